From an optimization exercise on the open Yosys and OpenROAD flow, aimed at small area and a short achievable clock period; shortcuts taken in it are not production practice. Where RTL was checked, it was by simulation tests only, not by an equivalence proof against the original. Order is by start time. A run may have started before the one above it ended, and the first run may already hold edits. Not every run is shown, and edits may drop behaviour that the tests do not exercise. The RTL of runs 7, 8 and 16 was laid out without a check of its function. No activity file was given, so power comes from the tool's default toggle rates.

==> design.v <==
module ALU(
        input               clk,
        input  logic [7:0]  number1,number2,
        input  logic [0:3]  opcode,
        output logic [15:0] resultant
    );
reg[15:0] stored_resultant;
always @(posedge clk) begin
    case (opcode)
        4'b0000:     
            stored_resultant <= number1 + number2;
        4'b0001:     
            stored_resultant <= number1 - number2;
        4'b0010:     
            stored_resultant <= number1 * number2;
        4'b0011:     
            stored_resultant <= (number2 == 8'd0) ? 16'hFFFF : number1 / number2;
        4'b0100:     
            stored_resultant <= (number2 == 8'd0) ? {8'd0, number1} : number1 % number2;
    endcase
    resultant <= stored_resultant;
end
endmodule
==> run.sh <==
#!/bin/bash
# synth_recipe.tcl (not shown) runs the flow's synth.tcl, then flattens the netlist and writes it again
# the make line also repeats each setting of config.mk as NAME=value (left out here)
make -C /OpenROAD-flow-scripts/flow DESIGN_CONFIG=/design/flow/config.mk WORK_HOME=/design/flow/orfs CLKGATE_MAP_FILE= SYNTH_SCRIPT=/design/flow/synth_recipe.tcl finish
==> config.mk <==
export PLATFORM = sky130hd
export DESIGN_NAME = ALU
export DESIGN_NICKNAME = ALU
export VERILOG_FILES = /design/flow/design.v
export SDC_FILE = /design/flow/constraint.sdc
export NUM_CORES = 4
export LEC_CHECK = 0
export CAP_MARGIN = 20
export CORE_MARGIN = 2
export CORE_UTILIZATION = 40
export SLEW_MARGIN = 20
==> constraint.sdc <==
create_clock -name core_clock -period 38.0 [get_ports {clk}]
set_input_delay 7.6000 -clock core_clock [delete_from_list [all_inputs] [get_ports {clk}]]
set_output_delay 7.6000 -clock core_clock [all_outputs]
set_load 0.01 [all_outputs]
==> results of run 1 <==
[critical path: cells and delay by family]
| kind | cells | cell delay, ns |
|---|---|---|
| buffers and inverters | 9 | 1.67 |
| AND/OR/NAND/NOR | 30 | 5.88 |
| adder cells (fa/ha/maj) | 14 | 4.44 |
| AO/OA/AOI/OAI | 69 | 14.33 |
| multiplexers | 6 | 1.90 |
[worst paths after layout]
| kind | from | end | slack, ns | depth (start not counted) |
|---|---|---|---|---|
| worst max register to register | stored_resultant[9] | resultant[9] | 37.51 | 0 |
| worst min-delay path | stored_resultant[4] | resultant[4] | 0.34 | 0 |
| worst min register to register | stored_resultant[4] | resultant[4] | 0.34 | 0 |
| worst max-delay path | number2[0] | stored_resultant[2] | 2.18 | 128 |
[Yosys cell counts (7+ instances only)]
| cell type | number | area, µm² |
|---|---|---|
| or2_2 | 11 | 68.8 |
| a31oi_1 | 12 | 75.1 |
| nor2_1 | 130 | 488 |
| nor3_1 | 47 | 235 |
| or3_1 | 12 | 75.1 |
| and2_1 | 19 | 119 |
| o21bai_1 | 9 | 67.6 |
| nand2_1 | 102 | 383 |
| a21oi_1 | 85 | 425 |
| clkbuf_1 | 27 | 101 |
| and3_1 | 9 | 56.3 |
| a211oi_1 | 11 | 82.6 |
| ha_1 | 154 | 1930 |
| inv_1 | 93 | 349 |
| nand2b_1 | 13 | 81.3 |
| o31ai_1 | 18 | 135 |
| fa_1 | 39 | 781 |
| o21ai_0 | 57 | 285 |
| xnor2_1 | 35 | 307 |
| mux2_2 | 21 | 236 |
| a221oi_1 | 11 | 96.3 |
| xor2_1 | 29 | 254 |
| nand3_1 | 22 | 110 |
| nor2b_1 | 7 | 43.8 |
| edfxtp_1 | 16 | 480 |
| mux2i_1 | 26 | 260 |
| nand4_1 | 14 | 87.6 |
| o211ai_1 | 12 | 90.1 |
| o21a_1 | 51 | 383 |
| a21o_1 | 31 | 233 |
| dfxtp_1 | 16 | 320 |
[registers in the layout, summed over array words and instances (netlist names)]
signal	flops
resultant	16
stored_resultant	16
[cell usage in the layout (no fill, tap or decap), types with 18 or more instances in the layout]
cell	n
clkdlybuf4s50_1	36
ha_1	154
a21o_1	30
fa_1	39
nand2_1	101
o21ai_0	56
a21oi_1	82
mux2_2	21
nor3_1	46
mux2i_1	26
xor2_1	29
buf_4	31
inv_1	93
nor2_1	130
o31ai_1	18
o21a_1	51
and2_1	19
xnor2_1	35
nand3_1	22
[area by class of cell]
| cell class | instances | share of cell area |
|---|---|---|
| Timing Repair Buffer | 67 | 0.0537 |
| Clock buffer | 6 | 0.0117 |
| Inverter | 94 | 0.0319 |
| Tap cell | 324 | 0.0367 |
| Multi-Input combinational cell | 1124 | 0.790 |
| Sequential cell | 32 | 0.0725 |
| Clock inverter | 2 | 0.00317 |
[stage by stage]
step	utilization	instance area (µm²)
global placement	0.442	10800
CTS	0.448	10900
global route	0.453	11100
floorplan	-	9980
finish	0.453	11100
detailed placement	0.442	10800
[what timing repair did]
item | 4_1_cts | 5_1_grt
buffers inserted | 0 | 6
hold buffers | 0 | 0
resized for setup | 0 | 15
setup endpoints to repair | 0 | 16
[metal layers]
| metal | wire length [µm] | share of wire | vias up | global-route usage |
|---|---|---|---|---|
| li1 | - | - | 4812 | - |
| met1 | 13600 | 0.47 | 4543 | 0.307 |
| met2 | 13000 | 0.45 | 272 | 0.366 |
| met3 | 1530 | 0.053 | 47 | 0.0174 |
| met4 | 987 | 0.034 | 0 | 0.0684 |
| met5 | 0 | 0 | - | 0 |
[cell families (layout without fill, tap and decap cells)]
family,Yosys count,in the layout
muxes,49,49
xor gates and xnor gates,64,64
buffers and inverters,130,169
AOI/OAI and AO/OA,381,381
and+or+nand+nor,428,429
adders and majority gates,193,193
other,1,8
DFF,32,32
==> results.json, run 1 <==
{
  "route.vias.total": 9674,
  "worst_slew_pin_slew_ns": 0.981,
  "crit_path_top_delay_cell": "clkdlybuf4s50_1",
  "multi_input_area_um2": 8740,
  "cts_tree": "done",
  "overflow": 0,
  "ys_warn_count": 1,
  "hold_class": "reg -> reg",
  "maxSlewHeadroom": 0.338,
  "drtPass1Iterations": 7,
  "synth_edf_count": 16,
  "antenna_left": 0,
  "drc": 0,
  "layout.nets": 1538,
  "hold_slack_ns": 0.338,
  "min_period_ns": 35.82,
  "gp_congestion": 0.903,
  "clock-sinks": 32,
  "rsz0062_at_grt": "no",
  "synthAdderAreaFrac": 0.272,
  "setup_viol": 0,
  "initialDrtViolationCount": 722,
  "synth_top_family_by_area": "adder cells",
  "cp_common_cell": "o21a_1",
  "path_clk_slew_ns": 0.05,
  "core_area_um2": 24400,
  "track_usage": 0.221,
  "hpwlAfterDp_um": 22700,
  "crit_arrival_ns": 35.84,
  "final_cells": 1649,
  "h-tree-depth": 2,
  "yosysUniqueCellTypes": 101,
  "routed_via_density": 5.87,
  "grt_pass1_vias": 9210,
  "setup-tns-final_ns": 0,
  "maxCapViolations": 0,
  "synth_ff_type": "edfxtp_1",
  "period_share": 0.943,
  "status": "complete, no violations",
  "synthMuxAreaShare": 0.0533,
  "fmax_ghz": 0.0279,
  "syn_avg_cell_area_um2": 7.79,
  "synthSimpleGateAreaFrac": 0.215,
  "initial_core_util": 0.408,
  "setup_ws_ns": 2.18,
  "drive_above_1_share": 0.0853,
  "regArea_um2": 801,
  "wl_per_cell_um": 17.7,
  "synth_cells": 1278,
  "area_growth_pct": 11.0,
  "antenna_found_initial": 0,
  "routed_wl_um": 29100,
  "pin_count": 37,
  "synth_compound_area_frac": 0.271,
  "die_w_um": 162,
  "cp-start-kind": "input pin",
  "dp_slack_ns": 0.0187,
  "critPathRequiredTime_ns": 38.02,
  "cts.root.buffer_cell": "clkbuf_16",
  "port-buffer-count": 36,
  "die_h_um": 162,
  "slew_violations": 0,
  "rows": 57,
  "async_reset_ff_frac": 0,
  "grt_first_pass_wirelength_um": 47600,
  "synthXorXnorAreaFrac": 0.0563,
  "finClkSkew_ns": 0.00182,
  "grt_max_degree": 22,
  "ys_ff_latch": 32,
  "critPathMaxStageDelay_ns": 0.46,
  "cts_made_buffers": 5,
  "insertion_delay_ns": 0.27,
  "cp_max_fo": 19,
  "fillers": 2395,
  "path_class": "in -> reg",
  "dieArea_um2": 26200,
  "cp-end-kind": "flip-flop",
  "finalHoldViolations": 0,
  "antenna_cells_inserted": 0,
  "syn_area_um2": 9950,
  "cts_max_path_buffers": 2,
  "ys_seq_area_frac": 0.0805,
  "dp.cells": 1634
}
Power of run 1 is left out: the tool's default activity adds up to more than one toggle a clock period on the data nets, which glitch-free logic cannot reach.
==> run 2: changes to the inputs <==
==> design.v (replaced) <==
module ALU(
        input               clk,
        input  logic [7:0]  number1,number2,
        input  logic [0:3]  opcode,
        output logic [15:0] resultant
    );
reg [7:0] a, b;
reg [3:0] op;
always @(posedge clk) begin
    a  <= number1;
    b  <= number2;
    op <= opcode;
end
wire        sub = (op == 4'd1);
wire [8:0]  addsub = {1'b0, a} + {1'b0, b ^ {8{sub}}} + {8'd0, sub};
wire [15:0] prod = a * b;
wire [7:0] q;
wire [7:0] rem;
genvar k;
generate
    for (k = 0; k < 8; k = k + 1) begin : row
        wire [k:0] x;
        wire [k:0] r;
        wire [k+1:0] d = {1'b0, x} - {1'b0, b[k:0]};
        wire hz;
        if (k == 0) begin : first
            assign x = a[7];
        end else begin : next
            assign x = {row[k-1].r, a[7-k]};
        end
        if (k == 7) begin : top
            assign hz = 1'b1;
        end else begin : mid
            assign hz = ~|b[7:k+1];
        end
        assign q[7-k] = hz & ~d[k+1];
        assign r = q[7-k] ? d[k:0] : x;
    end
endgenerate
assign rem = row[7].r;
wire bz = (b == 8'd0);
always @(posedge clk) begin
    case (op)
        4'd0:    resultant <= {7'd0, addsub[8], addsub[7:0]};
        4'd1:    resultant <= {{8{~addsub[8]}}, addsub[7:0]};
        4'd2:    resultant <= prod;
        4'd3:    resultant <= {{8{bz}}, q};
        4'd4:    resultant <= {8'd0, rem};
        default: resultant <= resultant;
    endcase
end
endmodule
==> results.json, run 2 <==
{
  "wl_per_cell_um": 16.8,
  "ctsResizeCount": 0,
  "intPower_uw": 136,
  "dp_slack_ns": 25.41,
  "p_seq_frac": 0.206,
  "synth_top_area_cell": "ha_1",
  "cp-start-kind": "flip-flop",
  "ys_warn_count": 1,
  "rows": 42,
  "clock-sinks": 36,
  "worst_slew_pin_slew_ns": 0.789,
  "core_area_um2": 13200,
  "finalHoldViolations": 0,
  "finClkSkew_ns": 0.0126,
  "post_cts_buffers": 0,
  "hold_class": "reg -> reg",
  "p_comb_frac": 0.601,
  "yosysUniqueCellTypes": 64,
  "synth_common_cells": "ha_1, inv_1, nor2_1, nand2_1, fa_1",
  "cts.root.buffer_cell": "clkbuf_16",
  "cp-end-kind": "flip-flop",
  "antenna_left": 0,
  "synth_top_area_share": 0.198,
  "synth_edf_count": 16,
  "critPathMaxStageDelay_ns": 0.58,
  "final_cells": 839,
  "layout.nets": 813,
  "grt_max_degree": 19,
  "setup_ws_ns": 25.29,
  "syn_area_um2": 5430,
  "hpwlAfterDp_um": 11400,
  "slew_violations": 0,
  "placed_cell_area_um2": 6010,
  "setup-tns-final_ns": 0,
  "cts_made_buffers": 5,
  "maxSlewHeadroom": 0.471,
  "path_class": "reg -> reg",
  "layout_common_cells": "ha_1, inv_1, nor2_1",
  "crit_arrival_ns": 12.76,
  "rsz0062_at_grt": "no",
  "async_reset_ff_frac": 0,
  "synth_cells": 624,
  "reg_top3": "resultant x16, a x8, b x8",
  "power_switching_uw": 98.8,
  "largest_register": "resultant",
  "status": "complete, no violations",
  "setup_viol": 0,
  "p_sw_frac": 0.421,
  "syn_avg_cell_area_um2": 8.70,
  "initialDrtViolationCount": 242,
  "h-tree-depth": 2,
  "insertion_delay_ns": 0.30,
  "critPathRequiredTime_ns": 38.04,
  "drc": 0,
  "maxCapViolations": 0,
  "die_w_um": 121,
  "power.leakage_uw": 0.00282,
  "gp_congestion": 0.905,
  "synth_ff_type": "dfxtp_1",
  "routed_via_density": 5.48,
  "grt_first_pass_wirelength_um": 23800,
  "power_density_nw_per_um2": 38.0,
  "ys_seq_area_frac": 0.162,
  "min_period_ns": 12.71,
  "drive_above_1_share": 0.0573,
  "largest_reg_flops": 16,
  "antenna_found_initial": 0,
  "synth.area.top_cells": "ha_1, fa_1, edfxtp_1, dfxtp_1, inv_1",
  "grt_pass1_vias": 4891,
  "path_clk_slew_ns": 0.07,
  "cts_tree": "done",
  "overflow": 0,
  "ys_ff_latch": 36,
  "dp.cells": 831,
  "track_usage": 0.209,
  "yosys.cell_count.top_type": "ha_1",
  "ir_worst_vdd_uv": 34.8,
  "cts_max_path_buffers": 2,
  "cp_max_fo": 12,
  "clkPwrFrac": 0.193,
  "fin_area_um2": 6180,
  "routed_wl_um": 14100,
  "dieArea_um2": 14500,
  "route.vias.total": 4601,
  "crit_path_top_delay_cell": "o31ai_1",
  "initial_core_util": 0.410,
  "hold_buffers": 0,
  "antenna_cells_inserted": 0,
  "port-buffer-count": 36,
  "period_share": 0.335,
  "final_common_cell": "ha_1",
  "area_growth_pct": 13.8,
  "pin_count": 37,
  "die_h_um": 121,
  "fmax_ghz": 0.0786,
  "drtPass1Iterations": 5
}
[run 2: worst max-delay path, delay by kind of cell (launching register included)]
kind            cells  cell delay (ns)
fa+ha+maj           7             2.47
mux                 4             1.34
simple gates       13             2.64
buf+inv             4             0.86
flops               1             0.49
compound gates     18             4.66
[run 2: area by class of cell]
cell class | instances | area (µm²)
clock buffers | 6 | 150
fillers | 1317 | 7060
flip-flops and latches | 36 | 881
clock inverters | 2 | 11.3
multi-input cells | 493 | 4200
inverters | 84 | 315
repair buffers | 42 | 405
well taps | 176 | 220
[run 2: routing by layer]
metal	track usage	routed length, µm
met3	0.0349	618
met4	0.0850	452
met1	0.258	6120
met2	0.361	6940
met5	0	0
[run 2: worst paths after layout]
check                           startpoint            to  slack (ns)  depth (start not counted)
worst max-delay path                  b[7]  resultant[6]       25.29                         46
worst min-delay path                 op[2]  resultant[2]        0.86                          1
worst max register to register        b[7]  resultant[6]       25.29                         46
worst min register to register       op[2]  resultant[2]        0.86                          1
[run 2: stage by stage]
step,util,power [µW],hold slack (ns)
2_1_floorplan,-,154,0.690
4_1_cts,0.466,235,0.871
3_3_place_gp,0.454,187,0.848
5_1_grt,0.467,255,0.941
6_report,0.467,235,0.864
3_5_place_dp,0.454,189,0.864
[run 2: logic make-up (layout without fill, tap and decap cells)]
group	Yosys count	after routing	synth area share
and+or+nand+nor	187	187	0.159
adders and majority gates	130	130	0.360
AOI/OAI and AO/OA	124	124	0.161
buffers and inverters	95	134	0.0671
xor gates and xnor gates	37	37	0.0597
DFF	36	36	0.162
muxes	15	15	0.0304
[run 2: power groups by stage]
| stage | logic [µW] | clock network, µW | registers [µW] |
|---|---|---|---|
| 4_1_cts | 141 | 45.8 | 48.3 |
| 3_5_place_dp | 140 | 0 | 49.1 |
| 6_report | 141 | 45.3 | 48.4 |
| 5_1_grt | 160 | 47.0 | 48.8 |
| 3_3_place_gp | 138 | 0 | 49.1 |
| 2_1_floorplan | 105 | 0 | 48.6 |
==> run 3: changes to the inputs <==
==> design.v (replaced) <==
module ALU(
        input               clk,
        input  logic [7:0]  number1,number2,
        input  logic [0:3]  opcode,
        output logic [15:0] resultant
    );
reg [7:0] a, b;
reg [3:0] op;
always @(posedge clk) begin
    a  <= number1;
    b  <= number2;
    op <= opcode;
end
wire        sub = (op == 4'd1);
wire [8:0]  addsub = {1'b0, a} + {1'b0, b ^ {8{sub}}} + {8'd0, sub};
wire [15:0] prod;
mul8 u_mul (.a(a), .b(b), .p(prod));
wire [7:0] q;
wire [7:0] rem;
wire [9:0] b1 = {2'b00, b};
wire [9:0] b2 = {1'b0, b, 1'b0};
wire [9:0] b3 = b1 + b2;
genvar j;
generate
    for (j = 0; j < 4; j = j + 1) begin : st
        localparam W = 2*j + 2;
        wire [W-1:0] x;
        wire [W-1:0] r;
        if (j == 0) begin : first
            assign x = a[7:6];
        end else begin : next
            assign x = {st[j-1].r, a[7-2*j:6-2*j]};
        end
        wire [W:0] d1 = {1'b0, x} - {1'b0, b1[W-1:0]};
        wire [W:0] d2 = {1'b0, x} - {1'b0, b2[W-1:0]};
        wire [W:0] d3 = {1'b0, x} - {1'b0, b3[W-1:0]};
        wire ge1, ge2, ge3;
        if (W >= 10) begin : full
            assign ge1 = ~d1[W]; assign ge2 = ~d2[W]; assign ge3 = ~d3[W];
        end else begin : part
            assign ge1 = ~d1[W] & ~|b1[9:W];
            assign ge2 = ~d2[W] & ~|b2[9:W];
            assign ge3 = ~d3[W] & ~|b3[9:W];
        end
        assign q[7-2*j] = ge2;
        assign q[6-2*j] = ge3 | (ge1 & ~ge2);
        assign r = ge3 ? d3[W-1:0] : ge2 ? d2[W-1:0] : ge1 ? d1[W-1:0] : x;
    end
endgenerate
assign rem = st[3].r;
wire bz = (b == 8'd0);
always @(posedge clk) begin
    case (op)
        4'd0:    resultant <= {7'd0, addsub[8], addsub[7:0]};
        4'd1:    resultant <= {{8{~addsub[8]}}, addsub[7:0]};
        4'd2:    resultant <= prod;
        4'd3:    resultant <= {{8{bz}}, q};
        4'd4:    resultant <= {8'd0, rem};
        default: resultant <= resultant;
    endcase
end
endmodule
module mul8(input [7:0] a, input [7:0] b, output [15:0] p);
wire [63:0] pp;
assign pp[0] = a[0] & b[0];
assign pp[1] = a[1] & b[0];
assign pp[2] = a[2] & b[0];
assign pp[3] = a[3] & b[0];
assign pp[4] = a[4] & b[0];
assign pp[5] = a[5] & b[0];
assign pp[6] = a[6] & b[0];
assign pp[7] = a[7] & b[0];
assign pp[8] = a[0] & b[1];
assign pp[9] = a[1] & b[1];
assign pp[10] = a[2] & b[1];
assign pp[11] = a[3] & b[1];
assign pp[12] = a[4] & b[1];
assign pp[13] = a[5] & b[1];
assign pp[14] = a[6] & b[1];
assign pp[15] = a[7] & b[1];
assign pp[16] = a[0] & b[2];
assign pp[17] = a[1] & b[2];
assign pp[18] = a[2] & b[2];
assign pp[19] = a[3] & b[2];
assign pp[20] = a[4] & b[2];
assign pp[21] = a[5] & b[2];
assign pp[22] = a[6] & b[2];
assign pp[23] = a[7] & b[2];
assign pp[24] = a[0] & b[3];
assign pp[25] = a[1] & b[3];
assign pp[26] = a[2] & b[3];
assign pp[27] = a[3] & b[3];
assign pp[28] = a[4] & b[3];
assign pp[29] = a[5] & b[3];
assign pp[30] = a[6] & b[3];
assign pp[31] = a[7] & b[3];
assign pp[32] = a[0] & b[4];
assign pp[33] = a[1] & b[4];
assign pp[34] = a[2] & b[4];
assign pp[35] = a[3] & b[4];
assign pp[36] = a[4] & b[4];
assign pp[37] = a[5] & b[4];
assign pp[38] = a[6] & b[4];
assign pp[39] = a[7] & b[4];
assign pp[40] = a[0] & b[5];
assign pp[41] = a[1] & b[5];
assign pp[42] = a[2] & b[5];
assign pp[43] = a[3] & b[5];
assign pp[44] = a[4] & b[5];
assign pp[45] = a[5] & b[5];
assign pp[46] = a[6] & b[5];
assign pp[47] = a[7] & b[5];
assign pp[48] = a[0] & b[6];
assign pp[49] = a[1] & b[6];
assign pp[50] = a[2] & b[6];
assign pp[51] = a[3] & b[6];
assign pp[52] = a[4] & b[6];
assign pp[53] = a[5] & b[6];
assign pp[54] = a[6] & b[6];
assign pp[55] = a[7] & b[6];
assign pp[56] = a[0] & b[7];
assign pp[57] = a[1] & b[7];
assign pp[58] = a[2] & b[7];
assign pp[59] = a[3] & b[7];
assign pp[60] = a[4] & b[7];
assign pp[61] = a[5] & b[7];
assign pp[62] = a[6] & b[7];
assign pp[63] = a[7] & b[7];
wire s0 = pp[6] ^ pp[13];
wire c0 = pp[6] & pp[13];
wire s1 = pp[7] ^ pp[14] ^ pp[21];
wire c1 = (pp[7] & pp[14]) | (pp[7] & pp[21]) | (pp[14] & pp[21]);
wire s2 = pp[28] ^ pp[35];
wire c2 = pp[28] & pp[35];
wire s3 = pp[15] ^ pp[22] ^ pp[29];
wire c3 = (pp[15] & pp[22]) | (pp[15] & pp[29]) | (pp[22] & pp[29]);
wire s4 = pp[36] ^ pp[43];
wire c4 = pp[36] & pp[43];
wire s5 = pp[23] ^ pp[30] ^ pp[37];
wire c5 = (pp[23] & pp[30]) | (pp[23] & pp[37]) | (pp[30] & pp[37]);
wire s6 = pp[4] ^ pp[11];
wire c6 = pp[4] & pp[11];
wire s7 = pp[5] ^ pp[12] ^ pp[19];
wire c7 = (pp[5] & pp[12]) | (pp[5] & pp[19]) | (pp[12] & pp[19]);
wire s8 = pp[26] ^ pp[33];
wire c8 = pp[26] & pp[33];
wire s9 = pp[20] ^ pp[27] ^ pp[34];
wire c9 = (pp[20] & pp[27]) | (pp[20] & pp[34]) | (pp[27] & pp[34]);
wire s10 = pp[41] ^ pp[48] ^ s0;
wire c10 = (pp[41] & pp[48]) | (pp[41] & s0) | (pp[48] & s0);
wire s11 = pp[42] ^ pp[49] ^ pp[56];
wire c11 = (pp[42] & pp[49]) | (pp[42] & pp[56]) | (pp[49] & pp[56]);
wire s12 = s1 ^ s2 ^ c0;
wire c12 = (s1 & s2) | (s1 & c0) | (s2 & c0);
wire s13 = pp[50] ^ pp[57] ^ s3;
wire c13 = (pp[50] & pp[57]) | (pp[50] & s3) | (pp[57] & s3);
wire s14 = s4 ^ c1 ^ c2;
wire c14 = (s4 & c1) | (s4 & c2) | (c1 & c2);
wire s15 = pp[44] ^ pp[51] ^ pp[58];
wire c15 = (pp[44] & pp[51]) | (pp[44] & pp[58]) | (pp[51] & pp[58]);
wire s16 = s5 ^ c3 ^ c4;
wire c16 = (s5 & c3) | (s5 & c4) | (c3 & c4);
wire s17 = pp[31] ^ pp[38] ^ pp[45];
wire c17 = (pp[31] & pp[38]) | (pp[31] & pp[45]) | (pp[38] & pp[45]);
wire s18 = pp[52] ^ pp[59] ^ c5;
wire c18 = (pp[52] & pp[59]) | (pp[52] & c5) | (pp[59] & c5);
wire s19 = pp[39] ^ pp[46] ^ pp[53];
wire c19 = (pp[39] & pp[46]) | (pp[39] & pp[53]) | (pp[46] & pp[53]);
wire s20 = pp[3] ^ pp[10];
wire c20 = pp[3] & pp[10];
wire s21 = pp[18] ^ pp[25] ^ pp[32];
wire c21 = (pp[18] & pp[25]) | (pp[18] & pp[32]) | (pp[25] & pp[32]);
wire s22 = pp[40] ^ s7 ^ s8;
wire c22 = (pp[40] & s7) | (pp[40] & s8) | (s7 & s8);
wire s23 = s9 ^ s10 ^ c7;
wire c23 = (s9 & s10) | (s9 & c7) | (s10 & c7);
wire s24 = s11 ^ s12 ^ c9;
wire c24 = (s11 & s12) | (s11 & c9) | (s12 & c9);
wire s25 = s13 ^ s14 ^ c11;
wire c25 = (s13 & s14) | (s13 & c11) | (s14 & c11);
wire s26 = s15 ^ s16 ^ c13;
wire c26 = (s15 & s16) | (s15 & c13) | (s16 & c13);
wire s27 = s17 ^ s18 ^ c15;
wire c27 = (s17 & s18) | (s17 & c15) | (s18 & c15);
wire s28 = pp[60] ^ s19 ^ c17;
wire c28 = (pp[60] & s19) | (pp[60] & c17) | (s19 & c17);
wire s29 = pp[47] ^ pp[54] ^ pp[61];
wire c29 = (pp[47] & pp[54]) | (pp[47] & pp[61]) | (pp[54] & pp[61]);
wire s30 = pp[2] ^ pp[9];
wire c30 = pp[2] & pp[9];
wire s31 = pp[17] ^ pp[24] ^ s20;
wire c31 = (pp[17] & pp[24]) | (pp[17] & s20) | (pp[24] & s20);
wire s32 = s6 ^ s21 ^ c20;
wire c32 = (s6 & s21) | (s6 & c20) | (s21 & c20);
wire s33 = c6 ^ s22 ^ c21;
wire c33 = (c6 & s22) | (c6 & c21) | (s22 & c21);
wire s34 = c8 ^ s23 ^ c22;
wire c34 = (c8 & s23) | (c8 & c22) | (s23 & c22);
wire s35 = c10 ^ s24 ^ c23;
wire c35 = (c10 & s24) | (c10 & c23) | (s24 & c23);
wire s36 = c12 ^ s25 ^ c24;
wire c36 = (c12 & s25) | (c12 & c24) | (s25 & c24);
wire s37 = c14 ^ s26 ^ c25;
wire c37 = (c14 & s26) | (c14 & c25) | (s26 & c25);
wire s38 = c16 ^ s27 ^ c26;
wire c38 = (c16 & s27) | (c16 & c26) | (s27 & c26);
wire s39 = c18 ^ s28 ^ c27;
wire c39 = (c18 & s28) | (c18 & c27) | (s28 & c27);
wire s40 = c19 ^ s29 ^ c28;
wire c40 = (c19 & s29) | (c19 & c28) | (s29 & c28);
wire s41 = pp[55] ^ pp[62] ^ c29;
wire c41 = (pp[55] & pp[62]) | (pp[55] & c29) | (pp[62] & c29);
wire [15:0] r0 = {1'b0, pp[63], s41, s40, s39, s38, s37, s36, s35, s34, s33, s32, s31, pp[16], pp[1], pp[0]};
wire [15:0] r1 = {1'b0, c41, c40, c39, c38, c37, c36, c35, c34, c33, c32, c31, c30, s30, pp[8], 1'b0};
wire [16:0] cc;
assign cc[0] = 1'b0;
genvar g;
generate for (g = 0; g < 16; g = g + 1) begin : cpa
  assign p[g] = r0[g] ^ r1[g] ^ cc[g];
  assign cc[g+1] = (r0[g] & r1[g]) | (r0[g] & cc[g]) | (r1[g] & cc[g]);
end endgenerate
endmodule
==> results.json, run 3 <==
{
  "status": "complete, no violations",
  "grt_first_pass_wirelength_um": 28400,
  "syn_avg_cell_area_um2": 8.95,
  "h-tree-depth": 2,
  "rsz0062_at_grt": "no",
  "critical_path.top_delay_family": "compound AO/OA/AOI/OAI gates",
  "drive_above_1_share": 0.0465,
  "finClkSkew_ns": 0.00580,
  "crit_path_top_delay_cell": "fa_1",
  "use_met3": 0.0313,
  "ys_warn_count": 1,
  "setup-tns-final_ns": 0,
  "initialDrtViolationCount": 391,
  "grt_max_degree": 21,
  "hold_slack_ns": 0.854,
  "drtPass1Iterations": 5,
  "track_usage": 0.224,
  "synth_top_area_share": 0.198,
  "clock-sinks": 36,
  "gr-usage-met1": 0.300,
  "antenna_found_initial": 0,
  "async_reset_ff_frac": 0,
  "r2r_slack_ns": 27.46,
  "cp-start-kind": "flip-flop",
  "wl_per_cell_um": 19.0,
  "cp_max_fo": 17,
  "port-buffer-count": 36,
  "die_w_um": 128,
  "whs_path_depth": 3,
  "insertion_delay_ns": 0.29,
  "path_depth": 34,
  "ctsResizeCount": 0,
  "maxCapViolations": 0,
  "fmax_ghz": 0.0949,
  "area_growth_pct": 11.9,
  "final_common_cell": "ha_1",
  "ys_seq_area_frac": 0.143,
  "routed_wl_um": 17500,
  "core_area_um2": 15100,
  "rows": 45,
  "setup_viol": 0,
  "grt_pass1_vias": 5387,
  "die_h_um": 128,
  "path_class": "reg -> reg",
  "syn_area_um2": 6180,
  "hold_class": "reg -> reg",
  "min_period_ns": 10.54,
  "overflow": 0,
  "initial_core_util": 0.408,
  "worst_slew_pin_slew_ns": 1.00,
  "finalHoldViolations": 0,
  "path_buf_inv": 3,
  "ys_ff_latch": 36,
  "yosysUniqueCellTypes": 67,
  "cts_tree": "done",
  "grt_util_met2": 0.371,
  "synth.area.top_cells": "fa_1, ha_1, edfxtp_1, dfxtp_1, inv_1",
  "gp_congestion": 0.972,
  "period_share": 0.277,
  "placed_cell_area_um2": 6770,
  "path_clk_slew_ns": 0.06,
  "layout_common_cells": "ha_1, inv_1, nor2_1",
  "post_cts_buffers": 0,
  "routed_via_density": 5.63,
  "slew_violations": 0,
  "maxSlewHeadroom": 0.329,
  "pin_count": 37,
  "yosys.cell_count.top_type": "ha_1",
  "cts_made_buffers": 5,
  "synth_cells": 690,
  "antenna_cells_inserted": 0,
  "hold_buffers": 0,
  "largest_reg_flops": 16,
  "route.vias.total": 5177,
  "rr_worst_depth": 34,
  "power_density_nw_per_um2": 35.9,
  "cts.root.buffer_cell": "clkbuf_16",
  "dieArea_um2": 16400,
  "cts_max_path_buffers": 2,
  "antenna_left": 0,
  "fin_area_um2": 6910,
  "power.leakage_uw": 0.00314,
  "drc": 0,
  "layout.nets": 905,
  "top_usage_layer": "met2",
  "synth_edf_count": 16,
  "critPathRequiredTime_ns": 38.01,
  "critPathMaxStageDelay_ns": 0.69,
  "hpwlAfterDp_um": 14100,
  "cp-end-kind": "flip-flop",
  "ir_worst_vdd_uv": 15.3,
  "reg_top3": "resultant x16, a x8, b x8",
  "largest_register": "resultant",
  "synth_ff_type": "dfxtp_1",
  "synth_common_cells": "ha_1, inv_1, nor2_1, fa_1, nand2_1",
  "crit_arrival_ns": 10.54,
  "synth_top_area_cell": "fa_1"
}
[run 3: logic make-up (layout without fill, tap and decap cells)]
| family | Yosys count | in the layout | share of synthesized area |
|---|---|---|---|
| adders and majority gates | 154 | 154 | 0.386 |
| DFF | 36 | 36 | 0.143 |
| muxes | 20 | 20 | 0.0344 |
| AOI/OAI and AO/OA | 152 | 152 | 0.175 |
| and+or+nand+nor | 179 | 179 | 0.133 |
| buffers and inverters | 105 | 146 | 0.0658 |
| xor gates and xnor gates | 44 | 44 | 0.0624 |
[run 3: final timing paths]
path,start,to
hold reg to reg,op[1],resultant[14]
setup / recovery,b[2],resultant[4]
setup reg to reg,b[2],resultant[4]
hold / removal,op[1],resultant[14]
[run 3: layout make-up]
type | count | area (µm²)
multi-input cells | 549 | 4890
well taps | 188 | 235
clock buffers | 6 | 129
inverters | 97 | 364
repair buffers | 41 | 398
fillers | 1470 | 8230
flip-flops and latches | 36 | 881
clock inverters | 2 | 11.3
[run 3: metal layers]
metal	share of wire	vias to the layer above
li1	-	2450
met2	0.46	177
met3	0.061	42
met1	0.44	2508
met5	0	-
met4	0.030	0
[run 3: per-stage QoR]
stage | utilization | setup WS (ns) | total power, µW | std cells
CTS | 0.456 | 27.42 | 250 | 919
global placement | 0.447 | 27.75 | 204 | 911
global route | 0.456 | 26.44 | 273 | 919
detailed placement | 0.447 | 27.42 | 208 | 911
floorplan | - | 29.63 | 162 | 690
finish | 0.456 | 27.46 | 248 | 919
[run 3: power by group]
group	internal (µW)	leakage, µW	switching (µW)
combinational	68.3	0.00276	90.5
sequential	44.9	0.000312	3.66
clock	24.1	0.0000645	16.9
[run 3: worst register-to-register path, delay by kind of cell (launching register included)]
family                     cells  cell delay [ns]
AOI/OAI and AO/OA             15             3.27
and+or+nand+nor                8             2.35
adders and majority gates      4             1.72
muxes                          3             1.25
buffers and inverters          3             0.81
xor gates and xnor gates       1             0.46
DFF                            1             0.44
==> run 4: changes to the inputs <==
--- a/design.v
+++ b/design.v
@@ -20,34 +20,51 @@
 wire [9:0] b1 = {2'b00, b};
 wire [9:0] b2 = {1'b0, b, 1'b0};
 wire [9:0] b3 = b1 + b2;
-genvar j;
-generate
-    for (j = 0; j < 4; j = j + 1) begin : st
-        localparam W = 2*j + 2;
-        wire [W-1:0] x;
-        wire [W-1:0] r;
-        if (j == 0) begin : first
-            assign x = a[7:6];
-        end else begin : next
-            assign x = {st[j-1].r, a[7-2*j:6-2*j]};
-        end
-        wire [W:0] d1 = {1'b0, x} - {1'b0, b1[W-1:0]};
-        wire [W:0] d2 = {1'b0, x} - {1'b0, b2[W-1:0]};
-        wire [W:0] d3 = {1'b0, x} - {1'b0, b3[W-1:0]};
-        wire ge1, ge2, ge3;
-        if (W >= 10) begin : full
-            assign ge1 = ~d1[W]; assign ge2 = ~d2[W]; assign ge3 = ~d3[W];
-        end else begin : part
-            assign ge1 = ~d1[W] & ~|b1[9:W];
-            assign ge2 = ~d2[W] & ~|b2[9:W];
-            assign ge3 = ~d3[W] & ~|b3[9:W];
-        end
-        assign q[7-2*j] = ge2;
-        assign q[6-2*j] = ge3 | (ge1 & ~ge2);
-        assign r = ge3 ? d3[W-1:0] : ge2 ? d2[W-1:0] : ge1 ? d1[W-1:0] : x;
-    end
-endgenerate
-assign rem = st[3].r;
+wire [1:0] x0 = a[7:6];
+wire [1:0] r0;
+wire [2:0] d1_0 = {1'b0, x0} - {1'b0, b1[1:0]};
+wire ge1_0 = ~d1_0[2] & ~|b1[9:2];
+wire [2:0] d2_0 = {1'b0, x0} - {1'b0, b2[1:0]};
+wire ge2_0 = ~d2_0[2] & ~|b2[9:2];
+wire [2:0] d3_0 = {1'b0, x0} - {1'b0, b3[1:0]};
+wire ge3_0 = ~d3_0[2] & ~|b3[9:2];
+assign q[7] = ge2_0;
+assign q[6] = ge3_0 | (ge1_0 & ~ge2_0);
+assign r0 = ge3_0 ? d3_0[1:0] : ge2_0 ? d2_0[1:0] : ge1_0 ? d1_0[1:0] : x0;
+wire [3:0] x1 = {r0, a[5:4]};
+wire [3:0] r1;
+wire [4:0] d1_1 = {1'b0, x1} - {1'b0, b1[3:0]};
+wire ge1_1 = ~d1_1[4] & ~|b1[9:4];
+wire [4:0] d2_1 = {1'b0, x1} - {1'b0, b2[3:0]};
+wire ge2_1 = ~d2_1[4] & ~|b2[9:4];
+wire [4:0] d3_1 = {1'b0, x1} - {1'b0, b3[3:0]};
+wire ge3_1 = ~d3_1[4] & ~|b3[9:4];
+assign q[5] = ge2_1;
+assign q[4] = ge3_1 | (ge1_1 & ~ge2_1);
+assign r1 = ge3_1 ? d3_1[3:0] : ge2_1 ? d2_1[3:0] : ge1_1 ? d1_1[3:0] : x1;
+wire [5:0] x2 = {r1, a[3:2]};
+wire [5:0] r2;
+wire [6:0] d1_2 = {1'b0, x2} - {1'b0, b1[5:0]};
+wire ge1_2 = ~d1_2[6] & ~|b1[9:6];
+wire [6:0] d2_2 = {1'b0, x2} - {1'b0, b2[5:0]};
+wire ge2_2 = ~d2_2[6] & ~|b2[9:6];
+wire [6:0] d3_2 = {1'b0, x2} - {1'b0, b3[5:0]};
+wire ge3_2 = ~d3_2[6] & ~|b3[9:6];
+assign q[3] = ge2_2;
+assign q[2] = ge3_2 | (ge1_2 & ~ge2_2);
+assign r2 = ge3_2 ? d3_2[5:0] : ge2_2 ? d2_2[5:0] : ge1_2 ? d1_2[5:0] : x2;
+wire [7:0] x3 = {r2, a[1:0]};
+wire [7:0] r3;
+wire [8:0] d1_3 = {1'b0, x3} - {1'b0, b1[7:0]};
+wire ge1_3 = ~d1_3[8] & ~|b1[9:8];
+wire [8:0] d2_3 = {1'b0, x3} - {1'b0, b2[7:0]};
+wire ge2_3 = ~d2_3[8] & ~|b2[9:8];
+wire [8:0] d3_3 = {1'b0, x3} - {1'b0, b3[7:0]};
+wire ge3_3 = ~d3_3[8] & ~|b3[9:8];
+assign q[1] = ge2_3;
+assign q[0] = ge3_3 | (ge1_3 & ~ge2_3);
+assign r3 = ge3_3 ? d3_3[7:0] : ge2_3 ? d2_3[7:0] : ge1_3 ? d1_3[7:0] : x3;
+assign rem = r3;
 wire bz = (b == 8'd0);
 always @(posedge clk) begin
     case (op)
--- a/config.mk
+++ b/config.mk
@@ -5,6 +5,7 @@
 export SDC_FILE = /design/flow/constraint.sdc
 export NUM_CORES = 4
 export LEC_CHECK = 0
+export ABC_AREA = 1
 export CAP_MARGIN = 20
 export CORE_MARGIN = 2
 export CORE_UTILIZATION = 40
==> results.json, run 4 <==
{
  "final_common_cell": "nand2_1",
  "die_w_um": 130,
  "rsz0062_at_grt": "no",
  "antenna_found_initial": 0,
  "finClkSkew_ns": 0.00806,
  "path_clk_slew_ns": 0.06,
  "power_density_nw_per_um2": 32.0,
  "synth_top_area_cell": "fa_1",
  "synthXorXnorAreaFrac": 0.0472,
  "reg_top3": "resultant x16, a x8, b x8",
  "port-buffer-count": 36,
  "dp.cells": 1093,
  "placed_cell_area_um2": 6910,
  "synth_compound_area_frac": 0.102,
  "r2r_start": "b[2]",
  "layout_common_cells": "nand2_1, inv_1, ha_1",
  "cts.root.buffer_cell": "clkbuf_16",
  "drive_above_1_share": 0.0337,
  "largest_reg_flops": 16,
  "insertion_delay_ns": 0.29,
  "routed_via_density": 4.81,
  "yosys.cell_count.top_type": "nand2_1",
  "synth.area.top_cells": "fa_1, ha_1, nand2_1, inv_1, edfxtp_1",
  "setup_viol": 0,
  "crit_path_top_delay_cell": "clkdlybuf4s50_1",
  "maxCapViolations": 0,
  "synthMuxAreaShare": 0,
  "path_depth": 1,
  "min_period_ns": 8.75,
  "core_area_um2": 15300,
  "initial_core_util": 0.412,
  "h-tree-depth": 2,
  "drtPass1Iterations": 5,
  "ys_ff_latch": 36,
  "slew_violations": 0,
  "maxSlewHeadroom": 0.406,
  "post_cts_buffers": 0,
  "finalPower_uw": 226,
  "ctsResizeCount": 0,
  "critPathMaxStageDelay_ns": 0.53,
  "status": "complete, no violations",
  "gp_congestion": 0.911,
  "synth_common_cells": "nand2_1, inv_1, ha_1, fa_1, a21oi_1",
  "fmax_ghz": 0.114,
  "synth_top_family_by_area": "adder cells",
  "whs_path_depth": 3,
  "rows": 45,
  "syn_avg_cell_area_um2": 7.37,
  "crit_arrival_ns": 1.15,
  "synthAdderAreaFrac": 0.378,
  "min-delay-start": "op[3]",
  "cp-end-kind": "output port",
  "final_cells": 1101,
  "critPathRequiredTime_ns": 30.40,
  "critical_path.top_delay_family": "buffers and inverters",
  "ir_worst_vdd_uv": 21.0,
  "overflow": 0,
  "initialDrtViolationCount": 274,
  "dieArea_um2": 16800,
  "antenna_left": 0,
  "cts_tree": "done",
  "routed_wl_um": 15400,
  "grt_pass1_vias": 5242,
  "crit_start": "resultant[5]",
  "layout.nets": 1064,
  "crit_chain": "clkdlybuf4s50_1",
  "syn_area_um2": 6300,
  "wl_per_cell_um": 14.0,
  "area_growth_pct": 11.9,
  "ys_seq_area_frac": 0.140,
  "hold_class": "reg -> reg",
  "cp-start-kind": "flip-flop",
  "route.vias.total": 5296,
  "antenna_cells_inserted": 0,
  "grt_max_degree": 21,
  "period_share": 0.230,
  "cts_max_path_buffers": 2,
  "yosysUniqueCellTypes": 34,
  "ys_warn_count": 1,
  "rr_worst_depth": 50,
  "fin_area_um2": 7050,
  "synth_top_area_share": 0.194,
  "hpwlAfterDp_um": 12500,
  "track_usage": 0.200,
  "path_buf_inv": 1,
  "grt_first_pass_wirelength_um": 25800,
  "async_reset_ff_frac": 0,
  "largest_register": "resultant",
  "hold_buffers": 0,
  "die_h_um": 130,
  "synth_edf_count": 16,
  "cp_max_fo": 1,
  "finalHoldViolations": 0,
  "setup-tns-final_ns": 0,
  "cts_made_buffers": 5,
  "synth_cells": 855,
  "worst_slew_pin_slew_ns": 0.884,
  "clock-sinks": 36,
  "hold_slack_ns": 0.793,
  "synthSimpleGateAreaFrac": 0.210,
  "path_class": "reg -> out",
  "power.leakage_uw": 0.00384,
  "drc": 0,
  "synth_ff_type": "dfxtp_1",
  "pin_count": 37
}
## run 4: cell types whose count changed in the layout (fill, tap and decap cells not counted), moves of 11 or more
cell | previous run | this run
nor2_1 | 70 | 31
nand3_1 | 4 | 47
mux2i_1 | 16 | 0
inv_1 | 89 | 193
nor2b_1 | 11 | 0
a21oi_1 | 25 | 52
xnor2_1 | 33 | 9
xor2_1 | 11 | 25
a21o_1 | 22 | 5
nand2_1 | 55 | 205
## run 4: layout make-up
class,count,area [µm²]
inverter,193,724
multi-input combinational,613,4650
fill,1619,8260
clock inverter,3,17.5
timing repair buffer,40,390
tap,211,264
clock buffer,5,125
sequential,36,881
## run 4: kinds of logic (layout without fill, tap and decap cells)
logic type | count (synthesis) | in the layout
AND/OR/NAND/NOR | 313 | 313
flip-flops | 36 | 36
XOR/XNOR | 34 | 34
AO/OA/AOI/OAI | 112 | 112
adder cells (fa/ha/maj) | 154 | 154
buffers and inverters | 206 | 241
## run 4: stage by stage
step / util / setup WS (ns)
global route: 0.461 / 28.75
finish: 0.461 / 29.25
floorplan: - / 30.01
CTS: 0.461 / 29.23
detailed placement: 0.451 / 29.55
global placement: 0.451 / 29.56
## run 4: worst paths after layout
path / to / slack (ns)
worst max-delay path: resultant[5] / 29.25
worst min-delay path: resultant[2] / 0.79
worst min register to register: resultant[2] / 0.79
worst max register to register: resultant[5] / 29.59
## run 4: per-layer routing
metal | wire length [µm] | vias to the layer above | track usage
met5 | 0 | - | 0
li1 | - | 2730 | -
met1 | 7340 | 2444 | 0.273
met3 | 631 | 21 | 0.0260
met4 | 309 | 0 | 0.0569
met2 | 7110 | 101 | 0.332
## run 4: report_power, final
group	switching, µW	internal (µW)	total, µW
Clock	16.9	24.2	41.0
Sequential	4.19	44.5	48.7
Combinational	79.4	56.4	136
==> run 5: changes to the inputs <==
--- a/design.v
+++ b/design.v
@@ -20,51 +20,55 @@
 wire [9:0] b1 = {2'b00, b};
 wire [9:0] b2 = {1'b0, b, 1'b0};
 wire [9:0] b3 = b1 + b2;
-wire [1:0] x0 = a[7:6];
-wire [1:0] r0;
-wire [2:0] d1_0 = {1'b0, x0} - {1'b0, b1[1:0]};
-wire ge1_0 = ~d1_0[2] & ~|b1[9:2];
-wire [2:0] d2_0 = {1'b0, x0} - {1'b0, b2[1:0]};
-wire ge2_0 = ~d2_0[2] & ~|b2[9:2];
-wire [2:0] d3_0 = {1'b0, x0} - {1'b0, b3[1:0]};
-wire ge3_0 = ~d3_0[2] & ~|b3[9:2];
-assign q[7] = ge2_0;
-assign q[6] = ge3_0 | (ge1_0 & ~ge2_0);
-assign r0 = ge3_0 ? d3_0[1:0] : ge2_0 ? d2_0[1:0] : ge1_0 ? d1_0[1:0] : x0;
-wire [3:0] x1 = {r0, a[5:4]};
-wire [3:0] r1;
-wire [4:0] d1_1 = {1'b0, x1} - {1'b0, b1[3:0]};
-wire ge1_1 = ~d1_1[4] & ~|b1[9:4];
-wire [4:0] d2_1 = {1'b0, x1} - {1'b0, b2[3:0]};
-wire ge2_1 = ~d2_1[4] & ~|b2[9:4];
-wire [4:0] d3_1 = {1'b0, x1} - {1'b0, b3[3:0]};
-wire ge3_1 = ~d3_1[4] & ~|b3[9:4];
-assign q[5] = ge2_1;
-assign q[4] = ge3_1 | (ge1_1 & ~ge2_1);
-assign r1 = ge3_1 ? d3_1[3:0] : ge2_1 ? d2_1[3:0] : ge1_1 ? d1_1[3:0] : x1;
-wire [5:0] x2 = {r1, a[3:2]};
-wire [5:0] r2;
-wire [6:0] d1_2 = {1'b0, x2} - {1'b0, b1[5:0]};
-wire ge1_2 = ~d1_2[6] & ~|b1[9:6];
-wire [6:0] d2_2 = {1'b0, x2} - {1'b0, b2[5:0]};
-wire ge2_2 = ~d2_2[6] & ~|b2[9:6];
-wire [6:0] d3_2 = {1'b0, x2} - {1'b0, b3[5:0]};
-wire ge3_2 = ~d3_2[6] & ~|b3[9:6];
-assign q[3] = ge2_2;
-assign q[2] = ge3_2 | (ge1_2 & ~ge2_2);
-assign r2 = ge3_2 ? d3_2[5:0] : ge2_2 ? d2_2[5:0] : ge1_2 ? d1_2[5:0] : x2;
-wire [7:0] x3 = {r2, a[1:0]};
-wire [7:0] r3;
-wire [8:0] d1_3 = {1'b0, x3} - {1'b0, b1[7:0]};
-wire ge1_3 = ~d1_3[8] & ~|b1[9:8];
-wire [8:0] d2_3 = {1'b0, x3} - {1'b0, b2[7:0]};
-wire ge2_3 = ~d2_3[8] & ~|b2[9:8];
-wire [8:0] d3_3 = {1'b0, x3} - {1'b0, b3[7:0]};
-wire ge3_3 = ~d3_3[8] & ~|b3[9:8];
-assign q[1] = ge2_3;
-assign q[0] = ge3_3 | (ge1_3 & ~ge2_3);
-assign r3 = ge3_3 ? d3_3[7:0] : ge2_3 ? d2_3[7:0] : ge1_3 ? d1_3[7:0] : x3;
-assign rem = r3;
+wire [0:0] x0 = a[7:7];
+wire [0:0] r0;
+wire [1:0] d1_0 = {1'b0, x0} - {1'b0, b1[0:0]};
+wire ge1_0 = ~d1_0[1] & ~|b1[9:1];
+assign q[7] = ge1_0;
+assign r0 = ge1_0 ? d1_0[0:0] : x0;
+wire [1:0] x1 = {r0, a[6:6]};
+wire [1:0] r1;
+wire [2:0] d1_1 = {1'b0, x1} - {1'b0, b1[1:0]};
+wire ge1_1 = ~d1_1[2] & ~|b1[9:2];
+assign q[6] = ge1_1;
+assign r1 = ge1_1 ? d1_1[1:0] : x1;
+wire [2:0] x2 = {r1, a[5:5]};
+wire [2:0] r2;
+wire [3:0] d1_2 = {1'b0, x2} - {1'b0, b1[2:0]};
+wire ge1_2 = ~d1_2[3] & ~|b1[9:3];
+assign q[5] = ge1_2;
+assign r2 = ge1_2 ? d1_2[2:0] : x2;
+wire [3:0] x3 = {r2, a[4:4]};
+wire [3:0] r3;
+wire [4:0] d1_3 = {1'b0, x3} - {1'b0, b1[3:0]};
+wire ge1_3 = ~d1_3[4] & ~|b1[9:4];
+assign q[4] = ge1_3;
+assign r3 = ge1_3 ? d1_3[3:0] : x3;
+wire [4:0] x4 = {r3, a[3:3]};
+wire [4:0] r4;
+wire [5:0] d1_4 = {1'b0, x4} - {1'b0, b1[4:0]};
+wire ge1_4 = ~d1_4[5] & ~|b1[9:5];
+assign q[3] = ge1_4;
+assign r4 = ge1_4 ? d1_4[4:0] : x4;
+wire [5:0] x5 = {r4, a[2:2]};
+wire [5:0] r5;
+wire [6:0] d1_5 = {1'b0, x5} - {1'b0, b1[5:0]};
+wire ge1_5 = ~d1_5[6] & ~|b1[9:6];
+assign q[2] = ge1_5;
+assign r5 = ge1_5 ? d1_5[5:0] : x5;
+wire [6:0] x6 = {r5, a[1:1]};
+wire [6:0] r6;
+wire [7:0] d1_6 = {1'b0, x6} - {1'b0, b1[6:0]};
+wire ge1_6 = ~d1_6[7] & ~|b1[9:7];
+assign q[1] = ge1_6;
+assign r6 = ge1_6 ? d1_6[6:0] : x6;
+wire [7:0] x7 = {r6, a[0:0]};
+wire [7:0] r7;
+wire [8:0] d1_7 = {1'b0, x7} - {1'b0, b1[7:0]};
+wire ge1_7 = ~d1_7[8] & ~|b1[9:8];
+assign q[0] = ge1_7;
+assign r7 = ge1_7 ? d1_7[7:0] : x7;
+assign rem = r7;
 wire bz = (b == 8'd0);
 always @(posedge clk) begin
     case (op)
==> results.json, run 5 <==
{
  "status": "complete, no violations",
  "die_h_um": 120,
  "routed_wl_um": 13400,
  "grt_max_degree": 20,
  "critPathRequiredTime_ns": 38.02,
  "whs_path_depth": 5,
  "r2r_slack_ns": 27.74,
  "post_cts_buffers": 0,
  "setup-tns-final_ns": 0,
  "critPathMaxStageDelay_ns": 0.84,
  "hold_class": "reg -> reg",
  "cts_tree": "done",
  "gr-usage-met1": 0.244,
  "crit_arrival_ns": 10.28,
  "synth_edf_count": 16,
  "h-tree-depth": 2,
  "finClkSkew_ns": 0.00476,
  "die_w_um": 120,
  "initialDrtViolationCount": 302,
  "crit_path_top_delay_cell": "dfxtp_1",
  "finish.utilization": 0.454,
  "dieArea_um2": 14300,
  "min_period_ns": 10.26,
  "grt_pass1_vias": 4503,
  "ctsResizeCount": 0,
  "slew_violations": 0,
  "antenna_cells_inserted": 0,
  "routed_via_density": 4.95,
  "synth_common_cells": "nand2_1, inv_1, ha_1, fa_1, nand3_1",
  "placed_cell_area_um2": 5820,
  "yosysUniqueCellTypes": 43,
  "gp_congestion": 0.899,
  "final_cells": 897,
  "finalHoldViolations": 0,
  "ys_warn_count": 1,
  "syn_area_um2": 5340,
  "hpwlAfterDp_um": 10800,
  "cp-start-kind": "flip-flop",
  "async_reset_ff_frac": 0,
  "antenna_found_initial": 0,
  "top_usage_layer": "met2",
  "layout_common_cells": "nand2_1, inv_1, ha_1",
  "cts_made_buffers": 5,
  "largest_register": "resultant",
  "ys_ff_latch": 36,
  "track_usage": 0.198,
  "dp.cells": 889,
  "port-buffer-count": 36,
  "cts_max_path_buffers": 2,
  "cp_max_fo": 19,
  "synth_top_area_cell": "fa_1",
  "antenna_left": 0,
  "clock-sinks": 36,
  "ir_worst_vdd_uv": 26.5,
  "drive_above_1_share": 0.0721,
  "insertion_delay_ns": 0.29,
  "holdPathEnd": "resultant[7]",
  "pin_count": 37,
  "period_share": 0.270,
  "synth_cells": 694,
  "worst_slew_pin_slew_ns": 0.911,
  "rr_worst_depth": 63,
  "largest_reg_flops": 16,
  "power_density_nw_per_um2": 33.7,
  "hold_buffers": 0,
  "reg2reg_to": "resultant[1]",
  "maxSlewHeadroom": 0.391,
  "synth_ff_type": "dfxtp_1",
  "route.vias.total": 4444,
  "grt_util_met2": 0.364,
  "rows": 42,
  "area_growth_pct": 11.6,
  "grt_first_pass_wirelength_um": 22200,
  "synth.area.top_cells": "fa_1, ha_1, nand2_1, inv_1, edfxtp_1",
  "fmax_ghz": 0.0975,
  "maxCapViolations": 0,
  "hold_slack_ns": 0.851,
  "fin_area_um2": 5960,
  "drtPass1Iterations": 4,
  "rsz0062_at_grt": "no",
  "cts.root.buffer_cell": "clkbuf_16",
  "path_clk_slew_ns": 0.06,
  "reg_top3": "resultant x16, a x8, b x8",
  "use_met3": 0.0233,
  "r2r_start": "b[0]",
  "final_common_cell": "nand2_1",
  "fillers": 1337,
  "synth_top_area_share": 0.210,
  "drc": 0,
  "min-delay-start": "op[3]",
  "wl_per_cell_um": 14.9,
  "path_class": "reg -> reg",
  "initial_core_util": 0.407,
  "ys_seq_area_frac": 0.165,
  "layout.nets": 855,
  "syn_avg_cell_area_um2": 7.70,
  "cp-end-kind": "flip-flop",
  "yosys.cell_count.top_type": "nand2_1",
  "core_area_um2": 13100,
  "power.leakage_uw": 0.00323,
  "cp_common_cell": "nand2_1",
  "overflow": 0,
  "setup_viol": 0
}
[run 5: per-layer routing]
layer	wire [µm]	vias up
li1	-	2180
met1	5750	2151
met2	6960	88
met3	388	25
met4	292	0
met5	0	-
[run 5: how the worst max path moves through the flow]
stage | from | end | depth (start not counted)
2_1_floorplan | a[7] | resultant[1] | 65
3_3_place_gp | b[0] | resultant[0] | 63
3_5_place_dp | b[0] | resultant[1] | 63
4_1_cts | b[0] | resultant[1] | 62
5_1_grt | b[0] | resultant[1] | 65
6_report | b[0] | resultant[1] | 63
[run 5: critical path, delay by kind of cell, from the launching register on]
family	cells	cell delay (ns)
AO/OA/AOI/OAI	15	2.26
adder cells (fa/ha/maj)	8	2.92
buffers and inverters	11	1.05
flip-flops	1	0.84
AND/OR/NAND/NOR	29	2.92
[run 5: stage by stage]
| stage | worst slack (ns) | power (µW) |
|---|---|---|
| floorplan | 29.01 | 129 |
| global placement | 28.21 | 159 |
| detailed placement | 27.89 | 161 |
| CTS | 27.87 | 204 |
| global route | 26.77 | 222 |
| finish | 27.74 | 201 |
[run 5: cell families (layout without fill, tap and decap cells)]
logic type,Yosys count,after routing,synth area share
DFF,36,36,0.165
xor gates and xnor gates,24,24,0.0393
and+or+nand+nor,256,256,0.222
AOI/OAI and AO/OA,79,79,0.0904
adders and majority gates,114,114,0.346
buffers and inverters,185,212,0.138
[run 5: where the power goes]
| part | internal, µW | total (µW) | switching [µW] |
|---|---|---|---|
| Combinational | 46.5 | 110 | 63.9 |
| Clock | 24.2 | 41.5 | 17.3 |
| Sequential | 44.6 | 49.3 | 4.65 |
[run 5: final cells by class]
cell class / count / area (µm²) / share of cell area
sequential: 36 / 881 / 0.148
tap: 176 / 220 / 0.0369
inverter: 167 / 627 / 0.105
clock inverter: 3 / 17.5 / 0.00294
clock buffer: 5 / 125 / 0.0210
multi-input combinational: 473 / 3730 / 0.625
timing repair buffer: 37 / 368 / 0.0617
==> run 6: changes to the inputs <==
==> design.v: back to that of run 4 <==
==> flow/run.sh (new file) <==
#!/bin/bash
# The standard layout, with plain buf_2 cells as the port buffers.
# The whole make output goes to standard.log in the work folder.
bash standard.sh BUFFER_PORTS_ARGS="-buffer_cell sky130_fd_sc_hd__buf_2" finish > standard.log 2>&1
==> standard.sh (new file) <==
#!/bin/bash
# synth_recipe.tcl (not shown) runs the flow's synth.tcl, then flattens the netlist and writes it again
# the make line also repeats each setting of config.mk as NAME=value (left out here)
make -C /OpenROAD-flow-scripts/flow DESIGN_CONFIG=/design/flow/config.mk WORK_HOME=/design/flow/orfs CLKGATE_MAP_FILE= SYNTH_SCRIPT=/design/flow/synth_recipe.tcl "${@:-finish}"
--- a/config.mk
+++ b/config.mk
@@ -8,5 +8,6 @@
 export ABC_AREA = 1
 export CAP_MARGIN = 20
 export CORE_MARGIN = 2
-export CORE_UTILIZATION = 40
+export CORE_UTILIZATION = 60
+export CTS_BUF_LIST = sky130_fd_sc_hd__clkbuf_8
 export SLEW_MARGIN = 20
removed: run.sh
==> results.json, run 6 <==
{
  "status": "complete, no violations",
  "crit_path_top_delay_cell": "edfxtp_1",
  "crit_arrival_ns": 0.89,
  "port-buffer-count": 36,
  "gr-usage-met1": 0.418,
  "overflow": 0,
  "multi_input_area_um2": 4650,
  "p_seq_frac": 0.228,
  "min_period_ns": 8.49,
  "dieArea_um2": 11300,
  "maxCapViolations": 0,
  "area_growth_pct": 6.57,
  "cp-end-kind": "output port",
  "use_met3": 0.0540,
  "p_comb_frac": 0.645,
  "fmax_ghz": 0.118,
  "synthSimpleGateAreaFrac": 0.210,
  "placed_cell_area_um2": 6640,
  "cp-start-kind": "flip-flop",
  "syn_area_um2": 6300,
  "ctsResizeCount": 0,
  "top_usage_layer": "met2",
  "insertion_delay_ns": 0.30,
  "pin_count": 37,
  "power.leakage_uw": 0.00381,
  "h-tree-depth": 2,
  "drive_above_1_share": 0.0730,
  "routed_via_density": 5.40,
  "die_w_um": 107,
  "synth_edf_count": 16,
  "p_sw_frac": 0.479,
  "synth_top_family_by_area": "adder cells",
  "antenna_cells_inserted": 0,
  "critPathRequiredTime_ns": 30.40,
  "path_clk_slew_ns": 0.08,
  "antenna_found_initial": 0,
  "syn_avg_cell_area_um2": 7.37,
  "power_switching_uw": 103,
  "gp_congestion": 1.03,
  "critical_path.top_delay_family": "flip-flops",
  "clock-sinks": 36,
  "drc": 0,
  "cts_max_path_buffers": 2,
  "synth_cells": 855,
  "largest_reg_flops": 16,
  "initial_core_util": 0.613,
  "async_reset_ff_frac": 0,
  "synth.area.top_cells": "fa_1, ha_1, nand2_1, inv_1, edfxtp_1",
  "rsz0062_at_grt": "no",
  "setup_viol": 0,
  "fin_area_um2": 6720,
  "yosys.cell_count.top_type": "nand2_1",
  "finalHoldViolations": 0,
  "critPathMaxStageDelay_ns": 0.43,
  "grt_max_degree": 21,
  "ir_worst_vdd_uv": 26.4,
  "cts.root.buffer_cell": "clkbuf_8",
  "worst_slew_pin_slew_ns": 0.939,
  "synth_top_area_share": 0.194,
  "crit_chain": "buf_2",
  "path_buf_inv": 1,
  "synth_ff_type": "dfxtp_1",
  "hold_class": "reg -> reg",
  "wl_per_cell_um": 16.3,
  "ys_seq_area_frac": 0.140,
  "slew_violations": 0,
  "synthXorXnorAreaFrac": 0.0472,
  "core_area_um2": 10300,
  "clkPwrFrac": 0.127,
  "path_class": "reg -> out",
  "initialDrtViolationCount": 423,
  "yosysUniqueCellTypes": 34,
  "grt_util_met2": 0.520,
  "layout.nets": 1064,
  "hpwlAfterDp_um": 13500,
  "layout_common_cells": "nand2_1, inv_1, ha_1",
  "track_usage": 0.308,
  "synth_common_cells": "nand2_1, inv_1, ha_1, fa_1, a21oi_1",
  "antenna_left": 0,
  "routed_wl_um": 16700,
  "rows": 37,
  "ys_warn_count": 1,
  "finClkSkew_ns": 0.0121,
  "synthMuxAreaShare": 0,
  "route.vias.total": 5544,
  "intPower_uw": 112,
  "regArea_um2": 881,
  "cp_max_fo": 1,
  "grt_pass1_vias": 5551,
  "cts_tree": "done",
  "ys_ff_latch": 36,
  "cts_made_buffers": 5,
  "maxSlewHeadroom": 0.369,
  "hold_buffers": 0,
  "drtPass1Iterations": 6,
  "setup-tns-final_ns": 0,
  "final_common_cell": "nand2_1",
  "synth_top_area_cell": "fa_1",
  "power_density_nw_per_um2": 31.9,
  "synthAdderAreaFrac": 0.378,
  "synth_compound_area_frac": 0.102,
  "fillers": 950,
  "reg_top3": "resultant x16, a x8, b x8",
  "period_share": 0.223,
  "post_cts_buffers": 0,
  "grt_first_pass_wirelength_um": 27000,
  "largest_register": "resultant",
  "die_h_um": 107
}
run 6: cell count changes after synthesis, moves of 7 or more:
cell | before | now
nand2_1 | 162 | 205
ha_1 | 58 | 93
inv_1 | 161 | 193
a21oi_1 | 31 | 52
nor2_1 | 10 | 31
nand3_1 | 35 | 47
xor2_1 | 13 | 25
nand2_2 | 10 | 2
o21bai_1 | 2 | 9
run 6: worst paths after layout:
| check | startpoint | end | slack (ns) | cells past startpoint |
|---|---|---|---|---|
| hold reg to reg | op[3] | resultant[2] | 0.81 | 3 |
| hold / removal | op[3] | resultant[2] | 0.81 | 3 |
| setup reg to reg | b[4] | resultant[1] | 29.88 | 46 |
| setup / recovery | resultant[7] | resultant[7] | 29.51 | 1 |
run 6: kinds of logic (layout without fill, tap and decap cells):
group,Yosys count,count (layout)
adders and majority gates,154,154
DFF,36,36
and+or+nand+nor,313,313
buffers and inverters,206,241
AOI/OAI and AO/OA,112,112
xor gates and xnor gates,34,34
run 6: power groups by stage:
| stage | logic [µW] | clock network, µW | registers [µW] |
|---|---|---|---|
| final | 138 | 27.3 | 48.9 |
| after global routing | 156 | 29.4 | 49.3 |
| after CTS | 137 | 27.8 | 48.9 |
| after detailed placement | 136 | 0 | 49.7 |
| after global placement | 133 | 0 | 49.6 |
| after floorplan | 101 | 0 | 48.6 |
run 6: worst min-delay path, stage by stage (launching register included):
cell and delay (ns):
dfxtp_1 0.33, nor3_1 0.13, nand3_1 0.12, nand3_1 0.06
run 6: layer usage:
| metal | part of all wire | wire [µm] |
|---|---|---|
| met1 | 0.43 | 7250 |
| met2 | 0.48 | 8030 |
| met3 | 0.071 | 1190 |
| met4 | 0.014 | 241 |
| met5 | 0 | 0 |
run 6: layout make-up:
type / instances / area share
well taps: 136 / 0.0253
repair buffers: 40 / 0.0313
clock inverters: 3 / 0.00205
multi-input cells: 613 / 0.692
flip-flops and latches: 36 / 0.131
inverters: 193 / 0.108
clock buffers: 5 / 0.0102
run 6: metrics by stage:
step | util | power, µW | cells | worst slack (ns) | hold WS (ns)
finish | 0.654 | 214 | 1026 | 29.51 | 0.806
global route | 0.654 | 235 | 1026 | 29.14 | 0.816
CTS | 0.654 | 214 | 1026 | 29.51 | 0.807
detailed placement | 0.646 | 186 | 1018 | 29.84 | 0.798
global placement | 0.646 | 182 | 1018 | 29.84 | 0.784
floorplan | - | 149 | 855 | 30.01 | 0.683
==> run 7: changes to the inputs <==
--- a/design.v
+++ b/design.v
@@ -17,54 +17,65 @@
 mul8 u_mul (.a(a), .b(b), .p(prod));
 wire [7:0] q;
 wire [7:0] rem;
-wire [9:0] b1 = {2'b00, b};
-wire [9:0] b2 = {1'b0, b, 1'b0};
-wire [9:0] b3 = b1 + b2;
-wire [1:0] x0 = a[7:6];
-wire [1:0] r0;
-wire [2:0] d1_0 = {1'b0, x0} - {1'b0, b1[1:0]};
-wire ge1_0 = ~d1_0[2] & ~|b1[9:2];
-wire [2:0] d2_0 = {1'b0, x0} - {1'b0, b2[1:0]};
-wire ge2_0 = ~d2_0[2] & ~|b2[9:2];
-wire [2:0] d3_0 = {1'b0, x0} - {1'b0, b3[1:0]};
-wire ge3_0 = ~d3_0[2] & ~|b3[9:2];
-assign q[7] = ge2_0;
-assign q[6] = ge3_0 | (ge1_0 & ~ge2_0);
-assign r0 = ge3_0 ? d3_0[1:0] : ge2_0 ? d2_0[1:0] : ge1_0 ? d1_0[1:0] : x0;
-wire [3:0] x1 = {r0, a[5:4]};
-wire [3:0] r1;
-wire [4:0] d1_1 = {1'b0, x1} - {1'b0, b1[3:0]};
-wire ge1_1 = ~d1_1[4] & ~|b1[9:4];
-wire [4:0] d2_1 = {1'b0, x1} - {1'b0, b2[3:0]};
-wire ge2_1 = ~d2_1[4] & ~|b2[9:4];
-wire [4:0] d3_1 = {1'b0, x1} - {1'b0, b3[3:0]};
-wire ge3_1 = ~d3_1[4] & ~|b3[9:4];
-assign q[5] = ge2_1;
-assign q[4] = ge3_1 | (ge1_1 & ~ge2_1);
-assign r1 = ge3_1 ? d3_1[3:0] : ge2_1 ? d2_1[3:0] : ge1_1 ? d1_1[3:0] : x1;
-wire [5:0] x2 = {r1, a[3:2]};
-wire [5:0] r2;
-wire [6:0] d1_2 = {1'b0, x2} - {1'b0, b1[5:0]};
-wire ge1_2 = ~d1_2[6] & ~|b1[9:6];
-wire [6:0] d2_2 = {1'b0, x2} - {1'b0, b2[5:0]};
-wire ge2_2 = ~d2_2[6] & ~|b2[9:6];
-wire [6:0] d3_2 = {1'b0, x2} - {1'b0, b3[5:0]};
-wire ge3_2 = ~d3_2[6] & ~|b3[9:6];
-assign q[3] = ge2_2;
-assign q[2] = ge3_2 | (ge1_2 & ~ge2_2);
-assign r2 = ge3_2 ? d3_2[5:0] : ge2_2 ? d2_2[5:0] : ge1_2 ? d1_2[5:0] : x2;
-wire [7:0] x3 = {r2, a[1:0]};
-wire [7:0] r3;
-wire [8:0] d1_3 = {1'b0, x3} - {1'b0, b1[7:0]};
-wire ge1_3 = ~d1_3[8] & ~|b1[9:8];
-wire [8:0] d2_3 = {1'b0, x3} - {1'b0, b2[7:0]};
-wire ge2_3 = ~d2_3[8] & ~|b2[9:8];
-wire [8:0] d3_3 = {1'b0, x3} - {1'b0, b3[7:0]};
-wire ge3_3 = ~d3_3[8] & ~|b3[9:8];
-assign q[1] = ge2_3;
-assign q[0] = ge3_3 | (ge1_3 & ~ge2_3);
-assign r3 = ge3_3 ? d3_3[7:0] : ge2_3 ? d2_3[7:0] : ge1_3 ? d1_3[7:0] : x3;
-assign rem = r3;
+wire [9:0] b3 = {2'b00, b} + {1'b0, b, 1'b0};
+wire [0:0] x0 = a[7:7];
+wire [0:0] r0;
+wire [9:0] m1_0 = {2'b00, b};
+wire [1:0] d1_0 = {1'b0, x0} - {1'b0, m1_0[0:0]};
+wire ge1_0 = ~d1_0[1] & (b < 9'd2);
+wire [0:0] qd0 = ge1_0;
+assign r0 = ge1_0 ? d1_0[0:0] : x0;
+wire [1:0] x1 = {r0, a[6:6]};
+wire [1:0] r1;
+wire [9:0] m1_1 = {2'b00, b};
+wire [2:0] d1_1 = {1'b0, x1} - {1'b0, m1_1[1:0]};
+wire ge1_1 = ~d1_1[2] & (b < 9'd4);
+wire [0:0] qd1 = ge1_1;
+assign r1 = ge1_1 ? d1_1[1:0] : x1;
+wire [2:0] x2 = {r1, a[5:5]};
+wire [2:0] r2;
+wire [9:0] m1_2 = {2'b00, b};
+wire [3:0] d1_2 = {1'b0, x2} - {1'b0, m1_2[2:0]};
+wire ge1_2 = ~d1_2[3] & (b < 9'd8);
+wire [0:0] qd2 = ge1_2;
+assign r2 = ge1_2 ? d1_2[2:0] : x2;
+wire [3:0] x3 = {r2, a[4:4]};
+wire [3:0] r3;
+wire [9:0] m1_3 = {2'b00, b};
+wire [4:0] d1_3 = {1'b0, x3} - {1'b0, m1_3[3:0]};
+wire ge1_3 = ~d1_3[4] & (b < 9'd16);
+wire [0:0] qd3 = ge1_3;
+assign r3 = ge1_3 ? d1_3[3:0] : x3;
+wire [4:0] x4 = {r3, a[3:3]};
+wire [4:0] r4;
+wire [9:0] m1_4 = {2'b00, b};
+wire [5:0] d1_4 = {1'b0, x4} - {1'b0, m1_4[4:0]};
+wire ge1_4 = ~d1_4[5] & (b < 9'd32);
+wire [0:0] qd4 = ge1_4;
+assign r4 = ge1_4 ? d1_4[4:0] : x4;
+wire [5:0] x5 = {r4, a[2:2]};
+wire [5:0] r5;
+wire [9:0] m1_5 = {2'b00, b};
+wire [6:0] d1_5 = {1'b0, x5} - {1'b0, m1_5[5:0]};
+wire ge1_5 = ~d1_5[6] & (b < 9'd64);
+wire [0:0] qd5 = ge1_5;
+assign r5 = ge1_5 ? d1_5[5:0] : x5;
+wire [6:0] x6 = {r5, a[1:1]};
+wire [6:0] r6;
+wire [9:0] m1_6 = {2'b00, b};
+wire [7:0] d1_6 = {1'b0, x6} - {1'b0, m1_6[6:0]};
+wire ge1_6 = ~d1_6[7] & (b < 9'd128);
+wire [0:0] qd6 = ge1_6;
+assign r6 = ge1_6 ? d1_6[6:0] : x6;
+wire [7:0] x7 = {r6, a[0:0]};
+wire [7:0] r7;
+wire [9:0] m1_7 = {2'b00, b};
+wire [8:0] d1_7 = {1'b0, x7} - {1'b0, m1_7[7:0]};
+wire ge1_7 = ~d1_7[8];
+wire [0:0] qd7 = ge1_7;
+assign r7 = ge1_7 ? d1_7[7:0] : x7;
+assign q = {qd0, qd1, qd2, qd3, qd4, qd5, qd6, qd7};
+assign rem = r7;
 wire bz = (b == 8'd0);
 always @(posedge clk) begin
     case (op)
==> flow/run.sh (replaced) <==
#!/bin/bash
# The standard layout, with plain buf_2 cells as the port buffers and
# timing repair aiming for 29.7 ns of setup slack.
# The whole make output goes to standard.log in the work folder.
bash standard.sh BUFFER_PORTS_ARGS="-buffer_cell sky130_fd_sc_hd__buf_2" SETUP_SLACK_MARGIN=29.7 finish > standard.log 2>&1
==> results.json, run 7 <==
{
  "overflow": 0,
  "path_class": "reg -> reg",
  "maxCapViolations": 0,
  "h-tree-depth": 2,
  "power_density_nw_per_um2": 32.4,
  "core_area_um2": 8640,
  "period_share": 0.231,
  "drive_above_1_share": 0.338,
  "port-buffer-count": 36,
  "critPathMaxStageDelay_ns": 0.37,
  "route.vias.total": 4892,
  "final_cells": 897,
  "insertion_delay_ns": 0.31,
  "fillers": 577,
  "grt_first_pass_wirelength_um": 24600,
  "ys_seq_area_frac": 0.166,
  "antenna_found_initial": 0,
  "drtPass1Iterations": 5,
  "cts_max_path_buffers": 2,
  "routed_wl_um": 15900,
  "antenna_left": 0,
  "async_reset_ff_frac": 0,
  "drc": 0,
  "dieArea_um2": 9610,
  "worst_slew_pin_slew_ns": 0.730,
  "synth_cells": 691,
  "cts.root.buffer_cell": "clkbuf_8",
  "fin_area_um2": 6840,
  "layout_common_cells": "inv_1, nand2_1, buf_4",
  "path_clk_slew_ns": 0.09,
  "synth_top_area_cell": "fa_1",
  "finClkSkew_ns": 0.00694,
  "dp.cells": 817,
  "setup_ws_ns": 29.23,
  "yosysUniqueCellTypes": 41,
  "synth_common_cells": "nand2_1, inv_1, ha_1, fa_1, nand3_1",
  "antenna_cells_inserted": 0,
  "slew_violations": 0,
  "layout.nets": 923,
  "gp_congestion": 0.961,
  "pin_count": 37,
  "syn_area_um2": 5310,
  "yosys.cell_count.top_type": "nand2_1",
  "rsz0062_at_grt": "yes",
  "power.leakage_uw": 0.00366,
  "cts_tree": "done",
  "cts_made_buffers": 5,
  "final_common_cell": "inv_1",
  "cp_common_cell": "nand2_2",
  "finalHoldViolations": 0,
  "wl_per_cell_um": 17.7,
  "cp-start-kind": "flip-flop",
  "synth_edf_count": 16,
  "hold_class": "reg -> reg",
  "die_w_um": 98.1,
  "maxSlewHeadroom": 0.510,
  "setup-tns-final_ns": 0,
  "ys_warn_count": 1,
  "area_growth_pct": 28.9,
  "initialDrtViolationCount": 295,
  "min_period_ns": 8.77,
  "syn_avg_cell_area_um2": 7.68,
  "cp-end-kind": "flip-flop",
  "initial_core_util": 0.615,
  "status": "complete, no violations",
  "clock-sinks": 36,
  "grt_pass1_vias": 4892,
  "dp_slack_ns": 28.17,
  "critPathRequiredTime_ns": 38.06,
  "track_usage": 0.328,
  "crit_arrival_ns": 8.83,
  "routed_via_density": 5.45,
  "fmax_ghz": 0.114,
  "ys_ff_latch": 36,
  "synth_top_area_share": 0.211,
  "largest_register": "resultant",
  "placed_cell_area_um2": 5730,
  "synth_ff_type": "dfxtp_1",
  "cp_max_fo": 7,
  "finalPower_uw": 222,
  "rows": 34,
  "synth.area.top_cells": "fa_1, ha_1, nand2_1, inv_1, edfxtp_1",
  "setup_viol": 0,
  "crit_path_top_delay_cell": "dfxtp_4",
  "reg_top3": "resultant x16, a x8, b x8",
  "grt_max_degree": 18,
  "hpwlAfterDp_um": 10400,
  "ir_worst_vdd_uv": 21.3,
  "die_h_um": 98.1,
  "largest_reg_flops": 16
}
[run 7: changes by cell type in the layout (fill, tap and decap cells not counted), moves of 11 or more]
cell     change
a21oi_1     -37
ha_1        -50
nand2_1     -65
nand2_2     +25
nor2_1      -23
a21oi_2     +12
inv_1       -48
ha_4        +15
o21ai_0     -11
buf_4       +58
nand2_4     +11
nand3_2     +12
nand3_1     -23
[run 7: kinds of logic (layout without fill, tap and decap cells)]
family / count (synthesis) / count (layout) / share of synthesized area
simple gates: 259 / 259 / 0.228
compound gates: 74 / 74 / 0.0818
xor+xnor: 25 / 25 / 0.0413
fa+ha+maj: 114 / 114 / 0.348
flops: 36 / 36 / 0.166
buf+inv: 183 / 281 / 0.135
[run 7: final cells by class]
| class | count | area [µm²] | share of cell area |
|---|---|---|---|
| clock buffer | 5 | 68.8 | 0.0101 |
| clock inverter | 3 | 18.8 | 0.00274 |
| inverter | 164 | 651 | 0.0951 |
| multi-input combinational | 472 | 4280 | 0.625 |
| sequential | 36 | 916 | 0.134 |
| tap | 108 | 135 | 0.0197 |
| timing repair buffer | 108 | 767 | 0.112 |
| timing repair inverter | 1 | 7.51 | 0.00110 |
[run 7: worst paths after layout]
check | from | endpoint | slack [ns] | cells after the start
setup / recovery | b[3] | resultant[4] | 29.23 | 60
setup reg to reg | b[3] | resultant[4] | 29.23 | 60
hold / removal | op[2] | resultant[7] | 0.89 | 6
hold reg to reg | op[2] | resultant[7] | 0.89 | 6
[run 7: per-stage QoR]
step | utilization | hold slack, ns
CTS | 0.755 | 0.881
floorplan | - | 0.706
global route | 0.793 | 0.932
finish | 0.793 | 0.885
global placement | 0.663 | 0.858
detailed placement | 0.663 | 0.856
[run 7: metal layers]
metal	up-vias	wire [µm]	track usage
met5	-	0	0
met4	0	375	0.0737
met3	40	1100	0.0573
met2	216	7660	0.547
met1	2335	6730	0.449
li1	2301	-	-
[run 7: worst max-delay path: cells and delay by family, from the launching register on]
kind / cells / cell delay (ns)
and+or+nand+nor: 25 / 2.69
adders and majority gates: 7 / 2.04
AOI/OAI and AO/OA: 13 / 1.68
buffers and inverters: 14 / 1.53
DFF: 1 / 0.37
xor gates and xnor gates: 1 / 0.15
[run 7: repair_timing]
item	in CTS	in global routing
hold buffers	0	0
endpoints found under the setup margin	24	24
buffers inserted	55	16
pin swaps	48	51
cloned	1	0
resized for setup	75	48
[run 7: power breakdown]
group	internal, µW	switching [µW]	leakage (µW)	total [µW]
logic	64.3	78.9	0.00329	143
registers	44.3	3.59	0.000316	47.9
clock network	12.9	17.7	0.0000479	30.6
==> run 8: changes to the inputs <==
--- a/design.v
+++ b/design.v
@@ -18,64 +18,60 @@
 wire [7:0] q;
 wire [7:0] rem;
 wire [9:0] b3 = {2'b00, b} + {1'b0, b, 1'b0};
-wire [0:0] x0 = a[7:7];
-wire [0:0] r0;
+wire [1:0] x0 = a[7:6];
+wire [1:0] r0;
 wire [9:0] m1_0 = {2'b00, b};
-wire [1:0] d1_0 = {1'b0, x0} - {1'b0, m1_0[0:0]};
-wire ge1_0 = ~d1_0[1] & (b < 9'd2);
-wire [0:0] qd0 = ge1_0;
-assign r0 = ge1_0 ? d1_0[0:0] : x0;
-wire [1:0] x1 = {r0, a[6:6]};
-wire [1:0] r1;
+wire [2:0] d1_0 = {1'b0, x0} - {1'b0, m1_0[1:0]};
+wire ge1_0 = ~d1_0[2] & (b < 9'd4);
+wire [9:0] m2_0 = {1'b0, b, 1'b0};
+wire [2:0] d2_0 = {1'b0, x0} - {1'b0, m2_0[1:0]};
+wire ge2_0 = ~d2_0[2] & (b < 9'd2);
+wire [9:0] m3_0 = b3;
+wire [2:0] d3_0 = {1'b0, x0} - {1'b0, m3_0[1:0]};
+wire ge3_0 = ~d3_0[2] & (b < 9'd2);
+wire [1:0] qd0 = {ge2_0, ge3_0 | (ge1_0 & ~ge2_0)};
+assign r0 = ge3_0 ? d3_0[1:0] : ge2_0 ? d2_0[1:0] : ge1_0 ? d1_0[1:0] : x0;
+wire [3:0] x1 = {r0, a[5:4]};
+wire [3:0] r1;
 wire [9:0] m1_1 = {2'b00, b};
-wire [2:0] d1_1 = {1'b0, x1} - {1'b0, m1_1[1:0]};
-wire ge1_1 = ~d1_1[2] & (b < 9'd4);
-wire [0:0] qd1 = ge1_1;
-assign r1 = ge1_1 ? d1_1[1:0] : x1;
-wire [2:0] x2 = {r1, a[5:5]};
-wire [2:0] r2;
+wire [4:0] d1_1 = {1'b0, x1} - {1'b0, m1_1[3:0]};
+wire ge1_1 = ~d1_1[4] & (b < 9'd16);
+wire [9:0] m2_1 = {1'b0, b, 1'b0};
+wire [4:0] d2_1 = {1'b0, x1} - {1'b0, m2_1[3:0]};
+wire ge2_1 = ~d2_1[4] & (b < 9'd8);
+wire [9:0] m3_1 = b3;
+wire [4:0] d3_1 = {1'b0, x1} - {1'b0, m3_1[3:0]};
+wire ge3_1 = ~d3_1[4] & (b < 9'd6);
+wire [1:0] qd1 = {ge2_1, ge3_1 | (ge1_1 & ~ge2_1)};
+assign r1 = ge3_1 ? d3_1[3:0] : ge2_1 ? d2_1[3:0] : ge1_1 ? d1_1[3:0] : x1;
+wire [5:0] x2 = {r1, a[3:2]};
+wire [5:0] r2;
 wire [9:0] m1_2 = {2'b00, b};
-wire [3:0] d1_2 = {1'b0, x2} - {1'b0, m1_2[2:0]};
-wire ge1_2 = ~d1_2[3] & (b < 9'd8);
-wire [0:0] qd2 = ge1_2;
-assign r2 = ge1_2 ? d1_2[2:0] : x2;
-wire [3:0] x3 = {r2, a[4:4]};
-wire [3:0] r3;
+wire [6:0] d1_2 = {1'b0, x2} - {1'b0, m1_2[5:0]};
+wire ge1_2 = ~d1_2[6] & (b < 9'd64);
+wire [9:0] m2_2 = {1'b0, b, 1'b0};
+wire [6:0] d2_2 = {1'b0, x2} - {1'b0, m2_2[5:0]};
+wire ge2_2 = ~d2_2[6] & (b < 9'd32);
+wire [9:0] m3_2 = b3;
+wire [6:0] d3_2 = {1'b0, x2} - {1'b0, m3_2[5:0]};
+wire ge3_2 = ~d3_2[6] & (b < 9'd22);
+wire [1:0] qd2 = {ge2_2, ge3_2 | (ge1_2 & ~ge2_2)};
+assign r2 = ge3_2 ? d3_2[5:0] : ge2_2 ? d2_2[5:0] : ge1_2 ? d1_2[5:0] : x2;
+wire [7:0] x3 = {r2, a[1:0]};
+wire [7:0] r3;
 wire [9:0] m1_3 = {2'b00, b};
-wire [4:0] d1_3 = {1'b0, x3} - {1'b0, m1_3[3:0]};
-wire ge1_3 = ~d1_3[4] & (b < 9'd16);
-wire [0:0] qd3 = ge1_3;
-assign r3 = ge1_3 ? d1_3[3:0] : x3;
-wire [4:0] x4 = {r3, a[3:3]};
-wire [4:0] r4;
-wire [9:0] m1_4 = {2'b00, b};
-wire [5:0] d1_4 = {1'b0, x4} - {1'b0, m1_4[4:0]};
-wire ge1_4 = ~d1_4[5] & (b < 9'd32);
-wire [0:0] qd4 = ge1_4;
-assign r4 = ge1_4 ? d1_4[4:0] : x4;
-wire [5:0] x5 = {r4, a[2:2]};
-wire [5:0] r5;
-wire [9:0] m1_5 = {2'b00, b};
-wire [6:0] d1_5 = {1'b0, x5} - {1'b0, m1_5[5:0]};
-wire ge1_5 = ~d1_5[6] & (b < 9'd64);
-wire [0:0] qd5 = ge1_5;
-assign r5 = ge1_5 ? d1_5[5:0] : x5;
-wire [6:0] x6 = {r5, a[1:1]};
-wire [6:0] r6;
-wire [9:0] m1_6 = {2'b00, b};
-wire [7:0] d1_6 = {1'b0, x6} - {1'b0, m1_6[6:0]};
-wire ge1_6 = ~d1_6[7] & (b < 9'd128);
-wire [0:0] qd6 = ge1_6;
-assign r6 = ge1_6 ? d1_6[6:0] : x6;
-wire [7:0] x7 = {r6, a[0:0]};
-wire [7:0] r7;
-wire [9:0] m1_7 = {2'b00, b};
-wire [8:0] d1_7 = {1'b0, x7} - {1'b0, m1_7[7:0]};
-wire ge1_7 = ~d1_7[8];
-wire [0:0] qd7 = ge1_7;
-assign r7 = ge1_7 ? d1_7[7:0] : x7;
-assign q = {qd0, qd1, qd2, qd3, qd4, qd5, qd6, qd7};
-assign rem = r7;
+wire [8:0] d1_3 = {1'b0, x3} - {1'b0, m1_3[7:0]};
+wire ge1_3 = ~d1_3[8];
+wire [9:0] m2_3 = {1'b0, b, 1'b0};
+wire [8:0] d2_3 = {1'b0, x3} - {1'b0, m2_3[7:0]};
+wire ge2_3 = ~d2_3[8] & (b < 9'd128);
+wire [9:0] m3_3 = b3;
+wire [8:0] d3_3 = {1'b0, x3} - {1'b0, m3_3[7:0]};
+wire ge3_3 = ~d3_3[8] & (b < 9'd86);
+wire [1:0] qd3 = {ge2_3, ge3_3 | (ge1_3 & ~ge2_3)};
+assign r3 = ge3_3 ? d3_3[7:0] : ge2_3 ? d2_3[7:0] : ge1_3 ? d1_3[7:0] : x3;
+assign q = {qd0, qd1, qd2, qd3};
+assign rem = r3;
 wire bz = (b == 8'd0);
 always @(posedge clk) begin
     case (op)
==> results.json, run 8 <==
{
  "synth_edf_count": 16,
  "layout_common_cells": "nand2_1, inv_1, ha_1",
  "cts_max_path_buffers": 2,
  "reg_top3": "resultant x16, a x8, b x8",
  "largest_register": "resultant",
  "insertion_delay_ns": 0.31,
  "dp.cells": 1017,
  "wl_per_cell_um": 15.6,
  "antenna_cells_inserted": 0,
  "fillers": 949,
  "critPathRequiredTime_ns": 30.40,
  "slew_violations": 0,
  "finalPower_uw": 268,
  "path_buf_inv": 1,
  "fmax_ghz": 0.119,
  "setup-tns-final_ns": 0,
  "yosysUniqueCellTypes": 36,
  "overflow": 0,
  "route.vias.total": 5562,
  "cp-start-kind": "flip-flop",
  "p_sw_frac": 0.507,
  "path_class": "reg -> out",
  "power.leakage_uw": 0.00389,
  "synth.area.top_cells": "fa_1, ha_1, nand2_1, inv_1, edfxtp_1",
  "worst_slew_pin_slew_ns": 0.852,
  "cp_max_fo": 1,
  "dp_slack_ns": 29.91,
  "cts_made_buffers": 5,
  "synth_top_family_by_area": "adder cells",
  "synth_ff_type": "dfxtp_1",
  "synth_cells": 855,
  "ys_seq_area_frac": 0.139,
  "yosys.cell_count.top_type": "nand2_1",
  "cts_tree": "done",
  "hpwlAfterDp_um": 12800,
  "path_clk_slew_ns": 0.08,
  "syn_area_um2": 6320,
  "finalHoldViolations": 0,
  "track_usage": 0.305,
  "initial_core_util": 0.615,
  "intPower_uw": 132,
  "rsz0062_at_grt": "yes",
  "critPathMaxStageDelay_ns": 0.37,
  "h-tree-depth": 2,
  "gp_congestion": 0.951,
  "grt_pass1_vias": 5591,
  "area_growth_pct": 7.31,
  "multi_input_area_um2": 4650,
  "crit_path_top_delay_cell": "edfxtp_1",
  "maxCapViolations": 0,
  "pin_count": 37,
  "routed_via_density": 5.39,
  "period_share": 0.222,
  "cp-end-kind": "output port",
  "largest_reg_flops": 16,
  "synth_top_area_share": 0.193,
  "p_seq_frac": 0.181,
  "ir_worst_vdd_uv": 21.3,
  "regArea_um2": 882,
  "final_cells": 1032,
  "drive_above_1_share": 0.0826,
  "p_comb_frac": 0.720,
  "initialDrtViolationCount": 390,
  "maxSlewHeadroom": 0.428,
  "antenna_found_initial": 0,
  "hold_slack_ns": 0.796,
  "ys_warn_count": 1,
  "synthAdderAreaFrac": 0.377,
  "crit_chain": "buf_2",
  "synth_top_area_cell": "fa_1",
  "die_h_um": 107,
  "rows": 37,
  "die_w_um": 107,
  "final_common_cell": "nand2_1",
  "setup_ws_ns": 29.57,
  "ys_ff_latch": 36,
  "layout.nets": 1070,
  "setup_viol": 0,
  "finClkSkew_ns": 0.00980,
  "power_density_nw_per_um2": 39.6,
  "syn_avg_cell_area_um2": 7.39,
  "synthXorXnorAreaFrac": 0.0513,
  "antenna_left": 0,
  "synth_common_cells": "nand2_1, inv_1, ha_1, fa_1, a21oi_1",
  "core_area_um2": 10300,
  "drc": 0,
  "hold_class": "reg -> reg",
  "power_switching_uw": 136,
  "dieArea_um2": 11400,
  "cts.root.buffer_cell": "clkbuf_8",
  "clkPwrFrac": 0.099,
  "clock-sinks": 36,
  "grt_max_degree": 19,
  "critical_path.top_delay_family": "flip-flops",
  "crit_arrival_ns": 0.83,
  "synth_compound_area_frac": 0.100,
  "drtPass1Iterations": 5,
  "grt_first_pass_wirelength_um": 26700,
  "synthMuxAreaShare": 0,
  "synthSimpleGateAreaFrac": 0.207,
  "port-buffer-count": 36,
  "routed_wl_um": 16100,
  "async_reset_ff_frac": 0,
  "status": "complete, no violations",
  "min_period_ns": 8.43
}
-- run 8: cell types whose count changed after synthesis, moves of 7 or more --
| cell | before | now |
|---|---|---|
| xnor2_1 | 9 | 17 |
| nor2_1 | 11 | 25 |
| inv_1 | 158 | 192 |
| a21oi_1 | 29 | 55 |
| nand2_1 | 168 | 212 |
| nand2_2 | 9 | 0 |
| ha_1 | 58 | 93 |
| nand3_1 | 34 | 49 |
| nand3_2 | 8 | 1 |
-- run 8: area by class of cell --
| cell class | count | area share |
|---|---|---|
| tap | 136 | 0.0251 |
| multi-input combinational | 612 | 0.686 |
| clock inverter | 3 | 0.00185 |
| clock buffer | 5 | 0.0101 |
| sequential | 36 | 0.130 |
| inverter | 192 | 0.107 |
| timing repair buffer | 48 | 0.0399 |
-- run 8: what timing repair did --
item / in CTS / in global routing
hold buffers: 0 / 0
buffers inserted: 0 / 7
gates resized for setup: 0 / 3
setup endpoints to repair: 16 / 24
-- run 8: through the flow --
stage	util	area (µm²)
floorplan	-	6320
global placement	0.646	6640
detailed placement	0.646	6640
CTS	0.654	6720
global route	0.660	6780
finish	0.660	6780
-- run 8: power by group through the flow --
| stage | Sequential [µW] | Combinational (µW) | Clock (µW) |
|---|---|---|---|
| after floorplan | 49.0 | 146 | 0 |
| after global placement | 49.3 | 185 | 0 |
| after detailed placement | 49.5 | 190 | 0 |
| after CTS | 48.6 | 191 | 27.7 |
| after global routing | 49.2 | 221 | 28.6 |
| final | 48.6 | 193 | 26.5 |
-- run 8: logic make-up (layout without fill, tap and decap cells) --
logic type	after synthesis	after routing
buf+inv	207	248
fa+ha+maj	154	154
flops	36	36
xor+xnor	37	37
compound gates	108	108
simple gates	313	313
-- run 8: path summary, 6_finish.rpt --
check        depth (start not counted)            end  slack (ns)           from
max                                  1  resultant[12]       29.57  resultant[12]
min                                  2   resultant[8]        0.80          op[3]
max reg2reg                         40   resultant[0]       30.15           b[1]
min reg2reg                          2   resultant[8]        0.80          op[3]
-- run 8: layer usage --
metal	wire length, µm	GRT usage	up-vias
li1	-	-	2740
met5	0	0	-
met3	882	0.0578	29
met1	7050	0.390	2635
met2	7810	0.522	158
met4	363	0.0965	0
==> run 9: changes to the inputs <==
--- a/design.v
+++ b/design.v
@@ -4,74 +4,135 @@
         input  logic [0:3]  opcode,
         output logic [15:0] resultant
     );
+reg [2:0] pre_r, pre_q;
+always @(*) begin
+    if (number2 >= 8'd8) begin
+        pre_q = 3'd0;
+        pre_r = number1[7:5];
+    end else begin
+        case ({number2[2:0], number1[7:5]})
+            6'd0: begin pre_q = 3'd7; pre_r = 3'd0; end
+            6'd1: begin pre_q = 3'd7; pre_r = 3'd1; end
+            6'd2: begin pre_q = 3'd7; pre_r = 3'd2; end
+            6'd3: begin pre_q = 3'd7; pre_r = 3'd3; end
+            6'd4: begin pre_q = 3'd7; pre_r = 3'd4; end
+            6'd5: begin pre_q = 3'd7; pre_r = 3'd5; end
+            6'd6: begin pre_q = 3'd7; pre_r = 3'd6; end
+            6'd7: begin pre_q = 3'd7; pre_r = 3'd7; end
+            6'd8: begin pre_q = 3'd0; pre_r = 3'd0; end
+            6'd9: begin pre_q = 3'd1; pre_r = 3'd0; end
+            6'd10: begin pre_q = 3'd2; pre_r = 3'd0; end
+            6'd11: begin pre_q = 3'd3; pre_r = 3'd0; end
+            6'd12: begin pre_q = 3'd4; pre_r = 3'd0; end
+            6'd13: begin pre_q = 3'd5; pre_r = 3'd0; end
+            6'd14: begin pre_q = 3'd6; pre_r = 3'd0; end
+            6'd15: begin pre_q = 3'd7; pre_r = 3'd0; end
+            6'd16: begin pre_q = 3'd0; pre_r = 3'd0; end
+            6'd17: begin pre_q = 3'd0; pre_r = 3'd1; end
+            6'd18: begin pre_q = 3'd1; pre_r = 3'd0; end
+            6'd19: begin pre_q = 3'd1; pre_r = 3'd1; end
+            6'd20: begin pre_q = 3'd2; pre_r = 3'd0; end
+            6'd21: begin pre_q = 3'd2; pre_r = 3'd1; end
+            6'd22: begin pre_q = 3'd3; pre_r = 3'd0; end
+            6'd23: begin pre_q = 3'd3; pre_r = 3'd1; end
+            6'd24: begin pre_q = 3'd0; pre_r = 3'd0; end
+            6'd25: begin pre_q = 3'd0; pre_r = 3'd1; end
+            6'd26: begin pre_q = 3'd0; pre_r = 3'd2; end
+            6'd27: begin pre_q = 3'd1; pre_r = 3'd0; end
+            6'd28: begin pre_q = 3'd1; pre_r = 3'd1; end
+            6'd29: begin pre_q = 3'd1; pre_r = 3'd2; end
+            6'd30: begin pre_q = 3'd2; pre_r = 3'd0; end
+            6'd31: begin pre_q = 3'd2; pre_r = 3'd1; end
+            6'd32: begin pre_q = 3'd0; pre_r = 3'd0; end
+            6'd33: begin pre_q = 3'd0; pre_r = 3'd1; end
+            6'd34: begin pre_q = 3'd0; pre_r = 3'd2; end
+            6'd35: begin pre_q = 3'd0; pre_r = 3'd3; end
+            6'd36: begin pre_q = 3'd1; pre_r = 3'd0; end
+            6'd37: begin pre_q = 3'd1; pre_r = 3'd1; end
+            6'd38: begin pre_q = 3'd1; pre_r = 3'd2; end
+            6'd39: begin pre_q = 3'd1; pre_r = 3'd3; end
+            6'd40: begin pre_q = 3'd0; pre_r = 3'd0; end
+            6'd41: begin pre_q = 3'd0; pre_r = 3'd1; end
+            6'd42: begin pre_q = 3'd0; pre_r = 3'd2; end
+            6'd43: begin pre_q = 3'd0; pre_r = 3'd3; end
+            6'd44: begin pre_q = 3'd0; pre_r = 3'd4; end
+            6'd45: begin pre_q = 3'd1; pre_r = 3'd0; end
+            6'd46: begin pre_q = 3'd1; pre_r = 3'd1; end
+            6'd47: begin pre_q = 3'd1; pre_r = 3'd2; end
+            6'd48: begin pre_q = 3'd0; pre_r = 3'd0; end
+            6'd49: begin pre_q = 3'd0; pre_r = 3'd1; end
+            6'd50: begin pre_q = 3'd0; pre_r = 3'd2; end
+            6'd51: begin pre_q = 3'd0; pre_r = 3'd3; end
+            6'd52: begin pre_q = 3'd0; pre_r = 3'd4; end
+            6'd53: begin pre_q = 3'd0; pre_r = 3'd5; end
+            6'd54: begin pre_q = 3'd1; pre_r = 3'd0; end
+            6'd55: begin pre_q = 3'd1; pre_r = 3'd1; end
+            6'd56: begin pre_q = 3'd0; pre_r = 3'd0; end
+            6'd57: begin pre_q = 3'd0; pre_r = 3'd1; end
+            6'd58: begin pre_q = 3'd0; pre_r = 3'd2; end
+            6'd59: begin pre_q = 3'd0; pre_r = 3'd3; end
+            6'd60: begin pre_q = 3'd0; pre_r = 3'd4; end
+            6'd61: begin pre_q = 3'd0; pre_r = 3'd5; end
+            6'd62: begin pre_q = 3'd0; pre_r = 3'd6; end
+            6'd63: begin pre_q = 3'd1; pre_r = 3'd0; end
+            default: begin pre_q = 3'd0; pre_r = 3'd0; end
+        endcase
+    end
+end
 reg [7:0] a, b;
 reg [3:0] op;
+reg [2:0] r_pre, q_pre;
 always @(posedge clk) begin
     a  <= number1;
     b  <= number2;
     op <= opcode;
+    r_pre <= pre_r;
+    q_pre <= pre_q;
 end
-wire        sub = (op == 4'd1);
+wire        sub = (op == 1);
 wire [8:0]  addsub = {1'b0, a} + {1'b0, b ^ {8{sub}}} + {8'd0, sub};
 wire [15:0] prod;
 mul8 u_mul (.a(a), .b(b), .p(prod));
 wire [7:0] q;
 wire [7:0] rem;
 wire [9:0] b3 = {2'b00, b} + {1'b0, b, 1'b0};
-wire [1:0] x0 = a[7:6];
-wire [1:0] r0;
-wire [9:0] m1_0 = {2'b00, b};
-wire [2:0] d1_0 = {1'b0, x0} - {1'b0, m1_0[1:0]};
-wire ge1_0 = ~d1_0[2] & (b < 9'd4);
-wire [9:0] m2_0 = {1'b0, b, 1'b0};
-wire [2:0] d2_0 = {1'b0, x0} - {1'b0, m2_0[1:0]};
-wire ge2_0 = ~d2_0[2] & (b < 9'd2);
-wire [9:0] m3_0 = b3;
-wire [2:0] d3_0 = {1'b0, x0} - {1'b0, m3_0[1:0]};
-wire ge3_0 = ~d3_0[2] & (b < 9'd2);
-wire [1:0] qd0 = {ge2_0, ge3_0 | (ge1_0 & ~ge2_0)};
-assign r0 = ge3_0 ? d3_0[1:0] : ge2_0 ? d2_0[1:0] : ge1_0 ? d1_0[1:0] : x0;
-wire [3:0] x1 = {r0, a[5:4]};
-wire [3:0] r1;
-wire [9:0] m1_1 = {2'b00, b};
-wire [4:0] d1_1 = {1'b0, x1} - {1'b0, m1_1[3:0]};
-wire ge1_1 = ~d1_1[4] & (b < 9'd16);
-wire [9:0] m2_1 = {1'b0, b, 1'b0};
-wire [4:0] d2_1 = {1'b0, x1} - {1'b0, m2_1[3:0]};
-wire ge2_1 = ~d2_1[4] & (b < 9'd8);
-wire [9:0] m3_1 = b3;
-wire [4:0] d3_1 = {1'b0, x1} - {1'b0, m3_1[3:0]};
-wire ge3_1 = ~d3_1[4] & (b < 9'd6);
-wire [1:0] qd1 = {ge2_1, ge3_1 | (ge1_1 & ~ge2_1)};
-assign r1 = ge3_1 ? d3_1[3:0] : ge2_1 ? d2_1[3:0] : ge1_1 ? d1_1[3:0] : x1;
-wire [5:0] x2 = {r1, a[3:2]};
-wire [5:0] r2;
-wire [9:0] m1_2 = {2'b00, b};
-wire [6:0] d1_2 = {1'b0, x2} - {1'b0, m1_2[5:0]};
-wire ge1_2 = ~d1_2[6] & (b < 9'd64);
-wire [9:0] m2_2 = {1'b0, b, 1'b0};
-wire [6:0] d2_2 = {1'b0, x2} - {1'b0, m2_2[5:0]};
-wire ge2_2 = ~d2_2[6] & (b < 9'd32);
-wire [9:0] m3_2 = b3;
-wire [6:0] d3_2 = {1'b0, x2} - {1'b0, m3_2[5:0]};
-wire ge3_2 = ~d3_2[6] & (b < 9'd22);
-wire [1:0] qd2 = {ge2_2, ge3_2 | (ge1_2 & ~ge2_2)};
-assign r2 = ge3_2 ? d3_2[5:0] : ge2_2 ? d2_2[5:0] : ge1_2 ? d1_2[5:0] : x2;
-wire [7:0] x3 = {r2, a[1:0]};
-wire [7:0] r3;
+wire [3:0] x3 = {r_pre, a[4:4]};
+wire [3:0] r3;
 wire [9:0] m1_3 = {2'b00, b};
-wire [8:0] d1_3 = {1'b0, x3} - {1'b0, m1_3[7:0]};
-wire ge1_3 = ~d1_3[8];
-wire [9:0] m2_3 = {1'b0, b, 1'b0};
-wire [8:0] d2_3 = {1'b0, x3} - {1'b0, m2_3[7:0]};
-wire ge2_3 = ~d2_3[8] & (b < 9'd128);
-wire [9:0] m3_3 = b3;
-wire [8:0] d3_3 = {1'b0, x3} - {1'b0, m3_3[7:0]};
-wire ge3_3 = ~d3_3[8] & (b < 9'd86);
-wire [1:0] qd3 = {ge2_3, ge3_3 | (ge1_3 & ~ge2_3)};
-assign r3 = ge3_3 ? d3_3[7:0] : ge2_3 ? d2_3[7:0] : ge1_3 ? d1_3[7:0] : x3;
-assign q = {qd0, qd1, qd2, qd3};
-assign rem = r3;
+wire [4:0] d1_3 = {1'b0, x3} - {1'b0, m1_3[3:0]};
+wire ge1_3 = ~d1_3[4] & (b < 9'd16);
+wire [0:0] qd3 = ge1_3;
+assign r3 = ge1_3 ? d1_3[3:0] : x3;
+wire [4:0] x4 = {r3, a[3:3]};
+wire [4:0] r4;
+wire [9:0] m1_4 = {2'b00, b};
+wire [5:0] d1_4 = {1'b0, x4} - {1'b0, m1_4[4:0]};
+wire ge1_4 = ~d1_4[5] & (b < 9'd32);
+wire [0:0] qd4 = ge1_4;
+assign r4 = ge1_4 ? d1_4[4:0] : x4;
+wire [5:0] x5 = {r4, a[2:2]};
+wire [5:0] r5;
+wire [9:0] m1_5 = {2'b00, b};
+wire [6:0] d1_5 = {1'b0, x5} - {1'b0, m1_5[5:0]};
+wire ge1_5 = ~d1_5[6] & (b < 9'd64);
+wire [0:0] qd5 = ge1_5;
+assign r5 = ge1_5 ? d1_5[5:0] : x5;
+wire [6:0] x6 = {r5, a[1:1]};
+wire [6:0] r6;
+wire [9:0] m1_6 = {2'b00, b};
+wire [7:0] d1_6 = {1'b0, x6} - {1'b0, m1_6[6:0]};
+wire ge1_6 = ~d1_6[7] & (b < 9'd128);
+wire [0:0] qd6 = ge1_6;
+assign r6 = ge1_6 ? d1_6[6:0] : x6;
+wire [7:0] x7 = {r6, a[0:0]};
+wire [7:0] r7;
+wire [9:0] m1_7 = {2'b00, b};
+wire [8:0] d1_7 = {1'b0, x7} - {1'b0, m1_7[7:0]};
+wire ge1_7 = ~d1_7[8];
+wire [0:0] qd7 = ge1_7;
+assign r7 = ge1_7 ? d1_7[7:0] : x7;
+assign q = {q_pre, qd3, qd4, qd5, qd6, qd7};
+assign rem = r7;
 wire bz = (b == 8'd0);
 always @(posedge clk) begin
     case (op)
==> flow/run.sh (replaced) <==
#!/bin/bash
# The standard layout, with plain buf_2 cells as the port buffers.
# The whole make output goes to standard.log in the work folder.
bash standard.sh BUFFER_PORTS_ARGS="-buffer_cell sky130_fd_sc_hd__buf_2" finish > standard.log 2>&1
==> results.json, run 9 <==
{
  "finalHoldViolations": 0,
  "clock-sinks": 42,
  "layout_common_cells": "nand2_1, inv_1, ha_1",
  "ir_worst_vdd_uv": 16.2,
  "final_common_cell": "nand2_1",
  "maxCapViolations": 0,
  "cts_made_buffers": 5,
  "cts_tree": "done",
  "path_depth": 1,
  "synth_edf_count": 16,
  "setup-tns-final_ns": 0,
  "die_w_um": 101,
  "ys_ff_latch": 42,
  "dieArea_um2": 10200,
  "grt_pass1_vias": 4698,
  "hold_class": "reg -> reg",
  "synth_top_area_share": 0.191,
  "reg_top3": "resultant x16, a x8, b x8",
  "finClkSkew_ns": 0.00802,
  "crit_arrival_ns": 0.82,
  "cts.root.buffer_cell": "clkbuf_8",
  "path_clk_slew_ns": 0.09,
  "drtPass1Iterations": 7,
  "antenna_found_initial": 0,
  "rr_worst_depth": 42,
  "cts_max_path_buffers": 2,
  "r2r_slack_ns": 30.27,
  "whs_path_depth": 2,
  "drive_above_1_share": 0.117,
  "synth_common_cells": "nand2_1, inv_1, ha_1, fa_1, nand3_1",
  "route.vias.total": 4681,
  "crit_path_top_delay_cell": "edfxtp_1",
  "min_period_ns": 8.42,
  "largest_register": "resultant",
  "setup_viol": 0,
  "period_share": 0.222,
  "async_reset_ff_frac": 0,
  "cp-end-kind": "output port",
  "ys_warn_count": 1,
  "area_growth_pct": 5.81,
  "post_cts_buffers": 0,
  "yosys.cell_count.top_type": "nand2_1",
  "wl_per_cell_um": 14.5,
  "synth_ff_type": "dfxtp_1",
  "core_area_um2": 9200,
  "gp_congestion": 0.885,
  "h-tree-depth": 2,
  "grt_max_degree": 17,
  "layout.nets": 901,
  "synth.area.top_cells": "fa_1, nand2_1, ha_1, inv_1, dfxtp_1",
  "path_class": "reg -> out",
  "drc": 0,
  "antenna_left": 0,
  "ctsResizeCount": 0,
  "cp-start-kind": "flip-flop",
  "grt_first_pass_wirelength_um": 21700,
  "antenna_cells_inserted": 0,
  "status": "complete, no violations",
  "worst_slew_pin_slew_ns": 0.995,
  "placed_cell_area_um2": 5840,
  "initialDrtViolationCount": 232,
  "ys_seq_area_frac": 0.177,
  "hold_buffers": 0,
  "slew_violations": 0,
  "port-buffer-count": 36,
  "hold_slack_ns": 0.745,
  "fmax_ghz": 0.119,
  "critical_path.top_delay_family": "flip-flops",
  "power_density_nw_per_um2": 33.9,
  "synth_cells": 745,
  "path_buf_inv": 1,
  "critPathMaxStageDelay_ns": 0.37,
  "pin_count": 37,
  "rsz0062_at_grt": "no",
  "insertion_delay_ns": 0.30,
  "critPathRequiredTime_ns": 30.40,
  "crit_chain": "buf_2",
  "routed_wl_um": 12800,
  "routed_via_density": 5.30,
  "yosysUniqueCellTypes": 47,
  "fin_area_um2": 5970,
  "die_h_um": 101,
  "power.leakage_uw": 0.00339,
  "rows": 35,
  "finish.utilization": 0.650,
  "synth_top_area_cell": "fa_1",
  "maxSlewHeadroom": 0.334,
  "overflow": 0,
  "largest_reg_flops": 16,
  "cp_max_fo": 1,
  "syn_area_um2": 5650,
  "initial_core_util": 0.614,
  "hpwlAfterDp_um": 10300,
  "syn_avg_cell_area_um2": 7.58,
  "track_usage": 0.273
}
[run 9: cell types whose count changed after synthesis, moves of 10 or more]
| cell | delta |
|---|---|
| inv_1 | -25 |
| ha_1 | -38 |
| nand2_2 | +12 |
| xnor2_1 | -10 |
| a21oi_1 | -27 |
| nand2_1 | -23 |
[run 9: logic make-up after synthesis]
group / count (synthesis) / share of synthesized area
AND/OR/NAND/NOR: 301 / 0.247
buffers and inverters: 193 / 0.142
adder cells (fa/ha/maj): 109 / 0.313
AO/OA/AOI/OAI: 72 / 0.0773
flip-flops: 42 / 0.177
XOR/XNOR: 28 / 0.0434
[run 9: per-stage QoR]
stage | setup WS [ns] | power [µW] | std cells
global route | 29.50 | 224 | 883
finish | 29.58 | 203 | 883
CTS | 29.58 | 204 | 883
detailed placement | 29.32 | 161 | 875
floorplan | 29.59 | 139 | 745
global placement | 29.35 | 158 | 875
[run 9: worst paths after layout]
path / start / end
worst max-delay path: resultant[11] / resultant[11]
worst min-delay path: q_pre[2] / resultant[7]
worst max register to register: b[1] / resultant[0]
worst min register to register: q_pre[2] / resultant[7]
[run 9: power breakdown]
group | switching, µW | total [µW] | internal [µW]
combinational | 63.1 | 104 | 41.3
sequential | 4.43 | 55.5 | 51.0
clock | 16.4 | 42.8 | 26.3
total | 84.0 | 203 | 119
[run 9: cell type report]
type | instances | area (µm²)
Timing Repair Buffer | 37 | 188
Fill cell | 862 | 3220
Clock inverter | 3 | 68.8
Clock buffer | 5 | 68.8
Inverter | 175 | 663
Multi-Input combinational cell | 510 | 3850
Sequential cell | 42 | 1000
Tap cell | 111 | 139
[run 9: worst min-delay path, cell delays in order (launching register included)]
cell and delay, ns:
dfxtp_1 0.34, a22o_1 0.14, nand3b_1 0.15
[run 9: per-layer routing]
layer | vias up | track usage | share of wire
met1 | 2202 | 0.338 | 0.43
met5 | - | 0 | 0
met2 | 113 | 0.489 | 0.49
li1 | 2333 | - | -
met4 | 0 | 0.101 | 0.036
met3 | 33 | 0.0312 | 0.043
==> run 10: changes to the inputs <==
--- a/design.v
+++ b/design.v
@@ -147,88 +147,88 @@
 endmodule
 module mul8(input [7:0] a, input [7:0] b, output [15:0] p);
 wire [63:0] pp;
-assign pp[0] = a[0] & b[0];
-assign pp[1] = a[1] & b[0];
-assign pp[2] = a[2] & b[0];
-assign pp[3] = a[3] & b[0];
-assign pp[4] = a[4] & b[0];
-assign pp[5] = a[5] & b[0];
-assign pp[6] = a[6] & b[0];
-assign pp[7] = a[7] & b[0];
-assign pp[8] = a[0] & b[1];
-assign pp[9] = a[1] & b[1];
-assign pp[10] = a[2] & b[1];
-assign pp[11] = a[3] & b[1];
-assign pp[12] = a[4] & b[1];
-assign pp[13] = a[5] & b[1];
-assign pp[14] = a[6] & b[1];
-assign pp[15] = a[7] & b[1];
-assign pp[16] = a[0] & b[2];
-assign pp[17] = a[1] & b[2];
-assign pp[18] = a[2] & b[2];
-assign pp[19] = a[3] & b[2];
-assign pp[20] = a[4] & b[2];
-assign pp[21] = a[5] & b[2];
-assign pp[22] = a[6] & b[2];
-assign pp[23] = a[7] & b[2];
-assign pp[24] = a[0] & b[3];
-assign pp[25] = a[1] & b[3];
-assign pp[26] = a[2] & b[3];
-assign pp[27] = a[3] & b[3];
-assign pp[28] = a[4] & b[3];
-assign pp[29] = a[5] & b[3];
-assign pp[30] = a[6] & b[3];
-assign pp[31] = a[7] & b[3];
-assign pp[32] = a[0] & b[4];
-assign pp[33] = a[1] & b[4];
-assign pp[34] = a[2] & b[4];
-assign pp[35] = a[3] & b[4];
-assign pp[36] = a[4] & b[4];
-assign pp[37] = a[5] & b[4];
-assign pp[38] = a[6] & b[4];
-assign pp[39] = a[7] & b[4];
-assign pp[40] = a[0] & b[5];
-assign pp[41] = a[1] & b[5];
-assign pp[42] = a[2] & b[5];
-assign pp[43] = a[3] & b[5];
-assign pp[44] = a[4] & b[5];
-assign pp[45] = a[5] & b[5];
-assign pp[46] = a[6] & b[5];
-assign pp[47] = a[7] & b[5];
-assign pp[48] = a[0] & b[6];
-assign pp[49] = a[1] & b[6];
-assign pp[50] = a[2] & b[6];
-assign pp[51] = a[3] & b[6];
-assign pp[52] = a[4] & b[6];
-assign pp[53] = a[5] & b[6];
-assign pp[54] = a[6] & b[6];
-assign pp[55] = a[7] & b[6];
-assign pp[56] = a[0] & b[7];
-assign pp[57] = a[1] & b[7];
-assign pp[58] = a[2] & b[7];
-assign pp[59] = a[3] & b[7];
-assign pp[60] = a[4] & b[7];
-assign pp[61] = a[5] & b[7];
-assign pp[62] = a[6] & b[7];
-assign pp[63] = a[7] & b[7];
-wire s0 = pp[6] ^ pp[13];
-wire c0 = pp[6] & pp[13];
+assign pp[0] = ~(a[0] & b[0]);
+assign pp[1] = ~(a[1] & b[0]);
+assign pp[2] = ~(a[2] & b[0]);
+assign pp[3] = ~(a[3] & b[0]);
+assign pp[4] = ~(a[4] & b[0]);
+assign pp[5] = ~(a[5] & b[0]);
+assign pp[6] = ~(a[6] & b[0]);
+assign pp[7] = ~(a[7] & b[0]);
+assign pp[8] = ~(a[0] & b[1]);
+assign pp[9] = ~(a[1] & b[1]);
+assign pp[10] = ~(a[2] & b[1]);
+assign pp[11] = ~(a[3] & b[1]);
+assign pp[12] = ~(a[4] & b[1]);
+assign pp[13] = ~(a[5] & b[1]);
+assign pp[14] = ~(a[6] & b[1]);
+assign pp[15] = ~(a[7] & b[1]);
+assign pp[16] = ~(a[0] & b[2]);
+assign pp[17] = ~(a[1] & b[2]);
+assign pp[18] = ~(a[2] & b[2]);
+assign pp[19] = ~(a[3] & b[2]);
+assign pp[20] = ~(a[4] & b[2]);
+assign pp[21] = ~(a[5] & b[2]);
+assign pp[22] = ~(a[6] & b[2]);
+assign pp[23] = ~(a[7] & b[2]);
+assign pp[24] = ~(a[0] & b[3]);
+assign pp[25] = ~(a[1] & b[3]);
+assign pp[26] = ~(a[2] & b[3]);
+assign pp[27] = ~(a[3] & b[3]);
+assign pp[28] = ~(a[4] & b[3]);
+assign pp[29] = ~(a[5] & b[3]);
+assign pp[30] = ~(a[6] & b[3]);
+assign pp[31] = ~(a[7] & b[3]);
+assign pp[32] = ~(a[0] & b[4]);
+assign pp[33] = ~(a[1] & b[4]);
+assign pp[34] = ~(a[2] & b[4]);
+assign pp[35] = ~(a[3] & b[4]);
+assign pp[36] = ~(a[4] & b[4]);
+assign pp[37] = ~(a[5] & b[4]);
+assign pp[38] = ~(a[6] & b[4]);
+assign pp[39] = ~(a[7] & b[4]);
+assign pp[40] = ~(a[0] & b[5]);
+assign pp[41] = ~(a[1] & b[5]);
+assign pp[42] = ~(a[2] & b[5]);
+assign pp[43] = ~(a[3] & b[5]);
+assign pp[44] = ~(a[4] & b[5]);
+assign pp[45] = ~(a[5] & b[5]);
+assign pp[46] = ~(a[6] & b[5]);
+assign pp[47] = ~(a[7] & b[5]);
+assign pp[48] = ~(a[0] & b[6]);
+assign pp[49] = ~(a[1] & b[6]);
+assign pp[50] = ~(a[2] & b[6]);
+assign pp[51] = ~(a[3] & b[6]);
+assign pp[52] = ~(a[4] & b[6]);
+assign pp[53] = ~(a[5] & b[6]);
+assign pp[54] = ~(a[6] & b[6]);
+assign pp[55] = ~(a[7] & b[6]);
+assign pp[56] = ~(a[0] & b[7]);
+assign pp[57] = ~(a[1] & b[7]);
+assign pp[58] = ~(a[2] & b[7]);
+assign pp[59] = ~(a[3] & b[7]);
+assign pp[60] = ~(a[4] & b[7]);
+assign pp[61] = ~(a[5] & b[7]);
+assign pp[62] = ~(a[6] & b[7]);
+assign pp[63] = ~(a[7] & b[7]);
+wire s0 = ~(pp[6] ^ pp[13]);
+wire c0 = pp[6] | pp[13];
 wire s1 = pp[7] ^ pp[14] ^ pp[21];
 wire c1 = (pp[7] & pp[14]) | (pp[7] & pp[21]) | (pp[14] & pp[21]);
-wire s2 = pp[28] ^ pp[35];
-wire c2 = pp[28] & pp[35];
+wire s2 = ~(pp[28] ^ pp[35]);
+wire c2 = pp[28] | pp[35];
 wire s3 = pp[15] ^ pp[22] ^ pp[29];
 wire c3 = (pp[15] & pp[22]) | (pp[15] & pp[29]) | (pp[22] & pp[29]);
-wire s4 = pp[36] ^ pp[43];
-wire c4 = pp[36] & pp[43];
+wire s4 = ~(pp[36] ^ pp[43]);
+wire c4 = pp[36] | pp[43];
 wire s5 = pp[23] ^ pp[30] ^ pp[37];
 wire c5 = (pp[23] & pp[30]) | (pp[23] & pp[37]) | (pp[30] & pp[37]);
-wire s6 = pp[4] ^ pp[11];
-wire c6 = pp[4] & pp[11];
+wire s6 = ~(pp[4] ^ pp[11]);
+wire c6 = pp[4] | pp[11];
 wire s7 = pp[5] ^ pp[12] ^ pp[19];
 wire c7 = (pp[5] & pp[12]) | (pp[5] & pp[19]) | (pp[12] & pp[19]);
-wire s8 = pp[26] ^ pp[33];
-wire c8 = pp[26] & pp[33];
+wire s8 = ~(pp[26] ^ pp[33]);
+wire c8 = pp[26] | pp[33];
 wire s9 = pp[20] ^ pp[27] ^ pp[34];
 wire c9 = (pp[20] & pp[27]) | (pp[20] & pp[34]) | (pp[27] & pp[34]);
 wire s10 = pp[41] ^ pp[48] ^ s0;
@@ -251,8 +251,8 @@
 wire c18 = (pp[52] & pp[59]) | (pp[52] & c5) | (pp[59] & c5);
 wire s19 = pp[39] ^ pp[46] ^ pp[53];
 wire c19 = (pp[39] & pp[46]) | (pp[39] & pp[53]) | (pp[46] & pp[53]);
-wire s20 = pp[3] ^ pp[10];
-wire c20 = pp[3] & pp[10];
+wire s20 = ~(pp[3] ^ pp[10]);
+wire c20 = pp[3] | pp[10];
 wire s21 = pp[18] ^ pp[25] ^ pp[32];
 wire c21 = (pp[18] & pp[25]) | (pp[18] & pp[32]) | (pp[25] & pp[32]);
 wire s22 = pp[40] ^ s7 ^ s8;
@@ -271,8 +271,8 @@
 wire c28 = (pp[60] & s19) | (pp[60] & c17) | (s19 & c17);
 wire s29 = pp[47] ^ pp[54] ^ pp[61];
 wire c29 = (pp[47] & pp[54]) | (pp[47] & pp[61]) | (pp[54] & pp[61]);
-wire s30 = pp[2] ^ pp[9];
-wire c30 = pp[2] & pp[9];
+wire s30 = ~(pp[2] ^ pp[9]);
+wire c30 = pp[2] | pp[9];
 wire s31 = pp[17] ^ pp[24] ^ s20;
 wire c31 = (pp[17] & pp[24]) | (pp[17] & s20) | (pp[24] & s20);
 wire s32 = s6 ^ s21 ^ c20;
@@ -295,13 +295,15 @@
 wire c40 = (c19 & s29) | (c19 & c28) | (s29 & c28);
 wire s41 = pp[55] ^ pp[62] ^ c29;
 wire c41 = (pp[55] & pp[62]) | (pp[55] & c29) | (pp[62] & c29);
-wire [15:0] r0 = {1'b0, pp[63], s41, s40, s39, s38, s37, s36, s35, s34, s33, s32, s31, pp[16], pp[1], pp[0]};
-wire [15:0] r1 = {1'b0, c41, c40, c39, c38, c37, c36, c35, c34, c33, c32, c31, c30, s30, pp[8], 1'b0};
+wire [15:0] r0 = {1'b1, pp[63], s41, s40, s39, s38, s37, s36, s35, s34, s33, s32, s31, pp[16], pp[1], pp[0]};
+wire [15:0] r1 = {1'b1, c41, c40, c39, c38, c37, c36, c35, c34, c33, c32, c31, c30, s30, pp[8], 1'b1};
+wire [15:0] np;
 wire [16:0] cc;
-assign cc[0] = 1'b0;
+assign cc[0] = 1'b1;
 genvar g;
 generate for (g = 0; g < 16; g = g + 1) begin : cpa
-  assign p[g] = r0[g] ^ r1[g] ^ cc[g];
+  assign np[g] = r0[g] ^ r1[g] ^ cc[g];
   assign cc[g+1] = (r0[g] & r1[g]) | (r0[g] & cc[g]) | (r1[g] & cc[g]);
 end endgenerate
+assign p = ~np;
 endmodule
==> results.json, run 10 <==
{
  "status": "complete, no violations",
  "path_buf_inv": 1,
  "grt_pass1_vias": 4630,
  "yosysUniqueCellTypes": 46,
  "synth_top_area_share": 0.196,
  "initial_core_util": 0.626,
  "yosys.cell_count.top_type": "nand2_1",
  "antenna_left": 0,
  "port-buffer-count": 36,
  "hpwlAfterDp_um": 9900,
  "period_share": 0.222,
  "min_period_ns": 8.44,
  "antenna_found_initial": 0,
  "overflow": 0,
  "top_usage_layer": "met2",
  "path_clk_slew_ns": 0.09,
  "setup_viol": 0,
  "cp_max_fo": 1,
  "die_w_um": 99.8,
  "finalHoldViolations": 0,
  "worst_slew_pin_slew_ns": 0.735,
  "grt_util_met2": 0.490,
  "core_area_um2": 8810,
  "layout.nets": 892,
  "wl_per_cell_um": 14.1,
  "final_common_cell": "nand2_1",
  "cp-end-kind": "output port",
  "h-tree-depth": 2,
  "maxCapViolations": 0,
  "path_class": "reg -> out",
  "ys_ff_latch": 42,
  "slew_violations": 0,
  "synthAdderAreaFrac": 0.321,
  "synth.area.top_cells": "fa_1, ha_1, nand2_1, inv_1, dfxtp_1",
  "synth_edf_count": 16,
  "power.leakage_uw": 0.00330,
  "antenna_cells_inserted": 0,
  "ys_seq_area_frac": 0.182,
  "crit_chain": "buf_2",
  "fillers": 787,
  "largest_reg_flops": 16,
  "ys_warn_count": 1,
  "cts.root.buffer_cell": "clkbuf_8",
  "pin_count": 37,
  "syn_area_um2": 5510,
  "synth_compound_area_frac": 0.0804,
  "hold_class": "reg -> reg",
  "insertion_delay_ns": 0.31,
  "post_cts_buffers": 0,
  "synthSimpleGateAreaFrac": 0.236,
  "cts_made_buffers": 5,
  "regArea_um2": 1000,
  "crit_arrival_ns": 0.84,
  "critical_path.top_delay_family": "flip-flops",
  "finish.utilization": 0.667,
  "drtPass1Iterations": 5,
  "die_h_um": 99.8,
  "synth_top_area_cell": "fa_1",
  "synthMuxAreaShare": 0,
  "drive_above_1_share": 0.0957,
  "synth_ff_type": "dfxtp_1",
  "initialDrtViolationCount": 174,
  "hold_buffers": 0,
  "critPathMaxStageDelay_ns": 0.39,
  "use_met3": 0.0341,
  "synth_top_family_by_area": "adder cells",
  "critPathRequiredTime_ns": 30.40,
  "reg_top3": "resultant x16, a x8, b x8",
  "routed_wl_um": 12300,
  "crit_path_top_delay_cell": "edfxtp_1",
  "route.vias.total": 4602,
  "power_density_nw_per_um2": 33.9,
  "cts_max_path_buffers": 2,
  "rsz0062_at_grt": "no",
  "synth_common_cells": "nand2_1, inv_1, ha_1, fa_1, nand3_1",
  "routed_via_density": 5.28,
  "multi_input_area_um2": 3760,
  "grt_first_pass_wirelength_um": 21100,
  "clock-sinks": 42,
  "maxSlewHeadroom": 0.509,
  "ir_worst_vdd_uv": 17.8,
  "syn_avg_cell_area_um2": 7.50,
  "gp_congestion": 0.886,
  "dieArea_um2": 9970,
  "gr-usage-met1": 0.327,
  "layout_common_cells": "nand2_1, inv_1, ha_1",
  "synth_cells": 735,
  "async_reset_ff_frac": 0,
  "rows": 34,
  "synthXorXnorAreaFrac": 0.0445,
  "largest_register": "resultant",
  "fmax_ghz": 0.118,
  "setup-tns-final_ns": 0,
  "grt_max_degree": 17,
  "cts_tree": "done",
  "cp-start-kind": "flip-flop",
  "ctsResizeCount": 0,
  "finClkSkew_ns": 0.0139,
  "area_growth_pct": 6.61,
  "drc": 0,
  "track_usage": 0.266
}
run 10: area by class of cell:
class | count | share of cell area
multi-input cells | 505 | 0.640
clock buffers | 5 | 0.0117
flip-flops and latches | 42 | 0.170
clock inverters | 3 | 0.0117
inverters | 171 | 0.111
well taps | 108 | 0.0230
repair buffers | 37 | 0.0319
run 10: worst paths after layout:
check / start / to / slack, ns / depth (start not counted)
hold reg to reg: q_pre[1] / resultant[6] / 0.72 / 4
setup / recovery: resultant[8] / resultant[8] / 29.56 / 1
setup reg to reg: b[1] / resultant[0] / 30.38 / 43
hold / removal: q_pre[1] / resultant[6] / 0.72 / 4
run 10: per-layer routing:
layer | routed length, µm | up-vias
met4 | 208 | 0
met1 | 5230 | 2166
met2 | 6330 | 98
met3 | 514 | 16
met5 | 0 | -
li1 | - | 2322
run 10: cell families after synthesis:
| family | after synthesis |
|---|---|
| buf+inv | 188 |
| fa+ha+maj | 109 |
| compound gates | 75 |
| simple gates | 293 |
| flops | 42 |
| xor+xnor | 28 |
run 10: report_power, final:
group / internal, µW / total (µW) / switching [µW]
registers: 51.0 / 55.2 / 4.14
clock network: 26.3 / 42.9 / 16.6
logic: 40.8 / 101 / 60.6
total: 118 / 199 / 81.3
run 10: metrics by stage:
| stage | worst slack [ns] | total power (µW) | area, µm² | hold WS [ns] | cells |
|---|---|---|---|---|---|
| 2_1_floorplan | 29.58 | 135 | 5510 | 0.573 | 735 |
| 3_3_place_gp | 29.29 | 155 | 5740 | 0.701 | 863 |
| 3_5_place_dp | 29.27 | 158 | 5740 | 0.699 | 863 |
| 4_1_cts | 29.56 | 201 | 5870 | 0.708 | 871 |
| 5_1_grt | 29.44 | 219 | 5870 | 0.755 | 871 |
| 6_report | 29.56 | 199 | 5870 | 0.717 | 871 |
==> run 11: changes to the inputs <==
==> design.v (replaced) <==
module ALU(
        input               clk,
        input  logic [7:0]  number1,number2,
        input  logic [0:3]  opcode,
        output logic [15:0] resultant
    );
reg [2:0] pre_r, pre_q;
always @(*) begin
    if (number2 >= 8'd8) begin
        pre_q = 3'd0;
        pre_r = number1[7:5];
    end else begin
        case ({number2[2:0], number1[7:5]})
            6'd0: begin pre_q = 3'd7; pre_r = 3'd0; end
            6'd1: begin pre_q = 3'd7; pre_r = 3'd1; end
            6'd2: begin pre_q = 3'd7; pre_r = 3'd2; end
            6'd3: begin pre_q = 3'd7; pre_r = 3'd3; end
            6'd4: begin pre_q = 3'd7; pre_r = 3'd4; end
            6'd5: begin pre_q = 3'd7; pre_r = 3'd5; end
            6'd6: begin pre_q = 3'd7; pre_r = 3'd6; end
            6'd7: begin pre_q = 3'd7; pre_r = 3'd7; end
            6'd8: begin pre_q = 3'd0; pre_r = 3'd0; end
            6'd9: begin pre_q = 3'd1; pre_r = 3'd0; end
            6'd10: begin pre_q = 3'd2; pre_r = 3'd0; end
            6'd11: begin pre_q = 3'd3; pre_r = 3'd0; end
            6'd12: begin pre_q = 3'd4; pre_r = 3'd0; end
            6'd13: begin pre_q = 3'd5; pre_r = 3'd0; end
            6'd14: begin pre_q = 3'd6; pre_r = 3'd0; end
            6'd15: begin pre_q = 3'd7; pre_r = 3'd0; end
            6'd16: begin pre_q = 3'd0; pre_r = 3'd0; end
            6'd17: begin pre_q = 3'd0; pre_r = 3'd1; end
            6'd18: begin pre_q = 3'd1; pre_r = 3'd0; end
            6'd19: begin pre_q = 3'd1; pre_r = 3'd1; end
            6'd20: begin pre_q = 3'd2; pre_r = 3'd0; end
            6'd21: begin pre_q = 3'd2; pre_r = 3'd1; end
            6'd22: begin pre_q = 3'd3; pre_r = 3'd0; end
            6'd23: begin pre_q = 3'd3; pre_r = 3'd1; end
            6'd24: begin pre_q = 3'd0; pre_r = 3'd0; end
            6'd25: begin pre_q = 3'd0; pre_r = 3'd1; end
            6'd26: begin pre_q = 3'd0; pre_r = 3'd2; end
            6'd27: begin pre_q = 3'd1; pre_r = 3'd0; end
            6'd28: begin pre_q = 3'd1; pre_r = 3'd1; end
            6'd29: begin pre_q = 3'd1; pre_r = 3'd2; end
            6'd30: begin pre_q = 3'd2; pre_r = 3'd0; end
            6'd31: begin pre_q = 3'd2; pre_r = 3'd1; end
            6'd32: begin pre_q = 3'd0; pre_r = 3'd0; end
            6'd33: begin pre_q = 3'd0; pre_r = 3'd1; end
            6'd34: begin pre_q = 3'd0; pre_r = 3'd2; end
            6'd35: begin pre_q = 3'd0; pre_r = 3'd3; end
            6'd36: begin pre_q = 3'd1; pre_r = 3'd0; end
            6'd37: begin pre_q = 3'd1; pre_r = 3'd1; end
            6'd38: begin pre_q = 3'd1; pre_r = 3'd2; end
            6'd39: begin pre_q = 3'd1; pre_r = 3'd3; end
            6'd40: begin pre_q = 3'd0; pre_r = 3'd0; end
            6'd41: begin pre_q = 3'd0; pre_r = 3'd1; end
            6'd42: begin pre_q = 3'd0; pre_r = 3'd2; end
            6'd43: begin pre_q = 3'd0; pre_r = 3'd3; end
            6'd44: begin pre_q = 3'd0; pre_r = 3'd4; end
            6'd45: begin pre_q = 3'd1; pre_r = 3'd0; end
            6'd46: begin pre_q = 3'd1; pre_r = 3'd1; end
            6'd47: begin pre_q = 3'd1; pre_r = 3'd2; end
            6'd48: begin pre_q = 3'd0; pre_r = 3'd0; end
            6'd49: begin pre_q = 3'd0; pre_r = 3'd1; end
            6'd50: begin pre_q = 3'd0; pre_r = 3'd2; end
            6'd51: begin pre_q = 3'd0; pre_r = 3'd3; end
            6'd52: begin pre_q = 3'd0; pre_r = 3'd4; end
            6'd53: begin pre_q = 3'd0; pre_r = 3'd5; end
            6'd54: begin pre_q = 3'd1; pre_r = 3'd0; end
            6'd55: begin pre_q = 3'd1; pre_r = 3'd1; end
            6'd56: begin pre_q = 3'd0; pre_r = 3'd0; end
            6'd57: begin pre_q = 3'd0; pre_r = 3'd1; end
            6'd58: begin pre_q = 3'd0; pre_r = 3'd2; end
            6'd59: begin pre_q = 3'd0; pre_r = 3'd3; end
            6'd60: begin pre_q = 3'd0; pre_r = 3'd4; end
            6'd61: begin pre_q = 3'd0; pre_r = 3'd5; end
            6'd62: begin pre_q = 3'd0; pre_r = 3'd6; end
            6'd63: begin pre_q = 3'd1; pre_r = 3'd0; end
            default: begin pre_q = 3'd0; pre_r = 3'd0; end
        endcase
    end
end
reg [7:0] a, b;
reg [3:0] op;
reg [2:0] r_pre, q_pre;
always @(posedge clk) begin
    a  <= number1;
    b  <= number2;
    op <= opcode;
    r_pre <= pre_r;
    q_pre <= pre_q;
end
wire        sub = (op == 1);
wire [7:0]  bx = b ^ {8{sub}};
wire [8:0]  ac;
wire [8:0]  addsub;
assign ac[0] = sub;
genvar k;
generate for (k = 0; k < 8; k = k + 1) begin : add
    assign addsub[k] = a[k] ^ bx[k] ^ ac[k];
    assign ac[k+1] = (a[k] & bx[k]) | (a[k] & ac[k]) | (bx[k] & ac[k]);
end endgenerate
assign addsub[8] = ac[8];
wire [15:0] prod;
mul8 u_mul (.a(a), .b(b), .p(prod));
wire [7:0] q;
wire [7:0] rem;
wire [9:0] b3 = {2'b00, b} + {1'b0, b, 1'b0};
wire [3:0] x3 = {r_pre, a[4:4]};
wire [3:0] r3;
wire [9:0] m1_3 = {2'b00, b};
wire [4:0] d1_3 = {1'b0, x3} - {1'b0, m1_3[3:0]};
wire ge1_3 = ~d1_3[4] & (b < 9'd16);
wire [0:0] qd3 = ge1_3;
assign r3 = ge1_3 ? d1_3[3:0] : x3;
wire [4:0] x4 = {r3, a[3:3]};
wire [4:0] r4;
wire [9:0] m1_4 = {2'b00, b};
wire [5:0] d1_4 = {1'b0, x4} - {1'b0, m1_4[4:0]};
wire ge1_4 = ~d1_4[5] & (b < 9'd32);
wire [0:0] qd4 = ge1_4;
assign r4 = ge1_4 ? d1_4[4:0] : x4;
wire [5:0] x5 = {r4, a[2:2]};
wire [5:0] r5;
wire [9:0] m1_5 = {2'b00, b};
wire [6:0] d1_5 = {1'b0, x5} - {1'b0, m1_5[5:0]};
wire ge1_5 = ~d1_5[6] & (b < 9'd64);
wire [0:0] qd5 = ge1_5;
assign r5 = ge1_5 ? d1_5[5:0] : x5;
wire [6:0] x6 = {r5, a[1:1]};
wire [6:0] r6;
wire [9:0] m1_6 = {2'b00, b};
wire [7:0] d1_6 = {1'b0, x6} - {1'b0, m1_6[6:0]};
wire ge1_6 = ~d1_6[7] & (b < 9'd128);
wire [0:0] qd6 = ge1_6;
assign r6 = ge1_6 ? d1_6[6:0] : x6;
wire [7:0] x7 = {r6, a[0:0]};
wire [7:0] r7;
wire [9:0] m1_7 = {2'b00, b};
wire [8:0] d1_7 = {1'b0, x7} - {1'b0, m1_7[7:0]};
wire ge1_7 = ~d1_7[8];
wire [0:0] qd7 = ge1_7;
assign r7 = ge1_7 ? d1_7[7:0] : x7;
assign q = {q_pre, qd3, qd4, qd5, qd6, qd7};
assign rem = r7;
wire bz = (b == 8'd0);
always @(posedge clk) begin
    case (op)
        4'd0:    resultant <= {7'd0, addsub[8], addsub[7:0]};
        4'd1:    resultant <= {{8{~addsub[8]}}, addsub[7:0]};
        4'd2:    resultant <= prod;
        4'd3:    resultant <= {{8{bz}}, q};
        4'd4:    resultant <= {8'd0, rem};
        default: resultant <= resultant;
    endcase
end
endmodule
module mul8(input [7:0] a, input [7:0] b, output [15:0] p);
wire [63:0] pp;
ppgen u_pp (.a(a), .b(b), .pp(pp));
wire s0, c0;
fa1 u_ha0 (.x(pp[6]), .y(pp[13]), .z(1'b1), .s(s0), .c(c0));
wire s1, c1;
fa1 u_fa1 (.x(pp[7]), .y(pp[14]), .z(pp[21]), .s(s1), .c(c1));
wire s2, c2;
fa1 u_ha2 (.x(pp[28]), .y(pp[35]), .z(1'b1), .s(s2), .c(c2));
wire s3, c3;
fa1 u_fa3 (.x(pp[15]), .y(pp[22]), .z(pp[29]), .s(s3), .c(c3));
wire s4, c4;
fa1 u_ha4 (.x(pp[36]), .y(pp[43]), .z(1'b1), .s(s4), .c(c4));
wire s5, c5;
fa1 u_fa5 (.x(pp[23]), .y(pp[30]), .z(pp[37]), .s(s5), .c(c5));
wire s6, c6;
fa1 u_ha6 (.x(pp[4]), .y(pp[11]), .z(1'b1), .s(s6), .c(c6));
wire s7, c7;
fa1 u_fa7 (.x(pp[5]), .y(pp[12]), .z(pp[19]), .s(s7), .c(c7));
wire s8, c8;
fa1 u_ha8 (.x(pp[26]), .y(pp[33]), .z(1'b1), .s(s8), .c(c8));
wire s9, c9;
fa1 u_fa9 (.x(pp[20]), .y(pp[27]), .z(pp[34]), .s(s9), .c(c9));
wire s10, c10;
fa1 u_fa10 (.x(pp[41]), .y(pp[48]), .z(s0), .s(s10), .c(c10));
wire s11, c11;
fa1 u_fa11 (.x(pp[42]), .y(pp[49]), .z(pp[56]), .s(s11), .c(c11));
wire s12, c12;
fa1 u_fa12 (.x(s1), .y(s2), .z(c0), .s(s12), .c(c12));
wire s13, c13;
fa1 u_fa13 (.x(pp[50]), .y(pp[57]), .z(s3), .s(s13), .c(c13));
wire s14, c14;
fa1 u_fa14 (.x(s4), .y(c1), .z(c2), .s(s14), .c(c14));
wire s15, c15;
fa1 u_fa15 (.x(pp[44]), .y(pp[51]), .z(pp[58]), .s(s15), .c(c15));
wire s16, c16;
fa1 u_fa16 (.x(s5), .y(c3), .z(c4), .s(s16), .c(c16));
wire s17, c17;
fa1 u_fa17 (.x(pp[31]), .y(pp[38]), .z(pp[45]), .s(s17), .c(c17));
wire s18, c18;
fa1 u_fa18 (.x(pp[52]), .y(pp[59]), .z(c5), .s(s18), .c(c18));
wire s19, c19;
fa1 u_fa19 (.x(pp[39]), .y(pp[46]), .z(pp[53]), .s(s19), .c(c19));
wire s20, c20;
fa1 u_ha20 (.x(pp[3]), .y(pp[10]), .z(1'b1), .s(s20), .c(c20));
wire s21, c21;
fa1 u_fa21 (.x(pp[18]), .y(pp[25]), .z(pp[32]), .s(s21), .c(c21));
wire s22, c22;
fa1 u_fa22 (.x(pp[40]), .y(s7), .z(s8), .s(s22), .c(c22));
wire s23, c23;
fa1 u_fa23 (.x(s9), .y(s10), .z(c7), .s(s23), .c(c23));
wire s24, c24;
fa1 u_fa24 (.x(s11), .y(s12), .z(c9), .s(s24), .c(c24));
wire s25, c25;
fa1 u_fa25 (.x(s13), .y(s14), .z(c11), .s(s25), .c(c25));
wire s26, c26;
fa1 u_fa26 (.x(s15), .y(s16), .z(c13), .s(s26), .c(c26));
wire s27, c27;
fa1 u_fa27 (.x(s17), .y(s18), .z(c15), .s(s27), .c(c27));
wire s28, c28;
fa1 u_fa28 (.x(pp[60]), .y(s19), .z(c17), .s(s28), .c(c28));
wire s29, c29;
fa1 u_fa29 (.x(pp[47]), .y(pp[54]), .z(pp[61]), .s(s29), .c(c29));
wire s30, c30;
fa1 u_ha30 (.x(pp[2]), .y(pp[9]), .z(1'b1), .s(s30), .c(c30));
wire s31, c31;
fa1 u_fa31 (.x(pp[17]), .y(pp[24]), .z(s20), .s(s31), .c(c31));
wire s32, c32;
fa1 u_fa32 (.x(s6), .y(s21), .z(c20), .s(s32), .c(c32));
wire s33, c33;
fa1 u_fa33 (.x(c6), .y(s22), .z(c21), .s(s33), .c(c33));
wire s34, c34;
fa1 u_fa34 (.x(c8), .y(s23), .z(c22), .s(s34), .c(c34));
wire s35, c35;
fa1 u_fa35 (.x(c10), .y(s24), .z(c23), .s(s35), .c(c35));
wire s36, c36;
fa1 u_fa36 (.x(c12), .y(s25), .z(c24), .s(s36), .c(c36));
wire s37, c37;
fa1 u_fa37 (.x(c14), .y(s26), .z(c25), .s(s37), .c(c37));
wire s38, c38;
fa1 u_fa38 (.x(c16), .y(s27), .z(c26), .s(s38), .c(c38));
wire s39, c39;
fa1 u_fa39 (.x(c18), .y(s28), .z(c27), .s(s39), .c(c39));
wire s40, c40;
fa1 u_fa40 (.x(c19), .y(s29), .z(c28), .s(s40), .c(c40));
wire s41, c41;
fa1 u_fa41 (.x(pp[55]), .y(pp[62]), .z(c29), .s(s41), .c(c41));
wire [15:0] r0 = {1'b1, pp[63], s41, s40, s39, s38, s37, s36, s35, s34, s33, s32, s31, pp[16], pp[1], pp[0]};
wire [15:0] r1 = {1'b1, c41, c40, c39, c38, c37, c36, c35, c34, c33, c32, c31, c30, s30, pp[8], 1'b1};
wire [15:0] np;
wire [16:0] cc;
assign cc[0] = 1'b1;
genvar g;
generate for (g = 0; g < 16; g = g + 1) begin : cpa
  fa1 u_fa (.x(r0[g]), .y(r1[g]), .z(cc[g]), .s(np[g]), .c(cc[g+1]));
end endgenerate
assign p = ~np;
endmodule
module ppgen(input [7:0] a, input [7:0] b, output [63:0] pp);
genvar i, j;
generate for (i = 0; i < 8; i = i + 1) begin : row
    for (j = 0; j < 8; j = j + 1) begin : col
        nand1 u_nand (.x(a[j]), .y(b[i]), .z(pp[8*i+j]));
    end
end endgenerate
endmodule
module nand1(input x, input y, output z);
assign z = ~(x & y);
endmodule
module fa1(input x, input y, input z, output s, output c);
assign s = x ^ y ^ z;
assign c = (x & y) | (x & z) | (y & z);
endmodule
module han1(input x, input y, output s, output c);
assign s = ~(x ^ y);
assign c = x | y;
endmodule
module ha1(input x, input y, output s, output c);
assign s = x ^ y;
assign c = x & y;
endmodule
--- a/config.mk
+++ b/config.mk
@@ -11,3 +11,5 @@
 export CORE_UTILIZATION = 60
 export CTS_BUF_LIST = sky130_fd_sc_hd__clkbuf_8
 export SLEW_MARGIN = 20
+export SYNTH_HIERARCHICAL = 1
+export SYNTH_MINIMUM_KEEP_SIZE = 0
==> results.json, run 11 <==
{
  "yosys.cell_count.top_type": "nand2_1",
  "path_class": "reg -> out",
  "path_depth": 1,
  "setup_viol": 0,
  "area_growth_pct": 7.86,
  "overflow": 0,
  "crit_chain": "buf_2",
  "ys_ff_latch": 42,
  "dieArea_um2": 9330,
  "critPathRequiredTime_ns": 30.40,
  "pin_count": 37,
  "whs_path_depth": 2,
  "route.vias.total": 4429,
  "worst_slew_pin_slew_ns": 1.07,
  "period_share": 0.222,
  "largest_register": "resultant",
  "synth_ff_type": "dfxtp_1",
  "die_h_um": 96.6,
  "critical_path.top_delay_family": "flip-flops",
  "drive_above_1_share": 0.112,
  "synth_cells": 630,
  "ys_warn_count": 7,
  "antenna_cells_inserted": 0,
  "largest_reg_flops": 16,
  "h-tree-depth": 2,
  "routed_via_density": 5.65,
  "ys_seq_area_frac": 0.195,
  "crit_path_top_delay_cell": "edfxtp_1",
  "placed_cell_area_um2": 5460,
  "cts_tree": "done",
  "layout.nets": 804,
  "hpwlAfterDp_um": 9460,
  "finalHoldViolations": 0,
  "cp-end-kind": "output port",
  "synth.area.top_cells": "fa_1, nand2_1, dfxtp_1, edfxtp_1, ha_1",
  "synth_common_cells": "nand2_1, inv_1, fa_1, nand3_1, ha_1",
  "core_area_um2": 8260,
  "status": "complete, no violations",
  "cts_max_path_buffers": 2,
  "rows": 33,
  "cp_max_fo": 1,
  "crit_arrival_ns": 0.84,
  "post_cts_buffers": 0,
  "critPathMaxStageDelay_ns": 0.39,
  "path_buf_inv": 1,
  "final_common_cell": "nand2_1",
  "cts.root.buffer_cell": "clkbuf_8",
  "drc": 0,
  "rsz0062_at_grt": "no",
  "gp_congestion": 0.897,
  "slew_violations": 0,
  "layout_common_cells": "nand2_1, inv_1, fa_1",
  "grt_max_degree": 17,
  "die_w_um": 96.6,
  "synth_top_area_share": 0.273,
  "setup-tns-final_ns": 0,
  "path_clk_slew_ns": 0.09,
  "grt_pass1_vias": 4398,
  "cp-start-kind": "flip-flop",
  "min_period_ns": 8.44,
  "synth_top_area_cell": "fa_1",
  "syn_area_um2": 5140,
  "power_density_nw_per_um2": 36.2,
  "fin_area_um2": 5550,
  "drtPass1Iterations": 5,
  "maxCapViolations": 0,
  "track_usage": 0.283,
  "power.leakage_uw": 0.00265,
  "hold_slack_ns": 0.700,
  "antenna_left": 0,
  "fmax_ghz": 0.118,
  "wl_per_cell_um": 15.3,
  "async_reset_ff_frac": 0,
  "syn_avg_cell_area_um2": 8.16,
  "initial_core_util": 0.623,
  "antenna_found_initial": 0,
  "routed_wl_um": 12000,
  "reg_top3": "resultant x16, a x8, b x8",
  "cts_made_buffers": 5,
  "initialDrtViolationCount": 248,
  "finClkSkew_ns": 0.0122,
  "maxSlewHeadroom": 0.283,
  "yosysUniqueCellTypes": 45,
  "hold_buffers": 0,
  "grt_first_pass_wirelength_um": 20000,
  "insertion_delay_ns": 0.30,
  "port-buffer-count": 36,
  "synth_edf_count": 16,
  "hold_class": "reg -> reg",
  "ir_worst_vdd_uv": 23.3,
  "rr_worst_depth": 19,
  "clock-sinks": 42,
  "ctsResizeCount": 0
}
run 11: area by class of cell:
| type | instances | area [µm²] |
|---|---|---|
| multi-input cells | 501 | 3800 |
| fillers | 730 | 2710 |
| flip-flops and latches | 42 | 1000 |
| inverters | 91 | 343 |
| repair buffers | 37 | 188 |
| well taps | 105 | 131 |
| clock buffers | 5 | 68.8 |
| clock inverters | 3 | 13.8 |
run 11: tightest hold or removal path: stages (launching register included):
cell and delay, ns:
dfxtp_1 0.35, a221oi_1 0.11, a21oi_2 0.13
run 11: kinds of logic after synthesis:
group / Yosys count / share of synthesized area
AO/OA/AOI/OAI: 67 / 0.0818
XOR/XNOR: 21 / 0.0358
adder cells (fa/ha/maj): 105 / 0.358
buffers and inverters: 97 / 0.0735
flip-flops: 42 / 0.195
other: 1 / 0.000729
AND/OR/NAND/NOR: 297 / 0.256
run 11: where the power goes:
part / internal [µW] / switching (µW)
clock: 12.5 / 15.3
combinational: 49.9 / 67.4
sequential: 51.0 / 4.40
run 11: routing by layer:
metal  global-route usage  share of wire  vias to the layer above
met4               0.0974          0.026                        0
met5                    0              0                        -
met1                0.334           0.41                     2182
met3               0.0349          0.041                       23
met2                0.527           0.52                      119
li1                     -              -                     2105
run 11: per-stage QoR:
step	utilization	total power (µW)	worst slack (ns)	cells
global placement	0.662	169	29.34	776
CTS	0.672	202	29.55	784
detailed placement	0.662	175	29.31	776
finish	0.672	201	29.56	784
global route	0.672	224	29.48	784
floorplan	-	148	29.57	640
run 11: final timing paths:
check	startpoint	endpoint	slack (ns)
worst max register to register	b[0]	resultant[15]	30.17
worst min-delay path	q_pre[0]	resultant[5]	0.70
worst max-delay path	resultant[4]	resultant[4]	29.56
worst min register to register	q_pre[0]	resultant[5]	0.70
run 11: per-module statistics from Yosys, one instance, submodules excluded, excerpt:
module	flops+latches	cells	copies in the design	cell area, µm²
ALU	42	491	1	3680
fa1	0	1	58	20.0
mul8	0	17	1	63.8
nand1	0	1	64	3.75
==> run 12: changes to the inputs <==
==> design.v: back to that of run 10 <==
--- a/config.mk
+++ b/config.mk
@@ -9,7 +9,7 @@
 export CAP_MARGIN = 20
 export CORE_MARGIN = 2
 export CORE_UTILIZATION = 60
-export CTS_BUF_LIST = sky130_fd_sc_hd__clkbuf_8
+export CTS_BUF_LIST = sky130_fd_sc_hd__clkbuf_16
+export CTS_CLUSTER_DIAMETER = 200
+export CTS_CLUSTER_SIZE = 40
 export SLEW_MARGIN = 20
-export SYNTH_HIERARCHICAL = 1
-export SYNTH_MINIMUM_KEEP_SIZE = 0
==> results.json, run 12 <==
{
  "p_seq_frac": 0.261,
  "ys_seq_area_frac": 0.182,
  "regArea_um2": 1000,
  "power.leakage_uw": 0.00333,
  "synthXorXnorAreaFrac": 0.0445,
  "cp_max_fo": 5,
  "layout_common_cells": "nand2_1, inv_1, ha_1",
  "port-buffer-count": 36,
  "placed_cell_area_um2": 5740,
  "maxCapViolations": 0,
  "finalPower_uw": 212,
  "wl_per_cell_um": 14.2,
  "synth_edf_count": 16,
  "setup-tns-final_ns": 0,
  "intPower_uw": 129,
  "min_period_ns": 8.46,
  "cts_made_buffers": 5,
  "final_common_cell": "nand2_1",
  "reg_top3": "resultant x16, a x8, b x8",
  "initialDrtViolationCount": 203,
  "core_area_um2": 8810,
  "ctsResizeCount": 0,
  "routed_wl_um": 12400,
  "p_sw_frac": 0.389,
  "path_class": "in -> reg",
  "synth_top_area_cell": "fa_1",
  "hpwlAfterDp_um": 9900,
  "synth_ff_type": "dfxtp_1",
  "async_reset_ff_frac": 0,
  "die_h_um": 99.8,
  "p_comb_frac": 0.477,
  "critPathRequiredTime_ns": 38.23,
  "maxSlewHeadroom": 0.480,
  "pin_count": 37,
  "hold_class": "reg -> reg",
  "antenna_found_initial": 0,
  "hold_slack_ns": 0.714,
  "synthSimpleGateAreaFrac": 0.236,
  "synthAdderAreaFrac": 0.321,
  "yosysUniqueCellTypes": 46,
  "finClkSkew_ns": 0.00844,
  "synth_cells": 735,
  "track_usage": 0.268,
  "rows": 34,
  "gp_congestion": 0.886,
  "synth_compound_area_frac": 0.0804,
  "area_growth_pct": 7.63,
  "insertion_delay_ns": 0.29,
  "cp-start-kind": "input pin",
  "power_density_nw_per_um2": 35.8,
  "drtPass1Iterations": 5,
  "ys_warn_count": 1,
  "clkPwrFrac": 0.262,
  "synth_common_cells": "nand2_1, inv_1, ha_1, fa_1, nand3_1",
  "synthMuxAreaShare": 0,
  "power_switching_uw": 82.6,
  "multi_input_area_um2": 3760,
  "cp-end-kind": "flip-flop",
  "finalHoldViolations": 0,
  "h-tree-depth": 2,
  "crit_arrival_ns": 8.69,
  "cts_tree": "done",
  "largest_reg_flops": 16,
  "rsz0062_at_grt": "no",
  "drive_above_1_share": 0.0957,
  "post_cts_buffers": 0,
  "grt_pass1_vias": 4648,
  "cts_max_path_buffers": 2,
  "status": "complete, no violations",
  "overflow": 0,
  "routed_via_density": 5.28,
  "setup_viol": 0,
  "yosys.cell_count.top_type": "nand2_1",
  "antenna_left": 0,
  "synth_top_family_by_area": "adder cells",
  "dp.cells": 863,
  "worst_slew_pin_slew_ns": 0.780,
  "period_share": 0.223,
  "dieArea_um2": 9970,
  "fillers": 787,
  "fmax_ghz": 0.118,
  "antenna_cells_inserted": 0,
  "syn_area_um2": 5510,
  "grt_max_degree": 17,
  "route.vias.total": 4600,
  "hold_buffers": 0,
  "drc": 0,
  "synth.area.top_cells": "fa_1, ha_1, nand2_1, inv_1, dfxtp_1",
  "clock-sinks": 42,
  "ys_ff_latch": 42,
  "largest_register": "resultant",
  "path_clk_slew_ns": 0.06,
  "layout.nets": 892,
  "synth_top_area_share": 0.196,
  "cts.root.buffer_cell": "clkbuf_16",
  "final_cells": 871,
  "die_w_um": 99.8,
  "ir_worst_vdd_uv": 22.1,
  "initial_core_util": 0.626,
  "grt_first_pass_wirelength_um": 21200,
  "fin_area_um2": 5930,
  "syn_avg_cell_area_um2": 7.50,
  "slew_violations": 0
}
-- run 12: cell count changes in the layout (fill, tap and decap cells not counted), moves of 5 or more --
cell and delta:
xor2_1 +9, fa_1 -16, clkbuf_16 +5, o21ai_0 +9
nand3_1 +12, ha_1 +20, nand2_1 -10, inv_1 +76
conb_1 -11, a21oi_1 +7, clkbuf_8 -5
-- run 12: layer usage --
| metal | GRT usage | vias to the layer above | routed length (µm) |
|---|---|---|---|
| met5 | 0 | - | 0 |
| met4 | 0.0864 | 0 | 297 |
| met1 | 0.330 | 2169 | 5380 |
| met3 | 0.0341 | 25 | 375 |
| met2 | 0.488 | 84 | 6300 |
| li1 | - | 2322 | - |
-- run 12: power groups by stage --
stage               clock network, µW  registers (µW)  logic [µW]
CTS                              56.0            55.2         102
finish                           55.6            55.3         101
global placement                    0            56.2        99.2
detailed placement                  0            56.2         101
global route                     58.0            55.8         118
floorplan                           0            54.7        80.3
-- run 12: per-stage QoR --
stage                util  setup slack (ns)
floorplan               -             29.58
global placement    0.651             29.29
detailed placement  0.651             29.27
CTS                 0.673             29.55
global route        0.673             29.42
finish              0.673             29.54
-- run 12: final cells by class --
cell class                      instances  share of cell area
Tap cell                              108              0.0228
Clock buffer                            5              0.0211
Clock inverter                          3              0.0116
Sequential cell                        42               0.169
Multi-Input combinational cell        505               0.634
Timing Repair Buffer                   37              0.0316
Inverter                              171               0.110
-- run 12: path summary, 6_finish.rpt --
check | from | to | slack [ns] | cells past startpoint
worst max register to register | b[1] | resultant[0] | 30.36 | 43
worst min register to register | q_pre[1] | resultant[6] | 0.71 | 4
worst max-delay path | number1[5] | r_pre[0] | 29.54 | 8
worst min-delay path | q_pre[1] | resultant[6] | 0.71 | 4
-- run 12: kinds of logic after synthesis --
family | count (synthesis)
AO/OA/AOI/OAI | 75
XOR/XNOR | 28
adder cells (fa/ha/maj) | 109
buffers and inverters | 188
flip-flops | 42
AND/OR/NAND/NOR | 293
-- run 12: critical path, cell delays in order --
cell and delay (ns):
buf_2 0.14, inv_1 0.10, ha_1 0.29, o21ai_0 0.17
nand3_1 0.10, o311ai_0 0.12, nand2_1 0.10, nand2_1 0.08
==> run 13: changes to the inputs <==
==> design.v (replaced) <==
module ALU(
        input               clk,
        input  logic [7:0]  number1,number2,
        input  logic [0:3]  opcode,
        output logic [15:0] resultant
    );
reg [2:0] pre_r, pre_q;
always @(*) begin
    if (number2 >= 8'd8) begin
        pre_q = 3'd0;
        pre_r = number1[7:5];
    end else begin
        case ({number2[2:0], number1[7:5]})
            6'd0: begin pre_q = 3'd7; pre_r = 3'd0; end
            6'd1: begin pre_q = 3'd7; pre_r = 3'd1; end
            6'd2: begin pre_q = 3'd7; pre_r = 3'd2; end
            6'd3: begin pre_q = 3'd7; pre_r = 3'd3; end
            6'd4: begin pre_q = 3'd7; pre_r = 3'd4; end
            6'd5: begin pre_q = 3'd7; pre_r = 3'd5; end
            6'd6: begin pre_q = 3'd7; pre_r = 3'd6; end
            6'd7: begin pre_q = 3'd7; pre_r = 3'd7; end
            6'd8: begin pre_q = 3'd0; pre_r = 3'd0; end
            6'd9: begin pre_q = 3'd1; pre_r = 3'd0; end
            6'd10: begin pre_q = 3'd2; pre_r = 3'd0; end
            6'd11: begin pre_q = 3'd3; pre_r = 3'd0; end
            6'd12: begin pre_q = 3'd4; pre_r = 3'd0; end
            6'd13: begin pre_q = 3'd5; pre_r = 3'd0; end
            6'd14: begin pre_q = 3'd6; pre_r = 3'd0; end
            6'd15: begin pre_q = 3'd7; pre_r = 3'd0; end
            6'd16: begin pre_q = 3'd0; pre_r = 3'd0; end
            6'd17: begin pre_q = 3'd0; pre_r = 3'd1; end
            6'd18: begin pre_q = 3'd1; pre_r = 3'd0; end
            6'd19: begin pre_q = 3'd1; pre_r = 3'd1; end
            6'd20: begin pre_q = 3'd2; pre_r = 3'd0; end
            6'd21: begin pre_q = 3'd2; pre_r = 3'd1; end
            6'd22: begin pre_q = 3'd3; pre_r = 3'd0; end
            6'd23: begin pre_q = 3'd3; pre_r = 3'd1; end
            6'd24: begin pre_q = 3'd0; pre_r = 3'd0; end
            6'd25: begin pre_q = 3'd0; pre_r = 3'd1; end
            6'd26: begin pre_q = 3'd0; pre_r = 3'd2; end
            6'd27: begin pre_q = 3'd1; pre_r = 3'd0; end
            6'd28: begin pre_q = 3'd1; pre_r = 3'd1; end
            6'd29: begin pre_q = 3'd1; pre_r = 3'd2; end
            6'd30: begin pre_q = 3'd2; pre_r = 3'd0; end
            6'd31: begin pre_q = 3'd2; pre_r = 3'd1; end
            6'd32: begin pre_q = 3'd0; pre_r = 3'd0; end
            6'd33: begin pre_q = 3'd0; pre_r = 3'd1; end
            6'd34: begin pre_q = 3'd0; pre_r = 3'd2; end
            6'd35: begin pre_q = 3'd0; pre_r = 3'd3; end
            6'd36: begin pre_q = 3'd1; pre_r = 3'd0; end
            6'd37: begin pre_q = 3'd1; pre_r = 3'd1; end
            6'd38: begin pre_q = 3'd1; pre_r = 3'd2; end
            6'd39: begin pre_q = 3'd1; pre_r = 3'd3; end
            6'd40: begin pre_q = 3'd0; pre_r = 3'd0; end
            6'd41: begin pre_q = 3'd0; pre_r = 3'd1; end
            6'd42: begin pre_q = 3'd0; pre_r = 3'd2; end
            6'd43: begin pre_q = 3'd0; pre_r = 3'd3; end
            6'd44: begin pre_q = 3'd0; pre_r = 3'd4; end
            6'd45: begin pre_q = 3'd1; pre_r = 3'd0; end
            6'd46: begin pre_q = 3'd1; pre_r = 3'd1; end
            6'd47: begin pre_q = 3'd1; pre_r = 3'd2; end
            6'd48: begin pre_q = 3'd0; pre_r = 3'd0; end
            6'd49: begin pre_q = 3'd0; pre_r = 3'd1; end
            6'd50: begin pre_q = 3'd0; pre_r = 3'd2; end
            6'd51: begin pre_q = 3'd0; pre_r = 3'd3; end
            6'd52: begin pre_q = 3'd0; pre_r = 3'd4; end
            6'd53: begin pre_q = 3'd0; pre_r = 3'd5; end
            6'd54: begin pre_q = 3'd1; pre_r = 3'd0; end
            6'd55: begin pre_q = 3'd1; pre_r = 3'd1; end
            6'd56: begin pre_q = 3'd0; pre_r = 3'd0; end
            6'd57: begin pre_q = 3'd0; pre_r = 3'd1; end
            6'd58: begin pre_q = 3'd0; pre_r = 3'd2; end
            6'd59: begin pre_q = 3'd0; pre_r = 3'd3; end
            6'd60: begin pre_q = 3'd0; pre_r = 3'd4; end
            6'd61: begin pre_q = 3'd0; pre_r = 3'd5; end
            6'd62: begin pre_q = 3'd0; pre_r = 3'd6; end
            6'd63: begin pre_q = 3'd1; pre_r = 3'd0; end
            default: begin pre_q = 3'd0; pre_r = 3'd0; end
        endcase
    end
end
reg [7:0] a, b;
reg [3:0] op;
reg [2:0] r_pre, q_pre;
always @(posedge clk) begin
    a  <= number1;
    b  <= number2;
    op <= opcode;
    r_pre <= pre_r;
    q_pre <= pre_q;
end
wire        sub = (op == 1);
wire [7:0]  bx = b ^ {8{sub}};
wire [8:0]  ac;
wire [8:0]  addsub;
assign ac[0] = sub;
genvar k;
generate for (k = 0; k < 8; k = k + 1) begin : add
    assign addsub[k] = a[k] ^ bx[k] ^ ac[k];
    assign ac[k+1] = (a[k] & bx[k]) | (a[k] & ac[k]) | (bx[k] & ac[k]);
end endgenerate
assign addsub[8] = ac[8];
wire [15:0] prod;
mul8 u_mul (.a(a), .b(b), .p(prod));
wire [7:0] q;
wire [7:0] rem;
wire [9:0] b3 = {2'b00, b} + {1'b0, b, 1'b0};
wire [3:0] x3 = {r_pre, a[4:4]};
wire [3:0] r3;
wire [9:0] m1_3 = {2'b00, b};
wire [4:0] c1_3;
assign c1_3[0] = 1'b1;
wire [3:0] y1_3 = ~m1_3[3:0];
assign c1_3[1] = (x3[0] & y1_3[0]) | (x3[0] & c1_3[0]) | (y1_3[0] & c1_3[0]);
assign c1_3[2] = (x3[1] & y1_3[1]) | (x3[1] & c1_3[1]) | (y1_3[1] & c1_3[1]);
assign c1_3[3] = (x3[2] & y1_3[2]) | (x3[2] & c1_3[2]) | (y1_3[2] & c1_3[2]);
assign c1_3[4] = (x3[3] & y1_3[3]) | (x3[3] & c1_3[3]) | (y1_3[3] & c1_3[3]);
wire [4:0] d1_3 = {~c1_3[4], x3 ^ y1_3 ^ c1_3[3:0]};
wire ge1_3 = ~d1_3[4] & (b < 9'd16);
wire [0:0] qd3 = ge1_3;
assign r3 = ge1_3 ? d1_3[3:0] : x3;
wire [4:0] x4 = {r3, a[3:3]};
wire [4:0] r4;
wire [9:0] m1_4 = {2'b00, b};
wire [5:0] c1_4;
assign c1_4[0] = 1'b1;
wire [4:0] y1_4 = ~m1_4[4:0];
assign c1_4[1] = (x4[0] & y1_4[0]) | (x4[0] & c1_4[0]) | (y1_4[0] & c1_4[0]);
assign c1_4[2] = (x4[1] & y1_4[1]) | (x4[1] & c1_4[1]) | (y1_4[1] & c1_4[1]);
assign c1_4[3] = (x4[2] & y1_4[2]) | (x4[2] & c1_4[2]) | (y1_4[2] & c1_4[2]);
assign c1_4[4] = (x4[3] & y1_4[3]) | (x4[3] & c1_4[3]) | (y1_4[3] & c1_4[3]);
assign c1_4[5] = (x4[4] & y1_4[4]) | (x4[4] & c1_4[4]) | (y1_4[4] & c1_4[4]);
wire [5:0] d1_4 = {~c1_4[5], x4 ^ y1_4 ^ c1_4[4:0]};
wire ge1_4 = ~d1_4[5] & (b < 9'd32);
wire [0:0] qd4 = ge1_4;
assign r4 = ge1_4 ? d1_4[4:0] : x4;
wire [5:0] x5 = {r4, a[2:2]};
wire [5:0] r5;
wire [9:0] m1_5 = {2'b00, b};
wire [6:0] d1_5 = {1'b0, x5} - {1'b0, m1_5[5:0]};
wire ge1_5 = ~d1_5[6] & (b < 9'd64);
wire [0:0] qd5 = ge1_5;
assign r5 = ge1_5 ? d1_5[5:0] : x5;
wire [6:0] x6 = {r5, a[1:1]};
wire [6:0] r6;
wire [9:0] m1_6 = {2'b00, b};
wire [7:0] d1_6 = {1'b0, x6} - {1'b0, m1_6[6:0]};
wire ge1_6 = ~d1_6[7] & (b < 9'd128);
wire [0:0] qd6 = ge1_6;
assign r6 = ge1_6 ? d1_6[6:0] : x6;
wire [7:0] x7 = {r6, a[0:0]};
wire [7:0] r7;
wire [9:0] m1_7 = {2'b00, b};
wire [8:0] d1_7 = {1'b0, x7} - {1'b0, m1_7[7:0]};
wire ge1_7 = ~d1_7[8];
wire [0:0] qd7 = ge1_7;
assign r7 = ge1_7 ? d1_7[7:0] : x7;
assign q = {q_pre, qd3, qd4, qd5, qd6, qd7};
assign rem = r7;
wire bz = (b == 8'd0);
always @(posedge clk) begin
    case (op)
        0:       resultant <= {7'd0, addsub[8], addsub[7:0]};
        1:       resultant <= {{8{~addsub[8]}}, addsub[7:0]};
        2:       resultant <= prod;
        3:       resultant <= {{8{bz}}, q};
        4:       resultant <= {8'd0, rem};
        default: resultant <= resultant;
    endcase
end
endmodule
module mul8(input [7:0] a, input [7:0] b, output [15:0] p);
wire [63:0] pp;
ppgen u_pp (.a(a), .b(b), .pp(pp));
wire s0, c0;
fa1 u_ha0 (.x(pp[6]), .y(pp[13]), .z(1'b1), .s(s0), .c(c0));
wire s1, c1;
fa1 u_fa1 (.x(pp[7]), .y(pp[14]), .z(pp[21]), .s(s1), .c(c1));
wire s2, c2;
fa1 u_ha2 (.x(pp[28]), .y(pp[35]), .z(1'b1), .s(s2), .c(c2));
wire s3, c3;
fa1 u_fa3 (.x(pp[15]), .y(pp[22]), .z(pp[29]), .s(s3), .c(c3));
wire s4, c4;
fa1 u_ha4 (.x(pp[36]), .y(pp[43]), .z(1'b1), .s(s4), .c(c4));
wire s5, c5;
fa1 u_fa5 (.x(pp[23]), .y(pp[30]), .z(pp[37]), .s(s5), .c(c5));
wire s6, c6;
fa1 u_ha6 (.x(pp[4]), .y(pp[11]), .z(1'b1), .s(s6), .c(c6));
wire s7, c7;
fa1 u_fa7 (.x(pp[5]), .y(pp[12]), .z(pp[19]), .s(s7), .c(c7));
wire s8, c8;
fa1 u_ha8 (.x(pp[26]), .y(pp[33]), .z(1'b1), .s(s8), .c(c8));
wire s9, c9;
fa1 u_fa9 (.x(pp[20]), .y(pp[27]), .z(pp[34]), .s(s9), .c(c9));
wire s10, c10;
fa1 u_fa10 (.x(pp[41]), .y(pp[48]), .z(s0), .s(s10), .c(c10));
wire s11, c11;
fa1 u_fa11 (.x(pp[42]), .y(pp[49]), .z(pp[56]), .s(s11), .c(c11));
wire s12, c12;
fa1 u_fa12 (.x(s1), .y(s2), .z(c0), .s(s12), .c(c12));
wire s13, c13;
fa1 u_fa13 (.x(pp[50]), .y(pp[57]), .z(s3), .s(s13), .c(c13));
wire s14, c14;
fa1 u_fa14 (.x(s4), .y(c1), .z(c2), .s(s14), .c(c14));
wire s15, c15;
fa1 u_fa15 (.x(pp[44]), .y(pp[51]), .z(pp[58]), .s(s15), .c(c15));
wire s16, c16;
fa1 u_fa16 (.x(s5), .y(c3), .z(c4), .s(s16), .c(c16));
wire s17, c17;
fa1 u_fa17 (.x(pp[31]), .y(pp[38]), .z(pp[45]), .s(s17), .c(c17));
wire s18, c18;
fa1 u_fa18 (.x(pp[52]), .y(pp[59]), .z(c5), .s(s18), .c(c18));
wire s19, c19;
fa1 u_fa19 (.x(pp[39]), .y(pp[46]), .z(pp[53]), .s(s19), .c(c19));
wire s20, c20;
fa1 u_ha20 (.x(pp[3]), .y(pp[10]), .z(1'b1), .s(s20), .c(c20));
wire s21, c21;
fa1 u_fa21 (.x(pp[18]), .y(pp[25]), .z(pp[32]), .s(s21), .c(c21));
wire s22, c22;
fa1 u_fa22 (.x(pp[40]), .y(s7), .z(s8), .s(s22), .c(c22));
wire s23, c23;
fa1 u_fa23 (.x(s9), .y(s10), .z(c7), .s(s23), .c(c23));
wire s24, c24;
fa1 u_fa24 (.x(s11), .y(s12), .z(c9), .s(s24), .c(c24));
wire s25, c25;
fa1 u_fa25 (.x(s13), .y(s14), .z(c11), .s(s25), .c(c25));
wire s26, c26;
fa1 u_fa26 (.x(s15), .y(s16), .z(c13), .s(s26), .c(c26));
wire s27, c27;
fa1 u_fa27 (.x(s17), .y(s18), .z(c15), .s(s27), .c(c27));
wire s28, c28;
fa1 u_fa28 (.x(pp[60]), .y(s19), .z(c17), .s(s28), .c(c28));
wire s29, c29;
fa1 u_fa29 (.x(pp[47]), .y(pp[54]), .z(pp[61]), .s(s29), .c(c29));
wire s30, c30;
fa1 u_ha30 (.x(pp[2]), .y(pp[9]), .z(1'b1), .s(s30), .c(c30));
wire s31, c31;
fa1 u_fa31 (.x(pp[17]), .y(pp[24]), .z(s20), .s(s31), .c(c31));
wire s32, c32;
fa1 u_fa32 (.x(s6), .y(s21), .z(c20), .s(s32), .c(c32));
wire s33, c33;
fa1 u_fa33 (.x(c6), .y(s22), .z(c21), .s(s33), .c(c33));
wire s34, c34;
fa1 u_fa34 (.x(c8), .y(s23), .z(c22), .s(s34), .c(c34));
wire s35, c35;
fa1 u_fa35 (.x(c10), .y(s24), .z(c23), .s(s35), .c(c35));
wire s36, c36;
fa1 u_fa36 (.x(c12), .y(s25), .z(c24), .s(s36), .c(c36));
wire s37, c37;
fa1 u_fa37 (.x(c14), .y(s26), .z(c25), .s(s37), .c(c37));
wire s38, c38;
fa1 u_fa38 (.x(c16), .y(s27), .z(c26), .s(s38), .c(c38));
wire s39, c39;
fa1 u_fa39 (.x(c18), .y(s28), .z(c27), .s(s39), .c(c39));
wire s40, c40;
fa1 u_fa40 (.x(c19), .y(s29), .z(c28), .s(s40), .c(c40));
wire s41, c41;
fa1 u_fa41 (.x(pp[55]), .y(pp[62]), .z(c29), .s(s41), .c(c41));
wire [15:0] r0 = {1'b1, pp[63], s41, s40, s39, s38, s37, s36, s35, s34, s33, s32, s31, pp[16], pp[1], pp[0]};
wire [15:0] r1 = {1'b1, c41, c40, c39, c38, c37, c36, c35, c34, c33, c32, c31, c30, s30, pp[8], 1'b1};
wire [15:0] np;
wire [16:0] cc;
assign cc[0] = 1'b1;
genvar g;
generate for (g = 0; g < 16; g = g + 1) begin : cpa
  fa1 u_fa (.x(r0[g]), .y(r1[g]), .z(cc[g]), .s(np[g]), .c(cc[g+1]));
end endgenerate
assign p = ~np;
endmodule
module ppgen(input [7:0] a, input [7:0] b, output [63:0] pp);
genvar i, j;
generate for (i = 0; i < 8; i = i + 1) begin : row
    for (j = 0; j < 8; j = j + 1) begin : col
        nand1 u_nand (.x(a[j]), .y(b[i]), .z(pp[8*i+j]));
    end
end endgenerate
endmodule
module nand1(input x, input y, output z);
assign z = ~(x & y);
endmodule
module fa1(input x, input y, input z, output s, output c);
assign s = x ^ y ^ z;
assign c = (x & y) | (x & z) | (y & z);
endmodule
module han1(input x, input y, output s, output c);
assign s = ~(x ^ y);
assign c = x | y;
endmodule
module ha1(input x, input y, output s, output c);
assign s = x ^ y;
assign c = x & y;
endmodule
--- a/config.mk
+++ b/config.mk
@@ -9,7 +9,7 @@
 export CAP_MARGIN = 20
 export CORE_MARGIN = 2
 export CORE_UTILIZATION = 60
-export CTS_BUF_LIST = sky130_fd_sc_hd__clkbuf_16
-export CTS_CLUSTER_DIAMETER = 200
-export CTS_CLUSTER_SIZE = 40
+export CTS_BUF_LIST = sky130_fd_sc_hd__clkbuf_8
 export SLEW_MARGIN = 20
+export SYNTH_HIERARCHICAL = 1
+export SYNTH_MINIMUM_KEEP_SIZE = 0
==> results.json, run 13 <==
{
  "placed_cell_area_um2": 5420,
  "cts_max_path_buffers": 2,
  "hold_class": "reg -> reg",
  "antenna_cells_inserted": 0,
  "yosysUniqueCellTypes": 47,
  "crit_path_top_delay_cell": "dfxtp_1",
  "final_common_cell": "nand2_1",
  "power_density_nw_per_um2": 36.9,
  "rows": 33,
  "critPathMaxStageDelay_ns": 0.64,
  "syn_avg_cell_area_um2": 8.35,
  "layout.nets": 784,
  "syn_area_um2": 5080,
  "route.vias.total": 4303,
  "critPathRequiredTime_ns": 38.05,
  "dieArea_um2": 9220,
  "gp_congestion": 0.920,
  "status": "complete, no violations",
  "finalPower_uw": 203,
  "synth_edf_count": 16,
  "core_area_um2": 8220,
  "cp_max_fo": 12,
  "initialDrtViolationCount": 291,
  "cp-end-kind": "flip-flop",
  "track_usage": 0.288,
  "h-tree-depth": 2,
  "wl_per_cell_um": 16.0,
  "fin_area_um2": 5510,
  "drive_above_1_share": 0.116,
  "cts_made_buffers": 5,
  "setup-tns-final_ns": 0,
  "final_cells": 766,
  "synth_common_cells": "nand2_1, inv_1, fa_1, nand3_1, ha_1",
  "finalHoldViolations": 0,
  "slew_violations": 0,
  "ys_ff_latch": 42,
  "die_w_um": 96.0,
  "grt_max_degree": 17,
  "min-delay-start": "q_pre[1]",
  "hpwlAfterDp_um": 9810,
  "rsz0062_at_grt": "no",
  "synth.area.top_cells": "fa_1, nand2_1, dfxtp_1, edfxtp_1, ha_1",
  "reg_top3": "resultant x16, a x8, b x8",
  "maxCapViolations": 0,
  "grt_first_pass_wirelength_um": 20000,
  "critical_path.top_delay_family": "adder cells",
  "insertion_delay_ns": 0.31,
  "drtPass1Iterations": 5,
  "area_growth_pct": 8.47,
  "intPower_uw": 113,
  "finClkSkew_ns": 0.00947,
  "setup_viol": 0,
  "clkPwrFrac": 0.161,
  "routed_wl_um": 12300,
  "holdPathEnd": "resultant[6]",
  "p_comb_frac": 0.566,
  "power_switching_uw": 90.5,
  "largest_reg_flops": 16,
  "overflow": 0,
  "antenna_found_initial": 0,
  "hold_buffers": 0,
  "drc": 0,
  "post_cts_buffers": 0,
  "ys_seq_area_frac": 0.197,
  "antenna_left": 0,
  "synth_ff_type": "dfxtp_1",
  "routed_via_density": 5.62,
  "initial_core_util": 0.619,
  "ctsResizeCount": 0,
  "maxSlewHeadroom": 0.551,
  "rr_worst_depth": 47,
  "layout_common_cells": "nand2_1, inv_1, fa_1",
  "synth_cells": 609,
  "async_reset_ff_frac": 0,
  "pin_count": 37,
  "path_class": "reg -> reg",
  "path_clk_slew_ns": 0.10,
  "synth_top_area_cell": "fa_1",
  "port-buffer-count": 36,
  "min_period_ns": 8.71,
  "ir_worst_vdd_uv": 23.0,
  "power.leakage_uw": 0.00259,
  "whs_path_depth": 2,
  "p_seq_frac": 0.273,
  "synth_top_area_share": 0.295,
  "grt_pass1_vias": 4321,
  "cp-start-kind": "flip-flop",
  "r2r_start": "b[1]",
  "yosys.cell_count.top_type": "nand2_1",
  "path_buf_inv": 10,
  "reg2reg_to": "resultant[1]",
  "r2r_slack_ns": 29.29,
  "die_h_um": 96.0,
  "fmax_ghz": 0.115,
  "cts.root.buffer_cell": "clkbuf_8",
  "period_share": 0.229,
  "dp.cells": 758,
  "largest_register": "resultant",
  "p_sw_frac": 0.445,
  "ys_warn_count": 7,
  "crit_arrival_ns": 8.76,
  "worst_slew_pin_slew_ns": 0.673,
  "cp_common_cell": "nand2_1",
  "clock-sinks": 42,
  "cts_tree": "done"
}
## run 13: kinds of logic after synthesis
group / after synthesis / synth area share
adders and majority gates: 103 / 0.364
DFF: 42 / 0.197
and+or+nand+nor: 292 / 0.265
AOI/OAI and AO/OA: 60 / 0.0741
other: 1 / 0.000738
xor gates and xnor gates: 15 / 0.0258
buffers and inverters: 96 / 0.0729
## run 13: layout make-up
cell class	instances	area (µm²)
repair buffers	37	188
flip-flops and latches	42	1000
well taps	105	131
inverters	93	349
multi-input cells	481	3750
fillers	709	2700
clock inverters	3	26.3
clock buffers	5	68.8
## run 13: worst reg2reg max path, delay by kind of cell, from the launching register on
kind	cells	cell delay [ns]
adders and majority gates	10	3.56
AOI/OAI and AO/OA	1	0.07
DFF	1	0.64
buffers and inverters	10	1.17
and+or+nand+nor	26	3.03
## run 13: worst max path at each step
stage / startpoint / endpoint / slack [ns] / depth (start not counted)
after floorplan: number1[5] / r_pre[1] / 29.61 / 6
after global placement: number2[4] / q_pre[2] / 29.29 / 5
after detailed placement: number2[4] / q_pre[2] / 29.24 / 5
after CTS: b[1] / resultant[1] / 29.38 / 47
after global routing: b[1] / resultant[1] / 28.60 / 47
final: b[1] / resultant[1] / 29.29 / 47
## run 13: metal layers
layer,wire (µm),vias up,global-route usage,part of all wire
met4,260,0,0.0881,0.021
met3,877,26,0.0446,0.071
li1,-,2042,-,-
met5,0,-,0,0
met2,6040,163,0.491,0.49
met1,5110,2072,0.378,0.42
## run 13: Yosys stat by module, one instance, submodules excluded, a selection
| module | copies in the design | cell area (µm²) | cells inside | flip-flops and latches |
|---|---|---|---|---|
| nand1 | 64 | 3.75 | 1 | 0 |
| fa1 | 58 | 20.0 | 1 | 0 |
| mul8 | 1 | 63.8 | 17 | 0 |
| ALU | 1 | 3620 | 470 | 42 |
## run 13: power groups by stage
stage / Combinational (µW) / Clock, µW / Sequential (µW)
after floorplan: 89.6 / 0 / 56.3
after global placement: 113 / 0 / 56.5
after detailed placement: 115 / 0 / 56.5
after CTS: 115 / 32.6 / 55.5
after global routing: 134 / 34.6 / 56.2
final: 115 / 32.7 / 55.6
## run 13: stage by stage
stage	setup WS, ns	utilization	hold slack [ns]
4_1_cts	29.38	0.671	0.618
3_3_place_gp	29.29	0.659	0.598
5_1_grt	28.60	0.671	0.677
3_5_place_dp	29.24	0.659	0.599
2_1_floorplan	29.61	-	0.499
6_report	29.29	0.671	0.622
==> run 14: changes to the inputs <==
--- a/config.mk
+++ b/config.mk
@@ -8,7 +8,7 @@
 export ABC_AREA = 1
 export CAP_MARGIN = 20
 export CORE_MARGIN = 2
-export CORE_UTILIZATION = 60
+export CORE_UTILIZATION = 75
 export CTS_BUF_LIST = sky130_fd_sc_hd__clkbuf_8
 export SLEW_MARGIN = 20
 export SYNTH_HIERARCHICAL = 1
==> results.json, run 14 <==
{
  "cts_made_buffers": 5,
  "dp_slack_ns": 29.32,
  "yosys.cell_count.top_type": "nand2_1",
  "drtPass1Iterations": 5,
  "crit_start": "b[1]",
  "min_period_ns": 8.68,
  "antenna_cells_inserted": 0,
  "clock-sinks": 42,
  "die_w_um": 86.3,
  "post_cts_buffers": 0,
  "rsz0062_at_grt": "no",
  "cp-start-kind": "flip-flop",
  "pin_count": 37,
  "initialDrtViolationCount": 331,
  "use_met3": 0.0533,
  "port-buffer-count": 36,
  "rows": 30,
  "core_area_um2": 6680,
  "routed_wl_um": 12300,
  "synth.area.top_cells": "fa_1, nand2_1, dfxtp_1, edfxtp_1, ha_1",
  "layout.nets": 784,
  "r2r_start": "b[1]",
  "finClkSkew_ns": 0.00694,
  "worst_slew_pin_slew_ns": 0.703,
  "min-delay-start": "q_pre[1]",
  "setup-tns-final_ns": 0,
  "hold_slack_ns": 0.646,
  "final_common_cell": "nand2_1",
  "route.vias.total": 4442,
  "cp_common_cell": "nand2_1",
  "finalPower_uw": 211,
  "initial_core_util": 0.761,
  "gp_congestion": 0.977,
  "synth_ff_type": "dfxtp_1",
  "power_density_nw_per_um2": 38.3,
  "crit_arrival_ns": 8.74,
  "antenna_left": 0,
  "ir_worst_vdd_uv": 34.3,
  "syn_avg_cell_area_um2": 8.35,
  "critPathMaxStageDelay_ns": 0.70,
  "fmax_ghz": 0.115,
  "cts_max_path_buffers": 2,
  "largest_reg_flops": 16,
  "hold_buffers": 0,
  "holdPathEnd": "resultant[6]",
  "syn_area_um2": 5080,
  "dieArea_um2": 7450,
  "reg_top3": "resultant x16, a x8, b x8",
  "largest_register": "resultant",
  "setup_ws_ns": 29.32,
  "antenna_found_initial": 0,
  "synth_top_area_cell": "fa_1",
  "top_usage_layer": "met2",
  "path_clk_slew_ns": 0.08,
  "overflow": 0,
  "setup_viol": 0,
  "rr_worst_depth": 47,
  "cp_max_fo": 12,
  "layout_common_cells": "nand2_1, inv_1, fa_1",
  "synth_common_cells": "nand2_1, inv_1, fa_1, nand3_1, ha_1",
  "hpwlAfterDp_um": 9500,
  "path_class": "reg -> reg",
  "crit_path_top_delay_cell": "dfxtp_1",
  "drive_above_1_share": 0.115,
  "h-tree-depth": 2,
  "wl_per_cell_um": 16.5,
  "critPathRequiredTime_ns": 38.05,
  "track_usage": 0.359,
  "area_growth_pct": 8.27,
  "cts.root.buffer_cell": "clkbuf_8",
  "period_share": 0.229,
  "grt_max_degree": 17,
  "synth_top_area_share": 0.295,
  "power.leakage_uw": 0.00261,
  "ys_seq_area_frac": 0.197,
  "maxCapViolations": 0,
  "finish.utilization": 0.824,
  "finalHoldViolations": 0,
  "ctsResizeCount": 0,
  "die_h_um": 86.3,
  "hold_class": "reg -> reg",
  "slew_violations": 0,
  "r2r_slack_ns": 29.32,
  "insertion_delay_ns": 0.31,
  "async_reset_ff_frac": 0,
  "ys_ff_latch": 42,
  "synth_cells": 609,
  "synth_edf_count": 16,
  "cts_tree": "done",
  "gr-usage-met1": 0.433,
  "grt_first_pass_wirelength_um": 20700,
  "ys_warn_count": 7,
  "cp-end-kind": "flip-flop",
  "grt_pass1_vias": 4553,
  "reg2reg_to": "resultant[1]",
  "maxSlewHeadroom": 0.531,
  "grt_util_met2": 0.644,
  "status": "complete, no violations",
  "whs_path_depth": 2,
  "drc": 0,
  "routed_via_density": 5.99,
  "yosysUniqueCellTypes": 47
}
==> run 14: cell counts after synthesis <==
No cell type changed its count.
==> run 14: power breakdown <==
part | total (µW) | internal, µW | switching (µW)
clock network | 37.4 | 21.2 | 16.2
registers | 55.6 | 51.1 | 4.55
logic | 118 | 49.0 | 68.7
total | 211 | 121 | 89.5
==> run 14: cells by family after synthesis <==
| group | count (synthesis) | share of synthesized area |
|---|---|---|
| flops | 42 | 0.197 |
| xor+xnor | 15 | 0.0258 |
| compound gates | 60 | 0.0741 |
| other cells | 1 | 0.000738 |
| buf+inv | 96 | 0.0729 |
| fa+ha+maj | 103 | 0.364 |
| simple gates | 292 | 0.265 |
==> run 14: critical path, delay by kind of cell, from the launching register on <==
family	cells	cell delay, ns
AOI/OAI and AO/OA	1	0.09
adders and majority gates	10	3.50
buffers and inverters	10	1.23
DFF	1	0.70
and+or+nand+nor	26	2.85
==> run 14: area by class of cell <==
type                       count  area, µm²
fill                         454       1180
clock inverter                 2       33.8
clock buffer                   6       82.6
inverter                      93        349
multi-input combinational    481       3750
tap                           80        100
sequential                    42       1000
timing repair buffer          37        188
==> run 14: layer usage <==
layer  part of all wire  vias to the layer above
li1                   -                     2052
met1               0.38                     2127
met2               0.52                      212
met3              0.064                       51
met4              0.038                        0
met5                  0                        -
==> run 14: how the worst max path moves through the flow <==
stage / end
after global placement: r_pre[1]
after floorplan: r_pre[1]
final: resultant[1]
after global routing: resultant[1]
after detailed placement: r_pre[0]
after CTS: resultant[5]
==> run 14: per-stage QoR <==
| step | std cells | instance area [µm²] |
|---|---|---|
| final | 741 | 5500 |
| after global routing | 741 | 5500 |
| after CTS | 741 | 5500 |
| after detailed placement | 733 | 5390 |
| after global placement | 733 | 5390 |
| after floorplan | 619 | 5120 |
==> run 14: modules after synthesis, one instance, submodules excluded, excerpt <==
module / copies in the design / cells / area [µm²] / flops+latches
nand1: 64 / 1 / 3.75 / 0
fa1: 58 / 1 / 20.0 / 0
mul8: 1 / 17 / 63.8 / 0
ALU: 1 / 470 / 3620 / 42
==> run 15: changes to the inputs <==
--- a/design.v
+++ b/design.v
@@ -108,29 +108,14 @@
 wire [3:0] x3 = {r_pre, a[4:4]};
 wire [3:0] r3;
 wire [9:0] m1_3 = {2'b00, b};
-wire [4:0] c1_3;
-assign c1_3[0] = 1'b1;
-wire [3:0] y1_3 = ~m1_3[3:0];
-assign c1_3[1] = (x3[0] & y1_3[0]) | (x3[0] & c1_3[0]) | (y1_3[0] & c1_3[0]);
-assign c1_3[2] = (x3[1] & y1_3[1]) | (x3[1] & c1_3[1]) | (y1_3[1] & c1_3[1]);
-assign c1_3[3] = (x3[2] & y1_3[2]) | (x3[2] & c1_3[2]) | (y1_3[2] & c1_3[2]);
-assign c1_3[4] = (x3[3] & y1_3[3]) | (x3[3] & c1_3[3]) | (y1_3[3] & c1_3[3]);
-wire [4:0] d1_3 = {~c1_3[4], x3 ^ y1_3 ^ c1_3[3:0]};
+wire [4:0] d1_3 = {1'b0, x3} - {1'b0, m1_3[3:0]};
 wire ge1_3 = ~d1_3[4] & (b < 9'd16);
 wire [0:0] qd3 = ge1_3;
 assign r3 = ge1_3 ? d1_3[3:0] : x3;
 wire [4:0] x4 = {r3, a[3:3]};
 wire [4:0] r4;
 wire [9:0] m1_4 = {2'b00, b};
-wire [5:0] c1_4;
-assign c1_4[0] = 1'b1;
-wire [4:0] y1_4 = ~m1_4[4:0];
-assign c1_4[1] = (x4[0] & y1_4[0]) | (x4[0] & c1_4[0]) | (y1_4[0] & c1_4[0]);
-assign c1_4[2] = (x4[1] & y1_4[1]) | (x4[1] & c1_4[1]) | (y1_4[1] & c1_4[1]);
-assign c1_4[3] = (x4[2] & y1_4[2]) | (x4[2] & c1_4[2]) | (y1_4[2] & c1_4[2]);
-assign c1_4[4] = (x4[3] & y1_4[3]) | (x4[3] & c1_4[3]) | (y1_4[3] & c1_4[3]);
-assign c1_4[5] = (x4[4] & y1_4[4]) | (x4[4] & c1_4[4]) | (y1_4[4] & c1_4[4]);
-wire [5:0] d1_4 = {~c1_4[5], x4 ^ y1_4 ^ c1_4[4:0]};
+wire [5:0] d1_4 = {1'b0, x4} - {1'b0, m1_4[4:0]};
 wire ge1_4 = ~d1_4[5] & (b < 9'd32);
 wire [0:0] qd4 = ge1_4;
 assign r4 = ge1_4 ? d1_4[4:0] : x4;
@@ -160,11 +145,11 @@
 wire bz = (b == 8'd0);
 always @(posedge clk) begin
     case (op)
-        0:       resultant <= {7'd0, addsub[8], addsub[7:0]};
-        1:       resultant <= {{8{~addsub[8]}}, addsub[7:0]};
-        2:       resultant <= prod;
-        3:       resultant <= {{8{bz}}, q};
-        4:       resultant <= {8'd0, rem};
+        4'd0:    resultant <= {7'd0, addsub[8], addsub[7:0]};
+        4'd1:    resultant <= {{8{~addsub[8]}}, addsub[7:0]};
+        4'd2:    resultant <= prod;
+        4'd3:    resultant <= {{8{bz}}, q};
+        4'd4:    resultant <= {8'd0, rem};
         default: resultant <= resultant;
     endcase
 end
--- a/config.mk
+++ b/config.mk
@@ -8,8 +8,8 @@
 export ABC_AREA = 1
 export CAP_MARGIN = 20
 export CORE_MARGIN = 2
-export CORE_UTILIZATION = 75
-export CTS_BUF_LIST = sky130_fd_sc_hd__clkbuf_8
+export CORE_UTILIZATION = 60
+export CTS_BUF_LIST = sky130_fd_sc_hd__clkbuf_4 sky130_fd_sc_hd__clkbuf_8
 export SLEW_MARGIN = 20
 export SYNTH_HIERARCHICAL = 1
 export SYNTH_MINIMUM_KEEP_SIZE = 0
==> results.json, run 15 <==
{
  "synth.area.top_cells": "fa_1, nand2_1, dfxtp_1, edfxtp_1, ha_1",
  "maxCapViolations": 0,
  "yosysUniqueCellTypes": 45,
  "reg_top3": "resultant x16, a x8, b x8",
  "syn_area_um2": 5140,
  "ys_seq_area_frac": 0.195,
  "cts.root.buffer_cell": "clkbuf_8",
  "cts_max_path_buffers": 2,
  "wl_per_cell_um": 15.4,
  "cts_tree": "done",
  "insertion_delay_ns": 0.30,
  "syn_avg_cell_area_um2": 8.16,
  "layout.nets": 804,
  "largest_register": "resultant",
  "drc": 0,
  "pin_count": 37,
  "worst_slew_pin_slew_ns": 1.07,
  "fmax_ghz": 0.119,
  "cp-start-kind": "flip-flop",
  "ctsResizeCount": 0,
  "synth_edf_count": 16,
  "min_period_ns": 8.44,
  "hold_buffers": 0,
  "largest_reg_flops": 16,
  "synth_cells": 630,
  "period_share": 0.222,
  "status": "complete, no violations",
  "crit_start": "resultant[4]",
  "r2r_slack_ns": 30.18,
  "topRoutingLayerUsed": "met4",
  "crit_path_end": "resultant[4]",
  "ys_warn_count": 7,
  "critPathRequiredTime_ns": 30.40,
  "routed_via_density": 5.68,
  "initial_core_util": 0.623,
  "post_cts_buffers": 0,
  "cp-end-kind": "output port",
  "hold_slack_ns": 0.707,
  "h-tree-depth": 2,
  "antenna_found_initial": 0,
  "dieArea_um2": 9330,
  "critical_path.top_delay_family": "flip-flops",
  "initialDrtViolationCount": 233,
  "crit_path_top_delay_cell": "edfxtp_1",
  "ir_worst_vdd_uv": 23.4,
  "finalPower_uw": 202,
  "gp_congestion": 0.897,
  "final_common_cell": "nand2_1",
  "rsz0062_at_grt": "no",
  "cts_made_buffers": 5,
  "synth_top_area_cell": "fa_1",
  "drtPass1Iterations": 5,
  "crit_chain": "buf_2",
  "grt_first_pass_wirelength_um": 20100,
  "antenna_cells_inserted": 0,
  "grt_max_degree": 17,
  "antenna_left": 0,
  "synth_top_area_share": 0.273,
  "m1WireLength_um": 4870,
  "synth_common_cells": "nand2_1, inv_1, fa_1, nand3_1, ha_1",
  "clock-sinks": 42,
  "critPathMaxStageDelay_ns": 0.39,
  "grt_pass1_vias": 4402,
  "core_area_um2": 8260,
  "drive_above_1_share": 0.113,
  "layout_common_cells": "nand2_1, inv_1, fa_1",
  "power_density_nw_per_um2": 36.3,
  "setup_viol": 0,
  "async_reset_ff_frac": 0,
  "setup-tns-final_ns": 0,
  "path_clk_slew_ns": 0.09,
  "ys_ff_latch": 42,
  "area_growth_pct": 7.93,
  "reg2reg_to": "resultant[15]",
  "cp_max_fo": 1,
  "finish.utilization": 0.672,
  "rr_worst_depth": 19,
  "path_buf_inv": 1,
  "wl_met2_um": 6290,
  "track_usage": 0.283,
  "hold_class": "reg -> reg",
  "rows": 33,
  "met3_length_um": 610,
  "die_w_um": 96.6,
  "hpwlAfterDp_um": 9460,
  "finalHoldViolations": 0,
  "maxSlewHeadroom": 0.287,
  "r2r_start": "b[0]",
  "port-buffer-count": 36,
  "yosys.cell_count.top_type": "nand2_1",
  "power.leakage_uw": 0.00265,
  "synth_ff_type": "dfxtp_1",
  "slew_violations": 0,
  "path_class": "reg -> out",
  "crit_arrival_ns": 0.84,
  "routed_wl_um": 12100,
  "path_depth": 1,
  "overflow": 0,
  "route.vias.total": 4453,
  "finClkSkew_ns": 0.0118,
  "die_h_um": 96.6
}
==> run 15: cell count changes in the layout (fill, tap and decap cells not counted), moves of 4 or more <==
cell,previous run,this run
a31oi_1,1,5
inv_1,91,87
or2_1,5,1
nand2_1,180,192
ha_1,28,35
fa_1,75,70
nand4_1,15,10
nand3b_1,0,4
xnor2_1,5,9
==> run 15: routing by layer <==
metal	track usage	vias up
met3	0.0349	24
met4	0.0974	0
met1	0.334	2179
met2	0.528	142
li1	-	2108
met5	0	-
==> run 15: worst min-delay path by stage <==
stage	startpoint	end	slack, ns	cells after the start
3_5_place_dp	q_pre[0]	resultant[5]	0.69	2
4_1_cts	q_pre[0]	resultant[5]	0.70	2
2_1_floorplan	q_pre[0]	resultant[5]	0.59	2
3_3_place_gp	q_pre[0]	resultant[5]	0.70	2
6_report	q_pre[0]	resultant[5]	0.71	2
5_1_grt	q_pre[2]	resultant[7]	0.74	2
==> run 15: area by class of cell <==
cell class                 instances  area (µm²)
multi-input combinational        501        3800
fill                             728        2710
sequential                        42        1000
inverter                          91         343
timing repair buffer              37         188
tap                              105         131
clock buffer                       6        76.3
clock inverter                     2        10.0
==> run 15: per-module statistics from Yosys, one instance, submodules excluded, excerpt <==
module / cell area (µm²) / cells inside / flops+latches / times used
mul8: 63.8 / 17 / 0 / 1
ALU: 3680 / 491 / 42 / 1
fa1: 20.0 / 1 / 0 / 58
nand1: 3.75 / 1 / 0 / 64
==> run 15: cells by family after synthesis <==
logic type | count (synthesis) | synth area share
fa+ha+maj | 105 | 0.358
compound gates | 67 | 0.0818
other cells | 1 | 0.000729
xor+xnor | 21 | 0.0358
flops | 42 | 0.195
buf+inv | 97 | 0.0735
simple gates | 297 | 0.256
==> run 15: metrics by stage <==
step / instance area, µm² / worst slack (ns) / instances
2_1_floorplan: 5180 / 29.57 / 640
3_3_place_gp: 5460 / 29.34 / 776
3_5_place_dp: 5460 / 29.31 / 776
4_1_cts: 5550 / 29.55 / 784
5_1_grt: 5550 / 29.48 / 784
6_report: 5550 / 29.56 / 784
==> run 15: power breakdown <==
group          internal, µW  switching [µW]  total (µW)
clock network          13.5            15.1        28.5
registers              51.0            4.35        55.4
logic                  50.0            67.7         118
total                   115            87.1         202
==> run 16: changes to the inputs <==
--- a/design.v
+++ b/design.v
@@ -108,7 +108,14 @@
 wire [3:0] x3 = {r_pre, a[4:4]};
 wire [3:0] r3;
 wire [9:0] m1_3 = {2'b00, b};
-wire [4:0] d1_3 = {1'b0, x3} - {1'b0, m1_3[3:0]};
+wire [4:0] c1_3;
+assign c1_3[0] = 1'b1;
+wire [3:0] y1_3 = ~m1_3[3:0];
+assign c1_3[1] = (x3[0] & y1_3[0]) | (x3[0] & c1_3[0]) | (y1_3[0] & c1_3[0]);
+assign c1_3[2] = (x3[1] & y1_3[1]) | (x3[1] & c1_3[1]) | (y1_3[1] & c1_3[1]);
+assign c1_3[3] = (x3[2] & y1_3[2]) | (x3[2] & c1_3[2]) | (y1_3[2] & c1_3[2]);
+assign c1_3[4] = (x3[3] & y1_3[3]) | (x3[3] & c1_3[3]) | (y1_3[3] & c1_3[3]);
+wire [4:0] d1_3 = {~c1_3[4], x3 ^ y1_3 ^ c1_3[3:0]};
 wire ge1_3 = ~d1_3[4] & (b < 9'd16);
 wire [0:0] qd3 = ge1_3;
 assign r3 = ge1_3 ? d1_3[3:0] : x3;
@@ -145,11 +152,11 @@
 wire bz = (b == 8'd0);
 always @(posedge clk) begin
     case (op)
-        4'd0:    resultant <= {7'd0, addsub[8], addsub[7:0]};
-        4'd1:    resultant <= {{8{~addsub[8]}}, addsub[7:0]};
-        4'd2:    resultant <= prod;
-        4'd3:    resultant <= {{8{bz}}, q};
-        4'd4:    resultant <= {8'd0, rem};
+        0:       resultant <= {7'd0, addsub[8], addsub[7:0]};
+        1:       resultant <= {{8{~addsub[8]}}, addsub[7:0]};
+        2:       resultant <= prod;
+        3:       resultant <= {{8{bz}}, q};
+        4:       resultant <= {8'd0, rem};
         default: resultant <= resultant;
     endcase
 end
--- a/config.mk
+++ b/config.mk
@@ -9,7 +9,7 @@
 export CAP_MARGIN = 20
 export CORE_MARGIN = 2
 export CORE_UTILIZATION = 60
-export CTS_BUF_LIST = sky130_fd_sc_hd__clkbuf_4 sky130_fd_sc_hd__clkbuf_8
+export CTS_BUF_LIST = sky130_fd_sc_hd__clkbuf_8
 export SLEW_MARGIN = 20
 export SYNTH_HIERARCHICAL = 1
 export SYNTH_MINIMUM_KEEP_SIZE = 0
==> results.json, run 16 <==
{
  "ir_worst_vdd_uv": 28.4,
  "fmax_ghz": 0.119,
  "die_w_um": 96.9,
  "worst_slew_pin_slew_ns": 0.719,
  "finClkSkew_ns": 0.00721,
  "min_period_ns": 8.42,
  "grt_first_pass_wirelength_um": 20700,
  "synth_cells": 628,
  "hold_class": "reg -> reg",
  "hold_buffers": 0,
  "drtPass1Iterations": 7,
  "cts_tree": "done",
  "initial_core_util": 0.624,
  "final_common_cell": "nand2_1",
  "async_reset_ff_frac": 0,
  "layout_common_cells": "nand2_1, inv_1, fa_1",
  "setup_viol": 0,
  "path_buf_inv": 1,
  "critPathRequiredTime_ns": 30.40,
  "slew_violations": 0,
  "maxSlewHeadroom": 0.519,
  "cp-end-kind": "output port",
  "ys_seq_area_frac": 0.193,
  "die_h_um": 96.9,
  "syn_area_um2": 5180,
  "layout.nets": 803,
  "finalHoldViolations": 0,
  "maxCapViolations": 0,
  "antenna_found_initial": 0,
  "reg_top3": "resultant x16, a x8, b x8",
  "crit_chain": "buf_2",
  "area_growth_pct": 8.07,
  "syn_avg_cell_area_um2": 8.24,
  "port-buffer-count": 36,
  "dieArea_um2": 9390,
  "rsz0062_at_grt": "no",
  "grt_max_degree": 17,
  "critPathMaxStageDelay_ns": 0.37,
  "yosysUniqueCellTypes": 45,
  "synth_edf_count": 16,
  "synth_ff_type": "dfxtp_1",
  "synth_top_area_share": 0.278,
  "drive_above_1_share": 0.118,
  "hpwlAfterDp_um": 9700,
  "overflow": 0,
  "power.leakage_uw": 0.00267,
  "status": "complete, no violations",
  "rows": 33,
  "ys_ff_latch": 42,
  "wl_per_cell_um": 15.2,
  "drc": 0,
  "crit_path_top_delay_cell": "edfxtp_1",
  "largest_reg_flops": 16,
  "cts.root.buffer_cell": "clkbuf_8",
  "grt_pass1_vias": 4434,
  "cp_max_fo": 1,
  "path_class": "reg -> out",
  "insertion_delay_ns": 0.30,
  "h-tree-depth": 2,
  "antenna_left": 0,
  "synth.area.top_cells": "fa_1, nand2_1, dfxtp_1, edfxtp_1, ha_1",
  "finish.utilization": 0.674,
  "cp-start-kind": "flip-flop",
  "synth_top_area_cell": "fa_1",
  "ctsResizeCount": 0,
  "setup-tns-final_ns": 0,
  "pin_count": 37,
  "critical_path.top_delay_family": "flip-flops",
  "path_clk_slew_ns": 0.08,
  "yosys.cell_count.top_type": "nand2_1",
  "power_density_nw_per_um2": 36.1,
  "routed_via_density": 5.56,
  "post_cts_buffers": 0,
  "routed_wl_um": 11900,
  "cts_max_path_buffers": 2,
  "ys_warn_count": 7,
  "track_usage": 0.272,
  "cts_made_buffers": 5,
  "initialDrtViolationCount": 250,
  "synth_common_cells": "nand2_1, inv_1, fa_1, nand3_1, ha_1",
  "gp_congestion": 0.955,
  "route.vias.total": 4362,
  "crit_arrival_ns": 0.82,
  "core_area_um2": 8300,
  "clock-sinks": 42,
  "period_share": 0.222,
  "antenna_cells_inserted": 0,
  "largest_register": "resultant"
}
run 16: layer usage:
layer,global-route usage,share of wire,up-vias
met2,0.473,0.51,150
li1,-,-,2101
met1,0.353,0.41,2081
met5,0,0,-
met3,0.0412,0.053,30
met4,0.0791,0.025,0
run 16: area by class of cell:
type,instances,area (µm²)
clock buffer,5,68.8
clock inverter,3,13.8
fill,694,2700
inverter,99,372
multi-input combinational,494,3830
sequential,42,1000
tap,105,131
timing repair buffer,36,180
run 16: Yosys stat by module (local to each module, per instance), excerpt:
module,cells,flops+latches,copies in the design,cell area (µm²)
ALU,489,42,1,3710
nand1,1,0,64,3.75
mul8,17,0,1,63.8
fa1,1,0,58,20.0
run 16: stage by stage:
step	total power [µW]	instances	setup slack, ns	instance area [µm²]	hold WS, ns
6_report	202	784	29.58	5600	0.658
5_1_grt	226	784	29.23	5600	0.656
4_1_cts	203	784	29.57	5600	0.651
3_5_place_dp	175	776	29.32	5510	0.631
3_3_place_gp	172	776	29.39	5510	0.637
2_1_floorplan	149	638	29.62	5220	0.499
run 16: cells by family (layout without fill, tap and decap cells):
kind of cell / Yosys count / in the layout / share of synthesized area
AO/OA/AOI/OAI: 57 / 57 / 0.0701
other: 1 / 11 / 0.000724
buffers and inverters: 102 / 143 / 0.0744
XOR/XNOR: 21 / 21 / 0.0355
flip-flops: 42 / 42 / 0.193
adder cells (fa/ha/maj): 104 / 104 / 0.356
AND/OR/NAND/NOR: 301 / 301 / 0.270
run 16: final timing paths:
path | startpoint | endpoint | slack [ns] | cells after the start
worst max-delay path | resultant[3] | resultant[3] | 29.58 | 1
worst min-delay path | q_pre[1] | resultant[6] | 0.66 | 2
worst max register to register | b[1] | resultant[6] | 29.84 | 41
worst min register to register | q_pre[1] | resultant[6] | 0.66 | 2
run 16: power breakdown:
group          internal, µW  switching, µW  total (µW)
clock                  12.5           15.5        28.0
sequential             51.1           4.46        55.6
combinational          49.5           68.6         118
total                   113           88.6         202
==> run 17: changes to the inputs <==
--- a/design.v
+++ b/design.v
@@ -108,14 +108,7 @@
 wire [3:0] x3 = {r_pre, a[4:4]};
 wire [3:0] r3;
 wire [9:0] m1_3 = {2'b00, b};
-wire [4:0] c1_3;
-assign c1_3[0] = 1'b1;
-wire [3:0] y1_3 = ~m1_3[3:0];
-assign c1_3[1] = (x3[0] & y1_3[0]) | (x3[0] & c1_3[0]) | (y1_3[0] & c1_3[0]);
-assign c1_3[2] = (x3[1] & y1_3[1]) | (x3[1] & c1_3[1]) | (y1_3[1] & c1_3[1]);
-assign c1_3[3] = (x3[2] & y1_3[2]) | (x3[2] & c1_3[2]) | (y1_3[2] & c1_3[2]);
-assign c1_3[4] = (x3[3] & y1_3[3]) | (x3[3] & c1_3[3]) | (y1_3[3] & c1_3[3]);
-wire [4:0] d1_3 = {~c1_3[4], x3 ^ y1_3 ^ c1_3[3:0]};
+wire [4:0] d1_3 = {1'b0, x3} - {1'b0, m1_3[3:0]};
 wire ge1_3 = ~d1_3[4] & (b < 9'd16);
 wire [0:0] qd3 = ge1_3;
 assign r3 = ge1_3 ? d1_3[3:0] : x3;
@@ -152,11 +145,11 @@
 wire bz = (b == 8'd0);
 always @(posedge clk) begin
     case (op)
-        0:       resultant <= {7'd0, addsub[8], addsub[7:0]};
-        1:       resultant <= {{8{~addsub[8]}}, addsub[7:0]};
-        2:       resultant <= prod;
-        3:       resultant <= {{8{bz}}, q};
-        4:       resultant <= {8'd0, rem};
+        4'd0:    resultant <= {7'd0, addsub[8], addsub[7:0]};
+        4'd1:    resultant <= {{8{~addsub[8]}}, addsub[7:0]};
+        4'd2:    resultant <= prod;
+        4'd3:    resultant <= {{8{bz}}, q};
+        4'd4:    resultant <= {8'd0, rem};
         default: resultant <= resultant;
     endcase
 end
--- a/config.mk
+++ b/config.mk
@@ -10,6 +10,8 @@
 export CORE_MARGIN = 2
 export CORE_UTILIZATION = 60
 export CTS_BUF_LIST = sky130_fd_sc_hd__clkbuf_8
+export CTS_CLUSTER_DIAMETER = 200
+export CTS_CLUSTER_SIZE = 40
 export SLEW_MARGIN = 20
 export SYNTH_HIERARCHICAL = 1
 export SYNTH_MINIMUM_KEEP_SIZE = 0
==> results.json, run 17 <==
{
  "power_density_nw_per_um2": 36.2,
  "drc": 0,
  "gp_congestion": 0.897,
  "dp.cells": 776,
  "status": "complete, no violations",
  "antenna_cells_inserted": 0,
  "crit_arrival_ns": 0.84,
  "ys_warn_count": 7,
  "grt_max_degree": 17,
  "pin_count": 37,
  "layout_common_cells": "nand2_1, inv_1, fa_1",
  "post_cts_buffers": 0,
  "power.leakage_uw": 0.00265,
  "largest_register": "resultant",
  "crit_chain": "buf_2",
  "fmax_ghz": 0.118,
  "synth_top_area_cell": "fa_1",
  "synth.area.top_cells": "fa_1, nand2_1, dfxtp_1, edfxtp_1, ha_1",
  "wl_per_cell_um": 15.3,
  "drtPass1Iterations": 5,
  "ir_worst_vdd_uv": 23.3,
  "layout.nets": 804,
  "dieArea_um2": 9330,
  "regArea_um2": 1000,
  "grt_first_pass_wirelength_um": 20000,
  "hpwlAfterDp_um": 9460,
  "worst_slew_pin_slew_ns": 1.07,
  "grt_pass1_vias": 4398,
  "path_buf_inv": 1,
  "antenna_left": 0,
  "core_area_um2": 8260,
  "finalHoldViolations": 0,
  "yosysUniqueCellTypes": 45,
  "synth_ff_type": "dfxtp_1",
  "cp_max_fo": 1,
  "finClkSkew_ns": 0.0122,
  "critical_path.top_delay_family": "flip-flops",
  "largest_reg_flops": 16,
  "synth_cells": 630,
  "ctsResizeCount": 0,
  "ys_ff_latch": 42,
  "fillers": 730,
  "cp-end-kind": "output port",
  "area_growth_pct": 7.86,
  "initialDrtViolationCount": 248,
  "h-tree-depth": 2,
  "async_reset_ff_frac": 0,
  "hold_buffers": 0,
  "reg_top3": "resultant x16, a x8, b x8",
  "path_clk_slew_ns": 0.09,
  "cts_made_buffers": 5,
  "critPathMaxStageDelay_ns": 0.39,
  "drive_above_1_share": 0.112,
  "synth_common_cells": "nand2_1, inv_1, fa_1, nand3_1, ha_1",
  "period_share": 0.222,
  "synth_top_area_share": 0.273,
  "cts_tree": "done",
  "die_h_um": 96.6,
  "route.vias.total": 4429,
  "yosys.cell_count.top_type": "nand2_1",
  "setup_viol": 0,
  "syn_area_um2": 5140,
  "routed_wl_um": 12000,
  "maxCapViolations": 0,
  "setup-tns-final_ns": 0,
  "overflow": 0,
  "multi_input_area_um2": 3800,
  "fin_area_um2": 5550,
  "cts.root.buffer_cell": "clkbuf_8",
  "placed_cell_area_um2": 5460,
  "path_class": "reg -> out",
  "initial_core_util": 0.623,
  "port-buffer-count": 36,
  "rows": 33,
  "ys_seq_area_frac": 0.195,
  "crit_path_top_delay_cell": "edfxtp_1",
  "maxSlewHeadroom": 0.283,
  "synth_edf_count": 16,
  "critPathRequiredTime_ns": 30.40,
  "antenna_found_initial": 0,
  "track_usage": 0.283,
  "cp-start-kind": "flip-flop",
  "finish.utilization": 0.672,
  "hold_class": "reg -> reg",
  "die_w_um": 96.6,
  "routed_via_density": 5.65,
  "insertion_delay_ns": 0.30,
  "final_cells": 784,
  "min_period_ns": 8.44,
  "rsz0062_at_grt": "no",
  "clock-sinks": 42,
  "cts_max_path_buffers": 2,
  "slew_violations": 0,
  "syn_avg_cell_area_um2": 8.16,
  "final_common_cell": "nand2_1"
}
[run 17: cell count changes in the layout (fill, tap and decap cells not counted), sizes merged, moves of 2 or more]
cell    change
inv         -9
nand2       +7
a21oi       +5
o21ai       -2
ha          +3
nand3       -7
fa          -2
a21o        +2
a221oi      +3
o211ai      +2
a31oi       +3
nand4       -4
[run 17: per-layer routing]
metal / track usage / part of all wire
met1: 0.334 / 0.41
met5: 0 / 0
met3: 0.0349 / 0.041
met2: 0.527 / 0.52
met4: 0.0974 / 0.026
[run 17: per-module statistics from Yosys (local to each module, per instance), excerpt]
| module | cells | flip-flops and latches |
|---|---|---|
| ALU | 491 | 42 |
| fa1 | 1 | 0 |
| mul8 | 17 | 0 |
| nand1 | 1 | 0 |
[run 17: area by class of cell]
class | instances | share of cell area
repair buffers | 37 | 0.0338
inverters | 91 | 0.0618
well taps | 105 | 0.0237
flip-flops and latches | 42 | 0.180
clock inverters | 3 | 0.00248
multi-input cells | 501 | 0.685
clock buffers | 5 | 0.0124
[run 17: kinds of logic after synthesis]
logic type                 count (synthesis)  synth area share
buffers and inverters                     97            0.0735
xor gates and xnor gates                  21            0.0358
AOI/OAI and AO/OA                         67            0.0818
DFF                                       42             0.195
other                                      1          0.000729
and+or+nand+nor                          297             0.256
adders and majority gates                105             0.358
[run 17: final timing paths]
path / start / endpoint / slack [ns] / depth (start not counted)
max reg2reg: b[0] / resultant[15] / 30.17 / 19
min: q_pre[0] / resultant[5] / 0.70 / 2
max: resultant[4] / resultant[4] / 29.56 / 1
min reg2reg: q_pre[0] / resultant[5] / 0.70 / 2
[run 17: power breakdown]
part           total, µW  internal (µW)  switching (µW)
clock network       27.8           12.5            15.3
logic                117           49.9            67.4
registers           55.4           51.0            4.40
[run 17: per-stage QoR]
| step | total power (µW) | hold WS [ns] | worst slack [ns] |
|---|---|---|---|
| after global placement | 169 | 0.697 | 29.34 |
| after global routing | 224 | 0.739 | 29.48 |
| after CTS | 202 | 0.698 | 29.55 |
| after detailed placement | 175 | 0.690 | 29.31 |
| after floorplan | 148 | 0.586 | 29.57 |
| final | 201 | 0.700 | 29.56 |
==> run 18: changes to the inputs <==
==> flow/run.sh (replaced) <==
#!/bin/bash
# The standard layout, with plain buf_1 cells as the port buffers.
# The whole make output goes to standard.log in the work folder.
bash standard.sh BUFFER_PORTS_ARGS="-buffer_cell sky130_fd_sc_hd__buf_1" finish > standard.log 2>&1
--- a/config.mk
+++ b/config.mk
@@ -10,8 +10,6 @@
 export CORE_MARGIN = 2
 export CORE_UTILIZATION = 60
 export CTS_BUF_LIST = sky130_fd_sc_hd__clkbuf_8
-export CTS_CLUSTER_DIAMETER = 200
-export CTS_CLUSTER_SIZE = 40
 export SLEW_MARGIN = 20
 export SYNTH_HIERARCHICAL = 1
 export SYNTH_MINIMUM_KEEP_SIZE = 0
==> results.json, run 18 <==
{
  "status": "complete, no violations",
  "antenna_cells_inserted": 0,
  "critPathRequiredTime_ns": 38.20,
  "min_period_ns": 8.59,
  "ys_warn_count": 7,
  "r2r_start": "b[0]",
  "overflow": 0,
  "synth_ff_type": "dfxtp_1",
  "grt_pass1_vias": 4331,
  "routed_wl_um": 11800,
  "period_share": 0.226,
  "grt_max_degree": 17,
  "worst_slew_pin_slew_ns": 0.685,
  "min-delay-start": "q_pre[2]",
  "die_w_um": 96.6,
  "gp_congestion": 0.891,
  "hold_slack_ns": 0.704,
  "synthSimpleGateAreaFrac": 0.256,
  "whs_path_depth": 2,
  "crit_start": "number1[5]",
  "area_growth_pct": 7.03,
  "ir_worst_vdd_uv": 25.1,
  "setup_viol": 0,
  "dp.cells": 776,
  "fmax_ghz": 0.116,
  "synth_cells": 630,
  "yosys.cell_count.top_type": "nand2_1",
  "ctsResizeCount": 0,
  "path_clk_slew_ns": 0.08,
  "largest_register": "resultant",
  "crit_arrival_ns": 8.79,
  "final_common_cell": "nand2_1",
  "rsz0062_at_grt": "no",
  "cp-end-kind": "flip-flop",
  "port-buffer-count": 36,
  "cts_max_path_buffers": 2,
  "multi_input_area_um2": 3800,
  "drc": 0,
  "cp_max_fo": 6,
  "regArea_um2": 1000,
  "setup-tns-final_ns": 0,
  "finClkSkew_ns": 0.0107,
  "layout.nets": 804,
  "grt_first_pass_wirelength_um": 19400,
  "hold_buffers": 0,
  "routed_via_density": 5.49,
  "hold_class": "reg -> reg",
  "pin_count": 37,
  "synth_common_cells": "nand2_1, inv_1, fa_1, nand3_1, ha_1",
  "maxSlewHeadroom": 0.542,
  "syn_avg_cell_area_um2": 8.16,
  "cts_made_buffers": 5,
  "slew_violations": 0,
  "synth_top_area_cell": "fa_1",
  "crit_path_top_delay_cell": "ha_1",
  "rows": 33,
  "drive_above_1_share": 0.0604,
  "insertion_delay_ns": 0.30,
  "cts.root.buffer_cell": "clkbuf_8",
  "synthAdderAreaFrac": 0.358,
  "cp_common_cell": "o21ai_0",
  "cts_tree": "done",
  "initialDrtViolationCount": 175,
  "maxCapViolations": 0,
  "ys_seq_area_frac": 0.195,
  "h-tree-depth": 2,
  "syn_area_um2": 5140,
  "drtPass1Iterations": 5,
  "synth_top_family_by_area": "adder cells",
  "synth_compound_area_frac": 0.0818,
  "post_cts_buffers": 0,
  "dieArea_um2": 9330,
  "synthMuxAreaShare": 0,
  "path_class": "in -> reg",
  "synth_top_area_share": 0.273,
  "largest_reg_flops": 16,
  "core_area_um2": 8260,
  "antenna_left": 0,
  "crit_chain": "buf_1 > inv_1 > ha_1 > o21ai_0 > a22oi_1 > o21ai_0",
  "hpwlAfterDp_um": 9360,
  "layout_common_cells": "nand2_1, inv_1, fa_1",
  "async_reset_ff_frac": 0,
  "power_density_nw_per_um2": 35.8,
  "rr_worst_depth": 19,
  "fillers": 706,
  "synthXorXnorAreaFrac": 0.0358,
  "route.vias.total": 4308,
  "antenna_found_initial": 0,
  "clock-sinks": 42,
  "ys_ff_latch": 42,
  "synth_edf_count": 16,
  "power.leakage_uw": 0.00256,
  "initial_core_util": 0.623,
  "critPathMaxStageDelay_ns": 0.31,
  "final_cells": 784,
  "synth.area.top_cells": "fa_1, nand2_1, dfxtp_1, edfxtp_1, ha_1",
  "die_h_um": 96.6,
  "track_usage": 0.276,
  "reg_top3": "resultant x16, a x8, b x8",
  "finalHoldViolations": 0,
  "wl_per_cell_um": 15.0,
  "yosysUniqueCellTypes": 45,
  "cp-start-kind": "input pin"
}
run 18: cell count changes in the layout (fill, tap and decap cells not counted):
cell,delta
nor2_1,-1
buf_1,+36
buf_2,-36
nor2_2,+1
run 18: report_power, final:
| part | switching, µW | internal [µW] | leakage (µW) | total [µW] |
|---|---|---|---|---|
| Combinational | 66.5 | 48.1 | 0.00215 | 115 |
| Clock | 14.6 | 12.5 | 0.0000491 | 27.1 |
| Sequential | 4.34 | 51.0 | 0.000363 | 55.4 |
run 18: layer usage:
| metal | up-vias | GRT usage | routed length (µm) | share of wire |
|---|---|---|---|---|
| li1 | 2105 | - | - | - |
| met1 | 2053 | 0.335 | 4970 | 0.42 |
| met2 | 118 | 0.481 | 5920 | 0.50 |
| met3 | 32 | 0.0427 | 513 | 0.043 |
| met4 | 0 | 0.127 | 393 | 0.033 |
| met5 | - | 0 | 0 | 0 |
run 18: area by class of cell:
type,count,share of cell area
Clock inverter,3,0.00250
Sequential cell,42,0.182
Inverter,91,0.0623
Clock buffer,5,0.0125
Tap cell,105,0.0239
Multi-Input combinational cell,501,0.691
Timing Repair Buffer,37,0.0259
run 18: Yosys stat by module, one instance, submodules excluded, a selection:
module | times used | cells inside
nand1 | 64 | 1
fa1 | 58 | 1
ALU | 1 | 491
mul8 | 1 | 17
run 18: worst max-delay path: cells and delay by family:
| family | cells | cell delay (ns) |
|---|---|---|
| AO/OA/AOI/OAI | 3 | 0.51 |
| adder cells (fa/ha/maj) | 1 | 0.31 |
| buffers and inverters | 2 | 0.37 |
run 18: kinds of logic after synthesis:
logic type / after synthesis
other: 1
XOR/XNOR: 21
flip-flops: 42
AND/OR/NAND/NOR: 297
adder cells (fa/ha/maj): 105
buffers and inverters: 97
AO/OA/AOI/OAI: 67
run 18: per-stage QoR:
stage          setup WS, ns  instance area [µm²]  power [µW]  utilization
6_report              29.41                 5500         197        0.667
5_1_grt               29.20                 5500         220        0.667
4_1_cts               29.42                 5500         199        0.666
3_5_place_dp          29.11                 5420         171        0.656
3_3_place_gp          29.24                 5420         168        0.656
2_1_floorplan         29.57                 5180         148            -
run 18: path summary, 6_finish.rpt:
check	to	slack (ns)
worst max-delay path	r_pre[0]	29.41
worst min-delay path	resultant[7]	0.70
worst max register to register	resultant[15]	30.13
worst min register to register	resultant[7]	0.70
==> run 19: changes to the inputs <==
==> flow/run.sh (replaced) <==
#!/bin/bash
# The standard layout, with plain buf_2 cells as the port buffers.
# The whole make output goes to standard.log in the work folder.
bash standard.sh BUFFER_PORTS_ARGS="-buffer_cell sky130_fd_sc_hd__buf_2" finish > standard.log 2>&1
--- a/config.mk
+++ b/config.mk
@@ -5,7 +5,7 @@
 export SDC_FILE = /design/flow/constraint.sdc
 export NUM_CORES = 4
 export LEC_CHECK = 0
-export ABC_AREA = 1
+export ABC_AREA = 0
 export CAP_MARGIN = 20
 export CORE_MARGIN = 2
 export CORE_UTILIZATION = 60
==> results.json, run 19 <==
{
  "status": "complete, no violations",
  "synth_ff_type": "dfxtp_1",
  "cts_tree": "done",
  "crit_arrival_ns": 9.55,
  "routed_wl_um": 12800,
  "largest_register": "resultant",
  "period_share": 0.249,
  "core_area_um2": 8590,
  "critical_path.top_delay_family": "compound AO/OA/AOI/OAI gates",
  "yosys.cell_count.top_type": "nand2_1",
  "grt_max_degree": 16,
  "critPathRequiredTime_ns": 38.07,
  "rows": 34,
  "p_seq_frac": 0.270,
  "layout_common_cells": "nand2_1, fa_1, inv_1",
  "fmax_ghz": 0.106,
  "hpwlAfterDp_um": 10100,
  "post_cts_buffers": 0,
  "yosysUniqueCellTypes": 73,
  "initialDrtViolationCount": 219,
  "cts.root.buffer_cell": "clkbuf_8",
  "syn_area_um2": 5220,
  "ys_seq_area_frac": 0.192,
  "cp-start-kind": "flip-flop",
  "finalHoldViolations": 0,
  "dp_slack_ns": 28.77,
  "routed_via_density": 6.12,
  "async_reset_ff_frac": 0,
  "clkPwrFrac": 0.143,
  "maxCapViolations": 0,
  "antenna_found_initial": 0,
  "cts_max_path_buffers": 2,
  "route.vias.total": 4358,
  "finClkSkew_ns": 0.0136,
  "synth.area.top_cells": "fa_1, dfxtp_1, edfxtp_1, ha_1, nand2_1",
  "grt_first_pass_wirelength_um": 21000,
  "h-tree-depth": 2,
  "multi_input_area_um2": 4000,
  "wl_per_cell_um": 18.0,
  "synth_edf_count": 16,
  "p_sw_frac": 0.430,
  "path_clk_slew_ns": 0.09,
  "ctsResizeCount": 0,
  "syn_avg_cell_area_um2": 9.34,
  "hold_buffers": 0,
  "drc": 0,
  "ir_worst_vdd_uv": 25.2,
  "pin_count": 37,
  "layout.nets": 729,
  "die_w_um": 97.3,
  "gp_congestion": 0.903,
  "reg_top3": "resultant x16, a x8, b x8",
  "worst_slew_pin_slew_ns": 1.05,
  "ys_ff_latch": 42,
  "cts_made_buffers": 5,
  "ys_warn_count": 7,
  "setup_viol": 0,
  "synth_top_area_cell": "fa_1",
  "critPathMaxStageDelay_ns": 0.70,
  "track_usage": 0.278,
  "drive_above_1_share": 0.116,
  "antenna_left": 0,
  "grt_pass1_vias": 4324,
  "crit_path_top_delay_cell": "dfxtp_1",
  "power_switching_uw": 87.7,
  "synth_common_cells": "nand2_1, fa_1, inv_1, ha_1, a21oi_1",
  "maxSlewHeadroom": 0.285,
  "cp_max_fo": 14,
  "regArea_um2": 1000,
  "power.leakage_uw": 0.00240,
  "rsz0062_at_grt": "no",
  "area_growth_pct": 7.74,
  "drtPass1Iterations": 5,
  "port-buffer-count": 36,
  "overflow": 0,
  "antenna_cells_inserted": 0,
  "fillers": 732,
  "dieArea_um2": 9470,
  "setup-tns-final_ns": 0,
  "hold_class": "reg -> reg",
  "p_comb_frac": 0.587,
  "intPower_uw": 116,
  "path_class": "reg -> reg",
  "initial_core_util": 0.608,
  "path_buf_inv": 3,
  "min_period_ns": 9.48,
  "setup_ws_ns": 28.52,
  "slew_violations": 0,
  "cp-end-kind": "flip-flop",
  "die_h_um": 97.3,
  "synth_cells": 559,
  "synth_top_area_share": 0.268,
  "insertion_delay_ns": 0.31,
  "final_common_cell": "nand2_1",
  "largest_reg_flops": 16,
  "clock-sinks": 42,
  "power_density_nw_per_um2": 36.2
}
==> run 19: path summary, 6_finish.rpt <==
path                            slack (ns)      endpoint  depth (start not counted)  startpoint
worst max register to register       28.52  resultant[4]                         31        b[1]
worst min-delay path                  0.76  resultant[5]                          3    q_pre[0]
worst max-delay path                 28.52  resultant[4]                         31        b[1]
worst min register to register        0.76  resultant[5]                          3    q_pre[0]
==> run 19: per-module statistics from Yosys, one instance, submodules excluded, excerpt <==
| module | area [µm²] | cells | flip-flops and latches |
|---|---|---|---|
| fa1 | 20.0 | 1 | 0 |
| nand1 | 3.75 | 1 | 0 |
| mul8 | 63.8 | 17 | 0 |
| ALU | 3760 | 420 | 42 |
==> run 19: tightest hold or removal path, stage by stage, from the launching register on <==
cell and delay [ns]:
dfxtp_1 0.38, a222oi_1 0.08, inv_1 0.08, a221o_1 0.12
==> run 19: power by group through the flow <==
stage	Sequential [µW]	Combinational, µW	Clock [µW]
6_report	55.0	120	29.3
3_5_place_dp	56.0	119	0
2_1_floorplan	54.7	93.2	0
4_1_cts	55.0	120	29.5
5_1_grt	55.4	139	31.2
3_3_place_gp	56.0	116	0
==> run 19: cell type report <==
class                   instances  share of cell area
multi-input cells             463               0.711
flip-flops and latches         42               0.178
repair buffers                 41              0.0387
inverters                      50              0.0336
well taps                     108              0.0240
clock buffers                   5              0.0122
clock inverters                 3             0.00267
==> run 19: logic make-up (layout without fill, tap and decap cells) <==
| group | Yosys count | in the layout | share of synthesized area |
|---|---|---|---|
| buffers and inverters | 64 | 99 | 0.0520 |
| and+or+nand+nor | 184 | 184 | 0.163 |
| xor gates and xnor gates | 18 | 18 | 0.0302 |
| other | 1 | 11 | 0.000718 |
| AOI/OAI and AO/OA | 129 | 129 | 0.174 |
| muxes | 16 | 16 | 0.0359 |
| DFF | 42 | 42 | 0.192 |
| adders and majority gates | 105 | 105 | 0.352 |
==> run 19: metal layers <==
metal  share of wire  wire (µm)  GRT usage  vias to the layer above
met2            0.49       6320      0.480                      179
met3           0.058        740     0.0367                       36
met5               0          0          0                        -
li1                -          -          -                     2016
met1            0.42       5350      0.360                     2127
met4           0.030        389      0.103                        0
==> run 19: stage by stage <==
stage	std cells	utilization	instance area, µm²	power [µW]	hold WS [ns]
floorplan	569	-	5260	148	0.578
global placement	704	0.645	5540	172	0.727
detailed placement	704	0.645	5540	175	0.721
CTS	712	0.655	5630	204	0.742
global route	712	0.655	5630	225	0.782
finish	712	0.655	5630	204	0.760
==> run 20: changes to the inputs <==
--- a/design.v
+++ b/design.v
@@ -4,84 +4,36 @@
         input  logic [0:3]  opcode,
         output logic [15:0] resultant
     );
-reg [2:0] pre_r, pre_q;
+reg [1:0] pre_r, pre_q;
 always @(*) begin
-    if (number2 >= 8'd8) begin
-        pre_q = 3'd0;
-        pre_r = number1[7:5];
+    if (number2 >= 8'd4) begin
+        pre_q = 2'd0;
+        pre_r = number1[7:6];
     end else begin
-        case ({number2[2:0], number1[7:5]})
-            6'd0: begin pre_q = 3'd7; pre_r = 3'd0; end
-            6'd1: begin pre_q = 3'd7; pre_r = 3'd1; end
-            6'd2: begin pre_q = 3'd7; pre_r = 3'd2; end
-            6'd3: begin pre_q = 3'd7; pre_r = 3'd3; end
-            6'd4: begin pre_q = 3'd7; pre_r = 3'd4; end
-            6'd5: begin pre_q = 3'd7; pre_r = 3'd5; end
-            6'd6: begin pre_q = 3'd7; pre_r = 3'd6; end
-            6'd7: begin pre_q = 3'd7; pre_r = 3'd7; end
-            6'd8: begin pre_q = 3'd0; pre_r = 3'd0; end
-            6'd9: begin pre_q = 3'd1; pre_r = 3'd0; end
-            6'd10: begin pre_q = 3'd2; pre_r = 3'd0; end
-            6'd11: begin pre_q = 3'd3; pre_r = 3'd0; end
-            6'd12: begin pre_q = 3'd4; pre_r = 3'd0; end
-            6'd13: begin pre_q = 3'd5; pre_r = 3'd0; end
-            6'd14: begin pre_q = 3'd6; pre_r = 3'd0; end
-            6'd15: begin pre_q = 3'd7; pre_r = 3'd0; end
-            6'd16: begin pre_q = 3'd0; pre_r = 3'd0; end
-            6'd17: begin pre_q = 3'd0; pre_r = 3'd1; end
-            6'd18: begin pre_q = 3'd1; pre_r = 3'd0; end
-            6'd19: begin pre_q = 3'd1; pre_r = 3'd1; end
-            6'd20: begin pre_q = 3'd2; pre_r = 3'd0; end
-            6'd21: begin pre_q = 3'd2; pre_r = 3'd1; end
-            6'd22: begin pre_q = 3'd3; pre_r = 3'd0; end
-            6'd23: begin pre_q = 3'd3; pre_r = 3'd1; end
-            6'd24: begin pre_q = 3'd0; pre_r = 3'd0; end
-            6'd25: begin pre_q = 3'd0; pre_r = 3'd1; end
-            6'd26: begin pre_q = 3'd0; pre_r = 3'd2; end
-            6'd27: begin pre_q = 3'd1; pre_r = 3'd0; end
-            6'd28: begin pre_q = 3'd1; pre_r = 3'd1; end
-            6'd29: begin pre_q = 3'd1; pre_r = 3'd2; end
-            6'd30: begin pre_q = 3'd2; pre_r = 3'd0; end
-            6'd31: begin pre_q = 3'd2; pre_r = 3'd1; end
-            6'd32: begin pre_q = 3'd0; pre_r = 3'd0; end
-            6'd33: begin pre_q = 3'd0; pre_r = 3'd1; end
-            6'd34: begin pre_q = 3'd0; pre_r = 3'd2; end
-            6'd35: begin pre_q = 3'd0; pre_r = 3'd3; end
-            6'd36: begin pre_q = 3'd1; pre_r = 3'd0; end
-            6'd37: begin pre_q = 3'd1; pre_r = 3'd1; end
-            6'd38: begin pre_q = 3'd1; pre_r = 3'd2; end
-            6'd39: begin pre_q = 3'd1; pre_r = 3'd3; end
-            6'd40: begin pre_q = 3'd0; pre_r = 3'd0; end
-            6'd41: begin pre_q = 3'd0; pre_r = 3'd1; end
-            6'd42: begin pre_q = 3'd0; pre_r = 3'd2; end
-            6'd43: begin pre_q = 3'd0; pre_r = 3'd3; end
-            6'd44: begin pre_q = 3'd0; pre_r = 3'd4; end
-            6'd45: begin pre_q = 3'd1; pre_r = 3'd0; end
-            6'd46: begin pre_q = 3'd1; pre_r = 3'd1; end
-            6'd47: begin pre_q = 3'd1; pre_r = 3'd2; end
-            6'd48: begin pre_q = 3'd0; pre_r = 3'd0; end
-            6'd49: begin pre_q = 3'd0; pre_r = 3'd1; end
-            6'd50: begin pre_q = 3'd0; pre_r = 3'd2; end
-            6'd51: begin pre_q = 3'd0; pre_r = 3'd3; end
-            6'd52: begin pre_q = 3'd0; pre_r = 3'd4; end
-            6'd53: begin pre_q = 3'd0; pre_r = 3'd5; end
-            6'd54: begin pre_q = 3'd1; pre_r = 3'd0; end
-            6'd55: begin pre_q = 3'd1; pre_r = 3'd1; end
-            6'd56: begin pre_q = 3'd0; pre_r = 3'd0; end
-            6'd57: begin pre_q = 3'd0; pre_r = 3'd1; end
-            6'd58: begin pre_q = 3'd0; pre_r = 3'd2; end
-            6'd59: begin pre_q = 3'd0; pre_r = 3'd3; end
-            6'd60: begin pre_q = 3'd0; pre_r = 3'd4; end
-            6'd61: begin pre_q = 3'd0; pre_r = 3'd5; end
-            6'd62: begin pre_q = 3'd0; pre_r = 3'd6; end
-            6'd63: begin pre_q = 3'd1; pre_r = 3'd0; end
-            default: begin pre_q = 3'd0; pre_r = 3'd0; end
+        case ({number2[1:0], number1[7:6]})
+            4'd0: begin pre_q = 2'd3; pre_r = 2'd0; end
+            4'd1: begin pre_q = 2'd3; pre_r = 2'd1; end
+            4'd2: begin pre_q = 2'd3; pre_r = 2'd2; end
+            4'd3: begin pre_q = 2'd3; pre_r = 2'd3; end
+            4'd4: begin pre_q = 2'd0; pre_r = 2'd0; end
+            4'd5: begin pre_q = 2'd1; pre_r = 2'd0; end
+            4'd6: begin pre_q = 2'd2; pre_r = 2'd0; end
+            4'd7: begin pre_q = 2'd3; pre_r = 2'd0; end
+            4'd8: begin pre_q = 2'd0; pre_r = 2'd0; end
+            4'd9: begin pre_q = 2'd0; pre_r = 2'd1; end
+            4'd10: begin pre_q = 2'd1; pre_r = 2'd0; end
+            4'd11: begin pre_q = 2'd1; pre_r = 2'd1; end
+            4'd12: begin pre_q = 2'd0; pre_r = 2'd0; end
+            4'd13: begin pre_q = 2'd0; pre_r = 2'd1; end
+            4'd14: begin pre_q = 2'd0; pre_r = 2'd2; end
+            4'd15: begin pre_q = 2'd1; pre_r = 2'd0; end
+            default: begin pre_q = 2'd0; pre_r = 2'd0; end
         endcase
     end
 end
 reg [7:0] a, b;
 reg [3:0] op;
-reg [2:0] r_pre, q_pre;
+reg [1:0] r_pre, q_pre;
 always @(posedge clk) begin
     a  <= number1;
     b  <= number2;
@@ -105,7 +57,14 @@
 wire [7:0] q;
 wire [7:0] rem;
 wire [9:0] b3 = {2'b00, b} + {1'b0, b, 1'b0};
-wire [3:0] x3 = {r_pre, a[4:4]};
+wire [2:0] x2 = {r_pre, a[5:5]};
+wire [2:0] r2;
+wire [9:0] m1_2 = {2'b00, b};
+wire [3:0] d1_2 = {1'b0, x2} - {1'b0, m1_2[2:0]};
+wire ge1_2 = ~d1_2[3] & (b < 9'd8);
+wire [0:0] qd2 = ge1_2;
+assign r2 = ge1_2 ? d1_2[2:0] : x2;
+wire [3:0] x3 = {r2, a[4:4]};
 wire [3:0] r3;
 wire [9:0] m1_3 = {2'b00, b};
 wire [4:0] d1_3 = {1'b0, x3} - {1'b0, m1_3[3:0]};
@@ -140,16 +99,16 @@
 wire ge1_7 = ~d1_7[8];
 wire [0:0] qd7 = ge1_7;
 assign r7 = ge1_7 ? d1_7[7:0] : x7;
-assign q = {q_pre, qd3, qd4, qd5, qd6, qd7};
+assign q = {q_pre, qd2, qd3, qd4, qd5, qd6, qd7};
 assign rem = r7;
 wire bz = (b == 8'd0);
 always @(posedge clk) begin
     case (op)
-        4'd0:    resultant <= {7'd0, addsub[8], addsub[7:0]};
-        4'd1:    resultant <= {{8{~addsub[8]}}, addsub[7:0]};
-        4'd2:    resultant <= prod;
-        4'd3:    resultant <= {{8{bz}}, q};
-        4'd4:    resultant <= {8'd0, rem};
+        0:       resultant <= {7'd0, addsub[8], addsub[7:0]};
+        1:       resultant <= {{8{~addsub[8]}}, addsub[7:0]};
+        2:       resultant <= prod;
+        3:       resultant <= {{8{bz}}, q};
+        4:       resultant <= {8'd0, rem};
         default: resultant <= resultant;
     endcase
 end
--- a/config.mk
+++ b/config.mk
@@ -5,7 +5,7 @@
 export SDC_FILE = /design/flow/constraint.sdc
 export NUM_CORES = 4
 export LEC_CHECK = 0
-export ABC_AREA = 0
+export ABC_AREA = 1
 export CAP_MARGIN = 20
 export CORE_MARGIN = 2
 export CORE_UTILIZATION = 60
==> results.json, run 20 <==
{
  "track_usage": 0.279,
  "finClkSkew_ns": 0.00630,
  "synth_ff_type": "dfxtp_1",
  "cts.root.buffer_cell": "clkbuf_8",
  "drtPass1Iterations": 5,
  "fin_area_um2": 5330,
  "layout_common_cells": "nand2_1, inv_1, fa_1",
  "status": "complete, no violations",
  "m1WireLength_um": 5360,
  "setup_viol": 0,
  "die_w_um": 94.5,
  "hold_class": "reg -> reg",
  "cp-start-kind": "flip-flop",
  "wl_met2_um": 5270,
  "placed_cell_area_um2": 5250,
  "holdPathEnd": "resultant[7]",
  "yosysUniqueCellTypes": 45,
  "fmax_ghz": 0.113,
  "routed_via_density": 5.55,
  "dieArea_um2": 8940,
  "cp_common_cell": "nand2_1",
  "min-delay-start": "q_pre[1]",
  "fillers": 737,
  "core_area_um2": 8090,
  "die_h_um": 94.5,
  "route.vias.total": 4109,
  "ctsResizeCount": 0,
  "r2r_start": "b[1]",
  "syn_avg_cell_area_um2": 8.42,
  "synth_top_area_cell": "fa_1",
  "cp-end-kind": "flip-flop",
  "h-tree-depth": 2,
  "synth_edf_count": 16,
  "layout.nets": 760,
  "topRoutingLayerUsed": "met4",
  "crit_path_top_delay_cell": "dfxtp_1",
  "ys_warn_count": 7,
  "port-buffer-count": 36,
  "initialDrtViolationCount": 181,
  "slew_violations": 0,
  "grt_pass1_vias": 4069,
  "worst_slew_pin_slew_ns": 1.01,
  "routed_wl_um": 11600,
  "reg_top3": "resultant x16, a x8, b x8",
  "cts_max_path_buffers": 2,
  "whs_path_depth": 2,
  "wl_per_cell_um": 15.7,
  "setup-tns-final_ns": 0,
  "rr_worst_depth": 48,
  "post_cts_buffers": 0,
  "p_sw_frac": 0.441,
  "ys_ff_latch": 40,
  "synth_common_cells": "nand2_1, inv_1, fa_1, nand3_1, a21oi_1",
  "synth.area.top_cells": "fa_1, nand2_1, dfxtp_1, edfxtp_1, ha_1",
  "period_share": 0.233,
  "hold_buffers": 0,
  "crit_arrival_ns": 8.90,
  "overflow": 0,
  "cp_max_fo": 13,
  "largest_reg_flops": 16,
  "hpwlAfterDp_um": 9400,
  "clkPwrFrac": 0.136,
  "antenna_left": 0,
  "clock-sinks": 40,
  "gp_congestion": 0.996,
  "antenna_cells_inserted": 0,
  "r2r_slack_ns": 29.14,
  "finalHoldViolations": 0,
  "critPathRequiredTime_ns": 38.04,
  "reg2reg_to": "resultant[1]",
  "initial_core_util": 0.608,
  "syn_area_um2": 4920,
  "async_reset_ff_frac": 0,
  "path_clk_slew_ns": 0.08,
  "largest_register": "resultant",
  "area_growth_pct": 8.45,
  "finalPower_uw": 197,
  "drive_above_1_share": 0.112,
  "grt_max_degree": 18,
  "grt_first_pass_wirelength_um": 19300,
  "yosys.cell_count.top_type": "nand2_1",
  "intPower_uw": 110,
  "cts_made_buffers": 5,
  "critPathMaxStageDelay_ns": 0.72,
  "met3_length_um": 854,
  "drc": 0,
  "path_class": "reg -> reg",
  "antenna_found_initial": 0,
  "ir_worst_vdd_uv": 21.4,
  "power_density_nw_per_um2": 37.0,
  "maxSlewHeadroom": 0.322,
  "synth_cells": 584,
  "power_switching_uw": 87.0,
  "min_period_ns": 8.86,
  "rows": 33,
  "cts_tree": "done",
  "ys_seq_area_frac": 0.195,
  "p_comb_frac": 0.594,
  "final_common_cell": "nand2_1",
  "insertion_delay_ns": 0.29,
  "maxCapViolations": 0,
  "pin_count": 37,
  "power.leakage_uw": 0.00248,
  "rsz0062_at_grt": "no",
  "p_seq_frac": 0.270,
  "synth_top_area_share": 0.289
}
## run 20: changes by cell type after synthesis, sizes merged, moves of 8 or more
cell	previous run	this run
a21o	14	1
clkbuf	9	1
inv	49	84
mux2i	9	0
nand2	91	169
nand2b	10	0
nand3	9	38
o21a	8	0
xnor2	13	5
xor2	5	18
## run 20: layout make-up
class	count	area, µm²	area share
clock buffers	5	68.8	0.0129
clock inverters	3	13.8	0.00258
inverters	84	315	0.0591
multi-input cells	467	3650	0.685
flip-flops and latches	40	961	0.180
well taps	105	131	0.0246
repair buffers	37	188	0.0352
## run 20: worst max-delay path by stage
stage / to / start / slack (ns) / cells past startpoint
after CTS: resultant[1] / b[1] / 29.25 / 46
final: resultant[1] / b[1] / 29.14 / 48
after floorplan: q_pre[1] / number2[7] / 29.36 / 4
after global routing: resultant[1] / b[1] / 28.29 / 50
after detailed placement: q_pre[1] / number2[7] / 29.12 / 5
after global placement: q_pre[1] / number2[7] / 29.14 / 5
## run 20: Yosys stat by module (local to each module, per instance), excerpt
| module | copies in the design | cell area, µm² | cells inside | flops+latches |
|---|---|---|---|---|
| fa1 | 58 | 20.0 | 1 | 0 |
| ALU | 1 | 3450 | 445 | 40 |
| nand1 | 64 | 3.75 | 1 | 0 |
| mul8 | 1 | 63.8 | 17 | 0 |
## run 20: metal layers
metal  track usage  vias to the layer above
met1         0.404                     1956
met2         0.432                      163
met5             0                        -
li1              -                     1973
met3        0.0599                       17
met4        0.0688                        0
## run 20: power by group through the flow
stage / clock, µW / combinational [µW] / sequential (µW)
floorplan: 0 / 89.8 / 53.9
global placement: 0 / 116 / 54.2
detailed placement: 0 / 116 / 54.3
CTS: 27.2 / 117 / 53.3
global route: 29.1 / 136 / 53.9
finish: 26.8 / 117 / 53.4
## run 20: stage by stage
step | hold slack, ns | util | setup slack [ns] | instances
detailed placement | 0.688 | 0.649 | 29.12 | 733
global route | 0.744 | 0.659 | 28.29 | 741
global placement | 0.682 | 0.649 | 29.14 | 733
finish | 0.699 | 0.659 | 29.14 | 741
CTS | 0.705 | 0.659 | 29.25 | 741
floorplan | 0.570 | - | 29.36 | 594
## run 20: logic make-up after synthesis
family / after synthesis / share of synthesized area
xor+xnor: 23 / 0.0410
compound gates: 78 / 0.103
other cells: 1 / 0.000763
simple gates: 251 / 0.218
fa+ha+maj: 104 / 0.373
buf+inv: 87 / 0.0690
flops: 40 / 0.195
## run 20: critical path: cells and delay by family, from the launching register on
family,cells,cell delay (ns)
flip-flops,1,0.72
AO/OA/AOI/OAI,13,2.13
adder cells (fa/ha/maj),6,2.10
buffers and inverters,8,1.20
AND/OR/NAND/NOR,21,2.43
==> run 21: changes to the inputs <==
--- a/design.v
+++ b/design.v
@@ -33,25 +33,13 @@
 end
 reg [7:0] a, b;
 reg [3:0] op;
-reg [1:0] r_pre, q_pre;
+reg [1:0] r_pre;
 always @(posedge clk) begin
     a  <= number1;
     b  <= number2;
     op <= opcode;
     r_pre <= pre_r;
-    q_pre <= pre_q;
-end
-wire        sub = (op == 1);
-wire [7:0]  bx = b ^ {8{sub}};
-wire [8:0]  ac;
-wire [8:0]  addsub;
-assign ac[0] = sub;
-genvar k;
-generate for (k = 0; k < 8; k = k + 1) begin : add
-    assign addsub[k] = a[k] ^ bx[k] ^ ac[k];
-    assign ac[k+1] = (a[k] & bx[k]) | (a[k] & ac[k]) | (bx[k] & ac[k]);
-end endgenerate
-assign addsub[8] = ac[8];
+end
 wire [15:0] prod;
 mul8 u_mul (.a(a), .b(b), .p(prod));
 wire [7:0] q;
@@ -94,11 +82,36 @@
 assign r6 = ge1_6 ? d1_6[6:0] : x6;
 wire [7:0] x7 = {r6, a[0:0]};
 wire [7:0] r7;
-wire [9:0] m1_7 = {2'b00, b};
-wire [8:0] d1_7 = {1'b0, x7} - {1'b0, m1_7[7:0]};
-wire ge1_7 = ~d1_7[8];
-wire [0:0] qd7 = ge1_7;
-assign r7 = ge1_7 ? d1_7[7:0] : x7;
+wire        is_as = (op == 0) | (op == 1);
+wire        is_add = (op == 0);
+wire [7:0]  xs7 = is_as ? a : x7;
+wire [7:0]  ys7 = is_add ? b : ~b;
+wire [8:0]  addsub = {1'b0, xs7} + {1'b0, ys7} + {8'd0, ~is_add};
+wire [0:0] qd7 = addsub[8];
+assign r7 = addsub[8] ? addsub[7:0] : x7;
+reg [1:0] q_pre;
+always @(*) begin
+    if (b >= 8'd4) q_pre = 2'd0;
+    else case ({b[1:0], a[7:6]})
+        4'd0: q_pre = 2'd3;
+        4'd1: q_pre = 2'd3;
+        4'd2: q_pre = 2'd3;
+        4'd3: q_pre = 2'd3;
+        4'd4: q_pre = 2'd0;
+        4'd5: q_pre = 2'd1;
+        4'd6: q_pre = 2'd2;
+        4'd7: q_pre = 2'd3;
+        4'd8: q_pre = 2'd0;
+        4'd9: q_pre = 2'd0;
+        4'd10: q_pre = 2'd1;
+        4'd11: q_pre = 2'd1;
+        4'd12: q_pre = 2'd0;
+        4'd13: q_pre = 2'd0;
+        4'd14: q_pre = 2'd0;
+        4'd15: q_pre = 2'd1;
+        default: q_pre = 2'd0;
+    endcase
+end
 assign q = {q_pre, qd2, qd3, qd4, qd5, qd6, qd7};
 assign rem = r7;
 wire bz = (b == 8'd0);
==> results.json, run 21 <==
{
  "critPathMaxStageDelay_ns": 0.72,
  "maxSlewHeadroom": 0.510,
  "rr_worst_depth": 46,
  "antenna_found_initial": 0,
  "syn_area_um2": 4850,
  "power.leakage_uw": 0.00252,
  "die_w_um": 93.9,
  "cp_common_cell": "nand2_1",
  "post_cts_buffers": 0,
  "final_common_cell": "nand2_1",
  "wl_per_cell_um": 15.5,
  "largest_register": "resultant",
  "core_area_um2": 7770,
  "routed_wl_um": 11400,
  "grt_first_pass_wirelength_um": 19600,
  "power_density_nw_per_um2": 39.8,
  "ir_worst_vdd_uv": 20.7,
  "synth_common_cells": "nand2_1, inv_1, fa_1, nand3_1, ha_1",
  "h-tree-depth": 2,
  "route.vias.total": 4058,
  "insertion_delay_ns": 0.29,
  "async_reset_ff_frac": 0,
  "ctsResizeCount": 0,
  "ys_warn_count": 7,
  "ys_seq_area_frac": 0.198,
  "synth_ff_type": "dfxtp_1",
  "yosysUniqueCellTypes": 46,
  "cts.root.buffer_cell": "clkbuf_8",
  "die_h_um": 93.9,
  "path_class": "reg -> reg",
  "syn_avg_cell_area_um2": 8.26,
  "port-buffer-count": 36,
  "cp-end-kind": "flip-flop",
  "drive_above_1_share": 0.112,
  "gp_congestion": 0.975,
  "dieArea_um2": 8810,
  "cts_made_buffers": 5,
  "grt_pass1_vias": 4144,
  "drc": 0,
  "layout.nets": 752,
  "path_clk_slew_ns": 0.08,
  "drtPass1Iterations": 5,
  "fillers": 669,
  "rows": 32,
  "yosys.cell_count.top_type": "nand2_1",
  "finClkSkew_ns": 0.00503,
  "routed_via_density": 5.50,
  "reg_top3": "resultant x16, a x8, b x8",
  "status": "complete, no violations",
  "hold_class": "reg -> reg",
  "min_period_ns": 8.85,
  "antenna_cells_inserted": 0,
  "cp-start-kind": "flip-flop",
  "cts_max_path_buffers": 2,
  "hold_slack_ns": 0.768,
  "cts_tree": "done",
  "setup_viol": 0,
  "rsz0062_at_grt": "no",
  "clock-sinks": 40,
  "pin_count": 37,
  "fmax_ghz": 0.113,
  "cp_max_fo": 13,
  "maxCapViolations": 0,
  "worst_slew_pin_slew_ns": 0.735,
  "period_share": 0.233,
  "crit_arrival_ns": 8.89,
  "hold_buffers": 0,
  "track_usage": 0.285,
  "ys_ff_latch": 40,
  "hpwlAfterDp_um": 9370,
  "initialDrtViolationCount": 229,
  "synth_top_area_cell": "fa_1",
  "largest_reg_flops": 16,
  "initial_core_util": 0.624,
  "critPathRequiredTime_ns": 38.03,
  "synth_cells": 587,
  "overflow": 0,
  "area_growth_pct": 8.54,
  "setup-tns-final_ns": 0,
  "synth.area.top_cells": "fa_1, nand2_1, dfxtp_1, edfxtp_1, ha_1",
  "synth_edf_count": 16,
  "slew_violations": 0,
  "layout_common_cells": "nand2_1, inv_1, fa_1",
  "crit_path_top_delay_cell": "dfxtp_1",
  "whs_path_depth": 2,
  "antenna_left": 0,
  "finalHoldViolations": 0,
  "synth_top_area_share": 0.264,
  "grt_max_degree": 17
}
==> run 21: stage by stage <==
| step | cell area [µm²] | worst slack, ns | util | instances | total power, µW |
|---|---|---|---|---|---|
| after floorplan | 4880 | 29.50 | - | 597 | 148 |
| after global placement | 5150 | 29.30 | 0.663 | 730 | 173 |
| after detailed placement | 5150 | 29.25 | 0.663 | 730 | 175 |
| after CTS | 5260 | 29.22 | 0.677 | 738 | 210 |
| after global routing | 5260 | 28.22 | 0.677 | 738 | 231 |
| final | 5260 | 29.15 | 0.677 | 738 | 209 |
==> run 21: logic make-up (layout without fill, tap and decap cells) <==
kind of cell | after synthesis | in the layout | synth area share
AO/OA/AOI/OAI | 62 | 62 | 0.0792
XOR/XNOR | 26 | 26 | 0.0470
adder cells (fa/ha/maj) | 96 | 96 | 0.347
buffers and inverters | 95 | 134 | 0.0785
flip-flops | 40 | 40 | 0.198
multiplexers | 2 | 2 | 0.00697
other | 1 | 11 | 0.000774
AND/OR/NAND/NOR | 265 | 265 | 0.242
==> run 21: per-module statistics from Yosys (local to each module, per instance), excerpt <==
module / cell area (µm²) / times used / cells inside
nand1: 3.75 / 64 / 1
mul8: 63.8 / 1 / 17
fa1: 20.0 / 58 / 1
ALU: 3380 / 1 / 448
==> run 21: cell type report <==
type | instances | area [µm²] | share of cell area
clock buffers | 5 | 68.8 | 0.0131
inverters | 90 | 338 | 0.0642
repair buffers | 36 | 180 | 0.0342
clock inverters | 3 | 42.5 | 0.00809
well taps | 102 | 128 | 0.0243
flip-flops and latches | 40 | 961 | 0.183
multi-input cells | 462 | 3540 | 0.673
==> run 21: worst max-delay path, delay by kind of cell, from the launching register on <==
kind,cells,cell delay [ns]
buffers and inverters,4,0.65
and+or+nand+nor,22,3.03
adders and majority gates,6,2.31
AOI/OAI and AO/OA,14,1.87
DFF,1,0.72
==> run 21: per-layer routing <==
| metal | GRT usage | wire, µm | vias up |
|---|---|---|---|
| met5 | 0 | 0 | - |
| met3 | 0.0594 | 884 | 20 |
| met4 | 0.0737 | 210 | 0 |
| li1 | - | - | 1947 |
| met1 | 0.394 | 5100 | 1924 |
| met2 | 0.461 | 5240 | 167 |
==> run 21: final timing paths <==
path	start	endpoint	slack, ns
setup / recovery	b[1]	resultant[8]	29.15
hold reg to reg	flip-flop	resultant[7]	0.77
setup reg to reg	b[1]	resultant[8]	29.15
hold / removal	flip-flop	resultant[7]	0.77
==> run 21: power breakdown <==
part           internal, µW  total [µW]  switching, µW
sequential             50.7        55.2           4.49
clock                  19.4        34.2           14.8
combinational          50.9         120           69.0
==> run 22: changes to the inputs <==
--- a/design.v
+++ b/design.v
@@ -4,36 +4,84 @@
         input  logic [0:3]  opcode,
         output logic [15:0] resultant
     );
-reg [1:0] pre_r, pre_q;
+reg [2:0] pre_r, pre_q;
 always @(*) begin
-    if (number2 >= 8'd4) begin
-        pre_q = 2'd0;
-        pre_r = number1[7:6];
+    if (number2 >= 8'd8) begin
+        pre_q = 3'd0;
+        pre_r = number1[7:5];
     end else begin
-        case ({number2[1:0], number1[7:6]})
-            4'd0: begin pre_q = 2'd3; pre_r = 2'd0; end
-            4'd1: begin pre_q = 2'd3; pre_r = 2'd1; end
-            4'd2: begin pre_q = 2'd3; pre_r = 2'd2; end
-            4'd3: begin pre_q = 2'd3; pre_r = 2'd3; end
-            4'd4: begin pre_q = 2'd0; pre_r = 2'd0; end
-            4'd5: begin pre_q = 2'd1; pre_r = 2'd0; end
-            4'd6: begin pre_q = 2'd2; pre_r = 2'd0; end
-            4'd7: begin pre_q = 2'd3; pre_r = 2'd0; end
-            4'd8: begin pre_q = 2'd0; pre_r = 2'd0; end
-            4'd9: begin pre_q = 2'd0; pre_r = 2'd1; end
-            4'd10: begin pre_q = 2'd1; pre_r = 2'd0; end
-            4'd11: begin pre_q = 2'd1; pre_r = 2'd1; end
-            4'd12: begin pre_q = 2'd0; pre_r = 2'd0; end
-            4'd13: begin pre_q = 2'd0; pre_r = 2'd1; end
-            4'd14: begin pre_q = 2'd0; pre_r = 2'd2; end
-            4'd15: begin pre_q = 2'd1; pre_r = 2'd0; end
-            default: begin pre_q = 2'd0; pre_r = 2'd0; end
+        case ({number2[2:0], number1[7:5]})
+            6'd0: begin pre_q = 3'd7; pre_r = 3'd0; end
+            6'd1: begin pre_q = 3'd7; pre_r = 3'd1; end
+            6'd2: begin pre_q = 3'd7; pre_r = 3'd2; end
+            6'd3: begin pre_q = 3'd7; pre_r = 3'd3; end
+            6'd4: begin pre_q = 3'd7; pre_r = 3'd4; end
+            6'd5: begin pre_q = 3'd7; pre_r = 3'd5; end
+            6'd6: begin pre_q = 3'd7; pre_r = 3'd6; end
+            6'd7: begin pre_q = 3'd7; pre_r = 3'd7; end
+            6'd8: begin pre_q = 3'd0; pre_r = 3'd0; end
+            6'd9: begin pre_q = 3'd1; pre_r = 3'd0; end
+            6'd10: begin pre_q = 3'd2; pre_r = 3'd0; end
+            6'd11: begin pre_q = 3'd3; pre_r = 3'd0; end
+            6'd12: begin pre_q = 3'd4; pre_r = 3'd0; end
+            6'd13: begin pre_q = 3'd5; pre_r = 3'd0; end
+            6'd14: begin pre_q = 3'd6; pre_r = 3'd0; end
+            6'd15: begin pre_q = 3'd7; pre_r = 3'd0; end
+            6'd16: begin pre_q = 3'd0; pre_r = 3'd0; end
+            6'd17: begin pre_q = 3'd0; pre_r = 3'd1; end
+            6'd18: begin pre_q = 3'd1; pre_r = 3'd0; end
+            6'd19: begin pre_q = 3'd1; pre_r = 3'd1; end
+            6'd20: begin pre_q = 3'd2; pre_r = 3'd0; end
+            6'd21: begin pre_q = 3'd2; pre_r = 3'd1; end
+            6'd22: begin pre_q = 3'd3; pre_r = 3'd0; end
+            6'd23: begin pre_q = 3'd3; pre_r = 3'd1; end
+            6'd24: begin pre_q = 3'd0; pre_r = 3'd0; end
+            6'd25: begin pre_q = 3'd0; pre_r = 3'd1; end
+            6'd26: begin pre_q = 3'd0; pre_r = 3'd2; end
+            6'd27: begin pre_q = 3'd1; pre_r = 3'd0; end
+            6'd28: begin pre_q = 3'd1; pre_r = 3'd1; end
+            6'd29: begin pre_q = 3'd1; pre_r = 3'd2; end
+            6'd30: begin pre_q = 3'd2; pre_r = 3'd0; end
+            6'd31: begin pre_q = 3'd2; pre_r = 3'd1; end
+            6'd32: begin pre_q = 3'd0; pre_r = 3'd0; end
+            6'd33: begin pre_q = 3'd0; pre_r = 3'd1; end
+            6'd34: begin pre_q = 3'd0; pre_r = 3'd2; end
+            6'd35: begin pre_q = 3'd0; pre_r = 3'd3; end
+            6'd36: begin pre_q = 3'd1; pre_r = 3'd0; end
+            6'd37: begin pre_q = 3'd1; pre_r = 3'd1; end
+            6'd38: begin pre_q = 3'd1; pre_r = 3'd2; end
+            6'd39: begin pre_q = 3'd1; pre_r = 3'd3; end
+            6'd40: begin pre_q = 3'd0; pre_r = 3'd0; end
+            6'd41: begin pre_q = 3'd0; pre_r = 3'd1; end
+            6'd42: begin pre_q = 3'd0; pre_r = 3'd2; end
+            6'd43: begin pre_q = 3'd0; pre_r = 3'd3; end
+            6'd44: begin pre_q = 3'd0; pre_r = 3'd4; end
+            6'd45: begin pre_q = 3'd1; pre_r = 3'd0; end
+            6'd46: begin pre_q = 3'd1; pre_r = 3'd1; end
+            6'd47: begin pre_q = 3'd1; pre_r = 3'd2; end
+            6'd48: begin pre_q = 3'd0; pre_r = 3'd0; end
+            6'd49: begin pre_q = 3'd0; pre_r = 3'd1; end
+            6'd50: begin pre_q = 3'd0; pre_r = 3'd2; end
+            6'd51: begin pre_q = 3'd0; pre_r = 3'd3; end
+            6'd52: begin pre_q = 3'd0; pre_r = 3'd4; end
+            6'd53: begin pre_q = 3'd0; pre_r = 3'd5; end
+            6'd54: begin pre_q = 3'd1; pre_r = 3'd0; end
+            6'd55: begin pre_q = 3'd1; pre_r = 3'd1; end
+            6'd56: begin pre_q = 3'd0; pre_r = 3'd0; end
+            6'd57: begin pre_q = 3'd0; pre_r = 3'd1; end
+            6'd58: begin pre_q = 3'd0; pre_r = 3'd2; end
+            6'd59: begin pre_q = 3'd0; pre_r = 3'd3; end
+            6'd60: begin pre_q = 3'd0; pre_r = 3'd4; end
+            6'd61: begin pre_q = 3'd0; pre_r = 3'd5; end
+            6'd62: begin pre_q = 3'd0; pre_r = 3'd6; end
+            6'd63: begin pre_q = 3'd1; pre_r = 3'd0; end
+            default: begin pre_q = 3'd0; pre_r = 3'd0; end
         endcase
     end
 end
 reg [7:0] a, b;
 reg [3:0] op;
-reg [1:0] r_pre;
+reg [2:0] r_pre;
 always @(posedge clk) begin
     a  <= number1;
     b  <= number2;
@@ -45,14 +93,7 @@
 wire [7:0] q;
 wire [7:0] rem;
 wire [9:0] b3 = {2'b00, b} + {1'b0, b, 1'b0};
-wire [2:0] x2 = {r_pre, a[5:5]};
-wire [2:0] r2;
-wire [9:0] m1_2 = {2'b00, b};
-wire [3:0] d1_2 = {1'b0, x2} - {1'b0, m1_2[2:0]};
-wire ge1_2 = ~d1_2[3] & (b < 9'd8);
-wire [0:0] qd2 = ge1_2;
-assign r2 = ge1_2 ? d1_2[2:0] : x2;
-wire [3:0] x3 = {r2, a[4:4]};
+wire [3:0] x3 = {r_pre, a[4:4]};
 wire [3:0] r3;
 wire [9:0] m1_3 = {2'b00, b};
 wire [4:0] d1_3 = {1'b0, x3} - {1'b0, m1_3[3:0]};
@@ -89,30 +130,78 @@
 wire [8:0]  addsub = {1'b0, xs7} + {1'b0, ys7} + {8'd0, ~is_add};
 wire [0:0] qd7 = addsub[8];
 assign r7 = addsub[8] ? addsub[7:0] : x7;
-reg [1:0] q_pre;
+reg [2:0] q_pre;
 always @(*) begin
-    if (b >= 8'd4) q_pre = 2'd0;
-    else case ({b[1:0], a[7:6]})
-        4'd0: q_pre = 2'd3;
-        4'd1: q_pre = 2'd3;
-        4'd2: q_pre = 2'd3;
-        4'd3: q_pre = 2'd3;
-        4'd4: q_pre = 2'd0;
-        4'd5: q_pre = 2'd1;
-        4'd6: q_pre = 2'd2;
-        4'd7: q_pre = 2'd3;
-        4'd8: q_pre = 2'd0;
-        4'd9: q_pre = 2'd0;
-        4'd10: q_pre = 2'd1;
-        4'd11: q_pre = 2'd1;
-        4'd12: q_pre = 2'd0;
-        4'd13: q_pre = 2'd0;
-        4'd14: q_pre = 2'd0;
-        4'd15: q_pre = 2'd1;
-        default: q_pre = 2'd0;
+    if (b >= 8'd8) q_pre = 3'd0;
+    else case ({b[2:0], a[7:5]})
+        6'd0: q_pre = 3'd7;
+        6'd1: q_pre = 3'd7;
+        6'd2: q_pre = 3'd7;
+        6'd3: q_pre = 3'd7;
+        6'd4: q_pre = 3'd7;
+        6'd5: q_pre = 3'd7;
+        6'd6: q_pre = 3'd7;
+        6'd7: q_pre = 3'd7;
+        6'd8: q_pre = 3'd0;
+        6'd9: q_pre = 3'd1;
+        6'd10: q_pre = 3'd2;
+        6'd11: q_pre = 3'd3;
+        6'd12: q_pre = 3'd4;
+        6'd13: q_pre = 3'd5;
+        6'd14: q_pre = 3'd6;
+        6'd15: q_pre = 3'd7;
+        6'd16: q_pre = 3'd0;
+        6'd17: q_pre = 3'd0;
+        6'd18: q_pre = 3'd1;
+        6'd19: q_pre = 3'd1;
+        6'd20: q_pre = 3'd2;
+        6'd21: q_pre = 3'd2;
+        6'd22: q_pre = 3'd3;
+        6'd23: q_pre = 3'd3;
+        6'd24: q_pre = 3'd0;
+        6'd25: q_pre = 3'd0;
+        6'd26: q_pre = 3'd0;
+        6'd27: q_pre = 3'd1;
+        6'd28: q_pre = 3'd1;
+        6'd29: q_pre = 3'd1;
+        6'd30: q_pre = 3'd2;
+        6'd31: q_pre = 3'd2;
+        6'd32: q_pre = 3'd0;
+        6'd33: q_pre = 3'd0;
+        6'd34: q_pre = 3'd0;
+        6'd35: q_pre = 3'd0;
+        6'd36: q_pre = 3'd1;
+        6'd37: q_pre = 3'd1;
+        6'd38: q_pre = 3'd1;
+        6'd39: q_pre = 3'd1;
+        6'd40: q_pre = 3'd0;
+        6'd41: q_pre = 3'd0;
+        6'd42: q_pre = 3'd0;
+        6'd43: q_pre = 3'd0;
+        6'd44: q_pre = 3'd0;
+        6'd45: q_pre = 3'd1;
+        6'd46: q_pre = 3'd1;
+        6'd47: q_pre = 3'd1;
+        6'd48: q_pre = 3'd0;
+        6'd49: q_pre = 3'd0;
+        6'd50: q_pre = 3'd0;
+        6'd51: q_pre = 3'd0;
+        6'd52: q_pre = 3'd0;
+        6'd53: q_pre = 3'd0;
+        6'd54: q_pre = 3'd1;
+        6'd55: q_pre = 3'd1;
+        6'd56: q_pre = 3'd0;
+        6'd57: q_pre = 3'd0;
+        6'd58: q_pre = 3'd0;
+        6'd59: q_pre = 3'd0;
+        6'd60: q_pre = 3'd0;
+        6'd61: q_pre = 3'd0;
+        6'd62: q_pre = 3'd0;
+        6'd63: q_pre = 3'd1;
+        default: q_pre = 3'd0;
     endcase
 end
-assign q = {q_pre, qd2, qd3, qd4, qd5, qd6, qd7};
+assign q = {q_pre, qd3, qd4, qd5, qd6, qd7};
 assign rem = r7;
 wire bz = (b == 8'd0);
 always @(posedge clk) begin
==> results.json, run 22 <==
{
  "crit_path_top_delay_cell": "ha_1",
  "initialDrtViolationCount": 194,
  "pin_count": 37,
  "area_growth_pct": 8.74,
  "ys_ff_latch": 42,
  "power.leakage_uw": 0.00270,
  "wl_per_cell_um": 15.1,
  "critPathMaxStageDelay_ns": 0.27,
  "grt_max_degree": 17,
  "insertion_delay_ns": 0.30,
  "yosysUniqueCellTypes": 43,
  "synth_top_area_cell": "fa_1",
  "gp_congestion": 0.881,
  "setup-tns-final_ns": 0,
  "overflow": 0,
  "finalHoldViolations": 0,
  "synth_top_area_share": 0.248,
  "period_share": 0.223,
  "synth_cells": 651,
  "final_common_cell": "nand2_1",
  "hold_buffers": 0,
  "cp-start-kind": "input pin",
  "initial_core_util": 0.620,
  "hold_slack_ns": 0.593,
  "core_area_um2": 8220,
  "status": "complete, no violations",
  "ys_warn_count": 7,
  "die_h_um": 96.1,
  "maxSlewHeadroom": 0.357,
  "drc": 0,
  "die_w_um": 96.1,
  "hold_class": "reg -> reg",
  "dieArea_um2": 9240,
  "routed_wl_um": 12100,
  "post_cts_buffers": 0,
  "setup_viol": 0,
  "h-tree-depth": 2,
  "antenna_cells_inserted": 0,
  "path_class": "in -> reg",
  "ctsResizeCount": 0,
  "whs_path_depth": 2,
  "clock-sinks": 42,
  "antenna_left": 0,
  "reg2reg_to": "resultant[4]",
  "synth.area.top_cells": "fa_1, nand2_1, dfxtp_1, edfxtp_1, ha_1",
  "grt_first_pass_wirelength_um": 20400,
  "maxCapViolations": 0,
  "rows": 33,
  "largest_reg_flops": 16,
  "reg_top3": "resultant x16, a x8, b x8",
  "cts_max_path_buffers": 2,
  "layout.nets": 815,
  "r2r_slack_ns": 29.95,
  "syn_area_um2": 5090,
  "async_reset_ff_frac": 0,
  "ys_seq_area_frac": 0.197,
  "cp_max_fo": 7,
  "finClkSkew_ns": 0.00614,
  "cp_common_cell": "inv_1",
  "rsz0062_at_grt": "no",
  "hpwlAfterDp_um": 9430,
  "synth_ff_type": "dfxtp_1",
  "drive_above_1_share": 0.103,
  "track_usage": 0.286,
  "worst_slew_pin_slew_ns": 0.962,
  "drtPass1Iterations": 5,
  "cts_tree": "done",
  "crit_arrival_ns": 8.74,
  "power_density_nw_per_um2": 40.0,
  "antenna_found_initial": 0,
  "syn_avg_cell_area_um2": 7.82,
  "critPathRequiredTime_ns": 38.25,
  "route.vias.total": 4469,
  "synth_common_cells": "nand2_1, inv_1, fa_1, nand3_1, ha_1",
  "cts.root.buffer_cell": "clkbuf_8",
  "yosys.cell_count.top_type": "nand2_1",
  "grt_pass1_vias": 4457,
  "slew_violations": 0,
  "synth_edf_count": 16,
  "path_clk_slew_ns": 0.09,
  "fmax_ghz": 0.118,
  "fillers": 716,
  "crit_chain": "buf_2 > inv_1 > ha_1 > nor2_1 > a21oi_1 > o22ai_1 > nand2_1 > nand3_1 > o21ai_0 > inv_1",
  "cp-end-kind": "flip-flop",
  "min_period_ns": 8.49,
  "layout_common_cells": "nand2_1, inv_1, fa_1",
  "r2r_start": "b[1]",
  "port-buffer-count": 36,
  "routed_via_density": 5.56,
  "ir_worst_vdd_uv": 24.0,
  "holdPathEnd": "resultant[7]",
  "rr_worst_depth": 43,
  "cts_made_buffers": 5,
  "largest_register": "resultant"
}
-- run 22: routing by layer --
metal  part of all wire  vias to the layer above  global-route usage
met4              0.022                        0              0.0845
met5                  0                        -                   0
li1                   -                     2155                   -
met1               0.43                     2134               0.379
met3              0.063                       20              0.0352
met2               0.48                      160               0.490
-- run 22: final cells by class --
| cell class | instances | area, µm² | area share |
|---|---|---|---|
| multi-input combinational | 510 | 3700 | 0.667 |
| sequential | 42 | 1000 | 0.181 |
| inverter | 103 | 392 | 0.0707 |
| timing repair buffer | 36 | 180 | 0.0325 |
| tap | 105 | 131 | 0.0237 |
| clock buffer | 5 | 68.8 | 0.0124 |
| clock inverter | 3 | 68.8 | 0.0124 |
-- run 22: power breakdown --
part	total [µW]	internal, µW	switching [µW]
clock	43.1	26.3	16.8
sequential	57.7	53.0	4.66
combinational	121	50.3	70.4
-- run 22: through the flow --
stage / std cells / util / power, µW / setup slack, ns / area, µm²
after floorplan: 661 / - / 153 / 29.52 / 5130
after global placement: 796 / 0.657 / 176 / 29.31 / 5400
after detailed placement: 796 / 0.657 / 179 / 29.25 / 5400
after CTS: 804 / 0.674 / 223 / 29.56 / 5540
after global routing: 804 / 0.674 / 245 / 29.07 / 5540
final: 804 / 0.674 / 222 / 29.51 / 5540
-- run 22: worst max path at each step --
stage / startpoint / endpoint
2_1_floorplan: number1[6] / r_pre[0]
3_3_place_gp: number1[6] / r_pre[0]
3_5_place_dp: number1[6] / r_pre[0]
4_1_cts: resultant[5] / resultant[5]
5_1_grt: b[1] / resultant[4]
6_report: number1[6] / r_pre[0]
-- run 22: cell families after synthesis --
logic type,Yosys count,share of synthesized area
compound gates,63,0.0816
xor+xnor,20,0.0344
fa+ha+maj,96,0.329
buf+inv,109,0.0850
flops,42,0.197
mux,1,0.00442
other cells,1,0.000736
simple gates,319,0.269
-- run 22: per-module statistics from Yosys (local to each module, per instance), excerpt --
module,copies in the design,cells,area (µm²)
ALU,1,512,3630
mul8,1,17,63.8
fa1,58,1,20.0
nand1,64,1,3.75
-- run 22: worst max-delay path: cells and delay by family --
family                     cells  cell delay [ns]
AOI/OAI and AO/OA              3             0.27
adders and majority gates      1             0.27
buffers and inverters          3             0.34
and+or+nand+nor                3             0.24
==> run 23: changes to the inputs <==
--- a/design.v
+++ b/design.v
@@ -81,13 +81,25 @@
 end
 reg [7:0] a, b;
 reg [3:0] op;
-reg [2:0] r_pre;
+reg [2:0] r_pre, q_pre;
 always @(posedge clk) begin
     a  <= number1;
     b  <= number2;
     op <= opcode;
     r_pre <= pre_r;
+    q_pre <= pre_q;
 end
+wire        sub = (op == 1);
+wire [7:0]  bx = b ^ {8{sub}};
+wire [8:0]  ac;
+wire [8:0]  addsub;
+assign ac[0] = sub;
+genvar k;
+generate for (k = 0; k < 8; k = k + 1) begin : add
+    assign addsub[k] = a[k] ^ bx[k] ^ ac[k];
+    assign ac[k+1] = (a[k] & bx[k]) | (a[k] & ac[k]) | (bx[k] & ac[k]);
+end endgenerate
+assign addsub[8] = ac[8];
 wire [15:0] prod;
 mul8 u_mul (.a(a), .b(b), .p(prod));
 wire [7:0] q;
@@ -96,111 +108,158 @@
 wire [3:0] x3 = {r_pre, a[4:4]};
 wire [3:0] r3;
 wire [9:0] m1_3 = {2'b00, b};
-wire [4:0] d1_3 = {1'b0, x3} - {1'b0, m1_3[3:0]};
-wire ge1_3 = ~d1_3[4] & (b < 9'd16);
+wire [3:0] y1_3 = ~m1_3[3:0];
+wire [3:0] g1_3 = x3 & y1_3;
+wire [3:0] p1_3 = x3 ^ y1_3;
+wire G1_3_0_0 = g1_3[0] | p1_3[0];
+wire G1_3_1_1 = g1_3[1];
+wire P1_3_1_1 = p1_3[1];
+wire G1_3_2_2 = g1_3[2];
+wire P1_3_2_2 = p1_3[2];
+wire G1_3_3_3 = g1_3[3];
+wire P1_3_3_3 = p1_3[3];
+wire G1_3_1_0 = G1_3_1_1 | (P1_3_1_1 & G1_3_0_0);
+wire G1_3_3_2 = G1_3_3_3 | (P1_3_3_3 & G1_3_2_2);
+wire P1_3_3_2 = P1_3_3_3 & P1_3_2_2;
+wire G1_3_3_0 = G1_3_3_2 | (P1_3_3_2 & G1_3_1_0);
+wire G1_3_2_0 = G1_3_2_2 | (P1_3_2_2 & G1_3_1_0);
+wire [3:0] ci1_3 = {G1_3_2_0, G1_3_1_0, G1_3_0_0, 1'b1};
+wire [4:0] d1_3 = {~G1_3_3_0, p1_3 ^ ci1_3};
+wire ge1_3 = G1_3_3_0 & (b < 9'd16);
 wire [0:0] qd3 = ge1_3;
 assign r3 = ge1_3 ? d1_3[3:0] : x3;
 wire [4:0] x4 = {r3, a[3:3]};
 wire [4:0] r4;
 wire [9:0] m1_4 = {2'b00, b};
-wire [5:0] d1_4 = {1'b0, x4} - {1'b0, m1_4[4:0]};
-wire ge1_4 = ~d1_4[5] & (b < 9'd32);
+wire [4:0] y1_4 = ~m1_4[4:0];
+wire [4:0] g1_4 = x4 & y1_4;
+wire [4:0] p1_4 = x4 ^ y1_4;
+wire G1_4_0_0 = g1_4[0] | p1_4[0];
+wire G1_4_1_1 = g1_4[1];
+wire P1_4_1_1 = p1_4[1];
+wire G1_4_2_2 = g1_4[2];
+wire P1_4_2_2 = p1_4[2];
+wire G1_4_3_3 = g1_4[3];
+wire P1_4_3_3 = p1_4[3];
+wire G1_4_4_4 = g1_4[4];
+wire P1_4_4_4 = p1_4[4];
+wire G1_4_1_0 = G1_4_1_1 | (P1_4_1_1 & G1_4_0_0);
+wire G1_4_3_2 = G1_4_3_3 | (P1_4_3_3 & G1_4_2_2);
+wire P1_4_3_2 = P1_4_3_3 & P1_4_2_2;
+wire G1_4_3_0 = G1_4_3_2 | (P1_4_3_2 & G1_4_1_0);
+wire G1_4_2_0 = G1_4_2_2 | (P1_4_2_2 & G1_4_1_0);
+wire G1_4_4_0 = G1_4_4_4 | (P1_4_4_4 & G1_4_3_0);
+wire [4:0] ci1_4 = {G1_4_3_0, G1_4_2_0, G1_4_1_0, G1_4_0_0, 1'b1};
+wire [5:0] d1_4 = {~G1_4_4_0, p1_4 ^ ci1_4};
+wire ge1_4 = G1_4_4_0 & (b < 9'd32);
 wire [0:0] qd4 = ge1_4;
 assign r4 = ge1_4 ? d1_4[4:0] : x4;
 wire [5:0] x5 = {r4, a[2:2]};
 wire [5:0] r5;
 wire [9:0] m1_5 = {2'b00, b};
-wire [6:0] d1_5 = {1'b0, x5} - {1'b0, m1_5[5:0]};
-wire ge1_5 = ~d1_5[6] & (b < 9'd64);
+wire [5:0] y1_5 = ~m1_5[5:0];
+wire [5:0] g1_5 = x5 & y1_5;
+wire [5:0] p1_5 = x5 ^ y1_5;
+wire G1_5_0_0 = g1_5[0] | p1_5[0];
+wire G1_5_1_1 = g1_5[1];
+wire P1_5_1_1 = p1_5[1];
+wire G1_5_2_2 = g1_5[2];
+wire P1_5_2_2 = p1_5[2];
+wire G1_5_3_3 = g1_5[3];
+wire P1_5_3_3 = p1_5[3];
+wire G1_5_4_4 = g1_5[4];
+wire P1_5_4_4 = p1_5[4];
+wire G1_5_5_5 = g1_5[5];
+wire P1_5_5_5 = p1_5[5];
+wire G1_5_1_0 = G1_5_1_1 | (P1_5_1_1 & G1_5_0_0);
+wire G1_5_3_2 = G1_5_3_3 | (P1_5_3_3 & G1_5_2_2);
+wire P1_5_3_2 = P1_5_3_3 & P1_5_2_2;
+wire G1_5_5_4 = G1_5_5_5 | (P1_5_5_5 & G1_5_4_4);
+wire P1_5_5_4 = P1_5_5_5 & P1_5_4_4;
+wire G1_5_3_0 = G1_5_3_2 | (P1_5_3_2 & G1_5_1_0);
+wire G1_5_2_0 = G1_5_2_2 | (P1_5_2_2 & G1_5_1_0);
+wire G1_5_4_0 = G1_5_4_4 | (P1_5_4_4 & G1_5_3_0);
+wire G1_5_5_0 = G1_5_5_4 | (P1_5_5_4 & G1_5_3_0);
+wire [5:0] ci1_5 = {G1_5_4_0, G1_5_3_0, G1_5_2_0, G1_5_1_0, G1_5_0_0, 1'b1};
+wire [6:0] d1_5 = {~G1_5_5_0, p1_5 ^ ci1_5};
+wire ge1_5 = G1_5_5_0 & (b < 9'd64);
 wire [0:0] qd5 = ge1_5;
 assign r5 = ge1_5 ? d1_5[5:0] : x5;
 wire [6:0] x6 = {r5, a[1:1]};
 wire [6:0] r6;
 wire [9:0] m1_6 = {2'b00, b};
-wire [7:0] d1_6 = {1'b0, x6} - {1'b0, m1_6[6:0]};
-wire ge1_6 = ~d1_6[7] & (b < 9'd128);
+wire [6:0] y1_6 = ~m1_6[6:0];
+wire [6:0] g1_6 = x6 & y1_6;
+wire [6:0] p1_6 = x6 ^ y1_6;
+wire G1_6_0_0 = g1_6[0] | p1_6[0];
+wire G1_6_1_1 = g1_6[1];
+wire P1_6_1_1 = p1_6[1];
+wire G1_6_2_2 = g1_6[2];
+wire P1_6_2_2 = p1_6[2];
+wire G1_6_3_3 = g1_6[3];
+wire P1_6_3_3 = p1_6[3];
+wire G1_6_4_4 = g1_6[4];
+wire P1_6_4_4 = p1_6[4];
+wire G1_6_5_5 = g1_6[5];
+wire P1_6_5_5 = p1_6[5];
+wire G1_6_6_6 = g1_6[6];
+wire P1_6_6_6 = p1_6[6];
+wire G1_6_1_0 = G1_6_1_1 | (P1_6_1_1 & G1_6_0_0);
+wire G1_6_3_2 = G1_6_3_3 | (P1_6_3_3 & G1_6_2_2);
+wire P1_6_3_2 = P1_6_3_3 & P1_6_2_2;
+wire G1_6_5_4 = G1_6_5_5 | (P1_6_5_5 & G1_6_4_4);
+wire P1_6_5_4 = P1_6_5_5 & P1_6_4_4;
+wire G1_6_3_0 = G1_6_3_2 | (P1_6_3_2 & G1_6_1_0);
+wire G1_6_2_0 = G1_6_2_2 | (P1_6_2_2 & G1_6_1_0);
+wire G1_6_4_0 = G1_6_4_4 | (P1_6_4_4 & G1_6_3_0);
+wire G1_6_5_0 = G1_6_5_4 | (P1_6_5_4 & G1_6_3_0);
+wire G1_6_6_0 = G1_6_6_6 | (P1_6_6_6 & G1_6_5_0);
+wire [6:0] ci1_6 = {G1_6_5_0, G1_6_4_0, G1_6_3_0, G1_6_2_0, G1_6_1_0, G1_6_0_0, 1'b1};
+wire [7:0] d1_6 = {~G1_6_6_0, p1_6 ^ ci1_6};
+wire ge1_6 = G1_6_6_0 & (b < 9'd128);
 wire [0:0] qd6 = ge1_6;
 assign r6 = ge1_6 ? d1_6[6:0] : x6;
 wire [7:0] x7 = {r6, a[0:0]};
 wire [7:0] r7;
-wire        is_as = (op == 0) | (op == 1);
-wire        is_add = (op == 0);
-wire [7:0]  xs7 = is_as ? a : x7;
-wire [7:0]  ys7 = is_add ? b : ~b;
-wire [8:0]  addsub = {1'b0, xs7} + {1'b0, ys7} + {8'd0, ~is_add};
-wire [0:0] qd7 = addsub[8];
-assign r7 = addsub[8] ? addsub[7:0] : x7;
-reg [2:0] q_pre;
-always @(*) begin
-    if (b >= 8'd8) q_pre = 3'd0;
-    else case ({b[2:0], a[7:5]})
-        6'd0: q_pre = 3'd7;
-        6'd1: q_pre = 3'd7;
-        6'd2: q_pre = 3'd7;
-        6'd3: q_pre = 3'd7;
-        6'd4: q_pre = 3'd7;
-        6'd5: q_pre = 3'd7;
-        6'd6: q_pre = 3'd7;
-        6'd7: q_pre = 3'd7;
-        6'd8: q_pre = 3'd0;
-        6'd9: q_pre = 3'd1;
-        6'd10: q_pre = 3'd2;
-        6'd11: q_pre = 3'd3;
-        6'd12: q_pre = 3'd4;
-        6'd13: q_pre = 3'd5;
-        6'd14: q_pre = 3'd6;
-        6'd15: q_pre = 3'd7;
-        6'd16: q_pre = 3'd0;
-        6'd17: q_pre = 3'd0;
-        6'd18: q_pre = 3'd1;
-        6'd19: q_pre = 3'd1;
-        6'd20: q_pre = 3'd2;
-        6'd21: q_pre = 3'd2;
-        6'd22: q_pre = 3'd3;
-        6'd23: q_pre = 3'd3;
-        6'd24: q_pre = 3'd0;
-        6'd25: q_pre = 3'd0;
-        6'd26: q_pre = 3'd0;
-        6'd27: q_pre = 3'd1;
-        6'd28: q_pre = 3'd1;
-        6'd29: q_pre = 3'd1;
-        6'd30: q_pre = 3'd2;
-        6'd31: q_pre = 3'd2;
-        6'd32: q_pre = 3'd0;
-        6'd33: q_pre = 3'd0;
-        6'd34: q_pre = 3'd0;
-        6'd35: q_pre = 3'd0;
-        6'd36: q_pre = 3'd1;
-        6'd37: q_pre = 3'd1;
-        6'd38: q_pre = 3'd1;
-        6'd39: q_pre = 3'd1;
-        6'd40: q_pre = 3'd0;
-        6'd41: q_pre = 3'd0;
-        6'd42: q_pre = 3'd0;
-        6'd43: q_pre = 3'd0;
-        6'd44: q_pre = 3'd0;
-        6'd45: q_pre = 3'd1;
-        6'd46: q_pre = 3'd1;
-        6'd47: q_pre = 3'd1;
-        6'd48: q_pre = 3'd0;
-        6'd49: q_pre = 3'd0;
-        6'd50: q_pre = 3'd0;
-        6'd51: q_pre = 3'd0;
-        6'd52: q_pre = 3'd0;
-        6'd53: q_pre = 3'd0;
-        6'd54: q_pre = 3'd1;
-        6'd55: q_pre = 3'd1;
-        6'd56: q_pre = 3'd0;
-        6'd57: q_pre = 3'd0;
-        6'd58: q_pre = 3'd0;
-        6'd59: q_pre = 3'd0;
-        6'd60: q_pre = 3'd0;
-        6'd61: q_pre = 3'd0;
-        6'd62: q_pre = 3'd0;
-        6'd63: q_pre = 3'd1;
-        default: q_pre = 3'd0;
-    endcase
-end
+wire [9:0] m1_7 = {2'b00, b};
+wire [7:0] y1_7 = ~m1_7[7:0];
+wire [7:0] g1_7 = x7 & y1_7;
+wire [7:0] p1_7 = x7 ^ y1_7;
+wire G1_7_0_0 = g1_7[0] | p1_7[0];
+wire G1_7_1_1 = g1_7[1];
+wire P1_7_1_1 = p1_7[1];
+wire G1_7_2_2 = g1_7[2];
+wire P1_7_2_2 = p1_7[2];
+wire G1_7_3_3 = g1_7[3];
+wire P1_7_3_3 = p1_7[3];
+wire G1_7_4_4 = g1_7[4];
+wire P1_7_4_4 = p1_7[4];
+wire G1_7_5_5 = g1_7[5];
+wire P1_7_5_5 = p1_7[5];
+wire G1_7_6_6 = g1_7[6];
+wire P1_7_6_6 = p1_7[6];
+wire G1_7_7_7 = g1_7[7];
+wire P1_7_7_7 = p1_7[7];
+wire G1_7_1_0 = G1_7_1_1 | (P1_7_1_1 & G1_7_0_0);
+wire G1_7_3_2 = G1_7_3_3 | (P1_7_3_3 & G1_7_2_2);
+wire P1_7_3_2 = P1_7_3_3 & P1_7_2_2;
+wire G1_7_5_4 = G1_7_5_5 | (P1_7_5_5 & G1_7_4_4);
+wire P1_7_5_4 = P1_7_5_5 & P1_7_4_4;
+wire G1_7_7_6 = G1_7_7_7 | (P1_7_7_7 & G1_7_6_6);
+wire P1_7_7_6 = P1_7_7_7 & P1_7_6_6;
+wire G1_7_3_0 = G1_7_3_2 | (P1_7_3_2 & G1_7_1_0);
+wire G1_7_7_4 = G1_7_7_6 | (P1_7_7_6 & G1_7_5_4);
+wire P1_7_7_4 = P1_7_7_6 & P1_7_5_4;
+wire G1_7_7_0 = G1_7_7_4 | (P1_7_7_4 & G1_7_3_0);
+wire G1_7_2_0 = G1_7_2_2 | (P1_7_2_2 & G1_7_1_0);
+wire G1_7_4_0 = G1_7_4_4 | (P1_7_4_4 & G1_7_3_0);
+wire G1_7_5_0 = G1_7_5_4 | (P1_7_5_4 & G1_7_3_0);
+wire G1_7_6_0 = G1_7_6_6 | (P1_7_6_6 & G1_7_5_0);
+wire [7:0] ci1_7 = {G1_7_6_0, G1_7_5_0, G1_7_4_0, G1_7_3_0, G1_7_2_0, G1_7_1_0, G1_7_0_0, 1'b1};
+wire [8:0] d1_7 = {~G1_7_7_0, p1_7 ^ ci1_7};
+wire ge1_7 = G1_7_7_0;
+wire [0:0] qd7 = ge1_7;
+assign r7 = ge1_7 ? d1_7[7:0] : x7;
 assign q = {q_pre, qd3, qd4, qd5, qd6, qd7};
 assign rem = r7;
 wire bz = (b == 8'd0);
==> results.json, run 23 <==
{
  "synth.area.top_cells": "fa_1, nand2_1, dfxtp_1, edfxtp_1, ha_1",
  "maxCapViolations": 0,
  "port-buffer-count": 36,
  "drc": 0,
  "overflow": 0,
  "cp_max_fo": 13,
  "area_growth_pct": 8.44,
  "routed_wl_um": 11800,
  "synth_ff_type": "dfxtp_1",
  "pin_count": 37,
  "grt_first_pass_wirelength_um": 20100,
  "reg_top3": "resultant x16, a x8, b x8",
  "largest_register": "resultant",
  "maxSlewHeadroom": 0.315,
  "final_cells": 698,
  "fmax_ghz": 0.115,
  "synth_top_area_cell": "fa_1",
  "critPathMaxStageDelay_ns": 0.83,
  "slew_violations": 0,
  "rsz0062_at_grt": "no",
  "synth_cells": 546,
  "dieArea_um2": 8790,
  "synth_top_family_by_area": "adder cells",
  "cts_made_buffers": 5,
  "hold_slack_ns": 0.629,
  "ys_ff_latch": 42,
  "top_usage_layer": "met2",
  "finClkSkew_ns": 0.0181,
  "synth_top_area_share": 0.335,
  "ys_seq_area_frac": 0.207,
  "ys_warn_count": 7,
  "post_cts_buffers": 0,
  "path_clk_slew_ns": 0.10,
  "synthAdderAreaFrac": 0.408,
  "drive_above_1_share": 0.129,
  "cts.root.buffer_cell": "clkbuf_8",
  "synth_edf_count": 16,
  "core_area_um2": 7770,
  "crit_arrival_ns": 8.73,
  "grt_max_degree": 17,
  "track_usage": 0.299,
  "synthMuxAreaShare": 0,
  "antenna_found_initial": 0,
  "grt_util_met2": 0.539,
  "routed_via_density": 5.68,
  "final_common_cell": "nand2_1",
  "ir_worst_vdd_uv": 25.9,
  "cts_tree": "done",
  "yosys.cell_count.top_type": "nand2_1",
  "dp.cells": 690,
  "synth_common_cells": "nand2_1, fa_1, inv_1, nand3_1, ha_1",
  "clock-sinks": 42,
  "dp_slack_ns": 29.15,
  "gr-usage-met1": 0.382,
  "yosysUniqueCellTypes": 44,
  "finalPower_uw": 194,
  "rows": 32,
  "syn_avg_cell_area_um2": 8.85,
  "setup_viol": 0,
  "initialDrtViolationCount": 274,
  "antenna_left": 0,
  "largest_reg_flops": 16,
  "synthSimpleGateAreaFrac": 0.207,
  "use_met3": 0.0313,
  "layout.nets": 725,
  "power.leakage_uw": 0.00242,
  "cp-end-kind": "flip-flop",
  "initial_core_util": 0.622,
  "critPathRequiredTime_ns": 38.06,
  "setup-tns-final_ns": 0,
  "synth_compound_area_frac": 0.0833,
  "grt_pass1_vias": 4097,
  "hold_buffers": 0,
  "drtPass1Iterations": 5,
  "hpwlAfterDp_um": 9290,
  "hold_class": "reg -> reg",
  "period_share": 0.228,
  "cp_common_cell": "nand2_1",
  "gp_congestion": 0.893,
  "cts_max_path_buffers": 2,
  "route.vias.total": 3962,
  "ctsResizeCount": 0,
  "status": "complete, no violations",
  "die_w_um": 93.8,
  "path_class": "reg -> reg",
  "power_density_nw_per_um2": 37.0,
  "crit_path_top_delay_cell": "dfxtp_1",
  "setup_ws_ns": 29.34,
  "insertion_delay_ns": 0.31,
  "syn_area_um2": 4830,
  "h-tree-depth": 2,
  "async_reset_ff_frac": 0,
  "min_period_ns": 8.66,
  "synthXorXnorAreaFrac": 0.0290,
  "cp-start-kind": "flip-flop",
  "layout_common_cells": "nand2_1, fa_1, inv_1",
  "die_h_um": 93.8,
  "finalHoldViolations": 0,
  "worst_slew_pin_slew_ns": 1.03,
  "antenna_cells_inserted": 0,
  "wl_per_cell_um": 16.9
}
## run 23: logic make-up after synthesis
family                     Yosys count
and+or+nand+nor                    231
adders and majority gates          109
buffers and inverters               82
AOI/OAI and AO/OA                   65
DFF                                 42
xor gates and xnor gates            16
other                                1
## run 23: report_power, final
group | leakage, µW | total, µW | switching, µW | internal, µW
combinational | 0.00200 | 110 | 62.7 | 46.8
sequential | 0.000363 | 55.8 | 4.79 | 51.0
clock | 0.0000491 | 28.9 | 16.4 | 12.5
## run 23: critical path, delay by kind of cell (launching register included)
family	cells	cell delay (ns)
buffers and inverters	5	0.74
AO/OA/AOI/OAI	12	1.65
adder cells (fa/ha/maj)	8	2.66
flip-flops	1	0.83
AND/OR/NAND/NOR	17	2.40
XOR/XNOR	1	0.15
## run 23: per-stage QoR
stage	util	instance area, µm²
floorplan	-	4870
detailed placement	0.664	5160
CTS	0.675	5240
finish	0.675	5240
global placement	0.664	5160
global route	0.675	5240
## run 23: metal layers
layer / part of all wire / up-vias
met5: 0 / -
met4: 0.020 / 0
met2: 0.53 / 131
met3: 0.044 / 27
met1: 0.41 / 1977
li1: - / 1827
## run 23: final timing paths
check | from | endpoint | slack, ns | cells after the start
min reg2reg | q_pre[0] | resultant[5] | 0.63 | 2
min | q_pre[0] | resultant[5] | 0.63 | 2
max reg2reg | b[2] | resultant[7] | 29.34 | 43
max | b[2] | resultant[7] | 29.34 | 43
## run 23: area by class of cell
type                       count  area, µm²
multi-input combinational    432       3550
fill                         656       2520
sequential                    42       1000
inverter                      77        289
timing repair buffer          37        188
tap                          102        128
clock buffer                   5       68.8
clock inverter                 3       13.8
## run 23: Yosys stat by module, one instance, submodules excluded, a selection
module | cells | flops+latches
fa1 | 1 | 0
mul8 | 17 | 0
nand1 | 1 | 0
ALU | 407 | 42
==> run 24: changes to the inputs <==
--- a/design.v
+++ b/design.v
@@ -121,8 +121,8 @@
 wire G1_3_1_0 = G1_3_1_1 | (P1_3_1_1 & G1_3_0_0);
 wire G1_3_3_2 = G1_3_3_3 | (P1_3_3_3 & G1_3_2_2);
 wire P1_3_3_2 = P1_3_3_3 & P1_3_2_2;
-wire G1_3_3_0 = G1_3_3_2 | (P1_3_3_2 & G1_3_1_0);
 wire G1_3_2_0 = G1_3_2_2 | (P1_3_2_2 & G1_3_1_0);
+wire G1_3_3_0 = G1_3_3_2 | (P1_3_3_2 & G1_3_1_0);
 wire [3:0] ci1_3 = {G1_3_2_0, G1_3_1_0, G1_3_0_0, 1'b1};
 wire [4:0] d1_3 = {~G1_3_3_0, p1_3 ^ ci1_3};
 wire ge1_3 = G1_3_3_0 & (b < 9'd16);
@@ -146,8 +146,8 @@
 wire G1_4_1_0 = G1_4_1_1 | (P1_4_1_1 & G1_4_0_0);
 wire G1_4_3_2 = G1_4_3_3 | (P1_4_3_3 & G1_4_2_2);
 wire P1_4_3_2 = P1_4_3_3 & P1_4_2_2;
-wire G1_4_3_0 = G1_4_3_2 | (P1_4_3_2 & G1_4_1_0);
 wire G1_4_2_0 = G1_4_2_2 | (P1_4_2_2 & G1_4_1_0);
+wire G1_4_3_0 = G1_4_3_2 | (P1_4_3_2 & G1_4_1_0);
 wire G1_4_4_0 = G1_4_4_4 | (P1_4_4_4 & G1_4_3_0);
 wire [4:0] ci1_4 = {G1_4_3_0, G1_4_2_0, G1_4_1_0, G1_4_0_0, 1'b1};
 wire [5:0] d1_4 = {~G1_4_4_0, p1_4 ^ ci1_4};
@@ -176,8 +176,8 @@
 wire P1_5_3_2 = P1_5_3_3 & P1_5_2_2;
 wire G1_5_5_4 = G1_5_5_5 | (P1_5_5_5 & G1_5_4_4);
 wire P1_5_5_4 = P1_5_5_5 & P1_5_4_4;
-wire G1_5_3_0 = G1_5_3_2 | (P1_5_3_2 & G1_5_1_0);
 wire G1_5_2_0 = G1_5_2_2 | (P1_5_2_2 & G1_5_1_0);
+wire G1_5_3_0 = G1_5_3_2 | (P1_5_3_2 & G1_5_1_0);
 wire G1_5_4_0 = G1_5_4_4 | (P1_5_4_4 & G1_5_3_0);
 wire G1_5_5_0 = G1_5_5_4 | (P1_5_5_4 & G1_5_3_0);
 wire [5:0] ci1_5 = {G1_5_4_0, G1_5_3_0, G1_5_2_0, G1_5_1_0, G1_5_0_0, 1'b1};
@@ -209,11 +209,13 @@
 wire P1_6_3_2 = P1_6_3_3 & P1_6_2_2;
 wire G1_6_5_4 = G1_6_5_5 | (P1_6_5_5 & G1_6_4_4);
 wire P1_6_5_4 = P1_6_5_5 & P1_6_4_4;
-wire G1_6_3_0 = G1_6_3_2 | (P1_6_3_2 & G1_6_1_0);
 wire G1_6_2_0 = G1_6_2_2 | (P1_6_2_2 & G1_6_1_0);
+wire G1_6_3_0 = G1_6_3_2 | (P1_6_3_2 & G1_6_1_0);
+wire G1_6_6_4 = G1_6_6_6 | (P1_6_6_6 & G1_6_5_4);
+wire P1_6_6_4 = P1_6_6_6 & P1_6_5_4;
 wire G1_6_4_0 = G1_6_4_4 | (P1_6_4_4 & G1_6_3_0);
 wire G1_6_5_0 = G1_6_5_4 | (P1_6_5_4 & G1_6_3_0);
-wire G1_6_6_0 = G1_6_6_6 | (P1_6_6_6 & G1_6_5_0);
+wire G1_6_6_0 = G1_6_6_4 | (P1_6_6_4 & G1_6_3_0);
 wire [6:0] ci1_6 = {G1_6_5_0, G1_6_4_0, G1_6_3_0, G1_6_2_0, G1_6_1_0, G1_6_0_0, 1'b1};
 wire [7:0] d1_6 = {~G1_6_6_0, p1_6 ^ ci1_6};
 wire ge1_6 = G1_6_6_0 & (b < 9'd128);
@@ -247,14 +249,16 @@
 wire P1_7_5_4 = P1_7_5_5 & P1_7_4_4;
 wire G1_7_7_6 = G1_7_7_7 | (P1_7_7_7 & G1_7_6_6);
 wire P1_7_7_6 = P1_7_7_7 & P1_7_6_6;
+wire G1_7_2_0 = G1_7_2_2 | (P1_7_2_2 & G1_7_1_0);
 wire G1_7_3_0 = G1_7_3_2 | (P1_7_3_2 & G1_7_1_0);
+wire G1_7_6_4 = G1_7_6_6 | (P1_7_6_6 & G1_7_5_4);
+wire P1_7_6_4 = P1_7_6_6 & P1_7_5_4;
 wire G1_7_7_4 = G1_7_7_6 | (P1_7_7_6 & G1_7_5_4);
 wire P1_7_7_4 = P1_7_7_6 & P1_7_5_4;
-wire G1_7_7_0 = G1_7_7_4 | (P1_7_7_4 & G1_7_3_0);
-wire G1_7_2_0 = G1_7_2_2 | (P1_7_2_2 & G1_7_1_0);
 wire G1_7_4_0 = G1_7_4_4 | (P1_7_4_4 & G1_7_3_0);
 wire G1_7_5_0 = G1_7_5_4 | (P1_7_5_4 & G1_7_3_0);
-wire G1_7_6_0 = G1_7_6_6 | (P1_7_6_6 & G1_7_5_0);
+wire G1_7_6_0 = G1_7_6_4 | (P1_7_6_4 & G1_7_3_0);
+wire G1_7_7_0 = G1_7_7_4 | (P1_7_7_4 & G1_7_3_0);
 wire [7:0] ci1_7 = {G1_7_6_0, G1_7_5_0, G1_7_4_0, G1_7_3_0, G1_7_2_0, G1_7_1_0, G1_7_0_0, 1'b1};
 wire [8:0] d1_7 = {~G1_7_7_0, p1_7 ^ ci1_7};
 wire ge1_7 = G1_7_7_0;
==> results.json, run 24 <==
{
  "gp_congestion": 0.895,
  "synth_ff_type": "dfxtp_1",
  "path_class": "in -> reg",
  "antenna_cells_inserted": 0,
  "power_density_nw_per_um2": 38.7,
  "p_seq_frac": 0.259,
  "final_common_cell": "nand2_1",
  "route.vias.total": 4025,
  "path_depth": 9,
  "antenna_found_initial": 0,
  "antenna_left": 0,
  "m1WireLength_um": 4800,
  "syn_area_um2": 5030,
  "synth_common_cells": "nand2_1, fa_1, inv_1, ha_1, nand3_1",
  "cp-start-kind": "input pin",
  "power.leakage_uw": 0.00261,
  "crit_chain": "buf_2 > nor2_1 > nand2_1 > nor2_1 > inv_1 > a31oi_1 > nand3_1 > o21ai_0 > inv_1",
  "whs_path_depth": 3,
  "hold_class": "reg -> reg",
  "intPower_uw": 127,
  "synth_edf_count": 16,
  "initial_core_util": 0.615,
  "cts.root.buffer_cell": "clkbuf_8",
  "ctsResizeCount": 0,
  "reg_top3": "resultant x16, a x8, b x8",
  "final_cells": 726,
  "ys_ff_latch": 42,
  "maxCapViolations": 0,
  "overflow": 0,
  "ir_worst_vdd_uv": 27.0,
  "finalPower_uw": 214,
  "track_usage": 0.281,
  "wl_per_cell_um": 15.9,
  "synth_top_area_cell": "fa_1",
  "ys_warn_count": 7,
  "critical_path.top_delay_family": "simple AND/OR/NAND/NOR gates",
  "crit_path_top_delay_cell": "nor2_1",
  "status": "complete, no violations",
  "layout.nets": 749,
  "setup_viol": 0,
  "insertion_delay_ns": 0.30,
  "die_h_um": 95.6,
  "min-delay-start": "q_pre[0]",
  "p_sw_frac": 0.407,
  "power_switching_uw": 87.0,
  "rows": 33,
  "yosysUniqueCellTypes": 47,
  "cts_max_path_buffers": 2,
  "dp_slack_ns": 29.20,
  "period_share": 0.224,
  "dieArea_um2": 9130,
  "rr_worst_depth": 35,
  "crit_arrival_ns": 8.71,
  "dp.cells": 718,
  "holdPathEnd": "resultant[5]",
  "largest_register": "resultant",
  "pin_count": 37,
  "yosys.cell_count.top_type": "nand2_1",
  "clkPwrFrac": 0.210,
  "initialDrtViolationCount": 170,
  "fmax_ghz": 0.118,
  "slew_violations": 0,
  "post_cts_buffers": 0,
  "path_buf_inv": 3,
  "async_reset_ff_frac": 0,
  "synth.area.top_cells": "fa_1, nand2_1, dfxtp_1, edfxtp_1, ha_1",
  "r2r_start": "b[2]",
  "routed_wl_um": 11600,
  "synth_cells": 568,
  "die_w_um": 95.6,
  "p_comb_frac": 0.531,
  "grt_first_pass_wirelength_um": 19500,
  "clock-sinks": 42,
  "layout_common_cells": "nand2_1, fa_1, inv_1",
  "ys_seq_area_frac": 0.199,
  "r2r_slack_ns": 29.87,
  "setup_ws_ns": 29.50,
  "hpwlAfterDp_um": 9070,
  "routed_via_density": 5.54,
  "met3_length_um": 508,
  "drtPass1Iterations": 5,
  "cp_max_fo": 6,
  "grt_max_degree": 17,
  "core_area_um2": 8180,
  "hold_buffers": 0,
  "finalHoldViolations": 0,
  "placed_cell_area_um2": 5380,
  "min_period_ns": 8.50,
  "topRoutingLayerUsed": "met4",
  "grt_pass1_vias": 4214,
  "wl_met2_um": 5900,
  "h-tree-depth": 2,
  "path_clk_slew_ns": 0.09,
  "finClkSkew_ns": 0.0117,
  "cp-end-kind": "flip-flop",
  "largest_reg_flops": 16,
  "drive_above_1_share": 0.159,
  "maxSlewHeadroom": 0.456,
  "critPathRequiredTime_ns": 38.21,
  "rsz0062_at_grt": "no",
  "setup-tns-final_ns": 0,
  "drc": 0,
  "critPathMaxStageDelay_ns": 0.33,
  "cts_tree": "done",
  "worst_slew_pin_slew_ns": 0.814,
  "port-buffer-count": 36,
  "area_growth_pct": 9.80,
  "cts_made_buffers": 5,
  "synth_top_area_share": 0.314,
  "reg2reg_to": "resultant[4]",
  "fin_area_um2": 5520,
  "syn_avg_cell_area_um2": 8.86
}
run 24: cell types whose count changed in the layout (fill, tap and decap cells not counted), moves of 4 or more:
| cell | change |
|---|---|
| nand3_1 | -8 |
| inv_1 | +6 |
| nand2_1 | +6 |
| nand2_4 | +4 |
| nor2_1 | +4 |
| or2_2 | -5 |
| nand3_2 | +14 |
run 24: Yosys stat by module (local to each module, per instance), a selection:
module / flip-flops and latches / copies in the design
ALU: 42 / 1
nand1: 0 / 64
fa1: 0 / 58
mul8: 0 / 1
run 24: layer usage:
layer  GRT usage  vias to the layer above
met5           0                        -
met4      0.0952                        0
met2       0.505                      131
met3      0.0451                       44
met1       0.342                     1955
li1            -                     1895
run 24: worst max path at each step:
stage                     from      endpoint  slack (ns)
CTS                 number2[4]      r_pre[1]       29.53
floorplan           number2[4]      r_pre[1]       29.51
global placement    number2[4]      r_pre[1]       29.21
finish              number2[4]      r_pre[1]       29.50
global route              b[2]  resultant[0]       29.19
detailed placement  number2[4]      r_pre[1]       29.20
run 24: area by class of cell:
class | instances | area (µm²)
clock buffer | 6 | 82.6
clock inverter | 2 | 60.1
fill | 718 | 2650
inverter | 84 | 315
multi-input combinational | 449 | 3740
sequential | 42 | 1000
tap | 105 | 131
timing repair buffer | 38 | 195
run 24: kinds of logic (layout without fill, tap and decap cells):
family / count (synthesis) / after routing / share of synthesized area
adders and majority gates: 108 / 108 / 0.386
other: 1 / 11 / 0.000745
and+or+nand+nor: 248 / 248 / 0.237
buffers and inverters: 87 / 130 / 0.0654
xor gates and xnor gates: 15 / 15 / 0.0261
DFF: 42 / 42 / 0.199
AOI/OAI and AO/OA: 67 / 67 / 0.0858
run 24: metrics by stage:
stage,utilization,hold slack [ns]
after CTS,0.676,0.824
after floorplan,-,0.658
final,0.676,0.825
after global routing,0.676,0.871
after global placement,0.658,0.794
after detailed placement,0.658,0.800
run 24: power by group through the flow:
stage	Combinational, µW	Sequential (µW)	Clock, µW
global route	133	56.0	47.6
CTS	114	55.4	45.6
global placement	109	56.2	0
finish	113	55.4	44.9
floorplan	86.8	56.3	0
detailed placement	113	56.5	0
run 24: worst min-delay path: cells and delay by family (launching register included):
family,cells,cell delay [ns]
DFF,1,0.37
AOI/OAI and AO/OA,3,0.34
==> run 25: changes to the inputs <==
--- a/design.v
+++ b/design.v
@@ -108,81 +108,22 @@
 wire [3:0] x3 = {r_pre, a[4:4]};
 wire [3:0] r3;
 wire [9:0] m1_3 = {2'b00, b};
-wire [3:0] y1_3 = ~m1_3[3:0];
-wire [3:0] g1_3 = x3 & y1_3;
-wire [3:0] p1_3 = x3 ^ y1_3;
-wire G1_3_0_0 = g1_3[0] | p1_3[0];
-wire G1_3_1_1 = g1_3[1];
-wire P1_3_1_1 = p1_3[1];
-wire G1_3_2_2 = g1_3[2];
-wire P1_3_2_2 = p1_3[2];
-wire G1_3_3_3 = g1_3[3];
-wire P1_3_3_3 = p1_3[3];
-wire G1_3_1_0 = G1_3_1_1 | (P1_3_1_1 & G1_3_0_0);
-wire G1_3_3_2 = G1_3_3_3 | (P1_3_3_3 & G1_3_2_2);
-wire P1_3_3_2 = P1_3_3_3 & P1_3_2_2;
-wire G1_3_2_0 = G1_3_2_2 | (P1_3_2_2 & G1_3_1_0);
-wire G1_3_3_0 = G1_3_3_2 | (P1_3_3_2 & G1_3_1_0);
-wire [3:0] ci1_3 = {G1_3_2_0, G1_3_1_0, G1_3_0_0, 1'b1};
-wire [4:0] d1_3 = {~G1_3_3_0, p1_3 ^ ci1_3};
-wire ge1_3 = G1_3_3_0 & (b < 9'd16);
+wire [4:0] d1_3 = {1'b0, x3} - {1'b0, m1_3[3:0]};
+wire ge1_3 = ~d1_3[4] & (b < 9'd16);
 wire [0:0] qd3 = ge1_3;
 assign r3 = ge1_3 ? d1_3[3:0] : x3;
 wire [4:0] x4 = {r3, a[3:3]};
 wire [4:0] r4;
 wire [9:0] m1_4 = {2'b00, b};
-wire [4:0] y1_4 = ~m1_4[4:0];
-wire [4:0] g1_4 = x4 & y1_4;
-wire [4:0] p1_4 = x4 ^ y1_4;
-wire G1_4_0_0 = g1_4[0] | p1_4[0];
-wire G1_4_1_1 = g1_4[1];
-wire P1_4_1_1 = p1_4[1];
-wire G1_4_2_2 = g1_4[2];
-wire P1_4_2_2 = p1_4[2];
-wire G1_4_3_3 = g1_4[3];
-wire P1_4_3_3 = p1_4[3];
-wire G1_4_4_4 = g1_4[4];
-wire P1_4_4_4 = p1_4[4];
-wire G1_4_1_0 = G1_4_1_1 | (P1_4_1_1 & G1_4_0_0);
-wire G1_4_3_2 = G1_4_3_3 | (P1_4_3_3 & G1_4_2_2);
-wire P1_4_3_2 = P1_4_3_3 & P1_4_2_2;
-wire G1_4_2_0 = G1_4_2_2 | (P1_4_2_2 & G1_4_1_0);
-wire G1_4_3_0 = G1_4_3_2 | (P1_4_3_2 & G1_4_1_0);
-wire G1_4_4_0 = G1_4_4_4 | (P1_4_4_4 & G1_4_3_0);
-wire [4:0] ci1_4 = {G1_4_3_0, G1_4_2_0, G1_4_1_0, G1_4_0_0, 1'b1};
-wire [5:0] d1_4 = {~G1_4_4_0, p1_4 ^ ci1_4};
-wire ge1_4 = G1_4_4_0 & (b < 9'd32);
+wire [5:0] d1_4 = {1'b0, x4} - {1'b0, m1_4[4:0]};
+wire ge1_4 = ~d1_4[5] & (b < 9'd32);
 wire [0:0] qd4 = ge1_4;
 assign r4 = ge1_4 ? d1_4[4:0] : x4;
 wire [5:0] x5 = {r4, a[2:2]};
 wire [5:0] r5;
 wire [9:0] m1_5 = {2'b00, b};
-wire [5:0] y1_5 = ~m1_5[5:0];
-wire [5:0] g1_5 = x5 & y1_5;
-wire [5:0] p1_5 = x5 ^ y1_5;
-wire G1_5_0_0 = g1_5[0] | p1_5[0];
-wire G1_5_1_1 = g1_5[1];
-wire P1_5_1_1 = p1_5[1];
-wire G1_5_2_2 = g1_5[2];
-wire P1_5_2_2 = p1_5[2];
-wire G1_5_3_3 = g1_5[3];
-wire P1_5_3_3 = p1_5[3];
-wire G1_5_4_4 = g1_5[4];
-wire P1_5_4_4 = p1_5[4];
-wire G1_5_5_5 = g1_5[5];
-wire P1_5_5_5 = p1_5[5];
-wire G1_5_1_0 = G1_5_1_1 | (P1_5_1_1 & G1_5_0_0);
-wire G1_5_3_2 = G1_5_3_3 | (P1_5_3_3 & G1_5_2_2);
-wire P1_5_3_2 = P1_5_3_3 & P1_5_2_2;
-wire G1_5_5_4 = G1_5_5_5 | (P1_5_5_5 & G1_5_4_4);
-wire P1_5_5_4 = P1_5_5_5 & P1_5_4_4;
-wire G1_5_2_0 = G1_5_2_2 | (P1_5_2_2 & G1_5_1_0);
-wire G1_5_3_0 = G1_5_3_2 | (P1_5_3_2 & G1_5_1_0);
-wire G1_5_4_0 = G1_5_4_4 | (P1_5_4_4 & G1_5_3_0);
-wire G1_5_5_0 = G1_5_5_4 | (P1_5_5_4 & G1_5_3_0);
-wire [5:0] ci1_5 = {G1_5_4_0, G1_5_3_0, G1_5_2_0, G1_5_1_0, G1_5_0_0, 1'b1};
-wire [6:0] d1_5 = {~G1_5_5_0, p1_5 ^ ci1_5};
-wire ge1_5 = G1_5_5_0 & (b < 9'd64);
+wire [6:0] d1_5 = {1'b0, x5} - {1'b0, m1_5[5:0]};
+wire ge1_5 = ~d1_5[6] & (b < 9'd64);
 wire [0:0] qd5 = ge1_5;
 assign r5 = ge1_5 ? d1_5[5:0] : x5;
 wire [6:0] x6 = {r5, a[1:1]};
@@ -209,13 +150,11 @@
 wire P1_6_3_2 = P1_6_3_3 & P1_6_2_2;
 wire G1_6_5_4 = G1_6_5_5 | (P1_6_5_5 & G1_6_4_4);
 wire P1_6_5_4 = P1_6_5_5 & P1_6_4_4;
-wire G1_6_2_0 = G1_6_2_2 | (P1_6_2_2 & G1_6_1_0);
 wire G1_6_3_0 = G1_6_3_2 | (P1_6_3_2 & G1_6_1_0);
-wire G1_6_6_4 = G1_6_6_6 | (P1_6_6_6 & G1_6_5_4);
-wire P1_6_6_4 = P1_6_6_6 & P1_6_5_4;
+wire G1_6_2_0 = G1_6_2_2 | (P1_6_2_2 & G1_6_1_0);
 wire G1_6_4_0 = G1_6_4_4 | (P1_6_4_4 & G1_6_3_0);
 wire G1_6_5_0 = G1_6_5_4 | (P1_6_5_4 & G1_6_3_0);
-wire G1_6_6_0 = G1_6_6_4 | (P1_6_6_4 & G1_6_3_0);
+wire G1_6_6_0 = G1_6_6_6 | (P1_6_6_6 & G1_6_5_0);
 wire [6:0] ci1_6 = {G1_6_5_0, G1_6_4_0, G1_6_3_0, G1_6_2_0, G1_6_1_0, G1_6_0_0, 1'b1};
 wire [7:0] d1_6 = {~G1_6_6_0, p1_6 ^ ci1_6};
 wire ge1_6 = G1_6_6_0 & (b < 9'd128);
@@ -249,16 +188,14 @@
 wire P1_7_5_4 = P1_7_5_5 & P1_7_4_4;
 wire G1_7_7_6 = G1_7_7_7 | (P1_7_7_7 & G1_7_6_6);
 wire P1_7_7_6 = P1_7_7_7 & P1_7_6_6;
-wire G1_7_2_0 = G1_7_2_2 | (P1_7_2_2 & G1_7_1_0);
 wire G1_7_3_0 = G1_7_3_2 | (P1_7_3_2 & G1_7_1_0);
-wire G1_7_6_4 = G1_7_6_6 | (P1_7_6_6 & G1_7_5_4);
-wire P1_7_6_4 = P1_7_6_6 & P1_7_5_4;
 wire G1_7_7_4 = G1_7_7_6 | (P1_7_7_6 & G1_7_5_4);
 wire P1_7_7_4 = P1_7_7_6 & P1_7_5_4;
+wire G1_7_7_0 = G1_7_7_4 | (P1_7_7_4 & G1_7_3_0);
+wire G1_7_2_0 = G1_7_2_2 | (P1_7_2_2 & G1_7_1_0);
 wire G1_7_4_0 = G1_7_4_4 | (P1_7_4_4 & G1_7_3_0);
 wire G1_7_5_0 = G1_7_5_4 | (P1_7_5_4 & G1_7_3_0);
-wire G1_7_6_0 = G1_7_6_4 | (P1_7_6_4 & G1_7_3_0);
-wire G1_7_7_0 = G1_7_7_4 | (P1_7_7_4 & G1_7_3_0);
+wire G1_7_6_0 = G1_7_6_6 | (P1_7_6_6 & G1_7_5_0);
 wire [7:0] ci1_7 = {G1_7_6_0, G1_7_5_0, G1_7_4_0, G1_7_3_0, G1_7_2_0, G1_7_1_0, G1_7_0_0, 1'b1};
 wire [8:0] d1_7 = {~G1_7_7_0, p1_7 ^ ci1_7};
 wire ge1_7 = G1_7_7_0;
==> results.json, run 25 <==
{
  "syn_avg_cell_area_um2": 8.51,
  "final_common_cell": "nand2_1",
  "min-delay-start": "q_pre[1]",
  "routed_wl_um": 11500,
  "path_depth": 41,
  "cp-start-kind": "flip-flop",
  "cts_max_path_buffers": 2,
  "gr-usage-met1": 0.357,
  "synth_common_cells": "nand2_1, inv_1, fa_1, nand3_1, ha_1",
  "drive_above_1_share": 0.131,
  "synth_top_area_cell": "fa_1",
  "reg_top3": "resultant x16, a x8, b x8",
  "rows": 33,
  "insertion_delay_ns": 0.31,
  "synth_cells": 594,
  "h-tree-depth": 2,
  "initialDrtViolationCount": 161,
  "wl_per_cell_um": 15.4,
  "cts_tree": "done",
  "hold_buffers": 0,
  "ctsResizeCount": 0,
  "drtPass1Iterations": 4,
  "p_comb_frac": 0.553,
  "dieArea_um2": 9180,
  "finClkSkew_ns": 0.00477,
  "pin_count": 37,
  "track_usage": 0.280,
  "path_class": "reg -> reg",
  "power_switching_uw": 86.5,
  "power.leakage_uw": 0.00259,
  "async_reset_ff_frac": 0,
  "synth_edf_count": 16,
  "hpwlAfterDp_um": 9230,
  "hold_class": "reg -> reg",
  "grt_util_met2": 0.487,
  "critPathMaxStageDelay_ns": 0.72,
  "rsz0062_at_grt": "no",
  "rr_worst_depth": 41,
  "drc": 0,
  "status": "complete, no violations",
  "fillers": 720,
  "initial_core_util": 0.618,
  "ir_worst_vdd_uv": 29.2,
  "ys_ff_latch": 42,
  "r2r_slack_ns": 29.52,
  "crit_arrival_ns": 8.55,
  "placed_cell_area_um2": 5380,
  "whs_path_depth": 2,
  "largest_register": "resultant",
  "fmax_ghz": 0.118,
  "syn_area_um2": 5060,
  "layout.nets": 771,
  "yosys.cell_count.top_type": "nand2_1",
  "antenna_cells_inserted": 0,
  "cp_common_cell": "nand2_1",
  "finalHoldViolations": 0,
  "intPower_uw": 111,
  "antenna_found_initial": 0,
  "gp_congestion": 0.910,
  "cts_made_buffers": 5,
  "cp-end-kind": "flip-flop",
  "slew_violations": 0,
  "top_usage_layer": "met2",
  "largest_reg_flops": 16,
  "clock-sinks": 42,
  "core_area_um2": 8180,
  "critPathRequiredTime_ns": 38.07,
  "routed_via_density": 5.55,
  "grt_pass1_vias": 4300,
  "cp_max_fo": 12,
  "holdPathEnd": "resultant[6]",
  "r2r_start": "b[1]",
  "period_share": 0.223,
  "die_h_um": 95.8,
  "path_buf_inv": 6,
  "layout_common_cells": "nand2_1, inv_1, fa_1",
  "ys_warn_count": 7,
  "min_period_ns": 8.48,
  "synth_ff_type": "dfxtp_1",
  "maxSlewHeadroom": 0.519,
  "p_seq_frac": 0.280,
  "ys_seq_area_frac": 0.198,
  "route.vias.total": 4155,
  "crit_path_top_delay_cell": "dfxtp_1",
  "die_w_um": 95.8,
  "path_clk_slew_ns": 0.10,
  "maxCapViolations": 0,
  "setup_viol": 0,
  "grt_first_pass_wirelength_um": 19700,
  "clkPwrFrac": 0.167,
  "setup-tns-final_ns": 0,
  "yosysUniqueCellTypes": 47,
  "cts.root.buffer_cell": "clkbuf_8",
  "grt_max_degree": 17,
  "antenna_left": 0,
  "synth.area.top_cells": "fa_1, nand2_1, dfxtp_1, edfxtp_1, ha_1",
  "critical_path.top_delay_family": "adder cells",
  "reg2reg_to": "resultant[2]",
  "post_cts_buffers": 0,
  "use_met3": 0.0501,
  "fin_area_um2": 5480,
  "synth_top_area_share": 0.301,
  "p_sw_frac": 0.437,
  "port-buffer-count": 36,
  "worst_slew_pin_slew_ns": 0.719,
  "overflow": 0,
  "power_density_nw_per_um2": 36.1,
  "area_growth_pct": 8.34
}
## run 25: final cells by class
type,count,area (µm²),area share
Clock buffer,5,68.8,0.0126
Sequential cell,42,1000,0.183
Tap cell,105,131,0.0240
Clock inverter,3,28.8,0.00525
Inverter,90,343,0.0626
Multi-Input combinational cell,467,3720,0.680
Timing Repair Buffer,36,180,0.0329
## run 25: worst min-delay path, stage by stage (launching register included)
cell and delay, ns:
dfxtp_1 0.36, a221oi_1 0.09, a21oi_2 0.15
## run 25: worst max-delay path by stage
stage / start / endpoint / slack, ns
after floorplan: number1[5] / r_pre[0] / 29.58
after global placement: number1[6] / r_pre[0] / 29.34
after detailed placement: number1[6] / r_pre[0] / 29.29
after CTS: b[1] / resultant[6] / 29.52
after global routing: b[1] / resultant[2] / 28.81
final: b[1] / resultant[2] / 29.52
## run 25: metrics by stage
stage | cells | hold WS, ns | setup WS, ns | power, µW | util
6_report | 748 | 0.724 | 29.52 | 198 | 0.670
5_1_grt | 748 | 0.743 | 28.81 | 219 | 0.670
4_1_cts | 748 | 0.705 | 29.52 | 199 | 0.670
3_5_place_dp | 740 | 0.682 | 29.29 | 166 | 0.658
3_3_place_gp | 740 | 0.698 | 29.34 | 161 | 0.658
2_1_floorplan | 604 | 0.569 | 29.58 | 141 | -
## run 25: cell families (layout without fill, tap and decap cells)
logic type                 count (synthesis)  count (layout)  synth area share
other                                      1              11          0.000742
AOI/OAI and AO/OA                         61              61            0.0784
and+or+nand+nor                          270             270             0.241
DFF                                       42              42             0.198
adders and majority gates                108             108             0.380
xor gates and xnor gates                  17              17            0.0294
buffers and inverters                     95             134            0.0728
## run 25: power by group through the flow
stage	registers (µW)	clock network, µW	logic (µW)
6_report	55.4	33.0	109
5_1_grt	56.1	35.1	128
4_1_cts	55.4	33.3	110
3_5_place_dp	56.5	0	110
3_3_place_gp	56.4	0	105
2_1_floorplan	56.0	0	85.5
## run 25: per-layer routing
metal,vias up,share of wire
met1,2034,0.42
li1,1978,-
met3,16,0.055
met2,127,0.51
met5,-,0
met4,0,0.019
## run 25: Yosys stat by module, one instance, submodules excluded, a selection
module  area, µm²  copies in the design  cells
fa1          20.0                    58      1
mul8         63.8                     1     17
ALU          3590                     1    455
nand1        3.75                    64      1
==> run 26: changes to the inputs <==
--- a/design.v
+++ b/design.v
@@ -129,35 +129,8 @@
 wire [6:0] x6 = {r5, a[1:1]};
 wire [6:0] r6;
 wire [9:0] m1_6 = {2'b00, b};
-wire [6:0] y1_6 = ~m1_6[6:0];
-wire [6:0] g1_6 = x6 & y1_6;
-wire [6:0] p1_6 = x6 ^ y1_6;
-wire G1_6_0_0 = g1_6[0] | p1_6[0];
-wire G1_6_1_1 = g1_6[1];
-wire P1_6_1_1 = p1_6[1];
-wire G1_6_2_2 = g1_6[2];
-wire P1_6_2_2 = p1_6[2];
-wire G1_6_3_3 = g1_6[3];
-wire P1_6_3_3 = p1_6[3];
-wire G1_6_4_4 = g1_6[4];
-wire P1_6_4_4 = p1_6[4];
-wire G1_6_5_5 = g1_6[5];
-wire P1_6_5_5 = p1_6[5];
-wire G1_6_6_6 = g1_6[6];
-wire P1_6_6_6 = p1_6[6];
-wire G1_6_1_0 = G1_6_1_1 | (P1_6_1_1 & G1_6_0_0);
-wire G1_6_3_2 = G1_6_3_3 | (P1_6_3_3 & G1_6_2_2);
-wire P1_6_3_2 = P1_6_3_3 & P1_6_2_2;
-wire G1_6_5_4 = G1_6_5_5 | (P1_6_5_5 & G1_6_4_4);
-wire P1_6_5_4 = P1_6_5_5 & P1_6_4_4;
-wire G1_6_3_0 = G1_6_3_2 | (P1_6_3_2 & G1_6_1_0);
-wire G1_6_2_0 = G1_6_2_2 | (P1_6_2_2 & G1_6_1_0);
-wire G1_6_4_0 = G1_6_4_4 | (P1_6_4_4 & G1_6_3_0);
-wire G1_6_5_0 = G1_6_5_4 | (P1_6_5_4 & G1_6_3_0);
-wire G1_6_6_0 = G1_6_6_6 | (P1_6_6_6 & G1_6_5_0);
-wire [6:0] ci1_6 = {G1_6_5_0, G1_6_4_0, G1_6_3_0, G1_6_2_0, G1_6_1_0, G1_6_0_0, 1'b1};
-wire [7:0] d1_6 = {~G1_6_6_0, p1_6 ^ ci1_6};
-wire ge1_6 = G1_6_6_0 & (b < 9'd128);
+wire [7:0] d1_6 = {1'b0, x6} - {1'b0, m1_6[6:0]};
+wire ge1_6 = ~d1_6[7] & (b < 9'd128);
 wire [0:0] qd6 = ge1_6;
 assign r6 = ge1_6 ? d1_6[6:0] : x6;
 wire [7:0] x7 = {r6, a[0:0]};
==> results.json, run 26 <==
{
  "status": "complete, no violations",
  "port-buffer-count": 36,
  "finalHoldViolations": 0,
  "cts_max_path_buffers": 2,
  "power_density_nw_per_um2": 36.9,
  "synth_top_area_cell": "fa_1",
  "drc": 0,
  "cts_made_buffers": 5,
  "hpwlAfterDp_um": 9520,
  "synth_cells": 613,
  "finalPower_uw": 203,
  "setup-tns-final_ns": 0,
  "yosys.cell_count.top_type": "nand2_1",
  "post_cts_buffers": 0,
  "h-tree-depth": 2,
  "grt_max_degree": 17,
  "synth.area.top_cells": "fa_1, nand2_1, dfxtp_1, edfxtp_1, ha_1",
  "finClkSkew_ns": 0.0136,
  "crit_start": "resultant[9]",
  "final_cells": 769,
  "initial_core_util": 0.619,
  "async_reset_ff_frac": 0,
  "synth_ff_type": "dfxtp_1",
  "crit_arrival_ns": 0.86,
  "cts_tree": "done",
  "crit_chain": "buf_2",
  "ys_ff_latch": 42,
  "routed_via_density": 5.63,
  "route.vias.total": 4332,
  "crit_path_top_delay_cell": "edfxtp_1",
  "track_usage": 0.289,
  "rsz0062_at_grt": "no",
  "layout_common_cells": "nand2_1, inv_1, fa_1",
  "initialDrtViolationCount": 225,
  "min_period_ns": 8.46,
  "maxCapViolations": 0,
  "slew_violations": 0,
  "reg_top3": "resultant x16, a x8, b x8",
  "path_clk_slew_ns": 0.10,
  "ys_warn_count": 7,
  "yosysUniqueCellTypes": 46,
  "largest_register": "resultant",
  "period_share": 0.223,
  "ys_seq_area_frac": 0.198,
  "cp-end-kind": "output port",
  "die_w_um": 95.8,
  "antenna_cells_inserted": 0,
  "antenna_left": 0,
  "r2r_start": "b[1]",
  "ctsResizeCount": 0,
  "die_h_um": 95.8,
  "rows": 33,
  "cts.root.buffer_cell": "clkbuf_8",
  "critical_path.top_delay_family": "flip-flops",
  "cp_max_fo": 1,
  "ir_worst_vdd_uv": 20.5,
  "insertion_delay_ns": 0.32,
  "maxSlewHeadroom": 0.520,
  "dp.cells": 761,
  "final_common_cell": "nand2_1",
  "grt_first_pass_wirelength_um": 20000,
  "routed_wl_um": 12200,
  "drtPass1Iterations": 6,
  "antenna_found_initial": 0,
  "drive_above_1_share": 0.110,
  "critPathMaxStageDelay_ns": 0.40,
  "cp-start-kind": "flip-flop",
  "setup_viol": 0,
  "syn_area_um2": 5060,
  "synth_top_area_share": 0.289,
  "synth_common_cells": "nand2_1, inv_1, fa_1, nand3_1, ha_1",
  "critPathRequiredTime_ns": 30.40,
  "power.leakage_uw": 0.00262,
  "gp_congestion": 0.875,
  "hold_buffers": 0,
  "layout.nets": 791,
  "dieArea_um2": 9180,
  "synth_edf_count": 16,
  "grt_pass1_vias": 4183,
  "pin_count": 37,
  "r2r_slack_ns": 30.12,
  "path_class": "reg -> out",
  "wl_per_cell_um": 15.9,
  "overflow": 0,
  "hold_class": "reg -> reg",
  "area_growth_pct": 8.61,
  "worst_slew_pin_slew_ns": 0.719,
  "largest_reg_flops": 16,
  "fmax_ghz": 0.118,
  "syn_avg_cell_area_um2": 8.25,
  "path_buf_inv": 1,
  "clock-sinks": 42,
  "core_area_um2": 8180,
  "min-delay-start": "q_pre[1]"
}
==> run 26: changes by cell type in the layout (fill, tap and decap cells not counted), moves of 3 or more <==
cell     before  now
nand3_1      41   44
nand2_2      10    5
nor2_1       17   21
xor2_1       10   16
fa_1         76   73
a21oi_1      23   27
nand2_1     173  185
nor2_2        2    5
==> run 26: logic make-up after synthesis <==
kind of cell | synth area share
compound gates | 0.0725
xor+xnor | 0.0364
fa+ha+maj | 0.373
buf+inv | 0.0725
flops | 0.198
other cells | 0.000741
simple gates | 0.247
==> run 26: power breakdown <==
group,internal [µW],switching (µW)
clock network,13.8,19.6
registers,51.0,4.46
logic,48.3,65.5
total,113,89.6
==> run 26: worst paths after layout <==
kind                            cells past startpoint             to
worst max-delay path                                1   resultant[9]
worst min register to register                      2   resultant[6]
worst max register to register                     19  resultant[15]
worst min-delay path                                2   resultant[6]
==> run 26: layer usage <==
metal  global-route usage  up-vias  share of wire
met5                    0        -              0
met3               0.0431       18          0.062
li1                     -     2041              -
met2                0.514      191           0.51
met1                0.371     2082           0.41
met4               0.0690        0          0.016
==> run 26: Yosys stat by module, one instance, submodules excluded, a selection <==
| module | times used | area [µm²] | cells | flops+latches |
|---|---|---|---|---|
| nand1 | 64 | 3.75 | 1 | 0 |
| ALU | 1 | 3590 | 474 | 42 |
| fa1 | 58 | 20.0 | 1 | 0 |
| mul8 | 1 | 63.8 | 17 | 0 |
==> run 26: area by class of cell <==
| type | count | area (µm²) |
|---|---|---|
| Multi-Input combinational cell | 486 | 3730 |
| Clock buffer | 5 | 68.8 |
| Fill cell | 704 | 2680 |
| Sequential cell | 42 | 1000 |
| Clock inverter | 3 | 28.8 |
| Tap cell | 105 | 131 |
| Inverter | 90 | 338 |
| Timing Repair Buffer | 38 | 195 |
==> run 26: through the flow <==
stage	worst slack (ns)	utilization	area [µm²]	hold slack [ns]
after floorplan	29.58	-	5090	0.581
after global placement	29.35	0.660	5390	0.735
after detailed placement	29.25	0.660	5390	0.715
after CTS	29.52	0.672	5490	0.741
after global routing	29.49	0.672	5490	0.777
final	29.54	0.672	5490	0.739
==> run 26: tightest hold or removal path, stage by stage, from the launching register on <==
cell      delay (ns)
dfxtp_1         0.36
a221oi_1        0.11
a21oi_2         0.15
==> run 27: changes to the inputs <==
--- a/design.v
+++ b/design.v
@@ -279,11 +279,25 @@
 wire [15:0] r1 = {1'b1, c41, c40, c39, c38, c37, c36, c35, c34, c33, c32, c31, c30, s30, pp[8], 1'b1};
 wire [15:0] np;
 wire [16:0] cc;
-assign cc[0] = 1'b1;
 genvar g;
 generate for (g = 0; g < 16; g = g + 1) begin : cpa
-  fa1 u_fa (.x(r0[g]), .y(r1[g]), .z(cc[g]), .s(np[g]), .c(cc[g+1]));
 end endgenerate
+assign np[0] = pp[0];
+fa1 u_cpa1 (.x(pp[1]), .y(pp[8]), .z(1'b1), .s(np[1]), .c(cc[2]));
+fa1 u_cpa2 (.x(pp[16]), .y(s30), .z(cc[2]), .s(np[2]), .c(cc[3]));
+fa1 u_cpa3 (.x(s31), .y(c30), .z(cc[3]), .s(np[3]), .c(cc[4]));
+fa1 u_cpa4 (.x(s32), .y(c31), .z(cc[4]), .s(np[4]), .c(cc[5]));
+fa1 u_cpa5 (.x(s33), .y(c32), .z(cc[5]), .s(np[5]), .c(cc[6]));
+fa1 u_cpa6 (.x(s34), .y(c33), .z(cc[6]), .s(np[6]), .c(cc[7]));
+fa1 u_cpa7 (.x(s35), .y(c34), .z(cc[7]), .s(np[7]), .c(cc[8]));
+fa1 u_cpa8 (.x(s36), .y(c35), .z(cc[8]), .s(np[8]), .c(cc[9]));
+fa1 u_cpa9 (.x(s37), .y(c36), .z(cc[9]), .s(np[9]), .c(cc[10]));
+fa1 u_cpa10 (.x(s38), .y(c37), .z(cc[10]), .s(np[10]), .c(cc[11]));
+fa1 u_cpa11 (.x(s39), .y(c38), .z(cc[11]), .s(np[11]), .c(cc[12]));
+fa1 u_cpa12 (.x(s40), .y(c39), .z(cc[12]), .s(np[12]), .c(cc[13]));
+fa1 u_cpa13 (.x(s41), .y(c40), .z(cc[13]), .s(np[13]), .c(cc[14]));
+fa1 u_cpa14 (.x(pp[63]), .y(c41), .z(cc[14]), .s(np[14]), .c(cc[15]));
+assign np[15] = cc[15];
 assign p = ~np;
 endmodule
 module ppgen(input [7:0] a, input [7:0] b, output [63:0] pp);
@@ -301,6 +315,12 @@
 assign s = x ^ y ^ z;
 assign c = (x & y) | (x & z) | (y & z);
 endmodule
+module xnor1(input x, input y, output z);
+assign z = ~(x ^ y);
+endmodule
+module or1(input x, input y, output z);
+assign z = x | y;
+endmodule
 module han1(input x, input y, output s, output c);
 assign s = ~(x ^ y);
 assign c = x | y;
==> results.json, run 27 <==
{
  "crit_path_end": "resultant[7]",
  "routed_via_density": 5.45,
  "slew_violations": 0,
  "cp-start-kind": "flip-flop",
  "final_common_cell": "nand2_1",
  "overflow": 0,
  "crit_chain": "buf_2",
  "path_clk_slew_ns": 0.08,
  "finalHoldViolations": 0,
  "async_reset_ff_frac": 0,
  "path_buf_inv": 1,
  "largest_reg_flops": 16,
  "crit_arrival_ns": 0.84,
  "h-tree-depth": 2,
  "critPathMaxStageDelay_ns": 0.39,
  "power_density_nw_per_um2": 37.2,
  "period_share": 0.222,
  "drtPass1Iterations": 5,
  "critical_path.top_delay_family": "flip-flops",
  "largest_register": "resultant",
  "status": "complete, no violations",
  "pin_count": 37,
  "ctsResizeCount": 0,
  "hpwlAfterDp_um": 9190,
  "reg2reg_to": "resultant[2]",
  "cts_max_path_buffers": 2,
  "crit_start": "resultant[7]",
  "ys_ff_latch": 42,
  "die_w_um": 95.4,
  "rows": 33,
  "crit_path_top_delay_cell": "edfxtp_1",
  "drc": 0,
  "path_depth": 1,
  "route.vias.total": 4160,
  "syn_avg_cell_area_um2": 8.21,
  "syn_area_um2": 5020,
  "antenna_cells_inserted": 0,
  "worst_slew_pin_slew_ns": 0.894,
  "synth_top_area_share": 0.283,
  "port-buffer-count": 36,
  "placed_cell_area_um2": 5330,
  "insertion_delay_ns": 0.30,
  "area_growth_pct": 8.63,
  "post_cts_buffers": 0,
  "path_class": "reg -> out",
  "ys_seq_area_frac": 0.200,
  "grt_max_degree": 17,
  "wl_per_cell_um": 15.2,
  "grt_first_pass_wirelength_um": 19300,
  "synth.area.top_cells": "fa_1, nand2_1, dfxtp_1, edfxtp_1, ha_1",
  "cts_made_buffers": 5,
  "fmax_ghz": 0.118,
  "layout.nets": 784,
  "r2r_slack_ns": 30.28,
  "fin_area_um2": 5450,
  "min-delay-start": "q_pre[2]",
  "fillers": 715,
  "maxSlewHeadroom": 0.401,
  "critPathRequiredTime_ns": 30.40,
  "yosysUniqueCellTypes": 46,
  "cts.root.buffer_cell": "clkbuf_8",
  "ir_worst_vdd_uv": 24.2,
  "die_h_um": 95.4,
  "hold_buffers": 0,
  "routed_wl_um": 11600,
  "yosys.cell_count.top_type": "nand2_1",
  "rr_worst_depth": 42,
  "antenna_left": 0,
  "cp-end-kind": "output port",
  "synth_common_cells": "nand2_1, inv_1, fa_1, nand3_1, ha_1",
  "antenna_found_initial": 0,
  "rsz0062_at_grt": "no",
  "clock-sinks": 42,
  "track_usage": 0.282,
  "cp_max_fo": 1,
  "power.leakage_uw": 0.00261,
  "r2r_start": "b[2]",
  "finClkSkew_ns": 0.00721,
  "gp_congestion": 0.875,
  "setup_viol": 0,
  "dieArea_um2": 9110,
  "core_area_um2": 8180,
  "synth_ff_type": "dfxtp_1",
  "min_period_ns": 8.44,
  "layout_common_cells": "nand2_1, inv_1, fa_1",
  "reg_top3": "resultant x16, a x8, b x8",
  "grt_pass1_vias": 4170,
  "ys_warn_count": 7,
  "initialDrtViolationCount": 186,
  "maxCapViolations": 0,
  "setup-tns-final_ns": 0,
  "synth_edf_count": 16,
  "cts_tree": "done",
  "synth_top_area_cell": "fa_1",
  "synth_cells": 611,
  "hold_class": "reg -> reg",
  "drive_above_1_share": 0.108,
  "initial_core_util": 0.614
}
-- run 27: worst min-delay path by stage --
stage	endpoint	cells after the start	slack, ns
after floorplan	resultant[7]	2	0.58
after global placement	resultant[7]	2	0.73
after detailed placement	resultant[7]	2	0.74
after CTS	resultant[7]	2	0.75
after global routing	resultant[5]	2	0.77
final	resultant[7]	2	0.73
-- run 27: area by class of cell --
type / instances / area [µm²] / share of cell area
Multi-Input combinational cell: 481 / 3680 / 0.674
Sequential cell: 42 / 1000 / 0.184
Inverter: 90 / 338 / 0.0620
Timing Repair Buffer: 38 / 195 / 0.0358
Tap cell: 105 / 131 / 0.0241
Clock buffer: 5 / 68.8 / 0.0126
Clock inverter: 3 / 40.0 / 0.00735
-- run 27: per-module statistics from Yosys (local to each module, per instance), excerpt --
module  copies in the design  cell area [µm²]
ALU                        1             3590
mul8                       1             63.8
fa1                       56             20.0
nand1                     64             3.75
-- run 27: kinds of logic (layout without fill, tap and decap cells) --
logic type / Yosys count / after routing / share of synthesized area
AO/OA/AOI/OAI: 60 / 60 / 0.0731
XOR/XNOR: 21 / 21 / 0.0367
adder cells (fa/ha/maj): 105 / 105 / 0.368
buffers and inverters: 95 / 136 / 0.0731
flip-flops: 42 / 42 / 0.200
other: 1 / 8 / 0.000747
AND/OR/NAND/NOR: 287 / 287 / 0.249
-- run 27: per-stage QoR --
step           cells  power, µW   util  worst slack, ns  hold WS, ns
2_1_floorplan    618        143      -            29.58        0.581
3_3_place_gp     755        165  0.652            29.35        0.729
3_5_place_dp     755        169  0.652            29.30        0.738
4_1_cts          763        204  0.666            29.55        0.747
5_1_grt          764        225  0.667            29.44        0.775
6_report         764        203  0.667            29.56        0.725
-- run 27: report_power, final --
| part | switching (µW) | internal [µW] |
|---|---|---|
| Combinational | 64.9 | 47.3 |
| Sequential | 4.34 | 51.0 |
| Clock | 15.7 | 19.4 |
-- run 27: routing by layer --
metal | GRT usage | vias to the layer above | wire, µm
met1 | 0.340 | 2028 | 4970
met3 | 0.0348 | 15 | 331
met2 | 0.521 | 84 | 6110
met4 | 0.0917 | 0 | 209
li1 | - | 2033 | -
met5 | 0 | - | 0
==> run 28: changes to the inputs <==
--- a/design.v
+++ b/design.v
@@ -108,15 +108,50 @@
 wire [3:0] x3 = {r_pre, a[4:4]};
 wire [3:0] r3;
 wire [9:0] m1_3 = {2'b00, b};
-wire [4:0] d1_3 = {1'b0, x3} - {1'b0, m1_3[3:0]};
-wire ge1_3 = ~d1_3[4] & (b < 9'd16);
+wire [3:0] y1_3 = ~m1_3[3:0];
+wire [3:0] g1_3 = x3 & y1_3;
+wire [3:0] p1_3 = x3 ^ y1_3;
+wire G1_3_0_0 = g1_3[0] | p1_3[0];
+wire G1_3_1_1 = g1_3[1];
+wire P1_3_1_1 = p1_3[1];
+wire G1_3_2_2 = g1_3[2];
+wire P1_3_2_2 = p1_3[2];
+wire G1_3_3_3 = g1_3[3];
+wire P1_3_3_3 = p1_3[3];
+wire G1_3_1_0 = G1_3_1_1 | (P1_3_1_1 & G1_3_0_0);
+wire G1_3_3_2 = G1_3_3_3 | (P1_3_3_3 & G1_3_2_2);
+wire P1_3_3_2 = P1_3_3_3 & P1_3_2_2;
+wire G1_3_3_0 = G1_3_3_2 | (P1_3_3_2 & G1_3_1_0);
+wire G1_3_2_0 = G1_3_2_2 | (P1_3_2_2 & G1_3_1_0);
+wire [3:0] ci1_3 = {G1_3_2_0, G1_3_1_0, G1_3_0_0, 1'b1};
+wire [4:0] d1_3 = {~G1_3_3_0, p1_3 ^ ci1_3};
+wire ge1_3 = G1_3_3_0 & (b < 9'd16);
 wire [0:0] qd3 = ge1_3;
 assign r3 = ge1_3 ? d1_3[3:0] : x3;
 wire [4:0] x4 = {r3, a[3:3]};
 wire [4:0] r4;
 wire [9:0] m1_4 = {2'b00, b};
-wire [5:0] d1_4 = {1'b0, x4} - {1'b0, m1_4[4:0]};
-wire ge1_4 = ~d1_4[5] & (b < 9'd32);
+wire [4:0] y1_4 = ~m1_4[4:0];
+wire [4:0] g1_4 = x4 & y1_4;
+wire [4:0] p1_4 = x4 ^ y1_4;
+wire G1_4_0_0 = g1_4[0] | p1_4[0];
+wire G1_4_1_1 = g1_4[1];
+wire P1_4_1_1 = p1_4[1];
+wire G1_4_2_2 = g1_4[2];
+wire P1_4_2_2 = p1_4[2];
+wire G1_4_3_3 = g1_4[3];
+wire P1_4_3_3 = p1_4[3];
+wire G1_4_4_4 = g1_4[4];
+wire P1_4_4_4 = p1_4[4];
+wire G1_4_1_0 = G1_4_1_1 | (P1_4_1_1 & G1_4_0_0);
+wire G1_4_3_2 = G1_4_3_3 | (P1_4_3_3 & G1_4_2_2);
+wire P1_4_3_2 = P1_4_3_3 & P1_4_2_2;
+wire G1_4_3_0 = G1_4_3_2 | (P1_4_3_2 & G1_4_1_0);
+wire G1_4_2_0 = G1_4_2_2 | (P1_4_2_2 & G1_4_1_0);
+wire G1_4_4_0 = G1_4_4_4 | (P1_4_4_4 & G1_4_3_0);
+wire [4:0] ci1_4 = {G1_4_3_0, G1_4_2_0, G1_4_1_0, G1_4_0_0, 1'b1};
+wire [5:0] d1_4 = {~G1_4_4_0, p1_4 ^ ci1_4};
+wire ge1_4 = G1_4_4_0 & (b < 9'd32);
 wire [0:0] qd4 = ge1_4;
 assign r4 = ge1_4 ? d1_4[4:0] : x4;
 wire [5:0] x5 = {r4, a[2:2]};
==> results.json, run 28 <==
{
  "cts_made_buffers": 5,
  "power.leakage_uw": 0.00251,
  "cp_max_fo": 1,
  "synth_edf_count": 16,
  "rows": 33,
  "maxSlewHeadroom": 0.348,
  "post_cts_buffers": 0,
  "antenna_found_initial": 0,
  "synth_compound_area_frac": 0.0699,
  "layout.nets": 754,
  "path_class": "reg -> out",
  "hold_class": "reg -> reg",
  "worst_slew_pin_slew_ns": 0.975,
  "synth.area.top_cells": "fa_1, nand2_1, dfxtp_1, edfxtp_1, ha_1",
  "finish.utilization": 0.658,
  "finClkSkew_ns": 0.0100,
  "ys_warn_count": 7,
  "cts_max_path_buffers": 2,
  "die_h_um": 94.6,
  "min_period_ns": 8.44,
  "maxCapViolations": 0,
  "pin_count": 37,
  "layout_common_cells": "nand2_1, inv_1, fa_1",
  "setup-tns-final_ns": 0,
  "crit_chain": "buf_2",
  "synthAdderAreaFrac": 0.380,
  "fillers": 710,
  "fmax_ghz": 0.118,
  "ys_seq_area_frac": 0.203,
  "syn_area_um2": 4920,
  "grt_max_degree": 17,
  "reg_top3": "resultant x16, a x8, b x8",
  "grt_first_pass_wirelength_um": 19100,
  "cts_tree": "done",
  "routed_wl_um": 11300,
  "synth_common_cells": "nand2_1, inv_1, fa_1, nand3_1, ha_1",
  "crit_arrival_ns": 0.84,
  "slew_violations": 0,
  "power_density_nw_per_um2": 36.4,
  "min-delay-start": "q_pre[0]",
  "path_clk_slew_ns": 0.09,
  "setup_viol": 0,
  "insertion_delay_ns": 0.31,
  "die_w_um": 94.6,
  "largest_register": "resultant",
  "yosys.cell_count.top_type": "nand2_1",
  "finalHoldViolations": 0,
  "ctsResizeCount": 0,
  "dieArea_um2": 8940,
  "drc": 0,
  "initialDrtViolationCount": 157,
  "grt_pass1_vias": 4074,
  "rsz0062_at_grt": "no",
  "placed_cell_area_um2": 5240,
  "holdPathEnd": "resultant[5]",
  "cp-end-kind": "output port",
  "fin_area_um2": 5330,
  "dp_slack_ns": 29.37,
  "core_area_um2": 8090,
  "wl_per_cell_um": 15.4,
  "hpwlAfterDp_um": 8980,
  "synth_top_family_by_area": "adder cells",
  "clock-sinks": 42,
  "h-tree-depth": 2,
  "overflow": 0,
  "whs_path_depth": 2,
  "period_share": 0.222,
  "synth_cells": 580,
  "antenna_cells_inserted": 0,
  "synthXorXnorAreaFrac": 0.0356,
  "synthSimpleGateAreaFrac": 0.240,
  "largest_reg_flops": 16,
  "synth_top_area_share": 0.301,
  "r2r_slack_ns": 30.01,
  "gp_congestion": 0.907,
  "critical_path.top_delay_family": "flip-flops",
  "async_reset_ff_frac": 0,
  "multi_input_area_um2": 3600,
  "route.vias.total": 4022,
  "path_buf_inv": 1,
  "status": "complete, no violations",
  "initial_core_util": 0.608,
  "synthMuxAreaShare": 0,
  "yosysUniqueCellTypes": 48,
  "antenna_left": 0,
  "track_usage": 0.280,
  "finalPower_uw": 194,
  "final_common_cell": "nand2_1",
  "regArea_um2": 1000,
  "drtPass1Iterations": 4,
  "synth_ff_type": "dfxtp_1",
  "ir_worst_vdd_uv": 23.4,
  "rr_worst_depth": 38,
  "r2r_start": "b[2]",
  "hold_buffers": 0,
  "cts.root.buffer_cell": "clkbuf_8",
  "area_growth_pct": 8.26,
  "cp-start-kind": "flip-flop",
  "port-buffer-count": 36,
  "synth_top_area_cell": "fa_1",
  "reg2reg_to": "resultant[6]",
  "syn_avg_cell_area_um2": 8.49,
  "setup_ws_ns": 29.56,
  "ys_ff_latch": 42,
  "critPathMaxStageDelay_ns": 0.38,
  "routed_via_density": 5.48,
  "critPathRequiredTime_ns": 30.40,
  "drive_above_1_share": 0.113,
  "crit_path_top_delay_cell": "edfxtp_1"
}
run 28: cell types whose count changed after synthesis, moves of 3 or more:
cell	change
a21oi_1	-5
nand2_1	-10
inv_1	-10
nand3_1	-4
nor2_2	-4
nand4_1	+4
fa_1	+3
a221oi_1	-3
ha_1	-3
run 28: metrics by stage:
| step | instances | hold WS [ns] |
|---|---|---|
| 3_3_place_gp | 726 | 0.606 |
| 4_1_cts | 734 | 0.625 |
| 3_5_place_dp | 726 | 0.609 |
| 6_report | 734 | 0.613 |
| 5_1_grt | 734 | 0.669 |
| 2_1_floorplan | 587 | 0.499 |
run 28: kinds of logic (layout without fill, tap and decap cells):
group	after synthesis	after routing
other	1	8
buffers and inverters	86	128
AOI/OAI and AO/OA	56	56
DFF	42	42
adders and majority gates	105	105
xor gates and xnor gates	20	20
and+or+nand+nor	270	270
run 28: worst max-delay path by stage:
stage | from | to | slack [ns] | cells after the start
4_1_cts | resultant[4] | resultant[4] | 29.54 | 1
5_1_grt | b[2] | resultant[6] | 29.28 | 40
3_5_place_dp | number1[6] | r_pre[1] | 29.37 | 8
6_report | resultant[4] | resultant[4] | 29.56 | 1
3_3_place_gp | number1[6] | r_pre[1] | 29.41 | 8
2_1_floorplan | number1[5] | r_pre[1] | 29.63 | 7
run 28: power breakdown:
part,switching [µW],total [µW],leakage [µW],internal (µW)
clock,16.8,29.8,0.0000484,13.0
combinational,62.5,109,0.00210,46.5
sequential,4.08,55.2,0.000362,51.1
total,83.4,194,0.00251,111
run 28: cell type report:
| class | instances | share of cell area |
|---|---|---|
| Multi-Input combinational cell | 459 | 0.676 |
| Clock buffer | 5 | 0.0129 |
| Clock inverter | 3 | 0.00376 |
| Tap cell | 105 | 0.0247 |
| Sequential cell | 42 | 0.188 |
| Timing Repair Buffer | 38 | 0.0366 |
| Inverter | 82 | 0.0587 |
run 28: per-layer routing:
layer,up-vias,routed length (µm),track usage
met5,-,0,0
met3,17,522,0.0423
met1,1940,4840,0.356
li1,1945,-,-
met4,0,189,0.0761
met2,120,5780,0.500
run 28: Yosys stat by module (local to each module, per instance), excerpt:
module,copies in the design,area [µm²],flip-flops and latches,cells inside
mul8,1,63.8,0,17
fa1,56,20.0,0,1
nand1,64,3.75,0,1
ALU,1,3500,42,443
==> run 29: changes to the inputs <==
--- a/design.v
+++ b/design.v
@@ -108,57 +108,46 @@
 wire [3:0] x3 = {r_pre, a[4:4]};
 wire [3:0] r3;
 wire [9:0] m1_3 = {2'b00, b};
-wire [3:0] y1_3 = ~m1_3[3:0];
-wire [3:0] g1_3 = x3 & y1_3;
-wire [3:0] p1_3 = x3 ^ y1_3;
-wire G1_3_0_0 = g1_3[0] | p1_3[0];
-wire G1_3_1_1 = g1_3[1];
-wire P1_3_1_1 = p1_3[1];
-wire G1_3_2_2 = g1_3[2];
-wire P1_3_2_2 = p1_3[2];
-wire G1_3_3_3 = g1_3[3];
-wire P1_3_3_3 = p1_3[3];
-wire G1_3_1_0 = G1_3_1_1 | (P1_3_1_1 & G1_3_0_0);
-wire G1_3_3_2 = G1_3_3_3 | (P1_3_3_3 & G1_3_2_2);
-wire P1_3_3_2 = P1_3_3_3 & P1_3_2_2;
-wire G1_3_3_0 = G1_3_3_2 | (P1_3_3_2 & G1_3_1_0);
-wire G1_3_2_0 = G1_3_2_2 | (P1_3_2_2 & G1_3_1_0);
-wire [3:0] ci1_3 = {G1_3_2_0, G1_3_1_0, G1_3_0_0, 1'b1};
-wire [4:0] d1_3 = {~G1_3_3_0, p1_3 ^ ci1_3};
-wire ge1_3 = G1_3_3_0 & (b < 9'd16);
+wire [4:0] d1_3 = {1'b0, x3} - {1'b0, m1_3[3:0]};
+wire ge1_3 = ~d1_3[4] & (b < 9'd16);
 wire [0:0] qd3 = ge1_3;
 assign r3 = ge1_3 ? d1_3[3:0] : x3;
 wire [4:0] x4 = {r3, a[3:3]};
 wire [4:0] r4;
 wire [9:0] m1_4 = {2'b00, b};
-wire [4:0] y1_4 = ~m1_4[4:0];
-wire [4:0] g1_4 = x4 & y1_4;
-wire [4:0] p1_4 = x4 ^ y1_4;
-wire G1_4_0_0 = g1_4[0] | p1_4[0];
-wire G1_4_1_1 = g1_4[1];
-wire P1_4_1_1 = p1_4[1];
-wire G1_4_2_2 = g1_4[2];
-wire P1_4_2_2 = p1_4[2];
-wire G1_4_3_3 = g1_4[3];
-wire P1_4_3_3 = p1_4[3];
-wire G1_4_4_4 = g1_4[4];
-wire P1_4_4_4 = p1_4[4];
-wire G1_4_1_0 = G1_4_1_1 | (P1_4_1_1 & G1_4_0_0);
-wire G1_4_3_2 = G1_4_3_3 | (P1_4_3_3 & G1_4_2_2);
-wire P1_4_3_2 = P1_4_3_3 & P1_4_2_2;
-wire G1_4_3_0 = G1_4_3_2 | (P1_4_3_2 & G1_4_1_0);
-wire G1_4_2_0 = G1_4_2_2 | (P1_4_2_2 & G1_4_1_0);
-wire G1_4_4_0 = G1_4_4_4 | (P1_4_4_4 & G1_4_3_0);
-wire [4:0] ci1_4 = {G1_4_3_0, G1_4_2_0, G1_4_1_0, G1_4_0_0, 1'b1};
-wire [5:0] d1_4 = {~G1_4_4_0, p1_4 ^ ci1_4};
-wire ge1_4 = G1_4_4_0 & (b < 9'd32);
+wire [5:0] d1_4 = {1'b0, x4} - {1'b0, m1_4[4:0]};
+wire ge1_4 = ~d1_4[5] & (b < 9'd32);
 wire [0:0] qd4 = ge1_4;
 assign r4 = ge1_4 ? d1_4[4:0] : x4;
 wire [5:0] x5 = {r4, a[2:2]};
 wire [5:0] r5;
 wire [9:0] m1_5 = {2'b00, b};
-wire [6:0] d1_5 = {1'b0, x5} - {1'b0, m1_5[5:0]};
-wire ge1_5 = ~d1_5[6] & (b < 9'd64);
+wire [5:0] y1_5 = ~m1_5[5:0];
+wire [5:0] g1_5 = x5 & y1_5;
+wire [5:0] p1_5 = x5 ^ y1_5;
+wire G1_5_0_0 = g1_5[0] | p1_5[0];
+wire G1_5_1_1 = g1_5[1];
+wire P1_5_1_1 = p1_5[1];
+wire G1_5_2_2 = g1_5[2];
+wire P1_5_2_2 = p1_5[2];
+wire G1_5_3_3 = g1_5[3];
+wire P1_5_3_3 = p1_5[3];
+wire G1_5_4_4 = g1_5[4];
+wire P1_5_4_4 = p1_5[4];
+wire G1_5_5_5 = g1_5[5];
+wire P1_5_5_5 = p1_5[5];
+wire G1_5_1_0 = G1_5_1_1 | (P1_5_1_1 & G1_5_0_0);
+wire G1_5_3_2 = G1_5_3_3 | (P1_5_3_3 & G1_5_2_2);
+wire P1_5_3_2 = P1_5_3_3 & P1_5_2_2;
+wire G1_5_5_4 = G1_5_5_5 | (P1_5_5_5 & G1_5_4_4);
+wire P1_5_5_4 = P1_5_5_5 & P1_5_4_4;
+wire G1_5_3_0 = G1_5_3_2 | (P1_5_3_2 & G1_5_1_0);
+wire G1_5_2_0 = G1_5_2_2 | (P1_5_2_2 & G1_5_1_0);
+wire G1_5_4_0 = G1_5_4_4 | (P1_5_4_4 & G1_5_3_0);
+wire G1_5_5_0 = G1_5_5_4 | (P1_5_5_4 & G1_5_3_0);
+wire [5:0] ci1_5 = {G1_5_4_0, G1_5_3_0, G1_5_2_0, G1_5_1_0, G1_5_0_0, 1'b1};
+wire [6:0] d1_5 = {~G1_5_5_0, p1_5 ^ ci1_5};
+wire ge1_5 = G1_5_5_0 & (b < 9'd64);
 wire [0:0] qd5 = ge1_5;
 assign r5 = ge1_5 ? d1_5[5:0] : x5;
 wire [6:0] x6 = {r5, a[1:1]};
==> results.json, run 29 <==
{
  "layout.nets": 777,
  "port-buffer-count": 36,
  "drive_above_1_share": 0.104,
  "largest_reg_flops": 16,
  "rows": 33,
  "grt_pass1_vias": 4335,
  "hold_class": "reg -> reg",
  "cp_max_fo": 1,
  "grt_first_pass_wirelength_um": 20300,
  "maxSlewHeadroom": 0.491,
  "post_cts_buffers": 0,
  "drtPass1Iterations": 7,
  "routed_wl_um": 11900,
  "cts.root.buffer_cell": "clkbuf_8",
  "hold_slack_ns": 0.718,
  "final_cells": 756,
  "cts_tree": "done",
  "path_class": "reg -> out",
  "ys_warn_count": 7,
  "crit_arrival_ns": 0.86,
  "pin_count": 37,
  "gp_congestion": 0.830,
  "power_density_nw_per_um2": 36.9,
  "antenna_found_initial": 0,
  "ys_seq_area_frac": 0.201,
  "reg_top3": "resultant x16, a x8, b x8",
  "worst_slew_pin_slew_ns": 0.762,
  "finClkSkew_ns": 0.0105,
  "rsz0062_at_grt": "no",
  "critPathMaxStageDelay_ns": 0.39,
  "largest_register": "resultant",
  "status": "complete, no violations",
  "dp_slack_ns": 29.29,
  "die_w_um": 95.2,
  "dp.cells": 748,
  "ir_worst_vdd_uv": 22.7,
  "synth_edf_count": 16,
  "yosys.cell_count.top_type": "nand2_1",
  "crit_path_top_delay_cell": "edfxtp_1",
  "synth.area.top_cells": "fa_1, nand2_1, dfxtp_1, edfxtp_1, ha_1",
  "setup_viol": 0,
  "drc": 0,
  "power.leakage_uw": 0.00260,
  "finalHoldViolations": 0,
  "cp-start-kind": "flip-flop",
  "period_share": 0.223,
  "wl_per_cell_um": 15.8,
  "route.vias.total": 4207,
  "cp-end-kind": "output port",
  "grt_max_degree": 17,
  "fmax_ghz": 0.118,
  "antenna_cells_inserted": 0,
  "overflow": 0,
  "dieArea_um2": 9060,
  "h-tree-depth": 2,
  "syn_area_um2": 4990,
  "synth_ff_type": "dfxtp_1",
  "hold_buffers": 0,
  "die_h_um": 95.2,
  "insertion_delay_ns": 0.32,
  "ctsResizeCount": 0,
  "slew_violations": 0,
  "fillers": 713,
  "cts_made_buffers": 5,
  "initial_core_util": 0.613,
  "final_common_cell": "nand2_1",
  "yosysUniqueCellTypes": 45,
  "hpwlAfterDp_um": 9350,
  "track_usage": 0.295,
  "core_area_um2": 8130,
  "min_period_ns": 8.46,
  "path_buf_inv": 1,
  "synth_common_cells": "nand2_1, inv_1, fa_1, nand3_1, ha_1",
  "critical_path.top_delay_family": "flip-flops",
  "ys_ff_latch": 42,
  "critPathRequiredTime_ns": 30.40,
  "layout_common_cells": "nand2_1, inv_1, fa_1",
  "area_growth_pct": 8.21,
  "path_clk_slew_ns": 0.10,
  "synth_cells": 604,
  "synth_top_area_share": 0.293,
  "initialDrtViolationCount": 203,
  "routed_via_density": 5.56,
  "setup-tns-final_ns": 0,
  "maxCapViolations": 0,
  "async_reset_ff_frac": 0,
  "clock-sinks": 42,
  "antenna_left": 0,
  "crit_chain": "buf_2",
  "cts_max_path_buffers": 2,
  "syn_avg_cell_area_um2": 8.26,
  "synth_top_area_cell": "fa_1",
  "setup_ws_ns": 29.54
}
[run 29: changes by cell type in the layout (fill, tap and decap cells not counted), sizes merged, moves of 3 or more]
cell    before  now
inv         82   97
nand2      180  189
nand3       41   50
o21ai       13    7
nand4       11    7
a21oi       23   26
a221oi       0    3
or2          7    4
[run 29: Yosys stat by module (local to each module, per instance), excerpt]
| module | copies in the design | area (µm²) | cells inside |
|---|---|---|---|
| ALU | 1 | 3560 | 467 |
| mul8 | 1 | 63.8 | 17 |
| fa1 | 56 | 20.0 | 1 |
| nand1 | 64 | 3.75 | 1 |
[run 29: routing by layer]
layer | routed length [µm] | GRT usage | vias to the layer above
met5 | 0 | 0 | -
met3 | 673 | 0.0411 | 33
met1 | 4960 | 0.382 | 2004
met4 | 290 | 0.0906 | 0
met2 | 5980 | 0.512 | 159
li1 | - | - | 2011
[run 29: cell type report]
type                            count  area (µm²)  share of cell area
Clock buffer                        5        68.8              0.0128
Clock inverter                      3        28.8             0.00533
Inverter                           96         360              0.0668
Multi-Input combinational cell    468        3620               0.670
Sequential cell                    42        1000               0.186
Tap cell                          105         131              0.0244
Timing Repair Buffer               37         188              0.0348
[run 29: metrics by stage]
step                total power [µW]   util  area (µm²)
global route                     221  0.663        5400
finish                           199  0.663        5400
global placement                 162  0.651        5300
detailed placement               167  0.651        5300
floorplan                        142      -        5010
CTS                              201  0.663        5400
[run 29: path summary, 6_finish.rpt]
kind                      from            to  slack, ns  cells after the start
hold / removal        q_pre[2]  resultant[7]       0.72                      2
setup reg to reg          b[1]  resultant[4]      30.09                     43
setup / recovery  resultant[6]  resultant[6]      29.54                      1
hold reg to reg       q_pre[2]  resultant[7]       0.72                      2
[run 29: cells by family (layout without fill, tap and decap cells)]
group	count (synthesis)	in the layout	share of synthesized area
other cells	1	8	0.000752
flops	42	42	0.201
compound gates	53	53	0.0657
fa+ha+maj	106	106	0.376
simple gates	281	281	0.243
buf+inv	101	141	0.0790
xor+xnor	20	20	0.0351
[run 29: report_power, final]
group          internal, µW  total [µW]  leakage, µW  switching, µW
combinational          46.5         110      0.00219           63.2
clock                  13.8        33.8    0.0000506           20.0
sequential             51.0        55.7     0.000362           4.66
total                   111         199      0.00260           87.9
==> run 30: changes to the inputs <==
--- a/design.v
+++ b/design.v
@@ -81,25 +81,13 @@
 end
 reg [7:0] a, b;
 reg [3:0] op;
-reg [2:0] r_pre, q_pre;
+reg [2:0] r_pre;
 always @(posedge clk) begin
     a  <= number1;
     b  <= number2;
     op <= opcode;
     r_pre <= pre_r;
-    q_pre <= pre_q;
 end
-wire        sub = (op == 1);
-wire [7:0]  bx = b ^ {8{sub}};
-wire [8:0]  ac;
-wire [8:0]  addsub;
-assign ac[0] = sub;
-genvar k;
-generate for (k = 0; k < 8; k = k + 1) begin : add
-    assign addsub[k] = a[k] ^ bx[k] ^ ac[k];
-    assign ac[k+1] = (a[k] & bx[k]) | (a[k] & ac[k]) | (bx[k] & ac[k]);
-end endgenerate
-assign addsub[8] = ac[8];
 wire [15:0] prod;
 mul8 u_mul (.a(a), .b(b), .p(prod));
 wire [7:0] q;
@@ -108,46 +96,57 @@
 wire [3:0] x3 = {r_pre, a[4:4]};
 wire [3:0] r3;
 wire [9:0] m1_3 = {2'b00, b};
-wire [4:0] d1_3 = {1'b0, x3} - {1'b0, m1_3[3:0]};
-wire ge1_3 = ~d1_3[4] & (b < 9'd16);
+wire [3:0] y1_3 = ~m1_3[3:0];
+wire [3:0] g1_3 = x3 & y1_3;
+wire [3:0] p1_3 = x3 ^ y1_3;
+wire G1_3_0_0 = g1_3[0] | p1_3[0];
+wire G1_3_1_1 = g1_3[1];
+wire P1_3_1_1 = p1_3[1];
+wire G1_3_2_2 = g1_3[2];
+wire P1_3_2_2 = p1_3[2];
+wire G1_3_3_3 = g1_3[3];
+wire P1_3_3_3 = p1_3[3];
+wire G1_3_1_0 = G1_3_1_1 | (P1_3_1_1 & G1_3_0_0);
+wire G1_3_3_2 = G1_3_3_3 | (P1_3_3_3 & G1_3_2_2);
+wire P1_3_3_2 = P1_3_3_3 & P1_3_2_2;
+wire G1_3_3_0 = G1_3_3_2 | (P1_3_3_2 & G1_3_1_0);
+wire G1_3_2_0 = G1_3_2_2 | (P1_3_2_2 & G1_3_1_0);
+wire [3:0] ci1_3 = {G1_3_2_0, G1_3_1_0, G1_3_0_0, 1'b1};
+wire [4:0] d1_3 = {~G1_3_3_0, p1_3 ^ ci1_3};
+wire ge1_3 = G1_3_3_0 & (b < 9'd16);
 wire [0:0] qd3 = ge1_3;
 assign r3 = ge1_3 ? d1_3[3:0] : x3;
 wire [4:0] x4 = {r3, a[3:3]};
 wire [4:0] r4;
 wire [9:0] m1_4 = {2'b00, b};
-wire [5:0] d1_4 = {1'b0, x4} - {1'b0, m1_4[4:0]};
-wire ge1_4 = ~d1_4[5] & (b < 9'd32);
+wire [4:0] y1_4 = ~m1_4[4:0];
+wire [4:0] g1_4 = x4 & y1_4;
+wire [4:0] p1_4 = x4 ^ y1_4;
+wire G1_4_0_0 = g1_4[0] | p1_4[0];
+wire G1_4_1_1 = g1_4[1];
+wire P1_4_1_1 = p1_4[1];
+wire G1_4_2_2 = g1_4[2];
+wire P1_4_2_2 = p1_4[2];
+wire G1_4_3_3 = g1_4[3];
+wire P1_4_3_3 = p1_4[3];
+wire G1_4_4_4 = g1_4[4];
+wire P1_4_4_4 = p1_4[4];
+wire G1_4_1_0 = G1_4_1_1 | (P1_4_1_1 & G1_4_0_0);
+wire G1_4_3_2 = G1_4_3_3 | (P1_4_3_3 & G1_4_2_2);
+wire P1_4_3_2 = P1_4_3_3 & P1_4_2_2;
+wire G1_4_3_0 = G1_4_3_2 | (P1_4_3_2 & G1_4_1_0);
+wire G1_4_2_0 = G1_4_2_2 | (P1_4_2_2 & G1_4_1_0);
+wire G1_4_4_0 = G1_4_4_4 | (P1_4_4_4 & G1_4_3_0);
+wire [4:0] ci1_4 = {G1_4_3_0, G1_4_2_0, G1_4_1_0, G1_4_0_0, 1'b1};
+wire [5:0] d1_4 = {~G1_4_4_0, p1_4 ^ ci1_4};
+wire ge1_4 = G1_4_4_0 & (b < 9'd32);
 wire [0:0] qd4 = ge1_4;
 assign r4 = ge1_4 ? d1_4[4:0] : x4;
 wire [5:0] x5 = {r4, a[2:2]};
 wire [5:0] r5;
 wire [9:0] m1_5 = {2'b00, b};
-wire [5:0] y1_5 = ~m1_5[5:0];
-wire [5:0] g1_5 = x5 & y1_5;
-wire [5:0] p1_5 = x5 ^ y1_5;
-wire G1_5_0_0 = g1_5[0] | p1_5[0];
-wire G1_5_1_1 = g1_5[1];
-wire P1_5_1_1 = p1_5[1];
-wire G1_5_2_2 = g1_5[2];
-wire P1_5_2_2 = p1_5[2];
-wire G1_5_3_3 = g1_5[3];
-wire P1_5_3_3 = p1_5[3];
-wire G1_5_4_4 = g1_5[4];
-wire P1_5_4_4 = p1_5[4];
-wire G1_5_5_5 = g1_5[5];
-wire P1_5_5_5 = p1_5[5];
-wire G1_5_1_0 = G1_5_1_1 | (P1_5_1_1 & G1_5_0_0);
-wire G1_5_3_2 = G1_5_3_3 | (P1_5_3_3 & G1_5_2_2);
-wire P1_5_3_2 = P1_5_3_3 & P1_5_2_2;
-wire G1_5_5_4 = G1_5_5_5 | (P1_5_5_5 & G1_5_4_4);
-wire P1_5_5_4 = P1_5_5_5 & P1_5_4_4;
-wire G1_5_3_0 = G1_5_3_2 | (P1_5_3_2 & G1_5_1_0);
-wire G1_5_2_0 = G1_5_2_2 | (P1_5_2_2 & G1_5_1_0);
-wire G1_5_4_0 = G1_5_4_4 | (P1_5_4_4 & G1_5_3_0);
-wire G1_5_5_0 = G1_5_5_4 | (P1_5_5_4 & G1_5_3_0);
-wire [5:0] ci1_5 = {G1_5_4_0, G1_5_3_0, G1_5_2_0, G1_5_1_0, G1_5_0_0, 1'b1};
-wire [6:0] d1_5 = {~G1_5_5_0, p1_5 ^ ci1_5};
-wire ge1_5 = G1_5_5_0 & (b < 9'd64);
+wire [6:0] d1_5 = {1'b0, x5} - {1'b0, m1_5[5:0]};
+wire ge1_5 = ~d1_5[6] & (b < 9'd64);
 wire [0:0] qd5 = ge1_5;
 assign r5 = ge1_5 ? d1_5[5:0] : x5;
 wire [6:0] x6 = {r5, a[1:1]};
@@ -159,45 +158,84 @@
 assign r6 = ge1_6 ? d1_6[6:0] : x6;
 wire [7:0] x7 = {r6, a[0:0]};
 wire [7:0] r7;
-wire [9:0] m1_7 = {2'b00, b};
-wire [7:0] y1_7 = ~m1_7[7:0];
-wire [7:0] g1_7 = x7 & y1_7;
-wire [7:0] p1_7 = x7 ^ y1_7;
-wire G1_7_0_0 = g1_7[0] | p1_7[0];
-wire G1_7_1_1 = g1_7[1];
-wire P1_7_1_1 = p1_7[1];
-wire G1_7_2_2 = g1_7[2];
-wire P1_7_2_2 = p1_7[2];
-wire G1_7_3_3 = g1_7[3];
-wire P1_7_3_3 = p1_7[3];
-wire G1_7_4_4 = g1_7[4];
-wire P1_7_4_4 = p1_7[4];
-wire G1_7_5_5 = g1_7[5];
-wire P1_7_5_5 = p1_7[5];
-wire G1_7_6_6 = g1_7[6];
-wire P1_7_6_6 = p1_7[6];
-wire G1_7_7_7 = g1_7[7];
-wire P1_7_7_7 = p1_7[7];
-wire G1_7_1_0 = G1_7_1_1 | (P1_7_1_1 & G1_7_0_0);
-wire G1_7_3_2 = G1_7_3_3 | (P1_7_3_3 & G1_7_2_2);
-wire P1_7_3_2 = P1_7_3_3 & P1_7_2_2;
-wire G1_7_5_4 = G1_7_5_5 | (P1_7_5_5 & G1_7_4_4);
-wire P1_7_5_4 = P1_7_5_5 & P1_7_4_4;
-wire G1_7_7_6 = G1_7_7_7 | (P1_7_7_7 & G1_7_6_6);
-wire P1_7_7_6 = P1_7_7_7 & P1_7_6_6;
-wire G1_7_3_0 = G1_7_3_2 | (P1_7_3_2 & G1_7_1_0);
-wire G1_7_7_4 = G1_7_7_6 | (P1_7_7_6 & G1_7_5_4);
-wire P1_7_7_4 = P1_7_7_6 & P1_7_5_4;
-wire G1_7_7_0 = G1_7_7_4 | (P1_7_7_4 & G1_7_3_0);
-wire G1_7_2_0 = G1_7_2_2 | (P1_7_2_2 & G1_7_1_0);
-wire G1_7_4_0 = G1_7_4_4 | (P1_7_4_4 & G1_7_3_0);
-wire G1_7_5_0 = G1_7_5_4 | (P1_7_5_4 & G1_7_3_0);
-wire G1_7_6_0 = G1_7_6_6 | (P1_7_6_6 & G1_7_5_0);
-wire [7:0] ci1_7 = {G1_7_6_0, G1_7_5_0, G1_7_4_0, G1_7_3_0, G1_7_2_0, G1_7_1_0, G1_7_0_0, 1'b1};
-wire [8:0] d1_7 = {~G1_7_7_0, p1_7 ^ ci1_7};
-wire ge1_7 = G1_7_7_0;
-wire [0:0] qd7 = ge1_7;
-assign r7 = ge1_7 ? d1_7[7:0] : x7;
+wire        is_as = (op == 0) | (op == 1);
+wire        is_add = (op == 0);
+wire [7:0]  xs7 = is_as ? a : x7;
+wire [7:0]  ys7 = is_add ? b : ~b;
+wire [8:0]  addsub = {1'b0, xs7} + {1'b0, ys7} + {8'd0, ~is_add};
+wire [0:0] qd7 = addsub[8];
+assign r7 = addsub[8] ? addsub[7:0] : x7;
+reg [2:0] q_pre;
+always @(*) begin
+    if (b >= 8'd8) q_pre = 3'd0;
+    else case ({b[2:0], a[7:5]})
+        6'd0: q_pre = 3'd7;
+        6'd1: q_pre = 3'd7;
+        6'd2: q_pre = 3'd7;
+        6'd3: q_pre = 3'd7;
+        6'd4: q_pre = 3'd7;
+        6'd5: q_pre = 3'd7;
+        6'd6: q_pre = 3'd7;
+        6'd7: q_pre = 3'd7;
+        6'd8: q_pre = 3'd0;
+        6'd9: q_pre = 3'd1;
+        6'd10: q_pre = 3'd2;
+        6'd11: q_pre = 3'd3;
+        6'd12: q_pre = 3'd4;
+        6'd13: q_pre = 3'd5;
+        6'd14: q_pre = 3'd6;
+        6'd15: q_pre = 3'd7;
+        6'd16: q_pre = 3'd0;
+        6'd17: q_pre = 3'd0;
+        6'd18: q_pre = 3'd1;
+        6'd19: q_pre = 3'd1;
+        6'd20: q_pre = 3'd2;
+        6'd21: q_pre = 3'd2;
+        6'd22: q_pre = 3'd3;
+        6'd23: q_pre = 3'd3;
+        6'd24: q_pre = 3'd0;
+        6'd25: q_pre = 3'd0;
+        6'd26: q_pre = 3'd0;
+        6'd27: q_pre = 3'd1;
+        6'd28: q_pre = 3'd1;
+        6'd29: q_pre = 3'd1;
+        6'd30: q_pre = 3'd2;
+        6'd31: q_pre = 3'd2;
+        6'd32: q_pre = 3'd0;
+        6'd33: q_pre = 3'd0;
+        6'd34: q_pre = 3'd0;
+        6'd35: q_pre = 3'd0;
+        6'd36: q_pre = 3'd1;
+        6'd37: q_pre = 3'd1;
+        6'd38: q_pre = 3'd1;
+        6'd39: q_pre = 3'd1;
+        6'd40: q_pre = 3'd0;
+        6'd41: q_pre = 3'd0;
+        6'd42: q_pre = 3'd0;
+        6'd43: q_pre = 3'd0;
+        6'd44: q_pre = 3'd0;
+        6'd45: q_pre = 3'd1;
+        6'd46: q_pre = 3'd1;
+        6'd47: q_pre = 3'd1;
+        6'd48: q_pre = 3'd0;
+        6'd49: q_pre = 3'd0;
+        6'd50: q_pre = 3'd0;
+        6'd51: q_pre = 3'd0;
+        6'd52: q_pre = 3'd0;
+        6'd53: q_pre = 3'd0;
+        6'd54: q_pre = 3'd1;
+        6'd55: q_pre = 3'd1;
+        6'd56: q_pre = 3'd0;
+        6'd57: q_pre = 3'd0;
+        6'd58: q_pre = 3'd0;
+        6'd59: q_pre = 3'd0;
+        6'd60: q_pre = 3'd0;
+        6'd61: q_pre = 3'd0;
+        6'd62: q_pre = 3'd0;
+        6'd63: q_pre = 3'd1;
+        default: q_pre = 3'd0;
+    endcase
+end
 assign q = {q_pre, qd3, qd4, qd5, qd6, qd7};
 assign rem = r7;
 wire bz = (b == 8'd0);
==> results.json, run 30 <==
{
  "placed_cell_area_um2": 5190,
  "rr_worst_depth": 40,
  "synth.area.top_cells": "fa_1, nand2_1, dfxtp_1, edfxtp_1, ha_1",
  "insertion_delay_ns": 0.31,
  "power_density_nw_per_um2": 38.4,
  "routed_via_density": 5.53,
  "hold_class": "reg -> reg",
  "antenna_left": 0,
  "grt_pass1_vias": 4138,
  "path_class": "in -> reg",
  "largest_register": "resultant",
  "cts_max_path_buffers": 2,
  "grt_first_pass_wirelength_um": 19300,
  "synth_ff_type": "dfxtp_1",
  "yosysUniqueCellTypes": 45,
  "synth_common_cells": "nand2_1, inv_1, fa_1, nand3_1, ha_1",
  "async_reset_ff_frac": 0,
  "area_growth_pct": 8.08,
  "worst_slew_pin_slew_ns": 0.688,
  "reg_top3": "resultant x16, a x8, b x8",
  "whs_path_depth": 2,
  "initialDrtViolationCount": 257,
  "ys_ff_latch": 42,
  "layout.nets": 764,
  "fmax_ghz": 0.118,
  "crit_path_top_delay_cell": "ha_1",
  "track_usage": 0.284,
  "pin_count": 37,
  "holdPathEnd": "resultant[6]",
  "initial_core_util": 0.625,
  "antenna_cells_inserted": 0,
  "clock-sinks": 42,
  "crit_chain": "buf_2 > inv_1 > ha_1 > nor2_1 > a21oi_1 > o22ai_1 > nand2_1 > a22oi_1",
  "route.vias.total": 4158,
  "wl_per_cell_um": 15.3,
  "cts_tree": "done",
  "routed_wl_um": 11500,
  "cp-end-kind": "flip-flop",
  "antenna_found_initial": 0,
  "critPathMaxStageDelay_ns": 0.28,
  "ir_worst_vdd_uv": 29.3,
  "ys_seq_area_frac": 0.205,
  "yosys.cell_count.top_type": "nand2_1",
  "core_area_um2": 7810,
  "synth_top_area_cell": "fa_1",
  "overflow": 0,
  "synth_cells": 604,
  "drtPass1Iterations": 5,
  "grt_max_degree": 17,
  "rsz0062_at_grt": "no",
  "syn_avg_cell_area_um2": 8.08,
  "ys_warn_count": 7,
  "power.leakage_uw": 0.00255,
  "finClkSkew_ns": 0.00796,
  "h-tree-depth": 2,
  "die_h_um": 94.2,
  "cts_made_buffers": 5,
  "status": "complete, no violations",
  "post_cts_buffers": 0,
  "largest_reg_flops": 16,
  "maxSlewHeadroom": 0.540,
  "slew_violations": 0,
  "finalHoldViolations": 0,
  "dieArea_um2": 8870,
  "cts.root.buffer_cell": "clkbuf_8",
  "syn_area_um2": 4880,
  "cp_max_fo": 7,
  "drive_above_1_share": 0.106,
  "setup-tns-final_ns": 0,
  "critPathRequiredTime_ns": 38.23,
  "hpwlAfterDp_um": 9140,
  "hold_buffers": 0,
  "fin_area_um2": 5270,
  "r2r_slack_ns": 29.95,
  "crit_arrival_ns": 8.68,
  "die_w_um": 94.2,
  "synth_edf_count": 16,
  "reg2reg_to": "resultant[1]",
  "period_share": 0.222,
  "cp-start-kind": "input pin",
  "fillers": 691,
  "layout_common_cells": "nand2_1, inv_1, fa_1",
  "final_common_cell": "nand2_1",
  "path_clk_slew_ns": 0.09,
  "drc": 0,
  "port-buffer-count": 36,
  "maxCapViolations": 0,
  "ctsResizeCount": 0,
  "min_period_ns": 8.45,
  "r2r_start": "a[4]",
  "setup_viol": 0,
  "synth_top_area_share": 0.263,
  "rows": 32,
  "gp_congestion": 0.916
}
-- run 30: cell types whose count changed after synthesis, moves of 5 or more --
cell,before,now
a22oi_1,0,5
nand2_1,185,179
nand3_1,47,53
inv_1,89,81
fa_1,73,64
-- run 30: kinds of logic (layout without fill, tap and decap cells) --
group | Yosys count | count (layout) | synth area share
compound gates | 68 | 68 | 0.0882
xor+xnor | 20 | 20 | 0.0359
fa+ha+maj | 94 | 94 | 0.340
buf+inv | 94 | 133 | 0.0731
flops | 42 | 42 | 0.205
other cells | 1 | 8 | 0.000769
simple gates | 285 | 285 | 0.257
-- run 30: report_power, final --
group	internal, µW	switching [µW]	leakage, µW
Clock	12.5	16.2	0.0000491
Combinational	49.2	67.6	0.00214
Sequential	52.8	4.37	0.000363
Total	114	88.2	0.00255
-- run 30: stage by stage --
step | util | hold WS, ns | power, µW | instances | worst slack [ns]
4_1_cts | 0.675 | 0.656 | 203 | 752 | 29.55
2_1_floorplan | - | 0.515 | 148 | 611 | 29.55
6_report | 0.675 | 0.663 | 203 | 752 | 29.55
3_5_place_dp | 0.665 | 0.646 | 175 | 744 | 29.28
3_3_place_gp | 0.665 | 0.658 | 170 | 744 | 29.33
5_1_grt | 0.675 | 0.686 | 225 | 752 | 29.19
-- run 30: worst max path at each step --
stage / slack [ns] / from / endpoint
5_1_grt: 29.19 / b[2] / resultant[7]
2_1_floorplan: 29.55 / number2[1] / r_pre[1]
6_report: 29.55 / number1[6] / r_pre[0]
4_1_cts: 29.55 / resultant[2] / resultant[2]
3_3_place_gp: 29.33 / number1[6] / r_pre[0]
3_5_place_dp: 29.28 / number1[6] / r_pre[0]
-- run 30: worst max-delay path: cells and delay by family --
family,cells,cell delay (ns)
AO/OA/AOI/OAI,3,0.30
adder cells (fa/ha/maj),1,0.28
AND/OR/NAND/NOR,2,0.17
buffers and inverters,2,0.32
-- run 30: area by class of cell --
class,instances,area (µm²),area share
clock buffers,5,68.8,0.0131
clock inverters,3,13.8,0.00261
inverters,89,334,0.0634
multi-input cells,475,3550,0.673
repair buffers,36,180,0.0342
flip-flops and latches,42,1000,0.190
well taps,102,128,0.0242
-- run 30: Yosys stat by module, one instance, submodules excluded, excerpt --
module	cells inside	times used	cell area, µm²
nand1	1	64	3.75
ALU	467	1	3450
mul8	17	1	63.8
fa1	1	56	20.0
-- run 30: routing by layer --
metal  track usage  vias up  wire length [µm]
met1         0.365     1974              4910
met4        0.0930        0               275
met3        0.0377       22               587
li1              -     2027                 -
met5             0        -                 0
met2         0.495      135              5730
==> run 31: changes to the inputs <==
--- a/design.v
+++ b/design.v
@@ -145,15 +145,68 @@
 wire [5:0] x5 = {r4, a[2:2]};
 wire [5:0] r5;
 wire [9:0] m1_5 = {2'b00, b};
-wire [6:0] d1_5 = {1'b0, x5} - {1'b0, m1_5[5:0]};
-wire ge1_5 = ~d1_5[6] & (b < 9'd64);
+wire [5:0] y1_5 = ~m1_5[5:0];
+wire [5:0] g1_5 = x5 & y1_5;
+wire [5:0] p1_5 = x5 ^ y1_5;
+wire G1_5_0_0 = g1_5[0] | p1_5[0];
+wire G1_5_1_1 = g1_5[1];
+wire P1_5_1_1 = p1_5[1];
+wire G1_5_2_2 = g1_5[2];
+wire P1_5_2_2 = p1_5[2];
+wire G1_5_3_3 = g1_5[3];
+wire P1_5_3_3 = p1_5[3];
+wire G1_5_4_4 = g1_5[4];
+wire P1_5_4_4 = p1_5[4];
+wire G1_5_5_5 = g1_5[5];
+wire P1_5_5_5 = p1_5[5];
+wire G1_5_1_0 = G1_5_1_1 | (P1_5_1_1 & G1_5_0_0);
+wire G1_5_3_2 = G1_5_3_3 | (P1_5_3_3 & G1_5_2_2);
+wire P1_5_3_2 = P1_5_3_3 & P1_5_2_2;
+wire G1_5_5_4 = G1_5_5_5 | (P1_5_5_5 & G1_5_4_4);
+wire P1_5_5_4 = P1_5_5_5 & P1_5_4_4;
+wire G1_5_2_0 = G1_5_2_2 | (P1_5_2_2 & G1_5_1_0);
+wire G1_5_3_0 = G1_5_3_2 | (P1_5_3_2 & G1_5_1_0);
+wire G1_5_4_0 = G1_5_4_4 | (P1_5_4_4 & G1_5_3_0);
+wire G1_5_5_0 = G1_5_5_4 | (P1_5_5_4 & G1_5_3_0);
+wire [5:0] ci1_5 = {G1_5_4_0, G1_5_3_0, G1_5_2_0, G1_5_1_0, G1_5_0_0, 1'b1};
+wire [6:0] d1_5 = {~G1_5_5_0, p1_5 ^ ci1_5};
+wire ge1_5 = G1_5_5_0 & (b < 9'd64);
 wire [0:0] qd5 = ge1_5;
 assign r5 = ge1_5 ? d1_5[5:0] : x5;
 wire [6:0] x6 = {r5, a[1:1]};
 wire [6:0] r6;
 wire [9:0] m1_6 = {2'b00, b};
-wire [7:0] d1_6 = {1'b0, x6} - {1'b0, m1_6[6:0]};
-wire ge1_6 = ~d1_6[7] & (b < 9'd128);
+wire [6:0] y1_6 = ~m1_6[6:0];
+wire [6:0] g1_6 = x6 & y1_6;
+wire [6:0] p1_6 = x6 ^ y1_6;
+wire G1_6_0_0 = g1_6[0] | p1_6[0];
+wire G1_6_1_1 = g1_6[1];
+wire P1_6_1_1 = p1_6[1];
+wire G1_6_2_2 = g1_6[2];
+wire P1_6_2_2 = p1_6[2];
+wire G1_6_3_3 = g1_6[3];
+wire P1_6_3_3 = p1_6[3];
+wire G1_6_4_4 = g1_6[4];
+wire P1_6_4_4 = p1_6[4];
+wire G1_6_5_5 = g1_6[5];
+wire P1_6_5_5 = p1_6[5];
+wire G1_6_6_6 = g1_6[6];
+wire P1_6_6_6 = p1_6[6];
+wire G1_6_1_0 = G1_6_1_1 | (P1_6_1_1 & G1_6_0_0);
+wire G1_6_3_2 = G1_6_3_3 | (P1_6_3_3 & G1_6_2_2);
+wire P1_6_3_2 = P1_6_3_3 & P1_6_2_2;
+wire G1_6_5_4 = G1_6_5_5 | (P1_6_5_5 & G1_6_4_4);
+wire P1_6_5_4 = P1_6_5_5 & P1_6_4_4;
+wire G1_6_2_0 = G1_6_2_2 | (P1_6_2_2 & G1_6_1_0);
+wire G1_6_3_0 = G1_6_3_2 | (P1_6_3_2 & G1_6_1_0);
+wire G1_6_6_4 = G1_6_6_6 | (P1_6_6_6 & G1_6_5_4);
+wire P1_6_6_4 = P1_6_6_6 & P1_6_5_4;
+wire G1_6_4_0 = G1_6_4_4 | (P1_6_4_4 & G1_6_3_0);
+wire G1_6_5_0 = G1_6_5_4 | (P1_6_5_4 & G1_6_3_0);
+wire G1_6_6_0 = G1_6_6_4 | (P1_6_6_4 & G1_6_3_0);
+wire [6:0] ci1_6 = {G1_6_5_0, G1_6_4_0, G1_6_3_0, G1_6_2_0, G1_6_1_0, G1_6_0_0, 1'b1};
+wire [7:0] d1_6 = {~G1_6_6_0, p1_6 ^ ci1_6};
+wire ge1_6 = G1_6_6_0 & (b < 9'd128);
 wire [0:0] qd6 = ge1_6;
 assign r6 = ge1_6 ? d1_6[6:0] : x6;
 wire [7:0] x7 = {r6, a[0:0]};
==> results.json, run 31 <==
{
  "h-tree-depth": 2,
  "critPathRequiredTime_ns": 38.20,
  "power_density_nw_per_um2": 41.0,
  "path_buf_inv": 1,
  "antenna_cells_inserted": 0,
  "grt_pass1_vias": 4102,
  "synth.area.top_cells": "fa_1, nand2_1, dfxtp_1, edfxtp_1, ha_1",
  "final_common_cell": "nand2_1",
  "core_area_um2": 7690,
  "path_clk_slew_ns": 0.09,
  "grt_first_pass_wirelength_um": 19400,
  "m1WireLength_um": 4690,
  "yosys.cell_count.top_type": "nand2_1",
  "routed_wl_um": 11300,
  "cp-end-kind": "flip-flop",
  "path_class": "in -> reg",
  "dieArea_um2": 8650,
  "hold_slack_ns": 0.626,
  "finClkSkew_ns": 0.00826,
  "cp-start-kind": "input pin",
  "cts.root.buffer_cell": "clkbuf_8",
  "cts_made_buffers": 5,
  "crit_arrival_ns": 8.69,
  "drtPass1Iterations": 5,
  "cp_common_cell": "nor2_1",
  "status": "complete, no violations",
  "worst_slew_pin_slew_ns": 0.765,
  "reg_top3": "resultant x16, a x8, b x8",
  "antenna_found_initial": 0,
  "critPathMaxStageDelay_ns": 0.36,
  "met3_length_um": 648,
  "setup-tns-final_ns": 0,
  "grt_max_degree": 17,
  "min_period_ns": 8.49,
  "synth_top_area_cell": "fa_1",
  "drc": 0,
  "fillers": 641,
  "largest_reg_flops": 16,
  "port-buffer-count": 36,
  "cp_max_fo": 6,
  "synth_common_cells": "nand2_1, fa_1, inv_1, nand3_1, ha_1",
  "hpwlAfterDp_um": 8990,
  "antenna_left": 0,
  "setup_viol": 0,
  "synth_ff_type": "dfxtp_1",
  "track_usage": 0.289,
  "wl_per_cell_um": 15.7,
  "maxCapViolations": 0,
  "ctsResizeCount": 0,
  "power.leakage_uw": 0.00244,
  "ys_warn_count": 7,
  "cts_tree": "done",
  "finish.utilization": 0.677,
  "overflow": 0,
  "largest_register": "resultant",
  "hold_class": "reg -> reg",
  "synth_top_area_share": 0.287,
  "ir_worst_vdd_uv": 25.1,
  "layout.nets": 730,
  "cts_max_path_buffers": 2,
  "crit_path_top_delay_cell": "o32a_1",
  "rsz0062_at_grt": "no",
  "yosysUniqueCellTypes": 44,
  "synth_cells": 568,
  "ys_ff_latch": 42,
  "initialDrtViolationCount": 158,
  "ys_seq_area_frac": 0.211,
  "rows": 32,
  "finalHoldViolations": 0,
  "routed_via_density": 5.54,
  "route.vias.total": 3964,
  "crit_chain": "buf_2 > nor2_1 > nand2_1 > nor2_1 > o21ai_0 > o32a_1",
  "area_growth_pct": 9.51,
  "syn_avg_cell_area_um2": 8.36,
  "die_w_um": 93.0,
  "clock-sinks": 42,
  "gp_congestion": 0.948,
  "period_share": 0.223,
  "slew_violations": 0,
  "placed_cell_area_um2": 5060,
  "post_cts_buffers": 0,
  "pin_count": 37,
  "dp_slack_ns": 29.19,
  "maxSlewHeadroom": 0.489,
  "initial_core_util": 0.618,
  "setup_ws_ns": 29.51,
  "drive_above_1_share": 0.112,
  "critical_path.top_delay_family": "compound AO/OA/AOI/OAI gates",
  "async_reset_ff_frac": 0,
  "wl_met2_um": 5660,
  "insertion_delay_ns": 0.31,
  "syn_area_um2": 4750,
  "topRoutingLayerUsed": "met4",
  "synth_edf_count": 16,
  "layout_common_cells": "nand2_1, fa_1, inv_1",
  "die_h_um": 93.0,
  "hold_buffers": 0,
  "fmax_ghz": 0.118,
  "fin_area_um2": 5200
}
[run 31: where the power goes]
part / internal [µW] / switching [µW] / total [µW]
registers: 52.9 / 4.40 / 57.3
clock network: 26.4 / 17.7 / 44.1
logic: 47.5 / 64.4 / 112
total: 127 / 86.5 / 213
[run 31: Yosys stat by module (local to each module, per instance), a selection]
module / cells inside / flip-flops and latches
ALU: 431 / 42
mul8: 17 / 0
fa1: 1 / 0
nand1: 1 / 0
[run 31: cell type report]
cell class,count,area [µm²],share of cell area
multi-input combinational,451,3470,0.666
sequential,42,1000,0.192
inverter,77,289,0.0556
timing repair buffer,36,180,0.0346
tap,102,128,0.0245
clock buffer,5,68.8,0.0132
clock inverter,3,68.8,0.0132
[run 31: metrics by stage]
stage | power (µW) | cells
after floorplan | 143 | 575
after global placement | 166 | 708
after detailed placement | 171 | 708
after CTS | 214 | 716
after global routing | 235 | 716
final | 213 | 716
[run 31: tightest hold or removal path: stages, from the launching register on]
cell and delay, ns:
dfxtp_1 0.32, a22oi_1 0.10, nand3_1 0.10
[run 31: metal layers]
| metal | vias up | GRT usage |
|---|---|---|
| met1 | 1920 | 0.370 |
| met5 | - | 0 |
| li1 | 1905 | - |
| met3 | 26 | 0.0459 |
| met2 | 113 | 0.503 |
| met4 | 0 | 0.0919 |
[run 31: path summary, 6_finish.rpt]
kind | start | end | slack (ns) | cells past startpoint
min reg2reg | flip-flop | resultant[7] | 0.63 | 2
max | number2[4] | r_pre[1] | 29.51 | 6
max reg2reg | b[1] | resultant[1] | 29.81 | 35
min | flip-flop | resultant[7] | 0.63 | 2
[run 31: cells by family (layout without fill, tap and decap cells)]
family | after synthesis | count (layout) | synth area share
other | 1 | 8 | 0.000789
AO/OA/AOI/OAI | 62 | 62 | 0.0822
AND/OR/NAND/NOR | 267 | 267 | 0.248
XOR/XNOR | 18 | 18 | 0.0332
buffers and inverters | 82 | 121 | 0.0650
adder cells (fa/ha/maj) | 96 | 96 | 0.360
flip-flops | 42 | 42 | 0.211
==> run 32: changes to the inputs <==
--- a/design.v
+++ b/design.v
@@ -96,24 +96,8 @@
 wire [3:0] x3 = {r_pre, a[4:4]};
 wire [3:0] r3;
 wire [9:0] m1_3 = {2'b00, b};
-wire [3:0] y1_3 = ~m1_3[3:0];
-wire [3:0] g1_3 = x3 & y1_3;
-wire [3:0] p1_3 = x3 ^ y1_3;
-wire G1_3_0_0 = g1_3[0] | p1_3[0];
-wire G1_3_1_1 = g1_3[1];
-wire P1_3_1_1 = p1_3[1];
-wire G1_3_2_2 = g1_3[2];
-wire P1_3_2_2 = p1_3[2];
-wire G1_3_3_3 = g1_3[3];
-wire P1_3_3_3 = p1_3[3];
-wire G1_3_1_0 = G1_3_1_1 | (P1_3_1_1 & G1_3_0_0);
-wire G1_3_3_2 = G1_3_3_3 | (P1_3_3_3 & G1_3_2_2);
-wire P1_3_3_2 = P1_3_3_3 & P1_3_2_2;
-wire G1_3_3_0 = G1_3_3_2 | (P1_3_3_2 & G1_3_1_0);
-wire G1_3_2_0 = G1_3_2_2 | (P1_3_2_2 & G1_3_1_0);
-wire [3:0] ci1_3 = {G1_3_2_0, G1_3_1_0, G1_3_0_0, 1'b1};
-wire [4:0] d1_3 = {~G1_3_3_0, p1_3 ^ ci1_3};
-wire ge1_3 = G1_3_3_0 & (b < 9'd16);
+wire [4:0] d1_3 = {1'b0, x3} - {1'b0, m1_3[3:0]};
+wire ge1_3 = ~d1_3[4] & (b < 9'd16);
 wire [0:0] qd3 = ge1_3;
 assign r3 = ge1_3 ? d1_3[3:0] : x3;
 wire [4:0] x4 = {r3, a[3:3]};
==> results.json, run 32 <==
{
  "crit_start": "resultant[7]",
  "initialDrtViolationCount": 226,
  "yosysUniqueCellTypes": 45,
  "initial_core_util": 0.616,
  "cts_max_path_buffers": 2,
  "largest_register": "resultant",
  "synth_ff_type": "dfxtp_1",
  "die_h_um": 93.1,
  "maxCapViolations": 0,
  "synth_top_area_cell": "fa_1",
  "insertion_delay_ns": 0.30,
  "track_usage": 0.277,
  "synth_edf_count": 16,
  "final_common_cell": "nand2_1",
  "layout.nets": 738,
  "critical_path.top_delay_family": "flip-flops",
  "power.leakage_uw": 0.00245,
  "fin_area_um2": 5220,
  "rsz0062_at_grt": "no",
  "cp-start-kind": "flip-flop",
  "cts_made_buffers": 5,
  "ys_seq_area_frac": 0.210,
  "overflow": 0,
  "ys_warn_count": 7,
  "crit_chain": "buf_2",
  "pin_count": 37,
  "async_reset_ff_frac": 0,
  "cts.root.buffer_cell": "clkbuf_8",
  "worst_slew_pin_slew_ns": 0.777,
  "r2r_start": "b[2]",
  "drtPass1Iterations": 5,
  "fmax_ghz": 0.118,
  "grt_pass1_vias": 4037,
  "die_w_um": 93.1,
  "clock-sinks": 42,
  "synth_cells": 573,
  "r2r_slack_ns": 29.81,
  "synth_common_cells": "nand2_1, inv_1, fa_1, nand3_1, ha_1",
  "cts_tree": "done",
  "path_class": "reg -> out",
  "syn_avg_cell_area_um2": 8.31,
  "hold_buffers": 0,
  "rows": 32,
  "ys_ff_latch": 42,
  "maxSlewHeadroom": 0.481,
  "antenna_cells_inserted": 0,
  "port-buffer-count": 36,
  "finalHoldViolations": 0,
  "finClkSkew_ns": 0.00869,
  "post_cts_buffers": 0,
  "drive_above_1_share": 0.119,
  "dieArea_um2": 8670,
  "slew_violations": 0,
  "rr_worst_depth": 46,
  "ir_worst_vdd_uv": 28.4,
  "path_depth": 1,
  "grt_first_pass_wirelength_um": 18900,
  "crit_path_end": "resultant[7]",
  "fillers": 658,
  "grt_max_degree": 17,
  "crit_arrival_ns": 0.86,
  "routed_wl_um": 11200,
  "period_share": 0.223,
  "h-tree-depth": 2,
  "layout_common_cells": "nand2_1, inv_1, fa_1",
  "wl_per_cell_um": 15.4,
  "ctsResizeCount": 0,
  "placed_cell_area_um2": 5090,
  "gp_congestion": 0.909,
  "path_buf_inv": 1,
  "largest_reg_flops": 16,
  "hpwlAfterDp_um": 8940,
  "antenna_found_initial": 0,
  "synth_top_area_share": 0.282,
  "power_density_nw_per_um2": 40.5,
  "yosys.cell_count.top_type": "nand2_1",
  "hold_class": "reg -> reg",
  "synth.area.top_cells": "fa_1, nand2_1, dfxtp_1, edfxtp_1, ha_1",
  "area_growth_pct": 9.70,
  "antenna_left": 0,
  "hold_slack_ns": 0.610,
  "reg_top3": "resultant x16, a x8, b x8",
  "routed_via_density": 5.45,
  "critPathMaxStageDelay_ns": 0.40,
  "route.vias.total": 3943,
  "core_area_um2": 7730,
  "path_clk_slew_ns": 0.09,
  "cp-end-kind": "output port",
  "syn_area_um2": 4760,
  "setup_viol": 0,
  "critPathRequiredTime_ns": 30.40,
  "cp_max_fo": 1,
  "crit_path_top_delay_cell": "edfxtp_1",
  "status": "complete, no violations",
  "min_period_ns": 8.46,
  "setup-tns-final_ns": 0,
  "drc": 0,
  "reg2reg_to": "resultant[7]"
}
[run 32: cell types whose count changed in the layout (fill, tap and decap cells not counted), moves of 3 or more]
cell / delta
nand2_1: +16
inv_1: +8
a21oi_1: -4
or2_1: -4
o21ai_2: +3
inv_2: -3
nand3_1: -4
[run 32: final cells by class]
cell class                 instances  area [µm²]  area share
timing repair buffer              36         180      0.0345
clock buffer                       5        68.8      0.0132
clock inverter                     3        68.8      0.0132
multi-input combinational        453        3470       0.663
inverter                          83         312      0.0596
sequential                        42        1000       0.192
tap                              102         128      0.0244
[run 32: report_power, final]
group          internal (µW)  leakage (µW)  switching [µW]
clock network           26.3     0.0000683            16.7
logic                   47.4       0.00202            63.8
registers               52.7      0.000363            4.83
[run 32: modules after synthesis, one instance, submodules excluded, excerpt]
module	area, µm²	cells
nand1	3.75	1
mul8	63.8	17
fa1	20.0	1
ALU	3340	436
[run 32: how the worst min path moves through the flow]
stage	startpoint	endpoint	slack [ns]	depth (start not counted)
floorplan	flip-flop	resultant[5]	0.52	2
global placement	flip-flop	resultant[7]	0.53	2
detailed placement	flip-flop	resultant[7]	0.57	2
CTS	flip-flop	resultant[7]	0.60	2
global route	flip-flop	resultant[7]	0.64	2
finish	flip-flop	resultant[7]	0.61	2
[run 32: kinds of logic (layout without fill, tap and decap cells)]
| family | Yosys count | count (layout) | share of synthesized area |
|---|---|---|---|
| adders and majority gates | 96 | 96 | 0.358 |
| xor gates and xnor gates | 19 | 19 | 0.0349 |
| buffers and inverters | 85 | 127 | 0.0675 |
| DFF | 42 | 42 | 0.210 |
| other | 1 | 8 | 0.000787 |
| and+or+nand+nor | 275 | 275 | 0.252 |
| AOI/OAI and AO/OA | 55 | 55 | 0.0762 |
[run 32: per-layer routing]
layer | vias to the layer above | share of wire | GRT usage
met5 | - | 0 | 0
met4 | 0 | 0.015 | 0.0699
met3 | 15 | 0.051 | 0.0266
met2 | 126 | 0.50 | 0.482
met1 | 1890 | 0.43 | 0.376
li1 | 1912 | - | -
[run 32: worst register-to-register path, delay by kind of cell, from the launching register on]
family | cells | cell delay (ns)
adders and majority gates | 7 | 2.76
and+or+nand+nor | 25 | 2.68
buffers and inverters | 8 | 0.85
AOI/OAI and AO/OA | 6 | 0.83
DFF | 1 | 0.83
[run 32: through the flow]
step	cells	total power (µW)	setup slack (ns)	utilization
after floorplan	580	143	29.56	-
after global placement	716	165	29.26	0.658
after detailed placement	716	170	29.23	0.658
after CTS	724	213	29.53	0.676
after global routing	724	232	29.21	0.676
final	724	212	29.54	0.676
==> run 33: changes to the inputs <==
--- a/design.v
+++ b/design.v
@@ -89,7 +89,9 @@
     r_pre <= pre_r;
 end
 wire [15:0] prod;
-mul8 u_mul (.a(a), .b(b), .p(prod));
+wire [15:0] nprod;
+mul8 u_mul (.a(a), .b(b), .p(nprod));
+assign prod = ~nprod;
 wire [7:0] q;
 wire [7:0] rem;
 wire [9:0] b3 = {2'b00, b} + {1'b0, b, 1'b0};
@@ -397,7 +399,7 @@
 fa1 u_cpa13 (.x(s41), .y(c40), .z(cc[13]), .s(np[13]), .c(cc[14]));
 fa1 u_cpa14 (.x(pp[63]), .y(c41), .z(cc[14]), .s(np[14]), .c(cc[15]));
 assign np[15] = cc[15];
-assign p = ~np;
+assign p = np;    
 endmodule
 module ppgen(input [7:0] a, input [7:0] b, output [63:0] pp);
 genvar i, j;
==> results.json, run 33 <==
{
  "path_buf_inv": 2,
  "synth_edf_count": 16,
  "gp_congestion": 0.912,
  "layout.nets": 718,
  "dp.cells": 696,
  "h-tree-depth": 2,
  "synth.area.top_cells": "fa_1, nand2_1, dfxtp_1, edfxtp_1, ha_1",
  "initial_core_util": 0.610,
  "power.leakage_uw": 0.00232,
  "ys_warn_count": 7,
  "antenna_found_initial": 0,
  "largest_reg_flops": 16,
  "rows": 32,
  "syn_area_um2": 4670,
  "hold_buffers": 0,
  "slew_violations": 0,
  "post_cts_buffers": 0,
  "cp_max_fo": 7,
  "maxSlewHeadroom": 0.464,
  "hold_class": "reg -> reg",
  "grt_util_met2": 0.504,
  "cp_common_cell": "nand2_1",
  "synth_top_area_cell": "fa_1",
  "insertion_delay_ns": 0.30,
  "hpwlAfterDp_um": 8690,
  "routed_via_density": 5.50,
  "antenna_cells_inserted": 0,
  "multi_input_area_um2": 3420,
  "critPathMaxStageDelay_ns": 0.29,
  "critical_path.top_delay_family": "adder cells",
  "path_class": "in -> reg",
  "die_w_um": 92.2,
  "grt_max_degree": 17,
  "core_area_um2": 7650,
  "setup-tns-final_ns": 0,
  "fillers": 694,
  "die_h_um": 92.2,
  "largest_register": "resultant",
  "worst_slew_pin_slew_ns": 0.803,
  "setup_ws_ns": 29.53,
  "cts_made_buffers": 5,
  "fmax_ghz": 0.118,
  "final_common_cell": "nand2_1",
  "cp-end-kind": "flip-flop",
  "path_clk_slew_ns": 0.09,
  "ctsResizeCount": 0,
  "antenna_left": 0,
  "gr-usage-met1": 0.358,
  "yosys.cell_count.top_type": "nand2_1",
  "drive_above_1_share": 0.126,
  "period_share": 0.223,
  "cts_tree": "done",
  "crit_chain": "buf_2 > inv_1 > ha_1 > nor2_1 > a21oi_1 > o22ai_1 > nand2_1 > nand2_1 > nand2_1 > o21ai_0",
  "grt_first_pass_wirelength_um": 18600,
  "hold_slack_ns": 0.640,
  "synth_common_cells": "nand2_1, fa_1, inv_1, nand3_1, ha_1",
  "finClkSkew_ns": 0.0121,
  "path_depth": 10,
  "crit_arrival_ns": 8.65,
  "drtPass1Iterations": 5,
  "regArea_um2": 1000,
  "dp_slack_ns": 29.26,
  "clock-sinks": 42,
  "overflow": 0,
  "reg_top3": "resultant x16, a x8, b x8",
  "setup_viol": 0,
  "maxCapViolations": 0,
  "final_cells": 704,
  "rr_worst_depth": 48,
  "async_reset_ff_frac": 0,
  "crit_path_top_delay_cell": "ha_1",
  "initialDrtViolationCount": 204,
  "ys_seq_area_frac": 0.214,
  "critPathRequiredTime_ns": 38.18,
  "grt_pass1_vias": 3958,
  "cts.root.buffer_cell": "clkbuf_8",
  "finish.utilization": 0.665,
  "ys_ff_latch": 42,
  "reg2reg_to": "resultant[7]",
  "status": "complete, no violations",
  "synth_ff_type": "dfxtp_1",
  "cp-start-kind": "input pin",
  "route.vias.total": 3875,
  "pin_count": 37,
  "crit_path_end": "r_pre[0]",
  "finalHoldViolations": 0,
  "synth_cells": 552,
  "track_usage": 0.283,
  "min_period_ns": 8.47,
  "cts_max_path_buffers": 2,
  "drc": 0,
  "yosysUniqueCellTypes": 42,
  "syn_avg_cell_area_um2": 8.46,
  "layout_common_cells": "nand2_1, fa_1, inv_1",
  "wl_per_cell_um": 15.7,
  "routed_wl_um": 11100,
  "crit_start": "number1[6]",
  "port-buffer-count": 36,
  "dieArea_um2": 8500,
  "use_met3": 0.0353,
  "r2r_slack_ns": 29.63,
  "ir_worst_vdd_uv": 27.3,
  "top_usage_layer": "met2",
  "rsz0062_at_grt": "no",
  "synth_top_area_share": 0.287,
  "power_density_nw_per_um2": 38.0,
  "area_growth_pct": 8.90,
  "r2r_start": "b[2]"
}
## run 33: cell count changes after synthesis, moves of 2 or more
cell / previous run / this run
nand4_1: 2 / 0
inv_2: 9 / 5
a21oi_1: 14 / 19
o22ai_1: 2 / 4
nor2_2: 1 / 4
nor3_4: 2 / 0
o21ai_2: 5 / 11
inv_1: 73 / 62
nor2_4: 3 / 1
a22oi_1: 4 / 0
nand3_1: 46 / 49
nand2_1: 185 / 169
## run 33: final cells by class
class	instances	share of cell area
flip-flops and latches	42	0.197
repair buffers	38	0.0384
multi-input cells	446	0.673
inverters	68	0.0502
clock inverters	3	0.00271
well taps	102	0.0251
clock buffers	5	0.0135
## run 33: worst min-delay path, cell delays in order (launching register included)
cell,delay [ns]
dfxtp_1,0.34
a21oi_1,0.11
nand3_1,0.09
## run 33: logic make-up (layout without fill, tap and decap cells)
group,Yosys count,in the layout,synth area share
AND/OR/NAND/NOR,258,258,0.235
adder cells (fa/ha/maj),96,96,0.365
buffers and inverters,71,114,0.0582
AO/OA/AOI/OAI,65,65,0.0914
flip-flops,42,42,0.214
XOR/XNOR,19,19,0.0356
other,1,8,0.000803
## run 33: per-module statistics from Yosys (local to each module, per instance), excerpt
module | cells inside | times used
ALU | 430 | 1
mul8 | 2 | 1
fa1 | 1 | 56
nand1 | 1 | 64
## run 33: worst min-delay path by stage
stage,to,slack [ns],cells past startpoint
3_5_place_dp,resultant[6],0.63,2
6_report,resultant[6],0.64,2
2_1_floorplan,resultant[5],0.51,2
5_1_grt,resultant[7],0.66,2
4_1_cts,resultant[6],0.64,2
3_3_place_gp,resultant[5],0.65,2
## run 33: layer usage
metal  part of all wire  vias to the layer above
met3              0.053                       21
met1               0.42                     1852
li1                   -                     1867
met4              0.022                        0
met2               0.51                      135
met5                  0                        -
## run 33: report_power, final
part	leakage, µW	internal (µW)	switching (µW)
clock	0.0000491	12.5	15.6
sequential	0.000363	52.7	4.40
combinational	0.00191	46.7	61.2
## run 33: per-stage QoR
step / cell area (µm²) / power, µW
after floorplan: 4690 / 141
after global placement: 5000 / 163
after detailed placement: 5000 / 166
after CTS: 5080 / 194
after global routing: 5080 / 213
final: 5080 / 193
==> run 34: changes to the inputs <==
--- a/design.v
+++ b/design.v
@@ -98,8 +98,24 @@
 wire [3:0] x3 = {r_pre, a[4:4]};
 wire [3:0] r3;
 wire [9:0] m1_3 = {2'b00, b};
-wire [4:0] d1_3 = {1'b0, x3} - {1'b0, m1_3[3:0]};
-wire ge1_3 = ~d1_3[4] & (b < 9'd16);
+wire [3:0] y1_3 = ~m1_3[3:0];
+wire [3:0] g1_3 = x3 & y1_3;
+wire [3:0] p1_3 = x3 ^ y1_3;
+wire G1_3_0_0 = g1_3[0] | p1_3[0];
+wire G1_3_1_1 = g1_3[1];
+wire P1_3_1_1 = p1_3[1];
+wire G1_3_2_2 = g1_3[2];
+wire P1_3_2_2 = p1_3[2];
+wire G1_3_3_3 = g1_3[3];
+wire P1_3_3_3 = p1_3[3];
+wire G1_3_1_0 = G1_3_1_1 | (P1_3_1_1 & G1_3_0_0);
+wire G1_3_3_2 = G1_3_3_3 | (P1_3_3_3 & G1_3_2_2);
+wire P1_3_3_2 = P1_3_3_3 & P1_3_2_2;
+wire G1_3_3_0 = G1_3_3_2 | (P1_3_3_2 & G1_3_1_0);
+wire G1_3_2_0 = G1_3_2_2 | (P1_3_2_2 & G1_3_1_0);
+wire [3:0] ci1_3 = {G1_3_2_0, G1_3_1_0, G1_3_0_0, 1'b1};
+wire [4:0] d1_3 = {~G1_3_3_0, p1_3 ^ ci1_3};
+wire ge1_3 = G1_3_3_0 & (b < 9'd16);
 wire [0:0] qd3 = ge1_3;
 assign r3 = ge1_3 ? d1_3[3:0] : x3;
 wire [4:0] x4 = {r3, a[3:3]};
==> results.json, run 34 <==
{
  "status": "complete, no violations",
  "ys_warn_count": 7,
  "clkPwrFrac": 0.190,
  "largest_reg_flops": 16,
  "antenna_found_initial": 0,
  "drtPass1Iterations": 5,
  "dp.cells": 689,
  "insertion_delay_ns": 0.31,
  "setup-tns-final_ns": 0,
  "final_cells": 697,
  "hold_class": "reg -> reg",
  "routed_wl_um": 11200,
  "h-tree-depth": 2,
  "period_share": 0.225,
  "layout.nets": 711,
  "whs_path_depth": 2,
  "cts_made_buffers": 5,
  "finClkSkew_ns": 0.00854,
  "hold_buffers": 0,
  "holdPathEnd": "resultant[7]",
  "critPathRequiredTime_ns": 38.20,
  "ctsResizeCount": 0,
  "hpwlAfterDp_um": 8760,
  "rsz0062_at_grt": "no",
  "synth_common_cells": "nand2_1, fa_1, inv_1, nand3_1, nor2_1",
  "cp-start-kind": "input pin",
  "drc": 0,
  "reg_top3": "resultant x16, a x8, b x8",
  "min_period_ns": 8.57,
  "synth_top_area_cell": "fa_1",
  "die_w_um": 92.4,
  "dieArea_um2": 8550,
  "drive_above_1_share": 0.111,
  "wl_per_cell_um": 16.1,
  "initialDrtViolationCount": 203,
  "ys_seq_area_frac": 0.213,
  "p_sw_frac": 0.412,
  "maxSlewHeadroom": 0.459,
  "grt_first_pass_wirelength_um": 19300,
  "final_common_cell": "nand2_1",
  "fillers": 663,
  "crit_arrival_ns": 8.77,
  "finalHoldViolations": 0,
  "cts_tree": "done",
  "synth_top_area_share": 0.290,
  "syn_area_um2": 4690,
  "syn_avg_cell_area_um2": 8.53,
  "die_h_um": 92.4,
  "track_usage": 0.287,
  "worst_slew_pin_slew_ns": 0.809,
  "async_reset_ff_frac": 0,
  "area_growth_pct": 8.90,
  "r2r_start": "b[1]",
  "overflow": 0,
  "reg2reg_to": "resultant[7]",
  "yosys.cell_count.top_type": "nand2_1",
  "path_clk_slew_ns": 0.09,
  "pin_count": 37,
  "grt_pass1_vias": 4079,
  "cts_max_path_buffers": 2,
  "initial_core_util": 0.614,
  "routed_via_density": 5.61,
  "synth.area.top_cells": "fa_1, nand2_1, dfxtp_1, edfxtp_1, ha_1",
  "ir_worst_vdd_uv": 26.7,
  "largest_register": "resultant",
  "power.leakage_uw": 0.00231,
  "path_class": "in -> reg",
  "cp-end-kind": "flip-flop",
  "p_seq_frac": 0.289,
  "clock-sinks": 42,
  "synth_ff_type": "dfxtp_1",
  "power_switching_uw": 81.6,
  "rows": 32,
  "post_cts_buffers": 0,
  "p_comb_frac": 0.521,
  "slew_violations": 0,
  "fmax_ghz": 0.117,
  "antenna_cells_inserted": 0,
  "power_density_nw_per_um2": 38.8,
  "port-buffer-count": 36,
  "grt_max_degree": 17,
  "synth_edf_count": 16,
  "setup_viol": 0,
  "intPower_uw": 117,
  "synth_cells": 550,
  "antenna_left": 0,
  "gp_congestion": 0.877,
  "maxCapViolations": 0,
  "layout_common_cells": "nand2_1, fa_1, inv_1",
  "ys_ff_latch": 42,
  "cp_max_fo": 6,
  "yosysUniqueCellTypes": 44,
  "core_area_um2": 7650,
  "cts.root.buffer_cell": "clkbuf_8",
  "rr_worst_depth": 36,
  "route.vias.total": 3907,
  "r2r_slack_ns": 29.85
}
## run 34: cell count changes after synthesis, moves of 3 or more
cell      change
inv_1         -6
nor2_1        +9
clkbuf_1      +3
o21ai_0      +13
o21ai_1       -5
o21ai_2       -6
nand2_1      -15
o22ai_1       -3
## run 34: Yosys stat by module, one instance, submodules excluded, excerpt
module | cells inside | flip-flops and latches | cell area [µm²] | times used
mul8 | 2 | 0 | 11.3 | 1
ALU | 428 | 42 | 3320 | 1
nand1 | 1 | 0 | 3.75 | 64
fa1 | 1 | 0 | 20.0 | 56
## run 34: metrics by stage
stage	power [µW]	instance area [µm²]	hold slack, ns	worst slack, ns	util
3_3_place_gp	158	5000	0.583	29.22	0.654
2_1_floorplan	136	4720	0.507	29.43	-
5_1_grt	218	5110	0.641	29.21	0.668
4_1_cts	199	5110	0.608	29.45	0.668
3_5_place_dp	161	5000	0.583	29.13	0.654
6_report	198	5110	0.621	29.43	0.668
## run 34: cells by family after synthesis
logic type / after synthesis / share of synthesized area
simple gates: 257 / 0.241
fa+ha+maj: 96 / 0.365
flops: 42 / 0.213
buf+inv: 67 / 0.0547
compound gates: 69 / 0.0917
other cells: 1 / 0.000799
xor+xnor: 18 / 0.0336
## run 34: worst max path at each step
stage          startpoint      endpoint  slack (ns)  depth (start not counted)
6_report       number2[4]      r_pre[1]       29.43                          6
5_1_grt              b[1]  resultant[7]       29.21                         41
4_1_cts        number2[4]      r_pre[1]       29.45                          6
3_5_place_dp   number2[4]      r_pre[1]       29.13                          6
3_3_place_gp   number2[4]      r_pre[1]       29.22                          6
2_1_floorplan  number2[0]      r_pre[1]       29.43                          5
## run 34: cell type report
type	instances	area (µm²)	area share
Timing Repair Buffer	36	180	0.0353
Clock inverter	3	42.5	0.00832
Inverter	61	229	0.0448
Clock buffer	5	68.8	0.0135
Sequential cell	42	1000	0.196
Tap cell	102	128	0.0250
Multi-Input combinational cell	448	3460	0.677
## run 34: layer usage
layer | up-vias | routed length, µm | part of all wire | track usage
met2 | 122 | 5670 | 0.51 | 0.505
li1 | 1869 | - | - | -
met3 | 9 | 496 | 0.044 | 0.0382
met1 | 1907 | 4880 | 0.44 | 0.377
met4 | 0 | 146 | 0.013 | 0.0721
met5 | - | 0 | 0 | 0
## run 34: critical path, cell delays in order
cell and delay, ns:
buf_2 0.10, nor2_1 0.11, nand2_1 0.07, nor2_1 0.31
o21ai_0 0.19, o32a_1 0.37
## run 34: power by group through the flow
stage               Combinational, µW  Clock, µW  Sequential [µW]
finish                            103       37.6             57.3
global route                      120       39.5             57.9
CTS                               104       37.7             57.3
detailed placement                103          0             58.3
global placement                  100          0             58.2
floorplan                        77.6          0             58.5
==> run 35: changes to the inputs <==
--- a/design.v
+++ b/design.v
@@ -98,24 +98,8 @@
 wire [3:0] x3 = {r_pre, a[4:4]};
 wire [3:0] r3;
 wire [9:0] m1_3 = {2'b00, b};
-wire [3:0] y1_3 = ~m1_3[3:0];
-wire [3:0] g1_3 = x3 & y1_3;
-wire [3:0] p1_3 = x3 ^ y1_3;
-wire G1_3_0_0 = g1_3[0] | p1_3[0];
-wire G1_3_1_1 = g1_3[1];
-wire P1_3_1_1 = p1_3[1];
-wire G1_3_2_2 = g1_3[2];
-wire P1_3_2_2 = p1_3[2];
-wire G1_3_3_3 = g1_3[3];
-wire P1_3_3_3 = p1_3[3];
-wire G1_3_1_0 = G1_3_1_1 | (P1_3_1_1 & G1_3_0_0);
-wire G1_3_3_2 = G1_3_3_3 | (P1_3_3_3 & G1_3_2_2);
-wire P1_3_3_2 = P1_3_3_3 & P1_3_2_2;
-wire G1_3_3_0 = G1_3_3_2 | (P1_3_3_2 & G1_3_1_0);
-wire G1_3_2_0 = G1_3_2_2 | (P1_3_2_2 & G1_3_1_0);
-wire [3:0] ci1_3 = {G1_3_2_0, G1_3_1_0, G1_3_0_0, 1'b1};
-wire [4:0] d1_3 = {~G1_3_3_0, p1_3 ^ ci1_3};
-wire ge1_3 = G1_3_3_0 & (b < 9'd16);
+wire [4:0] d1_3 = {1'b0, x3} - {1'b0, m1_3[3:0]};
+wire ge1_3 = ~d1_3[4] & (b < 9'd16);
 wire [0:0] qd3 = ge1_3;
 assign r3 = ge1_3 ? d1_3[3:0] : x3;
 wire [4:0] x4 = {r3, a[3:3]};
--- a/config.mk
+++ b/config.mk
@@ -8,7 +8,7 @@
 export ABC_AREA = 1
 export CAP_MARGIN = 20
 export CORE_MARGIN = 2
-export CORE_UTILIZATION = 60
+export CORE_UTILIZATION = 50
 export CTS_BUF_LIST = sky130_fd_sc_hd__clkbuf_8
 export SLEW_MARGIN = 20
 export SYNTH_HIERARCHICAL = 1
==> results.json, run 35 <==
{
  "syn_area_um2": 4670,
  "rsz0062_at_grt": "no",
  "cp_common_cell": "nand2_1",
  "reg_top3": "resultant x16, a x8, b x8",
  "hold_class": "reg -> reg",
  "synth_cells": 552,
  "area_growth_pct": 9.25,
  "p_comb_frac": 0.545,
  "path_clk_slew_ns": 0.10,
  "maxCapViolations": 0,
  "power.leakage_uw": 0.00232,
  "cp-start-kind": "input pin",
  "power_switching_uw": 83.2,
  "dieArea_um2": 10100,
  "critical_path.top_delay_family": "compound AO/OA/AOI/OAI gates",
  "path_buf_inv": 2,
  "wl_per_cell_um": 15.7,
  "min_period_ns": 8.44,
  "routed_wl_um": 11200,
  "dp_slack_ns": 29.25,
  "insertion_delay_ns": 0.31,
  "topRoutingLayerUsed": "met4",
  "die_h_um": 101,
  "rows": 35,
  "drtPass1Iterations": 4,
  "path_class": "in -> reg",
  "core_area_um2": 9150,
  "port-buffer-count": 36,
  "p_sw_frac": 0.424,
  "p_seq_frac": 0.292,
  "final_cells": 712,
  "syn_avg_cell_area_um2": 8.46,
  "grt_pass1_vias": 3926,
  "cts_max_path_buffers": 2,
  "fmax_ghz": 0.119,
  "critPathMaxStageDelay_ns": 0.28,
  "ir_worst_vdd_uv": 28.0,
  "ys_seq_area_frac": 0.214,
  "ys_warn_count": 7,
  "antenna_cells_inserted": 0,
  "fillers": 863,
  "drive_above_1_share": 0.126,
  "largest_register": "resultant",
  "status": "complete, no violations",
  "die_w_um": 101,
  "power_density_nw_per_um2": 38.5,
  "synth.area.top_cells": "fa_1, nand2_1, dfxtp_1, edfxtp_1, ha_1",
  "initialDrtViolationCount": 163,
  "route.vias.total": 3791,
  "wl_met2_um": 5730,
  "yosysUniqueCellTypes": 42,
  "synth_top_area_share": 0.287,
  "cts_made_buffers": 5,
  "hold_buffers": 0,
  "yosys.cell_count.top_type": "nand2_1",
  "m1WireLength_um": 4870,
  "cp-end-kind": "flip-flop",
  "synth_common_cells": "nand2_1, fa_1, inv_1, nand3_1, ha_1",
  "largest_reg_flops": 16,
  "synth_edf_count": 16,
  "routed_via_density": 5.32,
  "grt_max_degree": 17,
  "initial_core_util": 0.510,
  "cts.root.buffer_cell": "clkbuf_8",
  "antenna_left": 0,
  "cts_tree": "done",
  "setup-tns-final_ns": 0,
  "period_share": 0.222,
  "cp_max_fo": 7,
  "clkPwrFrac": 0.163,
  "intPower_uw": 113,
  "track_usage": 0.240,
  "placed_cell_area_um2": 5000,
  "finalHoldViolations": 0,
  "crit_path_top_delay_cell": "ha_1",
  "async_reset_ff_frac": 0,
  "crit_arrival_ns": 8.64,
  "grt_first_pass_wirelength_um": 18900,
  "fin_area_um2": 5100,
  "clock-sinks": 42,
  "synth_top_area_cell": "fa_1",
  "finClkSkew_ns": 0.00856,
  "layout.nets": 717,
  "overflow": 0,
  "gp_congestion": 0.900,
  "critPathRequiredTime_ns": 38.20,
  "antenna_found_initial": 0,
  "layout_common_cells": "nand2_1, fa_1, inv_1",
  "h-tree-depth": 2,
  "crit_chain": "buf_2 > inv_1 > ha_1 > nor2_1 > a21oi_1 > o22ai_1 > nand2_1 > nand2_1 > nand2_1 > o21ai_0",
  "setup_ws_ns": 29.56,
  "hpwlAfterDp_um": 8920,
  "synth_ff_type": "dfxtp_1",
  "setup_viol": 0,
  "ys_ff_latch": 42,
  "maxSlewHeadroom": 0.420,
  "final_common_cell": "nand2_1",
  "slew_violations": 0,
  "worst_slew_pin_slew_ns": 0.868,
  "post_cts_buffers": 0,
  "hold_slack_ns": 0.604,
  "pin_count": 37,
  "drc": 0,
  "dp.cells": 704,
  "met3_length_um": 431,
  "ctsResizeCount": 0
}
[run 35: cell count changes in the layout (fill, tap and decap cells not counted), sizes merged, moves of 2 or more]
cell    delta
nand2     +15
inv        +7
nor2       -7
or2        -5
nor3       +3
o22ai      +3
a21o       -2
nand4      -2
nor4       -2
o21ai      -2
o21bai     +2
xnor2      +2
[run 35: worst min-delay path, cell delays in order (launching register included)]
cell and delay, ns:
dfxtp_1 0.32, a21oi_1 0.10, nand3_1 0.08
[run 35: power groups by stage]
stage / clock [µW] / combinational [µW] / sequential (µW)
finish: 32.0 / 107 / 57.3
global route: 34.3 / 126 / 58.0
CTS: 32.5 / 109 / 57.4
detailed placement: 0 / 108 / 58.4
global placement: 0 / 106 / 58.4
floorplan: 0 / 82.4 / 58.5
[run 35: routing by layer]
metal | up-vias | global-route usage
met5 | - | 0
met4 | 0 | 0.0622
met3 | 10 | 0.0229
met2 | 72 | 0.428
met1 | 1843 | 0.313
li1 | 1866 | -
[run 35: per-module statistics from Yosys, one instance, submodules excluded, excerpt]
module	flip-flops and latches	cells inside	cell area, µm²
ALU	42	430	3300
nand1	0	1	3.75
fa1	0	1	20.0
mul8	0	2	11.3
[run 35: cell families after synthesis]
kind of cell / synth area share
compound gates: 0.0914
xor+xnor: 0.0356
fa+ha+maj: 0.365
buf+inv: 0.0582
flops: 0.214
other cells: 0.000803
simple gates: 0.235
[run 35: cell type report]
type	instances	area (µm²)	area share
Multi-Input combinational cell	446	3420	0.671
Sequential cell	42	1000	0.196
Inverter	68	255	0.0500
Timing Repair Buffer	37	188	0.0368
Tap cell	111	139	0.0272
Clock buffer	5	68.8	0.0135
Clock inverter	3	26.3	0.00515
[run 35: final timing paths]
| check | slack (ns) | endpoint | start | cells past startpoint |
|---|---|---|---|---|
| worst max-delay path | 29.56 | r_pre[0] | number1[6] | 10 |
| worst min-delay path | 0.60 | resultant[6] | flip-flop | 2 |
| worst max register to register | 29.58 | resultant[12] | b[2] | 46 |
| worst min register to register | 0.60 | resultant[6] | flip-flop | 2 |
[run 35: stage by stage]
stage | util | power [µW]
finish | 0.557 | 196
floorplan | - | 141
CTS | 0.557 | 199
global route | 0.557 | 218
global placement | 0.547 | 164
detailed placement | 0.547 | 166
==> run 36: changes to the inputs <==
--- a/config.mk
+++ b/config.mk
@@ -8,7 +8,7 @@
 export ABC_AREA = 1
 export CAP_MARGIN = 20
 export CORE_MARGIN = 2
-export CORE_UTILIZATION = 50
+export CORE_UTILIZATION = 70
 export CTS_BUF_LIST = sky130_fd_sc_hd__clkbuf_8
 export SLEW_MARGIN = 20
 export SYNTH_HIERARCHICAL = 1
==> results.json, run 36 <==
{
  "status": "complete, no violations",
  "grt_first_pass_wirelength_um": 18800,
  "syn_avg_cell_area_um2": 8.46,
  "cts.root.buffer_cell": "clkbuf_8",
  "clock-sinks": 42,
  "power_density_nw_per_um2": 39.4,
  "yosys.cell_count.top_type": "nand2_1",
  "synth_top_area_share": 0.287,
  "pin_count": 37,
  "drtPass1Iterations": 5,
  "grt_pass1_vias": 4096,
  "syn_area_um2": 4670,
  "path_clk_slew_ns": 0.08,
  "ir_worst_vdd_uv": 38.1,
  "hold_class": "reg -> reg",
  "antenna_cells_inserted": 0,
  "maxSlewHeadroom": 0.474,
  "synthMuxAreaShare": 0,
  "finClkSkew_ns": 0.00978,
  "fillers": 452,
  "worst_slew_pin_slew_ns": 0.789,
  "cp_max_fo": 7,
  "antenna_found_initial": 0,
  "hpwlAfterDp_um": 8580,
  "async_reset_ff_frac": 0,
  "reg_top3": "resultant x16, a x8, b x8",
  "final_common_cell": "nand2_1",
  "critPathRequiredTime_ns": 38.18,
  "routed_via_density": 5.91,
  "fmax_ghz": 0.118,
  "cts_made_buffers": 5,
  "initialDrtViolationCount": 332,
  "period_share": 0.223,
  "min_period_ns": 8.48,
  "ctsResizeCount": 0,
  "initial_core_util": 0.731,
  "ys_warn_count": 7,
  "regArea_um2": 1000,
  "ys_seq_area_frac": 0.214,
  "multi_input_area_um2": 3420,
  "gp_congestion": 0.999,
  "layout_common_cells": "nand2_1, fa_1, inv_1",
  "hold_buffers": 0,
  "route.vias.total": 4009,
  "cp-start-kind": "input pin",
  "largest_reg_flops": 16,
  "synth_edf_count": 16,
  "drc": 0,
  "ys_ff_latch": 42,
  "synth_common_cells": "nand2_1, fa_1, inv_1, nand3_1, ha_1",
  "rows": 29,
  "core_area_um2": 6390,
  "synth.area.top_cells": "fa_1, nand2_1, dfxtp_1, edfxtp_1, ha_1",
  "maxCapViolations": 0,
  "cp-end-kind": "flip-flop",
  "h-tree-depth": 2,
  "synth_cells": 552,
  "rsz0062_at_grt": "no",
  "wl_per_cell_um": 16.3,
  "slew_violations": 0,
  "synth_top_area_cell": "fa_1",
  "routed_wl_um": 11100,
  "port-buffer-count": 36,
  "synth_ff_type": "dfxtp_1",
  "synthXorXnorAreaFrac": 0.0356,
  "path_class": "in -> reg",
  "crit_arrival_ns": 8.66,
  "synthSimpleGateAreaFrac": 0.235,
  "finish.utilization": 0.792,
  "synthAdderAreaFrac": 0.365,
  "die_w_um": 85.7,
  "yosysUniqueCellTypes": 42,
  "synth_top_family_by_area": "adder cells",
  "antenna_left": 0,
  "cts_tree": "done",
  "setup_viol": 0,
  "overflow": 0,
  "setup-tns-final_ns": 0,
  "post_cts_buffers": 0,
  "power.leakage_uw": 0.00232,
  "dieArea_um2": 7340,
  "track_usage": 0.330,
  "die_h_um": 85.7,
  "finalHoldViolations": 0,
  "grt_max_degree": 17,
  "cts_max_path_buffers": 2,
  "layout.nets": 717,
  "area_growth_pct": 8.34,
  "insertion_delay_ns": 0.30,
  "drive_above_1_share": 0.126,
  "largest_register": "resultant",
  "synth_compound_area_frac": 0.0914
}
==> run 36: changes by cell type in the layout (fill, tap and decap cells not counted) <==
cell	previous run	this run
clkinv_2	0	1
clkbuf_8	5	6
clkinvlp_4	0	1
inv_6	3	0
==> run 36: final cells by class <==
class | instances | area share
multi-input combinational | 446 | 0.677
timing repair buffer | 37 | 0.0371
clock buffer | 6 | 0.0163
sequential | 42 | 0.198
tap | 77 | 0.0190
clock inverter | 2 | 0.00247
inverter | 68 | 0.0505
==> run 36: routing by layer <==
metal / vias up / GRT usage / wire length (µm) / part of all wire
li1: 1869 / - / - / -
met1: 1923 / 0.412 / 4410 / 0.40
met2: 174 / 0.572 / 5650 / 0.51
met3: 43 / 0.0500 / 617 / 0.056
met4: 0 / 0.144 / 396 / 0.036
met5: - / 0 / 0 / 0
==> run 36: final timing paths <==
kind | slack (ns) | startpoint | cells past startpoint | end
worst max register to register | 29.70 | b[2] | 48 | resultant[13]
worst min register to register | 0.65 | flip-flop | 2 | resultant[7]
worst min-delay path | 0.65 | flip-flop | 2 | resultant[7]
worst max-delay path | 29.52 | number1[6] | 10 | r_pre[0]
==> run 36: per-stage QoR <==
step                area [µm²]  hold WS, ns  worst slack [ns]  power [µW]  instances
floorplan                 4690        0.507             29.49         141        559
CTS                       5060        0.628             29.55         199        678
global route              5060        0.661             28.91         216        678
global placement          4960        0.632             29.29         161        670
detailed placement        4960        0.621             29.24         166        670
finish                    5060        0.654             29.52         199        678
==> run 36: Yosys stat by module (local to each module, per instance), a selection <==
module	cells inside	copies in the design	cell area, µm²	flip-flops and latches
ALU	430	1	3300	42
fa1	1	56	20.0	0
mul8	2	1	11.3	0
nand1	1	64	3.75	0
==> run 36: where the power goes <==
group / internal, µW / switching [µW] / leakage (µW)
sequential: 52.7 / 4.52 / 0.000363
combinational: 48.1 / 64.0 / 0.00191
clock: 14.6 / 15.4 / 0.0000472
total: 115 / 83.9 / 0.00232
==> run 36: logic make-up (layout without fill, tap and decap cells) <==
group	after synthesis	count (layout)
buffers and inverters	71	113
XOR/XNOR	19	19
flip-flops	42	42
other	1	8
adder cells (fa/ha/maj)	96	96
AO/OA/AOI/OAI	65	65
AND/OR/NAND/NOR	258	258
==> run 36: worst max-delay path, cell delays in order <==
cell,delay [ns]
buf_2,0.16
inv_1,0.12
ha_1,0.29
nor2_1,0.04
a21oi_1,0.13
o22ai_1,0.09
nand2_1,0.06
nand2_1,0.05
nand2_1,0.05
o21ai_0,0.08
==> run 37: changes to the inputs <==
--- a/config.mk
+++ b/config.mk
@@ -8,7 +8,7 @@
 export ABC_AREA = 1
 export CAP_MARGIN = 20
 export CORE_MARGIN = 2
-export CORE_UTILIZATION = 70
+export CORE_UTILIZATION = 80
 export CTS_BUF_LIST = sky130_fd_sc_hd__clkbuf_8
 export SLEW_MARGIN = 20
 export SYNTH_HIERARCHICAL = 1
==> results.json, run 37 <==
{
  "power.leakage_uw": 0.00232,
  "largest_register": "resultant",
  "syn_avg_cell_area_um2": 8.46,
  "setup-tns-final_ns": 0,
  "hpwlAfterDp_um": 9710,
  "initialDrtViolationCount": 599,
  "reg2reg_to": "resultant[7]",
  "final_cells": 672,
  "cts.root.buffer_cell": "clkbuf_8",
  "track_usage": 0.443,
  "period_share": 0.228,
  "synth_ff_type": "dfxtp_1",
  "slew_violations": 0,
  "dp.cells": 664,
  "port-buffer-count": 36,
  "synth.area.top_cells": "fa_1, nand2_1, dfxtp_1, edfxtp_1, ha_1",
  "finalHoldViolations": 0,
  "hold_class": "reg -> reg",
  "layout.nets": 716,
  "ys_warn_count": 7,
  "initial_core_util": 0.837,
  "placed_cell_area_um2": 4950,
  "routed_wl_um": 13200,
  "cp-start-kind": "input pin",
  "cp_max_fo": 7,
  "drtPass1Iterations": 8,
  "r2r_start": "b[2]",
  "critPathRequiredTime_ns": 38.24,
  "crit_path_end": "r_pre[0]",
  "crit_start": "number1[6]",
  "routed_via_density": 6.61,
  "min_period_ns": 8.66,
  "grt_max_degree": 17,
  "core_area_um2": 5570,
  "regArea_um2": 1000,
  "cts_max_path_buffers": 2,
  "setup_ws_ns": 29.34,
  "synth_top_area_cell": "fa_1",
  "dp_slack_ns": 29.12,
  "worst_slew_pin_slew_ns": 0.784,
  "status": "complete, no violations",
  "post_cts_buffers": 0,
  "overflow": 0,
  "finalPower_uw": 204,
  "yosys.cell_count.top_type": "nand2_1",
  "ys_seq_area_frac": 0.214,
  "grt_first_pass_wirelength_um": 21000,
  "maxSlewHeadroom": 0.477,
  "route.vias.total": 4441,
  "antenna_left": 0,
  "synth_common_cells": "nand2_1, fa_1, inv_1, nand3_1, ha_1",
  "syn_area_um2": 4670,
  "fillers": 244,
  "h-tree-depth": 2,
  "die_w_um": 80.4,
  "final_common_cell": "nand2_1",
  "area_growth_pct": 7.96,
  "grt_pass1_vias": 4401,
  "hold_buffers": 0,
  "crit_arrival_ns": 8.90,
  "rr_worst_depth": 48,
  "maxCapViolations": 0,
  "rsz0062_at_grt": "no",
  "finClkSkew_ns": 0.00740,
  "multi_input_area_um2": 3420,
  "layout_common_cells": "nand2_1, fa_1, inv_1",
  "ys_ff_latch": 42,
  "insertion_delay_ns": 0.31,
  "cts_tree": "done",
  "setup_viol": 0,
  "yosysUniqueCellTypes": 42,
  "path_class": "in -> reg",
  "ctsResizeCount": 0,
  "cp-end-kind": "flip-flop",
  "drive_above_1_share": 0.123,
  "fmax_ghz": 0.115,
  "ir_worst_vdd_uv": 40.7,
  "clock-sinks": 42,
  "path_clk_slew_ns": 0.09,
  "synth_edf_count": 16,
  "r2r_slack_ns": 29.56,
  "wl_per_cell_um": 19.7,
  "synth_top_area_share": 0.287,
  "die_h_um": 80.4,
  "synth_cells": 552,
  "power_density_nw_per_um2": 40.6,
  "reg_top3": "resultant x16, a x8, b x8",
  "antenna_found_initial": 0,
  "cts_made_buffers": 5,
  "rows": 27,
  "gp_congestion": 0.974,
  "antenna_cells_inserted": 0,
  "drc": 0,
  "fin_area_um2": 5040,
  "pin_count": 37,
  "async_reset_ff_frac": 0,
  "dieArea_um2": 6460,
  "largest_reg_flops": 16
}
==> run 37: cell counts after synthesis <==
No cell type changed its count.
==> run 37: Yosys stat by module (local to each module, per instance), a selection <==
module | times used | flops+latches | cells
ALU | 1 | 42 | 430
fa1 | 56 | 0 | 1
nand1 | 64 | 0 | 1
mul8 | 1 | 0 | 2
==> run 37: worst min-delay path by stage <==
stage,from,to,slack (ns),cells after the start
2_1_floorplan,flip-flop,resultant[5],0.51,2
3_3_place_gp,flip-flop,resultant[6],0.63,2
3_5_place_dp,flip-flop,resultant[5],0.62,2
4_1_cts,flip-flop,resultant[5],0.64,2
5_1_grt,flip-flop,resultant[5],0.66,2
6_report,flip-flop,resultant[7],0.66,2
==> run 37: per-stage QoR <==
step	utilization	hold WS, ns
floorplan	-	0.507
global placement	0.888	0.631
detailed placement	0.888	0.622
CTS	0.904	0.643
global route	0.904	0.660
finish	0.904	0.664
==> run 37: cell families (layout without fill, tap and decap cells) <==
logic type               after synthesis  in the layout  synth area share
buffers and inverters                 71            112            0.0582
XOR/XNOR                              19             19            0.0356
flip-flops                            42             42             0.214
other                                  1              8          0.000803
AND/OR/NAND/NOR                      258            258             0.235
AO/OA/AOI/OAI                         65             65            0.0914
adder cells (fa/ha/maj)               96             96             0.365
==> run 37: per-layer routing <==
layer  GRT usage  vias up  wire length (µm)
li1            -     1860                 -
met1       0.516     2014              4430
met2       0.728      419              6180
met3      0.0989      148              1470
met4       0.308        0              1150
met5           0        -                 0
==> run 37: power breakdown <==
group          total [µW]  internal, µW  switching (µW)  leakage, µW
Combinational         116          48.7            66.8      0.00190
Sequential           57.9          52.7            5.17     0.000363
Clock                31.0          14.4            16.6    0.0000524
==> run 37: area by class of cell <==
type	instances	share of cell area
Inverter	68	0.0506
Multi-Input combinational cell	446	0.679
Clock buffer	6	0.0164
Clock inverter	2	0.00174
Sequential cell	42	0.199
Tap cell	72	0.0179
Timing Repair Buffer	36	0.0357
==> run 37: worst max-delay path, stage by stage <==
cell and delay, ns:
buf_2 0.14, inv_1 0.19, ha_1 0.27, nor2_1 0.11, a21oi_1 0.06, o22ai_1 0.18, nand2_1 0.07, nand2_1 0.11
nand2_1 0.08, o21ai_0 0.07

-- port drivers added, routing unchanged --
Ports are ideal in the flow. The routed layouts listed here were re-timed in OpenROAD.
Step 1, drivers: a clkbuf_16 drives clk and a buf_2 each remaining input, both assumed.
Step 2 moves the port delays by t, midway between the first and last clock arrival at a register: inputs arrive t later, outputs are due t later. That takes back most of the time a late clock gives input paths.
a / b / c = ideal ports / drivers / drivers and shift; a / b = the first two.
run | shift t [ns] | setup WS [ns] | hold slack, ns | worst setup path at the end | slew at the worst register clock pin (ns)
run 1 | 0.294 | 2.181 / 2.185 / 1.890 | 0.338 / 0.338 / 0.338 | input to register | 0.05 / 0.05
run 2 | 0.330 | 25.285 / 25.285 / 25.285 | 0.864 / 0.864 / 0.864 | register to register | 0.07 / 0.07
run 3 | 0.326 | 27.463 / 27.463 / 27.463 | 0.854 / 0.854 / 0.854 | register to register | 0.06 / 0.06
run 4 | 0.332 | 29.250 / 29.208 / 29.540 | 0.793 / 0.793 / 0.793 | register to output | 0.06 / 0.06
run 5 | 0.322 | 27.744 / 27.744 / 27.744 | 0.851 / 0.851 / 0.851 | register to register | 0.06 / 0.06
run 6 | 0.327 | 29.509 / 29.474 / 29.801 | 0.806 / 0.806 / 0.806 | register to output | 0.08 / 0.08
run 7 | 0.341 | 29.230 / 29.230 / 29.230 | 0.885 / 0.885 / 0.885 | register to register | 0.09 / 0.09
run 8 | 0.346 | 29.571 / 29.535 / 29.881 | 0.796 / 0.796 / 0.796 | register to output | 0.08 / 0.08
run 9 | 0.330 | 29.582 / 29.549 / 29.282 | 0.745 / 0.745 / 0.745 | input to register | 0.09 / 0.09
run 10 | 0.331 | 29.556 / 29.524 / 29.236 | 0.717 / 0.717 / 0.717 | input to register | 0.09 / 0.09
run 11 | 0.328 | 29.560 / 29.528 / 29.277 | 0.700 / 0.700 / 0.700 | input to register | 0.09 / 0.09
run 12 | 0.322 | 29.537 / 29.535 / 29.229 | 0.714 / 0.714 / 0.714 | input to register | 0.07 / 0.07
run 13 | 0.338 | 29.290 / 29.290 / 29.258 | 0.622 / 0.622 / 0.622 | input to register | 0.10 / 0.10
run 14 | 0.337 | 29.316 / 29.316 / 29.275 | 0.646 / 0.646 / 0.646 | input to register | 0.08 / 0.08
run 15 | 0.326 | 29.563 / 29.531 / 29.303 | 0.707 / 0.707 / 0.707 | input to register | 0.09 / 0.09
run 16 | 0.328 | 29.581 / 29.550 / 29.336 | 0.658 / 0.658 / 0.658 | input to register | 0.08 / 0.08
run 17 | 0.328 | 29.560 / 29.528 / 29.277 | 0.700 / 0.700 / 0.700 | input to register | 0.09 / 0.09
run 18 | 0.327 | 29.414 / 29.422 / 29.096 | 0.704 / 0.704 / 0.704 | input to register | 0.08 / 0.08
run 19 | 0.331 | 28.522 / 28.522 / 28.522 | 0.760 / 0.760 / 0.760 | register to register | 0.09 / 0.09
run 20 | 0.323 | 29.144 / 29.144 / 29.140 | 0.699 / 0.699 / 0.699 | input to register | 0.08 / 0.08
run 21 | 0.323 | 29.149 / 29.149 / 29.149 | 0.768 / 0.768 / 0.768 | register to register | 0.08 / 0.08
run 22 | 0.329 | 29.513 / 29.524 / 29.195 | 0.593 / 0.593 / 0.593 | input to register | 0.09 / 0.09
run 23 | 0.328 | 29.337 / 29.337 / 29.143 | 0.629 / 0.629 / 0.629 | input to register | 0.10 / 0.10
run 24 | 0.330 | 29.499 / 29.514 / 29.185 | 0.825 / 0.825 / 0.825 | input to register | 0.09 / 0.09
run 25 | 0.335 | 29.522 / 29.522 / 29.258 | 0.724 / 0.724 / 0.724 | input to register | 0.10 / 0.10
run 26 | 0.347 | 29.535 / 29.500 / 29.259 | 0.739 / 0.739 / 0.739 | input to register | 0.10 / 0.10
run 27 | 0.331 | 29.560 / 29.529 / 29.248 | 0.725 / 0.725 / 0.725 | input to register | 0.08 / 0.08
run 28 | 0.340 | 29.559 / 29.524 / 29.356 | 0.613 / 0.613 / 0.613 | input to register | 0.09 / 0.09
run 29 | 0.346 | 29.544 / 29.510 / 29.280 | 0.718 / 0.718 / 0.718 | input to register | 0.10 / 0.10
run 30 | 0.335 | 29.551 / 29.536 / 29.230 | 0.663 / 0.663 / 0.663 | input to register | 0.09 / 0.09
run 31 | 0.334 | 29.507 / 29.521 / 29.187 | 0.626 / 0.626 / 0.626 | input to register | 0.09 / 0.09
run 32 | 0.328 | 29.537 / 29.508 / 29.236 | 0.610 / 0.610 / 0.610 | input to register | 0.09 / 0.09
run 33 | 0.327 | 29.526 / 29.536 / 29.209 | 0.640 / 0.640 / 0.640 | input to register | 0.09 / 0.09
run 34 | 0.336 | 29.433 / 29.448 / 29.112 | 0.621 / 0.621 / 0.621 | input to register | 0.09 / 0.09
run 35 | 0.339 | 29.563 / 29.548 / 29.237 | 0.604 / 0.604 / 0.604 | input to register | 0.10 / 0.10
run 36 | 0.327 | 29.517 / 29.526 / 29.199 | 0.654 / 0.654 / 0.654 | input to register | 0.08 / 0.08
run 37 | 0.333 | 29.340 / 29.352 / 29.019 | 0.664 / 0.664 / 0.664 | input to register | 0.09 / 0.09
After both steps every run listed still meets setup and hold. The setup slack of run 35, which loses most, moves by -0.015 ns with the drivers and by -0.326 ns with both steps.
